Context: an optimization exercise on an open-source flow, tuned for small area. The choices shown serve that exercise and are no tape-out recipe.
RTL that was checked went through simulation tests only; none was proved equivalent to the original.
Order is by start time. A run may have started before the one above it ended, and the first run may already hold edits.
Some runs may be left out. An edit can pass the tests and still lose a function that they never use.
The RTL of runs 1, 3, 4 and 8 to 10 was laid out without a check of its function.
Power figures rest on the tool's default switching activity, not on a simulated workload.

==> design.v <==
module frameCounter (
				input  logic 		Clk, Reset,
				input logic 		frame_clk,           
				output logic 		changeFrame);
	logic frame_clk_delayed, frame_clk_rising_edge;
   always_ff @ (posedge Clk) begin
        frame_clk_delayed <= frame_clk;
        frame_clk_rising_edge <= (frame_clk == 1'b1) && (frame_clk_delayed == 1'b0);
   end
	logic[6:0] counter, counter_in;
   logic	ChangeFrame, ChangeFrame_in;
	always_ff @ (posedge Clk)
   begin
		if (Reset)
		begin
			counter <= 7'd0;
			ChangeFrame <= 1'b0;
		end
		else
		begin
			counter <= counter_in;
			ChangeFrame <= ChangeFrame_in;
		end
   end
	always_comb
	begin
		counter_in = counter;
		ChangeFrame_in = changeFrame;
		if (frame_clk_rising_edge)
		begin
			if (counter == 7'd59)
				counter_in = 7'd0;
			else
				counter_in = counter + 1'd1;
			if (counter % 20 >= 0 && counter % 20 < 10)
				ChangeFrame_in = 1'b0;
			else
				ChangeFrame_in = 1'b1;
		end		
	end
	assign changeFrame = ChangeFrame;
endmodule
module health (
				input  logic 		Clk, Reset, hit_en,
				input logic 		frame_clk,           
            output logic[2:0] health_out,
				output logic 		game_over);
	logic frame_clk_delayed, frame_clk_rising_edge;
   always_ff @ (posedge Clk) begin
        frame_clk_delayed <= frame_clk;
        frame_clk_rising_edge <= (frame_clk == 1'b1) && (frame_clk_delayed == 1'b0);
   end
	logic[2:0] health, health_in;
	logic[6:0] counter, counter_in;
	always_ff @ (posedge Clk)
   begin
		if (Reset)
			begin
				health <= 3'b101;
				counter <= 7'd119;
			end
		else
			begin
				health <= health_in;
				counter <= counter_in;
			end
   end
	always_comb
	begin
		health_in = health;
		counter_in = counter;
		if (frame_clk_rising_edge)
			begin
				if (counter == 7'd0)
					counter_in = 7'd119;
				else
					counter_in = counter - 1'd1;
				if (health == 3'b00)
					health_in = 3'b00;
				else if (hit_en && counter == 7'd0)		 
					health_in = health - 1'b1;
				else
					health_in = health_in;
			end
	end
	assign health_out = health;
	always_comb
	begin
		if (health == 3'b0)
			game_over = 1'b1;
		else
			game_over = 1'b0;
	end
endmodule
module enemy_health4 (
				input  logic 		Clk, Reset, 
				input logic[0:3] 		enemy_hit_en, is_enemy_shield,
				input logic 		frame_clk,           
				output logic[0:3] 		dead,
				output logic		all_dead);
	logic frame_clk_delayed, frame_clk_rising_edge;
   always_ff @ (posedge Clk) begin
        frame_clk_delayed <= frame_clk;
        frame_clk_rising_edge <= (frame_clk == 1'b1) && (frame_clk_delayed == 1'b0);
   end
	logic[0:3][2:0] health, health_in;
	logic[6:0] counter, counter_in;
	always_ff @ (posedge Clk)
   begin
		if (Reset)
			begin
				health <= {3'b101, 3'b101, 3'b101, 3'b111};
				counter <= 7'd119;
			end
		else
			begin
				health <= health_in;
				counter <= counter_in;
			end
   end
	always_comb
	begin
		health_in = health;
		counter_in = counter;
		if (frame_clk_rising_edge)
			begin
				if (counter == 7'd0)
					counter_in = 7'd119;
				else
					counter_in = counter - 1'd1;
				for (int i = 0; i < 4; i++)
				begin
					if (health[i] == 3'b00)
						health_in[i] = 3'b00;
					else if (enemy_hit_en[i] && ~is_enemy_shield[i] && counter == 7'd0)		 
						health_in[i] = health[i] - 1'b1;
					else
						health_in[i] = health[i];
				end
			end
	end
	always_comb
	begin
		for (int i = 0; i < 4; i++)
		begin
			if (health[i] == 3'b0)
				dead[i] = 1'b1;
			else
				dead[i] = 1'b0;
		end
	end
	assign all_dead = dead[0] & dead[1] & dead[2] & dead[3];
endmodule
module platform(
input logic Clk,			 
input logic Reset,		 
input logic frame_clk,	 
input logic[7:0] keycode,					 
input logic[9:0] DrawX, DrawY,			 
input logic is_move,
input logic[13:0] excess_is_move,
input logic[13:0] player_location,		 
input logic game_over,
output logic[9:0] start_X,					 
output logic[9:0] start_Y,					 
output logic is_platform,					 
output logic can_move,						 
(* fsm_encoding = "none" *) output logic[13:0] top,						 
(* fsm_encoding = "none" *) output logic[13:0] top_left,
(* fsm_encoding = "none" *) output logic[13:0] top_right,
output logic[13:0] bot,
output logic[13:0] excess,
output logic[13:0] left_bound,
output logic [13:0] right_bound,
output logic [0:15][0:2][13:0] platform_change		 
);
	logic frame_clk_delayed, frame_clk_rising_edge;
	always_ff @ (posedge Clk) begin
		frame_clk_delayed <= frame_clk;
		frame_clk_rising_edge <= (frame_clk == 1'b1) && (frame_clk_delayed == 1'b0);
	end
	parameter [13:0] Ball_X_Size = 10'd15;
	parameter [13:0] Y_Min = 10'd0;        
	parameter [13:0] Y_Max = 10'd479;      
	parameter [13:0] X_Max = 10'd639;   
	parameter [13:0] X_Min = 10'd0;
	parameter [13:0] speed = 10'd6;		 
	parameter [13:0] platform_length = (7*X_Max)+6;		 
	logic [13:0] left_bound_in;					 
	logic [13:0] right_bound_in;
	logic [13:0] top_in, top_left_in, top_right_in;
	logic [13:0] bot_in;
	logic[13:0] OOB;
	logic found, found_p;
	logic debug1, debug3, debug2, debug4, debug5, debug6;
	logic debug1_in, debug3_in, debug2_in, debug4_in, debug5_in, debug6_in;
	logic[9:0] debug_comb, debug_comb_in;
	assign start_X = 10'd100;						 
	assign start_Y = 10'd300;
	assign platform_change = {{14'b0, 14'd300, 14'd350},
										{14'd400, 14'd400, 14'd450},
										{14'd500, 14'd300, 14'd350},
										{14'd750, 14'd225, 14'd275},
										{14'd870, 14'd150, 14'd200},
										{14'd910, 14'd180, 14'd230},
										{14'd1000, 14'd280, 14'd330},
										{14'd1200, 14'd380, 14'd430},
										{14'd1330, 14'd440, 14'd479},
										{14'd1650, 14'd340, 14'd390},
										{14'd2000, 14'd380, 14'd430},
										{14'd2050, 14'd280, 14'd330},
										{14'd2200, 14'd220, 14'd370},
										{14'd2600, 14'd340, 14'd390},
										{14'd3100, 14'd440, 14'd479},
										{platform_length, 14'd440, 14'd479}};
	always_ff @ (posedge Clk)			 
	begin
		if (Reset)
			begin
				left_bound <= 14'b0;
				right_bound <= 14'd639;
				top <= 10'd300;
				top_left <= 10'd300;
				top_right <= 10'd300;
				bot <= 10'd350;
				debug1 <= 1'b0;
				debug2 <= 1'b0;
				debug3 <= 1'b0;
				debug4 <= 1'b0;
				debug5 <= 1'b0;
				debug6 <= 1'b0;
				debug_comb <= 10'b0;
		end
		else
		begin	
				left_bound <= left_bound_in;
				right_bound <= right_bound_in;
				bot <= bot_in;
				top <= top_in;
				top_left <= top_left_in;
				top_right <= top_right_in;
				debug1 <= debug1_in;
				debug2 <= debug2_in;
				debug3 <= debug3_in;
				debug4 <= debug4_in;
				debug5 <= debug5_in;
				debug6 <= debug6_in;
				debug_comb <= debug_comb_in;
		end
	end
	always_comb
	begin
		OOB = left_bound - speed;
		found = 1'b0;
		debug1_in = debug1;
		debug2_in = debug2;
		debug3_in = debug3;
		debug4_in = debug4;
		debug5_in = debug5;
		debug6_in = is_move;
		debug_comb_in = debug_comb + 1'b1;
		left_bound_in = left_bound;					 
		right_bound_in = right_bound;
		top_in = top;
		top_right_in = top_right;
		top_left_in = top_left;
		bot_in = bot;
		excess = 14'b0;
		can_move = 1'b0;
		if (frame_clk_rising_edge & ~game_over)
		begin
			unique case (keycode)						 
				8'd04:	 
				begin
					if (left_bound == 0)					 
					begin
						debug1_in = 1'b1;
						excess = 14'b0;
						can_move = 1'b1;				 
						found = 1'b0;
						for (int i = 1; i < 16; i++)		 
						begin
							if (!found) begin
							if (player_location < platform_change[i][0])
							begin
								top_in = platform_change[i-1][1];
								bot_in = platform_change[i-1][2];
								found = 1'b1;
							end
							end
						end
						found = 1'b0;
						for (int i = 1; i < 16; i++)		 
						begin
							if (!found) begin
							if ((player_location - Ball_X_Size) < platform_change[i][0])
							begin
								top_left_in = platform_change[i-1][1];
								found = 1'b1;
							end
							end
						end
						found = 1'b0;
						for (int i = 1; i < 16; i++)		 
						begin
							if (!found) begin
							if ((player_location + Ball_X_Size) < platform_change[i][0])
							begin
								top_right_in = platform_change[i-1][1];
								found = 1'b1;
							end
							end
						end
					end
					else if (OOB == 0 || OOB[13] == 1)			 
					begin
						debug2_in = 1'b1;
						if (is_move)
						begin
							left_bound_in = 14'b0;
							right_bound_in = 14'd639;			 
							excess = 14'd320 - (player_location - speed);
						end
						can_move = 1'b0;							 
						found = 1'b0;
						for (int i = 1; i < 16; i++)				 
						begin
							if (!found) begin
							if (player_location < platform_change[i][0])
							begin
								top_in = platform_change[i-1][1];
								bot_in = platform_change[i-1][2];
								found = 1'b1;
							end
							end
						end
						found = 1'b0;
						for (int i = 1; i < 16; i++)		 
						begin
							if (!found) begin
							if ((player_location - Ball_X_Size) < platform_change[i][0])
							begin
								top_left_in = platform_change[i-1][1];
								found = 1'b1;
							end
							end
						end
						found = 1'b0;
						for (int i = 1; i < 16; i++)		 
						begin
							if (!found) begin
							if ((player_location + Ball_X_Size) < platform_change[i][0])
							begin
								top_right_in = platform_change[i-1][1];
								found = 1'b1;
							end
							end
						end
					end
					else if (right_bound == platform_length && (player_location > (platform_length - 14'd319)))
					begin
						can_move = 1'b1;
						excess = 14'b0;
						if (is_move)
						begin
							if ((player_location - speed) < (platform_length - 14'd319))
							begin
								left_bound_in = left_bound - ((platform_length - 14'd319) - (player_location - speed));
								right_bound_in = right_bound - ((platform_length - 14'd319) - (player_location - speed));
								can_move = 1'b0;
							end
						end
						found = 1'b0;
						for (int i = 1; i < 16; i++)		 
						begin
							if (!found) begin
							if (player_location < platform_change[i][0])
							begin
								top_in = platform_change[i-1][1];
								bot_in = platform_change[i-1][2];
								found = 1'b1;
							end
							end
						end
						found = 1'b0;
						for (int i = 1; i < 16; i++)		 
						begin
							if (!found) begin
							if ((player_location - Ball_X_Size) < platform_change[i][0])
							begin
								top_left_in = platform_change[i-1][1];
								found = 1'b1;
							end
							end
						end
						found = 1'b0;
						for (int i = 1; i < 16; i++)		 
						begin
							if (!found) begin
							if ((player_location + Ball_X_Size) < platform_change[i][0])
							begin
								top_right_in = platform_change[i-1][1];
								found = 1'b1;
							end
							end
						end
					end
					else													 
					begin
						debug3_in = 1'b1;
						excess = 14'b0;
						if (is_move)
						begin
							debug4_in = 1'b1;
							left_bound_in = left_bound - speed;		 
							right_bound_in = right_bound - speed;
						end
						else if (!is_move)
						begin
							debug5_in = 1'b1;
							left_bound_in = left_bound - excess_is_move;
							right_bound_in = right_bound - excess_is_move;
						end
						can_move = 1'b0;							 
						found = 1'b0;
						for (int i = 1; i < 16; i++)				 
						begin
							if (!found) begin
							if (player_location < platform_change[i][0])		 
							begin
								top_in = platform_change[i-1][1];
								bot_in = platform_change[i-1][2];
								found = 1'b1;
							end
							end
						end
						found = 1'b0;
						for (int i = 1; i < 16; i++)		 
						begin
							if (!found) begin
							if ((player_location - Ball_X_Size) < platform_change[i][0])
							begin
								top_left_in = platform_change[i-1][1];
								found = 1'b1;
							end
							end
						end
						found = 1'b0;
						for (int i = 1; i < 16; i++)		 
						begin
							if (!found) begin
							if ((player_location + Ball_X_Size) < platform_change[i][0])
							begin
								top_right_in = platform_change[i-1][1];
								found = 1'b1;
							end
							end
						end
					end
				end
				8'd07:	 
				begin
					if (right_bound == (platform_length))			 
					begin
						excess = 14'b0;
						can_move = 1'b1;								 
						found = 1'b0;
						for (int i = 1; i < 16; i++)					 
						begin
							if (!found) begin
							if (player_location  < platform_change[i][0])
							begin
								top_in = platform_change[i-1][1];
								bot_in = platform_change[i-1][2];
								found = 1'b1;
							end
							end
						end
						found = 1'b0;
						for (int i = 1; i < 16; i++)		 
						begin
							if (!found) begin
							if ((player_location - Ball_X_Size) < platform_change[i][0])
							begin
								top_left_in = platform_change[i-1][1];
								found = 1'b1;
							end
							end
						end
						found = 1'b0;
						for (int i = 1; i < 16; i++)		 
						begin
							if (!found) begin
							if ((player_location + Ball_X_Size) < platform_change[i][0])
							begin
								top_right_in = platform_change[i-1][1];
								found = 1'b1;
							end
							end
						end
					end
					else if ((right_bound + speed) >= (platform_length))		 
					begin
						if (is_move)
						begin
							left_bound_in = platform_length - 14'd640;			 
							right_bound_in = platform_length;
							excess = (player_location + speed) - (platform_length - 319);
						end
						can_move = 1'b0;
						found = 1'b0;
						for (int i = 1; i < 16; i++)				 
						begin
							if (!found) begin
							if (player_location < platform_change[i][0])
							begin
								top_in = platform_change[i-1][1];
								bot_in = platform_change[i-1][2];
								found = 1'b1;
							end
							end
						end
						found = 1'b0;
						for (int i = 1; i < 16; i++)		 
						begin
							if (!found) begin
							if ((player_location - Ball_X_Size) < platform_change[i][0])
							begin
								top_left_in = platform_change[i-1][1];
								found = 1'b1;
							end
							end
						end
						found = 1'b0;
						for (int i = 1; i < 16; i++)		 
						begin
							if (!found) begin
							if ((player_location + Ball_X_Size) < platform_change[i][0])
							begin
								top_right_in = platform_change[i-1][1];
								found = 1'b1;
							end
							end
						end
					end
					else if (left_bound == 0 && (player_location < 14'd320))
					begin
						excess = 14'b0;
						can_move = 1'b1;
						if (is_move)
						begin
							if ((player_location + speed) > 14'd320)
							begin
								left_bound_in = left_bound + ((player_location + speed) - 14'd320);
								right_bound_in = right_bound + ((player_location + speed) - 14'd320);
								can_move = 1'b0;
							end
						end
						found = 1'b0;
						for (int i = 1; i < 16; i++)		 
						begin
							if (!found) begin
							if (player_location < platform_change[i][0])
							begin
								top_in = platform_change[i-1][1];
								bot_in = platform_change[i-1][2];
								found = 1'b1;
							end
							end
						end
						found = 1'b0;
						for (int i = 1; i < 16; i++)		 
						begin
							if (!found) begin
							if ((player_location - Ball_X_Size) < platform_change[i][0])
							begin
								top_left_in = platform_change[i-1][1];
								found = 1'b1;
							end
							end
						end
						found = 1'b0;
						for (int i = 1; i < 16; i++)		 
						begin
							if (!found) begin
							if ((player_location + Ball_X_Size) < platform_change[i][0])
							begin
								top_right_in = platform_change[i-1][1];
								found = 1'b1;
							end
							end
						end
					end
					else										 
					begin
						excess = 14'b0;
						if (is_move)
						begin
							left_bound_in = left_bound + speed;		 
							right_bound_in = right_bound + speed;
						end
						else if (!is_move)
						begin
							left_bound_in = left_bound + excess_is_move;
							right_bound_in = right_bound + excess_is_move;
						end
						can_move = 1'b0;								 
						found = 1'b0;
						for (int i = 1; i < 16; i++)			 
						begin
							if (!found) begin
							if (player_location < platform_change[i][0])
							begin
								top_in = platform_change[i-1][1];
								bot_in = platform_change[i-1][2];
								found = 1'b1;
							end
							end
						end
						found = 1'b0;
						for (int i = 1; i < 16; i++)		 
						begin
							if (!found) begin
							if ((player_location - Ball_X_Size) < platform_change[i][0])
							begin
								top_left_in = platform_change[i-1][1];
								found = 1'b1;
							end
							end
						end
						found = 1'b0;
						for (int i = 1; i < 16; i++)		 
						begin
							if (!found) begin
							if ((player_location + Ball_X_Size) < platform_change[i][0])
							begin
								top_right_in = platform_change[i-1][1];
								found = 1'b1;
							end
							end
						end
					end
				end
				default:
				begin
					left_bound_in = left_bound;					 
					right_bound_in = right_bound;
					top_in = top;
					top_right_in = top_right;
					top_left_in = top_left;
					bot_in = bot;
				end
			endcase
		end
	end
	always_comb 			 
	begin
		is_platform = 1'b0;			 
		found_p = 1'b0;
		found_p = 1'b0;
		for (int i = 1; i < 16; i++)		 
		begin
			if (!found_p) begin
			if (DrawX + left_bound < platform_change[i][0])			 
			begin
				if (DrawY >= platform_change[i-1][1])	 
				begin
					is_platform = 1'b1;			 
					found_p = 1'b1;
				end
				else
				begin
					is_platform = 1'b0;
					found_p = 1'b1;
				end
			end
			else	
				is_platform = 1'b0;
			end
		end
	end
endmodule
module  ball4 ( input         Clk,                 
                             Reset,               
                             frame_clk,           
               input [9:0]   DrawX, DrawY,        
					input [7:0]   keycode,				 
					input 		  can_move,
					input logic[13:0] top,
					input logic[0:15][0:2][13:0] platform_change,
					input logic[13:0] excess,
					input logic[13:0] top_left,
					input logic[13:0] top_right,
               output logic  is_ball,             
					output logic  is_shield,			  
					output logic  is_punch,
					output logic[0:3] is_attack,		     
					output logic[13:0] player_location,
					output logic  is_move,
					output logic[13:0] excess_is_move,
					output logic  ball_direction,
					output logic[13:0] Ball_X, Ball_Y,
					input logic[0:3][13:0] enemy_location,
					input game_over,
					input logic[0:3] enemy_hit_en
              );
	 parameter [9:0] Ball_X_Size = 10'd20;         
	 parameter [9:0] Ball_Y_Size = 10'd30;         
	 parameter [9:0] Ball_Y_shield = 10'd20;		  
    parameter [9:0] Ball_X_Start = 10'd320;   
	 parameter [13:0] Ball_Y_Start = 10'd300 - Ball_Y_Size;  	 
    parameter [9:0] Ball_X_Min = 10'd0;        
    parameter [9:0] Ball_X_Max = 10'd639;      
    parameter [9:0] Ball_Y_Min = 10'd0;        
    parameter [9:0] Ball_Y_Max = 10'd479;      
    parameter [9:0] Ball_X_Step = 10'd6;       
    parameter [9:0] Ball_Y_Step = 10'd6;       
    logic[13:0] Ball_X_Pos, Ball_Y_Pos, Ball_Y_Motion;
    logic[13:0] Ball_X_Pos_in, Ball_Y_Pos_in, Ball_Y_Motion_in;
	 logic[13:0] location, location_in;
	 logic direction_, direction_in;
	 logic shield, shield_in, attack, attack_in;
	 logic[0:3] hit, hit_in;
	 logic found;
	 int im1, im2;
	 logic[13:0] OOB;
	 logic debugb1, debugb2, debugb3, debugb4, debugb5;
	 logic debugb1_in, debugb2_in, debugb3_in, debugb4_in, debugb5_in;
	 logic[9:0] debugb_Y;
    logic frame_clk_delayed, frame_clk_rising_edge;
    always_ff @ (posedge Clk) begin
        frame_clk_delayed <= frame_clk;
        frame_clk_rising_edge <= (frame_clk == 1'b1) && (frame_clk_delayed == 1'b0);
    end
    always_ff @ (posedge Clk)
    begin
        if (Reset)
        begin
            Ball_X_Pos <= Ball_X_Start;
            Ball_Y_Pos <= Ball_Y_Start;
				location <= Ball_X_Start;
				direction_ <= 1'b1;
				shield <= 1'd0;
				attack <= 1'd0;
				hit <= 4'b0000;
        end
        else
        begin
            Ball_X_Pos <= Ball_X_Pos_in;
            Ball_Y_Pos <= Ball_Y_Pos_in;
				location <= location_in;
				direction_ <= direction_in;
				shield <= shield_in;
				attack <= attack_in;	
				hit <= hit_in;
        end
    end
    always_comb
    begin
        Ball_X_Pos_in = Ball_X_Pos;
        Ball_Y_Pos_in = Ball_Y_Pos;
		  location_in = location; 
		  direction_in = direction_;
		  is_move = 1'b1;
		  excess_is_move = 14'b0;
		  OOB = 14'b0;
		  shield_in = shield;
		  attack_in = attack;
		  hit_in = hit;
		  debugb1 = 1'b0;
		  debugb2 = 1'b0;
		  debugb3 = 1'b0;
		  debugb4 = 1'b0;
		  debugb5 = 1'b0;
		  debugb_Y = 10'b0;
		  found = 1'b0;
		  im1 = 0;
		  im2 = 0;
        if (frame_clk_rising_edge && ~game_over)
        begin
				shield_in = 1'b0;
				attack_in = 1'b0;
				if ( (Ball_Y_Pos + Ball_Y_Size < top - 1'b1) && (Ball_Y_Pos + Ball_Y_Size < top_left - 1'b1) && (Ball_Y_Pos + Ball_Y_Size < top_right - 1'b1))
					begin
						Ball_Y_Pos_in = Ball_Y_Pos + Ball_Y_Step;
					end
            if( Ball_Y_Pos + Ball_Y_Step + Ball_Y_Size > top - 1'b1 )   
               begin
						Ball_Y_Pos_in = top - 1'b1 - Ball_Y_Size;
					end   
				if (keycode == 8'd04)	 
				begin
					direction_in = 1'b0;
					if (can_move)
						begin
							if ( Ball_X_Pos <= Ball_X_Min + 1'b1 + Ball_X_Size )  
								begin	
									Ball_X_Pos_in = Ball_X_Min + Ball_X_Size;
									location_in = Ball_X_Min + Ball_X_Size;
								end
							else
								begin
									Ball_X_Pos_in = Ball_X_Pos - Ball_X_Step;
									location_in = location - Ball_X_Step;					
								end
						end
					else if (!can_move)
						begin
							Ball_X_Pos_in = Ball_X_Start - excess;
							location_in = location - Ball_X_Step;
						end
					found = 1'b0;
					for (int i = 1; i < 16; i++)
					begin
						im1 = i - 1; im2 = (i >= 2) ? i - 2 : 0;
						if (!found) begin
						if ((location - Ball_X_Size) < platform_change[i][0])
						begin
							if (i == 1)
							begin
								excess_is_move = 14'b0;
								is_move = 1'b1;
								found = 1'b1;
							end
							else
							begin
							if ((location - Ball_X_Step - Ball_X_Size) <= platform_change[im1][0])
							begin
								if (Ball_Y_Pos > platform_change[im2][1] && Ball_Y_Pos < platform_change[im2][2])
								begin
									if (can_move)
									begin
										Ball_X_Pos_in = Ball_X_Pos - (location - platform_change[im1][0] + 1'b1);
										excess_is_move = 14'b0;
									end
									else if (!can_move)
									begin
										Ball_X_Pos_in = Ball_X_Start;
										excess_is_move = location - (platform_change[im1][0] + 1'b1 + Ball_X_Size);
									end
									location_in = platform_change[im1][0] + 1'b1 + Ball_X_Size;
									is_move = 1'b0;
								end
								else if ((Ball_Y_Pos - Ball_Y_Size) > platform_change[im2][1] && (Ball_Y_Pos - Ball_Y_Size) < platform_change[im2][2])
								begin
									if (can_move)
									begin
										Ball_X_Pos_in = Ball_X_Pos - (location - platform_change[im1][0] + 1'b1);
										excess_is_move = 14'b0;
									end
									else if (!can_move)
									begin
										Ball_X_Pos_in = Ball_X_Start;
										excess_is_move = location - (platform_change[im1][0] + 1'b1 + Ball_X_Size);
									end
									location_in = platform_change[im1][0] + 1'b1 + Ball_X_Size;
									is_move = 1'b0;
								end
								else if ((Ball_Y_Pos + Ball_Y_Size) > platform_change[im2][1] && (Ball_Y_Pos + Ball_Y_Size) < platform_change[im2][2])
								begin
									if (can_move)
									begin
										Ball_X_Pos_in = Ball_X_Pos - (location - platform_change[im1][0] + 1'b1);
										excess_is_move = 14'b0;
									end
									else if (!can_move)
									begin
										Ball_X_Pos_in = Ball_X_Start;
										excess_is_move = location - (platform_change[im1][0] + 1'b1 + Ball_X_Size);
									end
									location_in = platform_change[im1][0] + 1'b1 + Ball_X_Size;
									is_move = 1'b0;
								end
							end
							else
							begin
								excess_is_move = 14'b0;
								is_move = 1'b1;
							end
							end
							found = 1'b1;
						end
						else
						begin
							is_move = 1'b1;
						end
						end
					end
				end
				if (keycode == 8'd07)	 
				begin
					direction_in = 1'b1;
					if (can_move)
					begin
						if( Ball_X_Pos + Ball_X_Size >= Ball_X_Max - 1'b1)  
						begin	
							Ball_X_Pos_in = Ball_X_Max - Ball_X_Size;
							location_in = Ball_X_Max*7 - Ball_X_Size;
						end
						else
						begin
							Ball_X_Pos_in = Ball_X_Pos + Ball_X_Step;
							location_in = location + Ball_X_Step;
						end
					end
					else if (!can_move)
					begin
						Ball_X_Pos_in = Ball_X_Start + excess;
						location_in = location + Ball_X_Step;
					end
						found = 1'b0;
						for (int i = 1; i < 16; i++)
						begin
							if (!found) begin
							if ((location + Ball_X_Size) < platform_change[i][0])
							begin
								debugb_Y = Ball_Y_Pos;
								debugb1 = 1'b1;
								if (i == 15)
								begin
									excess_is_move = 14'b0;
									is_move = 1'b1;
									found = 1'b1;
								end
								else
								begin
								if ((location + Ball_X_Step + Ball_X_Size) >= platform_change[i][0])
								begin
									if (Ball_Y_Pos > platform_change[i][1] && Ball_Y_Pos < platform_change[i][2])
									begin
										if (can_move)
										begin
											Ball_X_Pos_in = Ball_X_Pos + ((platform_change[i][0] - location)- 1'b1);
											excess_is_move = 14'b0;
										end
										else if (!can_move)
										begin
											Ball_X_Pos_in = Ball_X_Start;
											excess_is_move = (platform_change[i][0] - 1'b1 - Ball_X_Size) - location;
										end
										location_in = platform_change[i][0] - 1'b1 - Ball_X_Size;
										is_move = 1'b0;
									end
									else if ((Ball_Y_Pos - Ball_Y_Size) > platform_change[i][1] && (Ball_Y_Pos - Ball_Y_Size) < platform_change[i][2])
									begin
										if (can_move)
										begin
											Ball_X_Pos_in = Ball_X_Pos + ((platform_change[i][0] - location)- 1'b1);
											excess_is_move = 14'b0;
										end
										else if (!can_move)
										begin
											Ball_X_Pos_in = Ball_X_Start;
											excess_is_move = (platform_change[i][0] - 1'b1 - Ball_X_Size) - location;
										end
										location_in = platform_change[i][0] - 1'b1 - Ball_X_Size;
										is_move = 1'b0;
									end
									else if ((Ball_Y_Pos + Ball_Y_Size) > platform_change[i][1] && (Ball_Y_Pos + Ball_Y_Size) < platform_change[i][2])
									begin
										if (can_move)
										begin
											Ball_X_Pos_in = Ball_X_Pos + ((platform_change[i][0] - location)- 1'b1);
											excess_is_move = 14'b0;
										end
										else if (!can_move)
										begin
											Ball_X_Pos_in = Ball_X_Start;
											excess_is_move = (platform_change[i][0] - 1'b1 - Ball_X_Size) - location;
										end
										location_in = platform_change[i][0] - 1'b1 - Ball_X_Size;
										is_move = 1'b0;
									end
								end
								else
								begin
									excess_is_move = 14'b0;
									is_move = 1'b1;
								end
								end
								found = 1'b1;
							end
							else
								is_move = 1'b1;
							end
						end
					end
				if(keycode == 8'd26)	 
					begin
						OOB = Ball_Y_Pos - 10'd200;
						if (Ball_Y_Pos + Ball_Y_Size >= top - 1'b1)
						begin
							if ((OOB == 0) || OOB[13] == 1'b1)
								Ball_Y_Pos_in = Ball_Y_Min + Ball_Y_Size;
							else
								Ball_Y_Pos_in = Ball_Y_Pos - 10'd200;
						end
						else
							Ball_Y_Pos_in = Ball_Y_Pos + Ball_Y_Step;			
					end
				if (keycode ==	8'd22)	 
					begin
						shield_in = 1'b1;
						attack_in = 1'b0;
					end	
				if (keycode == 8'd44)	 
					begin
						shield_in = 1'b0;
						attack_in = 1'b1;	
					end
				for (int i = 0; i < 4; i++)
				begin
					if (((player_location + Ball_X_Size <= enemy_location[i] + Ball_X_Size 
							&&	player_location + Ball_X_Size >= enemy_location[i] - Ball_X_Size) 
							||	(player_location - Ball_X_Size <= enemy_location[i] + Ball_X_Size
							&& player_location - Ball_X_Size >= enemy_location[i] - Ball_X_Size)) 
						&&	((player_location + Ball_Y_Size <= enemy_location[i] + Ball_Y_Size 
							&& player_location + Ball_Y_Size >= enemy_location[i] - Ball_Y_Size)
							|| (player_location - Ball_Y_Size <= enemy_location[i] + Ball_Y_Size
							&& player_location - Ball_Y_Size >= enemy_location[i] - Ball_Y_Size))
						&& !enemy_hit_en[i] && attack)
						begin
							hit_in[i] = 1'b1;
						end
					else
						begin
							hit_in[i] = 1'b0;
						end
				end
        end
		  else
			is_move = 1'b1;
    end
    int DistX, DistY, SizeX, SizeY;
	 assign DistX = DrawX - Ball_X_Pos;
    assign DistY = DrawY - Ball_Y_Pos;
    assign SizeX = Ball_X_Size;
	 assign SizeY = Ball_Y_Size;
    always_comb begin
		  if ( (DistX*DistX <= SizeX*SizeX) && (DistY*DistY <= SizeY*SizeY)) 
            is_ball = 1'b1;
        else
            is_ball = 1'b0;		
    end
	 assign player_location = location;
	 assign ball_direction = direction_;
	 assign is_shield = shield;
	 assign is_attack[0] = attack && ~game_over && hit_in[0];  
	 assign is_attack[1] = attack && ~game_over && hit_in[1];
	 assign is_attack[2] = attack && ~game_over && hit_in[2];
	 assign is_attack[3] = attack && ~game_over && hit_in[3];
	 assign is_punch = attack;
	 assign Ball_X = Ball_X_Pos;
	 assign Ball_Y = Ball_Y_Pos;
endmodule
module enemy4 (
				input 			Clk, Reset, frame_clk,
				input[9:0]   	DrawX, DrawY,          
				input[7:0]   	keycode,					  
				input[13:0]		Ball_X,	
				input				can_move,				
				input[0:15][0:2][13:0] 	platform_change,
				input[13:0] 	player_location,
				input		 		hit_en, 
				output logic[0:3]	is_enemy,
				output logic[0:3]   is_enemy_shield,			  
				output logic[0:3]	is_enemy_attack,		     
				output logic[0:3][13:0] enemy_location,	
				output logic[0:3]	direction,
				output logic[0:3][13:0] Enemy_X, Enemy_Y,
				input logic[0:3]		dead					
);
	 parameter [13:0] Enemy_X_Size = 10'd20;         
	 parameter [13:0] Enemy_Y_Size = 10'd30;         
    logic [0:3][13:0] Enemy_X_Start;
	 assign Enemy_X_Start = {14'd120, 14'd1500, 14'd2400, 14'd3800};   
	 logic [0:3][13:0] Enemy_Y_Start;
	 assign Enemy_Y_Start = {14'd449, 14'd449, 14'd449, 14'd449};   
    parameter [13:0] Enemy_X_Min = 10'd0;        
    parameter [13:0] Enemy_X_Max = 10'd639;      
    parameter [13:0] Enemy_Y_Min = 10'd0;        
    parameter [13:0] Enemy_Y_Max = 10'd479;      
    parameter [13:0] Enemy_X_Step = 10'd4;       
    parameter [13:0] Enemy_Y_Step = 10'd6;       
    parameter [13:0] Ball_X_Step = 10'd6;		   
	 logic [0:3][0:1][13:0] Border;
	 assign Border = {{14'd20, 14'd375},
							{14'd1023, 14'd1627},
							{14'd2220, 14'd2800},
							{14'd3121, 14'd4453} };
	 logic[0:3][13:0] Enemy_X_Pos, Enemy_Y_Pos, Enemy_Y_Motion;
    logic[0:3][13:0] Enemy_X_Pos_in, Enemy_Y_Pos_in, Enemy_Y_Motion_in;
	 logic[0:3][13:0] location, location_in;
	 logic[0:3] direction_, direction_in;
	 logic[0:3][16:0] attack_shield, attack_shield_in;
	 logic[0:3] shield, shield_in;
	 logic[0:3] attack, attack_in;
	 logic[0:3] hit, hit_in;
	 logic[0:3] appears, appears_in;
	 logic[0:3][9:0] Enemy_top, Enemy_top_in;
	 logic[0:3][13:0] OOB;
	 logic found;
	 int jm1, jm2;
    logic frame_clk_delayed, frame_clk_rising_edge;
    always_ff @ (posedge Clk) begin
        frame_clk_delayed <= frame_clk;
        frame_clk_rising_edge <= (frame_clk == 1'b1) && (frame_clk_delayed == 1'b0);
    end
    always_ff @ (posedge Clk)
    begin
        if (Reset)
        begin
            Enemy_X_Pos <= Enemy_X_Start;
            Enemy_Y_Pos <= Enemy_Y_Start;
            Enemy_Y_Motion <= '0;
				location <= Enemy_X_Start;
				direction_ <= 4'b1000;
				Enemy_top <= {platform_change[0][1][9:0], platform_change[0][1][9:0], platform_change[0][1][9:0], platform_change[0][1][9:0]};
				attack_shield <= '0;
				shield <= 4'b0000;
				attack <= 4'b0000;
				hit <= 4'b0000;
				appears <= 4'b1111;
        end
        else
        begin
            Enemy_X_Pos <= Enemy_X_Pos_in;
            Enemy_Y_Pos <= Enemy_Y_Pos_in;
            Enemy_Y_Motion <= Enemy_Y_Motion_in;
				location <= location_in;
				direction_ <= direction_in;
				Enemy_top <= Enemy_top_in;
				attack_shield <= attack_shield_in;
				shield <= shield_in;
				attack <= attack_in;		
				hit <=  hit_in;
				appears <= appears_in;
        end
    end
    always_comb
    begin
        Enemy_X_Pos_in = Enemy_X_Pos;
        Enemy_Y_Pos_in = Enemy_Y_Pos;
        Enemy_Y_Motion_in = Enemy_Y_Motion;
		  location_in = location; 
		  direction_in = direction_;
		  attack_shield_in = attack_shield;
		  shield_in = shield;
		  attack_in = attack;  
		  hit_in = hit;
		  appears_in = appears;
		  Enemy_top_in = Enemy_top;
		  OOB = '0;
		  found = 1'b0;
		  jm1 = 0;
		  jm2 = 0;
        if (frame_clk_rising_edge)
        begin
				Enemy_Y_Motion_in = '0;
				location_in = location;
				attack_shield_in[0] = (location[0] + Enemy_Y_Pos[0]) % 3;
				attack_shield_in[1] = (location[1] + Enemy_Y_Pos[0]) % 3;
				attack_shield_in[2] = (location[2] + Enemy_Y_Pos[0]) % 3;
				attack_shield_in[3] = (location[3] + Enemy_Y_Pos[0]) % 3;
				shield_in = 4'b0000;
				attack_in = 4'b0000;
				for (int i = 0; i < 4; i++)
				begin
					Enemy_Y_Pos_in[i] = Enemy_Y_Pos[i] + Enemy_Y_Motion[i];
					if (location[i] >= Border[i][0] && location[i] <= Border[i][1] && ~dead[i])
						appears_in[i] = 1'b1;
					else
						appears_in[i] = 1'b1;
					found = 1'b0;
					for (int j = 0; j < 15; j++)  
						begin
							if (!found && location[i] >= platform_change[j][0] + Enemy_X_Size[i] && location[i] + Enemy_X_Size[i] < platform_change[j+1][0])
							begin
								Enemy_top_in[i] = platform_change[j][1];			
								found = 1'b1;
							end
						end
					if (Enemy_Y_Pos[i] + Enemy_Y_Size[i] < Enemy_top[i] - 1'b1)	 
						begin
							Enemy_Y_Motion_in[i] = Enemy_Y_Step;
						end			
					if (Enemy_Y_Pos[i] + Enemy_Y_Motion[i] + Enemy_Y_Size > Enemy_top[i] - 1'b1)   
						begin
							Enemy_Y_Motion_in[i] = 1'b0;
							Enemy_Y_Pos_in[i] = Enemy_top[i] - 1'b1 - Enemy_Y_Size;
						end 
					if (Enemy_Y_Pos[i] <= Enemy_Y_Min + 1'b1 + Enemy_Y_Size + Enemy_Y_Motion[i])   
						begin
							Enemy_Y_Motion_in[i] = Enemy_Y_Step;
						end			
					if (player_location + Enemy_X_Size < location[i] - Enemy_X_Size)  
						begin
							direction_in[i] = 1'b0;
							attack_shield_in[i] = 10'd4;
							if (location[i] >= Border[i][0])
							begin
								if ((can_move) || (!can_move && keycode == 8'd07) || (!can_move && keycode == 8'd00) 
									|| (!can_move && keycode == 8'd22) || (!can_move && keycode == 8'd44) || (!can_move && keycode == 8'd26))
									begin
										if ((player_location <= Enemy_X_Max/2) && (location[i] <= Enemy_X_Min + 1'b1 + Enemy_X_Size))  
											begin	
												Enemy_X_Pos_in[i] = Enemy_X_Min + Enemy_X_Size;
												location_in[i] = Enemy_X_Min + Enemy_X_Size;
											end
										else
											begin
												location_in[i] = location[i] - Enemy_X_Step;	
												Enemy_X_Pos_in[i] = Ball_X + location[i] - player_location;	
											end
									end
								else
									begin	
										location_in[i] = location[i] - Enemy_X_Step;								
										if (location[i] - player_location <= 10'd320)
											Enemy_X_Pos_in[i] = 10'd320 + location[i] - player_location;
										else
											Enemy_X_Pos_in[i] = Enemy_X_Max + Enemy_X_Size + 10'd3;
									end
								found = 1'b0;
								for (int j = 1; j < 16; j++)
								begin
									jm1 = j - 1; jm2 = (j >= 2) ? j - 2 : 0;
									if (!found) begin
									if ((location[i] - Enemy_X_Size) < platform_change[j][0])
									begin
										found = 1'b1;
										if (j != 1) begin
										if ((location[i] - Enemy_X_Step - Enemy_X_Size - 2'd2) <= platform_change[jm1][0])  
										begin
											OOB[i] = Enemy_Y_Pos[i] - 10'd200;
											if (Enemy_Y_Pos[i] + Enemy_Y_Size >= Enemy_top[i] - 1'b1)
											begin
												if (OOB[i] == 0 || OOB[i][13] == 1'b1)
													Enemy_Y_Pos_in[i] = Enemy_Y_Min + Enemy_Y_Size;
												else
													Enemy_Y_Pos_in[i] = Enemy_Y_Pos[i] - (10'd200);
											end
											else
												Enemy_Y_Pos_in[i] = Enemy_Y_Pos[i] + Enemy_Y_Step;	
										end
										if ((location[i] - Enemy_X_Step - Enemy_X_Size) <= platform_change[jm1][0])
										begin
											if (Enemy_Y_Pos[i] > platform_change[jm2][1] && Enemy_Y_Pos[i] < platform_change[jm2][2])
											begin
												location_in[i] = location[i] - Enemy_X_Step;								
												if (location[i] - player_location <= 10'd320)
													Enemy_X_Pos_in[i] = 10'd320 + location[i] - player_location;
												else
													Enemy_X_Pos_in[i] = Enemy_X_Max + Enemy_X_Size + 10'd3;
											end
											else if ((Enemy_Y_Pos[i] - Enemy_Y_Size) > platform_change[jm2][1] && (Enemy_Y_Pos[i] - Enemy_Y_Size) < platform_change[jm2][2])
											begin
												location_in[i] = location[i] - Enemy_X_Step;								
												if (location[i] - player_location <= 10'd320)
													Enemy_X_Pos_in[i] = 10'd320 + location[i] - player_location;
												else
													Enemy_X_Pos_in[i] = Enemy_X_Max + Enemy_X_Size + 10'd3;
											end
											else if ((Enemy_Y_Pos[i] + Enemy_Y_Size) > platform_change[jm2][1] && (Enemy_Y_Pos[i] + Enemy_Y_Size) < platform_change[jm2][2])
											begin
												location_in[i] = location[i] - Enemy_X_Step;								
												if (location[i] - player_location <= 10'd320)
													Enemy_X_Pos_in[i] = 10'd320 + location[i] - player_location;
												else
													Enemy_X_Pos_in[i] = Enemy_X_Max + Enemy_X_Size + 10'd3;
											end
										end
										end
									end
									end
								end			
							end
							else 
								begin
									location_in[i] = location[i];
									Enemy_X_Pos_in[i] = Ball_X + location[i] - player_location;
								end
						end
					if (player_location - Enemy_X_Size > location[i] + Enemy_X_Size)  
						begin
							direction_in[i] = 1'b1;
							attack_shield_in[i] = 10'd4;
							if (location[i] <= Border[i][1])
							begin
								if (can_move || (!can_move && keycode == 8'd04)  || (!can_move && keycode == 8'd00)
									|| (!can_move && keycode == 8'd22) || (!can_move && keycode == 8'd44) || (!can_move && keycode == 8'd26))
									begin
										if((player_location >= Enemy_X_Max*7+10'd6 - Enemy_X_Max/2) && (location[i] + Enemy_X_Size >= Enemy_X_Max*7+10'd6 - 1'b1))  
											begin	
												Enemy_X_Pos_in[i] = Enemy_X_Max - Enemy_X_Size;
												location_in[i] = Enemy_X_Max*7+10'd6 - Enemy_X_Size;
											end
										else
											begin
												location_in[i] = location[i] + Enemy_X_Step;
												Enemy_X_Pos_in[i] = Ball_X + location[i] - player_location;
											end
									end
								else
									begin
										location_in[i] = location[i] + Enemy_X_Step;
										if (10'd320 + location[i] - player_location + Enemy_X_Size <= 10'd320)
											Enemy_X_Pos_in[i] = 10'd320 + location[i] - player_location;
										else
											Enemy_X_Pos_in[i] = (~(Enemy_X_Max) + 1'b1);
									end
								found = 1'b0;
								for (int j = 1; j < 16; j++)
								begin
									if (!found) begin
									if ((location[i] + Enemy_X_Size) < platform_change[i][0])
									begin
										found = 1'b1;
										if (i != 15) begin
										if ((location[i] + Enemy_X_Step + Enemy_X_Size + 2'd2) >= platform_change[j][0])  
										begin
											OOB[i] = Enemy_Y_Pos[i] - 10'd200;
											if (Enemy_Y_Pos[i] + Enemy_Y_Size >= Enemy_top[i] - 1'b1)
											begin
												if (OOB[i] == 0 || OOB[i][13] == 1'b1)
													Enemy_Y_Pos_in[i] = Enemy_Y_Min + Enemy_Y_Step;
												else
													Enemy_Y_Pos_in[i] = Enemy_Y_Pos[i] - 10'd200;
											end
											else
												Enemy_Y_Pos_in[i] = Enemy_Y_Pos[i] + Enemy_Y_Step;
										end										
										if ((location[i] + Enemy_X_Step + Enemy_X_Size) >= platform_change[j][0])
										begin
											if (Enemy_Y_Pos[i] > platform_change[j][1] && Enemy_Y_Pos[i] < platform_change[j][2])
											begin
												location_in[i] = location[i] + Enemy_X_Step;
												if (10'd320 + location[i] - player_location + Enemy_X_Size <= 10'd320)
													Enemy_X_Pos_in[i] = 10'd320 + location[i] - player_location;
												else
													Enemy_X_Pos_in[i] = (~(Enemy_X_Max) + 1'b1);
											end
											else if ((Enemy_Y_Pos[i] - Enemy_Y_Size) > platform_change[j][1] && (Enemy_Y_Pos[i] - Enemy_Y_Size) < platform_change[j][2])
											begin
												location_in[i] = location[i] + Enemy_X_Step;
												if (10'd320 + location[i] - player_location + Enemy_X_Size <= 10'd320)
													Enemy_X_Pos_in[i] = 10'd320 + location[i] - player_location;
												else
													Enemy_X_Pos_in[i] = (~(Enemy_X_Max) + 1'b1);
											end
											else if ((Enemy_Y_Pos[i] + Enemy_Y_Size) > platform_change[j][1] && (Enemy_Y_Pos[i] + Enemy_Y_Size) < platform_change[j][2])
											begin
												if (Enemy_Y_Pos[i] > platform_change[j][1] && Enemy_Y_Pos[i] < platform_change[j][2])
												begin
													location_in[i] = location[i] + Enemy_X_Step;
													if (10'd320 + location[i] - player_location + Enemy_X_Size <= 10'd320)
														Enemy_X_Pos_in[i] = 10'd320 + location[i] - player_location;
													else
														Enemy_X_Pos_in[i] = (~(Enemy_X_Max) + 1'b1);
												end
											end
										end
										end
									end
									end
								end
							end
							else 
								begin
									location_in[i] = location[i];
									Enemy_X_Pos_in[i] = Ball_X + location[i] - player_location;
								end
						end
					if ((player_location + Enemy_X_Size >= location[i] - Enemy_X_Size) || 
						 (player_location - Enemy_X_Size <= location[i] + Enemy_X_Size))
						begin	
						if (attack_shield[i] == 10'd1)	 
							begin
								shield_in[i] = 1'b1;
								attack_in[i] = 1'b0;
								Enemy_Y_Motion_in[i] = Enemy_Y_Motion_in[i];					
							end	
						if (attack_shield[i] == 10'd2)	 
							begin
								shield_in[i] = 1'b0;
								attack_in[i] = 1'b1;
								Enemy_Y_Motion_in[i] = Enemy_Y_Motion_in[i];	
							end
						end
					if (((player_location + Enemy_X_Size <= location[i] + Enemy_X_Size 
							&&	player_location + Enemy_X_Size >= location[i] - Enemy_X_Size) 
							||	(player_location - Enemy_X_Size <= location[i] + Enemy_X_Size
							&& player_location - Enemy_X_Size >= location[i] - Enemy_X_Size)) 
						&&	((player_location + Enemy_Y_Size <= location[i] + Enemy_Y_Size 
							&& player_location + Enemy_Y_Size >= location[i] - Enemy_Y_Size)
							|| (player_location - Enemy_Y_Size <= location[i] + Enemy_Y_Size
							&& player_location - Enemy_Y_Size >= location[i] - Enemy_Y_Size))
						&& hit_en && attack[i] && appears[i] && ~dead[i] 
						&& location[i] >= Border[i][0] && location[i] <= Border[i][1])
						begin
							hit_in[i] = 1'b1;
						end
					else
						begin
							hit_in[i] = 1'b0;
						end
				end
        end
    end
    logic [0:3][31:0] DistX, DistY;
    int SizeX, SizeY;
	 assign DistX[0] = DrawX - Enemy_X_Pos[0];  
	 assign DistY[0] = DrawY - Enemy_Y_Pos[0];
	 assign DistX[1] = DrawX - Enemy_X_Pos[1];  
	 assign DistY[1] = DrawY - Enemy_Y_Pos[1];
	 assign DistX[2] = DrawX - Enemy_X_Pos[2];  
	 assign DistY[2] = DrawY - Enemy_Y_Pos[2];
	 assign DistX[3] = DrawX - Enemy_X_Pos[3];  
	 assign DistY[3] = DrawY - Enemy_Y_Pos[3];
    assign SizeX = Enemy_X_Size;
	 assign SizeY = Enemy_Y_Size;
    always_comb begin
		for (int i = 0; i < 4; i++)
		begin
		  if ( ($signed(DistX[i])*$signed(DistX[i]) <= SizeX*SizeX) && ($signed(DistY[i])*$signed(DistY[i]) <= SizeY*SizeY) && appears[i] && ~dead[i]) 
            is_enemy[i] = 1'b1;
        else
            is_enemy[i] = 1'b0;
		end
    end
	 assign enemy_location = location;
	 assign direction = direction_;
	 assign is_enemy_shield[0] = shield[0];
	 assign is_enemy_shield[1] = shield[1];
	 assign is_enemy_shield[2] = shield[2];
	 assign is_enemy_shield[3] = shield[3];
	 assign is_enemy_attack[0] = attack[0] & hit[0] & appears[0];
	 assign is_enemy_attack[1] = attack[1] & hit[1] & appears[1];
	 assign is_enemy_attack[2] = attack[2] & hit[2] & appears[2];
	 assign is_enemy_attack[3] = attack[3] & hit[3] & appears[3];
	 assign Enemy_X[0] = Enemy_X_Pos[0];
	 assign Enemy_Y[0] = Enemy_Y_Pos[0];
	 assign Enemy_X[1] = Enemy_X_Pos[1];
	 assign Enemy_Y[1] = Enemy_Y_Pos[1];
	 assign Enemy_X[2] = Enemy_X_Pos[2];
	 assign Enemy_Y[2] = Enemy_Y_Pos[2];
	 assign Enemy_X[3] = Enemy_X_Pos[3];
	 assign Enemy_Y[3] = Enemy_Y_Pos[3];
endmodule
module game_core (
    input  logic        Clk,
    input  logic        Reset,           
    input  logic        frame_clk,       
    input  logic [7:0]  keycode,
    input  logic [9:0]  DrawX,
    input  logic [9:0]  DrawY,
    output logic        is_ball,
    output logic [3:0]  is_enemy,
    output logic        is_platform,
    output logic        is_shield,
    output logic        is_punch,
    output logic [3:0]  is_attack,
    output logic [13:0] player_location,
    output logic [13:0] Ball_X,
    output logic [13:0] Ball_Y,
    output logic        ball_direction,
    output logic [55:0] enemy_loc,
    output logic [55:0] Enemy_X,
    output logic [55:0] Enemy_Y,
    output logic [3:0]  enemy_direction,
    output logic [3:0]  is_enemy_shield,
    output logic [3:0]  is_enemy_attack,
    output logic [2:0]  health_out,
    output logic        game_over,
    output logic [3:0]  dead,
    output logic        all_dead,
    output logic        changeFrame,
    output logic [13:0] left_bound
);
    logic Reset_h;
    assign Reset_h = Reset;
    logic               is_shield_w, is_punch_w, is_move, ball_direction_w;
    logic [0:3]         is_attack_w;
    logic [13:0]        excess_is_move;
    logic [13:0]        player_location_w, Ball_X_w, Ball_Y_w;
    logic [9:0]         start_X, start_Y;
    logic               can_move;
    logic [13:0]        bot, top, top_left, top_right, excess, left_bound_w, right_bound;
    logic [0:15][0:2][13:0] platform_change;
    logic [0:3]         is_enemy_w, is_enemy_shield_w, is_enemy_attack_w, direction_w;
    logic [0:3][13:0]   enemy_loc_w, Enemy_X_w, Enemy_Y_w;
    logic [0:3]         dead_w;
    logic               all_dead_w;
    logic [2:0]         health_out_w;
    logic               game_over_w;
    logic               changeFrame_w;
    ball4 ball_instance (
        .Clk(Clk), .Reset(Reset_h), .frame_clk(frame_clk),
        .DrawX(DrawX), .DrawY(DrawY), .keycode(keycode),
        .can_move(can_move), .top(top), .platform_change(platform_change),
        .excess(excess), .top_left(top_left), .top_right(top_right),
        .is_ball(is_ball), .is_shield(is_shield_w), .is_punch(is_punch_w),
        .is_attack(is_attack_w), .player_location(player_location_w),
        .is_move(is_move), .excess_is_move(excess_is_move),
        .ball_direction(ball_direction_w), .Ball_X(Ball_X_w), .Ball_Y(Ball_Y_w),
        .enemy_location(enemy_loc_w), .game_over(game_over_w),
        .enemy_hit_en(is_enemy_shield_w)
    );
    enemy4 enemy (
        .Clk(Clk), .Reset(Reset_h), .frame_clk(frame_clk),
        .DrawX(DrawX), .DrawY(DrawY), .keycode(keycode), .Ball_X(Ball_X_w),
        .can_move(can_move), .platform_change(platform_change),
        .player_location(player_location_w), .hit_en(~is_shield_w),
        .is_enemy(is_enemy_w), .is_enemy_shield(is_enemy_shield_w),
        .is_enemy_attack(is_enemy_attack_w), .enemy_location(enemy_loc_w),
        .direction(direction_w), .Enemy_X(Enemy_X_w), .Enemy_Y(Enemy_Y_w),
        .dead(dead_w)
    );
    platform plat (
        .Clk(Clk), .Reset(Reset_h), .frame_clk(frame_clk), .keycode(keycode),
        .DrawX(DrawX), .DrawY(DrawY), .is_move(is_move),
        .excess_is_move(excess_is_move), .player_location(player_location_w),
        .game_over(game_over_w), .start_X(start_X), .start_Y(start_Y),
        .is_platform(is_platform), .can_move(can_move), .top(top),
        .top_left(top_left), .top_right(top_right), .bot(bot), .excess(excess),
        .left_bound(left_bound_w), .right_bound(right_bound),
        .platform_change(platform_change)
    );
    health player_health (
        .Clk(Clk), .Reset(Reset_h), .frame_clk(frame_clk),
        .hit_en(is_enemy_attack_w[0] || is_enemy_attack_w[1] || is_enemy_attack_w[2] || is_enemy_attack_w[3]),
        .health_out(health_out_w), .game_over(game_over_w)
    );
    enemy_health4 enemy_health (
        .Clk(Clk), .Reset(Reset_h), .frame_clk(frame_clk),
        .enemy_hit_en(is_attack_w), .is_enemy_shield(is_enemy_shield_w),
        .dead(dead_w), .all_dead(all_dead_w)
    );
    frameCounter frame_count (
        .Clk(Clk), .Reset(Reset_h), .frame_clk(frame_clk),
        .changeFrame(changeFrame_w)
    );
    always_comb begin
        for (int i = 0; i < 4; i++) begin
            is_enemy[i]              = is_enemy_w[i];
            is_attack[i]             = is_attack_w[i];
            enemy_direction[i]       = direction_w[i];
            is_enemy_shield[i]       = is_enemy_shield_w[i];
            is_enemy_attack[i]       = is_enemy_attack_w[i];
            dead[i]                  = dead_w[i];
            enemy_loc[14*i +: 14]    = enemy_loc_w[i];
            Enemy_X[14*i +: 14]      = Enemy_X_w[i];
            Enemy_Y[14*i +: 14]      = Enemy_Y_w[i];
        end
    end
    assign is_shield       = is_shield_w;
    assign is_punch        = is_punch_w;
    assign player_location = player_location_w;
    assign Ball_X          = Ball_X_w;
    assign Ball_Y          = Ball_Y_w;
    assign ball_direction  = ball_direction_w;
    assign health_out      = health_out_w;
    assign game_over       = game_over_w;
    assign all_dead        = all_dead_w;
    assign changeFrame     = changeFrame_w;
    assign left_bound      = left_bound_w;
endmodule
==> run.sh <==
#!/bin/bash
# synth_recipe.tcl (not shown) runs the flow's synth.tcl, then flattens the netlist and writes it again
# the make line also repeats each setting of config.mk as NAME=value (left out here)
make -C /OpenROAD-flow-scripts/flow DESIGN_CONFIG=/design/flow/config.mk WORK_HOME=/design/flow/orfs CLKGATE_MAP_FILE= SYNTH_SCRIPT=/design/flow/synth_recipe.tcl finish
==> config.mk <==
export PLATFORM = sky130hd
export DESIGN_NAME = game_core
export DESIGN_NICKNAME = game_core
export VERILOG_FILES = /design/flow/design.v
export SDC_FILE = /design/flow/constraint.sdc
export NUM_CORES = 8
export LEC_CHECK = 0
export CAP_MARGIN = 20
export CORE_MARGIN = 2
export CORE_UTILIZATION = 40
export PLACE_DENSITY = 0.6
export SLEW_MARGIN = 20
==> constraint.sdc <==
create_clock -name core_clock -period 25.0 [get_ports {Clk}]
set_input_delay 5.0000 -clock core_clock [delete_from_list [all_inputs] [get_ports {Clk}]]
set_output_delay 5.0000 -clock core_clock [all_outputs]
set_load 0.01 [all_outputs]
==> impl_summary.txt, run 1 <==
----------------------------------------------------
[Outcome]
  Run status ... timing/DRC/antenna clean

[Synth]
  Share of the synthesized area in the top cell type ... 21.76%
  Number of library cell types mapped by synthesis ... 140
  Post-synthesis sequential area ratio ... 4.477%
  Biggest area contributors in the synthesized netlist ... sky130_fd_sc_hd__fa_1, sky130_fd_sc_hd__ha_1, sky130_fd_sc_hd__xnor2_1, sky130_fd_sc_hd__inv_1, sky130_fd_sc_hd__nand2_1
  Cell type with the highest aggregate area in the netlist ... sky130_fd_sc_hd__fa_1
  Mean instance size in the synthesized netlist ... 7.482 µm²
  Dominant synthesized flop cell ... sky130_fd_sc_hd__dfxtp_1
  Count of yosys warnings during synthesis ... 7
  Ys async rst share ... 0%
  Number of flops mapped to enable cells by yosys ... 0
  Post-synthesis instance total ... 26.89k
  Synth Register Bits ... 450
  Mapped cell area ... 201,200 µm²

[Hold path]
  Tightest Hold Check Type ... reg -> reg

[Global routing]
  Wire length of the first global-routing pass ... 1,354,000 µm
  Number of global-route vias before repair ... 202.0k
  Largest net degree at the start of global routing ... 64
  GRT Resource Usage Total ... 35.33%
  GR Overflow Total ... 0
  Number of antenna violations at the first check in global routing ... 81

[CTS]
  Total CTS buffers ... 80
  Clock tree from TritonCTS ... done
  Sinks on the clock net ... 450
  Bufs on Longest Clock Path ... 4
  Depth of the CTS H-tree ... 3
  Number of hold buffers added after cts ... 0
  Number of gates resized after cts ... 0
  Clock Latency Late Sink ... 950 ps
  CTS root buf ... sky130_fd_sc_hd__clkbuf_16
  Worst-path clk slew ... 60 ps
  Buffers inserted during post-CTS setup optimization ... 0

[Detailed routing]
  Number of routed nets with antenna violations ... 0
  Detailed Routing Iterations Pass 1 ... 13
  Final routed wire length divided by cell count ... 27.63 µm
  Total Routed Length ... 930,700 µm
  Vias post-DR ... 209.2k
  Violation count after the first detailed-route iteration ... 23.98k
  Final routed DRC violation total ... 0
  Vias per cell ... 6.209

[Timing]
  Pins over their slew limit ... 0
  Worst slew slack as a fraction of its limit ... 8.917%
  Setup Total Neg Slack ... 0 ps
  Timing-limited maximum frequency ... 42.29 MHz
  Final setup violation count ... 0
  Portion of the clock cycle consumed by the worst path in the final layout ... 94.58%
  RSZ-0062 raised after global routing ... false
  Tmin final ... 23,650 ps
  Layout Skew ... 121.4 ps
  Final count of hold timing violations ... 0
  Transition at the pin with the smallest max-transition slack ... 1361 ps

[Worst setup path]
  Endpoint arrival time on the critical path ... 18,650 ps
  Cell class contributing the biggest share of worst-path delay ... compound AO/OA/AOI/OAI gates
  Setup CP Type ... in -> out
  Startpoint Class ... primary input
  Top cell by count, worst path ... sky130_fd_sc_hd__o21a_1
  Critical Path Sink Type ... primary output
  Data required, critical path ... 20,000 ps
  Worst-path maximum fanout ... 10
  Biggest cell delay along the critical path ... 890 ps
  Total buffers and inverters traversed by the critical path ... 8
  Critical-path cell with the highest stage delay ... sky130_fd_sc_hd__xor2_1

[Floorplanning]
  Die height ... 713.2 µm
  Width of the die ... 713.2 µm
  Die Footprint ... 508,700 µm²
  Number of primary I/O pins ... 290
  Total core area ... 501,300 µm²
  Row cnt ... 260
  Effective utilization at floorplan ... 40.14%

[Flow run]
  Max capacitance violation total ... 0

[Layout]
  Layout cell share with drive strength beyond 1 ... 5.028%
  Synthesis-to-layout area growth ... 7.929%
  Fin nets ... 31.33k

[Placed design]
  Final weighted congestion of routability-driven global placement ... 1.073
  Estimated wirelength of the detail-placed design ... 729,700 µm
  IO Port Bufs ... 289

----------------------------------------------------
final cells by class:
cell class                      instances  area [µm²]
Multi-Input combinational cell      22120      176500
Antenna cell                           57       142.6
Inverter                             3208       12050
Timing Repair Buffer                 1029        8401
Sequential cell                       450        9069
Clock inverter                         43       470.5
Tap cell                             6681        8359
Fill cell                           51560      284100
Clock buffer                           98        2201
routing by layer:
| metal | GRT usage (%) | vias up | share of wire, % |
|---|---|---|---|
| met5 | 0 | - | 0.045 |
| met4 | 21.49 | 66 | 7.1 |
| met3 | 9.443 | 2673 | 11 |
| met2 | 52.27 | 11340 | 42 |
| met1 | 45.87 | 101800 | 40 |
| li1 | - | 93290 | - |
layout by cell type (no fill, tap or decap), drive strengths merged, types with 96 or more instances in the layout:
master / n
xor2: 486
o21a: 311
o211ai: 256
and2: 214
a21o: 352
nand3: 658
or2: 104
nor4: 271
nor2b: 316
or3: 161
inv: 3154
a221oi: 96
xnor2: 1509
buf: 751
nor2: 2388
nand2b: 317
clkdlybuf4s50: 278
dfxtp: 450
clkbuf: 98
a21oi: 1953
and3: 153
mux2i: 113
o22ai: 189
nand4: 331
o21ai: 1516
fa: 2187
o21bai: 288
nor3: 823
a31oi: 336
nand2: 2606
o31ai: 149
a211oi: 253
ha: 2220
final timing paths:
kind	from	end	slack, ps	cells past startpoint
min	enemy.frame_clk_delayed	frame_count.frame_clk_rising_edge	380	1
max	DrawY[0]	is_enemy[0]	1350	45
max reg2reg	ball_instance.location[3]	plat.right_bound[13]	7880	47
min reg2reg	enemy.frame_clk_delayed	frame_count.frame_clk_rising_edge	380	1
cell families after synthesis:
logic type                 share of synthesized area [%]
AOI/OAI and AO/OA                                  22.25
xor gates and xnor gates                           8.706
adders and majority gates                          35.59
buffers and inverters                              8.106
DFF                                                4.477
muxes                                             0.7412
and+or+nand+nor                                    20.13
sequential cells by signal, indices dropped and copies added (netlist names), 36 cells and up:
| register | flops |
|---|---|
| enemy.Enemy_top | 36 |
| enemy.Enemy_Y_Pos | 56 |
| enemy.location | 56 |
| enemy.attack_shield | 68 |
| enemy.Enemy_X_Pos | 56 |
synth_stat cells (all sizes together), types with 336 or more instances:
cell type     n
a21o        352
inv        3135
xor2        486
clkbuf      949
a31oi       336
a21oi      1953
nor2       2388
fa         2187
dfxtp       450
o21ai      1516
nand3       658
xnor2      1509
ha         2220
nor3        823
nand2      2606
metrics by stage:
stage / std cells / area (µm²) / hold slack (ps) / util (%) / setup slack [ps]
after detailed placement: 33490 / 214300 / 368.5 / 42.74 / 1600
after CTS: 33630 / 216900 / 381.4 / 43.27 / 1567
after global routing: 33640 / 217000 / 394.2 / 43.29 / 685.3
after floorplan: 26890 / 201200 / 367.4 / - / 5222
final: 33690 / 217200 / 379.1 / 43.32 / 1354
after global placement: 33490 / 214200 / 363.8 / 42.74 / 1730
Power of run 1 is not shown: default switching activity piles up to over one toggle a cycle in this logic, so the estimate is an artifact.
==> inputs of run 2 (changes only) <==
==> design.v (replaced) <==
module frameCounter (
    input  logic Clk, Reset,
    input  logic fre,
    output logic changeFrame,
    output logic tick
);
    logic [3:0] a;
    logic       b;
    logic [2:0] c;
    always_ff @(posedge Clk) begin
        if (Reset) begin
            a <= 4'd0;
            b <= 1'b0;
            c <= 3'd0;
            changeFrame <= 1'b0;
        end else if (fre) begin
            changeFrame <= b;
            if (a == 4'd9) begin
                a <= 4'd0;
                b <= ~b;
                if (b) c <= (c == 3'd5) ? 3'd0 : c + 3'd1;
            end else
                a <= a + 4'd1;
        end
    end
    assign tick = (a == 4'd9) & b & (c == 3'd5);
endmodule
module health (
    input  logic       Clk, Reset,
    input  logic       fre, tick, hit_en,
    output logic [2:0] health_out,
    output logic       game_over
);
    always_ff @(posedge Clk) begin
        if (Reset)
            health_out <= 3'd5;
        else if (fre & tick & hit_en & ~game_over)
            health_out <= health_out - 3'd1;
    end
    assign game_over = (health_out == 3'd0);
endmodule
module enemy_health4 (
    input  logic       Clk, Reset,
    input  logic       fre, tick,
    input  logic [3:0] enemy_hit_en, is_enemy_shield,
    output logic [3:0] dead,
    output logic       all_dead
);
    logic [3:0][2:0] h;
    always_ff @(posedge Clk) begin
        for (int i = 0; i < 4; i++) begin
            if (Reset)
                h[i] <= (i == 3) ? 3'd7 : 3'd5;
            else if (fre & tick & enemy_hit_en[i] & ~is_enemy_shield[i] & ~dead[i])
                h[i] <= h[i] - 3'd1;
        end
    end
    always_comb
        for (int i = 0; i < 4; i++) dead[i] = (h[i] == 3'd0);
    assign all_dead = &dead;
endmodule
module platform (
    input  logic [9:0]  DrawX, DrawY,
    input  logic [13:0] left_bound,
    output logic        is_platform
);
    function automatic logic [8:0] top_of(input logic [3:0] k);
        case (k)
            4'd0:  top_of = 9'd300;  4'd1:  top_of = 9'd400;
            4'd2:  top_of = 9'd300;  4'd3:  top_of = 9'd225;
            4'd4:  top_of = 9'd150;  4'd5:  top_of = 9'd180;
            4'd6:  top_of = 9'd280;  4'd7:  top_of = 9'd380;
            4'd8:  top_of = 9'd440;  4'd9:  top_of = 9'd340;
            4'd10: top_of = 9'd380;  4'd11: top_of = 9'd280;
            4'd12: top_of = 9'd220;  4'd13: top_of = 9'd340;
            default: top_of = 9'd440;
        endcase
    endfunction
    function automatic logic [3:0] step_of(input logic [13:0] v);
        step_of = 4'd0;
        if (v >= 14'd400)  step_of = 4'd1;
        if (v >= 14'd500)  step_of = 4'd2;
        if (v >= 14'd750)  step_of = 4'd3;
        if (v >= 14'd870)  step_of = 4'd4;
        if (v >= 14'd910)  step_of = 4'd5;
        if (v >= 14'd1000) step_of = 4'd6;
        if (v >= 14'd1200) step_of = 4'd7;
        if (v >= 14'd1330) step_of = 4'd8;
        if (v >= 14'd1650) step_of = 4'd9;
        if (v >= 14'd2000) step_of = 4'd10;
        if (v >= 14'd2050) step_of = 4'd11;
        if (v >= 14'd2200) step_of = 4'd12;
        if (v >= 14'd2600) step_of = 4'd13;
        if (v >= 14'd3100) step_of = 4'd14;
    endfunction
    logic [13:0] sx;
    assign sx = {4'd0, DrawX} + left_bound;
    assign is_platform = (sx < 14'd4479) && ({1'b0, DrawY} >= {2'b0, top_of(step_of(sx))});
endmodule
module ball4 (
    input  logic        Clk, Reset,
    input  logic        fre,             
    input  logic        game_over,
    input  logic [7:0]  keycode,
    input  logic [9:0]  DrawX, DrawY,
    input  logic [3:0]  near,            
    input  logic [3:0]  enemy_shield,
    output logic        is_ball,
    output logic        is_shield, is_punch,
    output logic [3:0]  is_attack,
    output logic [13:0] player_location, Ball_X, Ball_Y, left_bound,
    output logic        ball_direction,
    output logic        can_move
);
    function automatic logic [13:0] C(input int k);
        case (k)
            0: C = 14'd0;     1: C = 14'd400;   2: C = 14'd500;   3: C = 14'd750;
            4: C = 14'd870;   5: C = 14'd910;   6: C = 14'd1000;  7: C = 14'd1200;
            8: C = 14'd1330;  9: C = 14'd1650;  10: C = 14'd2000; 11: C = 14'd2050;
            12: C = 14'd2200; 13: C = 14'd2600; 14: C = 14'd3100; default: C = 14'd4479;
        endcase
    endfunction
    function automatic logic [8:0] TOPK(input int k);
        case (k)
            0: TOPK = 9'd300;  1: TOPK = 9'd400;  2: TOPK = 9'd300;  3: TOPK = 9'd225;
            4: TOPK = 9'd150;  5: TOPK = 9'd180;  6: TOPK = 9'd280;  7: TOPK = 9'd380;
            8: TOPK = 9'd440;  9: TOPK = 9'd340;  10: TOPK = 9'd380; 11: TOPK = 9'd280;
            12: TOPK = 9'd220; 13: TOPK = 9'd340; default: TOPK = 9'd440;
        endcase
    endfunction
    function automatic logic [8:0] BOTK(input int k);
        case (k)
            0: BOTK = 9'd350;  1: BOTK = 9'd450;  2: BOTK = 9'd350;  3: BOTK = 9'd275;
            4: BOTK = 9'd200;  5: BOTK = 9'd230;  6: BOTK = 9'd330;  7: BOTK = 9'd430;
            8: BOTK = 9'd479;  9: BOTK = 9'd390;  10: BOTK = 9'd430; 11: BOTK = 9'd330;
            12: BOTK = 9'd370; 13: BOTK = 9'd390; default: BOTK = 9'd479;
        endcase
    endfunction
    function automatic logic [8:0] top_of(input logic [3:0] k);
        top_of = TOPK(int'(k));
    endfunction
    function automatic logic [3:0] step_of(input logic [13:0] v);
        step_of = 4'd0;
        for (int k = 1; k < 15; k++)
            if (v >= C(k)) step_of = 4'(k);
    endfunction
    logic [13:0] X, P, LB;
    logic [8:0]  Y;
    logic        f;                      
    logic [3:0]  top_i, tl_i, tr_i;      
    logic        dir, shield, attack;
    logic [3:0]  hit;
    logic [13:0] X_n, P_n, LB_n;
    logic [8:0]  Y_n;
    logic        f_n;
    logic [3:0]  top_n, tl_n, tr_n;
    logic        dir_n, shield_n, attack_n;
    logic [3:0]  hit_n;
    always_ff @(posedge Clk) begin
        if (Reset) begin
            X <= 14'd320; P <= 14'd320; LB <= 14'd0; Y <= 9'd270; f <= 1'b0;
            top_i <= 4'd0; tl_i <= 4'd0; tr_i <= 4'd0;
            dir <= 1'b1; shield <= 1'b0; attack <= 1'b0; hit <= 4'b0;
        end else begin
            X <= X_n; P <= P_n; LB <= LB_n; Y <= Y_n; f <= f_n;
            top_i <= top_n; tl_i <= tl_n; tr_i <= tr_n;
            dir <= dir_n; shield <= shield_n; attack <= attack_n; hit <= hit_n;
        end
    end
    logic fe, kl, kr, kj, ks, ka;
    assign fe = fre & ~game_over;
    assign kl = (keycode == 8'd4);
    assign kr = (keycode == 8'd7);
    assign kj = (keycode == 8'd26);
    assign ks = (keycode == 8'd22);
    assign ka = (keycode == 8'd44);
    logic [8:0] tv, tlv, trv;
    assign tv  = top_of(top_i);
    assign tlv = top_of(tl_i);
    assign trv = top_of(tr_i);
    logic [14:0] yb;
    always_comb
        for (int k = 0; k < 15; k++)
            yb[k] = ({1'b0, Y} + 10'd30 > {1'b0, TOPK(k)}) && ({1'b0, Y} < {1'b0, BOTK(k)} + 10'd30);
    logic [13:0] Q, R;
    logic        collL, collR;
    logic [2:0]  cl_lo, cr_lo;
    logic [13:0] pl_wall, pr_wall;
    assign Q = P - 14'd20;
    assign R = P + 14'd20;
    always_comb begin
        collL = 1'b0; cl_lo = 3'd0; pl_wall = 14'd0;
        collR = 1'b0; cr_lo = 3'd0; pr_wall = 14'd0;
        for (int k = 1; k < 15; k++) begin
            if (Q >= C(k) && Q <= C(k) + 14'd6 && yb[k-1]) begin
                collL = 1'b1; cl_lo = C(k) % 8; pl_wall = C(k) + 14'd21;
            end
            if (R >= C(k) - 14'd6 && R <= C(k) - 14'd1 && yb[k]) begin
                collR = 1'b1; cr_lo = (C(k) - 14'd1) % 8; pr_wall = C(k) - 14'd21;
            end
        end
    end
    logic [2:0] dl, er;                  
    assign dl = Q[2:0] - cl_lo;
    assign er = cr_lo - R[2:0];
    logic lb0, lbnear, rbend, c3, d2, d3;
    assign lb0    = (LB == 14'd0);
    assign lbnear = (LB <= 14'd6) || (LB >= 14'd8198);
    assign rbend  = f ? (LB == 14'd3839) : (LB == 14'd3840);
    assign c3     = rbend && (P > 14'd4160);
    assign d2     = ({1'b0, LB} + f >= 15'd3834) && ({1'b0, LB} + f <= 15'd15738);
    assign d3     = lb0 && (P < 14'd320);
    logic coll;
    assign coll = (kl & collL) | (kr & collR);
    always_comb begin
        can_move = 1'b0;
        if (fe) begin
            if (kl) begin
                if (lb0) can_move = 1'b1;
                else if (lbnear) can_move = 1'b0;
                else if (c3) can_move = ~(~collL && P < 14'd4166);
            end
            if (kr) begin
                if (rbend) can_move = 1'b1;
                else if (d2) can_move = 1'b0;
                else if (d3) can_move = ~(~collR && P >= 14'd315);
            end
        end
    end
    logic [3:0] w;
    logic       lb_add, lb_set0, lb_setR;
    always_comb begin
        w = 4'd0; lb_add = 1'b0; lb_set0 = 1'b0; lb_setR = 1'b0;
        if (kl) begin
            if (lb0) ;
            else if (lbnear) lb_set0 = ~collL;
            else if (c3) begin
                lb_add = ~collL && P < 14'd4166;
                w = {1'b0, P[2:0]} - 4'd6;
            end else begin
                lb_add = 1'b1;
                w = collL ? 4'd1 - {1'b0, dl} : -4'sd6;
            end
        end
        if (kr) begin
            if (rbend) ;
            else if (d2) lb_setR = ~collR;
            else if (d3) begin
                lb_add = ~collR && P >= 14'd315;
                w = P[3:0] - 4'd10;
            end else begin
                lb_add = 1'b1;
                w = collR ? {1'b0, er} : 4'd6;
            end
        end
    end
    always_comb begin
        X_n = X; P_n = P; LB_n = LB; Y_n = Y; f_n = f;
        top_n = top_i; tl_n = tl_i; tr_n = tr_i;
        dir_n = dir; shield_n = shield; attack_n = attack; hit_n = hit;
        if (fe) begin
            shield_n = ks;
            attack_n = ka;
            hit_n = near & ~enemy_shield & {4{attack}};
            if (kj) begin
                if (Y + 9'd31 >= tv)
                    Y_n = (Y <= 9'd200) ? 9'd30 : Y - 9'd200;
                else
                    Y_n = Y + 9'd6;
            end else if (Y + 9'd37 > tv)
                Y_n = tv - 9'd31;
            else if (Y + 9'd31 < tv && Y + 9'd31 < tlv && Y + 9'd31 < trv)
                Y_n = Y + 9'd6;
            if (kl) begin
                dir_n = 1'b0;
                if (can_move) begin
                    if (collL) X_n = X - 14'd21 - dl;
                    else if (X <= 14'd21) X_n = 14'd20;
                    else X_n = X - 14'd6;
                end else
                    X_n = (lbnear && !lb0 && !collL) ? P - 14'd6 : 14'd320;
                if (collL) P_n = pl_wall;
                else if (can_move && X <= 14'd21) P_n = 14'd20;
                else P_n = P - 14'd6;
            end
            if (kr) begin
                dir_n = 1'b1;
                if (can_move) begin
                    if (collR) X_n = X + 14'd20 + er;
                    else if (X >= 14'd618 && X <= 14'd16363) X_n = 14'd619;
                    else X_n = X + 14'd6;
                end else
                    X_n = (d2 && !rbend && !collR) ? P - 14'd3834 : 14'd320;
                if (collR) P_n = pr_wall;
                else if (can_move && X >= 14'd618 && X <= 14'd16363) P_n = 14'd4453;
                else P_n = P + 14'd6;
            end
            if (kl | kr) begin
                if (lb_set0) begin LB_n = 14'd0; f_n = 1'b0; end
                if (lb_setR) begin LB_n = 14'd3839; f_n = 1'b1; end
                if (lb_add) LB_n = LB + {{10{w[3]}}, w};
                if (P < 14'd4479) top_n = step_of(P);
                if (P - 14'd15 < 14'd4479) tl_n = step_of(P - 14'd15);
                if (P + 14'd15 < 14'd4479) tr_n = step_of(P + 14'd15);
            end
        end
    end
    logic [14:0] sx;
    logic [10:0] sy;
    assign sx = {5'd0, DrawX} + 15'd20 - {1'b0, X};
    assign sy = {1'b0, DrawY} + 11'd30 - {2'b0, Y};
    assign is_ball = (sx <= 15'd40) && (sy <= 11'd60);
    assign player_location = P;
    assign Ball_X          = X;
    assign Ball_Y          = {5'd0, Y};
    assign left_bound      = LB;
    assign ball_direction  = dir;
    assign is_shield       = shield;
    assign is_punch        = attack;
    assign is_attack       = {4{attack & ~game_over}} & (fe ? (near & ~enemy_shield) : hit);
endmodule
module enemy4 (
    input  logic        Clk, Reset,
    input  logic        fre,
    input  logic [9:0]  DrawX, DrawY,
    input  logic [7:0]  keycode,
    input  logic [13:0] Ball_X,
    input  logic        can_move,
    input  logic [13:0] player_location,
    input  logic        hit_en,
    input  logic [3:0]  dead,
    output logic [3:0]  is_enemy, is_enemy_shield, is_enemy_attack, direction, near,
    output logic [55:0] enemy_location, Enemy_X, Enemy_Y
);
    logic [8:0] y0;
    assign y0 = Enemy_Y[8:0];
    logic kany, k4, k7;
    assign kany = (keycode == 8'd0) || (keycode == 8'd22) || (keycode == 8'd44) || (keycode == 8'd26);
    assign k4 = (keycode == 8'd4);
    assign k7 = (keycode == 8'd7);
    logic plo20, phi20;
    assign plo20 = (player_location < 14'd20);
    assign phi20 = (player_location >= 14'd16364);
    for (genvar i = 0; i < 4; i++) begin : g
        enemy_unit #(.IDX(i)) u (
            .Clk(Clk), .Reset(Reset), .fre(fre), .DrawX(DrawX), .DrawY(DrawY),
            .P(player_location), .BX(Ball_X), .y0(y0),
            .cmL(can_move | k7 | kany), .cmR(can_move | k4 | kany),
            .plo20(plo20), .phi20(phi20), .hit_en(hit_en), .dead(dead[i]),
            .is_enemy(is_enemy[i]), .shield(is_enemy_shield[i]), .attack_hit(is_enemy_attack[i]),
            .dir(direction[i]), .near(near[i]),
            .L(enemy_location[14*i +: 14]), .X(Enemy_X[14*i +: 14]), .Y(Enemy_Y[14*i +: 14])
        );
    end
endmodule
module enemy_unit #(parameter int IDX = 0) (
    input  logic        Clk, Reset, fre,
    input  logic [9:0]  DrawX, DrawY,
    input  logic [13:0] P, BX,
    input  logic [8:0]  y0,
    input  logic        cmL, cmR,
    input  logic        plo20, phi20,
    input  logic        hit_en, dead,
    output logic        is_enemy, shield, attack_hit, dir, near,
    output logic [13:0] L, X, Y
);
    localparam int B0 = (IDX == 0) ? 20  : (IDX == 1) ? 1023 : (IDX == 2) ? 2220 : 3121;
    localparam int B1 = (IDX == 0) ? 375 : (IDX == 1) ? 1627 : (IDX == 2) ? 2800 : 4453;
    localparam int LS = (IDX == 0) ? 120 : (IDX == 1) ? 1500 : (IDX == 2) ? 2400 : 3800;
    localparam int LW = (IDX == 0) ? 9 : (IDX == 1) ? 11 : (IDX == 2) ? 12 : 13;
    logic [LW-1:0] l, l_n;
    logic [13:0]   x, x_n;
    logic [8:0]    y, y_n;
    logic          m, m_n;               
    logic [1:0]    t, t_n;               
    logic          s1, s2, s1_n, s2_n;   
    logic          sh, at, ht, dr, sh_n, at_n, ht_n, dr_n;
    always_ff @(posedge Clk) begin
        if (Reset) begin
            l <= LW'(LS); x <= 14'(LS); y <= 9'd449; m <= 1'b0; t <= 2'd0;
            s1 <= 1'b0; s2 <= 1'b0; sh <= 1'b0; at <= 1'b0; ht <= 1'b0; dr <= (IDX == 0);
        end else if (fre) begin
            l <= l_n; x <= x_n; y <= y_n; m <= m_n; t <= t_n;
            s1 <= s1_n; s2 <= s2_n; sh <= sh_n; at <= at_n; ht <= ht_n; dr <= dr_n;
        end
    end
    logic [8:0] tv;
    always_comb begin
        tv = 9'd300;
        if (IDX == 1) tv = (t == 2'd1) ? 9'd280 : (t == 2'd2) ? 9'd380 : (t == 2'd3) ? 9'd440 : 9'd300;
        if (IDX == 2) tv = (t == 2'd1) ? 9'd220 : (t == 2'd2) ? 9'd340 : 9'd300;
        if (IDX == 3) tv = t[0] ? 9'd440 : 9'd300;
    end
    always_comb begin
        t_n = t;
        if (IDX == 1) t_n = (l < 11'd1200) ? 2'd1 : (l < 11'd1330) ? 2'd2 : 2'd3;
        if (IDX == 2) begin
            if (l >= 12'd2201 && l <= 12'd2598) t_n = 2'd1;
            if (l >= 12'd2601 && l <= 12'd3098) t_n = 2'd2;
        end
        if (IDX == 3) t_n = 2'd1;
    end
    logic signed [15:0] D;
    assign D = $signed({2'b0, l}) - $signed({2'b0, P});
    logic ml, mr, az;
    if (IDX == 0) begin : g0
        logic ln20, ln30, plo30, phi30;
        assign ln20  = (l < 9'd20);
        assign ln30  = (l < 9'd30);
        assign plo30 = (P < 14'd30);
        assign phi30 = (P >= 14'd16354);
        function automatic logic ge(input logic signed [15:0] d, input int c, input int n);
            if (n >= 1) ge = 1'b0;
            else if (n <= -2) ge = 1'b1;
            else if (n == 0) ge = (d >= $signed(16'(c)));
            else ge = (d >= $signed(16'(c - 16384)));
        endfunction
        int wp20p, wp20m, wp30p, wp30m, wl20, wl30;
        always_comb begin
            wp20p = phi20 ? 1 : 0;  wp20m = plo20 ? -1 : 0;
            wp30p = phi30 ? 1 : 0;  wp30m = plo30 ? -1 : 0;
            wl20  = ln20 ? -1 : 0;  wl30  = ln30 ? -1 : 0;
        end
        logic le_p20_l20, ge_p20_lm20, le_m20_l20, ge_m20_lm20;
        logic le_p30_l30, ge_p30_lm30, le_m30_l30, ge_m30_lm30;
        always_comb begin
            le_p20_l20  = ge(D, 0, -wp20p);                   
            ge_p20_lm20 = ~ge(D, 41, wl20 - wp20p);           
            le_m20_l20  = ge(D, -40, -wp20m);                 
            ge_m20_lm20 = ~ge(D, 1, wl20 - wp20m);            
            le_p30_l30  = ge(D, 0, -wp30p);
            ge_p30_lm30 = ~ge(D, 61, wl30 - wp30p);
            le_m30_l30  = ge(D, -60, -wp30m);
            ge_m30_lm30 = ~ge(D, 1, wl30 - wp30m);
            ml = ~ge_p20_lm20;                                
            mr = ~ge(D, -40, -wp20m);                         
            az = ge_p20_lm20 | le_m20_l20;
            near = ((le_p20_l20 & ge_p20_lm20) | (le_m20_l20 & ge_m20_lm20)) &
                   ((le_p30_l30 & ge_p30_lm30) | (le_m30_l30 & ge_m30_lm30));
        end
    end else begin : g1
        assign ml   = phi20 | (D > 16'sd40);
        assign mr   = plo20 | (D < -16'sd40);
        assign az   = ~(plo20 | phi20);
        assign near = (D >= -16'sd40) && (D <= 16'sd40);
    end
    logic [13:0] q;
    logic        jw, cw;
    assign q = 14'(l) - 14'd20;
    always_comb begin
        jw = 1'b0; cw = 1'b0;
        if (IDX == 1) begin
            jw = (q >= 1000 && q <= 1006) || (q >= 1200 && q <= 1206) || (q >= 1330 && q <= 1336);
            cw = (q >= 1000 && q <= 1004 && y > 150 && y < 260) ||
                 (q >= 1200 && q <= 1204 && y > 250 && y < 360) ||
                 (q >= 1330 && q <= 1334 && y > 350 && y < 460);
        end
        if (IDX == 2) begin
            jw = (q >= 2200 && q <= 2206) || (q >= 2600 && q <= 2606);
            cw = (q >= 2200 && q <= 2204 && y > 250 && y < 360) ||
                 (q >= 2600 && q <= 2604 && y > 190 && y < 400);
        end
        if (IDX == 3) begin
            jw = (q >= 3100 && q <= 3106);
            cw = (q >= 3100 && q <= 3104 && y > 310 && y < 420);
        end
    end
    function automatic logic [1:0] mod3(input logic [13:0] v);
        logic [1:0] r;
        r = 2'd0;
        for (int b = 13; b >= 0; b--) begin
            case ({r, v[b]})
                3'b000: r = 2'd0; 3'b001: r = 2'd1;
                3'b010: r = 2'd2; 3'b011: r = 2'd0;
                3'b100: r = 2'd1; 3'b101: r = 2'd2;
                default: r = 2'd0;
            endcase
        end
        mod3 = r;
    endfunction
    logic [1:0] r3;
    assign r3 = mod3(14'(l) + 14'(y0));
    logic [13:0] xs;                     
    logic [8:0]  m6;
    assign m6 = m ? 9'd6 : 9'd0;
    always_comb begin
        l_n = l; x_n = x; dr_n = dr;
        s1_n = (r3 == 2'd1); s2_n = (r3 == 2'd2);
        y_n = y + m6;
        m_n = (IDX == 0) ? (y < tv - 9'd1) : (y < tv - 9'd2);
        if (y + m6 + 9'd31 > tv) begin
            m_n = 1'b0;
            y_n = tv - 9'd31;
        end
        if (y <= 9'd31 + m6) m_n = 1'b1;
        if (ml) begin
            dr_n = 1'b0;
            s1_n = 1'b0; s2_n = 1'b0;
            if (l >= LW'(B0)) begin
                if (IDX == 0 && cmL && P <= 14'd319 && l <= LW'(21)) begin
                    x_n = 14'd20; l_n = LW'(20);
                end else begin
                    l_n = l - LW'(4);
                    if (cmL && !cw) x_n = BX + D[13:0];
                    else x_n = (D[13:0] <= 14'd320) ? 14'd320 + D[13:0] : 14'd662;
                end
                if (jw) begin
                    if (y + 9'd31 >= tv)
                        y_n = (y <= 9'd200) ? 9'd30 : y - 9'd200;
                    else
                        y_n = y + 9'd6;
                end
            end else
                x_n = BX + D[13:0];
        end
        if (mr) begin
            dr_n = 1'b1;
            s1_n = 1'b0; s2_n = 1'b0;
            if (l <= LW'(B1)) begin
                l_n = l + LW'(4);
                if (cmR) x_n = BX + D[13:0];
                else x_n = (D[13:0] + 14'd340 <= 14'd320) ? 14'd320 + D[13:0] : 14'd15745;
            end else begin
                l_n = l;
                x_n = BX + D[13:0];
            end
        end
    end
    assign sh_n = az & s1;
    assign at_n = az & s2;
    assign ht_n = near & hit_en & at & ~dead & (l >= LW'(B0)) & (l <= LW'(B1));
    logic [14:0] sx;
    logic [10:0] sy;
    assign sx = {5'd0, DrawX} + 15'd20 - {1'b0, x};
    assign sy = {1'b0, DrawY} + 11'd30 - {2'b0, y};
    assign is_enemy = (sx <= 15'd40) && (sy <= 11'd60) && ~dead;
    assign shield     = sh;
    assign attack_hit = at & ht;
    assign dir        = dr;
    assign L          = 14'(l);
    assign X          = x;
    assign Y          = {5'd0, y};
endmodule
module game_core (
    input  logic        Clk,
    input  logic        Reset,           
    input  logic        frame_clk,       
    input  logic [7:0]  keycode,
    input  logic [9:0]  DrawX,
    input  logic [9:0]  DrawY,
    output logic        is_ball,
    output logic [3:0]  is_enemy,
    output logic        is_platform,
    output logic        is_shield,
    output logic        is_punch,
    output logic [3:0]  is_attack,
    output logic [13:0] player_location,
    output logic [13:0] Ball_X,
    output logic [13:0] Ball_Y,
    output logic        ball_direction,
    output logic [55:0] enemy_loc,
    output logic [55:0] Enemy_X,
    output logic [55:0] Enemy_Y,
    output logic [3:0]  enemy_direction,
    output logic [3:0]  is_enemy_shield,
    output logic [3:0]  is_enemy_attack,
    output logic [2:0]  health_out,
    output logic        game_over,
    output logic [3:0]  dead,
    output logic        all_dead,
    output logic        changeFrame,
    output logic [13:0] left_bound
);
    logic frame_clk_delayed, fre;
    always_ff @(posedge Clk) begin
        frame_clk_delayed <= frame_clk;
        fre <= frame_clk & ~frame_clk_delayed;
    end
    logic       tick, can_move;
    logic [3:0] near;
    frameCounter frame_count (
        .Clk(Clk), .Reset(Reset), .fre(fre), .changeFrame(changeFrame), .tick(tick)
    );
    ball4 ball_instance (
        .Clk(Clk), .Reset(Reset), .fre(fre), .game_over(game_over), .keycode(keycode),
        .DrawX(DrawX), .DrawY(DrawY), .near(near), .enemy_shield(is_enemy_shield),
        .is_ball(is_ball), .is_shield(is_shield), .is_punch(is_punch), .is_attack(is_attack),
        .player_location(player_location), .Ball_X(Ball_X), .Ball_Y(Ball_Y),
        .left_bound(left_bound), .ball_direction(ball_direction), .can_move(can_move)
    );
    enemy4 enemy (
        .Clk(Clk), .Reset(Reset), .fre(fre), .DrawX(DrawX), .DrawY(DrawY), .keycode(keycode),
        .Ball_X(Ball_X), .can_move(can_move), .player_location(player_location),
        .hit_en(~is_shield), .dead(dead), .is_enemy(is_enemy), .is_enemy_shield(is_enemy_shield),
        .is_enemy_attack(is_enemy_attack), .direction(enemy_direction), .near(near),
        .enemy_location(enemy_loc), .Enemy_X(Enemy_X), .Enemy_Y(Enemy_Y)
    );
    platform plat (
        .DrawX(DrawX), .DrawY(DrawY), .left_bound(left_bound), .is_platform(is_platform)
    );
    health player_health (
        .Clk(Clk), .Reset(Reset), .fre(fre), .tick(tick), .hit_en(|is_enemy_attack),
        .health_out(health_out), .game_over(game_over)
    );
    enemy_health4 enemy_health (
        .Clk(Clk), .Reset(Reset), .fre(fre), .tick(tick), .enemy_hit_en(is_attack),
        .is_enemy_shield(is_enemy_shield), .dead(dead), .all_dead(all_dead)
    );
endmodule
==> impl_summary.txt, run 2 <==
----------------------------------------------------
[Outcome]
  Run status ... timing/DRC/antenna clean

[Detailed routing]
  Detailed Routing Iterations Pass 1 ... 6
  Number of routed nets with antenna violations ... 0
  Vias per cell ... 6.364
  Final routed DRC violation total ... 0
  Violation count after the first detailed-route iteration ... 6,210
  Total Routed Length ... 193,400 µm
  Final routed wire length divided by cell count ... 24.12 µm
  Vias post-DR ... 51.04k

[Layout]
  Register cell area after layout ... 5731 µm²
  Layout cell share with drive strength beyond 1 ... 5.230%
  Multi-input gate area ... 36,720 µm²
  Commonest non-fill, non-tap cell in the layout ... sky130_fd_sc_hd__nand2_1
  Number of diodes added for antenna fixing ... 0
  Largest register FFs ... 56
  Fillers ... 11.50k
  Registers with the most flip-flops ... enemy.g.u.x (56), enemy.g.u.l (37), enemy.g.u.y (36)
  Most flops, register ... enemy.g.u.x
  Fin nets ... 7,055
  Final standard cell count with taps included and fillers excluded ... 8,020
  Most frequent cells in the layout ... sky130_fd_sc_hd__nand2_1, sky130_fd_sc_hd__nor2_1, sky130_fd_sc_hd__ha_1, sky130_fd_sc_hd__a21oi_1, sky130_fd_sc_hd__o21ai_0
  Synthesis-to-layout area growth ... 11.37%
  Design Area, Final ... 50,520 µm²

[Power]
  Peak ir drop on the vdd network ... 0.00008137 V
  Total power divided by cell area ... 85.95 nW/µm²
  Standby leakage power ... 20.66 nW
  Switching power ... 2.251 mW
  Power share of the sequential group ... 15.1%
  Sw Share ... 51.83%
  Clock Power Share ... 15.0%
  Combinational share of power ... 69.9%
  Internal Dissipation ... 2.091 mW

[Floorplanning]
  Effective utilization at floorplan ... 40.32%
  Die height ... 340.8 µm
  Total core area ... 112,500 µm²
  Number of primary I/O pins ... 290
  Width of the die ... 340.8 µm
  Die Footprint ... 116,100 µm²
  Row cnt ... 123

[Synth]
  Synth Register Bits ... 286
  Post-synthesis instance total ... 6,420
  Most common cell in the netlist ... sky130_fd_sc_hd__nand2_1
  Leading cell types by count after synthesis ... sky130_fd_sc_hd__nand2_1, sky130_fd_sc_hd__nor2_1, sky130_fd_sc_hd__ha_1, sky130_fd_sc_hd__a21oi_1, sky130_fd_sc_hd__o21ai_0
  Number of flops mapped to enable cells by yosys ... 0
  Dominant synthesized flop cell ... sky130_fd_sc_hd__dfxtp_1
  Mapped cell area ... 45,360 µm²
  Number of library cell types mapped by synthesis ... 117
  Cell type with the highest aggregate area in the netlist ... sky130_fd_sc_hd__ha_1
  Share of the synthesized area in the top cell type ... 14.23%
  Ys async rst share ... 0%
  Biggest area contributors in the synthesized netlist ... sky130_fd_sc_hd__ha_1, sky130_fd_sc_hd__dfxtp_1, sky130_fd_sc_hd__xnor2_1, sky130_fd_sc_hd__a21oi_1, sky130_fd_sc_hd__nand2_1
  Mean instance size in the synthesized netlist ... 7.066 µm²
  Count of yosys warnings during synthesis ... 10
  Post-synthesis sequential area ratio ... 12.62%

[Timing]
  Layout Skew ... 22.92 ps
  Tmin final ... 17,450 ps
  Pins over their slew limit ... 0
  Transition at the pin with the smallest max-transition slack ... 1292 ps
  Portion of the clock cycle consumed by the worst path in the final layout ... 69.80%
  Worst slew slack as a fraction of its limit ... 13.08%
  Final setup violation count ... 0
  Timing-limited maximum frequency ... 57.30 MHz
  RSZ-0062 raised after global routing ... false
  Setup Total Neg Slack ... 0 ps
  Final count of hold timing violations ... 0

[Placed design]
  IO Port Bufs ... 245
  Estimated wirelength of the detail-placed design ... 146,700 µm
  Final weighted congestion of routability-driven global placement ... 1.014
  Placed cells ... 7,948
  Post-place instance area ... 49,070 µm²

[Hold path]
  Hold_sp ... frame_clk_delayed
  Tightest Hold Check Type ... reg -> reg
  Worst hold stages ... 1
  Hold endpoint ... fre

[Global routing]
  Met3 layer usage reported by global route ... 5.470%
  GR Overflow Total ... 0
  Met2 track utilization from global routing ... 45.44%
  Busiest layer in global routing ... met1
  GRT Resource Usage Total ... 31.63%
  Number of global-route vias before repair ... 45.97k
  Met1 capacity usage during global routing ... 45.72%
  Largest net degree at the start of global routing ... 61
  Wire length of the first global-routing pass ... 288,100 µm
  Number of antenna violations at the first check in global routing ... 3

[Worst setup path]
  Critical register-to-register path endpoint ... ball_instance.X[13]
  Data required, critical path ... 20,000 ps
  Critical-path cell with the highest stage delay ... sky130_fd_sc_hd__clkdlybuf4s50_1
  Top cell by count, worst path ... sky130_fd_sc_hd__a21oi_1
  Critical Path Sink Type ... primary output
  Biggest cell delay along the critical path ... 830 ps
  Worst r2r path cells ... 30
  Setup CP Type ... in -> out
  Endpoint arrival time on the critical path ... 12,450 ps
  Worst R2R Start ... ball_instance.Y[4]
  Worst-path maximum fanout ... 14
  Worst reg2reg setup slack ... 15,590 ps
  Startpoint Class ... primary input

[Flow run]
  Max capacitance violation total ... 0

[CTS]
  Total CTS buffers ... 41
  Depth of the CTS H-tree ... 2
  CTS root buf ... sky130_fd_sc_hd__clkbuf_16
  Bufs on Longest Clock Path ... 3
  Clock tree from TritonCTS ... done
  Sinks on the clock net ... 286
  Number of gates resized after cts ... 0
  Number of hold buffers added after cts ... 0
  Worst-path clk slew ... 60 ps
  Clock Latency Late Sink ... 630 ps
  Buffers inserted during post-CTS setup optimization ... 0

----------------------------------------------------
## run 2: changes by cell type after synthesis, moves of 1155 or more
cell	before	now
sky130_fd_sc_hd__a21oi_1	1950	504
sky130_fd_sc_hd__fa_1	2187	17
sky130_fd_sc_hd__ha_1	2220	516
sky130_fd_sc_hd__inv_1	3096	348
sky130_fd_sc_hd__nand2_1	2605	586
sky130_fd_sc_hd__nor2_1	2386	552
sky130_fd_sc_hd__xnor2_1	1506	351
## run 2: per-layer routing
layer	wire length [µm]	vias up
met3	19610	440
met4	9764	4
li1	-	23790
met1	86470	24120
met5	24	-
met2	77580	2686
## run 2: stage by stage
stage	utilization [%]	hold WS (ps)	power (mW)	setup WS, ps
6_report	44.91	379.7	4.342	7549
5_1_grt	44.91	414.4	4.675	6888
4_1_cts	44.89	380.2	4.276	7618
3_5_place_dp	43.61	371.0	3.610	7646
3_3_place_gp	43.61	363.6	3.576	7565
2_1_floorplan	-	367.4	2.852	9350
## run 2: worst max path at each step
stage	startpoint	to	cells after the start
detailed placement	DrawX[1]	is_platform	32
global placement	DrawX[1]	is_platform	32
finish	DrawX[1]	is_platform	32
global route	DrawX[1]	is_platform	32
CTS	DrawX[1]	is_platform	32
floorplan	DrawX[1]	is_platform	30
## run 2: layout make-up
cell class,instances,area share (%)
Inverter,366,2.722
Tap cell,1500,3.715
Sequential cell,286,11.34
Clock inverter,24,0.6415
Multi-Input combinational cell,5427,72.68
Clock buffer,48,2.204
Timing Repair Buffer,369,6.699
## run 2: power by group through the flow
| stage | Clock [mW] | Sequential, mW | Combinational, mW |
|---|---|---|---|
| 3_5_place_dp | 0 | 0.660 | 2.95 |
| 5_1_grt | 0.669 | 0.663 | 3.34 |
| 6_report | 0.650 | 0.656 | 3.04 |
| 4_1_cts | 0.656 | 0.651 | 2.97 |
| 3_3_place_gp | 0 | 0.660 | 2.92 |
| 2_1_floorplan | 0 | 0.599 | 2.25 |
## run 2: cell families (layout without fill, tap and decap cells)
| group | Yosys count | in the layout | share of synthesized area (%) |
|---|---|---|---|
| compound gates | 2050 | 2050 | 30.22 |
| fa+ha+maj | 535 | 535 | 15.03 |
| simple gates | 2273 | 2273 | 24.75 |
| flops | 286 | 286 | 12.62 |
| xor+xnor | 443 | 443 | 8.553 |
| mux | 82 | 82 | 1.878 |
| buf+inv | 750 | 807 | 6.948 |
| other cells | 1 | 44 | 0.008267 |
## run 2: critical path, delay by kind of cell
family                   cells  cell delay, ps
buffers and inverters        2            1310
XOR/XNOR                     1             820
AO/OA/AOI/OAI               17            3300
AND/OR/NAND/NOR              8             950
multiplexers                 1             250
adder cells (fa/ha/maj)      3             800
==> inputs of run 3 (changes only) <==
--- a/design.v
+++ b/design.v
@@ -102,7 +102,10 @@
     input  logic        fre,             
     input  logic        game_over,
     input  logic [7:0]  keycode,
-    input  logic [9:0]  DrawX, DrawY,
+    input  logic [10:0] dxp, dxm,        
+    input  logic        dxlo,            
+    input  logic [10:0] dyp, dym,        
+    input  logic        dylo,            
     input  logic [3:0]  near,            
     input  logic [3:0]  enemy_shield,
     output logic        is_ball,
@@ -112,6 +115,20 @@
     output logic        ball_direction,
     output logic        can_move
 );
+    function automatic logic le14(input logic [13:0] a, input logic [13:0] b);
+        logic c;
+        c = 1'b1;
+        for (int i = 0; i < 14; i++) c = (~a[i] & b[i]) | (~a[i] & c) | (b[i] & c);
+        le14 = c;
+    endfunction
+    function automatic logic [13:0] add14(input logic [13:0] a, input logic [13:0] b, input logic ci);
+        logic c;
+        c = ci;
+        for (int i = 0; i < 14; i++) begin
+            add14[i] = a[i] ^ b[i] ^ c;
+            c = (a[i] & b[i]) | (c & (a[i] ^ b[i]));
+        end
+    endfunction
     function automatic logic [13:0] C(input int k);
         case (k)
             0: C = 14'd0;     1: C = 14'd400;   2: C = 14'd500;   3: C = 14'd750;
@@ -136,14 +153,6 @@
             12: BOTK = 9'd370; 13: BOTK = 9'd390; default: BOTK = 9'd479;
         endcase
     endfunction
-    function automatic logic [8:0] top_of(input logic [3:0] k);
-        top_of = TOPK(int'(k));
-    endfunction
-    function automatic logic [3:0] step_of(input logic [13:0] v);
-        step_of = 4'd0;
-        for (int k = 1; k < 15; k++)
-            if (v >= C(k)) step_of = 4'(k);
-    endfunction
     logic [13:0] X, P, LB;
     logic [8:0]  Y;
     logic        f;                      
@@ -174,56 +183,62 @@
     assign kj = (keycode == 8'd26);
     assign ks = (keycode == 8'd22);
     assign ka = (keycode == 8'd44);
-    logic [8:0] tv, tlv, trv;
-    assign tv  = top_of(top_i);
-    assign tlv = top_of(tl_i);
-    assign trv = top_of(tr_i);
-    logic [14:0] yb;
+    logic [14:0] below, landing;     
+    logic [14:0] yb;                 
     always_comb
-        for (int k = 0; k < 15; k++)
-            yb[k] = ({1'b0, Y} + 10'd30 > {1'b0, TOPK(k)}) && ({1'b0, Y} < {1'b0, BOTK(k)} + 10'd30);
-    logic [13:0] Q, R;
-    logic        collL, collR;
-    logic [2:0]  cl_lo, cr_lo;
-    logic [13:0] pl_wall, pr_wall;
-    assign Q = P - 14'd20;
-    assign R = P + 14'd20;
-    always_comb begin
-        collL = 1'b0; cl_lo = 3'd0; pl_wall = 14'd0;
-        collR = 1'b0; cr_lo = 3'd0; pr_wall = 14'd0;
-        for (int k = 1; k < 15; k++) begin
-            if (Q >= C(k) && Q <= C(k) + 14'd6 && yb[k-1]) begin
-                collL = 1'b1; cl_lo = C(k) % 8; pl_wall = C(k) + 14'd21;
-            end
-            if (R >= C(k) - 14'd6 && R <= C(k) - 14'd1 && yb[k]) begin
-                collR = 1'b1; cr_lo = (C(k) - 14'd1) % 8; pr_wall = C(k) - 14'd21;
-            end
+        for (int k = 0; k < 15; k++) begin
+            below[k]   = ~le14(14'(TOPK(k) - 9'd31), 14'(Y));
+            landing[k] = ~le14(14'(Y), 14'(TOPK(k) - 9'd37));
+            yb[k]      = ~le14(14'(Y), 14'(TOPK(k) - 9'd30)) & ~le14(14'(BOTK(k) + 9'd30), 14'(Y));
         end
+    logic [8:0] tv;
+    assign tv = TOPK(int'(top_i));
+    logic [3:0]  sP;
+    always_comb begin
+        sP = 4'd0;
+        for (int k = 1; k < 16; k++)
+            if (le14(C(k), P)) sP = 4'(k);
+    end
+    logic [13:0] cs, cn, gap;
+    logic [10:0] d, e;                   
+    always_comb begin
+        cs = 14'd0; cn = 14'd0;
+        for (int k = 0; k < 16; k++)
+            if (sP == 4'(k)) begin cs = C(k); cn = C(k + 1); end
+        gap = cn - cs;
+    end
+    assign d = 11'(add14(P, ~cs, 1'b1));
+    assign e = 11'(add14(gap, ~{3'd0, d}, 1'b1));
+    logic collL, collR;
+    logic [2:0] dl, er;
+    always_comb begin
+        collL = (sP >= 4'd1) && (sP <= 4'd14) && le14(14'd20, 14'(d)) && le14(14'(d), 14'd26) && yb[sP - 4'd1];
+        collR = (sP <= 4'd13) && le14(14'd21, 14'(e)) && le14(14'(e), 14'd26) && yb[sP + 4'd1];
+        dl = d[2:0] - 3'd4;              
+        er = e[2:0] - 3'd5;              
     end
-    logic [2:0] dl, er;                  
-    assign dl = Q[2:0] - cl_lo;
-    assign er = cr_lo - R[2:0];
     logic lb0, lbnear, rbend, c3, d2, d3;
     assign lb0    = (LB == 14'd0);
-    assign lbnear = (LB <= 14'd6) || (LB >= 14'd8198);
+    assign lbnear = le14(LB, 14'd6) || le14(14'd8198, LB);
     assign rbend  = f ? (LB == 14'd3839) : (LB == 14'd3840);
-    assign c3     = rbend && (P > 14'd4160);
-    assign d2     = ({1'b0, LB} + f >= 15'd3834) && ({1'b0, LB} + f <= 15'd15738);
-    assign d3     = lb0 && (P < 14'd320);
-    logic coll;
-    assign coll = (kl & collL) | (kr & collR);
+    assign c3     = rbend && ~le14(P, 14'd4160);
+    assign d2     = f ? (le14(14'd3833, LB) && le14(LB, 14'd15737)) : (le14(14'd3834, LB) && le14(LB, 14'd15738));
+    assign d3     = lb0 && ~le14(14'd320, P);
+    logic p4166, p315;
+    assign p4166 = ~le14(14'd4166, P);   
+    assign p315  = le14(14'd315, P);     
     always_comb begin
         can_move = 1'b0;
         if (fe) begin
             if (kl) begin
                 if (lb0) can_move = 1'b1;
                 else if (lbnear) can_move = 1'b0;
-                else if (c3) can_move = ~(~collL && P < 14'd4166);
+                else if (c3) can_move = ~(~collL && p4166);
             end
             if (kr) begin
                 if (rbend) can_move = 1'b1;
                 else if (d2) can_move = 1'b0;
-                else if (d3) can_move = ~(~collR && P >= 14'd315);
+                else if (d3) can_move = ~(~collR && p315);
             end
         end
     end
@@ -235,7 +250,7 @@
             if (lb0) ;
             else if (lbnear) lb_set0 = ~collL;
             else if (c3) begin
-                lb_add = ~collL && P < 14'd4166;
+                lb_add = ~collL && p4166;
                 w = {1'b0, P[2:0]} - 4'd6;
             end else begin
                 lb_add = 1'b1;
@@ -246,7 +261,7 @@
             if (rbend) ;
             else if (d2) lb_setR = ~collR;
             else if (d3) begin
-                lb_add = ~collR && P >= 14'd315;
+                lb_add = ~collR && p315;
                 w = P[3:0] - 4'd10;
             end else begin
                 lb_add = 1'b1;
@@ -254,6 +269,18 @@
             end
         end
     end
+    logic xle21, xre;
+    assign xle21 = le14(X, 14'd21);
+    assign xre   = le14(14'd618, X) && le14(X, 14'd16363);
+    logic [5:0]  xa;                     
+    logic [13:0] xs, ps, pm;             
+    always_comb begin
+        if (kl) xa = collL ? -6'sd21 - {3'd0, dl} : -6'sd6;
+        else    xa = collR ? 6'd20 + {3'd0, er} : 6'd6;
+    end
+    assign xs = add14(X, {{8{xa[5]}}, xa}, 1'b0);
+    assign ps = add14(P, kl ? -14'sd6 : 14'd6, 1'b0);
+    assign pm = {ps[13:8] - 6'd15, ps[7:0]};
     always_comb begin
         X_n = X; P_n = P; LB_n = LB; Y_n = Y; f_n = f;
         top_n = top_i; tl_n = tl_i; tr_n = tr_i;
@@ -263,53 +290,46 @@
             attack_n = ka;
             hit_n = near & ~enemy_shield & {4{attack}};
             if (kj) begin
-                if (Y + 9'd31 >= tv)
+                if (~below[top_i])
                     Y_n = (Y <= 9'd200) ? 9'd30 : Y - 9'd200;
                 else
                     Y_n = Y + 9'd6;
-            end else if (Y + 9'd37 > tv)
+            end else if (landing[top_i])
                 Y_n = tv - 9'd31;
-            else if (Y + 9'd31 < tv && Y + 9'd31 < tlv && Y + 9'd31 < trv)
+            else if (below[top_i] && below[tl_i] && below[tr_i])
                 Y_n = Y + 9'd6;
-            if (kl) begin
-                dir_n = 1'b0;
-                if (can_move) begin
-                    if (collL) X_n = X - 14'd21 - dl;
-                    else if (X <= 14'd21) X_n = 14'd20;
-                    else X_n = X - 14'd6;
-                end else
-                    X_n = (lbnear && !lb0 && !collL) ? P - 14'd6 : 14'd320;
-                if (collL) P_n = pl_wall;
-                else if (can_move && X <= 14'd21) P_n = 14'd20;
-                else P_n = P - 14'd6;
-            end
-            if (kr) begin
-                dir_n = 1'b1;
-                if (can_move) begin
-                    if (collR) X_n = X + 14'd20 + er;
-                    else if (X >= 14'd618 && X <= 14'd16363) X_n = 14'd619;
-                    else X_n = X + 14'd6;
-                end else
-                    X_n = (d2 && !rbend && !collR) ? P - 14'd3834 : 14'd320;
-                if (collR) P_n = pr_wall;
-                else if (can_move && X >= 14'd618 && X <= 14'd16363) P_n = 14'd4453;
-                else P_n = P + 14'd6;
-            end
             if (kl | kr) begin
+                dir_n = kr;
+                if (can_move) begin
+                    if (kl ? (~collL && xle21) : (~collR && xre))
+                        X_n = kl ? 14'd20 : 14'd619;
+                    else
+                        X_n = xs;
+                end else if (kl ? (lbnear && !lb0 && !collL) : (d2 && !rbend && !collR))
+                    X_n = kl ? ps : pm;
+                else
+                    X_n = 14'd320;
+                if (kl ? collL : collR)
+                    P_n = kl ? cs + 14'd21 : cn - 14'd21;
+                else if (can_move && (kl ? xle21 : xre))
+                    P_n = kl ? 14'd20 : 14'd4453;
+                else
+                    P_n = ps;
                 if (lb_set0) begin LB_n = 14'd0; f_n = 1'b0; end
                 if (lb_setR) begin LB_n = 14'd3839; f_n = 1'b1; end
-                if (lb_add) LB_n = LB + {{10{w[3]}}, w};
-                if (P < 14'd4479) top_n = step_of(P);
-                if (P - 14'd15 < 14'd4479) tl_n = step_of(P - 14'd15);
-                if (P + 14'd15 < 14'd4479) tr_n = step_of(P + 14'd15);
+                if (lb_add) LB_n = add14(LB, {{10{w[3]}}, w}, 1'b0);
+                if (sP != 4'd15) top_n = sP;
+                if (le14(14'd15, P) && ~le14(14'd4494, P))
+                    tl_n = (sP == 4'd15) ? 4'd14 : (sP != 4'd0 && d < 11'd15) ? sP - 4'd1 : sP;
+                if (~le14(14'd4464, P))
+                    tr_n = (e <= 11'd15) ? sP + 4'd1 : sP;
+                else if (le14(14'd16369, P))
+                    tr_n = 4'd0;
             end
         end
     end
-    logic [14:0] sx;
-    logic [10:0] sy;
-    assign sx = {5'd0, DrawX} + 15'd20 - {1'b0, X};
-    assign sy = {1'b0, DrawY} + 11'd30 - {2'b0, Y};
-    assign is_ball = (sx <= 15'd40) && (sy <= 11'd60);
+    assign is_ball = le14(X, 14'(dxp)) && (dxlo || le14(14'(dxm), X)) &&
+                     le14(14'(Y), 14'(dyp)) && (dylo || le14(14'(dym), 14'(Y)));
     assign player_location = P;
     assign Ball_X          = X;
     assign Ball_Y          = {5'd0, Y};
@@ -322,7 +342,10 @@
 module enemy4 (
     input  logic        Clk, Reset,
     input  logic        fre,
-    input  logic [9:0]  DrawX, DrawY,
+    input  logic [10:0] dxp, dxm,        
+    input  logic        dxlo,            
+    input  logic [10:0] dyp, dym,        
+    input  logic        dylo,            
     input  logic [7:0]  keycode,
     input  logic [13:0] Ball_X,
     input  logic        can_move,
@@ -332,8 +355,30 @@
     output logic [3:0]  is_enemy, is_enemy_shield, is_enemy_attack, direction, near,
     output logic [55:0] enemy_location, Enemy_X, Enemy_Y
 );
-    logic [8:0] y0;
-    assign y0 = Enemy_Y[8:0];
+    function automatic logic [14:0] add15(input logic [14:0] a, input logic [14:0] b, input logic ci);
+        logic c;
+        c = ci;
+        for (int i = 0; i < 15; i++) begin
+            add15[i] = a[i] ^ b[i] ^ c;
+            c = (a[i] & b[i]) | (c & (a[i] ^ b[i]));
+        end
+    endfunction
+    function automatic logic [1:0] mod3(input logic [8:0] v);
+        logic [1:0] r;
+        r = 2'd0;
+        for (int b = 8; b >= 0; b--)
+            case ({r, v[b]})
+                3'b000: r = 2'd0; 3'b001: r = 2'd1;
+                3'b010: r = 2'd2; 3'b011: r = 2'd0;
+                3'b100: r = 2'd1; 3'b101: r = 2'd2;
+                default: r = 2'd0;
+            endcase
+        mod3 = r;
+    endfunction
+    logic [13:0] P;
+    assign P = player_location;
+    logic [1:0] y0m3;
+    assign y0m3 = mod3(Enemy_Y[8:0]);
     logic kany, k4, k7;
     assign kany = (keycode == 8'd0) || (keycode == 8'd22) || (keycode == 8'd44) || (keycode == 8'd26);
     assign k4 = (keycode == 8'd4);
@@ -341,10 +386,23 @@
     logic plo20, phi20;
     assign plo20 = (player_location < 14'd20);
     assign phi20 = (player_location >= 14'd16364);
+    logic [14:0] pp40, pm40, pp320, pm340;
+    logic        plt40, plt340;
+    logic [13:0] k1, k2;                 
+    assign pp40   = add15({1'b0, P}, 15'd40, 1'b0);
+    assign pm40   = add15({1'b0, P}, ~15'd40, 1'b1);
+    assign pp320  = add15({1'b0, P}, 15'd320, 1'b0);
+    assign pm340  = add15({1'b0, P}, ~15'd340, 1'b1);
+    assign plt40  = pm40[14];
+    assign plt340 = pm340[14];
+    assign k1     = 14'(add15({1'b0, Ball_X}, ~{1'b0, P}, 1'b1));
+    assign k2     = 14'(add15(15'd320, ~{1'b0, P}, 1'b1));
     for (genvar i = 0; i < 4; i++) begin : g
         enemy_unit #(.IDX(i)) u (
-            .Clk(Clk), .Reset(Reset), .fre(fre), .DrawX(DrawX), .DrawY(DrawY),
-            .P(player_location), .BX(Ball_X), .y0(y0),
+            .Clk(Clk), .Reset(Reset), .fre(fre),
+            .dxp(dxp), .dxm(dxm), .dxlo(dxlo), .dyp(dyp), .dym(dym), .dylo(dylo),
+            .P(P), .k1(k1), .k2(k2), .pp40(pp40), .pm40(pm40), .pp320(pp320), .pm340(pm340),
+            .plt40(plt40), .plt340(plt340), .y0m3(y0m3),
             .cmL(can_move | k7 | kany), .cmR(can_move | k4 | kany),
             .plo20(plo20), .phi20(phi20), .hit_en(hit_en), .dead(dead[i]),
             .is_enemy(is_enemy[i]), .shield(is_enemy_shield[i]), .attack_hit(is_enemy_attack[i]),
@@ -355,9 +413,14 @@
 endmodule
 module enemy_unit #(parameter int IDX = 0) (
     input  logic        Clk, Reset, fre,
-    input  logic [9:0]  DrawX, DrawY,
-    input  logic [13:0] P, BX,
-    input  logic [8:0]  y0,
+    input  logic [10:0] dxp, dxm,
+    input  logic        dxlo,
+    input  logic [10:0] dyp, dym,
+    input  logic        dylo,
+    input  logic [13:0] P, k1, k2,
+    input  logic [14:0] pp40, pm40, pp320, pm340,
+    input  logic        plt40, plt340,
+    input  logic [1:0]  y0m3,
     input  logic        cmL, cmR,
     input  logic        plo20, phi20,
     input  logic        hit_en, dead,
@@ -368,6 +431,39 @@
     localparam int B1 = (IDX == 0) ? 375 : (IDX == 1) ? 1627 : (IDX == 2) ? 2800 : 4453;
     localparam int LS = (IDX == 0) ? 120 : (IDX == 1) ? 1500 : (IDX == 2) ? 2400 : 3800;
     localparam int LW = (IDX == 0) ? 9 : (IDX == 1) ? 11 : (IDX == 2) ? 12 : 13;
+    function automatic logic le15(input logic [14:0] a, input logic [14:0] b);
+        logic c;
+        c = 1'b1;
+        for (int i = 0; i < 15; i++) c = (~a[i] & b[i]) | (~a[i] & c) | (b[i] & c);
+        le15 = c;
+    endfunction
+    function automatic logic [13:0] add14(input logic [13:0] a, input logic [13:0] b, input logic ci);
+        logic c;
+        c = ci;
+        for (int i = 0; i < 14; i++) begin
+            add14[i] = a[i] ^ b[i] ^ c;
+            c = (a[i] & b[i]) | (c & (a[i] ^ b[i]));
+        end
+    endfunction
+    function automatic logic [1:0] mod3(input logic [12:0] v);
+        logic [1:0] r;
+        r = 2'd0;
+        for (int b = 12; b >= 0; b--)
+            case ({r, v[b]})
+                3'b000: r = 2'd0; 3'b001: r = 2'd1;
+                3'b010: r = 2'd2; 3'b011: r = 2'd0;
+                3'b100: r = 2'd1; 3'b101: r = 2'd2;
+                default: r = 2'd0;
+            endcase
+        mod3 = r;
+    endfunction
+    function automatic logic [4:0] ytest(input logic [8:0] y, input int tv);
+        ytest[4] = ~le15(15'(tv - 1), 15'(y));
+        ytest[3] = ~le15(15'(tv - 2), 15'(y));
+        ytest[2] = ~le15(15'(y), 15'(tv - 31));
+        ytest[1] = ~le15(15'(y), 15'(tv - 37));
+        ytest[0] = le15(15'(tv - 31), 15'(y));
+    endfunction
     logic [LW-1:0] l, l_n;
     logic [13:0]   x, x_n;
     logic [8:0]    y, y_n;
@@ -385,11 +481,21 @@
         end
     end
     logic [8:0] tv;
+    logic [4:0] yt;
     always_comb begin
-        tv = 9'd300;
-        if (IDX == 1) tv = (t == 2'd1) ? 9'd280 : (t == 2'd2) ? 9'd380 : (t == 2'd3) ? 9'd440 : 9'd300;
-        if (IDX == 2) tv = (t == 2'd1) ? 9'd220 : (t == 2'd2) ? 9'd340 : 9'd300;
-        if (IDX == 3) tv = t[0] ? 9'd440 : 9'd300;
+        tv = 9'd300; yt = ytest(y, 300);
+        if (IDX == 1) begin
+            tv = (t == 2'd1) ? 9'd280 : (t == 2'd2) ? 9'd380 : (t == 2'd3) ? 9'd440 : 9'd300;
+            yt = (t == 2'd1) ? ytest(y, 280) : (t == 2'd2) ? ytest(y, 380) : (t == 2'd3) ? ytest(y, 440) : ytest(y, 300);
+        end
+        if (IDX == 2) begin
+            tv = (t == 2'd1) ? 9'd220 : (t == 2'd2) ? 9'd340 : 9'd300;
+            yt = (t == 2'd1) ? ytest(y, 220) : (t == 2'd2) ? ytest(y, 340) : ytest(y, 300);
+        end
+        if (IDX == 3) begin
+            tv = t[0] ? 9'd440 : 9'd300;
+            yt = t[0] ? ytest(y, 440) : ytest(y, 300);
+        end
     end
     always_comb begin
         t_n = t;
@@ -400,10 +506,10 @@
         end
         if (IDX == 3) t_n = 2'd1;
     end
-    logic signed [15:0] D;
-    assign D = $signed({2'b0, l}) - $signed({2'b0, P});
-    logic ml, mr, az;
+    logic ml, mr, az, in320, in340;
     if (IDX == 0) begin : g0
+        logic signed [15:0] D;
+        assign D = $signed({7'b0, l}) - $signed({2'b0, P});
         logic ln20, ln30, plo30, phi30;
         assign ln20  = (l < 9'd20);
         assign ln30  = (l < 9'd30);
@@ -433,16 +539,23 @@
             le_m30_l30  = ge(D, -60, -wp30m);
             ge_m30_lm30 = ~ge(D, 1, wl30 - wp30m);
             ml = ~ge_p20_lm20;                                
-            mr = ~ge(D, -40, -wp20m);                         
+            mr = ~le_m20_l20;                                 
             az = ge_p20_lm20 | le_m20_l20;
             near = ((le_p20_l20 & ge_p20_lm20) | (le_m20_l20 & ge_m20_lm20)) &
                    ((le_p30_l30 & ge_p30_lm30) | (le_m30_l30 & ge_m30_lm30));
+            in320 = (D[13:0] <= 14'd320);
+            in340 = (D[13:0] >= 14'd16044) && (D[13:0] <= 14'd16364);
         end
     end else begin : g1
-        assign ml   = phi20 | (D > 16'sd40);
-        assign mr   = plo20 | (D < -16'sd40);
-        assign az   = ~(plo20 | phi20);
-        assign near = (D >= -16'sd40) && (D <= 16'sd40);
+        logic c_gt, c_lt;
+        assign c_gt  = ~le15(15'(l), pp40);                  
+        assign c_lt  = ~plt40 & ~le15(pm40, 15'(l));         
+        assign ml    = phi20 | c_gt;
+        assign mr    = plo20 | c_lt;
+        assign az    = ~(plo20 | phi20);
+        assign near  = ~c_gt & ~c_lt;
+        assign in320 = ~phi20 & le15(15'(l), pp320);         
+        assign in340 = ~plo20 & (plt340 | le15(pm340, 15'(l)));    
     end
     logic [13:0] q;
     logic        jw, cw;
@@ -465,75 +578,85 @@
             cw = (q >= 3100 && q <= 3104 && y > 310 && y < 420);
         end
     end
-    function automatic logic [1:0] mod3(input logic [13:0] v);
-        logic [1:0] r;
-        r = 2'd0;
-        for (int b = 13; b >= 0; b--) begin
-            case ({r, v[b]})
-                3'b000: r = 2'd0; 3'b001: r = 2'd1;
-                3'b010: r = 2'd2; 3'b011: r = 2'd0;
-                3'b100: r = 2'd1; 3'b101: r = 2'd2;
-                default: r = 2'd0;
-            endcase
-        end
-        mod3 = r;
-    endfunction
     logic [1:0] r3;
-    assign r3 = mod3(14'(l) + 14'(y0));
-    logic [13:0] xs;                     
-    logic [8:0]  m6;
-    assign m6 = m ? 9'd6 : 9'd0;
     always_comb begin
-        l_n = l; x_n = x; dr_n = dr;
+        logic [2:0] s;
+        s = {1'b0, mod3(13'(l))} + {1'b0, y0m3};
+        r3 = (s >= 3'd3) ? s[1:0] - 2'd3 : s[1:0];
+    end
+    logic [1:0]  la;                     
+    logic        selk2;                  
+    logic        xc;                     
+    logic [13:0] xcv;
+    logic [8:0]  ya;                     
+    logic        yc;                     
+    logic [8:0]  ycv;
+    always_comb begin
+        la = 2'd0; selk2 = 1'b0; xc = 1'b0; xcv = 14'd0;
+        dr_n = dr;
         s1_n = (r3 == 2'd1); s2_n = (r3 == 2'd2);
-        y_n = y + m6;
-        m_n = (IDX == 0) ? (y < tv - 9'd1) : (y < tv - 9'd2);
-        if (y + m6 + 9'd31 > tv) begin
+        m_n = (IDX == 0) ? yt[4] : yt[3];
+        ya = m ? 9'd6 : 9'd0; yc = 1'b0; ycv = tv - 9'd31;
+        if (m ? yt[1] : yt[2]) begin     
             m_n = 1'b0;
-            y_n = tv - 9'd31;
+            yc = 1'b1;
         end
-        if (y <= 9'd31 + m6) m_n = 1'b1;
+        if (y <= (m ? 9'd37 : 9'd31)) m_n = 1'b1;
         if (ml) begin
             dr_n = 1'b0;
             s1_n = 1'b0; s2_n = 1'b0;
             if (l >= LW'(B0)) begin
                 if (IDX == 0 && cmL && P <= 14'd319 && l <= LW'(21)) begin
-                    x_n = 14'd20; l_n = LW'(20);
+                    xc = 1'b1; xcv = 14'd20; la = 2'd3;
                 end else begin
-                    l_n = l - LW'(4);
-                    if (cmL && !cw) x_n = BX + D[13:0];
-                    else x_n = (D[13:0] <= 14'd320) ? 14'd320 + D[13:0] : 14'd662;
+                    la = 2'd1;
+                    if (!(cmL && !cw)) begin
+                        if (in320) selk2 = 1'b1;
+                        else begin xc = 1'b1; xcv = 14'd662; end
+                    end
                 end
                 if (jw) begin
-                    if (y + 9'd31 >= tv)
-                        y_n = (y <= 9'd200) ? 9'd30 : y - 9'd200;
-                    else
-                        y_n = y + 9'd6;
+                    if (yt[0]) begin
+                        if (y <= 9'd200) begin yc = 1'b1; ycv = 9'd30; end
+                        else begin yc = 1'b0; ya = -9'sd200; end
+                    end else begin
+                        yc = 1'b0; ya = 9'd6;
+                    end
                 end
-            end else
-                x_n = BX + D[13:0];
+            end
         end
         if (mr) begin
             dr_n = 1'b1;
             s1_n = 1'b0; s2_n = 1'b0;
+            xc = 1'b0; selk2 = 1'b0;
             if (l <= LW'(B1)) begin
-                l_n = l + LW'(4);
-                if (cmR) x_n = BX + D[13:0];
-                else x_n = (D[13:0] + 14'd340 <= 14'd320) ? 14'd320 + D[13:0] : 14'd15745;
-            end else begin
-                l_n = l;
-                x_n = BX + D[13:0];
-            end
+                la = 2'd2;
+                if (!cmR) begin
+                    if (in340) selk2 = 1'b1;
+                    else begin xc = 1'b1; xcv = 14'd15745; end
+                end
+            end else
+                la = 2'd0;
         end
     end
+    logic [13:0] xsum;
+    assign xsum = add14(selk2 ? k2 : k1, 14'(l), 1'b0);
+    always_comb begin
+        case (la)
+            2'd1:    l_n = l - LW'(4);
+            2'd2:    l_n = l + LW'(4);
+            2'd3:    l_n = LW'(20);
+            default: l_n = l;
+        endcase
+        x_n = x;
+        if (ml | mr) x_n = xc ? xcv : xsum;
+        y_n = yc ? ycv : y + ya;
+    end
     assign sh_n = az & s1;
     assign at_n = az & s2;
     assign ht_n = near & hit_en & at & ~dead & (l >= LW'(B0)) & (l <= LW'(B1));
-    logic [14:0] sx;
-    logic [10:0] sy;
-    assign sx = {5'd0, DrawX} + 15'd20 - {1'b0, x};
-    assign sy = {1'b0, DrawY} + 11'd30 - {2'b0, y};
-    assign is_enemy = (sx <= 15'd40) && (sy <= 11'd60) && ~dead;
+    assign is_enemy = le15({1'b0, x}, 15'(dxp)) && (dxlo || le15(15'(dxm), {1'b0, x})) &&
+                      le15(15'(y), 15'(dyp)) && (dylo || le15(15'(dym), 15'(y))) && ~dead;
     assign shield     = sh;
     assign attack_hit = at & ht;
     assign dir        = dr;
@@ -578,19 +701,27 @@
     end
     logic       tick, can_move;
     logic [3:0] near;
+    logic [10:0] dxp, dxm, dyp, dym;
+    logic        dxlo, dylo;
+    assign dxp  = {1'b0, DrawX} + 11'd20;
+    assign dxm  = {1'b0, DrawX} - 11'd20;
+    assign dxlo = (DrawX < 10'd20);
+    assign dyp  = {1'b0, DrawY} + 11'd30;
+    assign dym  = {1'b0, DrawY} - 11'd30;
+    assign dylo = (DrawY < 10'd30);
     frameCounter frame_count (
         .Clk(Clk), .Reset(Reset), .fre(fre), .changeFrame(changeFrame), .tick(tick)
     );
     ball4 ball_instance (
         .Clk(Clk), .Reset(Reset), .fre(fre), .game_over(game_over), .keycode(keycode),
-        .DrawX(DrawX), .DrawY(DrawY), .near(near), .enemy_shield(is_enemy_shield),
+        .dxp(dxp), .dxm(dxm), .dxlo(dxlo), .dyp(dyp), .dym(dym), .dylo(dylo), .near(near), .enemy_shield(is_enemy_shield),
         .is_ball(is_ball), .is_shield(is_shield), .is_punch(is_punch), .is_attack(is_attack),
         .player_location(player_location), .Ball_X(Ball_X), .Ball_Y(Ball_Y),
         .left_bound(left_bound), .ball_direction(ball_direction), .can_move(can_move)
     );
     enemy4 enemy (
-        .Clk(Clk), .Reset(Reset), .fre(fre), .DrawX(DrawX), .DrawY(DrawY), .keycode(keycode),
-        .Ball_X(Ball_X), .can_move(can_move), .player_location(player_location),
+        .Clk(Clk), .Reset(Reset), .fre(fre), .dxp(dxp), .dxm(dxm), .dxlo(dxlo), .dyp(dyp), .dym(dym), .dylo(dylo),
+        .keycode(keycode), .Ball_X(Ball_X), .can_move(can_move), .player_location(player_location),
         .hit_en(~is_shield), .dead(dead), .is_enemy(is_enemy), .is_enemy_shield(is_enemy_shield),
         .is_enemy_attack(is_enemy_attack), .direction(enemy_direction), .near(near),
         .enemy_location(enemy_loc), .Enemy_X(Enemy_X), .Enemy_Y(Enemy_Y)
==> config.mk (replaced) <==
export PLATFORM = sky130hd
export DESIGN_NAME = game_core
export DESIGN_NICKNAME = game_core
export VERILOG_FILES = /design/flow/design.v
export SDC_FILE = /design/flow/constraint.sdc
export NUM_CORES = 8
export LEC_CHECK = 0
export ABC_AREA = 1
export CAP_MARGIN = 0
export CORE_MARGIN = 2
export CORE_UTILIZATION = 65
export PLACE_DENSITY = 0.75
export SLEW_MARGIN = 0
==> impl_summary.txt, run 3 <==
----------------------------------------------------
[Outcome]
  Run status ... timing/DRC/antenna clean

[Floorplanning]
  Row cnt ... 82
  Die height ... 228.3 µm
  Width of the die ... 228.3 µm
  Total core area ... 49,860 µm²
  Effective utilization at floorplan ... 65.59%
  Number of primary I/O pins ... 290
  Die Footprint ... 52,130 µm²

[Power]
  Total power ... 2.148 mW
  Total power divided by cell area ... 58.82 nW/µm²
  Peak ir drop on the vdd network ... 0.00008966 V
  Standby leakage power ... 16.88 nW

[Synth]
  Ys async rst share ... 0%
  Post-synthesis sequential area ratio ... 16.40%
  Mapped cell area ... 32,710 µm²
  Count of yosys warnings during synthesis ... 11
  Share of the synthesized area in the top cell type ... 16.40%
  Number of flops mapped to enable cells by yosys ... 0
  Cell type with the highest aggregate area in the netlist ... sky130_fd_sc_hd__dfxtp_1
  Leading cell types by count after synthesis ... sky130_fd_sc_hd__nand2_1, sky130_fd_sc_hd__inv_1, sky130_fd_sc_hd__o21ai_0, sky130_fd_sc_hd__nor2_1, sky130_fd_sc_hd__a21oi_1
  Post-synthesis instance total ... 5,021
  Biggest area contributors in the synthesized netlist ... sky130_fd_sc_hd__dfxtp_1, sky130_fd_sc_hd__ha_1, sky130_fd_sc_hd__nand2_1, sky130_fd_sc_hd__inv_1, sky130_fd_sc_hd__fa_1
  Synth Register Bits ... 268
  Dominant synthesized flop cell ... sky130_fd_sc_hd__dfxtp_1
  Number of library cell types mapped by synthesis ... 81
  Mean instance size in the synthesized netlist ... 6.514 µm²
  Most common cell in the netlist ... sky130_fd_sc_hd__nand2_1

[Global routing]
  GR Overflow Total ... 0
  Number of antenna violations at the first check in global routing ... 1
  Number of global-route vias before repair ... 34.33k
  GRT Resource Usage Total ... 46.54%
  Wire length of the first global-routing pass ... 193,300 µm
  Largest net degree at the start of global routing ... 90

[Worst setup path]
  Cell class contributing the biggest share of worst-path delay ... compound AO/OA/AOI/OAI gates
  Top cell by count, worst path ... sky130_fd_sc_hd__nand2_1
  Worst R2R Start ... ball_instance.P[2]
  Endpoint arrival time on the critical path ... 11,860 ps
  Worst r2r path cells ... 71
  Data required, critical path ... 20,000 ps
  Setup CP Type ... in -> out
  Worst-path maximum fanout ... 16
  Biggest cell delay along the critical path ... 920 ps
  Beginning of the critical path ... DrawX[2]
  Critical-path cell with the highest stage delay ... sky130_fd_sc_hd__clkdlybuf4s50_1
  Total buffers and inverters traversed by the critical path ... 3
  Critical Path Sink Type ... primary output
  Startpoint Class ... primary input
  Number of cells on the critical path ... 37

[Timing]
  Worst slew slack as a fraction of its limit ... 27.91%
  Timing-limited maximum frequency ... 59.32 MHz
  Setup Total Neg Slack ... 0 ps
  Final count of hold timing violations ... 0
  Crit path setup slack, layout ... 8143 ps
  Portion of the clock cycle consumed by the worst path in the final layout ... 67.43%
  Transition at the pin with the smallest max-transition slack ... 1078 ps
  Tmin final ... 16,860 ps
  RSZ-0062 raised after global routing ... false
  Min Hold Slack ... 383.9 ps
  Final setup violation count ... 0
  Pins over their slew limit ... 0
  Layout Skew ... 34.49 ps

[Layout]
  Most frequent cells in the layout ... sky130_fd_sc_hd__nand2_1, sky130_fd_sc_hd__inv_1, sky130_fd_sc_hd__o21ai_0, sky130_fd_sc_hd__nor2_1, sky130_fd_sc_hd__a21oi_1
  Registers with the most flip-flops ... enemy.g.u.x (56), enemy.g.u.l (37), enemy.g.u.y (36)
  Most flops, register ... enemy.g.u.x
  Fin nets ... 5,584
  Register cell area after layout ... 5366 µm²
  Layout cell share with drive strength beyond 1 ... 3.945%
  Multi-input gate area ... 23,190 µm²
  Design Area, Final ... 36,520 µm²
  Fillers ... 4,251
  Commonest non-fill, non-tap cell in the layout ... sky130_fd_sc_hd__nand2_1
  Number of diodes added for antenna fixing ... 0
  Largest register FFs ... 56
  Synthesis-to-layout area growth ... 11.66%

[Hold path]
  Hold_sp ... frame_clk_delayed
  Tightest Hold Check Type ... reg -> reg
  Worst hold stages ... 1

[Detailed routing]
  Number of routed nets with antenna violations ... 0
  Final routed DRC violation total ... 0
  Total Routed Length ... 126,800 µm
  Vias per cell ... 6.455
  Violation count after the first detailed-route iteration ... 5,722
  Vias post-DR ... 37.88k
  Final routed wire length divided by cell count ... 21.61 µm
  Detailed Routing Iterations Pass 1 ... 9

[Placed design]
  Minimum setup slack after placement ... 8270 ps
  Estimated wirelength of the detail-placed design ... 97,150 µm
  Final weighted congestion of routability-driven global placement ... 1.072
  IO Port Bufs ... 245
  Post-place instance area ... 35,360 µm²

[CTS]
  Depth of the CTS H-tree ... 2
  Bufs on Longest Clock Path ... 3
  Buffers inserted during post-CTS setup optimization ... 0
  CTS root buf ... sky130_fd_sc_hd__clkbuf_16
  Sinks on the clock net ... 268
  Clock tree from TritonCTS ... done
  Clock Latency Late Sink ... 590 ps
  Number of gates resized after cts ... 0
  Number of hold buffers added after cts ... 0
  Total CTS buffers ... 34
  Worst-path clk slew ... 60 ps

[Flow run]
  Max capacitance violation total ... 0

----------------------------------------------------
[run 3: cell type report]
| cell class | instances | share of cell area (%) |
|---|---|---|
| Inverter | 861 | 8.864 |
| Clock inverter | 14 | 0.5345 |
| Multi-Input combinational cell | 3725 | 63.51 |
| Tap cell | 672 | 2.302 |
| Sequential cell | 268 | 14.70 |
| Timing Repair Buffer | 282 | 7.469 |
| Clock buffer | 47 | 2.628 |
[run 3: layer usage]
metal	vias up	global-route usage (%)	wire, µm
met1	17110	60.69	46830
met3	642	12.21	18420
li1	17260	-	-
met4	0	27.80	9362
met5	-	0	0
met2	2873	69.10	52230
[run 3: metrics by stage]
| stage | util [%] | std cells |
|---|---|---|
| floorplan | - | 5068 |
| global placement | 70.92 | 5808 |
| detailed placement | 70.92 | 5808 |
| CTS | 73.24 | 5869 |
| global route | 73.24 | 5869 |
| finish | 73.24 | 5869 |
[run 3: final timing paths]
kind,slack (ps),end
hold / removal,380,fre
hold reg to reg,380,fre
setup / recovery,8140,is_platform
setup reg to reg,9570,ball_instance.LB[13]
[run 3: cells by family (layout without fill, tap and decap cells)]
logic type / after synthesis / after routing / share of synthesized area [%]
simple gates: 1779 / 1779 / 23.37
compound gates: 1388 / 1388 / 26.24
buf+inv: 1075 / 1204 / 13.27
fa+ha+maj: 389 / 389 / 17.48
flops: 268 / 268 / 16.40
xor+xnor: 120 / 120 / 3.214
other cells: 2 / 49 / 0.02296
[run 3: worst register-to-register path, delay by kind of cell (launching register included)]
| kind | cells | cell delay (ps) |
|---|---|---|
| flops | 1 | 610 |
| xor+xnor | 2 | 370 |
| compound gates | 4 | 550 |
| buf+inv | 16 | 2230 |
| fa+ha+maj | 26 | 8920 |
| simple gates | 23 | 2670 |
[run 3: where the power goes]
group / internal (mW) / switching (mW)
clock network: 0.304 / 0.221
logic: 0.395 / 0.692
registers: 0.459 / 0.0775
==> inputs of run 4 (changes only) <==
==> flow/run.sh (new file) <==
#!/bin/bash
# Own layout flow: the standard synthesis, then the combinational logic of
# the synthesized netlist is re-mapped for area with ABC (flip-flops are kept
# as they are: same instances, names and cells), then the standard layout
# from floorplan to the final layout.  Each tool's output goes to its own log.
set -euo pipefail
here=$(pwd)
flowdir=$here/flow
results=$here/orfs/results/${FLOW_PLATFORM}/game_core/base
lib=$FLOW_HOME/platforms/${FLOW_PLATFORM}/lib/sky130_fd_sc_hd__tt_025C_1v80.lib
yosys_bin=$FLOW_HOME/../tools/install/yosys/bin/yosys
[ -x "$yosys_bin" ] || yosys_bin=yosys

# 1. standard synthesis
bash standard.sh synth > $here/log_1_synth.txt 2>&1

# 2. area re-mapping of the combinational logic
cp $results/1_2_yosys.v $here/remap_in.v
du=""
for c in $(cat $flowdir/dontuse.txt); do du="$du -dont_use $c"; done
printf 'set_driving_cell sky130_fd_sc_hd__buf_1\nset_load 5\n' > $here/remap_abc.constr
cat > $here/remap.ys <<EOY
read_liberty -ignore_miss_func $lib
blackbox $(tr '\n' ' ' < $flowdir/seqcells.txt) sky130_fd_sc_hd__conb_1
read_verilog $here/remap_in.v
hierarchy -top $FLOW_TOP
rename -hide c:_*
flatten
opt_clean -purge
tee -o $here/remap_stat_in.txt stat -liberty $lib
abc -liberty $lib $du -script $flowdir/remap.abc -constr $here/remap_abc.constr
opt_clean -purge
hilomap -singleton -hicell sky130_fd_sc_hd__conb_1 HI -locell sky130_fd_sc_hd__conb_1 LO
splitnets
opt_clean -purge
insbuf -buf sky130_fd_sc_hd__buf_4 A X

opt_clean -purge
check
tee -o $here/remap_stat_out.txt stat -liberty $lib
write_verilog -noattr -noexpr -nohex -nodec $here/remap_out.v
EOY
$yosys_bin -s $here/remap.ys > $here/log_2_remap.txt 2>&1
cp $here/remap_out.v $results/1_2_yosys.v
touch $results/1_2_yosys.v

# 3. standard layout from the re-mapped netlist
bash standard.sh > $here/log_3_layout.txt 2>&1
==> flow/dontuse.txt (new file) <==
sky130_fd_sc_hd__probe_p_8 sky130_fd_sc_hd__probec_p_8 sky130_fd_sc_hd__lpflow_bleeder_1 sky130_fd_sc_hd__lpflow_clkbufkapwr_1 sky130_fd_sc_hd__lpflow_clkbufkapwr_16 sky130_fd_sc_hd__lpflow_clkbufkapwr_2 sky130_fd_sc_hd__lpflow_clkbufkapwr_4 sky130_fd_sc_hd__lpflow_clkbufkapwr_8 sky130_fd_sc_hd__lpflow_clkinvkapwr_1 sky130_fd_sc_hd__lpflow_clkinvkapwr_16 sky130_fd_sc_hd__lpflow_clkinvkapwr_2 sky130_fd_sc_hd__lpflow_clkinvkapwr_4 sky130_fd_sc_hd__lpflow_clkinvkapwr_8 sky130_fd_sc_hd__lpflow_decapkapwr_12 sky130_fd_sc_hd__lpflow_decapkapwr_3 sky130_fd_sc_hd__lpflow_decapkapwr_4 sky130_fd_sc_hd__lpflow_decapkapwr_6 sky130_fd_sc_hd__lpflow_decapkapwr_8 sky130_fd_sc_hd__lpflow_inputiso0n_1 sky130_fd_sc_hd__lpflow_inputiso0p_1 sky130_fd_sc_hd__lpflow_inputiso1n_1 sky130_fd_sc_hd__lpflow_inputiso1p_1 sky130_fd_sc_hd__lpflow_inputisolatch_1 sky130_fd_sc_hd__lpflow_isobufsrc_1 sky130_fd_sc_hd__lpflow_isobufsrc_16 sky130_fd_sc_hd__lpflow_isobufsrc_2 sky130_fd_sc_hd__lpflow_isobufsrc_4 sky130_fd_sc_hd__lpflow_isobufsrc_8 sky130_fd_sc_hd__lpflow_isobufsrckapwr_16 sky130_fd_sc_hd__lpflow_lsbuf_lh_hl_isowell_tap_1 sky130_fd_sc_hd__lpflow_lsbuf_lh_hl_isowell_tap_2 sky130_fd_sc_hd__lpflow_lsbuf_lh_hl_isowell_tap_4 sky130_fd_sc_hd__lpflow_lsbuf_lh_isowell_4 sky130_fd_sc_hd__lpflow_lsbuf_lh_isowell_tap_1 sky130_fd_sc_hd__lpflow_lsbuf_lh_isowell_tap_2 sky130_fd_sc_hd__lpflow_lsbuf_lh_isowell_tap_4
==> flow/remap.abc (new file) <==
strash
dc2
&get -n
&deepsyn -T 200
&put
dch -f
amap
topo
stime -c
==> flow/seqcells.txt (new file) <==
sky130_fd_sc_hd__dfbbn_1
sky130_fd_sc_hd__dfbbn_2
sky130_fd_sc_hd__dfbbp_1
sky130_fd_sc_hd__dfrbp_1
sky130_fd_sc_hd__dfrbp_2
sky130_fd_sc_hd__dfrtn_1
sky130_fd_sc_hd__dfrtp_1
sky130_fd_sc_hd__dfrtp_2
sky130_fd_sc_hd__dfrtp_4
sky130_fd_sc_hd__dfsbp_1
sky130_fd_sc_hd__dfsbp_2
sky130_fd_sc_hd__dfstp_1
sky130_fd_sc_hd__dfstp_2
sky130_fd_sc_hd__dfstp_4
sky130_fd_sc_hd__dfxbp_1
sky130_fd_sc_hd__dfxbp_2
sky130_fd_sc_hd__dfxtp_1
sky130_fd_sc_hd__dfxtp_2
sky130_fd_sc_hd__dfxtp_4
sky130_fd_sc_hd__dlclkp_1
sky130_fd_sc_hd__dlclkp_2
sky130_fd_sc_hd__dlclkp_4
sky130_fd_sc_hd__dlrbn_1
sky130_fd_sc_hd__dlrbn_2
sky130_fd_sc_hd__dlrbp_1
sky130_fd_sc_hd__dlrbp_2
sky130_fd_sc_hd__dlrtn_1
sky130_fd_sc_hd__dlrtn_2
sky130_fd_sc_hd__dlrtn_4
sky130_fd_sc_hd__dlrtp_1
sky130_fd_sc_hd__dlrtp_2
sky130_fd_sc_hd__dlrtp_4
sky130_fd_sc_hd__dlxbn_1
sky130_fd_sc_hd__dlxbn_2
sky130_fd_sc_hd__dlxbp_1
sky130_fd_sc_hd__dlxtn_1
sky130_fd_sc_hd__dlxtn_2
sky130_fd_sc_hd__dlxtn_4
sky130_fd_sc_hd__dlxtp_1
sky130_fd_sc_hd__edfxbp_1
sky130_fd_sc_hd__edfxtp_1
sky130_fd_sc_hd__lpflow_inputisolatch_1
sky130_fd_sc_hd__sdfbbn_1
sky130_fd_sc_hd__sdfbbn_2
sky130_fd_sc_hd__sdfbbp_1
sky130_fd_sc_hd__sdfrbp_1
sky130_fd_sc_hd__sdfrbp_2
sky130_fd_sc_hd__sdfrtn_1
sky130_fd_sc_hd__sdfrtp_1
sky130_fd_sc_hd__sdfrtp_2
sky130_fd_sc_hd__sdfrtp_4
sky130_fd_sc_hd__sdfsbp_1
sky130_fd_sc_hd__sdfsbp_2
sky130_fd_sc_hd__sdfstp_1
sky130_fd_sc_hd__sdfstp_2
sky130_fd_sc_hd__sdfstp_4
sky130_fd_sc_hd__sdfxbp_1
sky130_fd_sc_hd__sdfxbp_2
sky130_fd_sc_hd__sdfxtp_1
sky130_fd_sc_hd__sdfxtp_2
sky130_fd_sc_hd__sdfxtp_4
sky130_fd_sc_hd__sdlclkp_1
sky130_fd_sc_hd__sdlclkp_2
sky130_fd_sc_hd__sdlclkp_4
sky130_fd_sc_hd__sedfxbp_1
sky130_fd_sc_hd__sedfxbp_2
sky130_fd_sc_hd__sedfxtp_1
sky130_fd_sc_hd__sedfxtp_2
sky130_fd_sc_hd__sedfxtp_4
==> standard.sh (new file) <==
#!/bin/bash
# synth_recipe.tcl (not shown) runs the flow's synth.tcl, then flattens the netlist and writes it again
# the make line also repeats each setting of config.mk as NAME=value (left out here)
make -C /OpenROAD-flow-scripts/flow DESIGN_CONFIG=/design/flow/config.mk WORK_HOME=/design/flow/orfs CLKGATE_MAP_FILE= SYNTH_SCRIPT=/design/flow/synth_recipe.tcl "${@:-finish}"
removed: run.sh
==> impl_summary.txt, run 4 <==
----------------------------------------------------
[Layout]
  Design Area, Final ... 28,770 µm²
  Layout cell share with drive strength beyond 1 ... 2.512%
  Multi-input gate area ... 16,720 µm²
  Registers with the most flip-flops ... enemy.g.u.x (56), enemy.g.u.l (37), enemy.g.u.y (36)
  Most frequent cells in the layout ... sky130_fd_sc_hd__nor2_1, sky130_fd_sc_hd__clkinv_1, sky130_fd_sc_hd__o21ai_0, sky130_fd_sc_hd__nand2_1, sky130_fd_sc_hd__a21oi_1
  Most flops, register ... enemy.g.u.x
  Core Util, Final ... 76.39%
  Synthesis-to-layout area growth ... 15.94%
  Register cell area after layout ... 5365 µm²
  Largest register FFs ... 56
  Fin nets ... 4,347
  Fillers ... 3,124
  Commonest non-fill, non-tap cell in the layout ... sky130_fd_sc_hd__nor2_1

[Floorplanning]
  Number of primary I/O pins ... 290
  Width of the die ... 199.4 µm
  Total core area ... 37,670 µm²
  Die height ... 199.4 µm
  Effective utilization at floorplan ... 65.89%
  Die Footprint ... 39,760 µm²
  Row cnt ... 71

[Timing]
  Layout Skew ... 29.26 ps
  Setup Total Neg Slack ... 0 ps
  Crit path setup slack, layout ... 7374 ps
  Tmin final ... 17,630 ps
  Worst slew slack as a fraction of its limit ... -9.174%
  Portion of the clock cycle consumed by the worst path in the final layout ... 70.50%
  RSZ-0062 raised after global routing ... false
  Final count of hold timing violations ... 0
  Transition at the pin with the smallest max-transition slack ... 1617 ps
  Timing-limited maximum frequency ... 56.74 MHz
  Pins over their slew limit ... 10
  Final setup violation count ... 0

[Placed design]
  Final weighted congestion of routability-driven global placement ... 1.241
  Estimated wirelength of the detail-placed design ... 87,540 µm
  Minimum setup slack after placement ... 7531 ps
  IO Port Bufs ... 245
  Post-place instance area ... 27,660 µm²

[Global routing]
  GRT Resource Usage Total ... 56.81%
  Number of antenna violations at the first check in global routing ... 7
  GR Overflow Total ... 0
  Largest net degree at the start of global routing ... 53
  Wire length of the first global-routing pass ... 174,700 µm
  Number of global-route vias before repair ... 31.03k

[Power]
  Clock Power Share ... 41.7%
  Total power divided by cell area ... 42.76 nW/µm²
  Sw Share ... 32.61%
  Total power ... 1.230 mW
  Switching power ... 401.1 µW
  Power share of the sequential group ... 38.1%
  Peak ir drop on the vdd network ... 0.00006026 V
  Internal Dissipation ... 829.1 µW
  Standby leakage power ... 9.751 nW
  Combinational share of power ... 20.1%

[Synth]
  Mapped cell area ... 24,820 µm²
  Mean instance size in the synthesized netlist ... 6.128 µm²
  Count of yosys warnings during synthesis ... 11
  Post-synthesis instance total ... 4,050

[Detailed routing]
  Final routed DRC violation total ... 0
  Top routing layer in use ... met5
  Total Routed Length ... 118,300 µm
  Sum of met3 wire segment lengths after detailed routing ... 22,250 µm
  Vias per cell ... 7.227
  Vias post-DR ... 35.08k
  Wire length on met2 ... 44,350 µm
  Violation count after the first detailed-route iteration ... 6,781
  Metal-1 WL ... 38,170 µm
  Detailed Routing Iterations Pass 1 ... 14
  Number of routed nets with antenna violations ... 0
  Final routed wire length divided by cell count ... 24.37 µm

[Worst setup path]
  Critical register-to-register path endpoint ... ball_instance.X[9]
  Startpoint Class ... primary input
  Endpoint arrival time on the critical path ... 12,630 ps
  Data required, critical path ... 20,000 ps
  Critical-path cell with the highest stage delay ... sky130_fd_sc_hd__clkdlybuf4s50_1
  Setup CP Type ... in -> out
  Cell class contributing the biggest share of worst-path delay ... compound AO/OA/AOI/OAI gates
  Worst r2r path cells ... 50
  Worst reg2reg setup slack ... 10,670 ps
  Critical Path Sink Type ... primary output
  Biggest cell delay along the critical path ... 630 ps
  Worst-path maximum fanout ... 7
  Worst R2R Start ... ball_instance.P[4]
  Top cell by count, worst path ... sky130_fd_sc_hd__nand2_1
  Total buffers and inverters traversed by the critical path ... 7

[Outcome]
  Run status ... finished with violations
  Layout Check Fail Reasons ... max-capacitance violations, max-slew violations

[CTS]
  Buffers inserted during post-CTS setup optimization ... 0
  Clock tree from TritonCTS ... done
  Bufs on Longest Clock Path ... 3
  CTS root buf ... sky130_fd_sc_hd__clkbuf_16
  Sinks on the clock net ... 268
  Clock Latency Late Sink ... 630 ps
  Number of hold buffers added after cts ... 0
  Total CTS buffers ... 29
  Number of gates resized after cts ... 0
  Depth of the CTS H-tree ... 1
  Worst-path clk slew ... 60 ps

[Hold path]
  Hold endpoint ... fre
  Hold_sp ... frame_clk_delayed
  Tightest Hold Check Type ... reg -> reg
  Worst hold stages ... 1

[Flow run]
  Max capacitance violation total ... 3

----------------------------------------------------
==> run 4: layout make-up <==
type / count / area share (%)
well taps: 511 / 2.222
repair buffers: 298 / 9.897
multi-input cells: 3164 / 58.13
flip-flops and latches: 268 / 18.65
clock inverters: 21 / 1.152
inverters: 555 / 7.240
clock buffers: 33 / 2.679
diodes: 4 / 0.03479
==> run 4: layer usage <==
metal | GRT usage (%) | vias to the layer above
met5 | 0.5109 | -
met4 | 47.85 | 8
met3 | 24.37 | 1195
met2 | 78.69 | 3555
met1 | 67.23 | 15050
li1 | - | 15270
==> run 4: power groups by stage <==
stage	clock, mW	combinational (mW)	sequential (mW)
after floorplan	0	0.154	0.466
after global placement	0	0.227	0.474
after detailed placement	0	0.230	0.474
after CTS	0.504	0.233	0.465
after global routing	0.522	0.264	0.468
final	0.513	0.248	0.469
==> run 4: through the flow <==
step                std cells  hold WS, ps
finish                   4854        419.5
global route             4851        435.6
CTS                      4850        416.1
detailed placement       4796        401.5
global placement         4796        372.9
floorplan                4097        367.4
==> run 4: how the worst max path moves through the flow <==
stage / start / endpoint / slack (ps) / cells after the start
final: DrawX[1] / is_platform / 7370 / 51
after CTS: DrawX[1] / is_platform / 7480 / 51
after global routing: DrawX[1] / is_platform / 6370 / 51
after global placement: DrawX[1] / is_platform / 7560 / 48
after detailed placement: DrawX[1] / is_platform / 7530 / 51
after floorplan: DrawX[1] / is_platform / 9550 / 46
==> inputs of run 5 (changes only) <==
--- a/design.v
+++ b/design.v
@@ -363,22 +363,8 @@
             c = (a[i] & b[i]) | (c & (a[i] ^ b[i]));
         end
     endfunction
-    function automatic logic [1:0] mod3(input logic [8:0] v);
-        logic [1:0] r;
-        r = 2'd0;
-        for (int b = 8; b >= 0; b--)
-            case ({r, v[b]})
-                3'b000: r = 2'd0; 3'b001: r = 2'd1;
-                3'b010: r = 2'd2; 3'b011: r = 2'd0;
-                3'b100: r = 2'd1; 3'b101: r = 2'd2;
-                default: r = 2'd0;
-            endcase
-        mod3 = r;
-    endfunction
     logic [13:0] P;
     assign P = player_location;
-    logic [1:0] y0m3;
-    assign y0m3 = mod3(Enemy_Y[8:0]);
     logic kany, k4, k7;
     assign kany = (keycode == 8'd0) || (keycode == 8'd22) || (keycode == 8'd44) || (keycode == 8'd26);
     assign k4 = (keycode == 8'd4);
@@ -386,23 +372,11 @@
     logic plo20, phi20;
     assign plo20 = (player_location < 14'd20);
     assign phi20 = (player_location >= 14'd16364);
-    logic [14:0] pp40, pm40, pp320, pm340;
-    logic        plt40, plt340;
-    logic [13:0] k1, k2;                 
-    assign pp40   = add15({1'b0, P}, 15'd40, 1'b0);
-    assign pm40   = add15({1'b0, P}, ~15'd40, 1'b1);
-    assign pp320  = add15({1'b0, P}, 15'd320, 1'b0);
-    assign pm340  = add15({1'b0, P}, ~15'd340, 1'b1);
-    assign plt40  = pm40[14];
-    assign plt340 = pm340[14];
-    assign k1     = 14'(add15({1'b0, Ball_X}, ~{1'b0, P}, 1'b1));
-    assign k2     = 14'(add15(15'd320, ~{1'b0, P}, 1'b1));
     for (genvar i = 0; i < 4; i++) begin : g
         enemy_unit #(.IDX(i)) u (
             .Clk(Clk), .Reset(Reset), .fre(fre),
             .dxp(dxp), .dxm(dxm), .dxlo(dxlo), .dyp(dyp), .dym(dym), .dylo(dylo),
-            .P(P), .k1(k1), .k2(k2), .pp40(pp40), .pm40(pm40), .pp320(pp320), .pm340(pm340),
-            .plt40(plt40), .plt340(plt340), .y0m3(y0m3),
+            .P(P), .BX(Ball_X),
             .cmL(can_move | k7 | kany), .cmR(can_move | k4 | kany),
             .plo20(plo20), .phi20(phi20), .hit_en(hit_en), .dead(dead[i]),
             .is_enemy(is_enemy[i]), .shield(is_enemy_shield[i]), .attack_hit(is_enemy_attack[i]),
@@ -417,10 +391,7 @@
     input  logic        dxlo,
     input  logic [10:0] dyp, dym,
     input  logic        dylo,
-    input  logic [13:0] P, k1, k2,
-    input  logic [14:0] pp40, pm40, pp320, pm340,
-    input  logic        plt40, plt340,
-    input  logic [1:0]  y0m3,
+    input  logic [13:0] P, BX,
     input  logic        cmL, cmR,
     input  logic        plo20, phi20,
     input  logic        hit_en, dead,
@@ -437,6 +408,14 @@
         for (int i = 0; i < 15; i++) c = (~a[i] & b[i]) | (~a[i] & c) | (b[i] & c);
         le15 = c;
     endfunction
+    function automatic logic [14:0] add15(input logic [14:0] a, input logic [14:0] b, input logic ci);
+        logic c;
+        c = ci;
+        for (int i = 0; i < 15; i++) begin
+            add15[i] = a[i] ^ b[i] ^ c;
+            c = (a[i] & b[i]) | (c & (a[i] ^ b[i]));
+        end
+    endfunction
     function automatic logic [13:0] add14(input logic [13:0] a, input logic [13:0] b, input logic ci);
         logic c;
         c = ci;
@@ -445,18 +424,6 @@
             c = (a[i] & b[i]) | (c & (a[i] ^ b[i]));
         end
     endfunction
-    function automatic logic [1:0] mod3(input logic [12:0] v);
-        logic [1:0] r;
-        r = 2'd0;
-        for (int b = 12; b >= 0; b--)
-            case ({r, v[b]})
-                3'b000: r = 2'd0; 3'b001: r = 2'd1;
-                3'b010: r = 2'd2; 3'b011: r = 2'd0;
-                3'b100: r = 2'd1; 3'b101: r = 2'd2;
-                default: r = 2'd0;
-            endcase
-        mod3 = r;
-    endfunction
     function automatic logic [4:0] ytest(input logic [8:0] y, input int tv);
         ytest[4] = ~le15(15'(tv - 1), 15'(y));
         ytest[3] = ~le15(15'(tv - 2), 15'(y));
@@ -469,15 +436,18 @@
     logic [8:0]    y, y_n;
     logic          m, m_n;               
     logic [1:0]    t, t_n;               
-    logic          s1, s2, s1_n, s2_n;   
+    logic          nm, nm_n;             
     logic          sh, at, ht, dr, sh_n, at_n, ht_n, dr_n;
+    logic [1:0]    lm3, lm3_n;           
     always_ff @(posedge Clk) begin
         if (Reset) begin
             l <= LW'(LS); x <= 14'(LS); y <= 9'd449; m <= 1'b0; t <= 2'd0;
-            s1 <= 1'b0; s2 <= 1'b0; sh <= 1'b0; at <= 1'b0; ht <= 1'b0; dr <= (IDX == 0);
+            nm <= 1'b0; sh <= 1'b0; at <= 1'b0; ht <= 1'b0; dr <= (IDX == 0);
+            lm3 <= 2'(LS % 3);
         end else if (fre) begin
+            lm3 <= lm3_n;
             l <= l_n; x <= x_n; y <= y_n; m <= m_n; t <= t_n;
-            s1 <= s1_n; s2 <= s2_n; sh <= sh_n; at <= at_n; ht <= ht_n; dr <= dr_n;
+            nm <= nm_n; sh <= sh_n; at <= at_n; ht <= ht_n; dr <= dr_n;
         end
     end
     logic [8:0] tv;
@@ -507,19 +477,19 @@
         if (IDX == 3) t_n = 2'd1;
     end
     logic ml, mr, az, in320, in340;
+    logic [14:0] D;                      
+    assign D = add15(15'(l), ~{1'b0, P}, 1'b1);
     if (IDX == 0) begin : g0
-        logic signed [15:0] D;
-        assign D = $signed({7'b0, l}) - $signed({2'b0, P});
         logic ln20, ln30, plo30, phi30;
         assign ln20  = (l < 9'd20);
         assign ln30  = (l < 9'd30);
         assign plo30 = (P < 14'd30);
         assign phi30 = (P >= 14'd16354);
-        function automatic logic ge(input logic signed [15:0] d, input int c, input int n);
+        function automatic logic ge(input logic signed [14:0] d, input int c, input int n);
             if (n >= 1) ge = 1'b0;
             else if (n <= -2) ge = 1'b1;
-            else if (n == 0) ge = (d >= $signed(16'(c)));
-            else ge = (d >= $signed(16'(c - 16384)));
+            else if (n == 0) ge = (d >= $signed(15'(c)));
+            else ge = (d >= $signed(15'(c - 16384)));
         endfunction
         int wp20p, wp20m, wp30p, wp30m, wl20, wl30;
         always_comb begin
@@ -548,14 +518,14 @@
         end
     end else begin : g1
         logic c_gt, c_lt;
-        assign c_gt  = ~le15(15'(l), pp40);                  
-        assign c_lt  = ~plt40 & ~le15(pm40, 15'(l));         
+        assign c_gt  = ~D[14] & ~le15(D, 15'd40);             
+        assign c_lt  = D[14] & ~le15(15'h7FD8, D);            
         assign ml    = phi20 | c_gt;
         assign mr    = plo20 | c_lt;
         assign az    = ~(plo20 | phi20);
         assign near  = ~c_gt & ~c_lt;
-        assign in320 = ~phi20 & le15(15'(l), pp320);         
-        assign in340 = ~plo20 & (plt340 | le15(pm340, 15'(l)));    
+        assign in320 = ~phi20 & ~D[14] & le15(D, 15'd320);           
+        assign in340 = ~plo20 & D[14] & le15(15'h7EAC, D);           
     end
     logic [13:0] q;
     logic        jw, cw;
@@ -578,12 +548,9 @@
             cw = (q >= 3100 && q <= 3104 && y > 310 && y < 420);
         end
     end
-    logic [1:0] r3;
-    always_comb begin
-        logic [2:0] s;
-        s = {1'b0, mod3(13'(l))} + {1'b0, y0m3};
-        r3 = (s >= 3'd3) ? s[1:0] - 2'd3 : s[1:0];
-    end
+    logic s1, s2;                        
+    assign s1 = nm & (lm3 == 2'd2);
+    assign s2 = nm & (lm3 == 2'd0);
     logic [1:0]  la;                     
     logic        selk2;                  
     logic        xc;                     
@@ -594,7 +561,7 @@
     always_comb begin
         la = 2'd0; selk2 = 1'b0; xc = 1'b0; xcv = 14'd0;
         dr_n = dr;
-        s1_n = (r3 == 2'd1); s2_n = (r3 == 2'd2);
+        nm_n = 1'b1;
         m_n = (IDX == 0) ? yt[4] : yt[3];
         ya = m ? 9'd6 : 9'd0; yc = 1'b0; ycv = tv - 9'd31;
         if (m ? yt[1] : yt[2]) begin     
@@ -604,7 +571,7 @@
         if (y <= (m ? 9'd37 : 9'd31)) m_n = 1'b1;
         if (ml) begin
             dr_n = 1'b0;
-            s1_n = 1'b0; s2_n = 1'b0;
+            nm_n = 1'b0;
             if (l >= LW'(B0)) begin
                 if (IDX == 0 && cmL && P <= 14'd319 && l <= LW'(21)) begin
                     xc = 1'b1; xcv = 14'd20; la = 2'd3;
@@ -627,7 +594,7 @@
         end
         if (mr) begin
             dr_n = 1'b1;
-            s1_n = 1'b0; s2_n = 1'b0;
+            nm_n = 1'b0;
             xc = 1'b0; selk2 = 1'b0;
             if (l <= LW'(B1)) begin
                 la = 2'd2;
@@ -640,13 +607,13 @@
         end
     end
     logic [13:0] xsum;
-    assign xsum = add14(selk2 ? k2 : k1, 14'(l), 1'b0);
+    assign xsum = add14(selk2 ? 14'd320 : BX, D[13:0], 1'b0);
     always_comb begin
         case (la)
-            2'd1:    l_n = l - LW'(4);
-            2'd2:    l_n = l + LW'(4);
-            2'd3:    l_n = LW'(20);
-            default: l_n = l;
+            2'd1:    begin l_n = l - LW'(4); lm3_n = (lm3 == 2'd0) ? 2'd2 : lm3 - 2'd1; end
+            2'd2:    begin l_n = l + LW'(4); lm3_n = (lm3 == 2'd2) ? 2'd0 : lm3 + 2'd1; end
+            2'd3:    begin l_n = LW'(20);    lm3_n = 2'd2; end
+            default: begin l_n = l;          lm3_n = lm3; end
         endcase
         x_n = x;
         if (ml | mr) x_n = xc ? xcv : xsum;
==> flow/run.sh (replaced) <==
#!/bin/bash
# Own layout flow: the standard synthesis; then the combinational logic of
# the synthesized netlist is re-mapped for area with ABC (flip-flops are kept
# as they are: same instances, names and cells; several ABC random seeds are
# tried in parallel and the smallest netlist is kept); then the standard
# layout from floorplan to the final layout, with the smallest buffer on each
# port.  Each tool's output goes to a log file of its own in this folder.
set -euo pipefail
here=$(pwd)
flowdir=$here/flow
results=$here/orfs/results/${FLOW_PLATFORM}/game_core/base
lib=$FLOW_HOME/platforms/${FLOW_PLATFORM}/lib/sky130_fd_sc_hd__tt_025C_1v80.lib
yosys_bin=$FLOW_HOME/../tools/install/yosys/bin/yosys
[ -x "$yosys_bin" ] || yosys_bin=yosys
seeds="1 2 3 4 5 6"
dstime=150

# 1. standard synthesis
bash standard.sh synth > $here/log_1_synth.txt 2>&1

# 2. area re-mapping of the combinational logic
cp $results/1_2_yosys.v $here/remap_in.v
du=""
for c in $(cat $flowdir/dontuse.txt); do du="$du -dont_use $c"; done
printf 'set_driving_cell sky130_fd_sc_hd__buf_1\nset_load 5\n' > $here/remap_abc.constr
for s in $seeds; do
  sed "s/@SEED@/$s/; s/@TIME@/$dstime/" $flowdir/remap.abc > $here/remap_$s.abc
  cat > $here/remap_$s.ys <<EOY
read_liberty -ignore_miss_func $lib
blackbox $(tr '\n' ' ' < $flowdir/seqcells.txt) sky130_fd_sc_hd__conb_1
read_verilog $here/remap_in.v
hierarchy -top $FLOW_TOP
rename -hide c:_*
flatten
opt_clean -purge
abc -liberty $lib $du -script $here/remap_$s.abc -constr $here/remap_abc.constr
opt_clean -purge
hilomap -singleton -hicell sky130_fd_sc_hd__conb_1 HI -locell sky130_fd_sc_hd__conb_1 LO
splitnets
opt_clean -purge
insbuf -buf sky130_fd_sc_hd__buf_4 A X
opt_clean -purge
tee -o $here/remap_stat_$s.txt stat -liberty $lib
write_verilog -noattr -noexpr -nohex -nodec $here/remap_out_$s.v
EOY
  $yosys_bin -s $here/remap_$s.ys > $here/log_2_remap_$s.txt 2>&1 &
done
wait
best=""; bestarea=""
for s in $seeds; do
  a=$(sed -n "s/.*Chip area for module.*: \([0-9.]*\).*/\1/p" $here/remap_stat_$s.txt 2>/dev/null | head -1)
  [ -n "$a" ] || continue
  if [ -z "$best" ] || awk "BEGIN{exit !($a < $bestarea)}"; then best=$s; bestarea=$a; fi
done
echo "remap: seed $best area $bestarea" > $here/log_2_remap_choice.txt
[ -n "$best" ]
cp $here/remap_out_$best.v $results/1_2_yosys.v
touch $results/1_2_yosys.v

# 3. standard layout from the re-mapped netlist
bash standard.sh BUFFER_PORTS_ARGS="-buffer_cell sky130_fd_sc_hd__buf_1" finish > $here/log_3_layout.txt 2>&1
==> flow/remap.abc (replaced) <==
strash
dc2
&get -n
&deepsyn -T @TIME@ -S @SEED@
&put
dch -f
amap -F 10 -A 20
topo
stime -c
--- a/config.mk
+++ b/config.mk
@@ -8,6 +8,6 @@
 export ABC_AREA = 1
 export CAP_MARGIN = 0
 export CORE_MARGIN = 2
-export CORE_UTILIZATION = 65
-export PLACE_DENSITY = 0.75
+export CORE_UTILIZATION = 60
+export PLACE_DENSITY = 0.72
 export SLEW_MARGIN = 0
==> impl_summary.txt, run 5 <==
----------------------------------------------------
[Worst setup path]
  Endpoint arrival time on the critical path ... 12,600 ps
  Cell class contributing the biggest share of worst-path delay ... compound AO/OA/AOI/OAI gates
  Worst R2R Start ... ball_instance.P[11]
  Data required, critical path ... 20,000 ps
  Total buffers and inverters traversed by the critical path ... 4
  Startpoint Class ... primary input
  Worst-path maximum fanout ... 10
  Critical-path cell with the highest stage delay ... sky130_fd_sc_hd__o31ai_1
  Critical Path Sink Type ... primary output
  Critical register-to-register path endpoint ... ball_instance.X[8]
  Worst r2r path cells ... 45
  Top cell by count, worst path ... sky130_fd_sc_hd__a21oi_1
  Biggest cell delay along the critical path ... 720 ps
  Setup CP Type ... in -> out
  Worst reg2reg setup slack ... 10,680 ps

[Detailed routing]
  Top routing layer in use ... met5
  Final routed DRC violation total ... 0
  Metal-1 WL ... 38,080 µm
  Sum of met3 wire segment lengths after detailed routing ... 19,020 µm
  Vias post-DR ... 31.97k
  Total Routed Length ... 109,200 µm
  Wire length on met2 ... 42,290 µm
  Detailed Routing Iterations Pass 1 ... 14
  Number of routed nets with antenna violations ... 0
  Vias per cell ... 7.187
  Violation count after the first detailed-route iteration ... 5,788
  Final routed wire length divided by cell count ... 24.55 µm

[Floorplanning]
  Row cnt ... 71
  Number of primary I/O pins ... 290
  Die Footprint ... 39,550 µm²
  Total core area ... 37,490 µm²
  Die height ... 198.9 µm
  Effective utilization at floorplan ... 60.78%
  Width of the die ... 198.9 µm

[Power]
  Peak ir drop on the vdd network ... 0.00006015 V
  Total power divided by cell area ... 46.79 nW/µm²
  Switching power ... 383.4 µW
  Sw Share ... 32.34%
  Clock Power Share ... 42.6%
  Standby leakage power ... 8.396 nW
  Power share of the sequential group ... 39.8%
  Internal Dissipation ... 802.2 µW
  Combinational share of power ... 17.6%

[Layout]
  Registers with the most flip-flops ... enemy.g.u.x (56), enemy.g.u.l (37), enemy.g.u.y (36)
  Layout cell share with drive strength beyond 1 ... 2.390%
  Fin nets ... 3,940
  Register cell area after layout ... 5445 µm²
  Multi-input gate area ... 14,930 µm²
  Fillers ... 3,419
  Commonest non-fill, non-tap cell in the layout ... sky130_fd_sc_hd__nor2_1
  Most frequent cells in the layout ... sky130_fd_sc_hd__nor2_1, sky130_fd_sc_hd__clkinv_1, sky130_fd_sc_hd__o21ai_0, sky130_fd_sc_hd__a21oi_1, sky130_fd_sc_hd__dfxtp_1
  Synthesis-to-layout area growth ... 11.21%
  Largest register FFs ... 56
  Most flops, register ... enemy.g.u.x

[CTS]
  Worst-path clk slew ... 60 ps
  Number of gates resized after cts ... 0
  CTS root buf ... sky130_fd_sc_hd__clkbuf_16
  Bufs on Longest Clock Path ... 3
  Buffers inserted during post-CTS setup optimization ... 0
  Number of hold buffers added after cts ... 0
  Sinks on the clock net ... 272
  Depth of the CTS H-tree ... 1
  Total CTS buffers ... 31
  Clock tree from TritonCTS ... done
  Clock Latency Late Sink ... 630 ps

[Timing]
  Final count of hold timing violations ... 0
  Min Hold Slack ... 407.6 ps
  Tmin final ... 17,600 ps
  Timing-limited maximum frequency ... 56.81 MHz
  Portion of the clock cycle consumed by the worst path in the final layout ... 70.41%
  Transition at the pin with the smallest max-transition slack ... 1510 ps
  RSZ-0062 raised after global routing ... false
  Layout Skew ... 35.24 ps
  Pins over their slew limit ... 8
  Final setup violation count ... 0
  Setup Total Neg Slack ... 0 ps
  Worst slew slack as a fraction of its limit ... -1.704%

[Flow run]
  Max capacitance violation total ... 1

[Global routing]
  GRT Resource Usage Total ... 52.95%
  Largest net degree at the start of global routing ... 80
  Number of antenna violations at the first check in global routing ... 2
  Wire length of the first global-routing pass ... 162,300 µm
  Number of global-route vias before repair ... 28.49k
  GR Overflow Total ... 0

[Hold path]
  Hold_sp ... frame_clk_delayed
  Tightest Hold Check Type ... reg -> reg
  Hold endpoint ... fre
  Worst hold stages ... 1

[Placed design]
  IO Port Bufs ... 245
  Estimated wirelength of the detail-placed design ... 82,670 µm
  Final weighted congestion of routability-driven global placement ... 1.202

[Synth]
  Mean instance size in the synthesized netlist ... 6.287 µm²
  Count of yosys warnings during synthesis ... 10
  Mapped cell area ... 22,780 µm²
  Post-synthesis instance total ... 3,624

[Outcome]
  Run status ... finished with violations
  Layout Check Fail Reasons ... max-capacitance violations, max-slew violations

----------------------------------------------------
-- run 5: stage by stage --
stage	worst slack (ps)	util (%)	instances	instance area, µm²	power, mW
after floorplan	9908	-	3668	22950	0.6077
after CTS	8074	67.57	4444	25330	1.163
after global placement	8352	64.65	4387	24230	0.6676
final	7398	67.59	4448	25340	1.186
after global routing	6762	67.58	4446	25330	1.209
after detailed placement	8106	64.65	4387	24230	0.6729
-- run 5: power groups by stage --
stage	Sequential (mW)	Clock (mW)	Combinational, mW
global placement	0.478	0	0.190
floorplan	0.475	0	0.133
finish	0.472	0.505	0.209
detailed placement	0.479	0	0.194
global route	0.472	0.514	0.223
CTS	0.469	0.498	0.196
-- run 5: layout make-up --
type / instances / area share, %
antenna: 4 / 0.03950
clock buffer: 42 / 3.382
clock inverter: 15 / 0.9382
inverter: 528 / 7.821
multi-input combinational: 2789 / 58.92
sequential: 272 / 21.49
tap: 511 / 2.523
timing repair buffer: 287 / 4.888
-- run 5: per-layer routing --
| metal | vias up | global-route usage (%) |
|---|---|---|
| met5 | - | 0.8940 |
| met2 | 3152 | 74.70 |
| li1 | 13810 | - |
| met3 | 747 | 18.04 |
| met4 | 2 | 37.18 |
| met1 | 14260 | 67.20 |
-- run 5: how the worst max path moves through the flow --
| stage | slack (ps) | start | end | cells after the start |
|---|---|---|---|---|
| after floorplan | 9910 | DrawX[1] | is_platform | 37 |
| after global placement | 8350 | DrawX[1] | is_platform | 39 |
| after detailed placement | 8110 | DrawX[1] | is_platform | 39 |
| after CTS | 8070 | DrawX[1] | is_platform | 39 |
| after global routing | 6760 | DrawX[1] | is_platform | 39 |
| final | 7400 | DrawX[2] | is_platform | 37 |
==> inputs of run 6 (changes only) <==
--- a/config.mk
+++ b/config.mk
@@ -6,8 +6,9 @@
 export NUM_CORES = 8
 export LEC_CHECK = 0
 export ABC_AREA = 1
-export CAP_MARGIN = 0
+export CAP_MARGIN = 20
 export CORE_MARGIN = 2
 export CORE_UTILIZATION = 60
+export CTS_BUF_LIST = sky130_fd_sc_hd__clkbuf_4 sky130_fd_sc_hd__clkbuf_8
 export PLACE_DENSITY = 0.72
-export SLEW_MARGIN = 0
+export SLEW_MARGIN = 20
==> impl_summary.txt, run 6 <==
----------------------------------------------------
[CTS]
  Number of gates resized after cts ... 0
  Number of hold buffers added after cts ... 0
  Total CTS buffers ... 49
  Worst-path clk slew ... 60 ps
  Bufs on Longest Clock Path ... 3
  Sinks on the clock net ... 272
  Depth of the CTS H-tree ... 2
  Clock Latency Late Sink ... 680 ps
  CTS root buf ... sky130_fd_sc_hd__clkbuf_8
  Buffers inserted during post-CTS setup optimization ... 0
  Clock tree from TritonCTS ... done

[Placed design]
  Minimum setup slack after placement ... 8061 ps
  Final weighted congestion of routability-driven global placement ... 1.202
  IO Port Bufs ... 245
  Estimated wirelength of the detail-placed design ... 82,700 µm

[Power]
  Switching power ... 383.8 µW
  Power share of the sequential group ... 40.6%
  Clock Power Share ... 41.4%
  Sw Share ... 33.06%
  Total power ... 1.161 mW
  Standby leakage power ... 8.448 nW
  Combinational share of power ... 18.0%
  Peak ir drop on the vdd network ... 0.00005006 V
  Total power divided by cell area ... 45.83 nW/µm²
  Internal Dissipation ... 777.0 µW

[Timing]
  Timing-limited maximum frequency ... 56.82 MHz
  Layout Skew ... 36.51 ps
  Transition at the pin with the smallest max-transition slack ... 1203 ps
  Worst slew slack as a fraction of its limit ... 19.16%
  RSZ-0062 raised after global routing ... false
  Pins over their slew limit ... 0
  Portion of the clock cycle consumed by the worst path in the final layout ... 70.40%
  Final count of hold timing violations ... 0
  Final setup violation count ... 0
  Setup Total Neg Slack ... 0 ps
  Tmin final ... 17,600 ps
  Crit path setup slack, layout ... 7401 ps
  Min Hold Slack ... 412.0 ps

[Hold path]
  Hold_sp ... frame_clk_delayed
  Tightest Hold Check Type ... reg -> reg

[Outcome]
  Run status ... timing/DRC/antenna clean

[Detailed routing]
  Final routed DRC violation total ... 0
  Vias post-DR ... 32.09k
  Final routed wire length divided by cell count ... 24.55 µm
  Violation count after the first detailed-route iteration ... 6,055
  Detailed Routing Iterations Pass 1 ... 21
  Total Routed Length ... 109,900 µm
  Number of routed nets with antenna violations ... 0
  Vias per cell ... 7.168

[Floorplanning]
  Die Footprint ... 39,550 µm²
  Total core area ... 37,490 µm²
  Row cnt ... 71
  Width of the die ... 198.9 µm
  Number of primary I/O pins ... 290
  Die height ... 198.9 µm
  Effective utilization at floorplan ... 60.78%

[Layout]
  Synthesis-to-layout area growth ... 11.16%
  Multi-input gate area ... 14,930 µm²
  Register cell area after layout ... 5445 µm²
  Largest register FFs ... 56
  Fin nets ... 3,960
  Registers with the most flip-flops ... enemy.g.u.x (56), enemy.g.u.l (37), enemy.g.u.y (36)
  Core Util, Final ... 67.56%
  Commonest non-fill, non-tap cell in the layout ... sky130_fd_sc_hd__nor2_1
  Most frequent cells in the layout ... sky130_fd_sc_hd__nor2_1, sky130_fd_sc_hd__clkinv_1, sky130_fd_sc_hd__o21ai_0, sky130_fd_sc_hd__a21oi_1, sky130_fd_sc_hd__dfxtp_1
  Most flops, register ... enemy.g.u.x
  Layout cell share with drive strength beyond 1 ... 3.306%
  Fillers ... 3,450

[Worst setup path]
  Worst r2r path cells ... 54
  Critical register-to-register path endpoint ... ball_instance.X[8]
  Startpoint Class ... primary input
  Critical-path cell with the highest stage delay ... sky130_fd_sc_hd__o31ai_1
  Worst reg2reg setup slack ... 10,670 ps
  Data required, critical path ... 20,000 ps
  Setup crit end ... is_platform
  Critical Path Sink Type ... primary output
  Beginning of the critical path ... DrawX[2]
  Worst R2R Start ... ball_instance.P[7]
  Top cell by count, worst path ... sky130_fd_sc_hd__a21oi_1
  Endpoint arrival time on the critical path ... 12,600 ps
  Setup CP Type ... in -> out
  Biggest cell delay along the critical path ... 720 ps
  Worst-path maximum fanout ... 10

[Synth]
  Mean instance size in the synthesized netlist ... 6.287 µm²
  Count of yosys warnings during synthesis ... 10
  Post-synthesis instance total ... 3,624
  Mapped cell area ... 22,780 µm²

[Global routing]
  Number of antenna violations at the first check in global routing ... 2
  GR Overflow Total ... 0
  Largest net degree at the start of global routing ... 80
  Number of global-route vias before repair ... 28.63k
  GRT Resource Usage Total ... 53.29%
  Wire length of the first global-routing pass ... 163,000 µm

[Flow run]
  Max capacitance violation total ... 0

----------------------------------------------------
## run 6: cell count changes in the layout (fill, tap and decap cells not counted), sizes merged
cell / delta
bufinv: -2
clkinv: -1
clkbuf: +32
inv: +1
diode: -1
buf: +2
clkinvlp: -2
## run 6: how the worst min path moves through the flow
stage | endpoint | slack, ps | cells past startpoint
2_1_floorplan | fre | 370 | 1
3_3_place_gp | fre | 370 | 1
3_5_place_dp | fre | 400 | 1
4_1_cts | fre | 410 | 1
5_1_grt | fre | 420 | 1
6_report | fre | 410 | 1
## run 6: power groups by stage
| stage | Sequential, mW | Combinational (mW) | Clock [mW] |
|---|---|---|---|
| after detailed placement | 0.479 | 0.195 | 0 |
| final | 0.472 | 0.209 | 0.480 |
| after global routing | 0.472 | 0.222 | 0.492 |
| after CTS | 0.469 | 0.196 | 0.475 |
| after floorplan | 0.475 | 0.133 | 0 |
| after global placement | 0.478 | 0.190 | 0 |
## run 6: per-stage QoR
| step | area [µm²] | instances |
|---|---|---|
| 2_1_floorplan | 22950 | 3668 |
| 3_3_place_gp | 24230 | 4387 |
| 3_5_place_dp | 24240 | 4389 |
| 4_1_cts | 25320 | 4474 |
| 5_1_grt | 25320 | 4474 |
| 6_report | 25330 | 4477 |
## run 6: worst max-delay path, delay by kind of cell
family / cells / cell delay, ps
AOI/OAI and AO/OA: 21 / 4460
and+or+nand+nor: 12 / 1800
buffers and inverters: 4 / 1350
## run 6: area by class of cell
type	instances	area share, %
Clock inverter	11	0.5928
Multi-Input combinational cell	2789	58.95
Inverter	528	7.825
Antenna cell	3	0.02964
Tap cell	511	2.524
Clock buffer	74	3.651
Timing Repair Buffer	289	4.930
Sequential cell	272	21.50
## run 6: layer usage
layer	GRT usage [%]	vias up	wire length (µm)
met3	20.26	803	19460
li1	-	13880	-
met1	65.95	14210	37910
met4	37.62	0	10030
met5	0	-	0
met2	75.64	3202	42520
==> inputs of run 7 (changes only) <==
--- a/config.mk
+++ b/config.mk
@@ -8,7 +8,6 @@
 export ABC_AREA = 1
 export CAP_MARGIN = 20
 export CORE_MARGIN = 2
-export CORE_UTILIZATION = 60
-export CTS_BUF_LIST = sky130_fd_sc_hd__clkbuf_4 sky130_fd_sc_hd__clkbuf_8
-export PLACE_DENSITY = 0.72
+export CORE_UTILIZATION = 45
+export PLACE_DENSITY = 0.6
 export SLEW_MARGIN = 20
==> impl_summary.txt, run 7 <==
----------------------------------------------------
[Detailed routing]
  Final routed wire length divided by cell count ... 24.65 µm
  Final routed DRC violation total ... 0
  Detailed Routing Iterations Pass 1 ... 10
  Vias per cell ... 6.503
  Vias post-DR ... 30.16k
  Total Routed Length ... 114,300 µm
  Number of routed nets with antenna violations ... 0
  Violation count after the first detailed-route iteration ... 4,184

[Timing]
  Layout Skew ... 38.41 ps
  Worst slew slack as a fraction of its limit ... 19.18%
  Setup Total Neg Slack ... 0 ps
  Final count of hold timing violations ... 0
  Timing-limited maximum frequency ... 58.19 MHz
  Tmin final ... 17,180 ps
  RSZ-0062 raised after global routing ... false
  Final setup violation count ... 0
  Transition at the pin with the smallest max-transition slack ... 1201 ps
  Min Hold Slack ... 383.4 ps
  Crit path setup slack, layout ... 7816 ps
  Portion of the clock cycle consumed by the worst path in the final layout ... 68.74%
  Pins over their slew limit ... 0

[Global routing]
  GRT Resource Usage Total ... 41.71%
  Largest net degree at the start of global routing ... 46
  Number of antenna violations at the first check in global routing ... 4
  GR Overflow Total ... 0
  Wire length of the first global-routing pass ... 168,700 µm
  Number of global-route vias before repair ... 26.82k

[CTS]
  CTS root buf ... sky130_fd_sc_hd__clkbuf_16
  Number of gates resized after cts ... 0
  Depth of the CTS H-tree ... 2
  Clock Latency Late Sink ... 590 ps
  Sinks on the clock net ... 272
  Total CTS buffers ... 35
  Buffers inserted during post-CTS setup optimization ... 0
  Worst-path clk slew ... 60 ps
  Bufs on Longest Clock Path ... 3
  Clock tree from TritonCTS ... done
  Number of hold buffers added after cts ... 0

[Layout]
  Most flops, register ... enemy.g.u.x
  Core Util, Final ... 51.63%
  Fillers ... 5,415
  Layout cell share with drive strength beyond 1 ... 3.204%
  Registers with the most flip-flops ... enemy.g.u.x (56), enemy.g.u.l (37), enemy.g.u.y (36)
  Fin nets ... 3,970
  Synthesis-to-layout area growth ... 13.45%
  Largest register FFs ... 56
  Most frequent cells in the layout ... sky130_fd_sc_hd__nor2_1, sky130_fd_sc_hd__clkinv_1, sky130_fd_sc_hd__o21ai_0, sky130_fd_sc_hd__a21oi_1, sky130_fd_sc_hd__dfxtp_1
  Commonest non-fill, non-tap cell in the layout ... sky130_fd_sc_hd__nor2_1

[Worst setup path]
  Worst reg2reg setup slack ... 11,150 ps
  Critical Path Sink Type ... primary output
  Setup CP Type ... in -> out
  Worst r2r path cells ... 53
  Worst-path maximum fanout ... 8
  Biggest cell delay along the critical path ... 720 ps
  Critical-path cell with the highest stage delay ... sky130_fd_sc_hd__o31ai_1
  Top cell by count, worst path ... sky130_fd_sc_hd__a21oi_1
  Startpoint Class ... primary input
  Data required, critical path ... 20,000 ps
  Endpoint arrival time on the critical path ... 12,180 ps

[Floorplanning]
  Number of primary I/O pins ... 290
  Total core area ... 50,070 µm²
  Row cnt ... 82
  Die height ... 229.0 µm
  Die Footprint ... 52,450 µm²
  Width of the die ... 229.0 µm
  Effective utilization at floorplan ... 45.51%

[Placed design]
  IO Port Bufs ... 245
  Minimum setup slack after placement ... 8116 ps
  Estimated wirelength of the detail-placed design ... 88,080 µm
  Final weighted congestion of routability-driven global placement ... 1.056

[Power]
  Peak ir drop on the vdd network ... 0.00004312 V
  Total power ... 1.224 mW
  Total power divided by cell area ... 47.37 nW/µm²
  Standby leakage power ... 8.582 nW

[Hold path]
  Worst hold stages ... 1
  Tightest Hold Check Type ... reg -> reg

[Flow run]
  Max capacitance violation total ... 0

[Synth]
  Mean instance size in the synthesized netlist ... 6.287 µm²
  Post-synthesis instance total ... 3,624
  Mapped cell area ... 22,780 µm²
  Count of yosys warnings during synthesis ... 10

[Outcome]
  Run status ... timing/DRC/antenna clean

----------------------------------------------------
[run 7: path summary, 6_finish.rpt]
kind / from / to
worst min-delay path: frame_clk_delayed / fre
worst max register to register: ball_instance.P[13] / ball_instance.X[8]
worst min register to register: frame_clk_delayed / fre
worst max-delay path: DrawX[1] / is_platform
[run 7: layer usage]
metal / global-route usage [%] / wire, µm / vias up / part of all wire, %
met2: 62.39 / 47230 / 1923 / 41
met3: 10.16 / 13680 / 455 / 12
met4: 22.81 / 7853 / 4 / 6.9
li1: - / - / 13930 / -
met1: 55.06 / 45510 / 13850 / 40
met5: 0 / 28 / - / 0.024
[run 7: metrics by stage]
stage / cell area, µm² / cells
5_1_grt: 25840 / 4636
3_5_place_dp: 24630 / 4574
4_1_cts: 25840 / 4636
6_report: 25850 / 4638
2_1_floorplan: 22950 / 3668
3_3_place_gp: 24630 / 4574
[run 7: worst max-delay path, delay by kind of cell]
family	cells	cell delay, ps
AO/OA/AOI/OAI	22	4440
AND/OR/NAND/NOR	13	1370
buffers and inverters	4	1360
[run 7: where the power goes]
part	leakage, nW	internal (mW)	switching [mW]
clock network	0.591	0.321	0.224
registers	2.21	0.447	0.0249
logic	5.78	0.0631	0.145
[run 7: final cells by class]
type                       instances  area, µm²  area share (%)
multi-input combinational       2789      14930           57.77
sequential                       272       5445           21.07
inverter                         528       1983           7.672
timing repair buffer             313       1434           5.547
clock buffer                      51       1036           4.008
tap                              672      840.8           3.253
clock inverter                    11      172.7          0.6680
antenna                            2      5.005         0.01936
==> inputs of run 8 (changes only) <==
--- a/design.v
+++ b/design.v
@@ -64,38 +64,46 @@
     input  logic [13:0] left_bound,
     output logic        is_platform
 );
-    function automatic logic [8:0] top_of(input logic [3:0] k);
+    function automatic logic [13:0] C(input int k);
         case (k)
-            4'd0:  top_of = 9'd300;  4'd1:  top_of = 9'd400;
-            4'd2:  top_of = 9'd300;  4'd3:  top_of = 9'd225;
-            4'd4:  top_of = 9'd150;  4'd5:  top_of = 9'd180;
-            4'd6:  top_of = 9'd280;  4'd7:  top_of = 9'd380;
-            4'd8:  top_of = 9'd440;  4'd9:  top_of = 9'd340;
-            4'd10: top_of = 9'd380;  4'd11: top_of = 9'd280;
-            4'd12: top_of = 9'd220;  4'd13: top_of = 9'd340;
-            default: top_of = 9'd440;
+            0: C = 14'd0;     1: C = 14'd400;   2: C = 14'd500;   3: C = 14'd750;
+            4: C = 14'd870;   5: C = 14'd910;   6: C = 14'd1000;  7: C = 14'd1200;
+            8: C = 14'd1330;  9: C = 14'd1650;  10: C = 14'd2000; 11: C = 14'd2050;
+            12: C = 14'd2200; 13: C = 14'd2600; 14: C = 14'd3100; default: C = 14'd4479;
         endcase
     endfunction
-    function automatic logic [3:0] step_of(input logic [13:0] v);
-        step_of = 4'd0;
-        if (v >= 14'd400)  step_of = 4'd1;
-        if (v >= 14'd500)  step_of = 4'd2;
-        if (v >= 14'd750)  step_of = 4'd3;
-        if (v >= 14'd870)  step_of = 4'd4;
-        if (v >= 14'd910)  step_of = 4'd5;
-        if (v >= 14'd1000) step_of = 4'd6;
-        if (v >= 14'd1200) step_of = 4'd7;
-        if (v >= 14'd1330) step_of = 4'd8;
-        if (v >= 14'd1650) step_of = 4'd9;
-        if (v >= 14'd2000) step_of = 4'd10;
-        if (v >= 14'd2050) step_of = 4'd11;
-        if (v >= 14'd2200) step_of = 4'd12;
-        if (v >= 14'd2600) step_of = 4'd13;
-        if (v >= 14'd3100) step_of = 4'd14;
+    function automatic logic [9:0] TOPK(input int k);
+        case (k)
+            0: TOPK = 10'd300;  1: TOPK = 10'd400;  2: TOPK = 10'd300;  3: TOPK = 10'd225;
+            4: TOPK = 10'd150;  5: TOPK = 10'd180;  6: TOPK = 10'd280;  7: TOPK = 10'd380;
+            8: TOPK = 10'd440;  9: TOPK = 10'd340;  10: TOPK = 10'd380; 11: TOPK = 10'd280;
+            12: TOPK = 10'd220; 13: TOPK = 10'd340; default: TOPK = 10'd440;
+        endcase
+    endfunction
+    function automatic logic ge14(input logic [13:0] a, input logic [13:0] b);
+        logic c;
+        c = 1'b1;
+        for (int i = 0; i < 14; i++) c = (a[i] & ~b[i]) | (a[i] & c) | (~b[i] & c);
+        ge14 = c;
     endfunction
     logic [13:0] sx;
-    assign sx = {4'd0, DrawX} + left_bound;
-    assign is_platform = (sx < 14'd4479) && ({1'b0, DrawY} >= {2'b0, top_of(step_of(sx))});
+    always_comb begin
+        logic c;
+        c = 1'b0;
+        for (int i = 0; i < 14; i++) begin
+            logic a;
+            a = (i < 10) ? DrawX[i] : 1'b0;
+            sx[i] = a ^ left_bound[i] ^ c;
+            c = (a & left_bound[i]) | (c & (a ^ left_bound[i]));
+        end
+    end
+    logic [15:0] past;
+    always_comb begin
+        for (int k = 0; k < 16; k++) past[k] = ge14(sx, C(k));
+        is_platform = 1'b0;
+        for (int k = 0; k < 15; k++)
+            if (past[k] && !past[k+1] && ge14(14'(DrawY), 14'(TOPK(k)))) is_platform = 1'b1;
+    end
 endmodule
 module ball4 (
     input  logic        Clk, Reset,
@@ -193,19 +201,26 @@
         end
     logic [8:0] tv;
     assign tv = TOPK(int'(top_i));
+    logic [8:0] land_y;                 
+    always_comb begin
+        land_y = 9'd0;
+        for (int k = 0; k < 16; k++) if (top_i == 4'(k)) land_y = TOPK(k) - 9'd31;
+    end
     logic [3:0]  sP;
     always_comb begin
         sP = 4'd0;
         for (int k = 1; k < 16; k++)
             if (le14(C(k), P)) sP = 4'(k);
     end
-    logic [13:0] cs, cn, gap;
+    logic [13:0] cs, cn, gap, plw, prw;    
     logic [10:0] d, e;                   
     always_comb begin
-        cs = 14'd0; cn = 14'd0;
+        cs = 14'd0; cn = 14'd0; gap = 14'd0; plw = 14'd0; prw = 14'd0;
         for (int k = 0; k < 16; k++)
-            if (sP == 4'(k)) begin cs = C(k); cn = C(k + 1); end
-        gap = cn - cs;
+            if (sP == 4'(k)) begin
+                cs = C(k); cn = C(k + 1); gap = C(k + 1) - C(k);
+                plw = C(k) + 14'd21; prw = C(k + 1) - 14'd21;
+            end
     end
     assign d = 11'(add14(P, ~cs, 1'b1));
     assign e = 11'(add14(gap, ~{3'd0, d}, 1'b1));
@@ -295,7 +310,7 @@
                 else
                     Y_n = Y + 9'd6;
             end else if (landing[top_i])
-                Y_n = tv - 9'd31;
+                Y_n = land_y;
             else if (below[top_i] && below[tl_i] && below[tr_i])
                 Y_n = Y + 9'd6;
             if (kl | kr) begin
@@ -310,7 +325,7 @@
                 else
                     X_n = 14'd320;
                 if (kl ? collL : collR)
-                    P_n = kl ? cs + 14'd21 : cn - 14'd21;
+                    P_n = kl ? plw : prw;
                 else if (can_move && (kl ? xle21 : xre))
                     P_n = kl ? 14'd20 : 14'd4453;
                 else
@@ -467,6 +482,13 @@
             yt = t[0] ? ytest(y, 440) : ytest(y, 300);
         end
     end
+    logic [8:0] land_y;                  
+    always_comb begin
+        land_y = 9'd269;
+        if (IDX == 1) land_y = (t == 2'd1) ? 9'd249 : (t == 2'd2) ? 9'd349 : (t == 2'd3) ? 9'd409 : 9'd269;
+        if (IDX == 2) land_y = (t == 2'd1) ? 9'd189 : (t == 2'd2) ? 9'd309 : 9'd269;
+        if (IDX == 3) land_y = t[0] ? 9'd409 : 9'd269;
+    end
     always_comb begin
         t_n = t;
         if (IDX == 1) t_n = (l < 11'd1200) ? 2'd1 : (l < 11'd1330) ? 2'd2 : 2'd3;
@@ -527,25 +549,23 @@
         assign in320 = ~phi20 & ~D[14] & le15(D, 15'd320);           
         assign in340 = ~plo20 & D[14] & le15(15'h7EAC, D);           
     end
-    logic [13:0] q;
-    logic        jw, cw;
-    assign q = 14'(l) - 14'd20;
+    logic jw, cw;
     always_comb begin
         jw = 1'b0; cw = 1'b0;
         if (IDX == 1) begin
-            jw = (q >= 1000 && q <= 1006) || (q >= 1200 && q <= 1206) || (q >= 1330 && q <= 1336);
-            cw = (q >= 1000 && q <= 1004 && y > 150 && y < 260) ||
-                 (q >= 1200 && q <= 1204 && y > 250 && y < 360) ||
-                 (q >= 1330 && q <= 1334 && y > 350 && y < 460);
+            jw = (l >= 1020 && l <= 1026) || (l >= 1220 && l <= 1226) || (l >= 1350 && l <= 1356);
+            cw = (l >= 1020 && l <= 1024 && y > 150 && y < 260) ||
+                 (l >= 1220 && l <= 1224 && y > 250 && y < 360) ||
+                 (l >= 1350 && l <= 1354 && y > 350 && y < 460);
         end
         if (IDX == 2) begin
-            jw = (q >= 2200 && q <= 2206) || (q >= 2600 && q <= 2606);
-            cw = (q >= 2200 && q <= 2204 && y > 250 && y < 360) ||
-                 (q >= 2600 && q <= 2604 && y > 190 && y < 400);
+            jw = (l >= 2220 && l <= 2226) || (l >= 2620 && l <= 2626);
+            cw = (l >= 2220 && l <= 2224 && y > 250 && y < 360) ||
+                 (l >= 2620 && l <= 2624 && y > 190 && y < 400);
         end
         if (IDX == 3) begin
-            jw = (q >= 3100 && q <= 3106);
-            cw = (q >= 3100 && q <= 3104 && y > 310 && y < 420);
+            jw = (l >= 3120 && l <= 3126);
+            cw = (l >= 3120 && l <= 3124 && y > 310 && y < 420);
         end
     end
     logic s1, s2;                        
@@ -563,12 +583,12 @@
         dr_n = dr;
         nm_n = 1'b1;
         m_n = (IDX == 0) ? yt[4] : yt[3];
-        ya = m ? 9'd6 : 9'd0; yc = 1'b0; ycv = tv - 9'd31;
+        ya = m ? 9'd6 : 9'd0; yc = 1'b0; ycv = land_y;
         if (m ? yt[1] : yt[2]) begin     
             m_n = 1'b0;
             yc = 1'b1;
         end
-        if (y <= (m ? 9'd37 : 9'd31)) m_n = 1'b1;
+        if (m ? (y <= 9'd37) : (y <= 9'd31)) m_n = 1'b1;
         if (ml) begin
             dr_n = 1'b0;
             nm_n = 1'b0;
==> impl_summary.txt, run 8 <==
----------------------------------------------------
[Outcome]
  Run status ... timing/DRC/antenna clean

[Layout]
  Register cell area after layout ... 5265 µm²
  Synthesis-to-layout area growth ... 13.16%
  Fillers ... 5,276
  Number of diodes added for antenna fixing ... 0
  Multi-input gate area ... 14,700 µm²
  Commonest non-fill, non-tap cell in the layout ... sky130_fd_sc_hd__nor2_1
  Layout cell share with drive strength beyond 1 ... 2.984%
  Most frequent cells in the layout ... sky130_fd_sc_hd__nor2_1, sky130_fd_sc_hd__clkinv_1, sky130_fd_sc_hd__o21ai_0, sky130_fd_sc_hd__a21oi_1, sky130_fd_sc_hd__dfxtp_1
  Design Area, Final ... 25,190 µm²
  Registers with the most flip-flops ... enemy.g.u.x (56), enemy.g.u.l (37), enemy.g.u.y (36)
  Largest register FFs ... 56
  Fin nets ... 3,827
  Most flops, register ... enemy.g.u.x

[Detailed routing]
  Vias per cell ... 6.469
  Final routed wire length divided by cell count ... 23.87 µm
  Total Routed Length ... 107,000 µm
  Final routed DRC violation total ... 0
  Detailed Routing Iterations Pass 1 ... 8
  Vias post-DR ... 29.01k
  Number of routed nets with antenna violations ... 0
  Violation count after the first detailed-route iteration ... 3,733

[Timing]
  Worst slew slack as a fraction of its limit ... 20.12%
  Final count of hold timing violations ... 0
  Transition at the pin with the smallest max-transition slack ... 1187 ps
  Portion of the clock cycle consumed by the worst path in the final layout ... 61.48%
  RSZ-0062 raised after global routing ... false
  Timing-limited maximum frequency ... 65.06 MHz
  Pins over their slew limit ... 0
  Final setup violation count ... 0
  Setup Total Neg Slack ... 0 ps
  Tmin final ... 15,370 ps
  Layout Skew ... 24.02 ps

[Worst setup path]
  Worst reg2reg setup slack ... 12,310 ps
  Data required, critical path ... 20,000 ps
  Beginning of the critical path ... DrawX[1]
  Worst r2r path cells ... 48
  Startpoint Class ... primary input
  Endpoint arrival time on the critical path ... 10,370 ps
  Setup CP Type ... in -> out
  Biggest cell delay along the critical path ... 520 ps
  Top cell by count, worst path ... sky130_fd_sc_hd__a21oi_1
  Worst-path maximum fanout ... 13
  Worst R2R Start ... ball_instance.P[8]
  Critical register-to-register path endpoint ... ball_instance.X[13]
  Critical-path cell with the highest stage delay ... sky130_fd_sc_hd__or4_1
  Critical Path Sink Type ... primary output

[Flow run]
  Max capacitance violation total ... 0

[CTS]
  Depth of the CTS H-tree ... 2
  Total CTS buffers ... 35
  Clock tree from TritonCTS ... done
  Number of hold buffers added after cts ... 0
  Clock Latency Late Sink ... 580 ps
  Sinks on the clock net ... 263
  Bufs on Longest Clock Path ... 3
  CTS root buf ... sky130_fd_sc_hd__clkbuf_16
  Buffers inserted during post-CTS setup optimization ... 0
  Number of gates resized after cts ... 0
  Worst-path clk slew ... 60 ps

[Floorplanning]
  Number of primary I/O pins ... 290
  Die Footprint ... 51,250 µm²
  Width of the die ... 226.4 µm
  Total core area ... 48,850 µm²
  Row cnt ... 81
  Die height ... 226.4 µm
  Effective utilization at floorplan ... 45.56%

[Hold path]
  Worst hold stages ... 1
  Hold endpoint ... fre
  Hold_sp ... frame_clk_delayed
  Tightest Hold Check Type ... reg -> reg

[Power]
  Clock Power Share ... 43.6%
  Switching power ... 429.2 µW
  Sw Share ... 34.00%
  Power share of the sequential group ... 36.8%
  Standby leakage power ... 8.219 nW
  Peak ir drop on the vdd network ... 0.00004882 V
  Combinational share of power ... 19.6%
  Internal Dissipation ... 833.1 µW
  Total power divided by cell area ... 50.12 nW/µm²

[Synth]
  Mapped cell area ... 22,260 µm²
  Mean instance size in the synthesized netlist ... 6.355 µm²
  Count of yosys warnings during synthesis ... 10
  Post-synthesis instance total ... 3,502

[Global routing]
  GR Overflow Total ... 0
  Wire length of the first global-routing pass ... 157,700 µm
  Number of global-route vias before repair ... 25.77k
  GRT Resource Usage Total ... 40.32%
  Largest net degree at the start of global routing ... 58
  Number of antenna violations at the first check in global routing ... 1

[Placed design]
  IO Port Bufs ... 245
  Final weighted congestion of routability-driven global placement ... 1.019
  Post-place instance area ... 23,950 µm²
  Estimated wirelength of the detail-placed design ... 83,340 µm

----------------------------------------------------
run 8: worst max-delay path by stage:
stage	end	slack (ps)	depth (start not counted)
2_1_floorplan	is_platform	10780	29
3_3_place_gp	is_platform	9740	31
3_5_place_dp	is_platform	9740	31
4_1_cts	is_platform	9690	31
5_1_grt	is_platform	8980	28
6_report	is_platform	9630	31
run 8: power by group through the flow:
stage	Clock (mW)	Combinational, mW	Sequential (mW)
final	0.551	0.247	0.464
after global routing	0.573	0.268	0.465
after CTS	0.555	0.239	0.462
after detailed placement	0	0.238	0.471
after global placement	0	0.239	0.472
after floorplan	0	0.158	0.464
run 8: layout make-up:
type | instances | area share, %
clock buffer | 48 | 3.989
clock inverter | 13 | 0.8793
inverter | 492 | 7.333
multi-input combinational | 2707 | 58.38
sequential | 263 | 20.91
tap | 664 | 3.299
timing repair buffer | 297 | 5.216
run 8: through the flow:
| step | power (mW) | setup WS (ps) | hold slack [ps] | instances | utilization (%) |
|---|---|---|---|---|---|
| after global placement | 0.7114 | 9736 | 369.9 | 4423 | 49.03 |
| after floorplan | 0.6223 | 10780 | 367.4 | 3545 | - |
| final | 1.262 | 9630 | 391.1 | 4484 | 51.56 |
| after detailed placement | 0.7096 | 9744 | 374.6 | 4423 | 49.03 |
| after global routing | 1.306 | 8983 | 417.2 | 4484 | 51.56 |
| after CTS | 1.256 | 9693 | 398.6 | 4484 | 51.54 |
run 8: critical path: cells and delay by family:
kind            cells  cell delay, ps
simple gates        8            1380
buf+inv             4             860
compound gates     19            3120
run 8: routing by layer:
metal	global-route usage [%]	routed length, µm
met5	0	11
met4	21.16	6580
met3	9.382	11800
met2	63.09	46140
met1	51.51	42520
==> inputs of run 9 (changes only) <==
--- a/design.v
+++ b/design.v
@@ -201,6 +201,8 @@
         end
     logic [8:0] tv;
     assign tv = TOPK(int'(top_i));
+    logic [8:0] yadd;                    
+    assign yadd = Y + ((kj && ~below[top_i]) ? 9'd312 : 9'd6);
     logic [8:0] land_y;                 
     always_comb begin
         land_y = 9'd0;
@@ -305,14 +307,14 @@
             attack_n = ka;
             hit_n = near & ~enemy_shield & {4{attack}};
             if (kj) begin
-                if (~below[top_i])
-                    Y_n = (Y <= 9'd200) ? 9'd30 : Y - 9'd200;
+                if (~below[top_i] && Y <= 9'd200)
+                    Y_n = 9'd30;
                 else
-                    Y_n = Y + 9'd6;
+                    Y_n = yadd;
             end else if (landing[top_i])
                 Y_n = land_y;
             else if (below[top_i] && below[tl_i] && below[tr_i])
-                Y_n = Y + 9'd6;
+                Y_n = yadd;
             if (kl | kr) begin
                 dir_n = kr;
                 if (can_move) begin
@@ -448,7 +450,8 @@
     endfunction
     logic [LW-1:0] l, l_n;
     logic [13:0]   x, x_n;
-    logic [8:0]    y, y_n;
+    logic [8:0]    y, yr, y_n;
+    logic          yl;                   
     logic          m, m_n;               
     logic [1:0]    t, t_n;               
     logic          nm, nm_n;             
@@ -456,15 +459,16 @@
     logic [1:0]    lm3, lm3_n;           
     always_ff @(posedge Clk) begin
         if (Reset) begin
-            l <= LW'(LS); x <= 14'(LS); y <= 9'd449; m <= 1'b0; t <= 2'd0;
+            l <= LW'(LS); x <= 14'(LS); yr <= 9'd449; yl <= 1'b0; m <= 1'b0; t <= 2'd0;
             nm <= 1'b0; sh <= 1'b0; at <= 1'b0; ht <= 1'b0; dr <= (IDX == 0);
             lm3 <= 2'(LS % 3);
         end else if (fre) begin
             lm3 <= lm3_n;
-            l <= l_n; x <= x_n; y <= y_n; m <= m_n; t <= t_n;
+            l <= l_n; x <= x_n; yr <= y_n; yl <= 1'b1; m <= m_n; t <= t_n;
             nm <= nm_n; sh <= sh_n; at <= at_n; ht <= ht_n; dr <= dr_n;
         end
     end
+    assign y = (IDX == 0) ? (yl ? 9'd269 : 9'd449) : yr;
     logic [8:0] tv;
     logic [4:0] yt;
     always_comb begin
@@ -625,6 +629,7 @@
             end else
                 la = 2'd0;
         end
+        if (IDX == 0) m_n = yl & ~m;
     end
     logic [13:0] xsum;
     assign xsum = add14(selk2 ? 14'd320 : BX, D[13:0], 1'b0);
--- a/config.mk
+++ b/config.mk
@@ -9,5 +9,7 @@
 export CAP_MARGIN = 20
 export CORE_MARGIN = 2
 export CORE_UTILIZATION = 45
+export CTS_CLUSTER_DIAMETER = 100
+export CTS_CLUSTER_SIZE = 20
 export PLACE_DENSITY = 0.6
 export SLEW_MARGIN = 20
==> impl_summary.txt, run 9 <==
----------------------------------------------------
[Worst setup path]
  Endpoint arrival time on the critical path ... 10,110 ps
  Beginning of the critical path ... DrawX[2]
  Critical Path Sink Type ... primary output
  Critical-path cell with the highest stage delay ... sky130_fd_sc_hd__a21oi_1
  Biggest cell delay along the critical path ... 560 ps
  Worst r2r path cells ... 52
  Critical register-to-register path endpoint ... ball_instance.LB[12]
  Worst R2R Start ... ball_instance.P[12]
  Top cell by count, worst path ... sky130_fd_sc_hd__nor2_1
  Data required, critical path ... 20,000 ps
  Worst-path maximum fanout ... 17
  Setup CP Type ... in -> out
  Setup crit end ... is_platform
  Startpoint Class ... primary input
  Worst reg2reg setup slack ... 13,070 ps

[Placed design]
  Final weighted congestion of routability-driven global placement ... 1.053
  Minimum setup slack after placement ... 10,040 ps
  Post-place instance area ... 23,530 µm²
  Estimated wirelength of the detail-placed design ... 83,920 µm
  Placed cells ... 4,361
  IO Port Bufs ... 240

[CTS]
  Total CTS buffers ... 18
  Worst-path clk slew ... 80 ps
  Buffers inserted during post-CTS setup optimization ... 0
  Number of hold buffers added after cts ... 0
  CTS root buf ... sky130_fd_sc_hd__clkbuf_16
  Clock Latency Late Sink ... 580 ps
  Depth of the CTS H-tree ... 1
  Number of gates resized after cts ... 0
  Sinks on the clock net ... 253
  Bufs on Longest Clock Path ... 3
  Clock tree from TritonCTS ... done

[Synth]
  Mean instance size in the synthesized netlist ... 6.276 µm²
  Mapped cell area ... 21,890 µm²
  Count of yosys warnings during synthesis ... 10
  Post-synthesis instance total ... 3,488

[Timing]
  Timing-limited maximum frequency ... 66.19 MHz
  Final count of hold timing violations ... 0
  Portion of the clock cycle consumed by the worst path in the final layout ... 60.44%
  Final setup violation count ... 0
  Layout Skew ... 30.80 ps
  Pins over their slew limit ... 0
  Worst slew slack as a fraction of its limit ... 16.82%
  Tmin final ... 15,110 ps
  Transition at the pin with the smallest max-transition slack ... 1236 ps
  RSZ-0062 raised after global routing ... false
  Setup Total Neg Slack ... 0 ps
  Crit path setup slack, layout ... 9891 ps

[Detailed routing]
  Violation count after the first detailed-route iteration ... 3,801
  Final routed DRC violation total ... 0
  Vias post-DR ... 28.68k
  Vias per cell ... 6.533
  Total Routed Length ... 106,700 µm
  Final routed wire length divided by cell count ... 24.30 µm
  Number of routed nets with antenna violations ... 0
  Detailed Routing Iterations Pass 1 ... 9

[Floorplanning]
  Die Footprint ... 50,430 µm²
  Total core area ... 47,850 µm²
  Effective utilization at floorplan ... 45.75%
  Row cnt ... 80
  Number of primary I/O pins ... 290
  Width of the die ... 224.6 µm
  Die height ... 224.6 µm

[Global routing]
  Number of global-route vias before repair ... 25.33k
  GRT Resource Usage Total ... 40.54%
  Largest net degree at the start of global routing ... 52
  GR Overflow Total ... 0
  Number of antenna violations at the first check in global routing ... 1
  Wire length of the first global-routing pass ... 157,000 µm

[Power]
  Total power ... 1.035 mW
  Total power divided by cell area ... 42.95 nW/µm²
  Standby leakage power ... 7.944 nW
  Peak ir drop on the vdd network ... 0.00005255 V

[Hold path]
  Hold_sp ... frame_clk_delayed
  Tightest Hold Check Type ... reg -> reg

[Layout]
  Most frequent cells in the layout ... sky130_fd_sc_hd__nor2_1, sky130_fd_sc_hd__clkinv_1, sky130_fd_sc_hd__o21ai_0, sky130_fd_sc_hd__a21oi_1, sky130_fd_sc_hd__nand2_1
  Most flops, register ... enemy.g.u.x
  Final standard cell count with taps included and fillers excluded ... 4,390
  Number of diodes added for antenna fixing ... 0
  Largest register FFs ... 56
  Layout cell share with drive strength beyond 1 ... 2.384%
  Fin nets ... 3,798
  Commonest non-fill, non-tap cell in the layout ... sky130_fd_sc_hd__nor2_1
  Synthesis-to-layout area growth ... 10.04%
  Design Area, Final ... 24,090 µm²
  Registers with the most flip-flops ... enemy.g.u.x (56), enemy.g.u.l (37), enemy.g.u.yr (27)

[Flow run]
  Max capacitance violation total ... 0

[Outcome]
  Run status ... timing/DRC/antenna clean

----------------------------------------------------
run 9: metal layers:
layer  track usage, %  wire length (µm)  up-vias
met5                0                13        -
met4            20.04              6026        2
met3            9.784             12130      329
met2            61.82             45480     1777
met1            53.45             43030    13180
li1                 -                 -    13390
run 9: per-stage QoR:
step	utilization (%)	hold WS, ps
6_report	50.35	384.8
5_1_grt	50.35	423.7
4_1_cts	50.33	387.0
3_5_place_dp	49.18	375.1
3_3_place_gp	49.18	372.5
2_1_floorplan	-	367.4
run 9: final cells by class:
class | instances | area (µm²)
Inverter | 483 | 1813
Timing Repair Buffer | 300 | 1353
Multi-Input combinational cell | 2711 | 14540
Sequential cell | 253 | 5065
Tap cell | 615 | 769.5
Clock buffer | 21 | 481.7
Fill cell | 5204 | 23760
Clock inverter | 7 | 71.32
run 9: critical path, delay by kind of cell:
family                 cells  cell delay [ps]
AO/OA/AOI/OAI             11             2550
AND/OR/NAND/NOR           14             1410
buffers and inverters      4             1150
run 9: power breakdown:
group | internal (mW) | switching, mW | leakage [nW]
registers | 0.419 | 0.0343 | 2.06
clock network | 0.142 | 0.174 | 0.274
logic | 0.0798 | 0.186 | 5.61
total | 0.641 | 0.394 | 7.94
run 9: worst min path at each step:
stage | to | slack [ps] | depth (start not counted)
2_1_floorplan | fre | 370 | 1
3_3_place_gp | fre | 370 | 1
3_5_place_dp | fre | 380 | 1
4_1_cts | fre | 390 | 1
5_1_grt | fre | 420 | 1
6_report | fre | 380 | 1
==> inputs of run 10 (changes only) <==
--- a/config.mk
+++ b/config.mk
@@ -9,7 +9,7 @@
 export CAP_MARGIN = 20
 export CORE_MARGIN = 2
 export CORE_UTILIZATION = 45
-export CTS_CLUSTER_DIAMETER = 100
-export CTS_CLUSTER_SIZE = 20
+export CTS_CLUSTER_DIAMETER = 80
+export CTS_CLUSTER_SIZE = 25
 export PLACE_DENSITY = 0.6
 export SLEW_MARGIN = 20
==> impl_summary.txt, run 10 <==
----------------------------------------------------
[Timing]
  Transition at the pin with the smallest max-transition slack ... 1184 ps
  Tmin final ... 14,500 ps
  Setup Total Neg Slack ... 0 ps
  Min Hold Slack ... 385.2 ps
  Layout Skew ... 39.07 ps
  Crit path setup slack, layout ... 10,500 ps
  RSZ-0062 raised after global routing ... false
  Worst slew slack as a fraction of its limit ... 20.47%
  Timing-limited maximum frequency ... 68.96 MHz
  Portion of the clock cycle consumed by the worst path in the final layout ... 58.01%
  Pins over their slew limit ... 0
  Final setup violation count ... 0
  Final count of hold timing violations ... 0

[Layout]
  Register cell area after layout ... 5065 µm²
  Number of diodes added for antenna fixing ... 0
  Synthesis-to-layout area growth ... 11.39%
  Registers with the most flip-flops ... enemy.g.u.x (56), enemy.g.u.l (37), enemy.g.u.yr (27)
  Commonest non-fill, non-tap cell in the layout ... sky130_fd_sc_hd__nor2_1
  Fin nets ... 3,818
  Most flops, register ... enemy.g.u.x
  Layout cell share with drive strength beyond 1 ... 2.601%
  Most frequent cells in the layout ... sky130_fd_sc_hd__nor2_1, sky130_fd_sc_hd__clkinv_1, sky130_fd_sc_hd__o21ai_0, sky130_fd_sc_hd__nand2_1, sky130_fd_sc_hd__a21oi_1
  Largest register FFs ... 56
  Multi-input gate area ... 14,500 µm²
  Fillers ... 5,198

[Global routing]
  Largest net degree at the start of global routing ... 52
  GR Overflow Total ... 0
  Number of global-route vias before repair ... 25.59k
  GRT Resource Usage Total ... 39.77%
  Number of antenna violations at the first check in global routing ... 1
  Wire length of the first global-routing pass ... 154,600 µm

[Flow run]
  Max capacitance violation total ... 0

[Floorplanning]
  Row cnt ... 80
  Effective utilization at floorplan ... 45.70%
  Number of primary I/O pins ... 290
  Die height ... 224.7 µm
  Die Footprint ... 50,470 µm²
  Total core area ... 47,950 µm²
  Width of the die ... 224.7 µm

[Synth]
  Count of yosys warnings during synthesis ... 10
  Post-synthesis instance total ... 3,511
  Mean instance size in the synthesized netlist ... 6.240 µm²
  Mapped cell area ... 21,910 µm²

[Worst setup path]
  Top cell by count, worst path ... sky130_fd_sc_hd__nor2_1
  Worst-path maximum fanout ... 9
  Setup CP Type ... in -> out
  Critical-path cell with the highest stage delay ... sky130_fd_sc_hd__clkinv_1
  Endpoint arrival time on the critical path ... 9500 ps
  Startpoint Class ... primary input
  Biggest cell delay along the critical path ... 350 ps
  Data required, critical path ... 20,000 ps
  Critical Path Sink Type ... primary output

[Power]
  Total power ... 1.105 mW
  Standby leakage power ... 8.067 nW
  Internal Dissipation ... 699.4 µW
  Power share of the sequential group ... 40.6%
  Peak ir drop on the vdd network ... 0.00005248 V
  Sw Share ... 36.68%
  Switching power ... 405.1 µW
  Clock Power Share ... 39.4%
  Total power divided by cell area ... 45.26 nW/µm²
  Combinational share of power ... 20.0%

[CTS]
  Bufs on Longest Clock Path ... 3
  Sinks on the clock net ... 253
  Number of gates resized after cts ... 0
  Depth of the CTS H-tree ... 1
  Clock tree from TritonCTS ... done
  Number of hold buffers added after cts ... 0
  Total CTS buffers ... 25
  Worst-path clk slew ... 80 ps
  CTS root buf ... sky130_fd_sc_hd__clkbuf_16
  Buffers inserted during post-CTS setup optimization ... 0
  Clock Latency Late Sink ... 600 ps

[Detailed routing]
  Final routed DRC violation total ... 0
  Detailed Routing Iterations Pass 1 ... 6
  Final routed wire length divided by cell count ... 23.71 µm
  Vias per cell ... 6.519
  Vias post-DR ... 28.82k
  Violation count after the first detailed-route iteration ... 4,005
  Number of routed nets with antenna violations ... 0
  Total Routed Length ... 104,800 µm

[Placed design]
  Estimated wirelength of the detail-placed design ... 82,460 µm
  IO Port Bufs ... 240
  Final weighted congestion of routability-driven global placement ... 1.064
  Minimum setup slack after placement ... 10,590 ps

[Hold path]
  Tightest Hold Check Type ... reg -> reg

[Outcome]
  Run status ... timing/DRC/antenna clean

----------------------------------------------------
run 10: power groups by stage:
stage                     clock [mW]  sequential [mW]  combinational [mW]
after floorplan                    0            0.449               0.146
after global placement             0            0.456               0.215
after detailed placement           0            0.456               0.213
after CTS                      0.439            0.446               0.214
after global routing           0.452            0.450               0.241
final                          0.435            0.448               0.221
run 10: per-stage QoR:
stage          instance area, µm²  utilization [%]  cells
2_1_floorplan               22090                -   3558
3_3_place_gp                23480            48.96   4375
3_5_place_dp                23480            48.98   4375
4_1_cts                     24410            50.90   4421
5_1_grt                     24410            50.90   4421
6_report                    24410            50.90   4421
run 10: path summary, 6_finish.rpt:
| check | depth (start not counted) | end | from | slack (ps) |
|---|---|---|---|---|
| worst max register to register | 54 | ball_instance.X[12] | ball_instance.P[13] | 12240 |
| worst max-delay path | 27 | is_platform | DrawX[1] | 10500 |
| worst min register to register | 1 | fre | frame_clk_delayed | 390 |
| worst min-delay path | 1 | fre | frame_clk_delayed | 390 |
run 10: layout make-up:
class                      instances  area share (%)
tap                              615           3.153
sequential                       253           20.75
inverter                         497           7.644
multi-input combinational       2720           59.42
clock buffer                      26           2.620
timing repair buffer             290           5.245
clock inverter                    20           1.164
run 10: metal layers:
| layer | GRT usage [%] | wire, µm | vias to the layer above |
|---|---|---|---|
| met3 | 9.014 | 12220 | 352 |
| li1 | - | - | 13440 |
| met1 | 52.12 | 41770 | 13180 |
| met5 | 0 | 13 | - |
| met2 | 61.27 | 44540 | 1844 |
| met4 | 20.06 | 6284 | 2 |
run 10: critical path, delay by kind of cell:
kind	cells	cell delay [ps]
simple gates	12	1390
buf+inv	4	1010
compound gates	11	2120
==> inputs of run 11 (changes only) <==
--- a/design.v
+++ b/design.v
@@ -9,21 +9,22 @@
     logic [2:0] c;
     always_ff @(posedge Clk) begin
         if (Reset) begin
-            a <= 4'd0;
+            a <= 4'd15;
             b <= 1'b0;
             c <= 3'd0;
-            changeFrame <= 1'b0;
         end else if (fre) begin
-            changeFrame <= b;
             if (a == 4'd9) begin
                 a <= 4'd0;
                 b <= ~b;
                 if (b) c <= (c == 3'd5) ? 3'd0 : c + 3'd1;
-            end else
+            end else if (a == 4'd15)
+                a <= 4'd0;
+            else
                 a <= a + 4'd1;
         end
     end
-    assign tick = (a == 4'd9) & b & (c == 3'd5);
+    assign changeFrame = b;
+    assign tick = (a == 4'd8) & b & (c == 3'd5);
 endmodule
 module health (
     input  logic       Clk, Reset,
@@ -382,6 +383,11 @@
     endfunction
     logic [13:0] P;
     assign P = player_location;
+    logic seen;
+    always_ff @(posedge Clk) begin
+        if (Reset) seen <= 1'b0;
+        else if (fre) seen <= 1'b1;
+    end
     logic kany, k4, k7;
     assign kany = (keycode == 8'd0) || (keycode == 8'd22) || (keycode == 8'd44) || (keycode == 8'd26);
     assign k4 = (keycode == 8'd4);
@@ -393,7 +399,7 @@
         enemy_unit #(.IDX(i)) u (
             .Clk(Clk), .Reset(Reset), .fre(fre),
             .dxp(dxp), .dxm(dxm), .dxlo(dxlo), .dyp(dyp), .dym(dym), .dylo(dylo),
-            .P(P), .BX(Ball_X),
+            .P(P), .BX(Ball_X), .seen(seen),
             .cmL(can_move | k7 | kany), .cmR(can_move | k4 | kany),
             .plo20(plo20), .phi20(phi20), .hit_en(hit_en), .dead(dead[i]),
             .is_enemy(is_enemy[i]), .shield(is_enemy_shield[i]), .attack_hit(is_enemy_attack[i]),
@@ -409,6 +415,7 @@
     input  logic [10:0] dyp, dym,
     input  logic        dylo,
     input  logic [13:0] P, BX,
+    input  logic        seen,
     input  logic        cmL, cmR,
     input  logic        plo20, phi20,
     input  logic        hit_en, dead,
@@ -451,7 +458,6 @@
     logic [LW-1:0] l, l_n;
     logic [13:0]   x, x_n;
     logic [8:0]    y, yr, y_n;
-    logic          yl;                   
     logic          m, m_n;               
     logic [1:0]    t, t_n;               
     logic          nm, nm_n;             
@@ -459,16 +465,16 @@
     logic [1:0]    lm3, lm3_n;           
     always_ff @(posedge Clk) begin
         if (Reset) begin
-            l <= LW'(LS); x <= 14'(LS); yr <= 9'd449; yl <= 1'b0; m <= 1'b0; t <= 2'd0;
+            l <= LW'(LS); x <= 14'(LS); yr <= 9'd449; m <= 1'b0; t <= 2'd0;
             nm <= 1'b0; sh <= 1'b0; at <= 1'b0; ht <= 1'b0; dr <= (IDX == 0);
             lm3 <= 2'(LS % 3);
         end else if (fre) begin
             lm3 <= lm3_n;
-            l <= l_n; x <= x_n; yr <= y_n; yl <= 1'b1; m <= m_n; t <= t_n;
+            l <= l_n; x <= x_n; yr <= y_n; m <= m_n; t <= t_n;
             nm <= nm_n; sh <= sh_n; at <= at_n; ht <= ht_n; dr <= dr_n;
         end
     end
-    assign y = (IDX == 0) ? (yl ? 9'd269 : 9'd449) : yr;
+    assign y = (IDX == 0) ? (seen ? 9'd269 : 9'd449) : yr;
     logic [8:0] tv;
     logic [4:0] yt;
     always_comb begin
@@ -482,8 +488,8 @@
             yt = (t == 2'd1) ? ytest(y, 220) : (t == 2'd2) ? ytest(y, 340) : ytest(y, 300);
         end
         if (IDX == 3) begin
-            tv = t[0] ? 9'd440 : 9'd300;
-            yt = t[0] ? ytest(y, 440) : ytest(y, 300);
+            tv = seen ? 9'd440 : 9'd300;
+            yt = seen ? ytest(y, 440) : ytest(y, 300);
         end
     end
     logic [8:0] land_y;                  
@@ -491,7 +497,7 @@
         land_y = 9'd269;
         if (IDX == 1) land_y = (t == 2'd1) ? 9'd249 : (t == 2'd2) ? 9'd349 : (t == 2'd3) ? 9'd409 : 9'd269;
         if (IDX == 2) land_y = (t == 2'd1) ? 9'd189 : (t == 2'd2) ? 9'd309 : 9'd269;
-        if (IDX == 3) land_y = t[0] ? 9'd409 : 9'd269;
+        if (IDX == 3) land_y = seen ? 9'd409 : 9'd269;
     end
     always_comb begin
         t_n = t;
@@ -500,7 +506,6 @@
             if (l >= 12'd2201 && l <= 12'd2598) t_n = 2'd1;
             if (l >= 12'd2601 && l <= 12'd3098) t_n = 2'd2;
         end
-        if (IDX == 3) t_n = 2'd1;
     end
     logic ml, mr, az, in320, in340;
     logic [14:0] D;                      
@@ -629,7 +634,7 @@
             end else
                 la = 2'd0;
         end
-        if (IDX == 0) m_n = yl & ~m;
+        if (IDX == 0) m_n = seen & ~m;
     end
     logic [13:0] xsum;
     assign xsum = add14(selk2 ? 14'd320 : BX, D[13:0], 1'b0);
==> flow/run.sh (replaced) <==
#!/bin/bash
# Own layout flow: the standard synthesis; then the combinational logic of
# the synthesized netlist is re-mapped for area with ABC (flip-flops are kept
# as they are: same instances, names and cells; several ABC random seeds are
# tried in parallel and the smallest netlist is kept); then the standard
# layout from floorplan to the final layout, with the smallest buffer on each
# port.  Each tool's output goes to a log file of its own in this folder.
set -euo pipefail
here=$(pwd)
flowdir=$here/flow
results=$here/orfs/results/${FLOW_PLATFORM}/game_core/base
lib=$FLOW_HOME/platforms/${FLOW_PLATFORM}/lib/sky130_fd_sc_hd__tt_025C_1v80.lib
yosys_bin=$FLOW_HOME/../tools/install/yosys/bin/yosys
[ -x "$yosys_bin" ] || yosys_bin=yosys

# 1. standard synthesis
bash standard.sh synth > $here/log_1_synth.txt 2>&1

# 2. area re-mapping of the combinational logic, in two passes; each pass
#    tries several ABC seeds in parallel and keeps the smallest netlist
du=""
for c in $(cat $flowdir/dontuse.txt); do du="$du -dont_use $c"; done
printf 'set_driving_cell sky130_fd_sc_hd__buf_1\nset_load 5\n' > $here/remap_abc.constr
remap_pass() {  # remap_pass NAME INPUT.v DSTIME SEEDS... ; leaves the best as NAME_best.v
  local name=$1 input=$2 dstime=$3; shift 3
  local s
  for s in "$@"; do
    sed "s/@SEED@/$s/; s/@TIME@/$dstime/" $flowdir/remap.abc > $here/${name}_$s.abc
    cat > $here/${name}_$s.ys <<EOY
read_liberty -ignore_miss_func $lib
blackbox $(tr '\n' ' ' < $flowdir/seqcells.txt)
read_verilog $input
hierarchy -top $FLOW_TOP
rename -hide c:_*
flatten
opt_clean -purge
abc -liberty $lib $du -script $here/${name}_$s.abc -constr $here/remap_abc.constr
opt_clean -purge
hilomap -singleton -hicell sky130_fd_sc_hd__conb_1 HI -locell sky130_fd_sc_hd__conb_1 LO
splitnets
opt_clean -purge
insbuf -buf sky130_fd_sc_hd__buf_4 A X
opt_clean -purge
tee -o $here/${name}_stat_$s.txt stat -liberty $lib
write_verilog -noattr -noexpr -nohex -nodec $here/${name}_out_$s.v
EOY
    $yosys_bin -s $here/${name}_$s.ys > $here/log_2_${name}_$s.txt 2>&1 &
  done
  wait
  local best="" bestarea="" a
  for s in "$@"; do
    a=$(sed -n "s/.*Chip area for module.*: \([0-9.]*\).*/\1/p" $here/${name}_stat_$s.txt 2>/dev/null | head -1)
    [ -n "$a" ] || continue
    if [ -z "$best" ] || awk "BEGIN{exit !($a < $bestarea)}"; then best=$s; bestarea=$a; fi
  done
  echo "$name: seed $best area $bestarea" >> $here/log_2_remap_choice.txt
  [ -n "$best" ]
  cp $here/${name}_out_$best.v $here/${name}_best.v
}
cp $results/1_2_yosys.v $here/remap_in.v
remap_pass remap1 $here/remap_in.v 240 1 2 3 4 5 6 7 8
remap_pass remap2 $here/remap1_best.v 120 11 12 13 14 15 16
cp $here/remap2_best.v $results/1_2_yosys.v
touch $results/1_2_yosys.v

# 3. standard layout from the re-mapped netlist
bash standard.sh BUFFER_PORTS_ARGS="-buffer_cell sky130_fd_sc_hd__buf_1" finish > $here/log_3_layout.txt 2>&1
--- a/config.mk
+++ b/config.mk
@@ -9,7 +9,7 @@
 export CAP_MARGIN = 20
 export CORE_MARGIN = 2
 export CORE_UTILIZATION = 45
-export CTS_CLUSTER_DIAMETER = 80
-export CTS_CLUSTER_SIZE = 25
+export CTS_CLUSTER_DIAMETER = 100
+export CTS_CLUSTER_SIZE = 20
 export PLACE_DENSITY = 0.6
 export SLEW_MARGIN = 20
==> impl_summary.txt, run 11 <==
----------------------------------------------------
[Outcome]
  Run status ... timing/DRC/antenna clean

[Synth]
  Mean instance size in the synthesized netlist ... 6.231 µm²
  Mapped cell area ... 21,490 µm²
  Post-synthesis instance total ... 3,448
  Count of yosys warnings during synthesis ... 11

[Worst setup path]
  Critical-path cell with the highest stage delay ... sky130_fd_sc_hd__buf_1
  Startpoint Class ... primary input
  Critical Path Sink Type ... primary output
  Top cell by count, worst path ... sky130_fd_sc_hd__nor2_1
  Worst-path maximum fanout ... 14
  Biggest cell delay along the critical path ... 470 ps
  Cell class contributing the biggest share of worst-path delay ... compound AO/OA/AOI/OAI gates
  Worst reg2reg setup slack ... 12,530 ps
  Data required, critical path ... 20,000 ps
  Endpoint arrival time on the critical path ... 9940 ps
  Total buffers and inverters traversed by the critical path ... 5
  Setup CP Type ... in -> out

[Timing]
  Tmin final ... 14,940 ps
  Final setup violation count ... 0
  Worst slew slack as a fraction of its limit ... 21.73%
  RSZ-0062 raised after global routing ... false
  Pins over their slew limit ... 0
  Final count of hold timing violations ... 0
  Transition at the pin with the smallest max-transition slack ... 1165 ps
  Setup Total Neg Slack ... 0 ps
  Layout Skew ... 17.31 ps
  Timing-limited maximum frequency ... 66.96 MHz
  Min Hold Slack ... 397.7 ps
  Portion of the clock cycle consumed by the worst path in the final layout ... 59.74%

[Layout]
  Most flops, register ... enemy.g.u.x
  Most frequent cells in the layout ... sky130_fd_sc_hd__nor2_1, sky130_fd_sc_hd__clkinv_1, sky130_fd_sc_hd__o21ai_0, sky130_fd_sc_hd__a21oi_1, sky130_fd_sc_hd__nand2_1
  Fillers ... 5,054
  Registers with the most flip-flops ... enemy.g.u.x (56), enemy.g.u.l (37), enemy.g.u.yr (27)
  Synthesis-to-layout area growth ... 9.737%
  Layout cell share with drive strength beyond 1 ... 2.124%
  Commonest non-fill, non-tap cell in the layout ... sky130_fd_sc_hd__nor2_1
  Fin nets ... 3,746
  Largest register FFs ... 56

[Global routing]
  Largest net degree at the start of global routing ... 55
  GR Overflow Total ... 0
  Number of global-route vias before repair ... 25.60k
  Wire length of the first global-routing pass ... 157,800 µm
  GRT Resource Usage Total ... 41.36%
  Number of antenna violations at the first check in global routing ... 5

[CTS]
  Worst-path clk slew ... 80 ps
  Number of hold buffers added after cts ... 0
  CTS root buf ... sky130_fd_sc_hd__clkbuf_16
  Total CTS buffers ... 17
  Number of gates resized after cts ... 0
  Clock tree from TritonCTS ... done
  Sinks on the clock net ... 252
  Bufs on Longest Clock Path ... 3
  Clock Latency Late Sink ... 540 ps
  Depth of the CTS H-tree ... 1
  Buffers inserted during post-CTS setup optimization ... 0

[Placed design]
  IO Port Bufs ... 240
  Estimated wirelength of the detail-placed design ... 83,240 µm
  Final weighted congestion of routability-driven global placement ... 1.040

[Power]
  Standby leakage power ... 7.975 nW
  Peak ir drop on the vdd network ... 0.00005303 V
  Total power divided by cell area ... 42.58 nW/µm²

[Floorplanning]
  Effective utilization at floorplan ... 45.28%
  Width of the die ... 222.5 µm
  Die Footprint ... 49,510 µm²
  Die height ... 222.5 µm
  Total core area ... 47,450 µm²
  Row cnt ... 80
  Number of primary I/O pins ... 290

[Detailed routing]
  Vias per cell ... 6.623
  Violation count after the first detailed-route iteration ... 3,704
  Total Routed Length ... 107,500 µm
  Vias post-DR ... 28.73k
  Final routed wire length divided by cell count ... 24.77 µm
  Detailed Routing Iterations Pass 1 ... 7
  Number of routed nets with antenna violations ... 0
  Final routed DRC violation total ... 0

[Flow run]
  Max capacitance violation total ... 0

[Hold path]
  Tightest Hold Check Type ... reg -> reg

----------------------------------------------------
run 11: stage by stage:
stage / setup WS (ps) / power (mW) / utilization [%] / instances / cell area [µm²]
2_1_floorplan: 11360 / 0.6180 / - / 3495 / 21660
3_5_place_dp: 10330 / 0.7043 / 48.58 / 4310 / 23050
6_report: 10060 / 1.004 / 49.69 / 4338 / 23580
4_1_cts: 10300 / 0.9961 / 49.61 / 4333 / 23540
3_3_place_gp: 10400 / 0.7026 / 48.58 / 4310 / 23050
5_1_grt: 9550 / 1.040 / 49.67 / 4334 / 23570
run 11: per-layer routing:
metal	vias up	routed length, µm	GRT usage (%)	share of wire (%)
met4	2	7319	23.97	6.8
met5	-	14	0	0.013
met2	1976	46570	65.38	43
li1	13090	-	-	-
met1	13240	40990	51.46	38
met3	420	12560	9.693	12
run 11: layout make-up:
class	count	area, µm²	area share (%)
clock inverters	5	60.06	0.2547
inverters	461	1730	7.339
well taps	615	769.5	3.264
multi-input cells	2693	14250	60.45
diodes	4	10.01	0.04245
repair buffers	290	1280	5.429
flip-flops and latches	252	5045	21.40
clock buffers	18	429.2	1.820
run 11: final timing paths:
kind	start	to	cells after the start
worst max-delay path	DrawX[2]	is_platform	25
worst min-delay path	frame_clk_delayed	fre	1
worst max register to register	ball_instance.P[12]	ball_instance.LB[12]	52
worst min register to register	frame_clk_delayed	fre	1
run 11: power breakdown:
group	total, mW	switching, mW	internal, mW
clock network	0.296	0.160	0.136
registers	0.449	0.0311	0.418
logic	0.259	0.182	0.0771
==> inputs of run 12 (changes only) <==
--- a/config.mk
+++ b/config.mk
@@ -6,10 +6,10 @@
 export NUM_CORES = 8
 export LEC_CHECK = 0
 export ABC_AREA = 1
-export CAP_MARGIN = 20
+export CAP_MARGIN = 10
 export CORE_MARGIN = 2
 export CORE_UTILIZATION = 45
 export CTS_CLUSTER_DIAMETER = 100
 export CTS_CLUSTER_SIZE = 20
 export PLACE_DENSITY = 0.6
-export SLEW_MARGIN = 20
+export SLEW_MARGIN = 10
==> impl_summary.txt, run 12 <==
----------------------------------------------------
[Global routing]
  Number of global-route vias before repair ... 26.37k
  Wire length of the first global-routing pass ... 160,100 µm
  GR Overflow Total ... 0
  GRT Resource Usage Total ... 41.70%
  Number of antenna violations at the first check in global routing ... 2
  Largest net degree at the start of global routing ... 58

[Timing]
  Final setup violation count ... 0
  Transition at the pin with the smallest max-transition slack ... 1360 ps
  Layout Skew ... 26.33 ps
  Final count of hold timing violations ... 0
  Pins over their slew limit ... 0
  RSZ-0062 raised after global routing ... false
  Portion of the clock cycle consumed by the worst path in the final layout ... 60.54%
  Setup Total Neg Slack ... 0 ps
  Timing-limited maximum frequency ... 66.08 MHz
  Tmin final ... 15,130 ps
  Worst slew slack as a fraction of its limit ... 8.343%

[CTS]
  Bufs on Longest Clock Path ... 3
  Number of hold buffers added after cts ... 0
  Depth of the CTS H-tree ... 1
  Clock tree from TritonCTS ... done
  Total CTS buffers ... 19
  Clock Latency Late Sink ... 560 ps
  CTS root buf ... sky130_fd_sc_hd__clkbuf_16
  Buffers inserted during post-CTS setup optimization ... 0
  Sinks on the clock net ... 252
  Worst-path clk slew ... 70 ps
  Number of gates resized after cts ... 0

[Layout]
  Layout cell share with drive strength beyond 1 ... 2.034%
  Fillers ... 5,114
  Most frequent cells in the layout ... sky130_fd_sc_hd__nor2_1, sky130_fd_sc_hd__clkinv_1, sky130_fd_sc_hd__o21ai_0, sky130_fd_sc_hd__a21oi_1, sky130_fd_sc_hd__nand2_1
  Most flops, register ... enemy.g.u.x
  Commonest non-fill, non-tap cell in the layout ... sky130_fd_sc_hd__nor2_1
  Fin nets ... 3,759
  Registers with the most flip-flops ... enemy.g.u.x (56), enemy.g.u.l (37), enemy.g.u.yr (27)
  Largest register FFs ... 56
  Register cell area after layout ... 5045 µm²
  Number of diodes added for antenna fixing ... 0
  Multi-input gate area ... 14,210 µm²
  Synthesis-to-layout area growth ... 9.869%

[Worst setup path]
  Worst R2R Start ... ball_instance.P[13]
  Endpoint arrival time on the critical path ... 10,130 ps
  Worst reg2reg setup slack ... 12,110 ps
  Biggest cell delay along the critical path ... 520 ps
  Critical-path cell with the highest stage delay ... sky130_fd_sc_hd__buf_1
  Beginning of the critical path ... DrawX[2]
  Worst-path maximum fanout ... 14
  Data required, critical path ... 20,000 ps
  Startpoint Class ... primary input
  Top cell by count, worst path ... sky130_fd_sc_hd__nor2_1
  Setup CP Type ... in -> out
  Critical Path Sink Type ... primary output

[Flow run]
  Max capacitance violation total ... 0

[Hold path]
  Tightest Hold Check Type ... reg -> reg
  Hold_sp ... frame_clk_delayed

[Outcome]
  Run status ... timing/DRC/antenna clean

[Placed design]
  Estimated wirelength of the detail-placed design ... 85,280 µm
  IO Port Bufs ... 240
  Final weighted congestion of routability-driven global placement ... 1.052

[Synth]
  Count of yosys warnings during synthesis ... 11
  Mapped cell area ... 21,650 µm²
  Mean instance size in the synthesized netlist ... 6.251 µm²
  Post-synthesis instance total ... 3,464

[Detailed routing]
  Final routed wire length divided by cell count ... 25.01 µm
  Final routed DRC violation total ... 0
  Violation count after the first detailed-route iteration ... 3,406
  Vias per cell ... 6.705
  Number of routed nets with antenna violations ... 0
  Total Routed Length ... 108,800 µm
  Vias post-DR ... 29.18k
  Detailed Routing Iterations Pass 1 ... 8

[Floorplanning]
  Die Footprint ... 49,890 µm²
  Row cnt ... 80
  Die height ... 223.4 µm
  Width of the die ... 223.4 µm
  Total core area ... 47,650 µm²
  Effective utilization at floorplan ... 45.45%
  Number of primary I/O pins ... 290

[Power]
  Standby leakage power ... 7.886 nW
  Peak ir drop on the vdd network ... 0.00005159 V
  Total power ... 1.127 mW
  Total power divided by cell area ... 47.37 nW/µm²

----------------------------------------------------
## run 12: report_power, final
part	switching (mW)	leakage, nW	total [mW]	internal, mW
Sequential	0.0359	2.05	0.454	0.418
Combinational	0.239	5.54	0.334	0.0944
Clock	0.181	0.299	0.339	0.159
Total	0.456	7.89	1.13	0.671
## run 12: layout make-up
class | count | area share, %
clock inverter | 8 | 0.4839
sequential | 252 | 21.21
timing repair buffer | 285 | 5.222
inverter | 508 | 8.015
tap | 615 | 3.234
clock buffer | 22 | 2.088
multi-input combinational | 2662 | 59.75
## run 12: metal layers
layer	up-vias	global-route usage, %	part of all wire, %
met5	-	0	0.012
met4	2	26.43	7.3
met3	435	7.876	11
met2	2056	65.13	43
met1	13510	52.94	38
li1	13180	-	-
## run 12: path summary, 6_finish.rpt
path / to / depth (start not counted)
worst max register to register: ball_instance.X[13] / 55
worst min register to register: fre / 1
worst min-delay path: fre / 1
worst max-delay path: is_platform / 26
## run 12: critical path: cells and delay by family
family / cells / cell delay [ps]
buffers and inverters: 4 / 1410
AND/OR/NAND/NOR: 10 / 1180
AO/OA/AOI/OAI: 12 / 2540
## run 12: metrics by stage
step	cell area, µm²	hold WS (ps)	cells	util [%]	setup slack, ps
after floorplan	21830	367.4	3511	-	11730
after global placement	23180	373.1	4322	48.65	10240
after detailed placement	23180	377.0	4322	48.65	10160
after CTS	23790	387.8	4352	49.93	10120
after global routing	23790	393.4	4352	49.93	9451
final	23790	385.7	4352	49.93	9866
==> inputs of run 13 (changes only) <==
--- a/design.v
+++ b/design.v
@@ -455,7 +455,14 @@
         ytest[1] = ~le15(15'(y), 15'(tv - 37));
         ytest[0] = le15(15'(tv - 31), 15'(y));
     endfunction
+    localparam int LR = (IDX == 2) ? 11 : LW;      
     logic [LW-1:0] l, l_n;
+    logic [LR-1:0] lr;
+    if (IDX == 2) begin : gl2
+        assign l = {1'b1, lr};           
+    end else begin : gl
+        assign l = lr;
+    end
     logic [13:0]   x, x_n;
     logic [8:0]    y, yr, y_n;
     logic          m, m_n;               
@@ -465,12 +472,12 @@
     logic [1:0]    lm3, lm3_n;           
     always_ff @(posedge Clk) begin
         if (Reset) begin
-            l <= LW'(LS); x <= 14'(LS); yr <= 9'd449; m <= 1'b0; t <= 2'd0;
+            lr <= LR'(LS); x <= 14'(LS); yr <= 9'd449; m <= 1'b0; t <= 2'd0;
             nm <= 1'b0; sh <= 1'b0; at <= 1'b0; ht <= 1'b0; dr <= (IDX == 0);
             lm3 <= 2'(LS % 3);
         end else if (fre) begin
             lm3 <= lm3_n;
-            l <= l_n; x <= x_n; yr <= y_n; m <= m_n; t <= t_n;
+            lr <= l_n[LR-1:0]; x <= x_n; yr <= y_n; m <= m_n; t <= t_n;
             nm <= nm_n; sh <= sh_n; at <= at_n; ht <= ht_n; dr <= dr_n;
         end
     end
==> impl_summary.txt, run 13 <==
----------------------------------------------------
[Outcome]
  Run status ... timing/DRC/antenna clean

[Floorplanning]
  Width of the die ... 222.4 µm
  Number of primary I/O pins ... 290
  Effective utilization at floorplan ... 45.22%
  Row cnt ... 80
  Die height ... 222.4 µm
  Total core area ... 47,450 µm²
  Die Footprint ... 49,440 µm²

[Flow run]
  Max capacitance violation total ... 0

[Detailed routing]
  Violation count after the first detailed-route iteration ... 4,124
  Vias per cell ... 6.776
  Number of routed nets with antenna violations ... 0
  Vias post-DR ... 29.15k
  Detailed Routing Iterations Pass 1 ... 9
  Total Routed Length ... 112,300 µm
  Final routed DRC violation total ... 0
  Final routed wire length divided by cell count ... 26.11 µm

[Timing]
  Final count of hold timing violations ... 0
  Timing-limited maximum frequency ... 67.29 MHz
  RSZ-0062 raised after global routing ... false
  Worst slew slack as a fraction of its limit ... 17.21%
  Setup Total Neg Slack ... 0 ps
  Layout Skew ... 19.49 ps
  Portion of the clock cycle consumed by the worst path in the final layout ... 59.44%
  Tmin final ... 14,860 ps
  Final setup violation count ... 0
  Transition at the pin with the smallest max-transition slack ... 1237 ps
  Min Hold Slack ... 387.3 ps
  Pins over their slew limit ... 0

[CTS]
  Buffers inserted during post-CTS setup optimization ... 0
  Depth of the CTS H-tree ... 1
  Bufs on Longest Clock Path ... 3
  CTS root buf ... sky130_fd_sc_hd__clkbuf_16
  Worst-path clk slew ... 80 ps
  Total CTS buffers ... 18
  Clock Latency Late Sink ... 550 ps
  Clock tree from TritonCTS ... done
  Number of hold buffers added after cts ... 0
  Number of gates resized after cts ... 0
  Sinks on the clock net ... 251

[Worst setup path]
  Startpoint Class ... primary input
  Critical Path Sink Type ... primary output
  Data required, critical path ... 20,000 ps
  Worst R2R Start ... ball_instance.P[6]
  Critical-path cell with the highest stage delay ... sky130_fd_sc_hd__buf_1
  Total buffers and inverters traversed by the critical path ... 5
  Cell class contributing the biggest share of worst-path delay ... compound AO/OA/AOI/OAI gates
  Biggest cell delay along the critical path ... 560 ps
  Beginning of the critical path ... DrawX[2]
  Worst-path maximum fanout ... 13
  Setup CP Type ... in -> out
  Endpoint arrival time on the critical path ... 9860 ps

[Global routing]
  GRT Resource Usage Total ... 42.97%
  Number of antenna violations at the first check in global routing ... 5
  Wire length of the first global-routing pass ... 162,800 µm
  Number of global-route vias before repair ... 25.52k
  Largest net degree at the start of global routing ... 64
  GR Overflow Total ... 0

[Power]
  Standby leakage power ... 7.798 nW
  Total power divided by cell area ... 43.32 nW/µm²
  Peak ir drop on the vdd network ... 0.00005055 V

[Layout]
  Largest register FFs ... 56
  Register cell area after layout ... 5025 µm²
  Multi-input gate area ... 14,110 µm²
  Fin nets ... 3,712
  Fillers ... 4,991
  Synthesis-to-layout area growth ... 9.850%
  Layout cell share with drive strength beyond 1 ... 2.252%
  Most frequent cells in the layout ... sky130_fd_sc_hd__nor2_1, sky130_fd_sc_hd__clkinv_1, sky130_fd_sc_hd__o21ai_0, sky130_fd_sc_hd__a21oi_1
  Most flops, register ... enemy.g.u.x
  Commonest non-fill, non-tap cell in the layout ... sky130_fd_sc_hd__nor2_1
  Registers with the most flip-flops ... enemy.g.u.x (56), enemy.g.u.lr (36), enemy.g.u.yr (27)

[Hold path]
  Tightest Hold Check Type ... reg -> reg
  Hold_sp ... frame_clk_delayed

[Synth]
  Mapped cell area ... 21,450 µm²
  Post-synthesis instance total ... 3,414
  Count of yosys warnings during synthesis ... 11
  Mean instance size in the synthesized netlist ... 6.284 µm²

[Placed design]
  Final weighted congestion of routability-driven global placement ... 1.071
  IO Port Bufs ... 239
  Estimated wirelength of the detail-placed design ... 87,490 µm

----------------------------------------------------
==> run 13: final timing paths <==
check / slack, ps / endpoint / depth (start not counted)
max: 10140 / is_platform / 27
min: 390 / fre / 1
max reg2reg: 11140 / ball_instance.X[9] / 58
min reg2reg: 390 / fre / 1
==> run 13: through the flow <==
stage | setup WS [ps] | power (mW) | instances | area (µm²) | util, %
final | 10140 | 1.021 | 4302 | 23570 | 49.67
after global routing | 9693 | 1.054 | 4301 | 23570 | 49.67
after CTS | 10260 | 1.010 | 4301 | 23560 | 49.66
after detailed placement | 10280 | 0.7030 | 4276 | 23010 | 48.51
after global placement | 10220 | 0.7017 | 4276 | 23010 | 48.51
after floorplan | 11530 | 0.6163 | 3462 | 21630 | -
==> run 13: per-layer routing <==
| metal | GRT usage, % | share of wire, % | vias up |
|---|---|---|---|
| met1 | 57.61 | 40 | 13450 |
| met4 | 23.23 | 6.8 | 10 |
| li1 | - | - | 13040 |
| met5 | 0 | 0.052 | - |
| met2 | 63.77 | 41 | 2232 |
| met3 | 9.997 | 13 | 415 |
==> run 13: final cells by class <==
type	count	share of cell area (%)
multi-input cells	2635	59.89
clock buffers	20	2.076
flip-flops and latches	251	21.32
well taps	615	3.265
inverters	483	7.693
diodes	1	0.01062
repair buffers	292	5.511
clock inverters	5	0.2389
==> run 13: power by group <==
part           internal [mW]  switching [mW]  total (mW)
logic                 0.0773           0.186       0.263
clock network          0.144           0.169       0.313
registers              0.415          0.0286       0.444
total                  0.637           0.384        1.02
==> inputs of run 14 (changes only) <==
--- a/config.mk
+++ b/config.mk
@@ -9,7 +9,7 @@
 export CAP_MARGIN = 10
 export CORE_MARGIN = 2
 export CORE_UTILIZATION = 45
-export CTS_CLUSTER_DIAMETER = 100
-export CTS_CLUSTER_SIZE = 20
+export CTS_CLUSTER_DIAMETER = 130
+export CTS_CLUSTER_SIZE = 24
 export PLACE_DENSITY = 0.6
 export SLEW_MARGIN = 10
==> impl_summary.txt, run 14 <==
----------------------------------------------------
[CTS]
  Worst-path clk slew ... 100 ps
  CTS root buf ... sky130_fd_sc_hd__clkbuf_16
  Depth of the CTS H-tree ... 1
  Sinks on the clock net ... 251
  Bufs on Longest Clock Path ... 3
  Buffers inserted during post-CTS setup optimization ... 0
  Clock Latency Late Sink ... 560 ps
  Total CTS buffers ... 15
  Clock tree from TritonCTS ... done
  Number of hold buffers added after cts ... 0
  Number of gates resized after cts ... 0

[Floorplanning]
  Die Footprint ... 49,440 µm²
  Total core area ... 47,450 µm²
  Effective utilization at floorplan ... 45.22%
  Width of the die ... 222.4 µm
  Row cnt ... 80
  Number of primary I/O pins ... 290
  Die height ... 222.4 µm

[Power]
  Peak ir drop on the vdd network ... 0.00006113 V
  Standby leakage power ... 7.744 nW
  Total power divided by cell area ... 42.16 nW/µm²

[Layout]
  Largest register FFs ... 56
  Most frequent cells in the layout ... sky130_fd_sc_hd__nor2_1, sky130_fd_sc_hd__clkinv_1, sky130_fd_sc_hd__o21ai_0, sky130_fd_sc_hd__a21oi_1
  Most flops, register ... enemy.g.u.x
  Registers with the most flip-flops ... enemy.g.u.x (56), enemy.g.u.lr (36), enemy.g.u.yr (27)
  Commonest non-fill, non-tap cell in the layout ... sky130_fd_sc_hd__nor2_1
  Fin nets ... 3,709
  Layout cell share with drive strength beyond 1 ... 2.173%
  Synthesis-to-layout area growth ... 9.407%
  Core Util, Final ... 49.47%

[Worst setup path]
  Worst R2R Start ... ball_instance.P[6]
  Setup CP Type ... in -> out
  Cell class contributing the biggest share of worst-path delay ... compound AO/OA/AOI/OAI gates
  Biggest cell delay along the critical path ... 390 ps
  Total buffers and inverters traversed by the critical path ... 5
  Worst reg2reg setup slack ... 11,190 ps
  Beginning of the critical path ... DrawX[1]
  Critical Path Sink Type ... primary output
  Data required, critical path ... 20,000 ps
  Endpoint arrival time on the critical path ... 9880 ps
  Top cell by count, worst path ... sky130_fd_sc_hd__a21oi_1
  Critical-path cell with the highest stage delay ... sky130_fd_sc_hd__a21oi_1
  Worst-path maximum fanout ... 10
  Startpoint Class ... primary input

[Synth]
  Mapped cell area ... 21,450 µm²
  Post-synthesis instance total ... 3,414
  Mean instance size in the synthesized netlist ... 6.284 µm²
  Count of yosys warnings during synthesis ... 11

[Detailed routing]
  Vias per cell ... 6.771
  Vias post-DR ... 29.11k
  Final routed DRC violation total ... 0
  Detailed Routing Iterations Pass 1 ... 7
  Violation count after the first detailed-route iteration ... 4,014
  Final routed wire length divided by cell count ... 26.17 µm
  Number of routed nets with antenna violations ... 0
  Total Routed Length ... 112,500 µm

[Timing]
  Pins over their slew limit ... 0
  Portion of the clock cycle consumed by the worst path in the final layout ... 59.53%
  Final setup violation count ... 0
  Final count of hold timing violations ... 0
  Layout Skew ... 25.45 ps
  Timing-limited maximum frequency ... 67.19 MHz
  RSZ-0062 raised after global routing ... false
  Tmin final ... 14,880 ps
  Min Hold Slack ... 392.1 ps
  Setup Total Neg Slack ... 0 ps
  Worst slew slack as a fraction of its limit ... 17.57%
  Transition at the pin with the smallest max-transition slack ... 1232 ps

[Global routing]
  Wire length of the first global-routing pass ... 162,800 µm
  Number of global-route vias before repair ... 25.52k
  GRT Resource Usage Total ... 43.00%
  GR Overflow Total ... 0
  Number of antenna violations at the first check in global routing ... 4
  Largest net degree at the start of global routing ... 64

[Outcome]
  Run status ... timing/DRC/antenna clean

[Placed design]
  Estimated wirelength of the detail-placed design ... 87,490 µm
  Final weighted congestion of routability-driven global placement ... 1.071
  IO Port Bufs ... 239

[Flow run]
  Max capacitance violation total ... 0

[Hold path]
  Tightest Hold Check Type ... reg -> reg
  Hold_sp ... frame_clk_delayed

----------------------------------------------------
run 14: layer usage:
metal / share of wire [%] / GRT usage, %
met1: 39 / 56.50
met2: 41 / 63.58
met3: 13 / 11.74
met4: 6.7 / 23.88
met5: 0.048 / 0
run 14: power breakdown:
group	internal [mW]	switching (mW)	leakage (nW)
sequential	0.416	0.0290	2.04
clock	0.117	0.164	0.215
combinational	0.0773	0.186	5.49
run 14: cell type report:
type	count	area (µm²)
fill	5015	23970
multi-input combinational	2635	14120
sequential	251	5025
inverter	483	1813
timing repair buffer	292	1299
tap	615	769.5
clock buffer	16	389.1
clock inverter	5	52.55
antenna	2	5.005
run 14: worst paths after layout:
check | to | cells after the start
max | is_platform | 30
min | fre | 1
max reg2reg | ball_instance.X[9] | 55
min reg2reg | fre | 1
run 14: worst reg2reg max path: cells and delay by family, from the launching register on:
family | cells | cell delay (ps)
compound gates | 21 | 5100
buf+inv | 8 | 2150
flops | 1 | 320
simple gates | 26 | 6150
run 14: through the flow:
step                std cells  total power [mW]  setup slack [ps]  instance area (µm²)
global route             4297             1.023              9693                23470
finish                   4299            0.9896             10120                23470
global placement         4276            0.7017             10220                23010
CTS                      4297            0.9788             10260                23460
floorplan                3462            0.6163             11530                21630
detailed placement       4276            0.7030             10280                23010
==> inputs of run 15 (changes only) <==
--- a/design.v
+++ b/design.v
@@ -203,7 +203,9 @@
     logic [8:0] tv;
     assign tv = TOPK(int'(top_i));
     logic [8:0] yadd;                    
-    assign yadd = Y + ((kj && ~below[top_i]) ? 9'd312 : 9'd6);
+    logic ymv;                           
+    assign ymv = fe && (kj || (~landing[top_i] && below[top_i] && below[tl_i] && below[tr_i]));
+    assign yadd = Y + (!ymv ? 9'd0 : (kj && ~below[top_i]) ? 9'd312 : 9'd6);
     logic [8:0] land_y;                 
     always_comb begin
         land_y = 9'd0;
@@ -292,15 +294,20 @@
     assign xre   = le14(14'd618, X) && le14(X, 14'd16363);
     logic [5:0]  xa;                     
     logic [13:0] xs, ps, pm;             
+    logic mv;
+    assign mv = fe & (kl | kr);
     always_comb begin
-        if (kl) xa = collL ? -6'sd21 - {3'd0, dl} : -6'sd6;
-        else    xa = collR ? 6'd20 + {3'd0, er} : 6'd6;
+        if (!mv)     xa = 6'd0;
+        else if (kl) xa = collL ? -6'sd21 - {3'd0, dl} : -6'sd6;
+        else         xa = collR ? 6'd20 + {3'd0, er} : 6'd6;
     end
     assign xs = add14(X, {{8{xa[5]}}, xa}, 1'b0);
-    assign ps = add14(P, kl ? -14'sd6 : 14'd6, 1'b0);
+    assign ps = add14(P, !mv ? 14'd0 : kl ? -14'sd6 : 14'd6, 1'b0);
     assign pm = {ps[13:8] - 6'd15, ps[7:0]};
+    logic [13:0] lbs;                    
+    assign lbs = add14(LB, (fe && lb_add) ? {{10{w[3]}}, w} : 14'd0, 1'b0);
     always_comb begin
-        X_n = X; P_n = P; LB_n = LB; Y_n = Y; f_n = f;
+        X_n = xs; P_n = ps; LB_n = lbs; Y_n = yadd; f_n = f;
         top_n = top_i; tl_n = tl_i; tr_n = tr_i;
         dir_n = dir; shield_n = shield; attack_n = attack; hit_n = hit;
         if (fe) begin
@@ -335,7 +342,6 @@
                     P_n = ps;
                 if (lb_set0) begin LB_n = 14'd0; f_n = 1'b0; end
                 if (lb_setR) begin LB_n = 14'd3839; f_n = 1'b1; end
-                if (lb_add) LB_n = add14(LB, {{10{w[3]}}, w}, 1'b0);
                 if (sP != 4'd15) top_n = sP;
                 if (le14(14'd15, P) && ~le14(14'd4494, P))
                     tl_n = (sP == 4'd15) ? 4'd14 : (sP != 4'd0 && d < 11'd15) ? sP - 4'd1 : sP;
@@ -472,15 +478,20 @@
     logic [1:0]    lm3, lm3_n;           
     always_ff @(posedge Clk) begin
         if (Reset) begin
-            lr <= LR'(LS); x <= 14'(LS); yr <= 9'd449; m <= 1'b0; t <= 2'd0;
+            x <= 14'(LS); m <= 1'b0; t <= 2'd0;
             nm <= 1'b0; sh <= 1'b0; at <= 1'b0; ht <= 1'b0; dr <= (IDX == 0);
-            lm3 <= 2'(LS % 3);
         end else if (fre) begin
-            lm3 <= lm3_n;
-            lr <= l_n[LR-1:0]; x <= x_n; yr <= y_n; m <= m_n; t <= t_n;
+            x <= x_n; m <= m_n; t <= t_n;
             nm <= nm_n; sh <= sh_n; at <= at_n; ht <= ht_n; dr <= dr_n;
         end
     end
+    always_ff @(posedge Clk) begin
+        if (Reset) begin
+            lr <= LR'(LS); yr <= 9'd449; lm3 <= 2'(LS % 3);
+        end else begin
+            lr <= l_n[LR-1:0]; yr <= y_n; lm3 <= lm3_n;
+        end
+    end
     assign y = (IDX == 0) ? (seen ? 9'd269 : 9'd449) : yr;
     logic [8:0] tv;
     logic [4:0] yt;
@@ -643,10 +654,16 @@
         end
         if (IDX == 0) m_n = seen & ~m;
     end
+    logic [1:0]  la_f;                   
+    logic [8:0]  ya_f;
+    logic        yc_f;
+    assign la_f = fre ? la : 2'd0;
+    assign ya_f = fre ? ya : 9'd0;
+    assign yc_f = fre & yc;
     logic [13:0] xsum;
     assign xsum = add14(selk2 ? 14'd320 : BX, D[13:0], 1'b0);
     always_comb begin
-        case (la)
+        case (la_f)
             2'd1:    begin l_n = l - LW'(4); lm3_n = (lm3 == 2'd0) ? 2'd2 : lm3 - 2'd1; end
             2'd2:    begin l_n = l + LW'(4); lm3_n = (lm3 == 2'd2) ? 2'd0 : lm3 + 2'd1; end
             2'd3:    begin l_n = LW'(20);    lm3_n = 2'd2; end
@@ -654,7 +671,7 @@
         endcase
         x_n = x;
         if (ml | mr) x_n = xc ? xcv : xsum;
-        y_n = yc ? ycv : y + ya;
+        y_n = yc_f ? ycv : y + ya_f;
     end
     assign sh_n = az & s1;
     assign at_n = az & s2;
--- a/flow/run.sh
+++ b/flow/run.sh
@@ -58,8 +58,8 @@
   cp $here/${name}_out_$best.v $here/${name}_best.v
 }
 cp $results/1_2_yosys.v $here/remap_in.v
-remap_pass remap1 $here/remap_in.v 240 1 2 3 4 5 6 7 8
-remap_pass remap2 $here/remap1_best.v 120 11 12 13 14 15 16
+remap_pass remap1 $here/remap_in.v 300 1 2 3 4 5 6 7 8
+remap_pass remap2 $here/remap1_best.v 150 11 12 13 14 15 16 17 18
 cp $here/remap2_best.v $results/1_2_yosys.v
 touch $results/1_2_yosys.v
 
--- a/config.mk
+++ b/config.mk
@@ -9,7 +9,7 @@
 export CAP_MARGIN = 10
 export CORE_MARGIN = 2
 export CORE_UTILIZATION = 45
-export CTS_CLUSTER_DIAMETER = 130
-export CTS_CLUSTER_SIZE = 24
+export CTS_CLUSTER_DIAMETER = 115
+export CTS_CLUSTER_SIZE = 22
 export PLACE_DENSITY = 0.6
 export SLEW_MARGIN = 10
==> impl_summary.txt, run 15 <==
----------------------------------------------------
[Synth]
  Count of yosys warnings during synthesis ... 11
  Post-synthesis instance total ... 3,413
  Mapped cell area ... 21,380 µm²
  Mean instance size in the synthesized netlist ... 6.263 µm²

[Placed design]
  Placed cells ... 4,270
  IO Port Bufs ... 239
  Final weighted congestion of routability-driven global placement ... 1.095
  Estimated wirelength of the detail-placed design ... 84,150 µm
  Post-place instance area ... 22,940 µm²

[CTS]
  Number of gates resized after cts ... 0
  Sinks on the clock net ... 251
  Bufs on Longest Clock Path ... 3
  Clock tree from TritonCTS ... done
  Clock Latency Late Sink ... 560 ps
  Depth of the CTS H-tree ... 1
  Buffers inserted during post-CTS setup optimization ... 0
  Number of hold buffers added after cts ... 0
  Total CTS buffers ... 17
  Worst-path clk slew ... 90 ps
  CTS root buf ... sky130_fd_sc_hd__clkbuf_16

[Timing]
  Transition at the pin with the smallest max-transition slack ... 1225 ps
  Worst slew slack as a fraction of its limit ... 17.60%
  Final count of hold timing violations ... 0
  Tmin final ... 14,850 ps
  RSZ-0062 raised after global routing ... false
  Final setup violation count ... 0
  Pins over their slew limit ... 0
  Setup Total Neg Slack ... 0 ps
  Layout Skew ... 31.01 ps
  Timing-limited maximum frequency ... 67.33 MHz
  Portion of the clock cycle consumed by the worst path in the final layout ... 59.41%

[Detailed routing]
  Number of routed nets with antenna violations ... 0
  Total Routed Length ... 107,400 µm
  Vias post-DR ... 28.84k
  Violation count after the first detailed-route iteration ... 4,427
  Final routed DRC violation total ... 0
  Vias per cell ... 6.710
  Detailed Routing Iterations Pass 1 ... 8
  Final routed wire length divided by cell count ... 24.99 µm

[Flow run]
  Max capacitance violation total ... 0

[Global routing]
  GRT Resource Usage Total ... 41.38%
  GR Overflow Total ... 0
  Wire length of the first global-routing pass ... 158,300 µm
  Number of global-route vias before repair ... 26.03k
  Number of antenna violations at the first check in global routing ... 6
  Largest net degree at the start of global routing ... 64

[Power]
  Total power ... 985.9 µW
  Total power divided by cell area ... 41.99 nW/µm²
  Standby leakage power ... 7.809 nW
  Sw Share ... 37.02%
  Internal Dissipation ... 621.0 µW
  Power share of the sequential group ... 44.8%
  Switching power ... 364.9 µW
  Clock Power Share ... 31.9%
  Combinational share of power ... 23.3%
  Peak ir drop on the vdd network ... 0.00005699 V

[Floorplanning]
  Number of primary I/O pins ... 290
  Row cnt ... 79
  Total core area ... 46,750 µm²
  Die Footprint ... 49,260 µm²
  Die height ... 222.0 µm
  Effective utilization at floorplan ... 45.72%
  Width of the die ... 222.0 µm

[Worst setup path]
  Startpoint Class ... primary input
  Critical Path Sink Type ... primary output
  Worst r2r path cells ... 52
  Setup CP Type ... in -> out
  Critical-path cell with the highest stage delay ... sky130_fd_sc_hd__buf_1
  Beginning of the critical path ... DrawX[2]
  Setup crit end ... is_platform
  Worst reg2reg setup slack ... 12,360 ps
  Biggest cell delay along the critical path ... 500 ps
  Worst-path maximum fanout ... 15
  Data required, critical path ... 20,000 ps
  Critical register-to-register path endpoint ... ball_instance.X[13]
  Endpoint arrival time on the critical path ... 9850 ps
  Top cell by count, worst path ... sky130_fd_sc_hd__nor2_1
  Worst R2R Start ... ball_instance.P[8]

[Layout]
  Final standard cell count with taps included and fillers excluded ... 4,298
  Synthesis-to-layout area growth ... 9.845%
  Fin nets ... 3,713
  Core Util, Final ... 50.22%
  Design Area, Final ... 23,480 µm²
  Largest register FFs ... 56
  Commonest non-fill, non-tap cell in the layout ... sky130_fd_sc_hd__nor2_1
  Layout cell share with drive strength beyond 1 ... 2.060%
  Most flops, register ... enemy.g.u.x
  Registers with the most flip-flops ... enemy.g.u.x (56), enemy.g.u.lr (36), enemy.g.u.yr (27)
  Most frequent cells in the layout ... sky130_fd_sc_hd__nor2_1, sky130_fd_sc_hd__clkinv_1, sky130_fd_sc_hd__o21ai_0, sky130_fd_sc_hd__a21oi_1, sky130_fd_sc_hd__dfxtp_1

[Outcome]
  Run status ... timing/DRC/antenna clean

[Hold path]
  Tightest Hold Check Type ... reg -> reg

----------------------------------------------------
-- run 15: cell types whose count changed in the layout (fill, tap and decap cells not counted), moves of 9 or more --
cell                       before  now
sky130_fd_sc_hd__nand2_1      251  216
sky130_fd_sc_hd__nor2_1       645  677
sky130_fd_sc_hd__o221ai_1      77   65
sky130_fd_sc_hd__o32ai_1       19   28
sky130_fd_sc_hd__o22ai_1      193  184
sky130_fd_sc_hd__o21a_1        47   37
sky130_fd_sc_hd__nor2b_1       29   20
sky130_fd_sc_hd__nor3_1       121   99
sky130_fd_sc_hd__clkinv_1     482  511
sky130_fd_sc_hd__or2_0         16   26
-- run 15: power by group through the flow --
stage          Clock, mW  Combinational [mW]  Sequential, mW
6_report           0.314               0.229           0.442
3_3_place_gp           0               0.218           0.449
3_5_place_dp           0               0.218           0.450
4_1_cts            0.316               0.220           0.440
2_1_floorplan          0               0.143           0.445
5_1_grt            0.325               0.246           0.443
-- run 15: cell type report --
class                   count  area (µm²)
diodes                      1       2.502
clock buffers              18       429.2
clock inverters             9       110.1
fillers                  4991       23270
inverters                 512        1922
multi-input cells        2613       13970
flip-flops and latches    251        5025
well taps                 607       759.5
repair buffers            287        1261
-- run 15: metrics by stage --
| step | hold slack (ps) | setup slack [ps] |
|---|---|---|
| global placement | 373.9 | 10270 |
| finish | 397.6 | 10150 |
| floorplan | 367.4 | 11670 |
| CTS | 401.2 | 10260 |
| global route | 414.5 | 9386 |
| detailed placement | 382.5 | 10290 |
-- run 15: how the worst min path moves through the flow --
stage / startpoint / endpoint / slack [ps] / depth (start not counted)
CTS: frame_clk_delayed / fre / 400 / 1
finish: frame_clk_delayed / fre / 400 / 1
floorplan: frame_clk_delayed / fre / 370 / 1
detailed placement: frame_clk_delayed / fre / 380 / 1
global route: frame_clk_delayed / fre / 410 / 1
global placement: frame_clk_delayed / fre / 370 / 1
-- run 15: worst max-delay path: cells and delay by family --
family                 cells  cell delay [ps]
AO/OA/AOI/OAI             11             2060
AND/OR/NAND/NOR           14             1440
buffers and inverters      4             1360
-- run 15: layer usage --
layer | up-vias | track usage [%] | part of all wire [%]
met4 | 6 | 23.58 | 6.7
met3 | 459 | 8.720 | 12
met2 | 2124 | 65.70 | 43
li1 | 12970 | - | -
met1 | 13280 | 52.04 | 38
met5 | - | 0 | 0.039
==> inputs of run 16 (changes only) <==
--- a/config.mk
+++ b/config.mk
@@ -11,5 +11,5 @@
 export CORE_UTILIZATION = 45
 export CTS_CLUSTER_DIAMETER = 115
 export CTS_CLUSTER_SIZE = 22
-export PLACE_DENSITY = 0.6
+export PLACE_DENSITY = 0.8
 export SLEW_MARGIN = 10
==> impl_summary.txt, run 16 <==
----------------------------------------------------
[Global routing]
  Wire length of the first global-routing pass ... 144,500 µm
  GR Overflow Total ... 0
  Number of global-route vias before repair ... 24.76k
  Number of antenna violations at the first check in global routing ... 4
  GRT Resource Usage Total ... 37.03%
  Largest net degree at the start of global routing ... 38

[Floorplanning]
  Total core area ... 46,560 µm²
  Die Footprint ... 48,980 µm²
  Row cnt ... 79
  Die height ... 221.3 µm
  Number of primary I/O pins ... 290
  Width of the die ... 221.3 µm
  Effective utilization at floorplan ... 45.65%

[Worst setup path]
  Critical register-to-register path endpoint ... ball_instance.X[13]
  Beginning of the critical path ... DrawX[2]
  Data required, critical path ... 20,000 ps
  Startpoint Class ... primary input
  Worst r2r path cells ... 46
  Endpoint arrival time on the critical path ... 9800 ps
  Worst reg2reg setup slack ... 12,350 ps
  Critical Path Sink Type ... primary output
  Setup crit end ... is_platform
  Worst R2R Start ... ball_instance.P[10]
  Worst-path maximum fanout ... 15
  Setup CP Type ... in -> out

[Detailed routing]
  Final routed DRC violation total ... 0
  Total Routed Length ... 96,300 µm
  Violation count after the first detailed-route iteration ... 4,433
  Vias post-DR ... 28.14k
  Vias per cell ... 6.636
  Number of routed nets with antenna violations ... 0
  Final routed wire length divided by cell count ... 22.71 µm
  Detailed Routing Iterations Pass 1 ... 11

[Timing]
  Portion of the clock cycle consumed by the worst path in the final layout ... 59.21%
  Final setup violation count ... 0
  Pins over their slew limit ... 0
  Layout Skew ... 59.01 ps
  Timing-limited maximum frequency ... 67.55 MHz
  Transition at the pin with the smallest max-transition slack ... 1130 ps
  Tmin final ... 14,800 ps
  Setup Total Neg Slack ... 0 ps
  Final count of hold timing violations ... 0
  RSZ-0062 raised after global routing ... false
  Worst slew slack as a fraction of its limit ... 24.09%
  Crit path setup slack, layout ... 10,200 ps

[CTS]
  Worst-path clk slew ... 90 ps
  Total CTS buffers ... 16
  Number of hold buffers added after cts ... 0
  CTS root buf ... sky130_fd_sc_hd__clkbuf_16
  Clock tree from TritonCTS ... done
  Sinks on the clock net ... 251
  Buffers inserted during post-CTS setup optimization ... 0
  Depth of the CTS H-tree ... 1
  Clock Latency Late Sink ... 580 ps
  Number of gates resized after cts ... 0
  Bufs on Longest Clock Path ... 3

[Outcome]
  Run status ... timing/DRC/antenna clean

[Layout]
  Fin nets ... 3,659
  Commonest non-fill, non-tap cell in the layout ... sky130_fd_sc_hd__nor2_1
  Largest register FFs ... 56
  Layout cell share with drive strength beyond 1 ... 1.652%
  Most flops, register ... enemy.g.u.x
  Most frequent cells in the layout ... sky130_fd_sc_hd__nor2_1, sky130_fd_sc_hd__clkinv_1, sky130_fd_sc_hd__o21ai_0, sky130_fd_sc_hd__a21oi_1, sky130_fd_sc_hd__nand2_1
  Registers with the most flip-flops ... enemy.g.u.x (56), enemy.g.u.lr (36), enemy.g.u.yr (27)
  Synthesis-to-layout area growth ... 9.290%

[Power]
  Total power divided by cell area ... 39.97 nW/µm²
  Peak ir drop on the vdd network ... 0.00004515 V
  Internal Dissipation ... 601.4 µW
  Standby leakage power ... 7.608 nW
  Power share of the sequential group ... 47.3%
  Clock Power Share ... 32.0%
  Switching power ... 326.9 µW
  Sw Share ... 35.21%
  Combinational share of power ... 20.7%

[Placed design]
  IO Port Bufs ... 239
  Estimated wirelength of the detail-placed design ... 75,330 µm
  Minimum setup slack after placement ... 10,460 ps
  Final weighted congestion of routability-driven global placement ... 1.056

[Synth]
  Post-synthesis instance total ... 3,371
  Mapped cell area ... 21,250 µm²
  Count of yosys warnings during synthesis ... 11
  Mean instance size in the synthesized netlist ... 6.305 µm²

[Flow run]
  Max capacitance violation total ... 0

[Hold path]
  Worst hold stages ... 1
  Tightest Hold Check Type ... reg -> reg

----------------------------------------------------
-- run 16: worst min-delay path by stage --
stage / to / startpoint / slack, ps
after floorplan: fre / frame_clk_delayed / 370
after global placement: fre / frame_clk_delayed / 370
after detailed placement: fre / frame_clk_delayed / 380
after CTS: fre / frame_clk_delayed / 390
after global routing: fre / frame_clk_delayed / 410
final: fre / frame_clk_delayed / 390
-- run 16: layout make-up --
| class | count | area [µm²] |
|---|---|---|
| repair buffers | 276 | 1179 |
| inverters | 463 | 1738 |
| diodes | 3 | 7.507 |
| clock inverters | 5 | 82.58 |
| fillers | 4878 | 23330 |
| well taps | 607 | 759.5 |
| flip-flops and latches | 251 | 5025 |
| clock buffers | 16 | 400.4 |
| multi-input cells | 2620 | 14040 |
-- run 16: power by group through the flow --
stage | Sequential [mW] | Combinational [mW] | Clock (mW)
floorplan | 0.442 | 0.125 | 0
global placement | 0.447 | 0.184 | 0
detailed placement | 0.447 | 0.184 | 0
CTS | 0.438 | 0.185 | 0.296
global route | 0.440 | 0.207 | 0.308
finish | 0.439 | 0.193 | 0.297
-- run 16: through the flow --
stage	utilization, %	cells	hold slack [ps]	cell area [µm²]	power [mW]
2_1_floorplan	-	3419	367.4	21430	0.5675
3_3_place_gp	48.82	4216	372.1	22730	0.6307
3_5_place_dp	48.82	4216	378.0	22730	0.6305
4_1_cts	49.86	4237	391.8	23210	0.9182
5_1_grt	49.89	4240	412.2	23220	0.9553
6_report	49.89	4241	389.1	23230	0.9283
-- run 16: critical path, stage by stage --
cell and delay, ps:
sky130_fd_sc_hd__buf_1 460, sky130_fd_sc_hd__clkinv_1 450, sky130_fd_sc_hd__o22ai_1 310, sky130_fd_sc_hd__nor2_1 90
sky130_fd_sc_hd__a21oi_1 200, sky130_fd_sc_hd__o22ai_1 160, sky130_fd_sc_hd__o22ai_1 260, sky130_fd_sc_hd__nor2_1 90
sky130_fd_sc_hd__a21oi_1 180, sky130_fd_sc_hd__nor2_1 70, sky130_fd_sc_hd__a21oi_1 180, sky130_fd_sc_hd__nor2_1 80
sky130_fd_sc_hd__a21oi_1 160, sky130_fd_sc_hd__nor2_1 80, sky130_fd_sc_hd__a21oi_1 160, sky130_fd_sc_hd__nor2_1 80
sky130_fd_sc_hd__a21oi_1 380, sky130_fd_sc_hd__clkinv_1 240, sky130_fd_sc_hd__a21oi_1 240, sky130_fd_sc_hd__nand3_1 130
sky130_fd_sc_hd__a21oi_1 150, sky130_fd_sc_hd__o21ai_0 80, sky130_fd_sc_hd__o311a_1 140, sky130_fd_sc_hd__a21oi_1 140
sky130_fd_sc_hd__nand2b_1 120, sky130_fd_sc_hd__buf_1 160
-- run 16: per-layer routing --
metal  up-vias  share of wire (%)  routed length, µm  track usage [%]
li1      12880                  -                  -                -
met1     12660                 36              35150            46.69
met5         -              0.030                 29                0
met3       438                 14              13210            8.936
met4         4                7.0               6703            22.28
met2      2165                 43              41210            57.17
==> inputs of run 17 (changes only) <==
--- a/flow/run.sh
+++ b/flow/run.sh
@@ -56,11 +56,17 @@
   echo "$name: seed $best area $bestarea" >> $here/log_2_remap_choice.txt
   [ -n "$best" ]
   cp $here/${name}_out_$best.v $here/${name}_best.v
+  echo "$bestarea" > $here/${name}_best_area.txt
 }
 cp $results/1_2_yosys.v $here/remap_in.v
-remap_pass remap1 $here/remap_in.v 300 1 2 3 4 5 6 7 8
+remap_pass remap1 $here/remap_in.v 300 1 2 3 4 5 6 7 8 9 10 11 12
 remap_pass remap2 $here/remap1_best.v 150 11 12 13 14 15 16 17 18
-cp $here/remap2_best.v $results/1_2_yosys.v
+# keep the second pass only if it improved on the first
+if awk "BEGIN{exit !($(cat $here/remap2_best_area.txt) < $(cat $here/remap1_best_area.txt))}"; then
+  cp $here/remap2_best.v $results/1_2_yosys.v
+else
+  cp $here/remap1_best.v $results/1_2_yosys.v
+fi
 touch $results/1_2_yosys.v
 
 # 3. standard layout from the re-mapped netlist
==> impl_summary.txt, run 17 <==
----------------------------------------------------
[CTS]
  Depth of the CTS H-tree ... 1
  Clock tree from TritonCTS ... done
  Bufs on Longest Clock Path ... 3
  Clock Latency Late Sink ... 580 ps
  Number of gates resized after cts ... 0
  CTS root buf ... sky130_fd_sc_hd__clkbuf_16
  Number of hold buffers added after cts ... 0
  Total CTS buffers ... 16
  Sinks on the clock net ... 251
  Worst-path clk slew ... 90 ps
  Buffers inserted during post-CTS setup optimization ... 0

[Global routing]
  GRT Resource Usage Total ... 37.03%
  Number of global-route vias before repair ... 24.76k
  Number of antenna violations at the first check in global routing ... 4
  Largest net degree at the start of global routing ... 38
  GR Overflow Total ... 0
  Wire length of the first global-routing pass ... 144,500 µm

[Timing]
  Timing-limited maximum frequency ... 67.55 MHz
  Worst slew slack as a fraction of its limit ... 24.09%
  Final count of hold timing violations ... 0
  Pins over their slew limit ... 0
  Final setup violation count ... 0
  Tmin final ... 14,800 ps
  Layout Skew ... 59.01 ps
  Portion of the clock cycle consumed by the worst path in the final layout ... 59.21%
  Crit path setup slack, layout ... 10,200 ps
  RSZ-0062 raised after global routing ... false
  Setup Total Neg Slack ... 0 ps
  Transition at the pin with the smallest max-transition slack ... 1130 ps

[Floorplanning]
  Die height ... 221.3 µm
  Number of primary I/O pins ... 290
  Width of the die ... 221.3 µm
  Total core area ... 46,560 µm²
  Effective utilization at floorplan ... 45.65%
  Row cnt ... 79
  Die Footprint ... 48,980 µm²

[Hold path]
  Tightest Hold Check Type ... reg -> reg

[Synth]
  Count of yosys warnings during synthesis ... 11
  Mapped cell area ... 21,250 µm²
  Post-synthesis instance total ... 3,371
  Mean instance size in the synthesized netlist ... 6.305 µm²

[Worst setup path]
  Endpoint arrival time on the critical path ... 9800 ps
  Setup CP Type ... in -> out
  Startpoint Class ... primary input
  Critical Path Sink Type ... primary output
  Data required, critical path ... 20,000 ps
  Worst-path maximum fanout ... 15

[Layout]
  Most flops, register ... enemy.g.u.x
  Largest register FFs ... 56
  Synthesis-to-layout area growth ... 9.290%
  Layout cell share with drive strength beyond 1 ... 1.652%
  Registers with the most flip-flops ... enemy.g.u.x (56), enemy.g.u.lr (36), enemy.g.u.yr (27)
  Fin nets ... 3,659
  Most frequent cells in the layout ... sky130_fd_sc_hd__nor2_1, sky130_fd_sc_hd__clkinv_1, sky130_fd_sc_hd__o21ai_0, sky130_fd_sc_hd__a21oi_1, sky130_fd_sc_hd__nand2_1
  Commonest non-fill, non-tap cell in the layout ... sky130_fd_sc_hd__nor2_1

[Placed design]
  IO Port Bufs ... 239
  Estimated wirelength of the detail-placed design ... 75,330 µm
  Final weighted congestion of routability-driven global placement ... 1.056
  Minimum setup slack after placement ... 10,460 ps

[Detailed routing]
  Final routed DRC violation total ... 0
  Total Routed Length ... 96,300 µm
  Number of routed nets with antenna violations ... 0
  Vias post-DR ... 28.14k
  Vias per cell ... 6.636
  Detailed Routing Iterations Pass 1 ... 11
  Final routed wire length divided by cell count ... 22.71 µm
  Violation count after the first detailed-route iteration ... 4,433

[Power]
  Total power divided by cell area ... 39.97 nW/µm²
  Standby leakage power ... 7.608 nW
  Peak ir drop on the vdd network ... 0.00004515 V

[Flow run]
  Max capacitance violation total ... 0

[Outcome]
  Run status ... timing/DRC/antenna clean

----------------------------------------------------
## run 17: worst max-delay path, stage by stage
cell                       delay [ps]
sky130_fd_sc_hd__buf_1            460
sky130_fd_sc_hd__clkinv_1         450
sky130_fd_sc_hd__o22ai_1          310
sky130_fd_sc_hd__nor2_1            90
sky130_fd_sc_hd__a21oi_1          200
sky130_fd_sc_hd__o22ai_1          160
sky130_fd_sc_hd__o22ai_1          260
sky130_fd_sc_hd__nor2_1            90
sky130_fd_sc_hd__a21oi_1          180
sky130_fd_sc_hd__nor2_1            70
sky130_fd_sc_hd__a21oi_1          180
sky130_fd_sc_hd__nor2_1            80
sky130_fd_sc_hd__a21oi_1          160
sky130_fd_sc_hd__nor2_1            80
sky130_fd_sc_hd__a21oi_1          160
sky130_fd_sc_hd__nor2_1            80
sky130_fd_sc_hd__a21oi_1          380
sky130_fd_sc_hd__clkinv_1         240
sky130_fd_sc_hd__a21oi_1          240
sky130_fd_sc_hd__nand3_1          130
sky130_fd_sc_hd__a21oi_1          150
sky130_fd_sc_hd__o21ai_0           80
sky130_fd_sc_hd__o311a_1          140
sky130_fd_sc_hd__a21oi_1          140
sky130_fd_sc_hd__nand2b_1         120
sky130_fd_sc_hd__buf_1            160
## run 17: final timing paths
kind / start / end / slack, ps / cells after the start
setup / recovery: DrawX[2] / is_platform / 10200 / 26
hold / removal: frame_clk_delayed / fre / 390 / 1
setup reg to reg: ball_instance.P[10] / ball_instance.X[13] / 12350 / 46
hold reg to reg: frame_clk_delayed / fre / 390 / 1
## run 17: routing by layer
layer | vias up | part of all wire [%] | track usage, %
met3 | 438 | 14 | 8.936
met2 | 2165 | 43 | 57.17
met4 | 4 | 7.0 | 22.28
met1 | 12660 | 36 | 46.69
li1 | 12880 | - | -
met5 | - | 0.030 | 0
## run 17: area by class of cell
type,count,area (µm²)
fillers,4878,23330
multi-input cells,2620,14040
flip-flops and latches,251,5025
inverters,463,1738
repair buffers,276,1179
well taps,607,759.5
clock buffers,16,400.4
clock inverters,5,82.58
diodes,3,7.507
## run 17: stage by stage
stage / hold WS (ps) / utilization [%] / total power, mW / cell area (µm²) / std cells
6_report: 389.1 / 49.89 / 0.9283 / 23230 / 4241
2_1_floorplan: 367.4 / - / 0.5675 / 21430 / 3419
3_5_place_dp: 378.0 / 48.82 / 0.6305 / 22730 / 4216
5_1_grt: 412.2 / 49.89 / 0.9553 / 23220 / 4240
3_3_place_gp: 372.1 / 48.82 / 0.6307 / 22730 / 4216
4_1_cts: 391.8 / 49.86 / 0.9182 / 23210 / 4237
## run 17: power breakdown
group	internal [mW]	total (mW)	switching, mW
sequential	0.414	0.439	0.0251
clock	0.131	0.297	0.166
combinational	0.0563	0.193	0.136
total	0.601	0.928	0.327
==> inputs of run 18 (changes only) <==
--- a/config.mk
+++ b/config.mk
@@ -11,5 +11,6 @@
 export CORE_UTILIZATION = 45
 export CTS_CLUSTER_DIAMETER = 115
 export CTS_CLUSTER_SIZE = 22
+export GPL_TIMING_DRIVEN = 0
 export PLACE_DENSITY = 0.8
 export SLEW_MARGIN = 10
==> impl_summary.txt, run 18 <==
----------------------------------------------------
[Outcome]
  Run status ... timing/DRC/antenna clean

[Synth]
  Mean instance size in the synthesized netlist ... 6.256 µm²
  Post-synthesis instance total ... 3,415
  Count of yosys warnings during synthesis ... 11
  Mapped cell area ... 21,360 µm²

[Timing]
  RSZ-0062 raised after global routing ... false
  Final setup violation count ... 0
  Worst slew slack as a fraction of its limit ... 14.92%
  Tmin final ... 15,610 ps
  Min Hold Slack ... 388.4 ps
  Setup Total Neg Slack ... 0 ps
  Timing-limited maximum frequency ... 64.07 MHz
  Portion of the clock cycle consumed by the worst path in the final layout ... 62.43%
  Transition at the pin with the smallest max-transition slack ... 1265 ps
  Final count of hold timing violations ... 0
  Layout Skew ... 28.54 ps
  Pins over their slew limit ... 0

[Placed design]
  Final weighted congestion of routability-driven global placement ... 1.041
  Placed cells ... 4,312
  IO Port Bufs ... 239
  Estimated wirelength of the detail-placed design ... 78,020 µm

[Layout]
  Synthesis-to-layout area growth ... 11.43%
  Final standard cell count with taps included and fillers excluded ... 4,340
  Fillers ... 4,931
  Most flops, register ... enemy.g.u.x
  Registers with the most flip-flops ... enemy.g.u.x (56), enemy.g.u.lr (36), enemy.g.u.yr (27)
  Layout cell share with drive strength beyond 1 ... 3.162%
  Fin nets ... 3,756
  Most frequent cells in the layout ... sky130_fd_sc_hd__nor2_1, sky130_fd_sc_hd__clkinv_1, sky130_fd_sc_hd__o21ai_0, sky130_fd_sc_hd__a21oi_1, sky130_fd_sc_hd__nand2_1
  Core Util, Final ... 50.92%
  Commonest non-fill, non-tap cell in the layout ... sky130_fd_sc_hd__nor2_1
  Largest register FFs ... 56

[Worst setup path]
  Critical Path Sink Type ... primary output
  Endpoint arrival time on the critical path ... 10,610 ps
  Data required, critical path ... 20,000 ps
  Worst-path maximum fanout ... 9
  Setup CP Type ... in -> out
  Biggest cell delay along the critical path ... 590 ps
  Total buffers and inverters traversed by the critical path ... 4
  Top cell by count, worst path ... sky130_fd_sc_hd__nor2_1
  Cell class contributing the biggest share of worst-path delay ... compound AO/OA/AOI/OAI gates
  Startpoint Class ... primary input
  Critical-path cell with the highest stage delay ... sky130_fd_sc_hd__a211oi_1

[CTS]
  Sinks on the clock net ... 251
  Clock tree from TritonCTS ... done
  Clock Latency Late Sink ... 560 ps
  Depth of the CTS H-tree ... 1
  Number of gates resized after cts ... 0
  Total CTS buffers ... 17
  CTS root buf ... sky130_fd_sc_hd__clkbuf_16
  Worst-path clk slew ... 90 ps
  Number of hold buffers added after cts ... 0
  Bufs on Longest Clock Path ... 3
  Buffers inserted during post-CTS setup optimization ... 0

[Power]
  Sw Share ... 34.86%
  Peak ir drop on the vdd network ... 0.00003839 V
  Internal Dissipation ... 616.6 µW
  Total power divided by cell area ... 39.76 nW/µm²
  Power share of the sequential group ... 46.3%
  Standby leakage power ... 8.144 nW
  Combinational share of power ... 20.9%
  Switching power ... 330.0 µW
  Clock Power Share ... 32.9%

[Detailed routing]
  Final routed DRC violation total ... 0
  Vias post-DR ... 28.32k
  Vias per cell ... 6.524
  Violation count after the first detailed-route iteration ... 3,993
  Total Routed Length ... 99,130 µm
  Detailed Routing Iterations Pass 1 ... 6
  Number of routed nets with antenna violations ... 0
  Final routed wire length divided by cell count ... 22.84 µm

[Global routing]
  Met1 capacity usage during global routing ... 47.59%
  Largest net degree at the start of global routing ... 77
  Met2 track utilization from global routing ... 61.38%
  GR Overflow Total ... 0
  Wire length of the first global-routing pass ... 147,000 µm
  Busiest layer in global routing ... met2
  Met3 layer usage reported by global route ... 8.375%
  Number of global-route vias before repair ... 24.97k
  Number of antenna violations at the first check in global routing ... 3
  GRT Resource Usage Total ... 38.04%

[Floorplanning]
  Die Footprint ... 49,240 µm²
  Effective utilization at floorplan ... 45.70%
  Row cnt ... 79
  Total core area ... 46,750 µm²
  Number of primary I/O pins ... 290
  Width of the die ... 221.9 µm
  Die height ... 221.9 µm

[Flow run]
  Max capacitance violation total ... 0

[Hold path]
  Tightest Hold Check Type ... reg -> reg

----------------------------------------------------
run 18: area by class of cell:
cell class | count | area [µm²] | area share [%]
diodes | 1 | 2.502 | 0.01051
multi-input cells | 2644 | 14080 | 59.15
well taps | 607 | 759.5 | 3.190
clock buffers | 18 | 429.2 | 1.803
clock inverters | 8 | 101.3 | 0.4257
repair buffers | 243 | 950.9 | 3.995
flip-flops and latches | 251 | 5025 | 21.11
plain buffers | 85 | 638.1 | 2.681
inverters | 483 | 1818 | 7.637
run 18: per-layer routing:
metal,vias up,wire [µm]
met5,-,30
met4,6,5901
met3,375,11680
met2,1930,43740
li1,13050,-
met1,12960,37780
run 18: path summary, 6_finish.rpt:
path,from,endpoint,slack [ps],cells after the start
min reg2reg,frame_clk_delayed,fre,390,1
min,frame_clk_delayed,fre,390,1
max,DrawX[1],is_platform,9390,30
max reg2reg,ball_instance.P[5],ball_instance.X[13],11570,54
run 18: metrics by stage:
stage / setup slack (ps) / power, mW / cell area [µm²]
floorplan: 11640 / 0.5646 / 21540
global placement: 9811 / 0.6336 / 23200
detailed placement: 9821 / 0.6352 / 23260
finish: 9393 / 0.9466 / 23810
global route: 9231 / 0.9771 / 23800
CTS: 9788 / 0.9376 / 23790
run 18: power by group through the flow:
stage               Sequential [mW]  Combinational, mW  Clock (mW)
floorplan                     0.442              0.123           0
global placement              0.445              0.188           0
detailed placement            0.446              0.189           0
CTS                           0.436              0.190       0.311
global route                  0.439              0.212       0.326
finish                        0.438              0.197       0.311
run 18: worst reg2reg max path: cells and delay by family (launching register included):
family	cells	cell delay, ps
buffers and inverters	8	2570
DFF	1	1000
and+or+nand+nor	26	5600
AOI/OAI and AO/OA	20	4150
==> inputs of run 19 (changes only) <==
--- a/design.v
+++ b/design.v
@@ -7,20 +7,21 @@
     logic [3:0] a;
     logic       b;
     logic [2:0] c;
+    logic wa, ia, tb, ic, wc;
+    assign wa = fre & ((a == 4'd9) | (a == 4'd15));     
+    assign ia = fre & ~wa;                              
+    assign tb = fre & (a == 4'd9);                      
+    assign ic = tb & b;                                 
+    assign wc = ic & (c == 3'd5);                       
     always_ff @(posedge Clk) begin
         if (Reset) begin
             a <= 4'd15;
             b <= 1'b0;
             c <= 3'd0;
-        end else if (fre) begin
-            if (a == 4'd9) begin
-                a <= 4'd0;
-                b <= ~b;
-                if (b) c <= (c == 3'd5) ? 3'd0 : c + 3'd1;
-            end else if (a == 4'd15)
-                a <= 4'd0;
-            else
-                a <= a + 4'd1;
+        end else begin
+            a <= wa ? 4'd0 : a + {3'd0, ia};
+            b <= b ^ tb;
+            c <= wc ? 3'd0 : c + {2'd0, ic};
         end
     end
     assign changeFrame = b;
@@ -32,11 +33,13 @@
     output logic [2:0] health_out,
     output logic       game_over
 );
+    logic dec;
+    assign dec = fre & tick & hit_en & ~game_over;
     always_ff @(posedge Clk) begin
         if (Reset)
             health_out <= 3'd5;
-        else if (fre & tick & hit_en & ~game_over)
-            health_out <= health_out - 3'd1;
+        else
+            health_out <= health_out - {2'd0, dec};
     end
     assign game_over = (health_out == 3'd0);
 endmodule
@@ -48,12 +51,14 @@
     output logic       all_dead
 );
     logic [3:0][2:0] h;
+    logic [3:0] dec;
+    assign dec = {4{fre & tick}} & enemy_hit_en & ~is_enemy_shield & ~dead;
     always_ff @(posedge Clk) begin
         for (int i = 0; i < 4; i++) begin
             if (Reset)
                 h[i] <= (i == 3) ? 3'd7 : 3'd5;
-            else if (fre & tick & enemy_hit_en[i] & ~is_enemy_shield[i] & ~dead[i])
-                h[i] <= h[i] - 3'd1;
+            else
+                h[i] <= h[i] - {2'd0, dec[i]};
         end
     end
     always_comb
@@ -200,8 +205,6 @@
             landing[k] = ~le14(14'(Y), 14'(TOPK(k) - 9'd37));
             yb[k]      = ~le14(14'(Y), 14'(TOPK(k) - 9'd30)) & ~le14(14'(BOTK(k) + 9'd30), 14'(Y));
         end
-    logic [8:0] tv;
-    assign tv = TOPK(int'(top_i));
     logic [8:0] yadd;                    
     logic ymv;                           
     assign ymv = fe && (kj || (~landing[top_i] && below[top_i] && below[tl_i] && below[tr_i]));
@@ -217,13 +220,13 @@
         for (int k = 1; k < 16; k++)
             if (le14(C(k), P)) sP = 4'(k);
     end
-    logic [13:0] cs, cn, gap, plw, prw;    
+    logic [13:0] cs, gap, plw, prw;        
     logic [10:0] d, e;                   
     always_comb begin
-        cs = 14'd0; cn = 14'd0; gap = 14'd0; plw = 14'd0; prw = 14'd0;
+        cs = 14'd0; gap = 14'd0; plw = 14'd0; prw = 14'd0;
         for (int k = 0; k < 16; k++)
             if (sP == 4'(k)) begin
-                cs = C(k); cn = C(k + 1); gap = C(k + 1) - C(k);
+                cs = C(k); gap = C(k + 1) - C(k);
                 plw = C(k) + 14'd21; prw = C(k + 1) - 14'd21;
             end
     end
@@ -493,20 +496,16 @@
         end
     end
     assign y = (IDX == 0) ? (seen ? 9'd269 : 9'd449) : yr;
-    logic [8:0] tv;
     logic [4:0] yt;
     always_comb begin
-        tv = 9'd300; yt = ytest(y, 300);
+        yt = ytest(y, 300);
         if (IDX == 1) begin
-            tv = (t == 2'd1) ? 9'd280 : (t == 2'd2) ? 9'd380 : (t == 2'd3) ? 9'd440 : 9'd300;
             yt = (t == 2'd1) ? ytest(y, 280) : (t == 2'd2) ? ytest(y, 380) : (t == 2'd3) ? ytest(y, 440) : ytest(y, 300);
         end
         if (IDX == 2) begin
-            tv = (t == 2'd1) ? 9'd220 : (t == 2'd2) ? 9'd340 : 9'd300;
             yt = (t == 2'd1) ? ytest(y, 220) : (t == 2'd2) ? ytest(y, 340) : ytest(y, 300);
         end
         if (IDX == 3) begin
-            tv = seen ? 9'd440 : 9'd300;
             yt = seen ? ytest(y, 440) : ytest(y, 300);
         end
     end
--- a/config.mk
+++ b/config.mk
@@ -11,6 +11,5 @@
 export CORE_UTILIZATION = 45
 export CTS_CLUSTER_DIAMETER = 115
 export CTS_CLUSTER_SIZE = 22
-export GPL_TIMING_DRIVEN = 0
 export PLACE_DENSITY = 0.8
 export SLEW_MARGIN = 10
==> impl_summary.txt, run 19 <==
----------------------------------------------------
[Detailed routing]
  Final routed wire length divided by cell count ... 22.23 µm
  Number of routed nets with antenna violations ... 0
  Wire length on met2 ... 40,570 µm
  Violation count after the first detailed-route iteration ... 3,527
  Detailed Routing Iterations Pass 1 ... 7
  Top routing layer in use ... met5
  Sum of met3 wire segment lengths after detailed routing ... 11,340 µm
  Vias per cell ... 6.516
  Final routed DRC violation total ... 0
  Metal-1 WL ... 35,930 µm
  Total Routed Length ... 94,620 µm
  Vias post-DR ... 27.73k

[Layout]
  Fin nets ... 3,674
  Most flops, register ... enemy.g.u.x
  Design Area, Final ... 23,180 µm²
  Layout cell share with drive strength beyond 1 ... 1.782%
  Multi-input gate area ... 14,000 µm²
  Most frequent cells in the layout ... sky130_fd_sc_hd__nor2_1, sky130_fd_sc_hd__clkinv_1, sky130_fd_sc_hd__o21ai_0, sky130_fd_sc_hd__a21oi_1, sky130_fd_sc_hd__nand2_1
  Registers with the most flip-flops ... enemy.g.u.x (56), enemy.g.u.lr (36), enemy.g.u.yr (27)
  Register cell area after layout ... 5025 µm²
  Largest register FFs ... 56
  Fillers ... 4,883
  Commonest non-fill, non-tap cell in the layout ... sky130_fd_sc_hd__nor2_1
  Synthesis-to-layout area growth ... 9.299%

[Worst setup path]
  Worst r2r path cells ... 56
  Biggest cell delay along the critical path ... 800 ps
  Worst R2R Start ... ball_instance.P[12]
  Data required, critical path ... 20,000 ps
  Worst-path maximum fanout ... 10
  Top cell by count, worst path ... sky130_fd_sc_hd__a21oi_1
  Critical-path cell with the highest stage delay ... sky130_fd_sc_hd__a2111oi_0
  Critical Path Sink Type ... primary output
  Beginning of the critical path ... DrawX[1]
  Worst reg2reg setup slack ... 11,410 ps
  Setup CP Type ... in -> out
  Endpoint arrival time on the critical path ... 9990 ps
  Startpoint Class ... primary input
  Critical register-to-register path endpoint ... ball_instance.X[13]

[Synth]
  Mean instance size in the synthesized netlist ... 6.270 µm²
  Post-synthesis instance total ... 3,382
  Count of yosys warnings during synthesis ... 11
  Mapped cell area ... 21,210 µm²

[Timing]
  Setup Total Neg Slack ... 0 ps
  Timing-limited maximum frequency ... 66.69 MHz
  Worst slew slack as a fraction of its limit ... 14.89%
  Layout Skew ... 36.66 ps
  RSZ-0062 raised after global routing ... false
  Portion of the clock cycle consumed by the worst path in the final layout ... 59.98%
  Tmin final ... 14,990 ps
  Final setup violation count ... 0
  Final count of hold timing violations ... 0
  Transition at the pin with the smallest max-transition slack ... 1245 ps
  Min Hold Slack ... 384.0 ps
  Pins over their slew limit ... 0

[Power]
  Total power divided by cell area ... 41.33 nW/µm²
  Standby leakage power ... 7.718 nW
  Peak ir drop on the vdd network ... 0.00005769 V

[CTS]
  Number of hold buffers added after cts ... 0
  Clock Latency Late Sink ... 550 ps
  Bufs on Longest Clock Path ... 3
  CTS root buf ... sky130_fd_sc_hd__clkbuf_16
  Buffers inserted during post-CTS setup optimization ... 0
  Depth of the CTS H-tree ... 1
  Worst-path clk slew ... 90 ps
  Total CTS buffers ... 15
  Clock tree from TritonCTS ... done
  Sinks on the clock net ... 251
  Number of gates resized after cts ... 0

[Hold path]
  Hold_sp ... frame_clk_delayed
  Hold endpoint ... fre
  Worst hold stages ... 1
  Tightest Hold Check Type ... reg -> reg

[Floorplanning]
  Die Footprint ... 48,880 µm²
  Width of the die ... 221.1 µm
  Total core area ... 46,560 µm²
  Die height ... 221.1 µm
  Effective utilization at floorplan ... 45.55%
  Row cnt ... 79
  Number of primary I/O pins ... 290

[Placed design]
  Estimated wirelength of the detail-placed design ... 73,730 µm
  Final weighted congestion of routability-driven global placement ... 1.029
  Post-place instance area ... 22,730 µm²
  IO Port Bufs ... 239

[Global routing]
  Wire length of the first global-routing pass ... 141,100 µm
  Number of global-route vias before repair ... 24.33k
  Number of antenna violations at the first check in global routing ... 4
  Largest net degree at the start of global routing ... 50
  GR Overflow Total ... 0
  GRT Resource Usage Total ... 36.34%

[Outcome]
  Run status ... timing/DRC/antenna clean

[Flow run]
  Max capacitance violation total ... 0

----------------------------------------------------
## run 19: stage by stage
| stage | setup slack [ps] | total power, mW | util [%] | instances |
|---|---|---|---|---|
| 2_1_floorplan | 11500 | 0.5995 | - | 3430 |
| 6_report | 10010 | 0.9579 | 49.79 | 4256 |
| 5_1_grt | 9523 | 0.9910 | 49.78 | 4254 |
| 4_1_cts | 10230 | 0.9471 | 49.78 | 4254 |
| 3_3_place_gp | 10240 | 0.6752 | 48.82 | 4233 |
| 3_5_place_dp | 10280 | 0.6751 | 48.82 | 4233 |
## run 19: power breakdown
part | internal (mW) | switching, mW
registers | 0.415 | 0.0284
clock network | 0.125 | 0.156
logic | 0.0698 | 0.164
## run 19: worst max path at each step
stage	to	depth (start not counted)	slack [ps]
6_report	is_platform	26	10010
5_1_grt	is_platform	26	9520
4_1_cts	is_platform	26	10230
3_5_place_dp	is_platform	26	10280
3_3_place_gp	is_platform	26	10240
2_1_floorplan	is_platform	24	11500
## run 19: area by class of cell
class                           instances  share of cell area, %
Multi-Input combinational cell       2635                  60.42
Clock inverter                          3                 0.1997
Tap cell                              607                  3.277
Antenna cell                            2                0.02159
Clock buffer                           18                  1.711
Timing Repair Buffer                  282                  5.279
Sequential cell                       251                  21.68
Inverter                              458                  7.417
## run 19: metal layers
layer	global-route usage (%)	vias to the layer above
met5	0	-
met4	22.17	2
met3	7.383	423
met2	56.90	1912
met1	45.94	12520
li1	-	12880
## run 19: critical path: cells and delay by family
kind / cells / cell delay (ps)
AOI/OAI and AO/OA: 13 / 3020
buffers and inverters: 4 / 960
and+or+nand+nor: 9 / 1000
==> inputs of run 20 (changes only) <==
--- a/flow/run.sh
+++ b/flow/run.sh
@@ -59,14 +59,16 @@
   echo "$bestarea" > $here/${name}_best_area.txt
 }
 cp $results/1_2_yosys.v $here/remap_in.v
-remap_pass remap1 $here/remap_in.v 300 1 2 3 4 5 6 7 8 9 10 11 12
-remap_pass remap2 $here/remap1_best.v 150 11 12 13 14 15 16 17 18
-# keep the second pass only if it improved on the first
-if awk "BEGIN{exit !($(cat $here/remap2_best_area.txt) < $(cat $here/remap1_best_area.txt))}"; then
-  cp $here/remap2_best.v $results/1_2_yosys.v
-else
-  cp $here/remap1_best.v $results/1_2_yosys.v
-fi
+remap_pass remap1 $here/remap_in.v 300 1 2 3 4 5 6 7 8 9 10 11 12 13 14 15 16
+remap_pass remap2 $here/remap1_best.v 200 21 22 23 24 25 26 27 28
+remap_pass remap3 $here/remap2_best.v 150 31 32 33 34 35 36 37 38
+# keep the smallest netlist of the three passes
+best=remap1
+for p in remap2 remap3; do
+  if awk "BEGIN{exit !($(cat $here/${p}_best_area.txt) < $(cat $here/${best}_best_area.txt))}"; then best=$p; fi
+done
+echo "kept: $best" >> $here/log_2_remap_choice.txt
+cp $here/${best}_best.v $results/1_2_yosys.v
 touch $results/1_2_yosys.v
 
 # 3. standard layout from the re-mapped netlist
==> impl_summary.txt, run 20 <==
----------------------------------------------------
[Detailed routing]
  Final routed wire length divided by cell count ... 23.45 µm
  Vias per cell ... 6.616
  Total Routed Length ... 99,810 µm
  Final routed DRC violation total ... 0
  Number of routed nets with antenna violations ... 0
  Detailed Routing Iterations Pass 1 ... 9
  Violation count after the first detailed-route iteration ... 4,064
  Vias post-DR ... 28.16k

[Hold path]
  Tightest Hold Check Type ... reg -> reg

[Synth]
  Count of yosys warnings during synthesis ... 11
  Mapped cell area ... 21,190 µm²
  Mean instance size in the synthesized netlist ... 6.279 µm²
  Post-synthesis instance total ... 3,374

[CTS]
  Number of hold buffers added after cts ... 0
  Sinks on the clock net ... 251
  Clock Latency Late Sink ... 560 ps
  Clock tree from TritonCTS ... done
  Number of gates resized after cts ... 0
  CTS root buf ... sky130_fd_sc_hd__clkbuf_16
  Buffers inserted during post-CTS setup optimization ... 0
  Depth of the CTS H-tree ... 1
  Bufs on Longest Clock Path ... 3
  Total CTS buffers ... 15
  Worst-path clk slew ... 80 ps

[Timing]
  Transition at the pin with the smallest max-transition slack ... 1264 ps
  Pins over their slew limit ... 0
  Tmin final ... 14,920 ps
  Setup Total Neg Slack ... 0 ps
  RSZ-0062 raised after global routing ... false
  Final count of hold timing violations ... 0
  Portion of the clock cycle consumed by the worst path in the final layout ... 59.69%
  Timing-limited maximum frequency ... 67.02 MHz
  Final setup violation count ... 0
  Layout Skew ... 37.31 ps
  Crit path setup slack, layout ... 10,080 ps
  Worst slew slack as a fraction of its limit ... 13.57%

[Global routing]
  Number of antenna violations at the first check in global routing ... 1
  Number of global-route vias before repair ... 24.70k
  GR Overflow Total ... 0
  Wire length of the first global-routing pass ... 148,100 µm
  Largest net degree at the start of global routing ... 65
  GRT Resource Usage Total ... 38.59%

[Layout]
  Register cell area after layout ... 5025 µm²
  Fin nets ... 3,675
  Design Area, Final ... 23,210 µm²
  Commonest non-fill, non-tap cell in the layout ... sky130_fd_sc_hd__nor2_1
  Most frequent cells in the layout ... sky130_fd_sc_hd__nor2_1, sky130_fd_sc_hd__clkinv_1, sky130_fd_sc_hd__o21ai_0, sky130_fd_sc_hd__a21oi_1, sky130_fd_sc_hd__nand2_1
  Most flops, register ... enemy.g.u.x
  Registers with the most flip-flops ... enemy.g.u.x (56), enemy.g.u.lr (36), enemy.g.u.yr (27)
  Multi-input gate area ... 13,880 µm²
  Synthesis-to-layout area growth ... 9.556%
  Layout cell share with drive strength beyond 1 ... 2.029%
  Fillers ... 4,951
  Largest register FFs ... 56

[Worst setup path]
  Cell class contributing the biggest share of worst-path delay ... compound AO/OA/AOI/OAI gates
  Total buffers and inverters traversed by the critical path ... 4
  Data required, critical path ... 20,000 ps
  Critical-path cell with the highest stage delay ... sky130_fd_sc_hd__or4_1
  Endpoint arrival time on the critical path ... 9920 ps
  Worst-path maximum fanout ... 9
  Startpoint Class ... primary input
  Setup CP Type ... in -> out
  Critical Path Sink Type ... primary output
  Biggest cell delay along the critical path ... 490 ps

[Floorplanning]
  Number of primary I/O pins ... 290
  Effective utilization at floorplan ... 45.51%
  Die Footprint ... 48,830 µm²
  Total core area ... 46,560 µm²
  Die height ... 221.0 µm
  Width of the die ... 221.0 µm
  Row cnt ... 79

[Placed design]
  IO Port Bufs ... 239
  Final weighted congestion of routability-driven global placement ... 1.048
  Estimated wirelength of the detail-placed design ... 76,930 µm
  Post-place instance area ... 22,770 µm²
  Minimum setup slack after placement ... 10,320 ps

[Outcome]
  Run status ... timing/DRC/antenna clean

[Power]
  Total power ... 963.0 µW
  Standby leakage power ... 7.717 nW
  Peak ir drop on the vdd network ... 0.00003277 V
  Total power divided by cell area ... 41.49 nW/µm²

[Flow run]
  Max capacitance violation total ... 0

----------------------------------------------------
-- run 20: final cells by class --
| type | instances | share of cell area, % |
|---|---|---|
| Multi-Input combinational cell | 2601 | 59.82 |
| Sequential cell | 251 | 21.65 |
| Inverter | 484 | 7.833 |
| Timing Repair Buffer | 291 | 5.553 |
| Tap cell | 607 | 3.272 |
| Clock buffer | 16 | 1.633 |
| Clock inverter | 4 | 0.2210 |
| Antenna cell | 2 | 0.02156 |
-- run 20: power breakdown --
group | switching, mW | total, mW | internal [mW]
Combinational | 0.169 | 0.240 | 0.0711
Clock | 0.157 | 0.279 | 0.121
Sequential | 0.0297 | 0.445 | 0.415
-- run 20: layer usage --
| layer | track usage, % | up-vias | share of wire, % |
|---|---|---|---|
| li1 | - | 12880 | - |
| met1 | 49.10 | 12780 | 38 |
| met2 | 58.27 | 2032 | 41 |
| met5 | 0 | - | 0 |
| met3 | 8.379 | 470 | 13 |
| met4 | 26.37 | 0 | 8.1 |
-- run 20: final timing paths --
path,from,end,slack (ps),cells past startpoint
max,DrawX[0],is_platform,10080,26
min,frame_clk_delayed,fre,390,1
max reg2reg,ball_instance.P[8],ball_instance.LB[12],11380,50
min reg2reg,frame_clk_delayed,fre,390,1
-- run 20: stage by stage --
stage,hold slack (ps),cells,util [%]
final,385.9,4256,49.85
after global routing,413.5,4254,49.84
after CTS,390.9,4254,49.84
after detailed placement,378.5,4234,48.92
after global placement,371.8,4234,48.92
after floorplan,367.4,3422,-
-- run 20: worst reg2reg max path, delay by kind of cell, from the launching register on --
| family | cells | cell delay (ps) |
|---|---|---|
| DFF | 1 | 320 |
| and+or+nand+nor | 21 | 5580 |
| AOI/OAI and AO/OA | 19 | 4780 |
| buffers and inverters | 10 | 2800 |
==> inputs of run 21 (changes only) <==
--- a/flow/run.sh
+++ b/flow/run.sh
@@ -59,16 +59,14 @@
   echo "$bestarea" > $here/${name}_best_area.txt
 }
 cp $results/1_2_yosys.v $here/remap_in.v
-remap_pass remap1 $here/remap_in.v 300 1 2 3 4 5 6 7 8 9 10 11 12 13 14 15 16
-remap_pass remap2 $here/remap1_best.v 200 21 22 23 24 25 26 27 28
-remap_pass remap3 $here/remap2_best.v 150 31 32 33 34 35 36 37 38
-# keep the smallest netlist of the three passes
-best=remap1
-for p in remap2 remap3; do
-  if awk "BEGIN{exit !($(cat $here/${p}_best_area.txt) < $(cat $here/${best}_best_area.txt))}"; then best=$p; fi
-done
-echo "kept: $best" >> $here/log_2_remap_choice.txt
-cp $here/${best}_best.v $results/1_2_yosys.v
+remap_pass remap1 $here/remap_in.v 300 1 2 3 4 5 6 7 8 9 10 11 12
+remap_pass remap2 $here/remap1_best.v 150 11 12 13 14 15 16 17 18
+# keep the second pass only if it improved on the first
+if awk "BEGIN{exit !($(cat $here/remap2_best_area.txt) < $(cat $here/remap1_best_area.txt))}"; then
+  cp $here/remap2_best.v $results/1_2_yosys.v
+else
+  cp $here/remap1_best.v $results/1_2_yosys.v
+fi
 touch $results/1_2_yosys.v
 
 # 3. standard layout from the re-mapped netlist
--- a/config.mk
+++ b/config.mk
@@ -11,5 +11,5 @@
 export CORE_UTILIZATION = 45
 export CTS_CLUSTER_DIAMETER = 115
 export CTS_CLUSTER_SIZE = 22
-export PLACE_DENSITY = 0.8
+export PLACE_DENSITY = 0.9
 export SLEW_MARGIN = 10
==> impl_summary.txt, run 21 <==
----------------------------------------------------
[Floorplanning]
  Row cnt ... 79
  Width of the die ... 221.1 µm
  Die Footprint ... 48,880 µm²
  Number of primary I/O pins ... 290
  Effective utilization at floorplan ... 45.55%
  Total core area ... 46,560 µm²
  Die height ... 221.1 µm

[Detailed routing]
  Violation count after the first detailed-route iteration ... 4,079
  Final routed wire length divided by cell count ... 22.41 µm
  Sum of met3 wire segment lengths after detailed routing ... 12,000 µm
  Metal-1 WL ... 35,700 µm
  Top routing layer in use ... met5
  Total Routed Length ... 95,280 µm
  Vias post-DR ... 27.89k
  Final routed DRC violation total ... 0
  Number of routed nets with antenna violations ... 0
  Vias per cell ... 6.560
  Wire length on met2 ... 40,350 µm
  Detailed Routing Iterations Pass 1 ... 7

[Worst setup path]
  Data required, critical path ... 20,000 ps
  Critical Path Sink Type ... primary output
  Startpoint Class ... primary input
  Worst reg2reg setup slack ... 10,960 ps
  Worst r2r path cells ... 55
  Worst-path maximum fanout ... 10
  Worst R2R Start ... ball_instance.P[12]
  Endpoint arrival time on the critical path ... 9800 ps
  Critical register-to-register path endpoint ... ball_instance.X[13]
  Setup CP Type ... in -> out

[CTS]
  Worst-path clk slew ... 90 ps
  Total CTS buffers ... 16
  Clock Latency Late Sink ... 570 ps
  Buffers inserted during post-CTS setup optimization ... 0
  Number of hold buffers added after cts ... 0
  CTS root buf ... sky130_fd_sc_hd__clkbuf_16
  Bufs on Longest Clock Path ... 3
  Sinks on the clock net ... 251
  Clock tree from TritonCTS ... done
  Depth of the CTS H-tree ... 1
  Number of gates resized after cts ... 0

[Power]
  Combinational share of power ... 24.0%
  Switching power ... 361.5 µW
  Total power divided by cell area ... 42.13 nW/µm²
  Sw Share ... 37.00%
  Internal Dissipation ... 615.6 µW
  Standby leakage power ... 7.727 nW
  Peak ir drop on the vdd network ... 0.00004597 V
  Total power ... 977.2 µW
  Power share of the sequential group ... 45.4%
  Clock Power Share ... 30.6%

[Hold path]
  Hold_sp ... frame_clk_delayed
  Worst hold stages ... 1
  Hold endpoint ... fre
  Tightest Hold Check Type ... reg -> reg

[Placed design]
  Estimated wirelength of the detail-placed design ... 73,720 µm
  IO Port Bufs ... 239
  Final weighted congestion of routability-driven global placement ... 1.056

[Timing]
  Pins over their slew limit ... 0
  Setup Total Neg Slack ... 0 ps
  Final count of hold timing violations ... 0
  Layout Skew ... 62.73 ps
  Worst slew slack as a fraction of its limit ... 15.73%
  Tmin final ... 14,800 ps
  Timing-limited maximum frequency ... 67.59 MHz
  Final setup violation count ... 0
  Portion of the clock cycle consumed by the worst path in the final layout ... 59.18%
  RSZ-0062 raised after global routing ... false
  Transition at the pin with the smallest max-transition slack ... 1253 ps

[Global routing]
  Number of antenna violations at the first check in global routing ... 3
  GRT Resource Usage Total ... 36.57%
  GR Overflow Total ... 0
  Number of global-route vias before repair ... 24.74k
  Wire length of the first global-routing pass ... 142,700 µm
  Largest net degree at the start of global routing ... 61

[Synth]
  Post-synthesis instance total ... 3,382
  Mapped cell area ... 21,210 µm²
  Mean instance size in the synthesized netlist ... 6.270 µm²
  Count of yosys warnings during synthesis ... 11

[Flow run]
  Max capacitance violation total ... 0

[Layout]
  Fillers ... 4,817
  Synthesis-to-layout area growth ... 9.369%
  Layout cell share with drive strength beyond 1 ... 1.756%
  Fin nets ... 3,672
  Largest register FFs ... 56
  Most frequent cells in the layout ... sky130_fd_sc_hd__nor2_1, sky130_fd_sc_hd__clkinv_1, sky130_fd_sc_hd__o21ai_0, sky130_fd_sc_hd__a21oi_1, sky130_fd_sc_hd__nand2_1
  Commonest non-fill, non-tap cell in the layout ... sky130_fd_sc_hd__nor2_1
  Most flops, register ... enemy.g.u.x
  Registers with the most flip-flops ... enemy.g.u.x (56), enemy.g.u.lr (36), enemy.g.u.yr (27)

[Outcome]
  Run status ... timing/DRC/antenna clean

----------------------------------------------------
## run 21: worst max-delay path, stage by stage
cell                        delay (ps)
sky130_fd_sc_hd__buf_1             200
sky130_fd_sc_hd__clkinv_1          320
sky130_fd_sc_hd__o22ai_1           270
sky130_fd_sc_hd__a21oi_1           110
sky130_fd_sc_hd__o21bai_1          220
sky130_fd_sc_hd__nor2_1            130
sky130_fd_sc_hd__a21oi_1            80
sky130_fd_sc_hd__o22ai_1           200
sky130_fd_sc_hd__nor2_1             80
sky130_fd_sc_hd__a21oi_1           160
sky130_fd_sc_hd__nor2_1             70
sky130_fd_sc_hd__a21oi_1           190
sky130_fd_sc_hd__nor2_1             80
sky130_fd_sc_hd__a21oi_1           160
sky130_fd_sc_hd__nor2_1             70
sky130_fd_sc_hd__a21oi_1           160
sky130_fd_sc_hd__nor2_1             70
sky130_fd_sc_hd__a21oi_1           310
sky130_fd_sc_hd__clkinv_1          230
sky130_fd_sc_hd__a2111oi_0         600
sky130_fd_sc_hd__a211oi_1          170
sky130_fd_sc_hd__nor4_1            330
sky130_fd_sc_hd__nor3_1            110
sky130_fd_sc_hd__o22a_1            210
sky130_fd_sc_hd__nand2_1            80
sky130_fd_sc_hd__buf_1             150
## run 21: power groups by stage
stage	Clock [mW]	Sequential (mW)	Combinational, mW
2_1_floorplan	0	0.446	0.154
3_3_place_gp	0	0.451	0.224
3_5_place_dp	0	0.451	0.224
4_1_cts	0.296	0.442	0.226
5_1_grt	0.310	0.445	0.254
6_report	0.299	0.444	0.235
## run 21: layout make-up
cell class	count	area, µm²	share of cell area (%)
Sequential cell	251	5025	21.66
Clock inverter	5	82.58	0.3560
Clock buffer	16	400.4	1.726
Timing Repair Buffer	279	1201	5.179
Tap cell	607	759.5	3.275
Antenna cell	1	2.502	0.01079
Inverter	458	1719	7.412
Multi-Input combinational cell	2635	14000	60.38
## run 21: worst max-delay path by stage
stage                     startpoint           to  cells past startpoint
after floorplan             DrawX[1]  is_platform                     24
after global placement      DrawX[1]  is_platform                     29
after detailed placement    DrawX[1]  is_platform                     26
after CTS                   DrawX[1]  is_platform                     29
after global routing        DrawX[1]  is_platform                     26
final                       DrawX[1]  is_platform                     26
## run 21: stage by stage
stage | setup WS [ps] | cell area, µm² | std cells | utilization, % | hold slack, ps
after detailed placement | 10480 | 22710 | 4230 | 48.78 | 373.5
final | 10200 | 23190 | 4252 | 49.82 | 387.3
after global placement | 10470 | 22710 | 4230 | 48.78 | 369.3
after CTS | 10450 | 23190 | 4251 | 49.81 | 386.7
after floorplan | 11500 | 21390 | 3430 | - | 367.4
after global routing | 9799 | 23190 | 4251 | 49.81 | 406.1
## run 21: routing by layer
metal	vias to the layer above	global-route usage (%)
li1	12860	-
met1	12480	46.19
met2	2094	56.67
met3	448	7.728
met4	4	23.14
met5	-	0
==> inputs of run 22 (changes only) <==
--- a/config.mk
+++ b/config.mk
@@ -8,8 +8,8 @@
 export ABC_AREA = 1
 export CAP_MARGIN = 10
 export CORE_MARGIN = 2
-export CORE_UTILIZATION = 45
+export CORE_UTILIZATION = 60
 export CTS_CLUSTER_DIAMETER = 115
 export CTS_CLUSTER_SIZE = 22
-export PLACE_DENSITY = 0.9
+export PLACE_DENSITY = 0.85
 export SLEW_MARGIN = 10
==> impl_summary.txt, run 22 <==
----------------------------------------------------
[Layout]
  Registers with the most flip-flops ... enemy.g.u.x (56), enemy.g.u.lr (36), enemy.g.u.yr (27)
  Most frequent cells in the layout ... sky130_fd_sc_hd__nor2_1, sky130_fd_sc_hd__clkinv_1, sky130_fd_sc_hd__o21ai_0, sky130_fd_sc_hd__a21oi_1, sky130_fd_sc_hd__nand2_1
  Fillers ... 3,486
  Largest register FFs ... 56
  Fin nets ... 3,668
  Most flops, register ... enemy.g.u.x
  Layout cell share with drive strength beyond 1 ... 1.594%
  Design Area, Final ... 22,890 µm²
  Final standard cell count with taps included and fillers excluded ... 4,095
  Synthesis-to-layout area growth ... 7.959%
  Commonest non-fill, non-tap cell in the layout ... sky130_fd_sc_hd__nor2_1

[Worst setup path]
  Critical Path Sink Type ... primary output
  Worst-path maximum fanout ... 10
  Setup CP Type ... in -> out
  Endpoint arrival time on the critical path ... 9820 ps
  Startpoint Class ... primary input
  Data required, critical path ... 20,000 ps

[Floorplanning]
  Die Footprint ... 36,860 µm²
  Effective utilization at floorplan ... 61.09%
  Die height ... 192 µm
  Width of the die ... 192 µm
  Row cnt ... 68
  Total core area ... 34,710 µm²
  Number of primary I/O pins ... 290

[Power]
  Internal Dissipation ... 595.1 µW
  Combinational share of power ... 24.8%
  Total power ... 943.6 µW
  Standby leakage power ... 7.676 nW
  Switching power ... 348.4 µW
  Total power divided by cell area ... 41.21 nW/µm²
  Power share of the sequential group ... 47.0%
  Sw Share ... 36.92%
  Peak ir drop on the vdd network ... 0.00005939 V
  Clock Power Share ... 28.2%

[Synth]
  Post-synthesis instance total ... 3,382
  Mean instance size in the synthesized netlist ... 6.270 µm²
  Mapped cell area ... 21,210 µm²
  Count of yosys warnings during synthesis ... 11

[Timing]
  Final setup violation count ... 0
  Timing-limited maximum frequency ... 67.50 MHz
  Tmin final ... 14,820 ps
  Portion of the clock cycle consumed by the worst path in the final layout ... 59.26%
  Worst slew slack as a fraction of its limit ... 8.559%
  Setup Total Neg Slack ... 0 ps
  Pins over their slew limit ... 0
  Final count of hold timing violations ... 0
  Transition at the pin with the smallest max-transition slack ... 1361 ps
  Layout Skew ... 29.45 ps
  RSZ-0062 raised after global routing ... false

[CTS]
  Number of hold buffers added after cts ... 0
  Clock Latency Late Sink ... 540 ps
  Clock tree from TritonCTS ... done
  Number of gates resized after cts ... 0
  Total CTS buffers ... 15
  Buffers inserted during post-CTS setup optimization ... 0
  Worst-path clk slew ... 100 ps
  Bufs on Longest Clock Path ... 3
  Depth of the CTS H-tree ... 1
  Sinks on the clock net ... 251
  CTS root buf ... sky130_fd_sc_hd__clkbuf_16

[Placed design]
  Placed cells ... 4,075
  Post-place instance area ... 22,490 µm²
  IO Port Bufs ... 239
  Estimated wirelength of the detail-placed design ... 71,540 µm
  Final weighted congestion of routability-driven global placement ... 1.084

[Detailed routing]
  Final routed DRC violation total ... 0
  Vias per cell ... 6.807
  Final routed wire length divided by cell count ... 22.64 µm
  Total Routed Length ... 92,720 µm
  Violation count after the first detailed-route iteration ... 3,997
  Number of routed nets with antenna violations ... 0
  Detailed Routing Iterations Pass 1 ... 8
  Vias post-DR ... 27.87k

[Flow run]
  Max capacitance violation total ... 0

[Global routing]
  GR Overflow Total ... 0
  Number of antenna violations at the first check in global routing ... 3
  Largest net degree at the start of global routing ... 62
  Number of global-route vias before repair ... 24.79k
  Wire length of the first global-routing pass ... 138,800 µm
  GRT Resource Usage Total ... 48.43%

[Outcome]
  Run status ... timing/DRC/antenna clean

[Hold path]
  Tightest Hold Check Type ... reg -> reg

----------------------------------------------------
run 22: area by class of cell:
cell class	instances	area, µm²	area share [%]
multi-input combinational	2635	14000	61.14
sequential	251	5025	21.95
inverter	458	1719	7.509
timing repair buffer	276	1179	5.148
tap	455	569.3	2.487
clock buffer	15	375.4	1.640
clock inverter	4	27.53	0.1202
antenna	1	2.502	0.01093
run 22: stage by stage:
| stage | utilization (%) | hold slack, ps | worst slack [ps] |
|---|---|---|---|
| global route | 65.95 | 410.9 | 9665 |
| detailed placement | 64.79 | 390.0 | 10410 |
| global placement | 64.79 | 379.8 | 10500 |
| finish | 65.95 | 399.7 | 10180 |
| floorplan | - | 367.4 | 11500 |
| CTS | 65.95 | 403.3 | 10370 |
run 22: path summary, 6_finish.rpt:
kind | from | endpoint | slack, ps | depth (start not counted)
worst max register to register | ball_instance.P[13] | ball_instance.X[13] | 11160 | 55
worst max-delay path | DrawX[1] | is_platform | 10180 | 26
worst min register to register | frame_clk_delayed | fre | 400 | 1
worst min-delay path | frame_clk_delayed | fre | 400 | 1
run 22: worst max-delay path, cell delays in order:
cell and delay (ps):
sky130_fd_sc_hd__buf_1 200, sky130_fd_sc_hd__clkinv_1 310, sky130_fd_sc_hd__o22ai_1 250, sky130_fd_sc_hd__a21oi_1 100
sky130_fd_sc_hd__o21bai_1 210, sky130_fd_sc_hd__nor2_1 130, sky130_fd_sc_hd__a21oi_1 90, sky130_fd_sc_hd__o22ai_1 200
sky130_fd_sc_hd__nor2_1 80, sky130_fd_sc_hd__a21oi_1 160, sky130_fd_sc_hd__nor2_1 70, sky130_fd_sc_hd__a21oi_1 230
sky130_fd_sc_hd__nor2_1 90, sky130_fd_sc_hd__a21oi_1 170, sky130_fd_sc_hd__nor2_1 80, sky130_fd_sc_hd__a21oi_1 200
sky130_fd_sc_hd__nor2_1 80, sky130_fd_sc_hd__a21oi_1 290, sky130_fd_sc_hd__clkinv_1 220, sky130_fd_sc_hd__a2111oi_0 670
sky130_fd_sc_hd__a211oi_1 170, sky130_fd_sc_hd__nor4_1 320, sky130_fd_sc_hd__nor3_1 90, sky130_fd_sc_hd__o22a_1 210
sky130_fd_sc_hd__nand2_1 60, sky130_fd_sc_hd__buf_1 150
run 22: power by group through the flow:
| stage | registers, mW | clock network, mW | logic, mW |
|---|---|---|---|
| 6_report | 0.444 | 0.266 | 0.234 |
| 3_5_place_dp | 0.451 | 0 | 0.222 |
| 2_1_floorplan | 0.446 | 0 | 0.154 |
| 4_1_cts | 0.442 | 0.264 | 0.224 |
| 5_1_grt | 0.444 | 0.275 | 0.253 |
| 3_3_place_gp | 0.451 | 0 | 0.222 |
run 22: per-layer routing:
layer / part of all wire (%) / wire, µm / GRT usage, % / vias up
li1: - / - / - / 12860
met1: 36 / 33050 / 58.59 / 12360
met5: 0.060 / 56 / 0 / -
met4: 8.5 / 7847 / 34.59 / 8
met3: 14 / 13010 / 13.81 / 536
met2: 42 / 38750 / 73.63 / 2115
==> inputs of run 23 (changes only) <==
--- a/config.mk
+++ b/config.mk
@@ -8,8 +8,8 @@
 export ABC_AREA = 1
 export CAP_MARGIN = 10
 export CORE_MARGIN = 2
-export CORE_UTILIZATION = 60
+export CORE_UTILIZATION = 70
 export CTS_CLUSTER_DIAMETER = 115
 export CTS_CLUSTER_SIZE = 22
-export PLACE_DENSITY = 0.85
+export PLACE_DENSITY = 0.9
 export SLEW_MARGIN = 10
==> impl_summary.txt, run 23 <==
----------------------------------------------------
[Layout]
  Registers with the most flip-flops ... enemy.g.u.x (56), enemy.g.u.lr (36), enemy.g.u.yr (27)
  Layout cell share with drive strength beyond 1 ... 1.431%
  Commonest non-fill, non-tap cell in the layout ... sky130_fd_sc_hd__nor2_1
  Most flops, register ... enemy.g.u.x
  Fillers ... 2,432
  Fin nets ... 3,662
  Synthesis-to-layout area growth ... 7.452%
  Most frequent cells in the layout ... sky130_fd_sc_hd__nor2_1, sky130_fd_sc_hd__clkinv_1, sky130_fd_sc_hd__o21ai_0, sky130_fd_sc_hd__a21oi_1, sky130_fd_sc_hd__nand2_1
  Core Util, Final ... 76.68%
  Largest register FFs ... 56

[Floorplanning]
  Total core area ... 29,720 µm²
  Effective utilization at floorplan ... 71.36%
  Row cnt ... 63
  Number of primary I/O pins ... 290
  Die height ... 178.1 µm
  Die Footprint ... 31,700 µm²
  Width of the die ... 178.1 µm

[Worst setup path]
  Critical Path Sink Type ... primary output
  Endpoint arrival time on the critical path ... 9950 ps
  Startpoint Class ... primary input
  Total buffers and inverters traversed by the critical path ... 5
  Cell class contributing the biggest share of worst-path delay ... compound AO/OA/AOI/OAI gates
  Critical-path cell with the highest stage delay ... sky130_fd_sc_hd__a21oi_1
  Setup CP Type ... in -> out
  Biggest cell delay along the critical path ... 340 ps
  Worst-path maximum fanout ... 10
  Data required, critical path ... 20,000 ps

[CTS]
  Total CTS buffers ... 15
  CTS root buf ... sky130_fd_sc_hd__clkbuf_16
  Number of hold buffers added after cts ... 0
  Bufs on Longest Clock Path ... 3
  Clock Latency Late Sink ... 550 ps
  Sinks on the clock net ... 251
  Worst-path clk slew ... 90 ps
  Depth of the CTS H-tree ... 1
  Number of gates resized after cts ... 0
  Clock tree from TritonCTS ... done
  Buffers inserted during post-CTS setup optimization ... 0

[Flow run]
  Max capacitance violation total ... 0

[Hold path]
  Tightest Hold Check Type ... reg -> reg

[Global routing]
  Largest net degree at the start of global routing ... 71
  Wire length of the first global-routing pass ... 138,300 µm
  Number of global-route vias before repair ... 26.62k
  GR Overflow Total ... 0
  GRT Resource Usage Total ... 55.24%
  Number of antenna violations at the first check in global routing ... 6

[Synth]
  Mean instance size in the synthesized netlist ... 6.270 µm²
  Post-synthesis instance total ... 3,382
  Mapped cell area ... 21,210 µm²
  Count of yosys warnings during synthesis ... 11

[Timing]
  Portion of the clock cycle consumed by the worst path in the final layout ... 59.82%
  Worst slew slack as a fraction of its limit ... 6.469%
  Layout Skew ... 23.24 ps
  RSZ-0062 raised after global routing ... false
  Crit path setup slack, layout ... 10,050 ps
  Pins over their slew limit ... 0
  Timing-limited maximum frequency ... 66.87 MHz
  Transition at the pin with the smallest max-transition slack ... 1400 ps
  Tmin final ... 14,950 ps
  Final setup violation count ... 0
  Setup Total Neg Slack ... 0 ps
  Final count of hold timing violations ... 0

[Detailed routing]
  Final routed wire length divided by cell count ... 22.66 µm
  Vias per cell ... 7.399
  Number of routed nets with antenna violations ... 0
  Detailed Routing Iterations Pass 1 ... 31
  Total Routed Length ... 91,290 µm
  Violation count after the first detailed-route iteration ... 7,213
  Vias post-DR ... 29.81k
  Final routed DRC violation total ... 0

[Power]
  Total power divided by cell area ... 41.47 nW/µm²
  Standby leakage power ... 7.642 nW
  Peak ir drop on the vdd network ... 0.00005275 V

[Placed design]
  IO Port Bufs ... 239
  Minimum setup slack after placement ... 10,420 ps
  Final weighted congestion of routability-driven global placement ... 1.218
  Estimated wirelength of the detail-placed design ... 67,510 µm

[Outcome]
  Run status ... timing/DRC/antenna clean

----------------------------------------------------
run 23: changes by cell type in the layout (fill, tap and decap cells not counted), sizes merged:
cell   delta
diode     +5
buf       -5
inv       -1
run 23: power by group:
| group | internal (mW) | switching [mW] |
|---|---|---|
| registers | 0.415 | 0.0298 |
| logic | 0.0687 | 0.167 |
| clock network | 0.111 | 0.154 |
run 23: path summary, 6_finish.rpt:
path	start	end	slack, ps	cells past startpoint
max	DrawX[1]	is_platform	10050	29
min	frame_clk_delayed	fre	400	1
max reg2reg	ball_instance.P[13]	ball_instance.X[13]	11040	55
min reg2reg	frame_clk_delayed	fre	400	1
run 23: metal layers:
layer | wire length (µm) | vias up | global-route usage, %
li1 | - | 12830 | -
met1 | 28420 | 12730 | 63.48
met2 | 35280 | 3127 | 79.25
met3 | 17090 | 1118 | 23.59
met4 | 10450 | 6 | 45.66
met5 | 51 | - | 0
run 23: cell type report:
class                           count  area, µm²  area share [%]
Tap cell                          390      488.0           2.141
Multi-Input combinational cell   2635      14000           61.45
Clock inverter                      3      26.28          0.1153
Antenna cell                        6      15.01         0.06589
Inverter                          458       1719           7.544
Clock buffer                       16      379.1           1.664
Timing Repair Buffer              270       1131           4.964
Sequential cell                   251       5025           22.05
run 23: metrics by stage:
step,instance area [µm²],power (mW),instances,hold slack (ps)
2_1_floorplan,21390,0.5995,3430,367.4
3_3_place_gp,22370,0.6597,4004,373.4
3_5_place_dp,22370,0.6674,4004,388.3
4_1_cts,22770,0.9165,4023,400.7
5_1_grt,22770,0.9666,4023,425.8
6_report,22790,0.9450,4029,397.8
==> inputs of run 24 (changes only) <==
--- a/config.mk
+++ b/config.mk
@@ -8,8 +8,8 @@
 export ABC_AREA = 1
 export CAP_MARGIN = 10
 export CORE_MARGIN = 2
-export CORE_UTILIZATION = 70
+export CORE_UTILIZATION = 65
 export CTS_CLUSTER_DIAMETER = 115
 export CTS_CLUSTER_SIZE = 22
-export PLACE_DENSITY = 0.9
+export PLACE_DENSITY = 0.85
 export SLEW_MARGIN = 10
==> impl_summary.txt, run 24 <==
----------------------------------------------------
[Placed design]
  IO Port Bufs ... 239
  Final weighted congestion of routability-driven global placement ... 1.128
  Placed cells ... 4,053
  Post-place instance area ... 22,410 µm²
  Estimated wirelength of the detail-placed design ... 70,440 µm
  Minimum setup slack after placement ... 10,350 ps

[Hold path]
  Tightest Hold Check Type ... reg -> reg
  Hold_sp ... frame_clk_delayed

[Timing]
  RSZ-0062 raised after global routing ... false
  Final count of hold timing violations ... 0
  Layout Skew ... 31.53 ps
  Portion of the clock cycle consumed by the worst path in the final layout ... 59.81%
  Worst slew slack as a fraction of its limit ... 6.705%
  Tmin final ... 14,950 ps
  Crit path setup slack, layout ... 10,050 ps
  Min Hold Slack ... 392.6 ps
  Final setup violation count ... 0
  Setup Total Neg Slack ... 0 ps
  Pins over their slew limit ... 0
  Timing-limited maximum frequency ... 66.87 MHz
  Transition at the pin with the smallest max-transition slack ... 1385 ps

[Power]
  Standby leakage power ... 7.624 nW
  Sw Share ... 37.20%
  Total power ... 946.8 µW
  Power share of the sequential group ... 47.0%
  Combinational share of power ... 25.0%
  Internal Dissipation ... 594.6 µW
  Clock Power Share ... 28.1%
  Total power divided by cell area ... 41.49 nW/µm²
  Switching power ... 352.2 µW
  Peak ir drop on the vdd network ... 0.00005864 V

[Floorplanning]
  Total core area ... 32,370 µm²
  Number of primary I/O pins ... 290
  Die Footprint ... 34,090 µm²
  Effective utilization at floorplan ... 65.51%
  Row cnt ... 66
  Die height ... 184.6 µm
  Width of the die ... 184.6 µm

[CTS]
  Total CTS buffers ... 15
  Clock tree from TritonCTS ... done
  Buffers inserted during post-CTS setup optimization ... 0
  Depth of the CTS H-tree ... 1
  Number of hold buffers added after cts ... 0
  Number of gates resized after cts ... 0
  Clock Latency Late Sink ... 540 ps
  CTS root buf ... sky130_fd_sc_hd__clkbuf_16
  Bufs on Longest Clock Path ... 3
  Worst-path clk slew ... 100 ps
  Sinks on the clock net ... 251

[Layout]
  Design Area, Final ... 22,820 µm²
  Synthesis-to-layout area growth ... 7.599%
  Most frequent cells in the layout ... sky130_fd_sc_hd__nor2_1, sky130_fd_sc_hd__clkinv_1, sky130_fd_sc_hd__o21ai_0, sky130_fd_sc_hd__a21oi_1, sky130_fd_sc_hd__nand2_1
  Final standard cell count with taps included and fillers excluded ... 4,073
  Fin nets ... 3,659
  Layout cell share with drive strength beyond 1 ... 1.323%
  Registers with the most flip-flops ... enemy.g.u.x (56), enemy.g.u.lr (36), enemy.g.u.yr (27)
  Commonest non-fill, non-tap cell in the layout ... sky130_fd_sc_hd__nor2_1
  Core Util, Final ... 70.49%
  Largest register FFs ... 56
  Most flops, register ... enemy.g.u.x

[Global routing]
  Largest net degree at the start of global routing ... 63
  GRT Resource Usage Total ... 52.78%
  GR Overflow Total ... 0
  Number of antenna violations at the first check in global routing ... 4
  Number of global-route vias before repair ... 26.30k
  Wire length of the first global-routing pass ... 141,300 µm

[Detailed routing]
  Wire length on met2 ... 38,100 µm
  Violation count after the first detailed-route iteration ... 5,002
  Vias per cell ... 7.154
  Vias post-DR ... 29.14k
  Top routing layer in use ... met5
  Number of routed nets with antenna violations ... 0
  Final routed DRC violation total ... 0
  Metal-1 WL ... 31,340 µm
  Final routed wire length divided by cell count ... 23.02 µm
  Total Routed Length ... 93,770 µm
  Sum of met3 wire segment lengths after detailed routing ... 15,100 µm
  Detailed Routing Iterations Pass 1 ... 14

[Worst setup path]
  Endpoint arrival time on the critical path ... 9950 ps
  Critical Path Sink Type ... primary output
  Worst-path maximum fanout ... 10
  Worst R2R Start ... ball_instance.P[12]
  Worst reg2reg setup slack ... 11,030 ps
  Data required, critical path ... 20,000 ps
  Startpoint Class ... primary input
  Beginning of the critical path ... DrawX[1]
  Setup CP Type ... in -> out

[Synth]
  Count of yosys warnings during synthesis ... 11
  Post-synthesis instance total ... 3,382
  Mapped cell area ... 21,210 µm²
  Mean instance size in the synthesized netlist ... 6.270 µm²

[Outcome]
  Run status ... timing/DRC/antenna clean

[Flow run]
  Max capacitance violation total ... 0

----------------------------------------------------
-- run 24: power by group through the flow --
stage / registers, mW / clock network (mW) / logic, mW
floorplan: 0.446 / 0 / 0.154
global placement: 0.450 / 0 / 0.217
detailed placement: 0.451 / 0 / 0.221
CTS: 0.441 / 0.258 / 0.223
global route: 0.445 / 0.273 / 0.254
finish: 0.445 / 0.266 / 0.236
-- run 24: final cells by class --
cell class              instances  area (µm²)
repair buffers                267        1111
clock inverters                 2       25.02
clock buffers                  15       375.4
fillers                      2892        9553
diodes                          3       7.507
well taps                     442       553.0
flip-flops and latches        251        5025
multi-input cells            2635       14000
inverters                     458        1719
-- run 24: layer usage --
metal	up-vias	track usage (%)
met2	2735	79.29
li1	12810	-
met1	12830	62.33
met3	759	17.49
met5	-	0.1481
met4	2	40.03
-- run 24: critical path, cell delays in order --
cell and delay, ps:
sky130_fd_sc_hd__buf_1 200, sky130_fd_sc_hd__clkinv_1 330, sky130_fd_sc_hd__o22ai_1 290, sky130_fd_sc_hd__a21oi_1 120, sky130_fd_sc_hd__o21bai_1 220, sky130_fd_sc_hd__nor2_1 130
sky130_fd_sc_hd__a21oi_1 80, sky130_fd_sc_hd__o22ai_1 210, sky130_fd_sc_hd__nor2_1 80, sky130_fd_sc_hd__a21oi_1 200, sky130_fd_sc_hd__nor2_1 90, sky130_fd_sc_hd__a21oi_1 170
sky130_fd_sc_hd__nor2_1 80, sky130_fd_sc_hd__a21oi_1 170, sky130_fd_sc_hd__nor2_1 80, sky130_fd_sc_hd__a21oi_1 180, sky130_fd_sc_hd__nor2_1 80, sky130_fd_sc_hd__a21oi_1 330
sky130_fd_sc_hd__clkinv_1 240, sky130_fd_sc_hd__a2111oi_0 670, sky130_fd_sc_hd__a211oi_1 170, sky130_fd_sc_hd__nor4_1 300, sky130_fd_sc_hd__nor3_1 90, sky130_fd_sc_hd__o22a_1 200
sky130_fd_sc_hd__nand2_1 80, sky130_fd_sc_hd__buf_1 150
-- run 24: worst paths after layout --
path | depth (start not counted) | endpoint
max | 26 | is_platform
min | 1 | fre
max reg2reg | 55 | ball_instance.X[13]
min reg2reg | 1 | fre
==> inputs of run 25 (changes only) <==
--- a/config.mk
+++ b/config.mk
@@ -6,10 +6,10 @@
 export NUM_CORES = 8
 export LEC_CHECK = 0
 export ABC_AREA = 1
-export CAP_MARGIN = 10
+export CAP_MARGIN = 5
 export CORE_MARGIN = 2
 export CORE_UTILIZATION = 65
 export CTS_CLUSTER_DIAMETER = 115
 export CTS_CLUSTER_SIZE = 22
 export PLACE_DENSITY = 0.85
-export SLEW_MARGIN = 10
+export SLEW_MARGIN = 5
==> impl_summary.txt, run 25 <==
----------------------------------------------------
[Detailed routing]
  Vias per cell ... 7.192
  Detailed Routing Iterations Pass 1 ... 11
  Total Routed Length ... 94,030 µm
  Final routed wire length divided by cell count ... 23.09 µm
  Vias post-DR ... 29.29k
  Final routed DRC violation total ... 0
  Number of routed nets with antenna violations ... 0
  Violation count after the first detailed-route iteration ... 4,954

[Timing]
  Tmin final ... 14,950 ps
  Timing-limited maximum frequency ... 66.87 MHz
  Layout Skew ... 30.20 ps
  Final setup violation count ... 0
  Worst slew slack as a fraction of its limit ... 1.798%
  Final count of hold timing violations ... 0
  RSZ-0062 raised after global routing ... false
  Setup Total Neg Slack ... 0 ps
  Transition at the pin with the smallest max-transition slack ... 1470 ps
  Portion of the clock cycle consumed by the worst path in the final layout ... 59.82%
  Pins over their slew limit ... 0

[Power]
  Total power divided by cell area ... 41.52 nW/µm²
  Standby leakage power ... 7.622 nW
  Total power ... 947.1 µW
  Peak ir drop on the vdd network ... 0.00005858 V

[Worst setup path]
  Data required, critical path ... 20,000 ps
  Worst-path maximum fanout ... 10
  Endpoint arrival time on the critical path ... 9950 ps
  Setup CP Type ... in -> out
  Critical Path Sink Type ... primary output
  Startpoint Class ... primary input

[CTS]
  CTS root buf ... sky130_fd_sc_hd__clkbuf_16
  Worst-path clk slew ... 100 ps
  Depth of the CTS H-tree ... 1
  Total CTS buffers ... 15
  Bufs on Longest Clock Path ... 3
  Sinks on the clock net ... 251
  Clock tree from TritonCTS ... done
  Number of hold buffers added after cts ... 0
  Clock Latency Late Sink ... 540 ps
  Number of gates resized after cts ... 0
  Buffers inserted during post-CTS setup optimization ... 0

[Layout]
  Most flops, register ... enemy.g.u.x
  Design Area, Final ... 22,810 µm²
  Fin nets ... 3,659
  Commonest non-fill, non-tap cell in the layout ... sky130_fd_sc_hd__nor2_1
  Registers with the most flip-flops ... enemy.g.u.x (56), enemy.g.u.lr (36), enemy.g.u.yr (27)
  Layout cell share with drive strength beyond 1 ... 1.295%
  Synthesis-to-layout area growth ... 7.564%
  Largest register FFs ... 56
  Core Util, Final ... 70.47%
  Most frequent cells in the layout ... sky130_fd_sc_hd__nor2_1, sky130_fd_sc_hd__clkinv_1, sky130_fd_sc_hd__o21ai_0, sky130_fd_sc_hd__a21oi_1, sky130_fd_sc_hd__nand2_1

[Global routing]
  Busiest layer in global routing ... met2
  Largest net degree at the start of global routing ... 63
  Met2 track utilization from global routing ... 79.29%
  Wire length of the first global-routing pass ... 141,300 µm
  GRT Resource Usage Total ... 52.78%
  Number of global-route vias before repair ... 26.30k
  Number of antenna violations at the first check in global routing ... 4
  Met3 layer usage reported by global route ... 17.49%
  GR Overflow Total ... 0
  Met1 capacity usage during global routing ... 62.33%

[Floorplanning]
  Number of primary I/O pins ... 290
  Die height ... 184.6 µm
  Effective utilization at floorplan ... 65.51%
  Row cnt ... 66
  Width of the die ... 184.6 µm
  Die Footprint ... 34,090 µm²
  Total core area ... 32,370 µm²

[Synth]
  Post-synthesis instance total ... 3,382
  Mean instance size in the synthesized netlist ... 6.270 µm²
  Count of yosys warnings during synthesis ... 11
  Mapped cell area ... 21,210 µm²

[Placed design]
  Post-place instance area ... 22,410 µm²
  Estimated wirelength of the detail-placed design ... 70,440 µm
  Final weighted congestion of routability-driven global placement ... 1.128
  IO Port Bufs ... 239

[Hold path]
  Tightest Hold Check Type ... reg -> reg

[Flow run]
  Max capacitance violation total ... 0

[Outcome]
  Run status ... timing/DRC/antenna clean

----------------------------------------------------
-- run 25: critical path: stages --
cell and delay (ps):
sky130_fd_sc_hd__buf_1 210, sky130_fd_sc_hd__clkinv_1 340, sky130_fd_sc_hd__o22ai_1 290, sky130_fd_sc_hd__a21oi_1 120
sky130_fd_sc_hd__o21bai_1 220, sky130_fd_sc_hd__nor2_1 130, sky130_fd_sc_hd__a21oi_1 80, sky130_fd_sc_hd__o22ai_1 210
sky130_fd_sc_hd__nor2_1 80, sky130_fd_sc_hd__a21oi_1 190, sky130_fd_sc_hd__nor2_1 80, sky130_fd_sc_hd__a21oi_1 180
sky130_fd_sc_hd__nor2_1 80, sky130_fd_sc_hd__a21oi_1 170, sky130_fd_sc_hd__nor2_1 80, sky130_fd_sc_hd__a21oi_1 180
sky130_fd_sc_hd__nor2_1 80, sky130_fd_sc_hd__a21oi_1 320, sky130_fd_sc_hd__clkinv_1 240, sky130_fd_sc_hd__a2111oi_0 670
sky130_fd_sc_hd__a211oi_1 170, sky130_fd_sc_hd__nor4_1 300, sky130_fd_sc_hd__nor3_1 90, sky130_fd_sc_hd__o22a_1 200
sky130_fd_sc_hd__nand2_1 70, sky130_fd_sc_hd__buf_1 150
-- run 25: final timing paths --
kind | startpoint | endpoint | slack, ps | cells past startpoint
worst min-delay path | frame_clk_delayed | fre | 390 | 1
worst max register to register | ball_instance.P[12] | ball_instance.X[13] | 10900 | 55
worst max-delay path | DrawX[1] | is_platform | 10050 | 26
worst min register to register | frame_clk_delayed | fre | 390 | 1
-- run 25: area by class of cell --
class	count	area, µm²
multi-input combinational	2635	14000
inverter	458	1719
fill	2893	9560
clock inverter	2	25.02
sequential	251	5025
clock buffer	15	375.4
timing repair buffer	267	1111
tap	442	553.0
antenna	2	5.005
-- run 25: power breakdown --
group	internal (mW)	leakage, nW	total [mW]	switching [mW]
combinational	0.0689	5.38	0.236	0.167
clock	0.110	0.196	0.266	0.156
sequential	0.415	2.04	0.445	0.0292
total	0.595	7.62	0.947	0.353
-- run 25: through the flow --
stage	setup WS, ps	std cells	hold slack (ps)
2_1_floorplan	11500	3430	367.4
3_3_place_gp	10470	4053	370.8
3_5_place_dp	10350	4053	379.9
4_1_cts	10280	4070	392.8
5_1_grt	9585	4071	413.1
6_report	10050	4072	393.0
-- run 25: routing by layer --
metal / share of wire (%) / routed length (µm) / up-vias
met5: 0 / 0 / -
met4: 9.6 / 9057 / 0
met3: 16 / 15280 / 750
met2: 41 / 38360 / 2782
met1: 33 / 31340 / 12940
li1: - / - / 12820

separate check: timing with driven ports:
The flow's constraints put no driver on any port. The routed layouts listed below were extracted and timed again, unchanged, in two steps.
Step 1 sets driving cells, clkbuf_16 on the clock port and buf_2 on the other inputs (assumed; they add their load-dependent delay and slew).
Step 2 also shifts input and output timing later by t, the mid clock arrival at the registers, as if the neighbouring blocks saw the same clock.
a / b / c = ideal / step 1 / step 2; a / b = the first two.
run | shift t [ns] | setup slack, ns | worst register clock-pin slew, ns
run 1 | 1.002 | 1.354 / 1.309 / 1.309 | 0.08 / 0.08
run 2 | 0.683 | 7.549 / 7.521 / 7.521 | 0.07 / 0.07
run 3 | 0.642 | 8.143 / 8.121 / 8.121 | 0.06 / 0.06
run 4 | 0.678 | 7.374 / 7.319 / 7.319 | 0.07 / 0.07
run 5 | 0.674 | 7.398 / 7.373 / 7.373 | 0.07 / 0.07
run 6 | 0.718 | 7.401 / 7.373 / 7.373 | 0.07 / 0.07
run 7 | 0.632 | 7.816 / 7.761 / 7.761 | 0.07 / 0.07
run 8 | 0.635 | 9.630 / 9.603 / 9.603 | 0.06 / 0.06
run 9 | 0.626 | 9.891 / 9.861 / 9.861 | 0.10 / 0.10
run 10 | 0.648 | 10.499 / 10.473 / 10.473 | 0.10 / 0.10
run 11 | 0.598 | 10.065 / 10.041 / 10.041 | 0.09 / 0.09
run 12 | 0.613 | 9.866 / 9.840 / 9.840 | 0.10 / 0.10
run 13 | 0.603 | 10.140 / 10.110 / 10.110 | 0.10 / 0.10
run 14 | 0.604 | 10.117 / 10.066 / 10.066 | 0.11 / 0.11
run 15 | 0.609 | 10.147 / 10.112 / 10.112 | 0.11 / 0.11
run 16 | 0.607 | 10.197 / 10.147 / 10.147 | 0.11 / 0.11
run 17 | 0.607 | 10.197 / 10.147 / 10.147 | 0.11 / 0.11
run 18 | 0.609 | 9.393 / 9.366 / 9.366 | 0.10 / 0.10
run 19 | 0.595 | 10.006 / 9.982 / 9.982 | 0.11 / 0.11
run 20 | 0.607 | 10.078 / 10.052 / 10.052 | 0.11 / 0.11
run 21 | 0.603 | 10.204 / 10.180 / 10.180 | 0.12 / 0.12
run 22 | 0.587 | 10.185 / 10.162 / 10.162 | 0.11 / 0.11
run 23 | 0.597 | 10.046 / 10.018 / 10.018 | 0.11 / 0.11
run 24 | 0.584 | 10.047 / 10.025 / 10.025 | 0.11 / 0.11
run 25 | 0.585 | 10.046 / 10.024 / 10.024 | 0.12 / 0.12
